This is an optimization exercise on Yosys and OpenROAD, whose aim is small area and a short achievable clock period, not a production implementation.
At most, simulation tests tie the RTL to the original design; equivalence was not proved.
Order is by start time. A run may have started before the one above it ended, and the first run may already hold edits.
Not every run is shown, and edits may drop behaviour that the tests do not exercise.
Only the layout flow was run in runs 2 to 8, 13, 17, 18, 22 to 24, 26, 28, 30, 33, 36 and 41; the RTL was not checked for function there. No driver is modelled on the clock port, so clocking that relies on it looks cheaper here than on a real chip.

--- design/flow/design.v ---
module fifo(
  input clk,rst,wr_en,rd_en,
  input [7:0] buf_in, 
  output reg [7:0]buf_out,
  output reg buf_empty,buf_full,
  output reg [6:0] fifo_counter
);
  reg [5:0] wr_ptr,rd_ptr;
  reg [7:0] buf_mem[63:0];
  always@(fifo_counter)begin
    buf_empty=(fifo_counter==0);
    buf_full=(fifo_counter==64);
  end
  always@(posedge clk or posedge rst)begin
    if(rst) 
      fifo_counter<=0; 
    else if(!buf_full && wr_en && !buf_empty && rd_en)
      fifo_counter<=fifo_counter;
      else if(!buf_full && wr_en)
        fifo_counter<= fifo_counter +1;
      else if(!buf_empty && rd_en)
        fifo_counter<= fifo_counter -1;
      else 
        fifo_counter<=fifo_counter;
    end
  always@(posedge clk or posedge rst)begin
    if(rst)begin
      buf_out<=0;
    end
    else if(!buf_empty && rd_en)begin
      buf_out<=buf_mem[rd_ptr];
    end
    else begin
      buf_out<=buf_out;
    end
  end
  always@(posedge clk)begin
    if(!buf_full && wr_en)begin
      buf_mem[wr_ptr]<=buf_in;
    end
    else begin
      buf_mem[wr_ptr]<= buf_mem[wr_ptr];
    end
  end
  always@(posedge clk or posedge rst) begin
    if(rst)begin
      wr_ptr<=0;
      rd_ptr<=0;
    end
    else begin
      if(!buf_full && wr_en)begin
        wr_ptr<= wr_ptr +1;
      end
        else begin
          wr_ptr<= wr_ptr;
        end
      if(!buf_empty && rd_en) begin
        rd_ptr <= rd_ptr +1;
      end
      else begin
        rd_ptr<= rd_ptr;
      end
  end
  end
    endmodule
--- design/flow/run.sh ---
#!/bin/bash
# synth_recipe.tcl (not shown) runs the flow's synth.tcl, then flattens the netlist and writes it again
# the make line also repeats each setting of config.mk as NAME=value (left out here)
make -C /OpenROAD-flow-scripts/flow DESIGN_CONFIG=/design/flow/config.mk WORK_HOME=/design/flow/orfs CLKGATE_MAP_FILE= SYNTH_SCRIPT=/design/flow/synth_recipe.tcl finish
--- design/flow/config.mk ---
export PLATFORM = sky130hd
export DESIGN_NAME = fifo
export DESIGN_NICKNAME = fifo
export VERILOG_FILES = /design/flow/design.v
export SDC_FILE = /design/flow/constraint.sdc
export NUM_CORES = 4
export LEC_CHECK = 0
export CAP_MARGIN = 20
export CORE_MARGIN = 2
export CORE_UTILIZATION = 40
export SLEW_MARGIN = 20
--- design/flow/constraint.sdc ---
create_clock -name core_clock -period 3.3 [get_ports {clk}]
set_input_delay 0.6600 -clock core_clock [delete_from_list [all_inputs] [get_ports {clk}]]
set_output_delay 0.6600 -clock core_clock [all_outputs]
set_load 0.01 [all_outputs]
==> impl_metrics.ini, run 1 <==
[hold_path]
hp-class = input pin to flip-flop
hold_path_depth = 1
min_to = buf_mem[58][6]
min_from = buf_in[6]

[yosys]
ys_seq_elements = 539
synthArstFlopShare = 0.05009
synth-main-ff-cell = edfxtp_1
syn-cell-area_um2 = 21300
synthesis.nets = 1150
synth_edf_count = 512
ys_seq_area_frac = 0.7535
ys_warn_count = 1
syn_avg_cell_area_um2 = 18.87
ys_types = 52
syn_inst = 1129

[sta]
tightest_slew_ps = 750.8
rsz0062_at_grt = no
fin_skew_ps = 13.31
slew_violations = 0
hold_violations = 0
setup_viol = 0
max_slew_margin = 0.4995
tns_ps = 0
fin_crit_ps = 3004
period_share = 0.9102
clock.fmax_mhz = 332.9

[global_route]
antenna_found_initial = 0
grt_max_degree = 65
grt_pass1_vias = 11270
grtUsageTotal = 0.1788
grt_pass1_wl_um = 73540
grt.overflow.total = 0

[setup_path]
crit_type = flip-flop to output pin
cp-start-kind = flip-flop
cp_max_fo = 6
crit_buf_inv = 1
end_kind = output pin
critPathLaunch = fifo_counter[3]
rrSetupSlack_ps = 410
crit_family = simple AND/OR/NAND/NOR gates
crit_arrival_ps = 2340
path_cells = or4_4 > nor4_1 > clkdlybuf4s50_1
cp_slowest_stage_delay_ps = 580
cp_slowest_cell = or4_4
crit_required_ps = 2640
ff2ff_path_depth = 7
rr_endpoint = buf_out[3]
timing.rr.start = rd_ptr[2]

[floorplanning]
ios = 29
core_area_um2 = 52660
die_height_um = 234.8
die_area_um2 = 55110
initial_core_util = 0.4045
row_count = 84
die_w_um = 234.8

[finish]
antennaDiodeCount = 0
layout.nets = 1300
layout-drive-gt1-share = 0.2309
syn2layout_area_growth_pct = 16.63

[flow_run]
cap_violations = 0

[status]
outcome = finished clean

[drt]
vias_per_cell = 5.567
drt_pass1_iterations = 5
vias = 11180
wl_um = 49240
detail-route-antenna-nets = 0
drc = 0
drt_iter0_drc = 1094
wl_per_cell_um = 24.51

[cts]
cts_sinks = 539
clk_pin_slew_ps = 60
tritoncts = yes
cts_root_buf = clkbuf_16
cts_buffer_depth = 3
clock_latency_ps = 590
hold_buffers = 0
cts_buffers = 53
cts_resized = 0
cts_setup_buffers = 0
h-tree-depth = 2

[place]
gp_congestion = 0.8927
dp_hpwl_um = 32210
io_buffers = 28
## state kept, by name (all words and copies together) (netlist names)
name and cells:
buf_mem 512, buf_out 8, fifo_counter 7, rd_ptr 6, wr_ptr 6
## cells in the final DEF, fill, tap and decap left out, types with 20 or more instances in the layout
cell type / count
edfxtp_1: 512
buf_4: 125
mux2i_1: 104
nor2_1: 84
mux4_2: 77
clkbuf_16: 53
a21oi_1: 37
nand2_1: 24
dfrtp_1: 24
a22oi_1: 22
clkdlybuf4s50_1: 20
## worst max-delay path by stage
stage | endpoint | slack (ps) | cells after the start
4_1_cts | buf_empty | 250 | 3
6_report | buf_empty | 300 | 3
3_5_place_dp | fifo_counter[6] | 330 | 10
5_1_grt | buf_empty | 200 | 3
2_1_floorplan | fifo_counter[6] | 500 | 10
3_3_place_gp | fifo_counter[6] | 310 | 10
## cell type report
cell class                 instances  area (µm²)
timing repair buffer             160        1319
inverter                           6       22.52
fill                            4359       27810
clock buffer                      74        1425
clock inverter                    23       252.7
multi-input combinational        519        4901
sequential                       539       16060
tap                              688       860.8
## cells by family after synthesis
group | count (synthesis) | share of synthesized area
DFF | 539 | 0.7535
muxes | 191 | 0.1357
and+or+nand+nor | 162 | 0.03466
AOI/OAI and AO/OA | 142 | 0.04717
buffers and inverters | 71 | 0.01674
xor gates and xnor gates | 15 | 0.006521
adders and majority gates | 9 | 0.005639
## worst reg2reg max path, cell delays in order (launching register included)
cell and delay [ps]:
dfrtp_4 850, buf_4 450, buf_4 220, mux2i_1 80, a22oi_1 190, nand3_1 200, a211oi_1 640, a221o_1 200
## stage by stage
| stage | instances | utilization | hold WS [ps] | worst slack, ps | cell area [µm²] |
|---|---|---|---|---|---|
| 2_1_floorplan | 1129 | - | 457.9 | 501.1 | 21300 |
| 3_3_place_gp | 1912 | 0.4399 | 476.8 | 314.1 | 23160 |
| 3_5_place_dp | 1912 | 0.4399 | 480.8 | 331.3 | 23160 |
| 4_1_cts | 2009 | 0.4718 | 430.6 | 252.7 | 24840 |
| 5_1_grt | 2009 | 0.4718 | 446.5 | 200.2 | 24840 |
| 6_report | 2009 | 0.4718 | 451.2 | 296.3 | 24840 |
## synth_stat cells (all sizes together), types with 3 or more instances
library cell | number | area share
o21ai | 10 | 0.0023
nor2b | 8 | 0.0023
a211oi | 7 | 0.0025
a221o | 7 | 0.0033
clkbuf | 15 | 0.0026
a21oi | 37 | 0.0087
nor3 | 7 | 0.0016
nor2 | 84 | 0.015
a21o | 3 | 0.0011
ha | 8 | 0.0047
o221ai | 16 | 0.0066
o2111ai | 6 | 0.0025
mux4 | 77 | 0.081
nand3 | 14 | 0.0033
dfrtp | 27 | 0.032
nand2 | 24 | 0.0042
nor4 | 3 | 0.00088
inv | 6 | 0.0011
a22oi | 22 | 0.0078
mux2 | 10 | 0.0055
nand3b | 5 | 0.0018
o22ai | 10 | 0.0029
nand4 | 3 | 0.00088
xnor2 | 13 | 0.0057
or3b | 3 | 0.0012
buf | 50 | 0.013
a221oi | 8 | 0.0033
a2bb2oi | 6 | 0.0025
edfxtp | 512 | 0.72
mux2i | 104 | 0.049
## routing by layer
metal	GRT usage	share of wire	up-vias
met5	0	0	-
met4	0.06463	0.032	0
met3	0.02502	0.062	86
met2	0.2804	0.47	377
met1	0.2565	0.44	5845
li1	-	-	4876
Power of run 1 is not shown: the default activity estimate is doubtful for this run.
==> run 2, diff against run 1 <==
==> design/flow/design.v (replaced) <==
module fifo(
  input clk,rst,wr_en,rd_en,
  input [7:0] buf_in,
  output reg [7:0]buf_out,
  output reg buf_empty,buf_full,
  output reg [6:0] fifo_counter
);
  reg [7:0] buf_mem[63:0];
  wire wr_acc = wr_en & ~buf_full;
  wire rd_acc = rd_en & ~buf_empty;
  integer i;
  always @(posedge clk) begin
    if (wr_acc) begin
      buf_mem[0] <= buf_in;
      for (i = 1; i < 64; i = i + 1)
        buf_mem[i] <= buf_mem[i-1];
    end
  end
  wire [7:0] sel_lo, sel_hi;
  wire [63:0] sel;
  reg  [7:0] rd_data;
  genvar k;
  generate
    for (k = 0; k < 8; k = k + 1) begin : g_pre
      assign sel_lo[k] = (fifo_counter[2:0] == k);
      assign sel_hi[k] = (fifo_counter[5:3] == k);
    end
    for (k = 0; k < 64; k = k + 1) begin : g_sel
      assign sel[(k + 63) % 64] = sel_hi[k / 8] & sel_lo[k % 8];
    end
  endgenerate
  integer j;
  always @* begin
    rd_data = 8'd0;
    for (j = 0; j < 64; j = j + 1)
      rd_data = rd_data | (buf_mem[j] & {8{sel[j]}});
  end
  always @(posedge clk or posedge rst) begin
    if (rst)
      buf_out <= 8'd0;
    else if (rd_acc)
      buf_out <= rd_data;
  end
  always @(posedge clk or posedge rst) begin
    if (rst) begin
      fifo_counter <= 7'd0;
      buf_empty <= 1'b1;
      buf_full <= 1'b0;
    end else begin
      if (wr_acc & ~rd_acc)
        fifo_counter <= fifo_counter + 7'd1;
      else if (rd_acc & ~wr_acc)
        fifo_counter <= fifo_counter - 7'd1;
      buf_full  <= buf_full ? ~rd_en : (fifo_counter == 7'd63) & wr_en & ~rd_en;
      buf_empty <= buf_empty ? ~wr_en : (fifo_counter == 7'd1) & rd_en & ~wr_en;
    end
  end
endmodule
==> run 2 against run 1 <==
  * Worst hold slack got worse by 15 ps
  * Worst setup slack worse by 33 ps
  * Sequential share of layout area rose by 1.9 points
  * Cell area is 4.4% lower
  * Still clean on timing, DRC and antenna
  * Via count up 18%
  * Clock skew rose by 18 ps
  * Non-clock buffer count is 21 lower
  * First-iteration DRC count is 110% higher
  * Highest routed layer is now met5
==> impl_metrics.ini, run 2 <==
[floorplanning]
initial_core_util = 0.4030
core_area_um2 = 49970
ios = 29
die_area_um2 = 52150
die_height_um = 228.4
die_w_um = 228.4
row_count = 82

[yosys]
yosys-top-cells-count = 512 x edfxtp_1, 125 x a22oi_1, 66 x nor2_1
syn_inst = 1167
syn-cell-area_um2 = 20140
syn_avg_cell_area_um2 = 17.25
ys_seq_area_frac = 0.7848
synth_largest_area_cell = edfxtp_1
synth-main-ff-cell = edfxtp_1
synthesis.nets = 1187
ys_seq_elements = 529
synthArstFlopShare = 0.03214
yosysMostFrequentCell = edfxtp_1
ys_types = 64
synth.area.top_cells = edfxtp_1 76%, a22oi_1 4.7%, dfrtp_1 2.0%, a32oi_1 1.6%, nor2_1 1.2%
synth_edf_count = 512
ys_warn_count = 2
yosysTopAreaCellShare = 0.7636

[place]
gp_congestion = 1.003
io_buffers = 28
dp_hpwl_um = 47680

[sta]
fin_skew_ps = 31.15
tightest_slew_ps = 1206
max_slew_margin = 0.1934
hold_violations = 0
fin_crit_ps = 3036
holdWs_ps = 436.0
setup_viol = 0
clock.fmax_mhz = 329.3
slew_violations = 0
rsz0062_at_grt = no
period_share = 0.9201

[global_route]
grt_max_degree = 90
grt_pass1_vias = 12560
grtUsageTotal = 0.2596
antenna_found_initial = 2
grt.overflow.total = 0
grt_pass1_wl_um = 95650

[drt]
vias_per_cell = 6.510
detail-route-antenna-nets = 0
wl_per_cell_um = 34.01
wl_um = 68770
vias = 13160
drt_pass1_iterations = 8
drc = 0
drt_iter0_drc = 2328

[setup_path]
path_common_cell = buf_4
cp-start-kind = flip-flop
crit_required_ps = 3830
cp_slowest_cell = nor2_1
cp_slowest_stage_delay_ps = 700
cp_max_fo = 11
end_kind = flip-flop
path_cells = inv_1 > ha_1 > buf_4 > nand3b_1 > buf_4 > nor2_1 > buf_4 > a22oi_1 > nand4_1 > nor4_1 > a31oi_1
crit_arrival_ps = 3560
crit_type = flip-flop to flip-flop
crit_buf_inv = 4
crit_family = simple AND/OR/NAND/NOR gates

[cts]
cts_root_buf = clkbuf_16
cts_buffer_depth = 3
cts_buffers = 54
clk_pin_slew_ps = 60
cts_sinks = 529
clock_latency_ps = 620
cts_resized = 0
hold_buffers = 0
cts_setup_buffers = 0
tritoncts = yes
h-tree-depth = 2

[flow_run]
cap_violations = 0

[hold_path]
hp-class = flip-flop to flip-flop

[finish]
mostFrequentLayoutCells = 512 x edfxtp_1, 125 x a22oi_1, 100 x buf_4
reg_top3 = buf_mem x512, buf_out x8, fifo_counter x7
post-route-util = 0.4754
top_register = buf_mem
mostFrequentLayoutCell = edfxtp_1
largest_reg_flops = 512
syn2layout_area_growth_pct = 17.97
layout-drive-gt1-share = 0.1646
layout.nets = 1324

[status]
outcome = finished clean
-- run 2: cell types whose count changed after synthesis, moves of 16 or more --
cell / previous run / this run
o221ai_1: 16 / 0
a22oi_1: 22 / 125
a32oi_1: 0 / 36
clkbuf_1: 15 / 33
mux2i_1: 104 / 18
nand4_1: 3 / 27
mux4_2: 77 / 2
a22o_1: 1 / 25
nor2_1: 84 / 66
a21oi_1: 37 / 12
-- run 2: layout make-up --
| type | count | area [µm²] |
|---|---|---|
| Inverter | 6 | 22.52 |
| Antenna cell | 1 | 2.502 |
| Multi-Input combinational cell | 574 | 4079 |
| Clock buffer | 79 | 1556 |
| Tap cell | 672 | 840.8 |
| Clock inverter | 22 | 214.0 |
| Timing Repair Buffer | 139 | 1234 |
| Fill cell | 4232 | 26210 |
| Sequential cell | 529 | 15810 |
-- run 2: path summary, 6_finish.rpt --
kind,from,to,slack (ps),cells past startpoint
setup / recovery,fifo_counter[0],buf_out[4],260,11
hold / removal,buf_mem[11][3],buf_mem[12][3],440,0
setup reg to reg,fifo_counter[0],buf_out[4],260,11
hold reg to reg,buf_mem[11][3],buf_mem[12][3],440,0
max in group asynchronous,rst,buf_out[7],2070,3
min in group asynchronous,rst,buf_out[5],540,2
-- run 2: routing by layer --
layer	wire length (µm)	track usage	vias up
met5	10	0	-
met4	4390	0.1413	2
met3	10260	0.09007	284
met2	28680	0.3655	1236
met1	25430	0.3531	6500
li1	-	-	5142
-- run 2: worst register-to-register path: stages (launching register included) --
cell,delay (ps)
dfrtp_1,480
inv_1,150
ha_1,460
buf_4,240
nand3b_1,100
buf_4,180
nor2_1,700
buf_4,270
a22oi_1,90
nand4_1,110
nor4_1,50
a31oi_1,130
-- run 2: stage by stage --
step / std cells / TNS (ps) / instance area (µm²) / setup WS (ps)
after floorplan: 1167 / -2836750 / 20170 / -6488
after global placement: 1918 / 0 / 21960 / 413.4
after detailed placement: 1919 / 0 / 21970 / 351.6
after CTS: 2020 / 0 / 23740 / 323.6
after global routing: 2021 / 0 / 23750 / 178.1
final: 2022 / 0 / 23750 / 263.5
-- run 2: cell families after synthesis --
logic type                 after synthesis  share of synthesized area
muxes                                   32                    0.01790
DFF                                    529                     0.7848
adders and majority gates                8                   0.004971
AOI/OAI and AO/OA                      290                     0.1121
xor gates and xnor gates                 6                   0.002610
buffers and inverters                   64                    0.01411
and+or+nand+nor                        238                    0.06357
Power of run 2 is not shown: the default activity estimate is doubtful for this run.
==> run 3, diff against run 2 <==
==> design/flow/design.v (replaced) <==
module fifo(
  input clk,rst,wr_en,rd_en,
  input [7:0] buf_in,
  output reg [7:0]buf_out,
  output reg buf_empty,buf_full,
  output reg [6:0] fifo_counter
);
  reg [7:0] buf_mem[63:0];
  reg [7:0] rsel_lo, rsel_hi;    
  wire wr_acc = wr_en & ~buf_full;
  wire rd_acc = rd_en & ~buf_empty;
  wire inc = wr_acc & ~rd_acc;
  wire dec = rd_acc & ~wr_acc;
  integer i;
  always @(posedge clk) begin
    if (wr_acc) begin
      buf_mem[0] <= buf_in;
      for (i = 1; i < 64; i = i + 1)
        buf_mem[i] <= buf_mem[i-1];
    end
  end
  reg [7:0] rd_data;
  integer j;
  always @* begin
    rd_data = 8'd0;
    for (j = 0; j < 64; j = j + 1)
      rd_data = rd_data | (buf_mem[j] & {8{rsel_hi[j/8] & rsel_lo[j%8]}});
  end
  always @(posedge clk or posedge rst) begin
    if (rst)
      buf_out <= 8'd0;
    else if (rd_acc)
      buf_out <= rd_data;
  end
  always @(posedge clk or posedge rst) begin
    if (rst) begin
      fifo_counter <= 7'd0;
      rsel_lo <= 8'h80;
      rsel_hi <= 8'h80;
      buf_empty <= 1'b1;
      buf_full <= 1'b0;
    end else begin
      if (inc) begin
        fifo_counter <= fifo_counter + 7'd1;
        rsel_lo <= {rsel_lo[6:0], rsel_lo[7]};
        if (rsel_lo[7]) rsel_hi <= {rsel_hi[6:0], rsel_hi[7]};
      end else if (dec) begin
        fifo_counter <= fifo_counter - 7'd1;
        rsel_lo <= {rsel_lo[0], rsel_lo[7:1]};
        if (rsel_lo[0]) rsel_hi <= {rsel_hi[0], rsel_hi[7:1]};
      end
      buf_full  <= buf_full ? ~rd_en : (fifo_counter == 7'd63) & wr_en & ~rd_en;
      buf_empty <= buf_empty ? ~wr_en : (fifo_counter == 7'd1) & rd_en & ~wr_en;
    end
  end
endmodule
--- a/design/flow/config.mk
+++ b/design/flow/config.mk
@@ -9,3 +9,4 @@
 export CORE_MARGIN = 2
 export CORE_UTILIZATION = 40
+export SETUP_SLACK_MARGIN = 1.4
 export SLEW_MARGIN = 20
==> run 3 against run 2 <==
  * Die area rose by 1.1%
  * Non-clock buffer count up 34
  * Utilization increased by 1.5 points
  * Register-to-register slack gained 980 ps
  * Worst hold slack worse by 130 ps
  * Worst setup slack improved by 980 ps
  * Wire length decreased by 17%
  * Sequential share of layout area is 0.54 points lower
  * Critical path depth fell by 4
  * Clock skew down 7.4 ps
  * Flip-flop and latch count up 16
  * Global-route usage decreased by 5.0 points
  * Critical path type unchanged
  * Largest cell class unchanged
==> impl_metrics.ini, run 3 <==
[status]
outcome = finished clean

[drt]
wl_um = 57150
drt_iter0_drc = 2066
vias = 12540
detail-route-antenna-nets = 0
drc = 0
vias_per_cell = 6.125
wl_per_cell_um = 27.90
drt_pass1_iterations = 9

[setup_path]
crit_arrival_ps = 2530
cp-start-kind = flip-flop
crit_buf_inv = 2
crit_type = flip-flop to flip-flop
cp_slowest_cell = dfrtp_4
cp_max_fo = 6
crit_required_ps = 3770
crit_family = compound AO/OA/AOI/OAI gates
cp_slowest_stage_delay_ps = 520
path_cells = buf_6 > buf_12 > a222oi_1 > nor2_1 > nor3_2 > o2111ai_2 > o32a_1
end_kind = flip-flop

[hold_path]
hp-class = input pin to flip-flop

[yosys]
synthArstFlopShare = 0.06055
syn-cell-area_um2 = 20350
syn_avg_cell_area_um2 = 17.09
synth-main-ff-cell = edfxtp_1
synth_edf_count = 512
yosys-top-cells-count = 512 x edfxtp_1, 149 x a22oi_1, 69 x nand3_1
synth_largest_area_cell = edfxtp_1
ys_warn_count = 2
ys_seq_elements = 545
ys_seq_area_frac = 0.7962
ys_types = 51
synthesis.nets = 1207
yosysMostFrequentCell = edfxtp_1
syn_inst = 1191
yosysTopAreaCellShare = 0.7554
synth.area.top_cells = edfxtp_1 76%, a22oi_1 5.5%, dfrtp_1 3.7%, a222oi_1 1.7%, nand3_1 1.7%

[finish]
antennaDiodeCount = 0
syn2layout_area_growth_pct = 20.96
largest_reg_flops = 512
layout-drive-gt1-share = 0.2188
mostFrequentLayoutCell = edfxtp_1
top_register = buf_mem
layout.nets = 1349
mostFrequentLayoutCells = 512 x edfxtp_1, 137 x a22oi_1, 94 x buf_4

[sta]
fin_skew_ps = 23.73
clock.fmax_mhz = 485.8
tightest_slew_ps = 950.5
tns_ps = 0
slew_violations = 0
hold_violations = 0
max_slew_margin = 0.3654
period_share = 0.6237
setup_viol = 0
rsz0062_at_grt = yes
fin_crit_ps = 2058

[place]
dp_hpwl_um = 31340
io_buffers = 28
gp_congestion = 0.8214

[global_route]
grt_pass1_vias = 12080
grt_pass1_wl_um = 81060
grt_max_degree = 146
antenna_found_initial = 2
grt.overflow.total = 0
grtUsageTotal = 0.2092

[floorplanning]
die_w_um = 229.6
core_area_um2 = 50170
initial_core_util = 0.4057
die_area_um2 = 52700
row_count = 82
ios = 29
die_height_um = 229.6

[cts]
clock_latency_ps = 590
h-tree-depth = 2
cts_buffers = 52
clk_pin_slew_ps = 70
hold_buffers = 0
cts_buffer_depth = 3
cts_root_buf = clkbuf_16
cts_sinks = 545
tritoncts = yes

[flow_run]
cap_violations = 0
-- run 3: changes by cell type after synthesis, moves of 15 or more --
| cell | previous run | this run |
|---|---|---|
| nand3_1 | 22 | 69 |
| a21oi_1 | 12 | 54 |
| a32oi_1 | 36 | 0 |
| a222oi_1 | 4 | 35 |
| nand4_1 | 27 | 12 |
| o22ai_1 | 5 | 24 |
| nor2_1 | 66 | 34 |
| a22oi_1 | 125 | 149 |
-- run 3: cell families (layout without fill, tap and decap cells) --
logic type	after synthesis	in the layout	share of synthesized area
AO/OA/AOI/OAI	344	344	0.1245
AND/OR/NAND/NOR	170	170	0.04150
adder cells (fa/ha/maj)	4	4	0.002459
multiplexers	17	17	0.008361
XOR/XNOR	7	7	0.003012
flip-flops	545	545	0.7962
buffers and inverters	104	289	0.02398
-- run 3: repair_timing --
| action | in CTS | in global routing |
|---|---|---|
| gates resized for setup | 113 | 59 |
| pin swaps | 23 | 31 |
| setup buffers | 57 | 25 |
| endpoints found under the setup margin | 511 | 528 |
| cloned | 1 | 8 |
-- run 3: final timing paths --
path | endpoint | slack, ps | depth (start not counted) | start
worst max-delay path | buf_out[2] | 1240 | 7 | rsel_hi[1]
worst min-delay path | buf_full | 310 | 2 | rd_en
worst max register to register | buf_out[2] | 1240 | 7 | rsel_hi[1]
worst min register to register | buf_mem[54][2] | 450 | 0 | buf_mem[53][2]
max in group asynchronous | rsel_lo[1] | 1980 | 2 | rst
min in group asynchronous | rsel_lo[0] | 620 | 2 | rst
-- run 3: layout make-up --
type	instances	area, µm²
Tap cell	672	840.8
Timing Repair Buffer	173	1906
Clock buffer	68	1404
Sequential cell	545	16250
Multi-Input combinational cell	542	3904
Clock inverter	29	220.2
Fill cell	4034	25550
Inverter	19	97.59
-- run 3: stage by stage --
step | hold WS (ps) | worst slack, ps | cell area [µm²] | std cells | util
after floorplan | 418.8 | -6580 | 20400 | 1191 | -
after global placement | 428.9 | 572.2 | 21590 | 1860 | 0.4302
after detailed placement | 433.6 | 506.3 | 21590 | 1860 | 0.4302
after CTS | 447.5 | 1244 | 24040 | 2015 | 0.4792
after global routing | 332.8 | 1184 | 24620 | 2048 | 0.4907
final | 308.9 | 1242 | 24620 | 2048 | 0.4907
-- run 3: layer usage --
metal	wire length, µm	global-route usage	part of all wire	vias up
met5	28	0	0.00049	-
met3	6212	0.05354	0.11	140
li1	-	-	-	5203
met4	2144	0.08279	0.038	4
met2	25690	0.3113	0.45	824
met1	23070	0.2944	0.40	6372
-- run 3: worst reg2reg max path, stage by stage (launching register included) --
cell and delay (ps):
dfrtp_4 520, buf_6 150, buf_12 130, a222oi_1 420, nor2_1 110, nor3_2 190
o2111ai_2 130, o32a_1 310
Power of run 3 is not shown: the default activity estimate is doubtful for this run.
==> run 4, diff against run 3 <==
--- a/design/flow/config.mk
+++ b/design/flow/config.mk
@@ -9,4 +9,3 @@
 export CORE_MARGIN = 2
 export CORE_UTILIZATION = 40
-export SETUP_SLACK_MARGIN = 1.4
 export SLEW_MARGIN = 20
==> run 4 against run 3 <==
  * First-iteration DRC count fell by 8.7%
  * Flip-flop and latch count did not move
  * Worst setup slack got worse by 390 ps
  * Die area did not move
  * Area after synthesis did not move
  * Via count fell by 5.5%
  * Highest routed layer unchanged
  * Register-to-register slack got worse by 390 ps
  * Non-clock buffer count fell by 91
  * Count of clock-buffer cells in the layout did not move
  * Cell count fell by 4.4%
  * Synthesized cell count did not move
==> impl_metrics.ini, run 4 <==
[hold_path]
hp-class = flip-flop to flip-flop
hold_path_depth = 0
min_from = buf_mem[21][4]
min_to = buf_mem[22][4]

[flow_run]
cap_violations = 0

[cts]
cts_sinks = 545
cts_resized = 0
h-tree-depth = 2
cts_setup_buffers = 0
tritoncts = yes
cts_buffer_depth = 3
clock_latency_ps = 590
clk_pin_slew_ps = 60
cts_root_buf = clkbuf_16
cts_buffers = 52
hold_buffers = 0

[global_route]
grt_max_degree = 146
grt_pass1_vias = 11610
grtUsageTotal = 0.1979
antenna_found_initial = 1
grt.overflow.total = 0
grt_pass1_wl_um = 77340

[floorplanning]
ios = 29
row_count = 82
initial_core_util = 0.4057
die_height_um = 229.6
core_area_um2 = 50170
die_w_um = 229.6
die_area_um2 = 52700

[setup_path]
crit_type = flip-flop to flip-flop
crit_arrival_ps = 2890
cp_max_fo = 15
path_cells = buf_4 > a222oi_1 > nor2_1 > nor4_1 > a31oi_1
cp_slowest_cell = dfrtp_1
end_kind = flip-flop
rrSetupSlack_ps = 850
crit_required_ps = 3740
timing.rr.start = rsel_hi[3]
cp_slowest_stage_delay_ps = 720
rr_endpoint = buf_out[1]
ff2ff_path_depth = 5
cp-start-kind = flip-flop

[yosys]
syn-cell-area_um2 = 20350
ys_seq_elements = 545
ys_seq_area_frac = 0.7962
ys_types = 51
synthesis.nets = 1207
yosys-top-cells-count = 512 x edfxtp_1, 149 x a22oi_1, 69 x nand3_1
yosysMostFrequentCell = edfxtp_1
ys_warn_count = 2
synth.area.top_cells = edfxtp_1 76%, a22oi_1 5.5%, dfrtp_1 3.7%, a222oi_1 1.7%, nand3_1 1.7%
synth_edf_count = 512
yosysTopAreaCellShare = 0.7554
synth_largest_area_cell = edfxtp_1
syn_inst = 1191
syn_avg_cell_area_um2 = 17.09
synth-main-ff-cell = edfxtp_1
synthArstFlopShare = 0.06055

[finish]
layout.nets = 1258
layout-drive-gt1-share = 0.1121
final_area_um2 = 23210
syn2layout_area_growth_pct = 14.05
multi_input_area_um2 = 3687
fin_cells = 1958
largest_reg_flops = 512
seq_area_um2 = 16210
n_fill_cell = 4209
top_register = buf_mem
mostFrequentLayoutCells = 512 x edfxtp_1, 149 x a22oi_1, 69 x nand3_1
mostFrequentLayoutCell = edfxtp_1

[drt]
vias_per_cell = 6.051
detail-route-antenna-nets = 0
wl_um = 52870
drt_iter0_drc = 1887
drt_pass1_iterations = 7
drc = 0
wl_per_cell_um = 27.00
vias = 11850

[place]
dpl_cell_area_um2 = 21590
gp_congestion = 0.8214
io_buffers = 28
place_inst = 1860
dp_hpwl_um = 31340

[sta]
hold_violations = 0
max_slew_margin = 0.3510
slew_violations = 0
tightest_slew_ps = 973.5
setup_viol = 0
holdWs_ps = 446.1
rsz0062_at_grt = no
fin_skew_ps = 26.30
period_share = 0.7425
fin_crit_ps = 2450
clock.fmax_mhz = 408.1
tns_ps = 0

[status]
outcome = finished clean
[run 4: cell types whose count changed in the layout (fill, tap and decap cells not counted), moves of 6 or more]
cell	delta
buf_4	-47
clkdlybuf4s50_1	+18
buf_6	-14
a22oi_1	+12
a22oi_2	-12
buf_12	-11
buf_2	-9
dfrtp_1	+9
buf_16	-7
clkbuf_16	-6
dfrtp_4	-6
[run 4: layout make-up]
class                      count  area share
tap                          672     0.03622
clock buffer                  68     0.06048
timing repair buffer          82     0.03331
sequential                   545      0.6985
multi-input combinational    542      0.1589
inverter                      19    0.003072
clock inverter                29    0.009487
antenna                        1   0.0001078
[run 4: critical path, delay by kind of cell, from the launching register on]
kind	cells	cell delay, ps
and+or+nand+nor	2	610
buffers and inverters	1	340
DFF	1	720
AOI/OAI and AO/OA	2	630
[run 4: worst max-delay path by stage]
stage,slack (ps),endpoint,depth (start not counted),from
after floorplan,-6580,rsel_hi[5],8,wr_en
after global placement,570,fifo_counter[5],9,rd_en
after detailed placement,510,fifo_counter[5],9,rd_en
after CTS,890,buf_out[2],6,rsel_hi[3]
after global routing,760,buf_out[5],6,rsel_hi[5]
final,850,buf_out[1],5,rsel_hi[3]
[run 4: stage by stage]
stage / worst slack, ps / util
6_report: 849.9 / 0.4627
5_1_grt: 758.2 / 0.4626
4_1_cts: 885.8 / 0.4626
3_5_place_dp: 506.3 / 0.4302
3_3_place_gp: 572.2 / 0.4302
2_1_floorplan: -6580 / -
[run 4: routing by layer]
layer	wire length [µm]	part of all wire	track usage
met1	21840	0.41	0.2852
met5	9	0.00017	0
met2	24000	0.45	0.2966
met4	1484	0.028	0.06331
met3	5538	0.10	0.04694
[run 4: kinds of logic after synthesis]
group,share of synthesized area
multiplexers,0.008361
buffers and inverters,0.02398
adder cells (fa/ha/maj),0.002459
AND/OR/NAND/NOR,0.04150
XOR/XNOR,0.003012
AO/OA/AOI/OAI,0.1245
flip-flops,0.7962
Power of run 4 is not shown: the default activity estimate is doubtful for this run.
==> run 5, diff against run 4 <==
==> design/flow/flow/run.sh (new file) <==
#!/bin/bash
# Standard ORFS layout, with plain buffers on the ports and resizing not
# limited to each cell's footprint.
set -euo pipefail
bash standard.sh MATCH_CELL_FOOTPRINT=0 \
  "BUFFER_PORTS_ARGS=-buffer_cell sky130_fd_sc_hd__buf_4" \
  finish > flow.log 2>&1
==> design/flow/standard.sh (new file) <==
#!/bin/bash
# synth_recipe.tcl (not shown) runs the flow's synth.tcl, then flattens the netlist and writes it again
# the make line also repeats each setting of config.mk as NAME=value (left out here)
make -C /OpenROAD-flow-scripts/flow DESIGN_CONFIG=/design/flow/config.mk WORK_HOME=/design/flow/orfs CLKGATE_MAP_FILE= SYNTH_SCRIPT=/design/flow/synth_recipe.tcl "${@:-finish}"
--- a/design/flow/config.mk
+++ b/design/flow/config.mk
@@ -9,3 +9,4 @@
 export CORE_MARGIN = 2
 export CORE_UTILIZATION = 40
+export SETUP_SLACK_MARGIN = 1.4
 export SLEW_MARGIN = 20
removed: design/flow/run.sh
==> run 5 against run 4 <==
  * Still clean on timing, DRC and antenna
  * Area after synthesis unchanged
  * Register-to-register slack improved by 350 ps
  * Maximum frequency increased by 17%
  * Sequential share of layout area decreased by 4.0 points
  * Die area unchanged
  * Non-clock buffer count increased by 88
  * Cell area increased by 6.3%
  * Count of clock-buffer cells in the layout increased by 1
==> impl_metrics.ini, run 5 <==
[status]
outcome = finished clean

[global_route]
grt_pass1_wl_um = 81970
antenna_found_initial = 1
grt_max_degree = 171
grt_pass1_vias = 12190
grtUsageTotal = 0.2122
grt.overflow.total = 0

[finish]
mostFrequentLayoutCells = 512 x edfxtp_1, 138 x a22oi_1, 116 x buf_4
largest_reg_flops = 512
post-route-util = 0.4920
top_register = buf_mem
mostFrequentLayoutCell = edfxtp_1
layout.nets = 1349
multi_input_area_um2 = 3923
syn2layout_area_growth_pct = 21.28
final_area_um2 = 24680
n_fill_cell = 4094
layout-drive-gt1-share = 0.2406
seq_area_um2 = 16260

[floorplanning]
die_w_um = 229.6
row_count = 82
die_height_um = 229.6
die_area_um2 = 52700
core_area_um2 = 50170
ios = 29
initial_core_util = 0.4057

[yosys]
ys_warn_count = 2
yosysTopAreaCellShare = 0.7554
ys_types = 51
ys_seq_elements = 545
synthArstFlopShare = 0.06055
syn_inst = 1191
ys_seq_area_frac = 0.7962
yosysMostFrequentCell = edfxtp_1
synth-main-ff-cell = edfxtp_1
synthesis.nets = 1207
synth_largest_area_cell = edfxtp_1
yosys-top-cells-count = 512 x edfxtp_1, 149 x a22oi_1, 69 x nand3_1
synth.area.top_cells = edfxtp_1 76%, a22oi_1 5.5%, dfrtp_1 3.7%, a222oi_1 1.7%, nand3_1 1.7%
syn_avg_cell_area_um2 = 17.09
synth_edf_count = 512
syn-cell-area_um2 = 20350

[sta]
slew_violations = 0
setup_viol = 0
rsz0062_at_grt = yes
clock.fmax_mhz = 476.1
fin_crit_ps = 2101
period_share = 0.6365
max_slew_margin = 0.3517
tightest_slew_ps = 971.1
hold_violations = 0
fin_skew_ps = 10.95

[place]
gp_congestion = 0.8221
dpl_cell_area_um2 = 21450
io_buffers = 28
dp_hpwl_um = 31030

[drt]
wl_um = 57140
drt_pass1_iterations = 8
drt_iter0_drc = 1882
wl_per_cell_um = 27.89
detail-route-antenna-nets = 0
vias = 12510
vias_per_cell = 6.105
drc = 0

[hold_path]
hp-class = input pin to flip-flop

[cts]
cts_buffer_depth = 3
h-tree-depth = 2
clk_pin_slew_ps = 60
cts_buffers = 55
cts_root_buf = clkbuf_16
clock_latency_ps = 600
tritoncts = yes
cts_sinks = 545

[setup_path]
crit_arrival_ps = 2580
cp_max_fo = 4
cp_slowest_cell = dfrtp_4
crit_type = flip-flop to flip-flop
end_kind = flip-flop
crit_required_ps = 3780
cp_slowest_stage_delay_ps = 510
path_cells = buf_4 > a222oi_1 > o22ai_1 > nor3_2 > o2111ai_1 > o32a_1
cp-start-kind = flip-flop

[flow_run]
cap_violations = 0
run 5: per-layer routing:
layer	global-route usage	up-vias	routed length (µm)
met5	0	-	11
met4	0.08523	2	2119
met3	0.05503	137	6137
met2	0.3169	755	25730
met1	0.2967	6404	23140
li1	-	5212	-
run 5: kinds of logic after synthesis:
logic type / count (synthesis) / synth area share
flip-flops: 545 / 0.7962
AO/OA/AOI/OAI: 344 / 0.1245
adder cells (fa/ha/maj): 4 / 0.002459
multiplexers: 17 / 0.008361
AND/OR/NAND/NOR: 170 / 0.04150
buffers and inverters: 104 / 0.02398
XOR/XNOR: 7 / 0.003012
run 5: path summary, 6_finish.rpt:
kind	endpoint	from	slack (ps)	cells past startpoint
worst max-delay path	buf_out[2]	rsel_hi[4]	1200	6
worst min-delay path	buf_empty	wr_en	190	2
worst max register to register	buf_out[2]	rsel_hi[4]	1200	6
worst min register to register	buf_mem[23][5]	buf_mem[22][5]	440	0
max in group asynchronous	rsel_hi[1]	rst	2280	2
min in group asynchronous	buf_out[6]	rst	290	2
run 5: worst max-delay path, delay by kind of cell (launching register included):
family | cells | cell delay, ps
and+or+nand+nor | 1 | 140
AOI/OAI and AO/OA | 4 | 1130
DFF | 1 | 510
buffers and inverters | 1 | 190
run 5: area by class of cell:
type,instances,share of cell area
inverter,19,0.004157
antenna,1,0.0001014
multi-input combinational,542,0.1589
sequential,545,0.6586
tap,672,0.03407
timing repair buffer,170,0.07082
clock buffer,69,0.06083
clock inverter,31,0.01247
run 5: repair_timing:
item,CTS,global route
gates cloned,2,2
setup endpoints to repair,204,280
setup buffers,59,32
pin swaps,31,34
endpoints found under the hold margin,0,0
hold buffers,0,0
resized for setup,87,49
run 5: through the flow:
step / instances / setup TNS [ps] / worst slack (ps) / hold WS, ps
after global routing: 2048 / 0 / 1179 / 188.1
after CTS: 2014 / 0 / 1226 / 173.3
after floorplan: 1191 / -2940510 / -6542 / 418.8
after global placement: 1853 / 0 / 728.6 / 428.0
final: 2049 / 0 / 1199 / 189.5
after detailed placement: 1853 / 0 / 700.0 / 433.8
Power of run 5 is not shown: the default activity estimate is doubtful for this run.
==> run 6, diff against run 5 <==
--- a/design/flow/design.v
+++ b/design/flow/design.v
@@ -20,16 +20,16 @@
     end
   end
-  reg [7:0] rd_data;
+  reg [7:0] rd_next;
   integer j;
   always @* begin
-    rd_data = 8'd0;
+    rd_next = buf_out & {8{~rd_acc}};
     for (j = 0; j < 64; j = j + 1)
-      rd_data = rd_data | (buf_mem[j] & {8{rsel_hi[j/8] & rsel_lo[j%8]}});
+      rd_next = rd_next | (buf_mem[j] & {8{rsel_hi[j/8] & rsel_lo[j%8] & rd_acc}});
   end
   always @(posedge clk or posedge rst) begin
     if (rst)
       buf_out <= 8'd0;
-    else if (rd_acc)
-      buf_out <= rd_data;
+    else
+      buf_out <= rd_next;
   end
   always @(posedge clk or posedge rst) begin
==> run 6 against run 5 <==
  * Global-route usage rose by 4.7 points
  * Cell area fell by 0.31%
  * Area after synthesis rose by 0.68%
  * Synthesized cell count fell by 3.9%
  * Wire length rose by 22%
  * Cell count fell by 3.3%
  * Utilization fell by 0.35 points
  * Flip-flop and latch count did not move
  * Critical endpoint is now buf_out[6]
  * Highest routed layer is now met4
==> impl_metrics.ini, run 6 <==
[status]
outcome = finished clean

[place]
gp_congestion = 0.9827
dp_hpwl_um = 46010
io_buffers = 28
preCtsSetupSlack_ps = 334.6

[sta]
fin_crit_ps = 2504
period_share = 0.7589
rsz0062_at_grt = yes
clock.fmax_mhz = 399.3
hold_violations = 0
tightest_slew_ps = 1184
setup_viol = 0
slew_violations = 0
fin_skew_ps = 22.26
max_slew_margin = 0.2092
timing.final.ws_setup_ps = 795.8

[yosys]
yosysMostFrequentCell = edfxtp_1
syn_avg_cell_area_um2 = 17.91
synthesis.nets = 1160
synthArstFlopShare = 0.06055
synth.area.top_cells = edfxtp_1 75%, dfrtp_1 3.7%, a22oi_1 3.4%, a22o_1 2.9%, a221oi_1 2.4%
yosysTopAreaCellShare = 0.7504
yosys-top-cells-count = 512 x edfxtp_1, 92 x a22oi_1, 67 x a22o_1
syn-cell-area_um2 = 20490
synth_largest_area_cell = edfxtp_1
syn_inst = 1144
ys_seq_area_frac = 0.7909
synth-main-ff-cell = edfxtp_1
ys_seq_elements = 545
ys_types = 55
ys_warn_count = 2
synth_edf_count = 512

[floorplanning]
core_area_um2 = 50380
row_count = 82
die_w_um = 230.3
ios = 29
die_area_um2 = 53050
die_height_um = 230.3
initial_core_util = 0.4067

[drt]
wl_um = 69980
detail-route-antenna-nets = 0
vias_per_cell = 6.591
vias = 13060
drt_iter0_drc = 2493
drc = 0
wl_per_cell_um = 35.32
drt_pass1_iterations = 5

[finish]
n_fill_cell = 4152
largest_reg_flops = 512
multi_input_area_um2 = 4285
seq_area_um2 = 16210
mostFrequentLayoutCell = edfxtp_1
mostFrequentLayoutCells = 512 x edfxtp_1, 114 x buf_4, 92 x a22oi_1
layout.nets = 1278
top_register = buf_mem
syn2layout_area_growth_pct = 20.08
layout-drive-gt1-share = 0.2594

[cts]
hold_buffers = 0
tritoncts = yes
clk_pin_slew_ps = 60
clock_latency_ps = 610
cts_sinks = 545
cts_buffer_depth = 3
h-tree-depth = 2
cts_buffers = 55
cts_root_buf = clkbuf_16

[setup_path]
ff2ff_path_depth = 5
cp_max_fo = 13
crit_arrival_ps = 3040
crit_type = flip-flop to flip-flop
cp_slowest_stage_delay_ps = 1010
cp-start-kind = flip-flop
crit_required_ps = 3840
end_kind = flip-flop
path_cells = nor3b_1 > buf_4 > a221oi_1 > nand4_1 > or4_1
cp_slowest_cell = nor3b_1

[global_route]
grt_pass1_wl_um = 95970
grt_max_degree = 91
antenna_found_initial = 1
grt_pass1_vias = 12250
grtUsageTotal = 0.2593
grt.overflow.total = 0

[hold_path]
hp-class = input pin to flip-flop
hold_path_depth = 2

[flow_run]
cap_violations = 0
[run 6: cell count changes after synthesis, sizes merged, moves of 23 or more]
| cell | previous run | this run |
|---|---|---|
| a221oi | 3 | 61 |
| and4b | 0 | 26 |
| buf | 53 | 30 |
| a22oi | 150 | 92 |
| o22ai | 24 | 1 |
| nand3 | 69 | 15 |
| a22o | 24 | 67 |
| a21oi | 54 | 15 |
[run 6: final timing paths]
path                                    to  slack [ps]           start
setup / recovery                buf_out[6]         800      rsel_lo[4]
hold / removal                   buf_empty         220           wr_en
setup reg to reg                buf_out[6]         800      rsel_lo[4]
hold reg to reg             buf_mem[16][5]         450  buf_mem[15][5]
max in group asynchronous       rsel_hi[0]        2310             rst
min in group asynchronous  fifo_counter[5]         290             rst
[run 6: timing repair]
action | 4_1_cts | 5_1_grt
setup endpoints to repair | 101 | 284
setup buffers | 24 | 10
pin swaps | 12 | 9
gates resized for setup | 86 | 42
hold endpoints to repair | 0 | 0
gates cloned | 3 | 4
[run 6: through the flow]
stage | hold WS, ps | instance area [µm²] | TNS (ps) | std cells | utilization
6_report | 218.5 | 24600 | 0 | 1981 | 0.4884
5_1_grt | 221.1 | 24600 | 0 | 1979 | 0.4883
2_1_floorplan | 418.8 | 20830 | -2940460 | 1144 | -
4_1_cts | 190.7 | 24310 | 0 | 1965 | 0.4826
3_3_place_gp | 429.5 | 21960 | 0 | 1836 | 0.4360
3_5_place_dp | 433.8 | 21960 | 0 | 1836 | 0.4360
[run 6: final cells by class]
cell class	count	area share
well taps	672	0.03417
multi-input cells	509	0.1742
clock inverters	27	0.01058
clock buffers	75	0.06194
repair buffers	144	0.05873
inverters	7	0.001220
diodes	2	0.0002034
flip-flops and latches	545	0.6590
[run 6: worst max-delay path: cells and delay by family (launching register included)]
family	cells	cell delay (ps)
simple gates	3	1270
compound gates	1	110
buf+inv	1	360
flops	1	690
[run 6: routing by layer]
layer | wire length [µm] | vias up | part of all wire | track usage
met5 | 0 | - | 0 | 0
met4 | 3516 | 0 | 0.050 | 0.1185
met3 | 9273 | 243 | 0.13 | 0.08048
met2 | 29530 | 1160 | 0.42 | 0.3636
met1 | 27650 | 6566 | 0.40 | 0.3689
li1 | - | 5088 | - | -
[run 6: logic make-up after synthesis]
| group | synth area share |
|---|---|
| and+or+nand+nor | 0.05581 |
| adders and majority gates | 0.002443 |
| muxes | 0.008305 |
| xor gates and xnor gates | 0.002992 |
| AOI/OAI and AO/OA | 0.1182 |
| buffers and inverters | 0.02137 |
| DFF | 0.7909 |
Power of run 6 is not shown: the default activity estimate is doubtful for this run.
==> run 7, diff against run 6 <==
--- a/design/flow/design.v
+++ b/design/flow/design.v
@@ -20,16 +20,16 @@
     end
   end
-  reg [7:0] rd_next;
+  reg [7:0] rd_data;
   integer j;
   always @* begin
-    rd_next = buf_out & {8{~rd_acc}};
+    rd_data = 8'd0;
     for (j = 0; j < 64; j = j + 1)
-      rd_next = rd_next | (buf_mem[j] & {8{rsel_hi[j/8] & rsel_lo[j%8] & rd_acc}});
+      rd_data = rd_data | (buf_mem[j] & {8{rsel_hi[j/8] & rsel_lo[j%8]}});
   end
   always @(posedge clk or posedge rst) begin
     if (rst)
       buf_out <= 8'd0;
-    else
-      buf_out <= rd_next;
+    else if (rd_acc)
+      buf_out <= rd_data;
   end
   always @(posedge clk or posedge rst) begin
--- a/design/flow/config.mk
+++ b/design/flow/config.mk
@@ -9,4 +9,5 @@
 export CORE_MARGIN = 2
 export CORE_UTILIZATION = 40
+export CTS_BUF_LIST = sky130_fd_sc_hd__clkbuf_4 sky130_fd_sc_hd__clkbuf_8
 export SETUP_SLACK_MARGIN = 1.4
 export SLEW_MARGIN = 20
==> run 7 against run 6 <==
  * Still clean
  * Critical path depth increased by 1
  * Flip-flop and latch count unchanged
  * First-iteration DRC count is 18% lower
  * Worst setup slack improved by 420 ps
  * Register-to-register slack better by 420 ps
  * Via count shrank 3.6%
  * Utilization grew 0.17 points
  * Clock skew decreased by 1.2 ps
  * Maximum frequency rose by 20%
  * Global-route usage is 4.7 points lower
  * Critical endpoint is now buf_out[2]
==> impl_metrics.ini, run 7 <==
[status]
outcome = finished clean

[cts]
tritoncts = yes
clock_latency_ps = 670
cts_sinks = 545
hold_buffers = 0
h-tree-depth = 3
cts_buffer_depth = 3
cts_buffers = 85
cts_root_buf = clkbuf_8
clk_pin_slew_ps = 60

[finish]
multi_input_area_um2 = 3909
layout.nets = 1379
syn2layout_area_growth_pct = 20.82
largest_reg_flops = 512
post-route-util = 0.4901
layout-drive-gt1-share = 0.2701
mostFrequentLayoutCell = edfxtp_1
mostFrequentLayoutCells = 512 x edfxtp_1, 137 x a22oi_1, 99 x buf_4
antennaDiodeCount = 0
seq_area_um2 = 16260
n_fill_cell = 4130
top_register = buf_mem

[setup_path]
cp_slowest_stage_delay_ps = 500
crit_required_ps = 3850
crit_family = compound AO/OA/AOI/OAI gates
crit_arrival_ps = 2630
crit_type = flip-flop to flip-flop
end_kind = flip-flop
cp-start-kind = flip-flop
cp_slowest_cell = dfrtp_4
cp_max_fo = 4
path_cells = buf_4 > a222oi_1 > o22ai_1 > nor3_2 > o2111ai_1 > o32a_1
crit_buf_inv = 1

[drt]
detail-route-antenna-nets = 0
drt_iter0_drc = 2044
wl_per_cell_um = 27.45
drt_pass1_iterations = 6
wl_um = 57680
vias = 12580
vias_per_cell = 5.989
drc = 0

[sta]
rsz0062_at_grt = yes
max_slew_margin = 0.3492
slew_violations = 0
hold_violations = 0
fin_skew_ps = 21.11
clock.fmax_mhz = 480.7
period_share = 0.6304
fin_crit_ps = 2080
tightest_slew_ps = 974.8
setup_viol = 0

[yosys]
synth_largest_area_cell = edfxtp_1
syn_inst = 1191
yosys-top-cells-count = 512 x edfxtp_1, 149 x a22oi_1, 69 x nand3_1
synth_edf_count = 512
synth.area.top_cells = edfxtp_1 76%, a22oi_1 5.5%, dfrtp_1 3.7%, a222oi_1 1.7%, nand3_1 1.7%
yosysTopAreaCellShare = 0.7554
ys_warn_count = 2
ys_seq_elements = 545
synthesis.nets = 1207
ys_types = 51
synth-main-ff-cell = edfxtp_1
ys_seq_area_frac = 0.7962
synthArstFlopShare = 0.06055
syn-cell-area_um2 = 20350
syn_avg_cell_area_um2 = 17.09
yosysMostFrequentCell = edfxtp_1

[floorplanning]
row_count = 82
die_w_um = 229.6
die_height_um = 229.6
initial_core_util = 0.4057
ios = 29
die_area_um2 = 52700
core_area_um2 = 50170

[hold_path]
hp-class = input pin to flip-flop

[place]
dp_hpwl_um = 31030
gp_congestion = 0.8221
io_buffers = 28

[global_route]
grtUsageTotal = 0.2126
grt_max_degree = 171
grt_pass1_vias = 12370
grt_pass1_wl_um = 82140
grt.overflow.total = 0
antenna_found_initial = 0

[flow_run]
cap_violations = 0
run 7: changes by cell type after synthesis, moves of 14 or more:
cell,delta
a222oi_1,+22
buf_2,+14
and3_1,-16
a221oi_1,-54
nand4_1,-21
clkbuf_1,-20
and4b_1,-26
o22ai_1,+23
nor2_1,+14
a22oi_1,+57
a22o_1,-43
nand3_1,+54
a21oi_1,+39
run 7: final cells by class:
class | instances | share of cell area
clock inverter | 25 | 0.004885
sequential | 545 | 0.6612
multi-input combinational | 542 | 0.1590
clock buffer | 128 | 0.06198
timing repair buffer | 170 | 0.07480
inverter | 19 | 0.004020
tap | 672 | 0.03419
run 7: repair_timing:
item                       in CTS  in global routing
gates resized for setup       103                 43
gates cloned                    0                  6
hold endpoints to repair        0                  0
pin swaps                      21                 34
setup endpoints to repair     215                360
buffers inserted               63                 26
run 7: per-stage QoR:
step / instance area (µm²) / hold WS, ps / worst slack [ps] / setup TNS (ps) / cells
2_1_floorplan: 20410 / 418.8 / -6542 / -2940510 / 1191
3_3_place_gp: 21450 / 428.0 / 728.6 / 0 / 1853
3_5_place_dp: 21450 / 433.8 / 700.0 / 0 / 1853
4_1_cts: 24050 / 99.52 / 1219 / 0 / 2069
5_1_grt: 24590 / 113.2 / 1171 / 0 / 2101
6_report: 24590 / 125.1 / 1220 / 0 / 2101
run 7: cells by family (layout without fill, tap and decap cells):
| family | after synthesis | after routing | share of synthesized area |
|---|---|---|---|
| simple gates | 170 | 170 | 0.04150 |
| xor+xnor | 7 | 7 | 0.003012 |
| fa+ha+maj | 4 | 4 | 0.002459 |
| buf+inv | 104 | 342 | 0.02398 |
| mux | 17 | 17 | 0.008361 |
| flops | 545 | 545 | 0.7962 |
| compound gates | 344 | 344 | 0.1245 |
run 7: final timing paths:
path,start,end,slack (ps),cells past startpoint
worst max-delay path,rsel_hi[4],buf_out[2],1220,6
worst min-delay path,wr_en,buf_empty,130,2
worst max register to register,rsel_hi[4],buf_out[2],1220,6
worst min register to register,buf_mem[34][2],buf_mem[35][2],440,0
max in group asynchronous,rst,rsel_hi[2],2340,2
min in group asynchronous,rst,buf_out[4],230,2
run 7: per-layer routing:
metal	wire (µm)	vias up	global-route usage
li1	-	5287	-
met1	23210	6331	0.2974
met2	25960	817	0.3154
met3	6227	148	0.05715
met4	2281	0	0.08665
met5	0	-	0
Power of run 7 is not shown: the default activity estimate is doubtful for this run.
==> run 8, diff against run 7 <==
==> design/flow/flow/run.sh (replaced) <==
#!/bin/bash
# Standard ORFS layout, with plain buffers on the ports, resizing not limited
# to each cell's footprint, and larger clock-tree sink clusters.
set -euo pipefail
bash standard.sh MATCH_CELL_FOOTPRINT=0 \
  "BUFFER_PORTS_ARGS=-buffer_cell sky130_fd_sc_hd__buf_4" \
  "CTS_ARGS=-sink_clustering_enable -repair_clock_nets -dont_use_dummy_load -sink_clustering_size 30 -sink_clustering_max_diameter 100" \
  finish > flow.log 2>&1
--- a/design/flow/config.mk
+++ b/design/flow/config.mk
@@ -9,5 +9,4 @@
 export CORE_MARGIN = 2
 export CORE_UTILIZATION = 40
-export CTS_BUF_LIST = sky130_fd_sc_hd__clkbuf_4 sky130_fd_sc_hd__clkbuf_8
 export SETUP_SLACK_MARGIN = 1.4
 export SLEW_MARGIN = 20
==> run 8 against run 7 <==
  * Critical path depth increased by 2
  * Largest cell class unchanged
  * Die area unchanged
  * Non-clock buffer count down 18
  * Worst setup slack got worse by 43 ps
  * Still clean
  * Worst hold slack better by 86 ps
  * Sequential share of layout area increased by 4.0 points
  * Critical path type unchanged
  * Cell area down 5.7%
  * Synthesized cell count stayed put
==> impl_metrics.ini, run 8 <==
[global_route]
grt.overflow.total = 0
antenna_found_initial = 1
grtUsageTotal = 0.2019
grt_pass1_wl_um = 78720
grt_pass1_vias = 11730
grt_max_degree = 171

[sta]
tightest_slew_ps = 976.7
setup_viol = 0
rsz0062_at_grt = yes
fin_crit_ps = 2123
hold_violations = 0
period_share = 0.6434
fin_skew_ps = 60.62
slew_violations = 0
max_slew_margin = 0.3479
clock.fmax_mhz = 471.0

[yosys]
yosysTopAreaCellShare = 0.7554
syn-cell-area_um2 = 20350
synth.area.top_cells = edfxtp_1 76%, a22oi_1 5.5%, dfrtp_1 3.7%, a222oi_1 1.7%, nand3_1 1.7%
ys_seq_elements = 545
synthesis.nets = 1207
ys_warn_count = 2
syn_inst = 1191
synthArstFlopShare = 0.06055
synth-main-ff-cell = edfxtp_1
yosysMostFrequentCell = edfxtp_1
ys_seq_area_frac = 0.7962
synth_largest_area_cell = edfxtp_1
syn_avg_cell_area_um2 = 17.09
yosys-top-cells-count = 512 x edfxtp_1, 149 x a22oi_1, 69 x nand3_1
synth_edf_count = 512
ys_types = 51

[finish]
largest_reg_flops = 512
post-route-util = 0.4622
final_area_um2 = 23190
layout-drive-gt1-share = 0.1914
antennaDiodeCount = 0
top_register = buf_mem
syn2layout_area_growth_pct = 13.94
mostFrequentLayoutCells = 512 x edfxtp_1, 143 x a22oi_1, 106 x buf_4
layout.nets = 1298
mostFrequentLayoutCell = edfxtp_1

[drt]
wl_per_cell_um = 28.14
wl_um = 54920
detail-route-antenna-nets = 0
vias = 12080
drt_pass1_iterations = 8
drt_iter0_drc = 1951
drc = 0
vias_per_cell = 6.186

[setup_path]
worst-path-stages = 8
crit_family = flip-flops
path_cells = buf_12 > buf_8 > buf_4 > a22oi_1 > a21oi_2 > nor3_2 > nor4bb_4 > a31oi_1
crit_type = flip-flop to flip-flop
crit_arrival_ps = 2580
crit_required_ps = 3750
crit_buf_inv = 3
cp_max_fo = 6
end_kind = flip-flop
ff2ff_path_depth = 8
cp_slowest_cell = dfrtp_4
cp_slowest_stage_delay_ps = 590
cp-start-kind = flip-flop

[place]
io_buffers = 28
dpl_cell_area_um2 = 21450
dp_hpwl_um = 31030
gp_congestion = 0.8221

[hold_path]
hold_path_depth = 2
hp-class = input pin to flip-flop

[cts]
clock_latency_ps = 570
h-tree-depth = 1
tritoncts = yes
cts_root_buf = clkbuf_16
hold_buffers = 0
clk_pin_slew_ps = 110
cts_sinks = 545
cts_buffer_depth = 3
cts_buffers = 22

[floorplanning]
core_area_um2 = 50170
die_area_um2 = 52700
ios = 29
die_height_um = 229.6
initial_core_util = 0.4057
die_w_um = 229.6
row_count = 82

[flow_run]
cap_violations = 0

[status]
outcome = finished clean
[run 8: changes by cell type in the layout (fill, tap and decap cells not counted), sizes merged]
cell,previous run,this run
inv,9,10
clkinvlp,11,5
clkinv,24,4
clkbuf,135,26
buf,163,148
[run 8: area by class of cell]
| class | instances | area (µm²) |
|---|---|---|
| fill | 4222 | 26980 |
| sequential | 545 | 16260 |
| multi-input combinational | 542 | 3885 |
| timing repair buffer | 152 | 1562 |
| tap | 672 | 840.8 |
| clock buffer | 22 | 550.5 |
| inverter | 19 | 95.09 |
[run 8: per-stage QoR]
step / TNS, ps / hold WS, ps / std cells / setup slack, ps
after floorplan: -2940510 / 418.8 / 1191 / -6542
after global placement: 0 / 428.0 / 1853 / 728.6
after detailed placement: 0 / 433.8 / 1853 / 700.0
after CTS: 0 / 203.3 / 1926 / 1221
after global routing: 0 / 209.7 / 1952 / 1160
final: 0 / 210.8 / 1952 / 1177
[run 8: path summary, 6_finish.rpt]
kind                                start              to  slack (ps)
setup / recovery               rsel_lo[3]      buf_out[7]        1180
hold / removal                      wr_en       buf_empty         210
setup reg to reg               rsel_lo[3]      buf_out[7]        1180
hold reg to reg            buf_mem[32][1]  buf_mem[33][1]         390
max in group asynchronous             rst      rsel_hi[1]        2270
min in group asynchronous             rst      buf_out[6]         310
[run 8: timing repair]
item                                    in CTS  in global routing
gates cloned                                 0                  4
pin swaps                                   22                 21
endpoints found under the setup margin     203                234
gates resized for setup                     74                 34
buffers inserted                            51                 22
[run 8: cells by family after synthesis]
logic type	Yosys count	synth area share
AO/OA/AOI/OAI	344	0.1245
XOR/XNOR	7	0.003012
adder cells (fa/ha/maj)	4	0.002459
buffers and inverters	104	0.02398
flip-flops	545	0.7962
multiplexers	17	0.008361
AND/OR/NAND/NOR	170	0.04150
[run 8: layer usage]
layer  routed length [µm]  GRT usage  share of wire  up-vias
li1                     -          -              -     5061
met1                22280     0.2913           0.41     6155
met2                25040     0.3073           0.46      742
met3                 5536    0.04171           0.10      116
met4                 2060    0.06453          0.038        2
met5                   11          0        0.00020        -
[run 8: worst reg2reg max path: cells and delay by family, from the launching register on]
| kind | cells | cell delay (ps) |
|---|---|---|
| DFF | 1 | 590 |
| AOI/OAI and AO/OA | 3 | 420 |
| buffers and inverters | 3 | 450 |
| and+or+nand+nor | 2 | 570 |
Power of run 8 is not shown: the default activity estimate is doubtful for this run.
==> run 9, diff against run 8 <==
--- a/design/flow/design.v
+++ b/design/flow/design.v
@@ -20,10 +20,16 @@
     end
   end
+  reg [7:0] grp [7:0];
   reg [7:0] rd_data;
-  integer j;
+  integer g, j;
   always @* begin
+    for (g = 0; g < 8; g = g + 1) begin
+      grp[g] = 8'd0;
+      for (j = 0; j < 8; j = j + 1)
+        grp[g] = grp[g] | (buf_mem[8*g+j] & {8{rsel_lo[j]}});
+    end
     rd_data = 8'd0;
-    for (j = 0; j < 64; j = j + 1)
-      rd_data = rd_data | (buf_mem[j] & {8{rsel_hi[j/8] & rsel_lo[j%8]}});
+    for (g = 0; g < 8; g = g + 1)
+      rd_data = rd_data | (grp[g] & {8{rsel_hi[g]}});
   end
   always @(posedge clk or posedge rst) begin
==> design/flow/flow/run.sh (replaced) <==
#!/bin/bash
# Standard ORFS layout, with plain buffers on the ports and resizing not
# limited to each cell's footprint.
set -euo pipefail
bash standard.sh MATCH_CELL_FOOTPRINT=0 \
  "BUFFER_PORTS_ARGS=-buffer_cell sky130_fd_sc_hd__buf_4" \
  finish > flow.log 2>&1
==> run 9 against run 8 <==
  * Flip-flop and latch count stayed put
  * Worst setup slack better by 110 ps
  * Clock skew is 38 ps lower
  * Global-route usage down 1.2 points
  * Area after synthesis fell by 1.9%
  * Maximum frequency is 5.6% higher
  * Critical path depth is 2 lower
  * Worst hold slack got worse by 15 ps
  * Utilization is 2.9 points higher
  * Critical endpoint is now buf_out[0]
  * Largest cell class unchanged
==> impl_metrics.ini, run 9 <==
[yosys]
synth_compound_area_frac = 0.1300
synth_edf_count = 512
synth_fa_ha_area_frac = 0.002508
synth.area.top_cells = edfxtp_1 77%, a22oi_1 9.8%, dfrtp_1 3.8%, a41oi_1 1.5%, nand4_1 1.3%
ys_seq_area_frac = 0.8120
synthesis.nets = 1086
yosysTopAreaCellShare = 0.7704
ys_types = 32
synth_largest_area_cell = edfxtp_1
yosys.area_share.simple = 0.02232
synth-main-ff-cell = edfxtp_1
synthArstFlopShare = 0.06055
syn_inst = 1070
yosys-top-cells-count = 512 x edfxtp_1, 261 x a22oi_1, 45 x buf_2
ys_warn_count = 3
syn-cell-area_um2 = 19960
syn_avg_cell_area_um2 = 18.65
ys_seq_elements = 545
yosysMostFrequentCell = edfxtp_1
yosys.area_share.xor_xnor = 0.003072
synth_top_family_by_area = compound AO/OA/AOI/OAI gates
synthMuxAreaShare = 0.009028

[sta]
max_slew_margin = 0.1281
fin_skew_ps = 22.17
clock.fmax_mhz = 497.2
hold_violations = 0
tightest_slew_ps = 1308
rsz0062_at_grt = yes
tns_ps = 0
fin_crit_ps = 2011
period_share = 0.6094
slew_violations = 0
setup_viol = 0
holdWs_ps = 196.1

[setup_path]
cp_slowest_cell = dfrtp_4
ff2ff_path_depth = 6
path_common_cell = a41oi_2
crit_buf_inv = 2
end_kind = flip-flop
crit_type = flip-flop to flip-flop
crit_family = compound AO/OA/AOI/OAI gates
critPathLaunch = rsel_lo[2]
crit_required_ps = 3760
timing.rr.start = rsel_lo[2]
cp_max_fo = 7
crit_arrival_ps = 2470
cp-start-kind = flip-flop
cp_slowest_stage_delay_ps = 590
worst-path-stages = 6
path_cells = buf_12 > buf_4 > a22oi_2 > a41oi_2 > a2111oi_4 > a41oi_2
rrSetupSlack_ps = 1290

[floorplanning]
row_count = 81
die_area_um2 = 51690
initial_core_util = 0.4068
die_w_um = 227.4
die_height_um = 227.4
ios = 29
core_area_um2 = 49050

[drt]
drc = 0
detail-route-antenna-nets = 0
drt_pass1_iterations = 6
vias = 11180
vias_per_cell = 5.907
wl_per_cell_um = 26.06
drt_iter0_drc = 1306
wl_um = 49310

[finish]
layout-drive-gt1-share = 0.2476
layout.nets = 1198
fin_cells = 1892
top_register = buf_mem
mostFrequentLayoutCells = 512 x edfxtp_1, 223 x a22oi_1, 74 x buf_4
final_area_um2 = 24090
antennaDiodeCount = 0
syn2layout_area_growth_pct = 20.71
mostFrequentLayoutCell = edfxtp_1
largest_reg_flops = 512

[place]
gp_congestion = 0.7592
dpl_cell_area_um2 = 20930
io_buffers = 28
place_inst = 1720
dp_hpwl_um = 22910

[status]
outcome = finished clean

[global_route]
grt_pass1_vias = 11020
grt.overflow.total = 0
grt_max_degree = 168
antenna_found_initial = 0
grtUsageTotal = 0.1901
grt_pass1_wl_um = 72080

[hold_path]
hp-class = input pin to asynchronous set/reset pin

[cts]
cts_sinks = 545
clk_pin_slew_ps = 60
tritoncts = yes
hold_buffers = 0
cts_buffer_depth = 3
clock_latency_ps = 610
cts_buffers = 54
cts_root_buf = clkbuf_16
h-tree-depth = 2

[flow_run]
cap_violations = 0
run 9: cell types whose count changed after synthesis, moves of 29 or more:
cell and delta:
a22oi_1 +112, a222oi_1 -35, nand3_1 -67, a41oi_1 +33, a21oi_1 -43, nand4_1 +29
run 9: per-layer routing:
layer  up-vias  track usage  wire length, µm
met4         0      0.07042             1738
li1       4757            -                -
met2       484       0.2815            22380
met5         -            0                0
met1      5834       0.2731            21410
met3       101      0.04646             3782
run 9: worst reg2reg max path: cells and delay by family, from the launching register on:
kind / cells / cell delay (ps)
flip-flops: 1 / 590
AO/OA/AOI/OAI: 4 / 960
buffers and inverters: 2 / 310
run 9: cell type report:
cell class	instances	area [µm²]
well taps	664	830.8
clock buffers	75	1491
inverters	8	33.78
clock inverters	27	171.4
repair buffers	127	1476
fillers	4032	24960
flip-flops and latches	545	16240
multi-input cells	446	3841
run 9: final timing paths:
check	end
min in group core_clock	buf_empty
max in group asynchronous	buf_out[2]
worst min-delay path	rsel_lo[2]
worst max-delay path	buf_out[0]
worst max register to register	buf_out[0]
worst min register to register	buf_mem[42][3]
run 9: cells by family (layout without fill, tap and decap cells):
family          Yosys count  in the layout
buf+inv                  79            237
mux                      18             18
simple gates             82             82
xor+xnor                  7              7
fa+ha+maj                 4              4
flops                   545            545
compound gates          335            335
run 9: metrics by stage:
step                      setup WS, ps  utilization
after floorplan                  -6557            -
after global placement           802.3       0.4266
after detailed placement         855.4       0.4266
after CTS                         1340       0.4822
after global routing              1279       0.4911
final                             1289       0.4911
run 9: repair_timing:
item / in CTS / in global routing
resized for setup: 65 / 57
setup endpoints to repair: 37 / 352
pin swaps: 22 / 36
buffers inserted: 55 / 9
gates cloned: 5 / 1
Power of run 9 is not shown: the default activity estimate is doubtful for this run.
==> run 10, diff against run 9 <==
==> design/flow/design.v (replaced) <==
module fifo(
  input clk,rst,wr_en,rd_en,
  input [7:0] buf_in,
  output reg [7:0]buf_out,
  output buf_empty,
  output reg buf_full,
  output reg [6:0] fifo_counter
);
  reg [7:0] buf_mem[63:0];
  reg [7:0] rsel_lo0, rsel_lo1, rsel_lo2, rsel_lo3;   
  reg [7:0] rsel_hi;                                  
  reg not_empty;
  assign buf_empty = ~not_empty;
  wire wr_acc = wr_en & ~buf_full;
  wire rd_acc = rd_en & not_empty;
  wire inc = wr_acc & ~rd_acc;
  wire dec = rd_acc & ~wr_acc;
  integer i;
  always @(posedge clk) begin
    if (wr_acc) begin
      buf_mem[0] <= buf_in;
      for (i = 1; i < 64; i = i + 1)
        buf_mem[i] <= buf_mem[i-1];
    end
  end
  reg [7:0] grp [7:0];
  reg [7:0] lo;
  reg [7:0] rd_data;
  integer g, j;
  always @* begin
    for (g = 0; g < 8; g = g + 1) begin
      case (g / 2)
        0: lo = rsel_lo0;
        1: lo = rsel_lo1;
        2: lo = rsel_lo2;
        default: lo = rsel_lo3;
      endcase
      grp[g] = 8'd0;
      for (j = 0; j < 8; j = j + 1)
        grp[g] = grp[g] | (buf_mem[8*g+j] & {8{lo[j]}});
    end
    rd_data = 8'd0;
    for (g = 0; g < 8; g = g + 1)
      rd_data = rd_data | (grp[g] & {8{rsel_hi[g]}});
  end
  always @(posedge clk or posedge rst) begin
    if (rst)
      buf_out <= 8'd0;
    else if (rd_acc)
      buf_out <= rd_data;
  end
  wire [6:0] cnt_up = fifo_counter + 7'd1;
  wire [6:0] cnt_dn = fifo_counter - 7'd1;
  always @(posedge clk or posedge rst) begin
    if (rst) begin
      fifo_counter <= 7'd0;
      rsel_lo0 <= 8'h80;
      rsel_lo1 <= 8'h80;
      rsel_lo2 <= 8'h80;
      rsel_lo3 <= 8'h80;
      rsel_hi <= 8'h80;
      not_empty <= 1'b0;
      buf_full <= 1'b0;
    end else begin
      if (inc) begin
        fifo_counter <= cnt_up;
        rsel_lo0 <= {rsel_lo0[6:0], rsel_lo0[7]};
        rsel_lo1 <= {rsel_lo1[6:0], rsel_lo1[7]};
        rsel_lo2 <= {rsel_lo2[6:0], rsel_lo2[7]};
        rsel_lo3 <= {rsel_lo3[6:0], rsel_lo3[7]};
        if (rsel_lo0[7]) rsel_hi <= {rsel_hi[6:0], rsel_hi[7]};
      end else if (dec) begin
        fifo_counter <= cnt_dn;
        rsel_lo0 <= {rsel_lo0[0], rsel_lo0[7:1]};
        rsel_lo1 <= {rsel_lo1[0], rsel_lo1[7:1]};
        rsel_lo2 <= {rsel_lo2[0], rsel_lo2[7:1]};
        rsel_lo3 <= {rsel_lo3[0], rsel_lo3[7:1]};
        if (rsel_lo0[0]) rsel_hi <= {rsel_hi[0], rsel_hi[7:1]};
      end
      buf_full  <= buf_full ? ~rd_en : (fifo_counter == 7'd63) & wr_en & ~rd_en;
      not_empty <= not_empty ? ~((fifo_counter == 7'd1) & rd_en & ~wr_en) : wr_en;
    end
  end
endmodule
==> design/flow/flow/run.sh (replaced) <==
#!/bin/bash
# Standard ORFS layout, with plain buffers on the ports, resizing not limited
# to each cell's footprint, and larger clock-tree sink clusters.
set -euo pipefail
bash standard.sh MATCH_CELL_FOOTPRINT=0 \
  "BUFFER_PORTS_ARGS=-buffer_cell sky130_fd_sc_hd__buf_4" \
  "CTS_ARGS=-sink_clustering_enable -repair_clock_nets -dont_use_dummy_load -sink_clustering_size 30 -sink_clustering_max_diameter 100" \
  finish > flow.log 2>&1
==> run 10 against run 9 <==
  * Flip-flop and latch count grew 24
  * Maximum frequency increased by 3.5%
  * Wire length decreased by 7.3%
  * Register-to-register slack improved by 70 ps
  * Worst hold slack improved by 8.0 ps
  * Utilization down 4.9 points
  * Cell count grew 0.11%
  * Clock skew grew 16 ps
  * Cell area fell by 3.9%
  * Count of clock-buffer cells in the layout is 52 lower
==> impl_metrics.ini, run 10 <==
[status]
outcome = finished clean

[place]
gp_congestion = 0.7885
dp_hpwl_um = 27020
io_buffers = 28
dpl_cell_area_um2 = 21930

[cts]
cts_buffers = 23
tritoncts = yes
h-tree-depth = 1
hold_buffers = 0
clock_latency_ps = 580
cts_buffer_depth = 3
cts_sinks = 569
clk_pin_slew_ps = 120
cts_root_buf = clkbuf_16

[yosys]
ys_seq_elements = 569
yosysTopAreaCellShare = 0.7291
ys_warn_count = 3
synth_largest_area_cell = edfxtp_1
ys_types = 36
yosys-top-cells-count = 512 x edfxtp_1, 263 x a22oi_1, 52 x dfrtp_1
ys_seq_area_frac = 0.7970
syn_avg_cell_area_um2 = 17.83
yosysMostFrequentCell = edfxtp_1
syn-cell-area_um2 = 21090
synthArstFlopShare = 0.1002
syn_inst = 1183
synth.area.top_cells = edfxtp_1 73%, a22oi_1 9.4%, dfrtp_1 6.2%, mux2i_1 2.0%, a41oi_1 1.7%
synthesis.nets = 1199
synth-main-ff-cell = edfxtp_1
synth_edf_count = 512

[finish]
largest_reg_flops = 512
final_area_um2 = 23140
antennaDiodeCount = 0
layout.nets = 1224
mostFrequentLayoutCell = edfxtp_1
top_register = buf_mem
layout-drive-gt1-share = 0.1451
mostFrequentLayoutCells = 512 x edfxtp_1, 260 x a22oi_1, 66 x buf_4
syn2layout_area_growth_pct = 9.731
n_fill_cell = 4526

[global_route]
grtUsageTotal = 0.1632
grt_max_degree = 95
antenna_found_initial = 0
grt_pass1_wl_um = 68250
grt.overflow.total = 0
grt_pass1_vias = 10650

[hold_path]
hp-class = input pin to asynchronous set/reset pin

[drt]
drt_pass1_iterations = 5
drc = 0
wl_um = 45730
detail-route-antenna-nets = 0
wl_per_cell_um = 24.14
vias = 11090
drt_iter0_drc = 1350
vias_per_cell = 5.854

[floorplanning]
die_height_um = 233.6
core_area_um2 = 52340
row_count = 84
initial_core_util = 0.4029
die_w_um = 233.6
ios = 29
die_area_um2 = 54570

[sta]
hold_violations = 0
tightest_slew_ps = 858.2
max_slew_margin = 0.4279
clock.fmax_mhz = 514.5
holdWs_ps = 204.1
fin_crit_ps = 1944
slew_violations = 0
fin_skew_ps = 38.57
period_share = 0.5889
setup_viol = 0
rsz0062_at_grt = yes

[setup_path]
crit_required_ps = 3750
path_cells = buf_2 > buf_4 > a22oi_2 > nand4_1 > a2111oi_2 > a41oi_1
end_kind = flip-flop
ff2ff_path_depth = 6
cp_max_fo = 6
crit_type = flip-flop to flip-flop
cp-start-kind = flip-flop
crit_arrival_ps = 2390
cp_slowest_cell = dfrtp_2
cp_slowest_stage_delay_ps = 500

[flow_run]
cap_violations = 0
[run 10: cell types whose count changed after synthesis, moves of 3 or more]
| cell | before | now |
|---|---|---|
| buf_4 | 0 | 3 |
| a21oi_1 | 11 | 19 |
| buf_2 | 45 | 49 |
| nand2_1 | 9 | 33 |
| buf_6 | 9 | 14 |
| nand4_1 | 41 | 35 |
| a22oi_2 | 11 | 1 |
| o21ai_0 | 9 | 33 |
| a41oi_1 | 34 | 41 |
| dfrtp_1 | 30 | 52 |
| mux2i_1 | 18 | 42 |
[run 10: timing repair]
item | 4_1_cts | 5_1_grt
setup buffers | 1 | 27
gates resized for setup | 46 | 35
cloned | 2 | 2
pin swaps | 2 | 8
endpoints found under the setup margin | 310 | 294
[run 10: per-stage QoR]
step / utilization / setup TNS (ps) / cells / setup WS, ps
after floorplan: - / -3097810 / 1183 / -6564
after detailed placement: 0.4190 / 0 / 1839 / 824.6
final: 0.4421 / 0 / 1894 / 1356
after CTS: 0.4336 / 0 / 1865 / 1318
after global placement: 0.4190 / 0 / 1839 / 866.0
after global routing: 0.4421 / 0 / 1894 / 1293
[run 10: cell families after synthesis]
family          share of synthesized area
flops                              0.7970
xor+xnor                         0.002907
fa+ha+maj                        0.002373
buf+inv                           0.02628
mux                               0.01994
simple gates                      0.02302
compound gates                     0.1285
[run 10: final timing paths]
| path | end | from | slack (ps) |
|---|---|---|---|
| max | buf_out[1] | rsel_lo2[5] | 1360 |
| min | buf_full | rst | 200 |
| max reg2reg | buf_out[1] | rsel_lo2[5] | 1360 |
| min reg2reg | buf_mem[7][2] | buf_mem[6][2] | 420 |
| max in group asynchronous | rsel_lo3[7] | rst | 2400 |
| min in group core_clock | buf_full | rd_en | 250 |
[run 10: routing by layer]
layer	vias to the layer above	global-route usage	wire (µm)
met1	5780	0.2513	21380
met2	348	0.2482	20980
met4	0	0.03619	959
li1	4909	-	-
met5	-	0	0
met3	51	0.01978	2407
[run 10: critical path: cells and delay by family, from the launching register on]
kind                   cells  cell delay [ps]
and+or+nand+nor            1              180
DFF                        1              500
AOI/OAI and AO/OA          3              780
buffers and inverters      2              350
[run 10: area by class of cell]
| class | count | area [µm²] | area share |
|---|---|---|---|
| well taps | 688 | 860.8 | 0.03720 |
| clock buffers | 23 | 575.6 | 0.02487 |
| flip-flops and latches | 569 | 16880 | 0.7296 |
| multi-input cells | 520 | 3941 | 0.1703 |
| repair buffers | 85 | 840.8 | 0.03634 |
| inverters | 9 | 37.54 | 0.001622 |
Power of run 10 is not shown: the default activity estimate is doubtful for this run.
==> run 11, diff against run 10 <==
==> design/flow/design.v (replaced) <==
module fifo(
  input clk,rst,wr_en,rd_en,
  input [7:0] buf_in,
  output reg [7:0]buf_out,
  output reg buf_empty,buf_full,
  output reg [6:0] fifo_counter
);
  reg [7:0] buf_mem[63:0];
  reg [7:0] rsel_lo, rsel_hi;    
  wire wr_acc = wr_en & ~buf_full;
  wire rd_acc = rd_en & ~buf_empty;
  wire inc = wr_acc & ~rd_acc;
  wire dec = rd_acc & ~wr_acc;
  integer i;
  always @(posedge clk) begin
    if (wr_acc) begin
      buf_mem[0] <= buf_in;
      for (i = 1; i < 64; i = i + 1)
        buf_mem[i] <= buf_mem[i-1];
    end
  end
  reg [7:0] grp [7:0];
  reg [7:0] rd_data;
  integer g, j;
  always @* begin
    for (g = 0; g < 8; g = g + 1) begin
      grp[g] = 8'd0;
      for (j = 0; j < 8; j = j + 1)
        grp[g] = grp[g] | (buf_mem[8*g+j] & {8{rsel_lo[j]}});
    end
    rd_data = 8'd0;
    for (g = 0; g < 8; g = g + 1)
      rd_data = rd_data | (grp[g] & {8{rsel_hi[g]}});
  end
  always @(posedge clk or posedge rst) begin
    if (rst)
      buf_out <= 8'd0;
    else if (rd_acc)
      buf_out <= rd_data;
  end
  always @(posedge clk or posedge rst) begin
    if (rst) begin
      fifo_counter <= 7'd0;
      rsel_lo <= 8'h80;
      rsel_hi <= 8'h80;
      buf_empty <= 1'b1;
      buf_full <= 1'b0;
    end else begin
      if (inc) begin
        fifo_counter <= fifo_counter + 7'd1;
        rsel_lo <= {rsel_lo[6:0], rsel_lo[7]};
        if (rsel_lo[7]) rsel_hi <= {rsel_hi[6:0], rsel_hi[7]};
      end else if (dec) begin
        fifo_counter <= fifo_counter - 7'd1;
        rsel_lo <= {rsel_lo[0], rsel_lo[7:1]};
        if (rsel_lo[0]) rsel_hi <= {rsel_hi[0], rsel_hi[7:1]};
      end
      buf_full  <= buf_full ? ~rd_en : (fifo_counter == 7'd63) & wr_en & ~rd_en;
      buf_empty <= buf_empty ? ~wr_en : (fifo_counter == 7'd1) & rd_en & ~wr_en;
    end
  end
endmodule
==> run 11 against run 10 <==
  * Global-route usage grew 1.6 points
  * Synthesized cell count shrank 9.6%
  * Worst hold slack lost 24 ps
  * Highest routed layer unchanged
  * Area after synthesis shrank 5.4%
  * Cell area shrank 1.6%
  * Register-to-register slack lost 40 ps
  * Critical path type unchanged
  * Worst setup slack lost 35 ps
==> impl_metrics.ini, run 11 <==
[yosys]
syn_inst = 1070
synthMuxAreaShare = 0.009028
yosysMostFrequentCell = edfxtp_1
ys_seq_area_frac = 0.8120
yosysTopAreaCellShare = 0.7704
synth.area.top_cells = edfxtp_1 77%, a22oi_1 9.8%, dfrtp_1 3.8%, a41oi_1 1.5%, nand4_1 1.3%
synthArstFlopShare = 0.06055
synth-main-ff-cell = edfxtp_1
syn-cell-area_um2 = 19960
synth_fa_ha_area_frac = 0.002508
ys_warn_count = 3
yosys-top-cells-count = 512 x edfxtp_1, 261 x a22oi_1, 45 x buf_2
synth_edf_count = 512
ys_types = 32
syn_avg_cell_area_um2 = 18.65
synth_top_family_by_area = compound AO/OA/AOI/OAI gates
synth_compound_area_frac = 0.1300
synthesis.nets = 1086
yosys.area_share.simple = 0.02232
synth_largest_area_cell = edfxtp_1
yosys.area_share.xor_xnor = 0.003072
ys_seq_elements = 545

[cts]
cts_sinks = 545
cts_buffers = 22
h-tree-depth = 1
tritoncts = yes
clock_latency_ps = 580
clk_pin_slew_ps = 120
cts_root_buf = clkbuf_16
cts_buffer_depth = 3
hold_buffers = 0

[flow_run]
cap_violations = 0

[global_route]
grtUsageTotal = 0.1797
grt.overflow.total = 0
grt_pass1_wl_um = 68930
grt_max_degree = 168
grt_pass1_vias = 10510
antenna_found_initial = 0

[place]
gp_congestion = 0.7592
dpl_cell_area_um2 = 20930
preCtsSetupSlack_ps = 855.4
dp_hpwl_um = 22910
io_buffers = 28

[sta]
timing.final.ws_setup_ps = 1321
fin_skew_ps = 102.2
fin_crit_ps = 1979
setup_viol = 0
period_share = 0.5996
hold_violations = 0
rsz0062_at_grt = yes
clock.fmax_mhz = 505.4
tns_ps = 0
max_slew_margin = 0.3781
tightest_slew_ps = 932.8
slew_violations = 0
holdWs_ps = 180.3

[setup_path]
crit_family = compound AO/OA/AOI/OAI gates
crit_arrival_ps = 2420
crit_buf_inv = 1
cp_slowest_cell = dfrtp_4
path_cells = buf_12 > a22oi_1 > nand4_1 > a2111oi_4 > a41oi_1
rrSetupSlack_ps = 1320
crit_required_ps = 3740
critPathLaunch = rsel_lo[3]
timing.rr.start = rsel_lo[3]
end_kind = flip-flop
cp_max_fo = 11
crit_type = flip-flop to flip-flop
cp_slowest_stage_delay_ps = 610
cp-start-kind = flip-flop

[floorplanning]
die_area_um2 = 51690
die_height_um = 227.4
core_area_um2 = 49050
initial_core_util = 0.4068
row_count = 81
die_w_um = 227.4
ios = 29

[drt]
drt_pass1_iterations = 5
vias = 10690
vias_per_cell = 5.968
drt_iter0_drc = 1406
wl_per_cell_um = 25.92
detail-route-antenna-nets = 0
drc = 0
wl_um = 46440

[finish]
n_fill_cell = 4180
seq_area_um2 = 16240
antennaDiodeCount = 0
top_register = buf_mem
mostFrequentLayoutCells = 512 x edfxtp_1, 227 x a22oi_1, 55 x buf_4
layout-drive-gt1-share = 0.2021
mostFrequentLayoutCell = edfxtp_1
largest_reg_flops = 512
final_area_um2 = 22760
multi_input_area_um2 = 3809
layout.nets = 1146
syn2layout_area_growth_pct = 14.04

[hold_path]
hp-class = input pin to asynchronous set/reset pin

[status]
outcome = finished clean
[run 11: what timing repair did]
action	CTS	global route
pin swaps	26	18
endpoints found under the setup margin	37	373
gates cloned	2	0
buffers inserted	43	5
resized for setup	86	37
[run 11: metal layers]
layer  part of all wire  track usage  vias up
met4              0.022      0.04428        0
met1               0.44       0.2656     5634
met2               0.47       0.2812      405
met5                  0            0        -
met3              0.066      0.02646       67
li1                   -            -     4588
[run 11: worst register-to-register path, stage by stage, from the launching register on]
cell	delay (ps)
dfrtp_4	610
buf_12	210
a22oi_1	190
nand4_1	180
a2111oi_4	490
a41oi_1	160
[run 11: kinds of logic (layout without fill, tap and decap cells)]
group | after synthesis | in the layout
AO/OA/AOI/OAI | 335 | 335
XOR/XNOR | 7 | 7
adder cells (fa/ha/maj) | 4 | 4
buffers and inverters | 79 | 137
flip-flops | 545 | 545
multiplexers | 18 | 18
AND/OR/NAND/NOR | 82 | 82
[run 11: layout make-up]
cell class	instances	area share
sequential	545	0.7138
multi-input combinational	446	0.1674
timing repair buffer	107	0.05652
tap	664	0.03651
clock buffer	22	0.02419
inverter	8	0.001649
[run 11: through the flow]
step / util / instances
2_1_floorplan: - / 1070
3_3_place_gp: 0.4266 / 1720
3_5_place_dp: 0.4266 / 1720
4_1_cts: 0.4592 / 1787
5_1_grt: 0.4640 / 1792
6_report: 0.4640 / 1792
[run 11: path summary, 6_finish.rpt]
| path | end | cells past startpoint |
|---|---|---|
| worst max-delay path | buf_out[7] | 5 |
| worst min-delay path | buf_full | 2 |
| worst max register to register | buf_out[7] | 5 |
| worst min register to register | buf_mem[8][6] | 0 |
| max in group asynchronous | rsel_hi[7] | 3 |
| min in group core_clock | buf_empty | 2 |
Power of run 11 is not shown: the default activity estimate is doubtful for this run.
==> run 12, diff against run 11 <==
==> design/flow/design.v: back to that of run 10 <==
--- a/design/flow/config.mk
+++ b/design/flow/config.mk
@@ -9,4 +9,4 @@
 export CORE_MARGIN = 2
 export CORE_UTILIZATION = 40
-export SETUP_SLACK_MARGIN = 1.4
+export SETUP_SLACK_MARGIN = 1.7
 export SLEW_MARGIN = 20
==> run 12 against run 11 <==
  * Worst hold slack improved by 18 ps
  * Register-to-register slack improved by 60 ps
  * Wire length increased by 18%
  * First-iteration DRC count increased by 13%
  * Cell count increased by 17%
  * Non-clock buffer count increased by 175
  * Critical endpoint is now buf_out[3]
  * Flip-flop and latch count increased by 24
==> impl_metrics.ini, run 12 <==
[status]
outcome = finished clean

[finish]
n_fill_cell = 4139
mostFrequentLayoutCell = edfxtp_1
antennaDiodeCount = 0
syn2layout_area_growth_pct = 26.97
top_register = buf_mem
final_area_um2 = 26780
post-route-util = 0.5116
layout.nets = 1421
mostFrequentLayoutCells = 512 x edfxtp_1, 221 x a22oi_1, 110 x buf_4
layout-drive-gt1-share = 0.3286
largest_reg_flops = 512

[setup_path]
critPathLaunch = rsel_lo3[6]
end_kind = flip-flop
timing.rr.start = rsel_lo3[6]
crit_required_ps = 3750
cp_max_fo = 6
cp_slowest_stage_delay_ps = 550
crit_type = flip-flop to flip-flop
crit_family = compound AO/OA/AOI/OAI gates
cp_slowest_cell = dfrtp_4
cp-start-kind = flip-flop
path_common_cell = a41oi_2
crit_buf_inv = 1
path_cells = buf_4 > a22oi_1 > a41oi_2 > a2111oi_4 > a41oi_2
crit_arrival_ps = 2360

[sta]
slew_violations = 0
clock.fmax_mhz = 522.3
hold_violations = 0
setup_viol = 0
tightest_slew_ps = 988.9
fin_crit_ps = 1915
timing.final.ws_setup_ps = 1385
rsz0062_at_grt = yes
period_share = 0.5802
max_slew_margin = 0.3408
fin_skew_ps = 38.12

[drt]
drt_iter0_drc = 1594
vias_per_cell = 5.912
wl_um = 54720
vias = 12360
detail-route-antenna-nets = 0
drt_pass1_iterations = 5
drc = 0
wl_per_cell_um = 26.17

[floorplanning]
initial_core_util = 0.4029
die_height_um = 233.6
die_w_um = 233.6
die_area_um2 = 54570
row_count = 84
ios = 29
core_area_um2 = 52340

[yosys]
ys_seq_area_frac = 0.7970
ys_types = 36
synth_largest_area_cell = edfxtp_1
yosysTopAreaCellShare = 0.7291
syn_inst = 1183
synth.area.top_cells = edfxtp_1 73%, a22oi_1 9.4%, dfrtp_1 6.2%, mux2i_1 2.0%, a41oi_1 1.7%
syn-cell-area_um2 = 21090
synth_edf_count = 512
synth-main-ff-cell = edfxtp_1
synthArstFlopShare = 0.1002
ys_seq_elements = 569
yosysMostFrequentCell = edfxtp_1
ys_warn_count = 3
yosys-top-cells-count = 512 x edfxtp_1, 263 x a22oi_1, 52 x dfrtp_1
synthesis.nets = 1199
syn_avg_cell_area_um2 = 17.83

[cts]
cts_sinks = 569
cts_root_buf = clkbuf_16
hold_buffers = 0
clock_latency_ps = 580
clk_pin_slew_ps = 120
tritoncts = yes
cts_buffers = 23
h-tree-depth = 1
cts_buffer_depth = 3

[global_route]
grtUsageTotal = 0.1798
antenna_found_initial = 1
grt_pass1_vias = 11540
grt.overflow.total = 0
grt_pass1_wl_um = 74000
grt_max_degree = 61

[place]
gp_congestion = 0.7885
dp_hpwl_um = 27020
io_buffers = 28
preCtsSetupSlack_ps = 824.6
dpl_cell_area_um2 = 21930

[hold_path]
hp-class = input pin to asynchronous set/reset pin

[flow_run]
cap_violations = 0
==> run 12: layout make-up <==
cell class,count,area (µm²),area share
multi-input combinational,520,4508,0.1684
sequential,569,16910,0.6316
tap,688,860.8,0.03215
clock buffer,23,575.6,0.02150
timing repair buffer,282,3877,0.1448
inverter,9,41.29,0.001542
==> run 12: kinds of logic (layout without fill, tap and decap cells) <==
| group | count (synthesis) | after routing | synth area share |
|---|---|---|---|
| AO/OA/AOI/OAI | 368 | 368 | 0.1285 |
| flip-flops | 569 | 569 | 0.7970 |
| multiplexers | 42 | 42 | 0.01994 |
| adder cells (fa/ha/maj) | 4 | 4 | 0.002373 |
| AND/OR/NAND/NOR | 99 | 99 | 0.02302 |
| buffers and inverters | 94 | 314 | 0.02628 |
| XOR/XNOR | 7 | 7 | 0.002907 |
==> run 12: repair_timing <==
action / in CTS / in global routing
gates resized for setup: 166 / 163
gates cloned: 9 / 61
buffers inserted: 106 / 53
pin swaps: 31 / 39
endpoints found under the setup margin: 532 / 503
==> run 12: path summary, 6_finish.rpt <==
kind                             endpoint  slack [ps]  cells after the start
min reg2reg                buf_mem[12][0]         420                      0
min in group core_clock          buf_full         240                      2
max in group asynchronous      rsel_hi[7]        2400                      3
max                            buf_out[3]        1390                      5
min                              buf_full         200                      2
max reg2reg                    buf_out[3]        1390                      5
==> run 12: stage by stage <==
step	TNS, ps	hold WS (ps)	std cells
after floorplan	-3097810	427.2	1183
after global placement	0	429.7	1839
after detailed placement	0	433.7	1839
after CTS	0	211.6	1977
after global routing	0	229.9	2091
final	0	198.7	2091
==> run 12: per-layer routing <==
| layer | vias to the layer above | wire (µm) | track usage |
|---|---|---|---|
| met5 | - | 0 | 0 |
| met4 | 0 | 1100 | 0.05459 |
| met3 | 61 | 3333 | 0.03210 |
| met2 | 466 | 25990 | 0.2730 |
| met1 | 6520 | 24300 | 0.2642 |
| li1 | 5316 | - | - |
==> run 12: worst reg2reg max path: stages (launching register included) <==
cell and delay [ps]:
dfrtp_4 550, buf_4 190, a22oi_1 220, a41oi_2 240, a2111oi_4 430, a41oi_2 160
Power of run 12 is not shown: the default activity estimate is doubtful for this run.
==> run 13, diff against run 12 <==
--- a/design/flow/design.v
+++ b/design/flow/design.v
@@ -24,24 +24,23 @@
     end
   end
-  reg [7:0] grp [7:0];
-  reg [7:0] lo;
-  reg [7:0] rd_data;
-  integer g, j;
-  always @* begin
-    for (g = 0; g < 8; g = g + 1) begin
-      case (g / 2)
-        0: lo = rsel_lo0;
-        1: lo = rsel_lo1;
-        2: lo = rsel_lo2;
-        default: lo = rsel_lo3;
-      endcase
-      grp[g] = 8'd0;
-      for (j = 0; j < 8; j = j + 1)
-        grp[g] = grp[g] | (buf_mem[8*g+j] & {8{lo[j]}});
+  wire [7:0] grp [7:0];
+  wire [7:0] rd_data;
+  genvar gg, bb;
+  generate
+    for (gg = 0; gg < 8; gg = gg + 1) begin : g_grp
+      wire [7:0] lo = (gg < 2) ? rsel_lo0 : (gg < 4) ? rsel_lo1 : (gg < 6) ? rsel_lo2 : rsel_lo3;
+      for (bb = 0; bb < 8; bb = bb + 1) begin : g_bit
+        fifo_sel8 u_lo (
+          .d({buf_mem[8*gg+7][bb], buf_mem[8*gg+6][bb], buf_mem[8*gg+5][bb], buf_mem[8*gg+4][bb],
+              buf_mem[8*gg+3][bb], buf_mem[8*gg+2][bb], buf_mem[8*gg+1][bb], buf_mem[8*gg][bb]}),
+          .s(lo), .y(grp[gg][bb]));
+      end
     end
-    rd_data = 8'd0;
-    for (g = 0; g < 8; g = g + 1)
-      rd_data = rd_data | (grp[g] & {8{rsel_hi[g]}});
-  end
+    for (bb = 0; bb < 8; bb = bb + 1) begin : g_out
+      fifo_sel8 u_hi (
+        .d({grp[7][bb], grp[6][bb], grp[5][bb], grp[4][bb], grp[3][bb], grp[2][bb], grp[1][bb], grp[0][bb]}),
+        .s(rsel_hi), .y(rd_data[bb]));
+    end
+  endgenerate
   always @(posedge clk or posedge rst) begin
     if (rst)
@@ -83,2 +82,9 @@
   end
 endmodule
+module fifo_sel8(
+  input [7:0] d,
+  input [7:0] s,
+  output y
+);
+  assign y = |(d & s);
+endmodule
--- a/design/flow/config.mk
+++ b/design/flow/config.mk
@@ -9,4 +9,6 @@
 export CORE_MARGIN = 2
 export CORE_UTILIZATION = 40
-export SETUP_SLACK_MARGIN = 1.7
+export SETUP_SLACK_MARGIN = 1.4
 export SLEW_MARGIN = 20
+export SYNTH_HIERARCHICAL = 1
+export SYNTH_MINIMUM_KEEP_SIZE = 0
==> run 13 against run 12 <==
  * Still clean
  * Global-route usage decreased by 1.4 points
  * Worst hold slack got worse by 15 ps
  * Synthesized cell count decreased by 6.5%
  * Cell area down 13%
  * Sequential share of layout area up 9.7 points
  * Flip-flop and latch count unchanged
  * Register-to-register slack got worse by 97 ps
  * Critical path type unchanged
  * Largest cell class unchanged
==> impl_metrics.ini, run 13 <==
[yosys]
yosys-top-cells-count = 512 x edfxtp_1, 288 x a22oi_1, 74 x nand4_1
synth_largest_area_cell = edfxtp_1
synthesis.nets = 1122
syn-cell-area_um2 = 20680
synthMuxAreaShare = 0.02952
synth_top_family_by_area = compound AO/OA/AOI/OAI gates
yosys.area_share.simple = 0.03327
synthArstFlopShare = 0.1002
synth-main-ff-cell = edfxtp_1
syn_avg_cell_area_um2 = 18.70
ys_types = 31
syn_inst = 1106
synth_fa_ha_area_frac = 0.002420
synth_compound_area_frac = 0.1150
ys_seq_area_frac = 0.8126
yosysMostFrequentCell = edfxtp_1
synth_edf_count = 512
ys_warn_count = 9
ys_seq_elements = 569
yosysTopAreaCellShare = 0.7434
yosys.area_share.xor_xnor = 0.002964
synth.area.top_cells = edfxtp_1 74%, a22oi_1 10%, dfrtp_1 6.3%, nand4_1 2.2%, mux2i_1 1.6%

[setup_path]
cp_max_fo = 4
rrSetupSlack_ps = 1290
cp_slowest_cell = dfrtp_4
endpoint = buf_out[5]
ff2ff_path_depth = 6
path_cells = buf_4 > a22oi_1 > nand4_1 > a22oi_2 > nand4_1 > mux2_4
worst-path-stages = 6
rr_endpoint = buf_out[5]
timing.rr.start = rsel_lo0[4]
cp_slowest_stage_delay_ps = 520
crit_family = compound AO/OA/AOI/OAI gates
critPathLaunch = rsel_lo0[4]
cp-start-kind = flip-flop
crit_buf_inv = 1
end_kind = flip-flop
crit_type = flip-flop to flip-flop
crit_required_ps = 3760
crit_arrival_ps = 2470
path_common_cell = nand4_1

[drt]
vias_per_cell = 5.881
drc = 0
wl_met2_um = 20980
detail-route-antenna-nets = 0
dr_wl_met3_um = 3313
drt_iter0_drc = 1629
top_layer_used = met4
vias = 11060
met1_length_um = 20490
wl_per_cell_um = 24.17
wl_um = 45440
drt_pass1_iterations = 5

[sta]
period_share = 0.6094
tightest_slew_ps = 1076
slew_violations = 0
tns_ps = 0
hold_violations = 0
clock.fmax_mhz = 497.2
setup_viol = 0
rsz0062_at_grt = yes
fin_skew_ps = 33.57
max_slew_margin = 0.2826
fin_crit_ps = 2011

[finish]
syn2layout_area_growth_pct = 12.15
top_register = buf_mem
n_fill_cell = 4306
largest_reg_flops = 512
mostFrequentLayoutCell = edfxtp_1
final_area_um2 = 23190
mostFrequentLayoutCells = 512 x edfxtp_1, 253 x a22oi_1, 74 x nand4_1
layout.nets = 1217
layout-drive-gt1-share = 0.1827

[floorplanning]
die_area_um2 = 53540
die_w_um = 231.4
initial_core_util = 0.4040
core_area_um2 = 51200
ios = 29
row_count = 83
die_height_um = 231.4

[place]
io_buffers = 28
dp_hpwl_um = 25730
dpl_cell_area_um2 = 21820
gp_congestion = 0.8421

[global_route]
grt_max_degree = 189
grtUsageTotal = 0.1658
grt_pass1_wl_um = 67940
antenna_found_initial = 3
grt.overflow.total = 0
grt_pass1_vias = 10620

[cts]
cts_buffer_depth = 3
hold_buffers = 0
cts_buffers = 22
tritoncts = yes
clock_latency_ps = 580
cts_root_buf = clkbuf_16
h-tree-depth = 1
clk_pin_slew_ps = 120
cts_sinks = 569

[status]
outcome = finished clean

[flow_run]
cap_violations = 0

[hold_path]
hp-class = input pin to asynchronous set/reset pin
==> run 13: changes by cell type after synthesis, sizes merged, moves of 2 or more <==
cell / change
and3: -2
inv: -5
nand4: +39
mux2i: -8
nor3: -2
a22oi: +24
nor2: -17
a2111oi: -8
buf: -61
a41oi: -41
nand4b: +3
a21oi: -17
clkbuf: -9
mux2: +24
==> run 13: layout make-up <==
class,count,area (µm²),share of cell area
inverter,4,18.77,0.0008092
timing repair buffer,86,850.8,0.03668
clock buffer,22,550.5,0.02374
sequential,569,16890,0.7283
tap,680,850.8,0.03668
antenna,1,2.502,0.0001079
multi-input combinational,518,4029,0.1737
==> run 13: repair_timing <==
action,CTS,global route
buffers inserted,31,13
cloned,0,1
gates resized for setup,84,34
setup endpoints to repair,193,382
pin swaps,31,26
==> run 13: layer usage <==
layer | track usage | vias to the layer above
met3 | 0.03137 | 37
met1 | 0.2550 | 5779
met5 | 0 | -
li1 | - | 4877
met4 | 0.02742 | 0
met2 | 0.2490 | 363
==> run 13: through the flow <==
step / util / std cells / setup WS (ps) / hold WS [ps]
after detailed placement: 0.4263 / 1812 / 752.3 / 432.4
after CTS: 0.4473 / 1865 / 1362 / 201.4
after floorplan: - / 1106 / -6702 / 427.3
after global placement: 0.4263 / 1812 / 775.6 / 427.8
final: 0.4530 / 1880 / 1289 / 184.1
after global routing: 0.4530 / 1879 / 1258 / 216.0
==> run 13: cells by family after synthesis <==
logic type	after synthesis
flops	569
compound gates	327
simple gates	122
mux	58
buf+inv	19
xor+xnor	7
fa+ha+maj	4
==> run 13: worst min path at each step <==
stage	endpoint	slack [ps]
5_1_grt	buf_full	220
3_3_place_gp	buf_mem[35][2]	430
2_1_floorplan	buf_mem[10][0]	430
6_report	buf_full	180
4_1_cts	buf_full	200
3_5_place_dp	buf_mem[58][7]	430
==> run 13: per-module statistics from Yosys, one instance, submodules excluded <==
module	cell area (µm²)	cells
fifo	18070	746
fifo_sel8	36.28	5
==> run 13: worst reg2reg max path: stages (launching register included) <==
cell and delay (ps):
dfrtp_4 520, buf_4 160, a22oi_1 170, nand4_1 220
a22oi_2 380, nand4_1 150, mux2_4 280
Power of run 13 is not shown: the default activity estimate is doubtful for this run.
==> run 14, diff against run 13 <==
--- a/design/flow/design.v
+++ b/design/flow/design.v
@@ -24,23 +24,24 @@
     end
   end
-  wire [7:0] grp [7:0];
-  wire [7:0] rd_data;
-  genvar gg, bb;
-  generate
-    for (gg = 0; gg < 8; gg = gg + 1) begin : g_grp
-      wire [7:0] lo = (gg < 2) ? rsel_lo0 : (gg < 4) ? rsel_lo1 : (gg < 6) ? rsel_lo2 : rsel_lo3;
-      for (bb = 0; bb < 8; bb = bb + 1) begin : g_bit
-        fifo_sel8 u_lo (
-          .d({buf_mem[8*gg+7][bb], buf_mem[8*gg+6][bb], buf_mem[8*gg+5][bb], buf_mem[8*gg+4][bb],
-              buf_mem[8*gg+3][bb], buf_mem[8*gg+2][bb], buf_mem[8*gg+1][bb], buf_mem[8*gg][bb]}),
-          .s(lo), .y(grp[gg][bb]));
-      end
+  reg [7:0] grp [7:0];
+  reg [7:0] lo;
+  reg [7:0] rd_data;
+  integer g, j;
+  always @* begin
+    for (g = 0; g < 8; g = g + 1) begin
+      case (g / 2)
+        0: lo = rsel_lo0;
+        1: lo = rsel_lo1;
+        2: lo = rsel_lo2;
+        default: lo = rsel_lo3;
+      endcase
+      grp[g] = 8'd0;
+      for (j = 0; j < 8; j = j + 1)
+        grp[g] = grp[g] | (buf_mem[8*g+j] & {8{lo[j]}});
     end
-    for (bb = 0; bb < 8; bb = bb + 1) begin : g_out
-      fifo_sel8 u_hi (
-        .d({grp[7][bb], grp[6][bb], grp[5][bb], grp[4][bb], grp[3][bb], grp[2][bb], grp[1][bb], grp[0][bb]}),
-        .s(rsel_hi), .y(rd_data[bb]));
-    end
-  endgenerate
+    rd_data = 8'd0;
+    for (g = 0; g < 8; g = g + 1)
+      rd_data = rd_data | (grp[g] & {8{rsel_hi[g]}});
+  end
   always @(posedge clk or posedge rst) begin
     if (rst)
@@ -82,9 +83,2 @@
   end
 endmodule
-module fifo_sel8(
-  input [7:0] d,
-  input [7:0] s,
-  output y
-);
-  assign y = |(d & s);
-endmodule
--- a/design/flow/config.mk
+++ b/design/flow/config.mk
@@ -9,6 +9,4 @@
 export CORE_MARGIN = 2
 export CORE_UTILIZATION = 40
-export SETUP_SLACK_MARGIN = 1.4
+export SETUP_SLACK_MARGIN = 1.1
 export SLEW_MARGIN = 20
-export SYNTH_HIERARCHICAL = 1
-export SYNTH_MINIMUM_KEEP_SIZE = 0
==> run 14 against run 13 <==
  * Still clean
  * Sequential share of layout area rose by 1.8 points
  * Die area rose by 1.9%
  * Utilization fell by 2.2 points
  * Count of clock-buffer cells in the layout rose by 1
  * Flip-flop and latch count did not move
  * Non-clock buffer count fell by 33
  * Global-route usage fell by 0.22 points
  * Cell area fell by 2.8%
  * Cell count fell by 0.96%
  * Via count fell by 1.1%
  * Largest cell class unchanged
==> impl_metrics.ini, run 14 <==
[status]
outcome = finished clean

[global_route]
grt_pass1_vias = 10630
grtUsageTotal = 0.1636
antenna_found_initial = 1
grt_pass1_wl_um = 68060
grt.overflow.total = 0
grt_max_degree = 179

[floorplanning]
die_height_um = 233.6
initial_core_util = 0.4029
die_area_um2 = 54570
core_area_um2 = 52340
die_w_um = 233.6
ios = 29
row_count = 84

[sta]
fin_skew_ps = 52.87
holdWs_ps = 194.7
rsz0062_at_grt = yes
tightest_slew_ps = 965.9
period_share = 0.6441
max_slew_margin = 0.3560
slew_violations = 0
fin_crit_ps = 2126
hold_violations = 0
setup_viol = 0
clock.fmax_mhz = 470.5

[drt]
drc = 0
drt_iter0_drc = 1440
vias = 10940
vias_per_cell = 5.873
wl_per_cell_um = 24.03
drt_pass1_iterations = 8
detail-route-antenna-nets = 0
wl_um = 44740

[setup_path]
cp_slowest_stage_delay_ps = 970
crit_arrival_ps = 2600
timing.rr.start = rsel_lo1[3]
crit_type = flip-flop to flip-flop
path_cells = a22oi_1 > a41oi_1 > a2111oi_4 > a41oi_1
end_kind = flip-flop
crit_buf_inv = 0
cp-start-kind = flip-flop
rrSetupSlack_ps = 1170
path_common_cell = a41oi_1
cp_slowest_cell = dfrtp_1
ff2ff_path_depth = 4
crit_family = compound AO/OA/AOI/OAI gates
rr_endpoint = buf_out[4]
cp_max_fo = 19
crit_required_ps = 3780

[yosys]
syn_avg_cell_area_um2 = 17.83
syn-cell-area_um2 = 21090
ys_types = 36
ys_warn_count = 3
synth_edf_count = 512
synth.area.top_cells = edfxtp_1 73%, a22oi_1 9.4%, dfrtp_1 6.2%, mux2i_1 2.0%, a41oi_1 1.7%
ys_seq_area_frac = 0.7970
synth_fa_ha_area_frac = 0.002373
yosys.area_share.simple = 0.02302
synthArstFlopShare = 0.1002
syn_inst = 1183
synth_compound_area_frac = 0.1285
yosys.area_share.xor_xnor = 0.002907
synth-main-ff-cell = edfxtp_1
yosys-top-cells-count = 512 x edfxtp_1, 263 x a22oi_1, 52 x dfrtp_1
synthMuxAreaShare = 0.01994
synth_largest_area_cell = edfxtp_1
synth_top_family_by_area = compound AO/OA/AOI/OAI gates
yosysMostFrequentCell = edfxtp_1
synthesis.nets = 1199
ys_seq_elements = 569
yosysTopAreaCellShare = 0.7291

[finish]
seq_area_um2 = 16810
syn2layout_area_growth_pct = 6.894
mostFrequentLayoutCells = 512 x edfxtp_1, 263 x a22oi_1, 49 x buf_4
largest_reg_flops = 512
top_register = buf_mem
n_fill_cell = 4541
layout.nets = 1192
antennaDiodeCount = 0
layout-drive-gt1-share = 0.08518
multi_input_area_um2 = 3804
mostFrequentLayoutCell = edfxtp_1
fin_cells = 1862

[cts]
cts_sinks = 569
cts_root_buf = clkbuf_16
cts_buffers = 23
h-tree-depth = 1
tritoncts = yes
clk_pin_slew_ps = 120
cts_setup_buffers = 0
cts_buffer_depth = 3
clock_latency_ps = 580

[place]
dp_hpwl_um = 27090
place_inst = 1839
io_buffers = 28
gp_congestion = 0.7913

[hold_path]
hp-class = input pin to asynchronous set/reset pin

[flow_run]
cap_violations = 0
[run 14: cell types whose count changed in the layout (fill, tap and decap cells not counted), sizes merged, moves of 3 or more]
| cell | before | now |
|---|---|---|
| a22oi | 288 | 264 |
| inv | 3 | 9 |
| nand4 | 74 | 35 |
| mux2 | 24 | 0 |
| nor2 | 3 | 20 |
| a41oi | 0 | 41 |
| a2111oi | 0 | 8 |
| buf | 84 | 53 |
| mux2i | 34 | 42 |
| a21oi | 2 | 19 |
| nand4b | 3 | 0 |
[run 14: how the worst max path moves through the flow]
stage                startpoint               to  slack [ps]  depth (start not counted)
global placement          rd_en       rsel_hi[5]         900                          8
floorplan                 wr_en  fifo_counter[4]       -6560                          6
CTS                 rsel_lo3[6]       buf_out[2]        1110                          5
finish              rsel_lo1[3]       buf_out[4]        1170                          4
global route           buf_full    buf_mem[7][0]        1060                          3
detailed placement        rd_en       rsel_hi[7]         870                          8
[run 14: cell families after synthesis]
group                    after synthesis
XOR/XNOR                               7
AO/OA/AOI/OAI                        368
adder cells (fa/ha/maj)                4
AND/OR/NAND/NOR                       99
multiplexers                          42
flip-flops                           569
buffers and inverters                 94
[run 14: cell type report]
class	instances	share of cell area
well taps	688	0.03819
flip-flops and latches	569	0.7459
repair buffers	53	0.02015
multi-input cells	520	0.1687
inverters	9	0.001499
clock buffers	23	0.02553
[run 14: metrics by stage]
stage	instance area (µm²)	utilization	setup slack, ps	TNS [ps]
2_1_floorplan	21170	-	-6564	-3097810
3_3_place_gp	21890	0.4182	900.1	0
3_5_place_dp	21890	0.4182	874.5	0
4_1_cts	22480	0.4296	1112	0
5_1_grt	22540	0.4307	1058	0
6_report	22540	0.4307	1174	0
[run 14: what timing repair did]
action | in CTS | in global routing
resized for setup | 5 | 12
hold buffers | 0 | 0
endpoints found under the setup margin | 5 | 236
pin swaps | 0 | 0
gates cloned | 0 | 0
[run 14: per-layer routing]
layer	share of wire	track usage	vias to the layer above	wire [µm]
li1	-	-	4834	-
met1	0.45	0.2511	5618	20320
met2	0.45	0.2416	437	20290
met3	0.067	0.02710	47	3011
met4	0.025	0.04193	0	1119
met5	0	0	-	0
Power of run 14 is not shown: the default activity estimate is doubtful for this run.
==> run 15, diff against run 14 <==
--- a/design/flow/config.mk
+++ b/design/flow/config.mk
@@ -8,5 +8,6 @@
 export CAP_MARGIN = 20
 export CORE_MARGIN = 2
-export CORE_UTILIZATION = 40
-export SETUP_SLACK_MARGIN = 1.1
+export CORE_UTILIZATION = 70
+export PLACE_DENSITY = 0.8
+export SETUP_SLACK_MARGIN = 1.4
 export SLEW_MARGIN = 20
==> run 15 against run 14 <==
  * Maximum frequency rose by 7.8%
  * Critical path depth grew 1
  * Register-to-register slack improved by 150 ps
  * Flip-flop and latch count unchanged
  * Area after synthesis unchanged
  * Cell count fell by 11%
  * Count of clock-buffer cells in the layout is 1 lower
  * Cell area is 3.8% higher
  * Worst hold slack worse by 140 ps
  * Sequential share of layout area fell by 2.4 points
  * Synthesized cell count is the same
  * Global-route usage grew 13 points
  * Critical path type unchanged
  * Highest routed layer unchanged
==> impl_metrics.ini, run 15 <==
[sta]
fin_skew_ps = 52.95
max_slew_margin = 0.2622
tightest_slew_ps = 1107
slew_violations = 0
setup_viol = 0
fin_crit_ps = 1971
clock.fmax_mhz = 507.4
period_share = 0.5972
rsz0062_at_grt = yes
hold_violations = 0

[setup_path]
path_cells = buf_4 > a22oi_1 > nand4_1 > a22oi_2 > a41oi_1
rr_endpoint = buf_out[5]
crit_buf_inv = 1
ff2ff_path_depth = 5
cp_max_fo = 8
crit_arrival_ps = 2370
crit_required_ps = 3700
crit_type = flip-flop to flip-flop
timing.rr.start = rsel_lo2[5]
end_kind = flip-flop
cp_slowest_stage_delay_ps = 590
cp-start-kind = flip-flop
crit_family = compound AO/OA/AOI/OAI gates
cp_slowest_cell = dfrtp_4
rrSetupSlack_ps = 1330

[drt]
drt_iter0_drc = 1971
drc = 0
vias_per_cell = 7.300
wl_per_cell_um = 29.59
detail-route-antenna-nets = 0
vias = 12090
drt_pass1_iterations = 6
wl_um = 48990

[yosys]
ys_seq_elements = 569
synthesis.nets = 1199
synth-main-ff-cell = edfxtp_1
syn_avg_cell_area_um2 = 17.83
yosysMostFrequentCell = edfxtp_1
synth_edf_count = 512
synth_largest_area_cell = edfxtp_1
yosysTopAreaCellShare = 0.7291
ys_types = 36
synth.area.top_cells = edfxtp_1 73%, a22oi_1 9.4%, dfrtp_1 6.2%, mux2i_1 2.0%, a41oi_1 1.7%
syn-cell-area_um2 = 21090
ys_warn_count = 3
yosys-top-cells-count = 512 x edfxtp_1, 263 x a22oi_1, 52 x dfrtp_1
synthArstFlopShare = 0.1002
syn_inst = 1183
ys_seq_area_frac = 0.7970

[status]
outcome = finished clean

[cts]
cts_root_buf = clkbuf_16
cts_sinks = 569
tritoncts = yes
clock_latency_ps = 580
h-tree-depth = 1
clk_pin_slew_ps = 120
cts_buffer_depth = 3
cts_buffers = 22
hold_buffers = 0

[floorplanning]
initial_core_util = 0.7115
core_area_um2 = 29640
ios = 29
die_height_um = 177.6
die_w_um = 177.6
die_area_um2 = 31530
row_count = 63

[global_route]
grt_pass1_vias = 11300
grt.overflow.total = 0
grtUsageTotal = 0.2896
grt_pass1_wl_um = 67870
antenna_found_initial = 0
grt_max_degree = 142

[flow_run]
cap_violations = 0

[finish]
n_fill_cell = 1493
largest_reg_flops = 512
top_register = buf_mem
mostFrequentLayoutCells = 512 x edfxtp_1, 233 x a22oi_1, 119 x buf_4
layout-drive-gt1-share = 0.2133
post-route-util = 0.7898
antennaDiodeCount = 0
layout.nets = 1284
mostFrequentLayoutCell = edfxtp_1
syn2layout_area_growth_pct = 11.00

[place]
io_buffers = 28
gp_congestion = 0.7838
dp_hpwl_um = 26540

[hold_path]
hp-class = input pin to asynchronous set/reset pin
## run 15: layout make-up
type | count | area (µm²) | area share
Timing Repair Buffer | 145 | 1266 | 0.05409
Inverter | 9 | 41.29 | 0.001764
Sequential cell | 569 | 16900 | 0.7219
Tap cell | 390 | 488.0 | 0.02085
Clock buffer | 22 | 550.5 | 0.02352
Multi-Input combinational cell | 521 | 4164 | 0.1779
## run 15: worst reg2reg max path, cell delays in order (launching register included)
cell and delay, ps:
dfrtp_4 590, buf_4 210, a22oi_1 250, nand4_1 250, a22oi_2 330, a41oi_1 170
## run 15: logic make-up (layout without fill, tap and decap cells)
kind of cell / count (synthesis) / in the layout / share of synthesized area
DFF: 569 / 569 / 0.7970
AOI/OAI and AO/OA: 368 / 368 / 0.1285
and+or+nand+nor: 99 / 100 / 0.02302
buffers and inverters: 94 / 176 / 0.02628
muxes: 42 / 42 / 0.01994
xor gates and xnor gates: 7 / 7 / 0.002907
adders and majority gates: 4 / 4 / 0.002373
## run 15: worst max-delay path by stage
| stage | startpoint | to | cells past startpoint |
|---|---|---|---|
| 2_1_floorplan | wr_en | fifo_counter[4] | 6 |
| 3_3_place_gp | wr_en | rsel_hi[5] | 7 |
| 3_5_place_dp | wr_en | rsel_hi[1] | 7 |
| 4_1_cts | rsel_lo2[7] | buf_out[5] | 5 |
| 5_1_grt | rsel_lo2[5] | buf_out[2] | 5 |
| 6_report | rsel_lo2[5] | buf_out[5] | 5 |
## run 15: metal layers
layer  routed length, µm  share of wire  global-route usage  vias to the layer above
li1                    -              -                   -                     5013
met1               18420           0.38              0.4207                     6130
met2               24330           0.50              0.4612                      830
met3                4397          0.090             0.04477                      115
met4                1842          0.038             0.09665                        0
met5                   0              0                   0                        -
## run 15: through the flow
| stage | TNS, ps | area (µm²) | std cells | hold slack, ps | setup slack (ps) |
|---|---|---|---|---|---|
| floorplan | -3097810 | 21180 | 1183 | 427.2 | -6564 |
| global placement | 0 | 21570 | 1544 | 429.1 | 699.7 |
| detailed placement | 0 | 21570 | 1544 | 433.5 | 660.8 |
| CTS | 0 | 22560 | 1597 | 251.0 | 1300 |
| global route | 0 | 23410 | 1656 | 70.39 | 1294 |
| finish | 0 | 23410 | 1656 | 58.86 | 1329 |
## run 15: what timing repair did
item | in CTS | in global routing
pin swaps | 3 | 34
setup endpoints to repair | 54 | 23
gates cloned | 0 | 1
setup buffers | 31 | 57
gates resized for setup | 54 | 73
Power of run 15 is not shown: the default activity estimate is doubtful for this run.
==> run 16, diff against run 15 <==
--- a/design/flow/config.mk
+++ b/design/flow/config.mk
@@ -8,6 +8,6 @@
 export CAP_MARGIN = 20
 export CORE_MARGIN = 2
-export CORE_UTILIZATION = 70
-export PLACE_DENSITY = 0.8
+export CORE_UTILIZATION = 55
+export PLACE_DENSITY = 0.65
 export SETUP_SLACK_MARGIN = 1.4
 export SLEW_MARGIN = 20
==> run 16 against run 15 <==
  * Via count fell by 7.3%
  * Area after synthesis did not move
  * Worst hold slack improved by 160 ps
  * Register-to-register slack improved by 20 ps
  * Worst setup slack improved by 17 ps
  * Critical path depth fell by 2
==> impl_metrics.ini, run 16 <==
[setup_path]
rr_endpoint = buf_mem[60][1]
crit_required_ps = 3470
crit_arrival_ps = 2120
end_kind = flip-flop
crit_type = flip-flop to flip-flop
cp_max_fo = 196
timing.rr.start = buf_full
ff2ff_path_depth = 3
critPathLaunch = buf_full
endpoint = buf_mem[60][1]
cp-start-kind = flip-flop
rrSetupSlack_ps = 1350

[finish]
largest_reg_flops = 512
layout.nets = 1247
fin_cells = 1740
layout-drive-gt1-share = 0.1644
n_fill_cell = 2687
syn2layout_area_growth_pct = 9.837
top_register = buf_mem
mostFrequentLayoutCells = 512 x edfxtp_1, 255 x a22oi_1, 92 x buf_4
antennaDiodeCount = 0
mostFrequentLayoutCell = edfxtp_1

[floorplanning]
initial_core_util = 0.5585
die_area_um2 = 39920
row_count = 71
die_w_um = 199.8
die_height_um = 199.8
ios = 29
core_area_um2 = 37760

[yosys]
synthesis.nets = 1199
synth.area.top_cells = edfxtp_1 73%, a22oi_1 9.4%, dfrtp_1 6.2%, mux2i_1 2.0%, a41oi_1 1.7%
ys_types = 36
ys_seq_area_frac = 0.7970
synth_edf_count = 512
yosys-top-cells-count = 512 x edfxtp_1, 263 x a22oi_1, 52 x dfrtp_1
synth-main-ff-cell = edfxtp_1
syn-cell-area_um2 = 21090
yosysMostFrequentCell = edfxtp_1
synth_largest_area_cell = edfxtp_1
ys_seq_elements = 569
ys_warn_count = 3
yosysTopAreaCellShare = 0.7291
syn_inst = 1183
synthArstFlopShare = 0.1002
syn_avg_cell_area_um2 = 17.83

[global_route]
grt_max_degree = 197
grtUsageTotal = 0.2221
grt_pass1_wl_um = 66900
antenna_found_initial = 0
grt_pass1_vias = 11130
grt.overflow.total = 0

[drt]
vias_per_cell = 6.441
wl_per_cell_um = 25.78
drt_iter0_drc = 1234
vias = 11210
wl_um = 44870
drc = 0
drt_pass1_iterations = 5
detail-route-antenna-nets = 0

[sta]
fin_skew_ps = 37.99
rsz0062_at_grt = yes
hold_violations = 0
clock.fmax_mhz = 511.7
period_share = 0.5922
setup_viol = 0
tightest_slew_ps = 1095
fin_crit_ps = 1954
max_slew_margin = 0.2703
slew_violations = 0

[place]
dp_hpwl_um = 25930
place_inst = 1663
gp_congestion = 0.8032
io_buffers = 28

[cts]
cts_buffers = 22
cts_sinks = 569
clock_latency_ps = 570
cts_buffer_depth = 3
clk_pin_slew_ps = 110
h-tree-depth = 1
cts_root_buf = clkbuf_16
tritoncts = yes
hold_buffers = 0

[hold_path]
hp-class = input pin to asynchronous set/reset pin

[flow_run]
cap_violations = 0

[status]
outcome = finished clean
[run 16: cell counts after synthesis]
Identical to the previous run, type by type.
[run 16: cell type report]
class	count	area [µm²]	share of cell area
clock buffer	22	550.5	0.02377
inverter	9	37.54	0.001621
multi-input combinational	520	4041	0.1745
sequential	569	16890	0.7292
tap	511	639.4	0.02760
timing repair buffer	109	1003	0.04332
[run 16: repair_timing]
action                     4_1_cts  5_1_grt
pin swaps                        4       17
resized for setup               50       47
setup buffers                   16       38
setup endpoints to repair      282      372
gates cloned                     0        1
[run 16: stage by stage]
stage                     setup TNS, ps  setup WS, ps  hold slack (ps)  cell area, µm²  utilization
after floorplan                -3097810         -6564            427.2           21180            -
after global placement                0         704.9            430.2           21680       0.5742
after detailed placement              0         660.6            434.7           21680       0.5742
after CTS                             0          1350            221.5           22550       0.5973
after global routing                  0          1290            226.0           23160       0.6135
final                                 0          1346            218.5           23160       0.6135
[run 16: worst min-delay path by stage]
| stage | end | slack (ps) | cells past startpoint |
|---|---|---|---|
| final | buf_out[7] | 220 | 2 |
| after global routing | buf_full | 230 | 2 |
| after CTS | rsel_lo0[6] | 220 | 2 |
| after detailed placement | buf_mem[30][2] | 430 | 0 |
| after global placement | buf_mem[50][2] | 430 | 0 |
| after floorplan | buf_mem[11][3] | 430 | 0 |
[run 16: worst max-delay path: stages (launching register included)]
cell and delay [ps]:
dfrtp_1 450, nor2b_4 170, buf_12 130, buf_16 480
[run 16: routing by layer]
metal | share of wire | GRT usage | up-vias
li1 | - | - | 4948
met1 | 0.43 | 0.3242 | 5740
met2 | 0.49 | 0.3583 | 441
met3 | 0.061 | 0.02806 | 78
met4 | 0.026 | 0.06173 | 0
met5 | 0 | 0 | -
[run 16: cells by family (layout without fill, tap and decap cells)]
| kind of cell | after synthesis | after routing | synth area share |
|---|---|---|---|
| AO/OA/AOI/OAI | 368 | 368 | 0.1285 |
| XOR/XNOR | 7 | 7 | 0.002907 |
| adder cells (fa/ha/maj) | 4 | 4 | 0.002373 |
| multiplexers | 42 | 42 | 0.01994 |
| flip-flops | 569 | 569 | 0.7970 |
| buffers and inverters | 94 | 140 | 0.02628 |
| AND/OR/NAND/NOR | 99 | 99 | 0.02302 |
Power of run 16 is not shown: the default activity estimate is doubtful for this run.
==> run 17, diff against run 16 <==
--- a/design/flow/design.v
+++ b/design/flow/design.v
@@ -11,4 +11,5 @@
   reg [7:0] rsel_hi;                                  
   reg not_empty;
+  reg [7:0] full_g;    
   assign buf_empty = ~not_empty;
   wire wr_acc = wr_en & ~buf_full;
@@ -16,11 +17,10 @@
   wire inc = wr_acc & ~rd_acc;
   wire dec = rd_acc & ~wr_acc;
+  wire [7:0] shift_g = {8{wr_en}} & ~full_g;
   integer i;
   always @(posedge clk) begin
-    if (wr_acc) begin
-      buf_mem[0] <= buf_in;
-      for (i = 1; i < 64; i = i + 1)
-        buf_mem[i] <= buf_mem[i-1];
-    end
+    for (i = 0; i < 64; i = i + 1)
+      if (shift_g[i/8])
+        buf_mem[i] <= (i == 0) ? buf_in : buf_mem[(i+63)%64];
   end
   reg [7:0] grp [7:0];
@@ -62,4 +62,5 @@
       not_empty <= 1'b0;
       buf_full <= 1'b0;
+      full_g <= 8'd0;
     end else begin
       if (inc) begin
@@ -79,4 +80,6 @@
       end
       buf_full  <= buf_full ? ~rd_en : (fifo_counter == 7'd63) & wr_en & ~rd_en;
+      for (i = 0; i < 8; i = i + 1)
+        full_g[i] <= full_g[i] ? ~rd_en : (fifo_counter == 7'd63) & wr_en & ~rd_en;
       not_empty <= not_empty ? ~((fifo_counter == 7'd1) & rd_en & ~wr_en) : wr_en;
     end
--- a/design/flow/config.mk
+++ b/design/flow/config.mk
@@ -8,6 +8,5 @@
 export CAP_MARGIN = 20
 export CORE_MARGIN = 2
-export CORE_UTILIZATION = 55
-export PLACE_DENSITY = 0.65
+export CORE_UTILIZATION = 40
 export SETUP_SLACK_MARGIN = 1.4
 export SLEW_MARGIN = 20
==> run 17 against run 16 <==
  * Count of clock-buffer cells in the layout increased by 1
  * Sequential share of layout area is 2.3 points lower
  * Clock skew grew 15 ps
  * First-iteration DRC count is 8.6% higher
  * Wire length is 8.4% higher
  * Cell count grew 14%
  * Critical path type unchanged
==> impl_metrics.ini, run 17 <==
[global_route]
grt_max_degree = 65
use_met2 = 0.2644
grt-busiest-layer = met2
antenna_found_initial = 0
use_met1 = 0.2594
grt_pass1_vias = 11370
grtUsageMet3 = 0.02369
grt_pass1_wl_um = 73420
grt.overflow.total = 0
grtUsageTotal = 0.1718

[cts]
hold_buffers = 0
clock_latency_ps = 580
cts_buffers = 23
cts_buffer_depth = 3
h-tree-depth = 1
tritoncts = yes
cts_root_buf = clkbuf_16
cts_sinks = 577
clk_pin_slew_ps = 120

[finish]
syn2layout_area_growth_pct = 12.91
mostFrequentLayoutCell = edfxtp_1
top_register = buf_mem
layout-drive-gt1-share = 0.2196
mostFrequentLayoutCells = 512 x edfxtp_1, 235 x a22oi_1, 122 x buf_4
layout.nets = 1311
multi_input_area_um2 = 4375
n_fill_cell = 4516
seq_area_um2 = 17090
antennaDiodeCount = 0
largest_reg_flops = 512

[place]
io_buffers = 28
dp_hpwl_um = 28820
gp_congestion = 0.8028

[setup_path]
crit_type = flip-flop to flip-flop
end_kind = flip-flop
cp_max_fo = 7
crit_required_ps = 3740
cp-start-kind = flip-flop
crit_arrival_ps = 2360

[yosys]
ys_types = 36
yosysTopAreaCellShare = 0.7170
yosys-top-cells-count = 512 x edfxtp_1, 260 x a22oi_1, 60 x dfrtp_1
synth_largest_area_cell = edfxtp_1
syn_inst = 1215
synth-main-ff-cell = edfxtp_1
synth_edf_count = 512
synthesis.nets = 1231
ys_warn_count = 3
synthArstFlopShare = 0.1127
ys_seq_area_frac = 0.7932
syn_avg_cell_area_um2 = 17.65
ys_seq_elements = 577
syn-cell-area_um2 = 21440
yosysMostFrequentCell = edfxtp_1
synth.area.top_cells = edfxtp_1 72%, a22oi_1 9.1%, dfrtp_1 7.0%, mux2i_1 2.0%, a41oi_1 1.6%

[sta]
clock.fmax_mhz = 521.2
hold_violations = 0
rsz0062_at_grt = yes
fin_crit_ps = 1918
max_slew_margin = 0.4153
tightest_slew_ps = 877.0
period_share = 0.5814
tns_ps = 0
fin_skew_ps = 53.10
slew_violations = 0
setup_viol = 0

[drt]
drt_iter0_drc = 1340
detail-route-antenna-nets = 0
wl_per_cell_um = 24.56
vias_per_cell = 5.860
drc = 0
vias = 11610
drt_pass1_iterations = 5
wl_um = 48650

[hold_path]
hp-class = input pin to asynchronous set/reset pin

[floorplanning]
ios = 29
die_area_um2 = 55470
initial_core_util = 0.4064
row_count = 84
core_area_um2 = 52760
die_height_um = 235.5
die_w_um = 235.5

[status]
outcome = finished clean

[flow_run]
cap_violations = 0
==> run 17: cell count changes after synthesis, sizes merged, moves of 2 or more <==
cell / change
dfrtp: +8
nand4b: +2
inv: +9
nor2b: +7
a21oi: +8
nor4: +2
nor2: -2
==> run 17: cells by family after synthesis <==
group,count (synthesis),synth area share
AO/OA/AOI/OAI,374,0.1293
buffers and inverters,105,0.02725
AND/OR/NAND/NOR,106,0.02550
XOR/XNOR,7,0.002859
adder cells (fa/ha/maj),4,0.002334
flip-flops,577,0.7932
multiplexers,42,0.01961
==> run 17: final cells by class <==
type	instances	area share
Sequential cell	577	0.7059
Multi-Input combinational cell	533	0.1807
Timing Repair Buffer	142	0.05085
Tap cell	688	0.03556
Clock buffer	23	0.02377
Inverter	18	0.003204
==> run 17: routing by layer <==
layer | vias up | routed length, µm
met1 | 6044 | 21860
met2 | 410 | 22750
met4 | 0 | 983
met3 | 47 | 3054
li1 | 5108 | -
met5 | - | 0
==> run 17: critical path, cell delays in order (launching register included) <==
cell and delay [ps]:
dfrtp_4 550, buf_4 180, a22oi_1 190, a41oi_2 240, a2111oi_4 460, a41oi_1 160
==> run 17: path summary, 6_finish.rpt <==
path,endpoint,depth (start not counted),start,slack [ps]
max,buf_out[6],5,rsel_lo3[6],1380
min,rsel_lo1[2],2,rst,50
max reg2reg,buf_out[6],5,rsel_lo3[6],1380
min reg2reg,buf_mem[29][0],0,buf_mem[28][0],410
max in group asynchronous,rsel_lo3[7],3,rst,2500
min in group core_clock,buf_mem[0][7],1,buf_in[7],250
==> run 17: repair_timing <==
item	CTS	global route
pin swaps	14	22
resized for setup	73	45
cloned	0	1
setup endpoints to repair	36	36
buffers inserted	57	26
==> run 17: through the flow <==
step / utilization / instances / setup WS, ps / hold WS, ps / cell area [µm²]
after floorplan: - / 1215 / 1101 / 427.2 / 21650
after global placement: 0.4241 / 1874 / 763.9 / 429.5 / 22380
after detailed placement: 0.4241 / 1874 / 710.7 / 434.4 / 22380
after CTS: 0.4499 / 1954 / 1322 / 36.29 / 23740
after global routing: 0.4589 / 1981 / 1312 / 52.69 / 24210
final: 0.4589 / 1981 / 1382 / 51.75 / 24210
Power of run 17 is not shown: the default activity estimate is doubtful for this run.
==> run 18, diff against run 17 <==
--- a/design/flow/design.v
+++ b/design/flow/design.v
@@ -11,5 +11,4 @@
   reg [7:0] rsel_hi;                                  
   reg not_empty;
-  reg [7:0] full_g;    
   assign buf_empty = ~not_empty;
   wire wr_acc = wr_en & ~buf_full;
@@ -17,31 +16,33 @@
   wire inc = wr_acc & ~rd_acc;
   wire dec = rd_acc & ~wr_acc;
-  wire [7:0] shift_g = {8{wr_en}} & ~full_g;
   integer i;
   always @(posedge clk) begin
-    for (i = 0; i < 64; i = i + 1)
-      if (shift_g[i/8])
-        buf_mem[i] <= (i == 0) ? buf_in : buf_mem[(i+63)%64];
+    if (wr_acc) begin
+      buf_mem[0] <= buf_in;
+      for (i = 1; i < 64; i = i + 1)
+        buf_mem[i] <= buf_mem[i-1];
+    end
   end
-  reg [7:0] grp [7:0];
-  reg [7:0] lo;
-  reg [7:0] rd_data;
-  integer g, j;
-  always @* begin
-    for (g = 0; g < 8; g = g + 1) begin
-      case (g / 2)
-        0: lo = rsel_lo0;
-        1: lo = rsel_lo1;
-        2: lo = rsel_lo2;
-        default: lo = rsel_lo3;
-      endcase
-      grp[g] = 8'd0;
-      for (j = 0; j < 8; j = j + 1)
-        grp[g] = grp[g] | (buf_mem[8*g+j] & {8{lo[j]}});
+  wire [7:0] rd_data;
+  genvar gg, kk, bb;
+  generate
+    for (bb = 0; bb < 8; bb = bb + 1) begin : g_bit
+      wire [31:0] a;    
+      wire [7:0]  grp;  
+      wire [3:0]  c;    
+      for (gg = 0; gg < 8; gg = gg + 1) begin : g_grp
+        wire [7:0] lo = (gg < 2) ? rsel_lo0 : (gg < 4) ? rsel_lo1 : (gg < 6) ? rsel_lo2 : rsel_lo3;
+        for (kk = 0; kk < 4; kk = kk + 1) begin : g_pair
+          fifo_aoi22 u_a (.a1(buf_mem[8*gg+2*kk][bb]), .a2(lo[2*kk]),
+                          .b1(buf_mem[8*gg+2*kk+1][bb]), .b2(lo[2*kk+1]), .y(a[4*gg+kk]));
+        end
+        fifo_nand4 u_g (.a(a[4*gg]), .b(a[4*gg+1]), .c(a[4*gg+2]), .d(a[4*gg+3]), .y(grp[gg]));
+      end
+      for (kk = 0; kk < 4; kk = kk + 1) begin : g_hi
+        fifo_aoi22 u_c (.a1(grp[2*kk]), .a2(rsel_hi[2*kk]), .b1(grp[2*kk+1]), .b2(rsel_hi[2*kk+1]), .y(c[kk]));
+      end
+      fifo_nand4 u_o (.a(c[0]), .b(c[1]), .c(c[2]), .d(c[3]), .y(rd_data[bb]));
     end
-    rd_data = 8'd0;
-    for (g = 0; g < 8; g = g + 1)
-      rd_data = rd_data | (grp[g] & {8{rsel_hi[g]}});
-  end
+  endgenerate
   always @(posedge clk or posedge rst) begin
     if (rst)
@@ -62,5 +63,4 @@
       not_empty <= 1'b0;
       buf_full <= 1'b0;
-      full_g <= 8'd0;
     end else begin
       if (inc) begin
@@ -80,8 +80,12 @@
       end
       buf_full  <= buf_full ? ~rd_en : (fifo_counter == 7'd63) & wr_en & ~rd_en;
-      for (i = 0; i < 8; i = i + 1)
-        full_g[i] <= full_g[i] ? ~rd_en : (fifo_counter == 7'd63) & wr_en & ~rd_en;
       not_empty <= not_empty ? ~((fifo_counter == 7'd1) & rd_en & ~wr_en) : wr_en;
     end
   end
 endmodule
+module fifo_aoi22(input a1, a2, b1, b2, output y);
+  assign y = ~((a1 & a2) | (b1 & b2));
+endmodule
+module fifo_nand4(input a, b, c, d, output y);
+  assign y = ~(a & b & c & d);
+endmodule
--- a/design/flow/config.mk
+++ b/design/flow/config.mk
@@ -11,2 +11,4 @@
 export SETUP_SLACK_MARGIN = 1.4
 export SLEW_MARGIN = 20
+export SYNTH_HIERARCHICAL = 1
+export SYNTH_MINIMUM_KEEP_SIZE = 0
==> run 18 against run 17 <==
  * Non-clock buffer count is 4 lower
  * Wire length down 7.0%
  * Clock skew fell by 8.5 ps
  * Utilization is 0.61 points lower
  * Worst hold slack gained 160 ps
  * Sequential share of layout area is 2.5 points lower
  * Maximum frequency shrank 4.2%
==> impl_metrics.ini, run 18 <==
[drt]
vias = 11020
vias_per_cell = 5.633
drt_pass1_iterations = 4
wl_um = 45220
wl_per_cell_um = 23.12
drt_iter0_drc = 1098
drc = 0
detail-route-antenna-nets = 0

[finish]
seq_area_um2 = 16910
top_register = buf_mem
multi_input_area_um2 = 5269
mostFrequentLayoutCell = edfxtp_1
antennaDiodeCount = 0
layout.nets = 1270
largest_reg_flops = 512
mostFrequentLayoutCells = 512 x edfxtp_1, 288 x a22oi_2, 117 x buf_4
syn2layout_area_growth_pct = 12.31
n_fill_cell = 4690
layout-drive-gt1-share = 0.4161

[global_route]
grt_max_degree = 203
antenna_found_initial = 0
grt.overflow.total = 0
grt_pass1_wl_um = 70300
grtUsageTotal = 0.1594
grt_pass1_vias = 11390

[cts]
hold_buffers = 0
cts_sinks = 569
tritoncts = yes
clk_pin_slew_ps = 110
cts_buffer_depth = 3
h-tree-depth = 1
cts_buffers = 23
clock_latency_ps = 580
cts_root_buf = clkbuf_16

[hold_path]
hp-class = input pin to asynchronous set/reset pin

[setup_path]
crit_arrival_ps = 2190
end_kind = flip-flop
crit_type = flip-flop to flip-flop
crit_required_ps = 3490
cp_max_fo = 202
cp-start-kind = flip-flop

[yosys]
ys_warn_count = 9
syn_inst = 1106
synth.area.top_cells = edfxtp_1 69%, a22oi_2 16%, dfrtp_1 5.9%, nand4_1 2.1%, mux2i_1 1.5%
synth-main-ff-cell = edfxtp_1
yosysTopAreaCellShare = 0.6949
ys_seq_elements = 569
syn_avg_cell_area_um2 = 20.00
yosysMostFrequentCell = edfxtp_1
ys_seq_area_frac = 0.7597
synth_largest_area_cell = edfxtp_1
syn-cell-area_um2 = 22120
synthesis.nets = 1122
yosys.area_share.xor_xnor = 0.002771
synth_top_family_by_area = compound AO/OA/AOI/OAI gates
synth_compound_area_frac = 0.1727
yosys.area_share.simple = 0.03111
synth_edf_count = 512
synthArstFlopShare = 0.1002
synthMuxAreaShare = 0.02760
synth_fa_ha_area_frac = 0.002262
yosys-top-cells-count = 512 x edfxtp_1, 288 x a22oi_2, 74 x nand4_1
ys_types = 31

[floorplanning]
die_area_um2 = 57210
core_area_um2 = 54880
die_w_um = 239.2
die_height_um = 239.2
ios = 29
initial_core_util = 0.4031
row_count = 86

[place]
gp_congestion = 0.7284
dp_hpwl_um = 26260
io_buffers = 28

[status]
outcome = finished clean

[sta]
rsz0062_at_grt = yes
clock.fmax_mhz = 499.2
holdWs_ps = 215.0
fin_skew_ps = 44.61
slew_violations = 0
max_slew_margin = 0.1350
setup_viol = 0
hold_violations = 0
tightest_slew_ps = 1297
fin_crit_ps = 2003
period_share = 0.6071

[flow_run]
cap_violations = 0
==> run 18: cell types whose count changed after synthesis, sizes merged, moves of 7 or more <==
cell     change
nor2        -15
mux2        +24
nor2b        -8
a41oi       -40
mux2i        -8
a22oi       +23
dfrtp        -8
nand4       +40
buf         -62
a2111oi      -7
inv         -14
a21oi       -25
clkbuf      -10
==> run 18: cell type report <==
| type | count | share of cell area |
|---|---|---|
| flip-flops and latches | 569 | 0.6804 |
| multi-input cells | 518 | 0.2120 |
| clock buffers | 23 | 0.02316 |
| inverters | 4 | 0.0007553 |
| repair buffers | 138 | 0.04819 |
| well taps | 704 | 0.03545 |
==> run 18: cell families after synthesis <==
group / count (synthesis)
and+or+nand+nor: 122
muxes: 58
DFF: 569
AOI/OAI and AO/OA: 327
buffers and inverters: 19
xor gates and xnor gates: 7
adders and majority gates: 4
==> run 18: worst paths after layout <==
kind | start | end | slack, ps | cells past startpoint
worst max-delay path | buf_full | buf_mem[59][3] | 1300 | 2
worst min-delay path | rst | buf_out[1] | 210 | 2
worst max register to register | buf_full | buf_mem[59][3] | 1300 | 2
worst min register to register | buf_mem[5][6] | buf_mem[6][6] | 450 | 0
max in group asynchronous | rst | rsel_lo3[7] | 2310 | 3
min in group core_clock | buf_in[1] | buf_mem[0][1] | 260 | 1
==> run 18: critical path: stages (launching register included) <==
cell and delay (ps):
dfrtp_1 420, nor2b_4 280, buf_16 480
==> run 18: per-module statistics from Yosys, one instance, submodules excluded <==
module | area (µm²) | times used | cells | flip-flops and latches
fifo | 18070 | 1 | 746 | 569
fifo_aoi22 | 12.51 | 288 | 1 | 0
fifo_nand4 | 6.256 | 72 | 1 | 0
==> run 18: per-stage QoR <==
step	setup WS (ps)	std cells	utilization	instance area, µm²	TNS, ps
after floorplan	-6702	1106	-	22210	-3100260
after global placement	807.4	1857	0.4276	23470	0
after detailed placement	764.0	1857	0.4276	23470	0
after CTS	1371	1938	0.4494	24660	0
after global routing	1284	1956	0.4528	24850	0
final	1297	1956	0.4528	24850	0
==> run 18: metal layers <==
| metal | track usage | wire length (µm) |
|---|---|---|
| met3 | 0.01936 | 1462 |
| met2 | 0.2652 | 22190 |
| met4 | 0.03144 | 866 |
| met5 | 0 | 0 |
| met1 | 0.2270 | 20700 |
==> run 18: timing repair <==
action / CTS / global route
setup buffers: 58 / 18
setup endpoints to repair: 186 / 408
resized for setup: 61 / 11
cloned: 0 / 0
pin swaps: 18 / 9
Power of run 18 is not shown: the default activity estimate is doubtful for this run.
==> run 19, diff against run 18 <==
--- a/design/flow/design.v
+++ b/design/flow/design.v
@@ -24,25 +24,24 @@
     end
   end
-  wire [7:0] rd_data;
-  genvar gg, kk, bb;
-  generate
-    for (bb = 0; bb < 8; bb = bb + 1) begin : g_bit
-      wire [31:0] a;    
-      wire [7:0]  grp;  
-      wire [3:0]  c;    
-      for (gg = 0; gg < 8; gg = gg + 1) begin : g_grp
-        wire [7:0] lo = (gg < 2) ? rsel_lo0 : (gg < 4) ? rsel_lo1 : (gg < 6) ? rsel_lo2 : rsel_lo3;
-        for (kk = 0; kk < 4; kk = kk + 1) begin : g_pair
-          fifo_aoi22 u_a (.a1(buf_mem[8*gg+2*kk][bb]), .a2(lo[2*kk]),
-                          .b1(buf_mem[8*gg+2*kk+1][bb]), .b2(lo[2*kk+1]), .y(a[4*gg+kk]));
-        end
-        fifo_nand4 u_g (.a(a[4*gg]), .b(a[4*gg+1]), .c(a[4*gg+2]), .d(a[4*gg+3]), .y(grp[gg]));
-      end
-      for (kk = 0; kk < 4; kk = kk + 1) begin : g_hi
-        fifo_aoi22 u_c (.a1(grp[2*kk]), .a2(rsel_hi[2*kk]), .b1(grp[2*kk+1]), .b2(rsel_hi[2*kk+1]), .y(c[kk]));
-      end
-      fifo_nand4 u_o (.a(c[0]), .b(c[1]), .c(c[2]), .d(c[3]), .y(rd_data[bb]));
+  reg [7:0] grp [7:0];
+  reg [7:0] lo;
+  reg [7:0] rd_data;
+  integer g, j;
+  always @* begin
+    for (g = 0; g < 8; g = g + 1) begin
+      case (g / 2)
+        0: lo = rsel_lo0;
+        1: lo = rsel_lo1;
+        2: lo = rsel_lo2;
+        default: lo = rsel_lo3;
+      endcase
+      grp[g] = 8'd0;
+      for (j = 0; j < 8; j = j + 1)
+        grp[g] = grp[g] | (buf_mem[8*g+j] & {8{lo[j]}});
     end
-  endgenerate
+    rd_data = 8'd0;
+    for (g = 0; g < 8; g = g + 1)
+      rd_data = rd_data | (grp[g] & {8{rsel_hi[g]}});
+  end
   always @(posedge clk or posedge rst) begin
     if (rst)
@@ -84,8 +83,2 @@
   end
 endmodule
-module fifo_aoi22(input a1, a2, b1, b2, output y);
-  assign y = ~((a1 & a2) | (b1 & b2));
-endmodule
-module fifo_nand4(input a, b, c, d, output y);
-  assign y = ~(a & b & c & d);
-endmodule
==> design/flow/flow/run.sh (replaced) <==
#!/bin/bash
# Standard ORFS layout, with plain buffers on the ports, resizing not limited
# to each cell's footprint, larger clock-tree sink clusters, and downsizing
# of gates off the critical paths after global routing.
set -euo pipefail
bash standard.sh MATCH_CELL_FOOTPRINT=0 \
  "BUFFER_PORTS_ARGS=-buffer_cell sky130_fd_sc_hd__buf_4" \
  "CTS_ARGS=-sink_clustering_enable -repair_clock_nets -dont_use_dummy_load -sink_clustering_size 30 -sink_clustering_max_diameter 100" \
  RECOVER_POWER=100 \
  finish > flow.log 2>&1
--- a/design/flow/config.mk
+++ b/design/flow/config.mk
@@ -6,4 +6,5 @@
 export NUM_CORES = 4
 export LEC_CHECK = 0
+export ABC_AREA = 1
 export CAP_MARGIN = 20
 export CORE_MARGIN = 2
@@ -11,4 +12,2 @@
 export SETUP_SLACK_MARGIN = 1.4
 export SLEW_MARGIN = 20
-export SYNTH_HIERARCHICAL = 1
-export SYNTH_MINIMUM_KEEP_SIZE = 0
==> run 19 against run 18 <==
  * Cell count grew 40%
  * Worst setup slack got worse by 340 ps
  * Worst hold slack got worse by 41 ps
  * Global-route usage down 0.77 points
  * Clock skew increased by 7.6 ps
  * Register-to-register slack got worse by 340 ps
  * Critical path depth rose by 1
  * Wire length is 0.53% higher
  * Sequential share of layout area rose by 1.7 points
  * Synthesized cell count up 79%
  * Area after synthesis rose by 3.4%
  * Flip-flop and latch count is the same
  * Critical path type unchanged
  * Critical endpoint is now buf_mem[45][2]
==> impl_metrics.ini, run 19 <==
[yosys]
synth-main-ff-cell = edfxtp_1
yosys-top-cells-count = 996 x nand2_1, 512 x edfxtp_1, 179 x nor2_1
syn-cell-area_um2 = 22870
synth.area.top_cells = edfxtp_1 67%, nand2_1 16%, dfrtp_1 5.7%, nor2_1 2.9%, buf_6 2.8%
yosysMostFrequentCell = nand2_1
synthesis.nets = 1999
ys_seq_area_frac = 0.7350
syn_inst = 1983
synth_edf_count = 512
ys_warn_count = 3
ys_seq_elements = 569
synthArstFlopShare = 0.1002
syn_avg_cell_area_um2 = 11.53
ys_types = 28
yosysTopAreaCellShare = 0.6724
synth_largest_area_cell = edfxtp_1

[cts]
hold_buffers = 0
h-tree-depth = 1
cts_buffers = 23
tritoncts = yes
clk_pin_slew_ps = 120
clock_latency_ps = 590
cts_sinks = 569
cts_root_buf = clkbuf_16
cts_buffer_depth = 3

[global_route]
grt_pass1_wl_um = 72110
grt.overflow.total = 0
use_met1 = 0.2101
grt-busiest-layer = met2
grtUsageTotal = 0.1517
antenna_found_initial = 0
grt_max_degree = 94
grt_pass1_vias = 12990
use_met2 = 0.2563
grtUsageMet3 = 0.02012

[drt]
detail-route-antenna-nets = 0
drc = 0
drt_iter0_drc = 1142
wl_per_cell_um = 16.61
drt_pass1_iterations = 5
vias_per_cell = 4.823
wl_um = 45460
vias = 13200

[floorplanning]
die_w_um = 243.1
ios = 29
die_height_um = 243.1
core_area_um2 = 56500
die_area_um2 = 59090
initial_core_util = 0.4047
row_count = 87

[sta]
setup_viol = 0
rsz0062_at_grt = yes
timing.final.ws_setup_ps = 952.5
hold_violations = 0
max_slew_margin = 0.1897
slew_violations = 0
fin_crit_ps = 2348
fin_skew_ps = 52.21
clock.fmax_mhz = 426.0
period_share = 0.7114
tightest_slew_ps = 1216

[finish]
fin_cells = 2737
syn2layout_area_growth_pct = 5.833
layout-drive-gt1-share = 0.06865
antennaDiodeCount = 0
n_fill_cell = 5210
mostFrequentLayoutCell = nand2_1
layout.nets = 1999
largest_reg_flops = 512
final_area_um2 = 24200
mostFrequentLayoutCells = 995 x nand2_1, 512 x edfxtp_1, 177 x nor2_1
top_register = buf_mem

[setup_path]
crit_buf_inv = 2
crit_family = buffers and inverters
cp_max_fo = 85
end_kind = flip-flop
cp_slowest_stage_delay_ps = 980
cp_slowest_cell = clkbuf_4
crit_arrival_ps = 2530
critPathLaunch = buf_full
rrSetupSlack_ps = 950
cp-start-kind = flip-flop
crit_required_ps = 3480
path_cells = nor2_1 > buf_12 > clkbuf_4
timing.rr.start = buf_full
crit_type = flip-flop to flip-flop

[flow_run]
cap_violations = 0

[place]
gp_congestion = 0.7539
io_buffers = 28
dpl_cell_area_um2 = 23480
dp_hpwl_um = 26520
place_inst = 2694
preCtsSetupSlack_ps = 780.4

[status]
outcome = finished clean

[hold_path]
hp-class = input pin to asynchronous set/reset pin
-- run 19: area by class of cell --
type | instances | area [µm²] | share of cell area
Multi-Input combinational cell | 1299 | 5165 | 0.2134
Inverter | 25 | 112.6 | 0.004653
Sequential cell | 569 | 16890 | 0.6978
Clock buffer | 23 | 575.6 | 0.02378
Tap cell | 756 | 945.9 | 0.03909
Timing Repair Buffer | 65 | 513.0 | 0.02120
-- run 19: through the flow --
| stage | TNS [ps] | hold WS [ps] | util |
|---|---|---|---|
| after floorplan | -3052570 | 426.8 | - |
| after global routing | 0 | 191.6 | 0.4283 |
| after CTS | 0 | 217.9 | 0.4287 |
| after global placement | 0 | 429.6 | 0.4157 |
| after detailed placement | 0 | 432.4 | 0.4157 |
| final | 0 | 174.0 | 0.4283 |
-- run 19: metal layers --
layer	wire length (µm)	share of wire	vias up
li1	-	-	6485
met1	20740	0.46	6422
met2	22190	0.49	243
met3	1711	0.038	51
met4	820	0.018	0
met5	0	0	-
-- run 19: cell families (layout without fill, tap and decap cells) --
kind of cell | count (synthesis) | count (layout) | synth area share
flip-flops | 569 | 569 | 0.7350
AO/OA/AOI/OAI | 89 | 89 | 0.02129
buffers and inverters | 115 | 113 | 0.03984
XOR/XNOR | 6 | 6 | 0.002298
AND/OR/NAND/NOR | 1200 | 1200 | 0.1993
adder cells (fa/ha/maj) | 4 | 4 | 0.002189
-- run 19: timing repair --
item                                    CTS  global route
pin swaps                                 1             0
endpoints found under the setup margin  490           154
setup buffers                             5            11
cloned                                    2             1
gates resized for setup                  34            33
-- run 19: path summary, 6_finish.rpt --
kind	endpoint	cells after the start
hold / removal	buf_out[7]	2
max in group asynchronous	rsel_lo0[1]	4
hold reg to reg	buf_mem[12][3]	0
setup reg to reg	buf_mem[45][2]	3
setup / recovery	buf_mem[45][2]	3
min in group core_clock	buf_mem[0][4]	1
Power of run 19 is not shown: the default activity estimate is doubtful for this run.
==> run 20, diff against run 19 <==
==> design/flow/flow/run.sh (replaced) <==
#!/bin/bash
# Standard ORFS layout, with plain buffers on the ports, resizing not limited
# to each cell's footprint, and larger clock-tree sink clusters.
set -euo pipefail
bash standard.sh MATCH_CELL_FOOTPRINT=0 \
  "BUFFER_PORTS_ARGS=-buffer_cell sky130_fd_sc_hd__buf_4" \
  "CTS_ARGS=-sink_clustering_enable -repair_clock_nets -dont_use_dummy_load -sink_clustering_size 30 -sink_clustering_max_diameter 100" \
  finish > flow.log 2>&1
==> run 20 against run 19 <==
  * Critical endpoint is now buf_empty
  * Highest routed layer unchanged
  * Synthesized cell count unchanged
  * First-iteration DRC count shrank 1.4%
  * Non-clock buffer count unchanged
  * Cell area rose by 1.0%
  * Maximum frequency up 26%
  * Sequential share of layout area down 0.70 points
==> impl_metrics.ini, run 20 <==
[global_route]
grtUsageTotal = 0.1517
grt_pass1_wl_um = 72110
grt.overflow.total = 0
grt_max_degree = 94
grt_pass1_vias = 12990
antenna_found_initial = 0

[status]
outcome = finished clean

[sta]
max_slew_margin = 0.6179
fin_crit_ps = 1861
holdWs_ps = 66.56
clock.fmax_mhz = 537.4
tns_ps = 0
setup_viol = 0
fin_skew_ps = 52.57
hold_violations = 0
rsz0062_at_grt = yes
period_share = 0.5639
slew_violations = 0
tightest_slew_ps = 573.2

[drt]
drt_pass1_iterations = 8
vias_per_cell = 4.830
drt_iter0_drc = 1126
wl_um = 45640
vias = 13220
detail-route-antenna-nets = 0
wl_per_cell_um = 16.67
drc = 0

[cts]
cts_buffer_depth = 3
h-tree-depth = 1
cts_root_buf = clkbuf_16
tritoncts = yes
cts_sinks = 569
cts_buffers = 23
clock_latency_ps = 590
clk_pin_slew_ps = 120

[floorplanning]
ios = 29
die_area_um2 = 59090
die_w_um = 243.1
initial_core_util = 0.4047
core_area_um2 = 56500
row_count = 87
die_height_um = 243.1

[yosys]
syn_inst = 1983
ys_seq_area_frac = 0.7350
yosysMostFrequentCell = nand2_1
ys_warn_count = 3
synth_edf_count = 512
syn_avg_cell_area_um2 = 11.53
yosys-top-cells-count = 996 x nand2_1, 512 x edfxtp_1, 179 x nor2_1
synth.area.top_cells = edfxtp_1 67%, nand2_1 16%, dfrtp_1 5.7%, nor2_1 2.9%, buf_6 2.8%
yosysTopAreaCellShare = 0.6724
synth_largest_area_cell = edfxtp_1
synthArstFlopShare = 0.1002
synthesis.nets = 1999
ys_seq_elements = 569
synth-main-ff-cell = edfxtp_1
ys_types = 28
syn-cell-area_um2 = 22870

[setup_path]
crit_required_ps = 2640
cp_slowest_stage_delay_ps = 450
cp-start-kind = flip-flop
crit_arrival_ps = 1200
crit_type = flip-flop to output pin
end_kind = output pin
path_cells = inv_2 > buf_6
cp_slowest_cell = dfrtp_1
cp_max_fo = 3

[flow_run]
cap_violations = 0

[finish]
fin_cells = 2737
layout.nets = 1999
syn2layout_area_growth_pct = 6.911
mostFrequentLayoutCell = nand2_1
post-route-util = 0.4327
layout-drive-gt1-share = 0.08783
antennaDiodeCount = 0
largest_reg_flops = 512
mostFrequentLayoutCells = 994 x nand2_1, 512 x edfxtp_1, 176 x nor2_1
top_register = buf_mem

[place]
place_inst = 2694
gp_congestion = 0.7539
dp_hpwl_um = 26520
io_buffers = 28

[hold_path]
hp-class = input pin to asynchronous set/reset pin
run 20: cell counts after synthesis:
No cell type changed its count.
run 20: per-stage QoR:
step / worst slack, ps / instance area (µm²)
6_report: 1439 / 24450
5_1_grt: 1371 / 24450
4_1_cts: 1341 / 24220
3_5_place_dp: 780.4 / 23480
3_3_place_gp: 828.6 / 23480
2_1_floorplan: -6529 / 23040
run 20: cell type report:
cell class                 count  area [µm²]
timing repair buffer          65       654.4
clock buffer                  23       575.6
tap                          756       945.9
sequential                   569       16890
fill                        5163       32050
inverter                      25       115.1
multi-input combinational   1299        5266
run 20: final timing paths:
kind / start / slack, ps / to / cells after the start
hold reg to reg: buf_mem[11][3] / 400 / buf_mem[12][3] / 0
hold / removal: rst / 70 / buf_out[7] / 2
min in group core_clock: buf_in[1] / 240 / buf_mem[0][1] / 1
max in group asynchronous: rst / 2500 / rsel_lo0[7] / 4
setup reg to reg: rsel_lo1[2] / 1490 / buf_out[5] / 11
setup / recovery: not_empty / 1440 / buf_empty / 2
run 20: routing by layer:
layer  GRT usage  routed length (µm)
met5           0                   0
met4     0.03266                 836
met3     0.02012                1712
met2      0.2563               22130
met1      0.2101               20950
run 20: worst max-delay path: cells and delay by family (launching register included):
family | cells | cell delay (ps)
flip-flops | 1 | 450
buffers and inverters | 2 | 160
run 20: what timing repair did:
action	in CTS	in global routing
endpoints found under the setup margin	490	154
gates resized for setup	34	33
pin swaps	1	0
hold buffers	0	0
cloned	2	1
buffers inserted	5	11
run 20: kinds of logic after synthesis:
| family | after synthesis | share of synthesized area |
|---|---|---|
| xor gates and xnor gates | 6 | 0.002298 |
| buffers and inverters | 115 | 0.03984 |
| adders and majority gates | 4 | 0.002189 |
| and+or+nand+nor | 1200 | 0.1993 |
| AOI/OAI and AO/OA | 89 | 0.02129 |
| DFF | 569 | 0.7350 |
Power of run 20 is not shown: the default activity estimate is doubtful for this run.
==> run 21, diff against run 20 <==
==> design/flow/design.v (replaced) <==
module fifo(
  input clk,rst,wr_en,rd_en,
  input [7:0] buf_in,
  output reg [7:0]buf_out,
  output reg buf_empty,buf_full,
  output reg [6:0] fifo_counter
);
  reg [7:0] buf_mem[63:0];
  reg [7:0] rsel_lo, rsel_hi;    
  wire wr_acc = wr_en & ~buf_full;
  wire rd_acc = rd_en & ~buf_empty;
  wire inc = wr_acc & ~rd_acc;
  wire dec = rd_acc & ~wr_acc;
  integer i;
  always @(posedge clk) begin
    if (wr_acc) begin
      buf_mem[0] <= buf_in;
      for (i = 1; i < 64; i = i + 1)
        buf_mem[i] <= buf_mem[i-1];
    end
  end
  reg [7:0] grp [7:0];
  reg [7:0] rd_data;
  integer g, j;
  always @* begin
    for (g = 0; g < 8; g = g + 1) begin
      grp[g] = 8'd0;
      for (j = 0; j < 8; j = j + 1)
        grp[g] = grp[g] | (buf_mem[8*g+j] & {8{rsel_lo[j]}});
    end
    rd_data = 8'd0;
    for (g = 0; g < 8; g = g + 1)
      rd_data = rd_data | (grp[g] & {8{rsel_hi[g]}});
  end
  always @(posedge clk or posedge rst) begin
    if (rst)
      buf_out <= 8'd0;
    else if (rd_acc)
      buf_out <= rd_data;
  end
  always @(posedge clk or posedge rst) begin
    if (rst) begin
      fifo_counter <= 7'd0;
      rsel_lo <= 8'h80;
      rsel_hi <= 8'h80;
      buf_empty <= 1'b1;
      buf_full <= 1'b0;
    end else begin
      if (inc) begin
        fifo_counter <= fifo_counter + 7'd1;
        rsel_lo <= {rsel_lo[6:0], rsel_lo[7]};
        if (rsel_lo[7]) rsel_hi <= {rsel_hi[6:0], rsel_hi[7]};
      end else if (dec) begin
        fifo_counter <= fifo_counter - 7'd1;
        rsel_lo <= {rsel_lo[0], rsel_lo[7:1]};
        if (rsel_lo[0]) rsel_hi <= {rsel_hi[0], rsel_hi[7:1]};
      end
      buf_full  <= buf_full ? ~rd_en : (fifo_counter == 7'd63) & wr_en & ~rd_en;
      buf_empty <= buf_empty ? ~wr_en : (fifo_counter == 7'd1) & rd_en & ~wr_en;
    end
  end
endmodule
==> run 21 against run 20 <==
  * Still clean on timing, DRC and antenna
  * Clock skew is 7.4 ps lower
  * First-iteration DRC count up 2.1%
  * Worst setup slack worse by 140 ps
  * Synthesized cell count fell by 7.0%
  * Flip-flop and latch count shrank 24
  * Worst hold slack better by 180 ps
  * Sequential share of layout area grew 0.45 points
  * Cell area decreased by 4.4%
  * Critical path type is now flip-flop to flip-flop
  * Largest cell class unchanged
==> impl_metrics.ini, run 21 <==
[finish]
mostFrequentLayoutCells = 986 x nand2_1, 512 x edfxtp_1, 160 x nor2_1
layout-drive-gt1-share = 0.07234
syn2layout_area_growth_pct = 8.609
layout.nets = 1898
top_register = buf_mem
mostFrequentLayoutCell = nand2_1
antennaDiodeCount = 0
fin_cells = 2568
largest_reg_flops = 512
final_area_um2 = 23360

[yosys]
yosys.area_share.xor_xnor = 0.002850
yosysMostFrequentCell = nand2_1
synthMuxAreaShare = 0
yosys-top-cells-count = 987 x nand2_1, 512 x edfxtp_1, 161 x nor2_1
synth_fa_ha_area_frac = 0.002327
synthArstFlopShare = 0.06055
synth_compound_area_frac = 0.01006
synth-main-ff-cell = edfxtp_1
ys_seq_elements = 545
syn_avg_cell_area_um2 = 11.66
yosysTopAreaCellShare = 0.7148
ys_types = 23
yosys.area_share.simple = 0.2027
synth_top_family_by_area = simple AND/OR/NAND/NOR gates
syn_inst = 1844
synthesis.nets = 1860
synth_edf_count = 512
ys_seq_area_frac = 0.7534
synth.area.top_cells = edfxtp_1 71%, nand2_1 17%, dfrtp_1 3.5%, nor2_1 2.8%, buf_6 1.4%
ys_warn_count = 3
synth_largest_area_cell = edfxtp_1
syn-cell-area_um2 = 21510

[setup_path]
crit_type = flip-flop to flip-flop
cp_max_fo = 164
cp-start-kind = flip-flop
end_kind = flip-flop
crit_required_ps = 3470
rrSetupSlack_ps = 1300
crit_arrival_ps = 2180

[cts]
cts_sinks = 545
cts_root_buf = clkbuf_16
cts_buffer_depth = 3
hold_buffers = 0
tritoncts = yes
clk_pin_slew_ps = 110
cts_buffers = 22
clock_latency_ps = 590
h-tree-depth = 1

[global_route]
grt_pass1_wl_um = 69910
grt.overflow.total = 0
grtUsageTotal = 0.1588
grt_pass1_vias = 12100
grt_max_degree = 165
antenna_found_initial = 0

[place]
place_inst = 2512
dpl_cell_area_um2 = 22370
gp_congestion = 0.7519
dp_hpwl_um = 24730
io_buffers = 28

[sta]
period_share = 0.6071
clock.fmax_mhz = 499.2
fin_skew_ps = 45.14
rsz0062_at_grt = yes
tightest_slew_ps = 935.3
max_slew_margin = 0.3758
fin_crit_ps = 2003
setup_viol = 0
hold_violations = 0
slew_violations = 0

[drt]
drt_iter0_drc = 1150
drt_pass1_iterations = 5
vias = 12490
drc = 0
detail-route-antenna-nets = 0
wl_per_cell_um = 17.74
wl_um = 45550
vias_per_cell = 4.864

[floorplanning]
ios = 29
die_w_um = 235.9
die_height_um = 235.9
die_area_um2 = 55640
initial_core_util = 0.4069
core_area_um2 = 52870
row_count = 84

[flow_run]
cap_violations = 0

[status]
outcome = finished clean

[hold_path]
hp-class = input pin to flip-flop
[run 21: worst paths after layout]
check,start,to,cells past startpoint
max,buf_full,buf_mem[42][1],3
min,buf_in[6],buf_mem[0][6],1
max reg2reg,buf_full,buf_mem[42][1],3
min reg2reg,buf_mem[42][1],buf_mem[43][1],0
max in group asynchronous,rst,rsel_hi[7],3
min in group asynchronous,rst,fifo_counter[3],2
[run 21: cell families (layout without fill, tap and decap cells)]
group                      count (synthesis)  count (layout)
AOI/OAI and AO/OA                         38              38
xor gates and xnor gates                   7               7
and+or+nand+nor                         1157            1157
DFF                                      545             545
buffers and inverters                     93             129
adders and majority gates                  4               4
[run 21: area by class of cell]
cell class | count | area [µm²]
fillers | 4754 | 29500
repair buffers | 84 | 882.1
multi-input cells | 1206 | 4722
well taps | 688 | 860.8
clock buffers | 22 | 550.5
repair inverters | 1 | 5.005
flip-flops and latches | 545 | 16240
inverters | 22 | 96.34
[run 21: critical path: stages, from the launching register on]
cell and delay, ps:
dfrtp_1 430, nor2_4 130, buf_4 290, buf_16 530
[run 21: metrics by stage]
stage,utilization,setup WS [ps],TNS [ps],hold WS (ps)
after CTS,0.4376,1304,0,227.4
after global placement,0.4231,793.8,0,428.6
after floorplan,-,-6514,-2894410,426.8
after detailed placement,0.4231,734.3,0,431.7
final,0.4419,1297,0,243.3
after global routing,0.4419,1213,0,227.1
[run 21: layer usage]
metal	GRT usage	vias to the layer above	wire, µm	share of wire
met5	0	-	0	0
met2	0.2593	262	21410	0.47
met3	0.01311	36	1869	0.041
met4	0.02953	0	587	0.013
met1	0.2350	6085	21680	0.48
li1	-	6107	-	-
[run 21: repair_timing]
item | in CTS | in global routing
gates resized for setup | 22 | 15
hold endpoints to repair | 0 | 0
setup buffers | 10 | 22
cloned | 2 | 0
pin swaps | 2 | 0
endpoints found under the setup margin | 288 | 416
Power of run 21 is not shown: the default activity estimate is doubtful for this run.
==> run 22, diff against run 21 <==
==> design/flow/design.v (replaced) <==
module fifo(
  input clk,rst,wr_en,rd_en,
  input [7:0] buf_in,
  output reg [7:0]buf_out,
  output buf_empty,
  output buf_full,
  output [6:0] fifo_counter
);
  reg [6:0] count;
  reg full;
  reg [6:0] count_o;
  reg full_o;
  reg not_empty_o;
  assign fifo_counter = count_o;
  assign buf_full = full_o;
  assign buf_empty = ~not_empty_o;
  reg [7:0] buf_mem[63:0];
  reg [7:0] rsel_lo0, rsel_lo1, rsel_lo2, rsel_lo3;   
  reg [7:0] rsel_hi;                                  
  reg not_empty;
  wire wr_acc = wr_en & ~full;
  wire rd_acc = rd_en & not_empty;
  wire inc = wr_acc & ~rd_acc;
  wire dec = rd_acc & ~wr_acc;
  integer i;
  always @(posedge clk) begin
    if (wr_acc) begin
      buf_mem[0] <= buf_in;
      for (i = 1; i < 64; i = i + 1)
        buf_mem[i] <= buf_mem[i-1];
    end
  end
  reg [7:0] grp [7:0];
  reg [7:0] lo;
  reg [7:0] rd_data;
  integer g, j;
  always @* begin
    for (g = 0; g < 8; g = g + 1) begin
      case (g / 2)
        0: lo = rsel_lo0;
        1: lo = rsel_lo1;
        2: lo = rsel_lo2;
        default: lo = rsel_lo3;
      endcase
      grp[g] = 8'd0;
      for (j = 0; j < 8; j = j + 1)
        grp[g] = grp[g] | (buf_mem[8*g+j] & {8{lo[j]}});
    end
    rd_data = 8'd0;
    for (g = 0; g < 8; g = g + 1)
      rd_data = rd_data | (grp[g] & {8{rsel_hi[g]}});
  end
  always @(posedge clk or posedge rst) begin
    if (rst)
      buf_out <= 8'd0;
    else if (rd_acc)
      buf_out <= rd_data;
  end
  wire [6:0] cnt_up = count + 7'd1;
  wire [6:0] cnt_dn = count - 7'd1;
  wire [6:0] cnt_up_o = count_o + 7'd1;
  wire [6:0] cnt_dn_o = count_o - 7'd1;
  always @(posedge clk or posedge rst) begin
    if (rst) begin
      count <= 7'd0;
      count_o <= 7'd0;
      full_o <= 1'b0;
      not_empty_o <= 1'b0;
      rsel_lo0 <= 8'h80;
      rsel_lo1 <= 8'h80;
      rsel_lo2 <= 8'h80;
      rsel_lo3 <= 8'h80;
      rsel_hi <= 8'h80;
      not_empty <= 1'b0;
      full <= 1'b0;
    end else begin
      if (inc) begin
        count <= cnt_up;
        count_o <= cnt_up_o;
        rsel_lo0 <= {rsel_lo0[6:0], rsel_lo0[7]};
        rsel_lo1 <= {rsel_lo1[6:0], rsel_lo1[7]};
        rsel_lo2 <= {rsel_lo2[6:0], rsel_lo2[7]};
        rsel_lo3 <= {rsel_lo3[6:0], rsel_lo3[7]};
        if (rsel_lo0[7]) rsel_hi <= {rsel_hi[6:0], rsel_hi[7]};
      end else if (dec) begin
        count <= cnt_dn;
        count_o <= cnt_dn_o;
        rsel_lo0 <= {rsel_lo0[0], rsel_lo0[7:1]};
        rsel_lo1 <= {rsel_lo1[0], rsel_lo1[7:1]};
        rsel_lo2 <= {rsel_lo2[0], rsel_lo2[7:1]};
        rsel_lo3 <= {rsel_lo3[0], rsel_lo3[7:1]};
        if (rsel_lo0[0]) rsel_hi <= {rsel_hi[0], rsel_hi[7:1]};
      end
      full <= full ? ~rd_en : (count == 7'd63) & wr_en & ~rd_en;
      not_empty <= not_empty ? ~((count == 7'd1) & rd_en & ~wr_en) : wr_en;
      full_o <= full_o ? ~rd_en : (count == 7'd63) & wr_en & ~rd_en;
      not_empty_o <= not_empty_o ? ~((count == 7'd1) & rd_en & ~wr_en) : wr_en;
    end
  end
endmodule
==> run 22 against run 21 <==
  * Sequential share of layout area shrank 1.7 points
  * Worst setup slack gained 150 ps
  * Via count grew 9.5%
  * Register-to-register slack gained 150 ps
  * Count of clock-buffer cells in the layout grew 1
  * Critical path depth shrank 2
  * Maximum frequency grew 8.0%
  * Cell count grew 9.1%
  * Still clean on timing, DRC and antenna
  * Synthesized cell count grew 9.2%
  * Highest routed layer unchanged
==> impl_metrics.ini, run 22 <==
[sta]
tns_ps = 0
slew_violations = 0
setup_viol = 0
max_slew_margin = 0.4319
fin_skew_ps = 47.32
rsz0062_at_grt = yes
holdWs_ps = 83.01
period_share = 0.5621
fin_crit_ps = 1855
tightest_slew_ps = 852.2
hold_violations = 0
clock.fmax_mhz = 539.1

[finish]
mostFrequentLayoutCell = nand2_1
syn2layout_area_growth_pct = 7.686
largest_reg_flops = 512
layout.nets = 2060
antennaDiodeCount = 0
layout-drive-gt1-share = 0.1095
top_register = buf_mem
mostFrequentLayoutCells = 933 x nand2_1, 512 x edfxtp_1, 166 x nor2_1
n_fill_cell = 5336

[yosys]
yosys-top-cells-count = 935 x nand2_1, 512 x edfxtp_1, 173 x nor2_1
syn-cell-area_um2 = 23420
synthesis.nets = 2035
yosysMostFrequentCell = nand2_1
synth.area.top_cells = edfxtp_1 66%, nand2_1 15%, dfrtp_1 6.5%, buf_6 3.0%, nor2_1 2.8%
syn_inst = 2013
ys_types = 34
ys_warn_count = 3
syn_avg_cell_area_um2 = 11.64
synth_largest_area_cell = edfxtp_1
ys_seq_elements = 578
ys_seq_area_frac = 0.7271
synth-main-ff-cell = edfxtp_1
yosysTopAreaCellShare = 0.6563
synth_edf_count = 512
synthArstFlopShare = 0.1142

[flow_run]
cap_violations = 0

[cts]
h-tree-depth = 1
cts_buffer_depth = 3
clk_pin_slew_ps = 110
cts_buffers = 23
tritoncts = yes
cts_root_buf = clkbuf_16
clock_latency_ps = 580
cts_sinks = 578

[global_route]
antenna_found_initial = 0
grt.overflow.total = 0
grt_pass1_wl_um = 75970
grt_pass1_vias = 13530
grtUsageTotal = 0.1578
grt_max_degree = 108

[hold_path]
hp-class = input pin to asynchronous set/reset pin

[place]
gp_congestion = 0.7562
io_buffers = 28
dp_hpwl_um = 28100

[status]
outcome = finished clean

[setup_path]
path_cells = buf_6
rr_endpoint = buf_mem[45][5]
endpoint = buf_out[1]
crit_type = flip-flop to output pin
crit_required_ps = 2640
timing.rr.start = full
worst-path-stages = 1
cp_max_fo = 2
rrSetupSlack_ps = 1450
end_kind = output pin
crit_buf_inv = 1
crit_arrival_ps = 1190
crit_family = flip-flops
ff2ff_path_depth = 4
cp-start-kind = flip-flop
cp_slowest_stage_delay_ps = 480
cp_slowest_cell = dfrtp_2
critPathLaunch = buf_out[1]

[drt]
vias = 13680
drc = 0
detail-route-antenna-nets = 0
wl_per_cell_um = 17.23
wl_um = 48270
drt_iter0_drc = 1121
vias_per_cell = 4.883
drt_pass1_iterations = 5

[floorplanning]
die_area_um2 = 60510
initial_core_util = 0.4052
die_height_um = 246.0
row_count = 88
core_area_um2 = 57810
ios = 29
die_w_um = 246.0
## run 22: worst min path at each step
stage,startpoint,endpoint,slack [ps],cells after the start
after floorplan,buf_mem[9][0],buf_mem[10][0],430,0
after global placement,buf_mem[5][5],buf_mem[6][5],430,0
after detailed placement,buf_mem[45][6],buf_mem[46][6],430,0
after CTS,rst,full_o,70,2
after global routing,rst,full_o,80,2
final,rst,not_empty,80,2
## run 22: cells by family after synthesis
family / after synthesis / synth area share
xor+xnor: 13 / 0.004861
compound gates: 116 / 0.02729
fa+ha+maj: 10 / 0.005662
simple gates: 1161 / 0.1905
flops: 578 / 0.7271
buf+inv: 135 / 0.04460
## run 22: layer usage
layer,share of wire,vias to the layer above,track usage
met5,0,-,0
met1,0.46,6694,0.2158
li1,-,6681,-
met4,0.022,0,0.03743
met2,0.49,240,0.2684
met3,0.035,62,0.01917
## run 22: what timing repair did
item,CTS,global route
setup buffers,10,34
pin swaps,4,7
hold buffers,0,0
setup endpoints to repair,236,265
resized for setup,42,33
gates cloned,2,1
## run 22: area by class of cell
cell class              count  area (µm²)  share of cell area
repair buffers             91       818.3             0.03244
multi-input cells        1300        5579              0.2212
well taps                 765       957.2             0.03794
flip-flops and latches    578       17110              0.6781
clock buffers              23       575.6             0.02282
inverters                  44       188.9            0.007490
## run 22: per-stage QoR
step / setup WS (ps) / utilization / instances / instance area (µm²)
floorplan: -6985 / - / 2013 / 23710
global placement: 682.7 / 0.4163 / 2731 / 24060
detailed placement: 627.2 / 0.4163 / 2731 / 24060
CTS: 1328 / 0.4301 / 2766 / 24860
global route: 1365 / 0.4364 / 2801 / 25230
finish: 1445 / 0.4364 / 2801 / 25230
Power of run 22 is not shown: the default activity estimate is doubtful for this run.
==> run 23, diff against run 22 <==
==> design/flow/design.v (replaced) <==
module fifo(
  input clk,rst,wr_en,rd_en,
  input [7:0] buf_in,
  output reg [7:0]buf_out,
  output buf_empty,
  output reg buf_full,
  output reg [6:0] fifo_counter
);
  reg [7:0] buf_mem[63:0];
  reg [7:0] rsel_lo0, rsel_lo1, rsel_lo2, rsel_lo3;   
  reg [7:0] rsel_hi;                                  
  reg not_empty;
  assign buf_empty = ~not_empty;
  wire wr_acc = wr_en & ~buf_full;
  wire rd_acc = rd_en & not_empty;
  wire inc = wr_acc & ~rd_acc;
  wire dec = rd_acc & ~wr_acc;
  integer i;
  always @(posedge clk) begin
    if (wr_acc) begin
      buf_mem[0] <= buf_in;
      for (i = 1; i < 64; i = i + 1)
        buf_mem[i] <= buf_mem[i-1];
    end
  end
  wire [7:0] rd_data;
  genvar gg, kk, bb;
  generate
    for (bb = 0; bb < 8; bb = bb + 1) begin : g_bit
      wire [7:0] grp;   
      wire [7:0] n;     
      wire [3:0] m;
      wire [1:0] k;
      for (gg = 0; gg < 8; gg = gg + 1) begin : g_grp
        wire [7:0] lo = (gg < 2) ? rsel_lo0 : (gg < 4) ? rsel_lo1 : (gg < 6) ? rsel_lo2 : rsel_lo3;
        fifo_sel8 u_s (
          .d({buf_mem[8*gg+7][bb], buf_mem[8*gg+6][bb], buf_mem[8*gg+5][bb], buf_mem[8*gg+4][bb],
              buf_mem[8*gg+3][bb], buf_mem[8*gg+2][bb], buf_mem[8*gg+1][bb], buf_mem[8*gg][bb]}),
          .s(lo), .y(grp[gg]));
        fifo_nand2 u_n (.a(grp[gg]), .b(rsel_hi[gg]), .y(n[gg]));
      end
      for (kk = 0; kk < 4; kk = kk + 1) begin : g_m
        fifo_nand2 u_m (.a(n[2*kk]), .b(n[2*kk+1]), .y(m[kk]));
      end
      for (kk = 0; kk < 2; kk = kk + 1) begin : g_k
        fifo_nor2 u_k (.a(m[2*kk]), .b(m[2*kk+1]), .y(k[kk]));
      end
      fifo_nand2 u_o (.a(k[0]), .b(k[1]), .y(rd_data[bb]));
    end
  endgenerate
  always @(posedge clk or posedge rst) begin
    if (rst)
      buf_out <= 8'd0;
    else if (rd_acc)
      buf_out <= rd_data;
  end
  wire [6:0] cnt_up = fifo_counter + 7'd1;
  wire [6:0] cnt_dn = fifo_counter - 7'd1;
  always @(posedge clk or posedge rst) begin
    if (rst) begin
      fifo_counter <= 7'd0;
      rsel_lo0 <= 8'h80;
      rsel_lo1 <= 8'h80;
      rsel_lo2 <= 8'h80;
      rsel_lo3 <= 8'h80;
      rsel_hi <= 8'h80;
      not_empty <= 1'b0;
      buf_full <= 1'b0;
    end else begin
      if (inc) begin
        fifo_counter <= cnt_up;
        rsel_lo0 <= {rsel_lo0[6:0], rsel_lo0[7]};
        rsel_lo1 <= {rsel_lo1[6:0], rsel_lo1[7]};
        rsel_lo2 <= {rsel_lo2[6:0], rsel_lo2[7]};
        rsel_lo3 <= {rsel_lo3[6:0], rsel_lo3[7]};
        if (rsel_lo0[7]) rsel_hi <= {rsel_hi[6:0], rsel_hi[7]};
      end else if (dec) begin
        fifo_counter <= cnt_dn;
        rsel_lo0 <= {rsel_lo0[0], rsel_lo0[7:1]};
        rsel_lo1 <= {rsel_lo1[0], rsel_lo1[7:1]};
        rsel_lo2 <= {rsel_lo2[0], rsel_lo2[7:1]};
        rsel_lo3 <= {rsel_lo3[0], rsel_lo3[7:1]};
        if (rsel_lo0[0]) rsel_hi <= {rsel_hi[0], rsel_hi[7:1]};
      end
      buf_full  <= buf_full ? ~rd_en : (fifo_counter == 7'd63) & wr_en & ~rd_en;
      not_empty <= not_empty ? ~((fifo_counter == 7'd1) & rd_en & ~wr_en) : wr_en;
    end
  end
endmodule
module fifo_sel8(
  input [7:0] d,
  input [7:0] s,
  output y
);
  assign y = |(d & s);
endmodule
module fifo_nand2(input a, b, output y);
  assign y = ~(a & b);
endmodule
module fifo_nor2(input a, b, output y);
  assign y = ~(a | b);
endmodule
--- a/design/flow/config.mk
+++ b/design/flow/config.mk
@@ -6,5 +6,4 @@
 export NUM_CORES = 4
 export LEC_CHECK = 0
-export ABC_AREA = 1
 export CAP_MARGIN = 20
 export CORE_MARGIN = 2
@@ -12,2 +11,4 @@
 export SETUP_SLACK_MARGIN = 1.4
 export SLEW_MARGIN = 20
+export SYNTH_HIERARCHICAL = 1
+export SYNTH_MINIMUM_KEEP_SIZE = 0
==> run 23 against run 22 <==
  * Flip-flop and latch count shrank 9
  * Critical path depth grew 8
  * First-iteration DRC count grew 1.9%
  * Non-clock buffer count grew 2
  * Sequential share of layout area grew 4.2 points
  * Maximum frequency shrank 1.9%
  * Clock skew shrank 34 ps
  * Cell count shrank 30%
==> impl_metrics.ini, run 23 <==
[status]
outcome = finished clean

[setup_path]
crit_required_ps = 3770
cp_max_fo = 6
rrSetupSlack_ps = 1410
end_kind = flip-flop
crit_arrival_ps = 2370
crit_type = flip-flop to flip-flop
cp-start-kind = flip-flop

[place]
preCtsSetupSlack_ps = 784.7
dp_hpwl_um = 23840
io_buffers = 28
gp_congestion = 0.7708
place_inst = 1889

[yosys]
synth.area.top_cells = edfxtp_1 74%, a22oi_1 9.2%, dfrtp_1 6.2%, nand2_1 2.5%, nand4_1 2.0%
ys_warn_count = 8
synth_largest_area_cell = edfxtp_1
ys_seq_area_frac = 0.8046
yosys-top-cells-count = 512 x edfxtp_1, 257 x a22oi_1, 139 x nand2_1
yosysMostFrequentCell = edfxtp_1
yosysTopAreaCellShare = 0.7360
synth_edf_count = 512
synthArstFlopShare = 0.1002
synthesis.nets = 1201
syn-cell-area_um2 = 20890
syn_inst = 1185
ys_seq_elements = 569
ys_types = 31
synth-main-ff-cell = edfxtp_1
syn_avg_cell_area_um2 = 17.63

[global_route]
antenna_found_initial = 0
grt_max_degree = 193
grt_pass1_wl_um = 65490
grtUsageTotal = 0.1555
grt_pass1_vias = 10990
grt.overflow.total = 0

[sta]
slew_violations = 0
timing.final.ws_setup_ps = 1408
fin_skew_ps = 13.30
period_share = 0.5732
hold_violations = 0
rsz0062_at_grt = yes
clock.fmax_mhz = 528.6
max_slew_margin = 0.4883
setup_viol = 0
tightest_slew_ps = 765.9
fin_crit_ps = 1892
holdWs_ps = 201.9

[finish]
mostFrequentLayoutCells = 512 x edfxtp_1, 236 x a22oi_1, 127 x nand2_1
layout.nets = 1304
fin_cells = 1966
post-route-util = 0.4558
layout-drive-gt1-share = 0.1820
largest_reg_flops = 512
antennaDiodeCount = 0
mostFrequentLayoutCell = edfxtp_1
top_register = buf_mem
syn2layout_area_growth_pct = 12.39

[floorplanning]
die_area_um2 = 54070
die_height_um = 232.5
initial_core_util = 0.4055
ios = 29
die_w_um = 232.5
row_count = 83
core_area_um2 = 51510

[hold_path]
hp-class = input pin to asynchronous set/reset pin

[drt]
vias = 11180
wl_um = 44540
vias_per_cell = 5.684
wl_per_cell_um = 22.65
drc = 0
drt_iter0_drc = 1142
detail-route-antenna-nets = 0
drt_pass1_iterations = 5

[cts]
tritoncts = yes
clk_pin_slew_ps = 120
h-tree-depth = 1
cts_root_buf = clkbuf_16
cts_buffer_depth = 3
cts_buffers = 22
cts_sinks = 569
hold_buffers = 0
clock_latency_ps = 570

[flow_run]
cap_violations = 0
run 23: layout make-up:
class                   count  area (µm²)
inverters                   5       22.52
well taps                 680       850.8
clock buffers              22       550.5
fillers                  4507       28030
multi-input cells         597        4192
repair buffers             93       955.9
flip-flops and latches    569       16910
run 23: what timing repair did:
action                     4_1_cts  5_1_grt
setup buffers                   18       35
setup endpoints to repair      335      441
gates cloned                     0        2
pin swaps                        2       21
resized for setup               53       67
run 23: worst max-delay path, cell delays in order (launching register included):
cell and delay [ps]:
dfrtp_4 540, buf_4 160, buf_4 140, a22oi_1 170, nand4_1 130, nand2_1 100
nand2_2 110, nor2_4 130, nand2_1 80, mux2_2 260
run 23: path summary, 6_finish.rpt:
kind / startpoint / cells past startpoint / endpoint
setup reg to reg: rsel_lo1[3] / 9 / buf_out[7]
hold reg to reg: buf_mem[7][2] / 0 / buf_mem[8][2]
setup / recovery: rsel_lo1[3] / 9 / buf_out[7]
hold / removal: rst / 2 / fifo_counter[5]
max in group asynchronous: rst / 3 / rsel_lo1[7]
min in group core_clock: rd_en / 2 / buf_full
run 23: stage by stage:
stage	instance area (µm²)	setup TNS [ps]
floorplan	20940	-3106490
CTS	22810	0
finish	23480	0
global placement	21990	0
detailed placement	21990	0
global route	23480	0
run 23: modules after synthesis, one instance, submodules excluded:
module      cells  copies in the design  flip-flops and latches
fifo          745                     1                     569
fifo_nor2       1                    16                       0
fifo_nand2      1                   104                       0
fifo_sel8       5                    64                       0
run 23: cell families (layout without fill, tap and decap cells):
| group | after synthesis | count (layout) | synth area share |
|---|---|---|---|
| simple gates | 233 | 233 | 0.05247 |
| mux | 58 | 58 | 0.02923 |
| flops | 569 | 569 | 0.8046 |
| xor+xnor | 7 | 7 | 0.002935 |
| buf+inv | 19 | 120 | 0.005690 |
| fa+ha+maj | 4 | 4 | 0.002396 |
| compound gates | 295 | 295 | 0.1027 |
run 23: metal layers:
layer / vias to the layer above / wire (µm) / GRT usage
met5: - / 0 / 0
met1: 5775 / 19780 / 0.2272
li1: 5047 / - / -
met4: 0 / 958 / 0.03185
met3: 58 / 2197 / 0.02108
met2: 295 / 21600 / 0.2503
Power of run 23 is not shown: the default activity estimate is doubtful for this run.
==> run 24, diff against run 23 <==
==> design/flow/design.v (replaced) <==
module fifo(
  input clk,rst,wr_en,rd_en,
  input [7:0] buf_in,
  output reg [7:0]buf_out,
  output buf_empty,
  output reg buf_full,
  output reg [6:0] fifo_counter
);
  reg [7:0] buf_mem[63:0];
  reg not_empty;
  assign buf_empty = ~not_empty;
  wire wr_acc = wr_en & ~buf_full;
  wire rd_acc = rd_en & not_empty;
  wire inc = wr_acc & ~rd_acc;
  wire dec = rd_acc & ~wr_acc;
  integer i;
  always @(posedge clk) begin
    if (wr_acc) begin
      buf_mem[1] <= buf_in;
      for (i = 2; i < 64; i = i + 1)
        buf_mem[i] <= buf_mem[i-1];
      buf_mem[0] <= buf_mem[63];
    end
  end
  wire [7:0] lo0, lo1, lo2, lo3, hi;
  fifo_dec3 u_lo0 (.a(fifo_counter[2:0]), .y(lo0));
  fifo_dec3 u_lo1 (.a(fifo_counter[2:0]), .y(lo1));
  fifo_dec3 u_lo2 (.a(fifo_counter[2:0]), .y(lo2));
  fifo_dec3 u_lo3 (.a(fifo_counter[2:0]), .y(lo3));
  fifo_dec3 u_hi  (.a(fifo_counter[5:3]), .y(hi));
  wire [7:0] out_next;
  wire rd_hold_n = ~rd_acc;
  genvar gg, kk, bb;
  generate
    for (bb = 0; bb < 8; bb = bb + 1) begin : g_bit
      wire [7:0] grp;   
      wire [7:0] n;     
      wire [3:0] m;
      wire [1:0] k;
      wire h;           
      for (gg = 0; gg < 8; gg = gg + 1) begin : g_grp
        wire [7:0] lo = (gg < 2) ? lo0 : (gg < 4) ? lo1 : (gg < 6) ? lo2 : lo3;
        fifo_sel8 u_s (
          .d({buf_mem[8*gg+7][bb], buf_mem[8*gg+6][bb], buf_mem[8*gg+5][bb], buf_mem[8*gg+4][bb],
              buf_mem[8*gg+3][bb], buf_mem[8*gg+2][bb], buf_mem[8*gg+1][bb], buf_mem[8*gg][bb]}),
          .s(lo), .y(grp[gg]));
        fifo_nand3 u_n (.a(grp[gg]), .b(hi[gg]), .c(rd_acc), .y(n[gg]));
      end
      for (kk = 0; kk < 4; kk = kk + 1) begin : g_m
        fifo_nand2 u_m (.a(n[2*kk]), .b(n[2*kk+1]), .y(m[kk]));
      end
      for (kk = 0; kk < 2; kk = kk + 1) begin : g_k
        fifo_nor2 u_k (.a(m[2*kk]), .b(m[2*kk+1]), .y(k[kk]));
      end
      fifo_nand2 u_h (.a(buf_out[bb]), .b(rd_hold_n), .y(h));
      fifo_nand3 u_o (.a(k[0]), .b(k[1]), .c(h), .y(out_next[bb]));
    end
  endgenerate
  always @(posedge clk or posedge rst) begin
    if (rst)
      buf_out <= 8'd0;
    else
      buf_out <= out_next;
  end
  wire [6:0] cnt_up = fifo_counter + 7'd1;
  wire [6:0] cnt_dn = fifo_counter - 7'd1;
  always @(posedge clk or posedge rst) begin
    if (rst) begin
      fifo_counter <= 7'd0;
      not_empty <= 1'b0;
      buf_full <= 1'b0;
    end else begin
      if (inc)
        fifo_counter <= cnt_up;
      else if (dec)
        fifo_counter <= cnt_dn;
      buf_full  <= buf_full ? ~rd_en : (fifo_counter == 7'd63) & wr_en & ~rd_en;
      not_empty <= not_empty ? ~((fifo_counter == 7'd1) & rd_en & ~wr_en) : wr_en;
    end
  end
endmodule
module fifo_dec3(
  input [2:0] a,
  output [7:0] y
);
  assign y = 8'd1 << a;
endmodule
module fifo_sel8(
  input [7:0] d,
  input [7:0] s,
  output y
);
  assign y = |(d & s);
endmodule
module fifo_nand2(input a, b, output y);
  assign y = ~(a & b);
endmodule
module fifo_nand3(input a, b, c, output y);
  assign y = ~(a & b & c);
endmodule
module fifo_nor2(input a, b, output y);
  assign y = ~(a | b);
endmodule
==> run 24 against run 23 <==
  * Wire length rose by 1.9%
  * Area after synthesis fell by 7.5%
  * Cell area fell by 5.0%
  * Synthesized cell count fell by 11%
  * Cell count fell by 8.3%
  * Die area fell by 7.3%
  * Flip-flop and latch count fell by 40
  * Count of clock-buffer cells in the layout fell by 1
  * Register-to-register slack got worse by 210 ps
  * Critical path depth did not move
==> impl_metrics.ini, run 24 <==
[global_route]
grt_pass1_vias = 10480
grt_max_degree = 148
grt.overflow.total = 0
antenna_found_initial = 0
grt_pass1_wl_um = 66250
grtUsageTotal = 0.1744

[sta]
setup_viol = 0
hold_violations = 0
fin_skew_ps = 66.57
tns_ps = 0
clock.fmax_mhz = 476.7
fin_crit_ps = 2098
rsz0062_at_grt = yes
tightest_slew_ps = 861.2
max_slew_margin = 0.4259
slew_violations = 0
period_share = 0.6357

[setup_path]
worst-path-stages = 9
path_common_cell = nand3_1
path_cells = buf_6 > nor3b_4 > buf_8 > a22oi_1 > nand4_1 > nand3_1 > nand2_2 > nor2_4 > nand3_1
end_kind = flip-flop
timing.rr.start = fifo_counter[0]
crit_type = flip-flop to flip-flop
crit_family = simple AND/OR/NAND/NOR gates
endpoint = buf_out[6]
crit_required_ps = 3770
ff2ff_path_depth = 9
cp-start-kind = flip-flop
rrSetupSlack_ps = 1200
cp_max_fo = 16
rr_endpoint = buf_out[6]
cp_slowest_stage_delay_ps = 550
crit_buf_inv = 2
cp_slowest_cell = dfrtp_4
critPathLaunch = fifo_counter[0]
crit_arrival_ps = 2560

[finish]
multi_input_area_um2 = 4064
layout-drive-gt1-share = 0.2003
syn2layout_area_growth_pct = 15.37
n_fill_cell = 3978
layout.nets = 1206
top_register = buf_mem
antennaDiodeCount = 0
seq_area_um2 = 15820
largest_reg_flops = 512
mostFrequentLayoutCells = 512 x edfxtp_1, 228 x a22oi_1, 67 x nand4_1
reg_top3 = buf_mem x512, buf_out x8, fifo_counter x7
mostFrequentLayoutCell = edfxtp_1

[cts]
cts_root_buf = clkbuf_16
hold_buffers = 0
tritoncts = yes
cts_buffers = 21
cts_buffer_depth = 3
clk_pin_slew_ps = 120
cts_sinks = 529
clock_latency_ps = 580
h-tree-depth = 1

[floorplanning]
core_area_um2 = 47750
ios = 29
die_w_um = 223.8
die_height_um = 223.8
initial_core_util = 0.4048
die_area_um2 = 50100
row_count = 80

[place]
dp_hpwl_um = 26130
gp_congestion = 0.8253
io_buffers = 28

[drt]
drc = 0
wl_per_cell_um = 25.16
vias = 10850
detail-route-antenna-nets = 0
drt_pass1_iterations = 5
wl_um = 45370
vias_per_cell = 6.019
drt_iter0_drc = 1597

[yosys]
synth-main-ff-cell = edfxtp_1
ys_seq_area_frac = 0.8174
synth_largest_area_cell = edfxtp_1
syn_avg_cell_area_um2 = 18.24
syn-cell-area_um2 = 19330
ys_types = 30
yosys-top-cells-count = 512 x edfxtp_1, 257 x a22oi_1, 73 x nand3_1
ys_warn_count = 8
yosysTopAreaCellShare = 0.7954
syn_inst = 1060
synth_edf_count = 512
yosysMostFrequentCell = edfxtp_1
synth.area.top_cells = edfxtp_1 80%, a22oi_1 10%, dfrtp_1 2.2%, nand4_1 2.2%, nand3_1 1.9%
synthArstFlopShare = 0.03214
synthesis.nets = 1076
ys_seq_elements = 529

[flow_run]
cap_violations = 0

[hold_path]
hp-class = input pin to asynchronous set/reset pin

[status]
outcome = finished clean
-- run 24: cell count changes after synthesis, sizes merged, moves of 5 or more --
cell / before / now
and3: 0 / 5
and3b: 1 / 16
buf: 8 / 1
clkbuf: 6 / 1
dfrtp: 52 / 17
dfstp: 5 / 0
mux2: 24 / 0
mux2i: 34 / 1
nand2: 139 / 42
nand3: 0 / 73
nor3: 0 / 5
nor3b: 1 / 16
o21ai: 33 / 1
-- run 24: kinds of logic after synthesis --
kind of cell | after synthesis | share of synthesized area
simple gates | 248 | 0.07250
mux | 1 | 0.0005179
xor+xnor | 7 | 0.003172
fa+ha+maj | 4 | 0.002589
buf+inv | 8 | 0.001618
flops | 529 | 0.8174
compound gates | 263 | 0.1022
-- run 24: per-module statistics from Yosys (local to each module, per instance) --
module,flip-flops and latches,cells inside,cell area (µm²)
fifo,529,572,16110
fifo_dec3,0,8,65.06
fifo_sel8,0,5,36.28
fifo_nand3,0,1,5.005
fifo_nand2,0,1,3.754
fifo_nor2,0,1,3.754
-- run 24: area by class of cell --
class,instances,area share
clock buffers,21,0.02356
well taps,615,0.03450
repair buffers,103,0.04920
multi-input cells,529,0.1822
inverters,6,0.001178
flip-flops and latches,529,0.7093
-- run 24: how the worst min path moves through the flow --
| stage | from | end |
|---|---|---|
| after floorplan | buf_mem[63][0] | buf_mem[0][0] |
| after global placement | buf_mem[34][6] | buf_mem[35][6] |
| after detailed placement | buf_mem[25][2] | buf_mem[26][2] |
| after CTS | rst | fifo_counter[6] |
| after global routing | rst | not_empty |
| final | rst | fifo_counter[6] |
-- run 24: repair_timing --
| action | in CTS | in global routing |
|---|---|---|
| pin swaps | 31 | 47 |
| buffers inserted | 34 | 10 |
| resized for setup | 74 | 48 |
| cloned | 3 | 5 |
| setup endpoints to repair | 199 | 216 |
-- run 24: per-layer routing --
layer | vias up | track usage | routed length [µm]
met5 | - | 0 | 0
met4 | 0 | 0.03978 | 1048
met3 | 58 | 0.03423 | 3479
met2 | 452 | 0.2675 | 20880
met1 | 5579 | 0.2585 | 19950
li1 | 4764 | - | -
-- run 24: metrics by stage --
step	util	hold slack (ps)	cell area [µm²]	std cells	setup WS, ps
2_1_floorplan	-	427.3	19590	1060	-6564
3_3_place_gp	0.4357	428.3	20800	1730	871.5
3_5_place_dp	0.4357	433.5	20800	1730	897.0
4_1_cts	0.4603	232.2	21980	1788	1227
5_1_grt	0.4671	262.2	22300	1803	1190
6_report	0.4671	211.7	22300	1803	1202
Power of run 24 is not shown: the default activity estimate is doubtful for this run.
==> run 25, diff against run 24 <==
--- a/design/flow/design.v
+++ b/design/flow/design.v
@@ -8,4 +8,6 @@
 );
   reg [7:0] buf_mem[63:0];
+  reg [7:0] rsel_lo0, rsel_lo1, rsel_lo2, rsel_lo3;   
+  reg [7:0] rsel_hi;                                  
   reg not_empty;
   assign buf_empty = ~not_empty;
@@ -17,16 +19,9 @@
   always @(posedge clk) begin
     if (wr_acc) begin
-      buf_mem[1] <= buf_in;
-      for (i = 2; i < 64; i = i + 1)
+      buf_mem[0] <= buf_in;
+      for (i = 1; i < 64; i = i + 1)
         buf_mem[i] <= buf_mem[i-1];
-      buf_mem[0] <= buf_mem[63];
     end
   end
-  wire [7:0] lo0, lo1, lo2, lo3, hi;
-  fifo_dec3 u_lo0 (.a(fifo_counter[2:0]), .y(lo0));
-  fifo_dec3 u_lo1 (.a(fifo_counter[2:0]), .y(lo1));
-  fifo_dec3 u_lo2 (.a(fifo_counter[2:0]), .y(lo2));
-  fifo_dec3 u_lo3 (.a(fifo_counter[2:0]), .y(lo3));
-  fifo_dec3 u_hi  (.a(fifo_counter[5:3]), .y(hi));
   wire [7:0] out_next;
   wire rd_hold_n = ~rd_acc;
@@ -40,10 +35,10 @@
       wire h;           
       for (gg = 0; gg < 8; gg = gg + 1) begin : g_grp
-        wire [7:0] lo = (gg < 2) ? lo0 : (gg < 4) ? lo1 : (gg < 6) ? lo2 : lo3;
+        wire [7:0] lo = (gg < 2) ? rsel_lo0 : (gg < 4) ? rsel_lo1 : (gg < 6) ? rsel_lo2 : rsel_lo3;
         fifo_sel8 u_s (
           .d({buf_mem[8*gg+7][bb], buf_mem[8*gg+6][bb], buf_mem[8*gg+5][bb], buf_mem[8*gg+4][bb],
               buf_mem[8*gg+3][bb], buf_mem[8*gg+2][bb], buf_mem[8*gg+1][bb], buf_mem[8*gg][bb]}),
           .s(lo), .y(grp[gg]));
-        fifo_nand3 u_n (.a(grp[gg]), .b(hi[gg]), .c(rd_acc), .y(n[gg]));
+        fifo_nand3 u_n (.a(grp[gg]), .b(rsel_hi[gg]), .c(rd_acc), .y(n[gg]));
       end
       for (kk = 0; kk < 4; kk = kk + 1) begin : g_m
@@ -68,21 +63,31 @@
     if (rst) begin
       fifo_counter <= 7'd0;
+      rsel_lo0 <= 8'h80;
+      rsel_lo1 <= 8'h80;
+      rsel_lo2 <= 8'h80;
+      rsel_lo3 <= 8'h80;
+      rsel_hi <= 8'h80;
       not_empty <= 1'b0;
       buf_full <= 1'b0;
     end else begin
-      if (inc)
+      if (inc) begin
         fifo_counter <= cnt_up;
-      else if (dec)
+        rsel_lo0 <= {rsel_lo0[6:0], rsel_lo0[7]};
+        rsel_lo1 <= {rsel_lo1[6:0], rsel_lo1[7]};
+        rsel_lo2 <= {rsel_lo2[6:0], rsel_lo2[7]};
+        rsel_lo3 <= {rsel_lo3[6:0], rsel_lo3[7]};
+        if (rsel_lo0[7]) rsel_hi <= {rsel_hi[6:0], rsel_hi[7]};
+      end else if (dec) begin
         fifo_counter <= cnt_dn;
+        rsel_lo0 <= {rsel_lo0[0], rsel_lo0[7:1]};
+        rsel_lo1 <= {rsel_lo1[0], rsel_lo1[7:1]};
+        rsel_lo2 <= {rsel_lo2[0], rsel_lo2[7:1]};
+        rsel_lo3 <= {rsel_lo3[0], rsel_lo3[7:1]};
+        if (rsel_lo0[0]) rsel_hi <= {rsel_hi[0], rsel_hi[7:1]};
+      end
       buf_full  <= buf_full ? ~rd_en : (fifo_counter == 7'd63) & wr_en & ~rd_en;
       not_empty <= not_empty ? ~((fifo_counter == 7'd1) & rd_en & ~wr_en) : wr_en;
     end
   end
-endmodule
-module fifo_dec3(
-  input [2:0] a,
-  output [7:0] y
-);
-  assign y = 8'd1 << a;
 endmodule
 module fifo_sel8(
--- a/design/flow/config.mk
+++ b/design/flow/config.mk
@@ -9,5 +9,5 @@
 export CORE_MARGIN = 2
 export CORE_UTILIZATION = 40
-export SETUP_SLACK_MARGIN = 1.4
+export SETUP_SLACK_MARGIN = 1.55
 export SLEW_MARGIN = 20
 export SYNTH_HIERARCHICAL = 1
==> run 25 against run 24 <==
  * Flip-flop and latch count up 40
  * Count of clock-buffer cells in the layout is 1 higher
  * Clock skew down 46 ps
  * Register-to-register slack better by 170 ps
  * First-iteration DRC count decreased by 21%
==> impl_metrics.ini, run 25 <==
[global_route]
antenna_found_initial = 0
grt_pass1_vias = 11090
grtUsageTotal = 0.1596
grt_pass1_wl_um = 67390
grt_max_degree = 199
grt.overflow.total = 0

[floorplanning]
initial_core_util = 0.4053
die_w_um = 232.2
row_count = 83
ios = 29
die_area_um2 = 53930
die_height_um = 232.2
core_area_um2 = 51410

[cts]
tritoncts = yes
cts_root_buf = clkbuf_16
hold_buffers = 0
cts_sinks = 569
clk_pin_slew_ps = 120
cts_buffers = 22
clock_latency_ps = 570
cts_buffer_depth = 3
h-tree-depth = 1

[drt]
vias = 11430
drt_pass1_iterations = 5
drc = 0
drt_iter0_drc = 1269
detail-route-antenna-nets = 0
wl_per_cell_um = 22.96
vias_per_cell = 5.738
wl_um = 45740

[flow_run]
cap_violations = 0

[yosys]
ys_warn_count = 8
yosysTopAreaCellShare = 0.7380
synth_edf_count = 512
ys_seq_area_frac = 0.8067
yosys-top-cells-count = 512 x edfxtp_1, 256 x a22oi_1, 80 x nand2_1
synth_largest_area_cell = edfxtp_1
synthArstFlopShare = 0.1002
syn-cell-area_um2 = 20830
synth.area.top_cells = edfxtp_1 74%, a22oi_1 9.2%, dfrtp_1 6.2%, mux2i_1 2.0%, nand4_1 2.0%
synth-main-ff-cell = edfxtp_1
syn_inst = 1198
ys_types = 30
syn_avg_cell_area_um2 = 17.39
yosysMostFrequentCell = edfxtp_1
synthesis.nets = 1214
ys_seq_elements = 569

[setup_path]
cp_slowest_cell = dfrtp_2
crit_family = flip-flops
crit_type = flip-flop to flip-flop
crit_arrival_ps = 2120
cp_slowest_stage_delay_ps = 450
end_kind = flip-flop
crit_required_ps = 3490
crit_buf_inv = 1
cp-start-kind = flip-flop
cp_max_fo = 198
path_cells = nor2b_4 > buf_16

[finish]
syn2layout_area_growth_pct = 12.95
mostFrequentLayoutCells = 512 x edfxtp_1, 249 x a22oi_1, 79 x nand2_1
seq_area_um2 = 16910
n_fill_cell = 4477
layout.nets = 1330
top_register = buf_mem
largest_reg_flops = 512
fin_cells = 1992
antennaDiodeCount = 0
multi_input_area_um2 = 4100
layout-drive-gt1-share = 0.1578
mostFrequentLayoutCell = edfxtp_1

[sta]
fin_skew_ps = 20.86
fin_crit_ps = 1928
rsz0062_at_grt = yes
timing.final.ws_setup_ps = 1372
slew_violations = 0
period_share = 0.5843
tightest_slew_ps = 1252
setup_viol = 0
hold_violations = 0
max_slew_margin = 0.1654
clock.fmax_mhz = 518.6

[place]
io_buffers = 28
dp_hpwl_um = 25170
preCtsSetupSlack_ps = 856.1
gp_congestion = 0.7541
place_inst = 1904

[hold_path]
hp-class = input pin to asynchronous set/reset pin

[status]
outcome = finished clean
run 25: area by class of cell:
type | count | share of cell area
repair buffers | 106 | 0.04663
flip-flops and latches | 569 | 0.7185
inverters | 5 | 0.001117
clock buffers | 22 | 0.02339
well taps | 680 | 0.03615
multi-input cells | 610 | 0.1742
run 25: worst register-to-register path, stage by stage (launching register included):
cell and delay (ps):
dfrtp_2 450, nor2b_4 210, buf_16 430
run 25: final timing paths:
| check | end | slack [ps] | from | cells past startpoint |
|---|---|---|---|---|
| setup reg to reg | buf_mem[0][7] | 1370 | buf_full | 2 |
| setup / recovery | buf_mem[0][7] | 1370 | buf_full | 2 |
| min in group core_clock | buf_mem[0][5] | 270 | buf_in[5] | 1 |
| max in group asynchronous | rsel_lo0[6] | 2270 | rst | 3 |
| hold reg to reg | buf_mem[21][0] | 450 | buf_mem[20][0] | 0 |
| hold / removal | buf_out[4] | 20 | rst | 2 |
run 25: cell families (layout without fill, tap and decap cells):
logic type | Yosys count | after routing | synth area share
xor gates and xnor gates | 7 | 7 | 0.002943
buffers and inverters | 19 | 133 | 0.004144
adders and majority gates | 4 | 4 | 0.002402
muxes | 42 | 42 | 0.02018
DFF | 569 | 569 | 0.8067
and+or+nand+nor | 256 | 256 | 0.05994
AOI/OAI and AO/OA | 301 | 301 | 0.1037
run 25: repair_timing:
item                                    CTS  global route
endpoints found under the setup margin  422           365
resized for setup                        61            53
setup buffers                            11            51
gates cloned                              2             2
pin swaps                                 6            16
run 25: through the flow:
step	TNS, ps	utilization	cell area (µm²)	hold slack (ps)
2_1_floorplan	-3101100	-	20960	427.3
3_5_place_dp	0	0.4286	22030	432.6
5_1_grt	0	0.4578	23530	14.87
4_1_cts	0	0.4449	22870	1.584
6_report	0	0.4578	23530	18.90
3_3_place_gp	0	0.4286	22030	428.5
run 25: per-module statistics from Yosys (local to each module, per instance):
module      cells inside  copies in the design  area [µm²]  flip-flops and latches
fifo                 750                     1       17940                     569
fifo_sel8              5                    64       36.28                       0
fifo_nand3             1                    72       5.005                       0
fifo_nand2             1                    40       3.754                       0
fifo_nor2              1                    16       3.754                       0
run 25: layer usage:
layer  GRT usage  vias up  wire (µm)
li1            -     5160          -
met1      0.2307     5901      20380
met2      0.2642      319      22340
met3     0.01928       51       2203
met4     0.02604        0        825
met5           0        -          0
Power of run 25 is not shown: the default activity estimate is doubtful for this run.
==> run 26, diff against run 25 <==
--- a/design/flow/design.v
+++ b/design/flow/design.v
@@ -9,5 +9,4 @@
   reg [7:0] buf_mem[63:0];
   reg [7:0] rsel_lo0, rsel_lo1, rsel_lo2, rsel_lo3;   
-  reg [7:0] rsel_hi;                                  
   reg not_empty;
   assign buf_empty = ~not_empty;
@@ -19,9 +18,12 @@
   always @(posedge clk) begin
     if (wr_acc) begin
-      buf_mem[0] <= buf_in;
-      for (i = 1; i < 64; i = i + 1)
+      buf_mem[1] <= buf_in;
+      for (i = 2; i < 64; i = i + 1)
         buf_mem[i] <= buf_mem[i-1];
+      buf_mem[0] <= buf_mem[63];
     end
   end
+  wire [7:0] rsel_hi;
+  fifo_dec3 u_hi (.a(fifo_counter[5:3]), .y(rsel_hi));
   wire [7:0] out_next;
   wire rd_hold_n = ~rd_acc;
@@ -63,9 +65,8 @@
     if (rst) begin
       fifo_counter <= 7'd0;
-      rsel_lo0 <= 8'h80;
-      rsel_lo1 <= 8'h80;
-      rsel_lo2 <= 8'h80;
-      rsel_lo3 <= 8'h80;
-      rsel_hi <= 8'h80;
+      rsel_lo0 <= 8'h01;
+      rsel_lo1 <= 8'h01;
+      rsel_lo2 <= 8'h01;
+      rsel_lo3 <= 8'h01;
       not_empty <= 1'b0;
       buf_full <= 1'b0;
@@ -77,5 +78,4 @@
         rsel_lo2 <= {rsel_lo2[6:0], rsel_lo2[7]};
         rsel_lo3 <= {rsel_lo3[6:0], rsel_lo3[7]};
-        if (rsel_lo0[7]) rsel_hi <= {rsel_hi[6:0], rsel_hi[7]};
       end else if (dec) begin
         fifo_counter <= cnt_dn;
@@ -84,5 +84,4 @@
         rsel_lo2 <= {rsel_lo2[0], rsel_lo2[7:1]};
         rsel_lo3 <= {rsel_lo3[0], rsel_lo3[7:1]};
-        if (rsel_lo0[0]) rsel_hi <= {rsel_hi[0], rsel_hi[7:1]};
       end
       buf_full  <= buf_full ? ~rd_en : (fifo_counter == 7'd63) & wr_en & ~rd_en;
@@ -90,4 +89,10 @@
     end
   end
+endmodule
+module fifo_dec3(
+  input [2:0] a,
+  output [7:0] y
+);
+  assign y = 8'd1 << a;
 endmodule
 module fifo_sel8(
--- a/design/flow/config.mk
+++ b/design/flow/config.mk
@@ -9,5 +9,5 @@
 export CORE_MARGIN = 2
 export CORE_UTILIZATION = 40
-export SETUP_SLACK_MARGIN = 1.55
+export SETUP_SLACK_MARGIN = 1.4
 export SLEW_MARGIN = 20
 export SYNTH_HIERARCHICAL = 1
==> run 26 against run 25 <==
  * Still clean on timing, DRC and antenna
  * Worst hold slack worse by 10 ps
  * Die area shrank 1.3%
  * First-iteration DRC count is 19% higher
  * Maximum frequency rose by 0.36%
  * Area after synthesis fell by 1.4%
  * Global-route usage is 1.2 points higher
==> impl_metrics.ini, run 26 <==
[cts]
h-tree-depth = 1
clk_pin_slew_ps = 120
tritoncts = yes
cts_sinks = 561
clock_latency_ps = 580
cts_buffer_depth = 3
cts_buffers = 22
cts_root_buf = clkbuf_16

[setup_path]
cp_slowest_stage_delay_ps = 540
crit_buf_inv = 1
end_kind = output pin
crit_required_ps = 2640
cp-start-kind = flip-flop
rr_endpoint = buf_mem[24][4]
cp_slowest_cell = dfrtp_4
crit_arrival_ps = 1260
crit_family = flip-flops
path_cells = buf_6
crit_type = flip-flop to output pin
rrSetupSlack_ps = 1480
ff2ff_path_depth = 3
timing.rr.start = buf_full
cp_max_fo = 2

[yosys]
ys_warn_count = 8
synth_largest_area_cell = edfxtp_1
yosysMostFrequentCell = edfxtp_1
synth.area.top_cells = edfxtp_1 75%, a22oi_1 9.4%, dfrtp_1 5.5%, nand4_1 2.0%, nand3_1 1.8%
ys_types = 35
synth_edf_count = 512
syn-cell-area_um2 = 20550
syn_avg_cell_area_um2 = 17.58
yosys-top-cells-count = 512 x edfxtp_1, 256 x a22oi_1, 76 x nand2_1
synth-main-ff-cell = edfxtp_1
synthArstFlopShare = 0.08734
yosysTopAreaCellShare = 0.7481
ys_seq_elements = 561
ys_seq_area_frac = 0.8080
synthesis.nets = 1185
syn_inst = 1169

[floorplanning]
row_count = 83
initial_core_util = 0.4022
core_area_um2 = 51090
die_area_um2 = 53210
ios = 29
die_height_um = 230.7
die_w_um = 230.7

[sta]
clock.fmax_mhz = 520.5
rsz0062_at_grt = yes
max_slew_margin = 0.4199
tightest_slew_ps = 870.2
fin_skew_ps = 26.65
hold_violations = 0
period_share = 0.5822
fin_crit_ps = 1921
slew_violations = 0
setup_viol = 0

[finish]
top_register = buf_mem
layout.nets = 1249
mostFrequentLayoutCells = 512 x edfxtp_1, 256 x a22oi_1, 75 x nand2_1
antennaDiodeCount = 0
mostFrequentLayoutCell = edfxtp_1
n_fill_cell = 4465
final_area_um2 = 22520
post-route-util = 0.4408
fin_cells = 1911
layout-drive-gt1-share = 0.1137
syn2layout_area_growth_pct = 9.601
largest_reg_flops = 512

[drt]
drt_pass1_iterations = 6
drc = 0
vias_per_cell = 5.854
wl_per_cell_um = 24.05
wl_um = 45960
detail-route-antenna-nets = 0
vias = 11190
drt_iter0_drc = 1516

[global_route]
antenna_found_initial = 0
grt_max_degree = 157
grt_pass1_wl_um = 69730
grt.overflow.total = 0
grt_pass1_vias = 10880
grtUsageTotal = 0.1714

[place]
dpl_cell_area_um2 = 21780
gp_congestion = 0.7838
io_buffers = 28
dp_hpwl_um = 26990
place_inst = 1878

[flow_run]
cap_violations = 0

[status]
outcome = finished clean

[hold_path]
hp-class = input pin to asynchronous set/reset pin
run 26: how the worst max path moves through the flow:
stage | startpoint | to | slack (ps) | depth (start not counted)
global placement | wr_en | fifo_counter[3] | 970 | 6
detailed placement | wr_en | fifo_counter[3] | 940 | 6
floorplan | wr_en | fifo_counter[5] | -6620 | 6
CTS | fifo_counter[3] | fifo_counter[3] | 1330 | 1
finish | fifo_counter[3] | fifo_counter[3] | 1380 | 1
global route | fifo_counter[3] | fifo_counter[3] | 1350 | 1
run 26: repair_timing:
item	in CTS	in global routing
pin swaps	0	0
setup endpoints to repair	51	48
gates resized for setup	19	30
hold buffers	0	0
setup buffers	11	0
run 26: metal layers:
layer,part of all wire,wire length [µm],vias up,track usage
met2,0.46,20970,375,0.2542
met1,0.44,20340,5772,0.2569
met4,0.033,1537,0,0.05202
li1,-,-,4977,-
met5,0,0,-,0
met3,0.068,3113,63,0.03249
run 26: through the flow:
step	TNS [ps]	setup slack [ps]	hold WS, ps
after floorplan	-3044380	-6623	427.3
after global placement	0	971.2	428.5
after detailed placement	0	942.8	432.4
after CTS	0	1330	5.532
after global routing	0	1346	13.37
final	0	1379	8.528
run 26: cell families (layout without fill, tap and decap cells):
kind of cell	count (synthesis)	after routing	share of synthesized area
compound gates	296	296	0.1044
mux	32	32	0.01559
fa+ha+maj	4	4	0.002435
simple gates	251	251	0.06192
flops	561	561	0.8080
xor+xnor	7	7	0.002983
buf+inv	18	80	0.004688
run 26: area by class of cell:
cell class	instances	area, µm²	share of cell area
Clock buffer	22	550.5	0.02444
Sequential cell	561	16660	0.7396
Timing Repair Buffer	53	515.5	0.02289
Tap cell	680	850.8	0.03777
Inverter	5	22.52	0.0009999
Multi-Input combinational cell	590	3926	0.1743
run 26: per-module statistics from Yosys, one instance, submodules excluded:
module | area, µm² | copies in the design | flip-flops and latches | cells
fifo_nor2 | 3.754 | 16 | 0 | 1
fifo_dec3 | 65.06 | 1 | 0 | 8
fifo_sel8 | 36.28 | 64 | 0 | 5
fifo_nand2 | 3.754 | 40 | 0 | 1
fifo | 17590 | 1 | 561 | 713
fifo_nand3 | 5.005 | 72 | 0 | 1
Power of run 26 is not shown: the default activity estimate is doubtful for this run.
==> run 27, diff against run 26 <==
--- a/design/flow/design.v
+++ b/design/flow/design.v
@@ -9,4 +9,5 @@
   reg [7:0] buf_mem[63:0];
   reg [7:0] rsel_lo0, rsel_lo1, rsel_lo2, rsel_lo3;   
+  reg [7:0] rsel_hi;                                  
   reg not_empty;
   assign buf_empty = ~not_empty;
@@ -18,12 +19,9 @@
   always @(posedge clk) begin
     if (wr_acc) begin
-      buf_mem[1] <= buf_in;
-      for (i = 2; i < 64; i = i + 1)
+      buf_mem[0] <= buf_in;
+      for (i = 1; i < 64; i = i + 1)
         buf_mem[i] <= buf_mem[i-1];
-      buf_mem[0] <= buf_mem[63];
     end
   end
-  wire [7:0] rsel_hi;
-  fifo_dec3 u_hi (.a(fifo_counter[5:3]), .y(rsel_hi));
   wire [7:0] out_next;
   wire rd_hold_n = ~rd_acc;
@@ -65,8 +63,9 @@
     if (rst) begin
       fifo_counter <= 7'd0;
-      rsel_lo0 <= 8'h01;
-      rsel_lo1 <= 8'h01;
-      rsel_lo2 <= 8'h01;
-      rsel_lo3 <= 8'h01;
+      rsel_lo0 <= 8'h80;
+      rsel_lo1 <= 8'h80;
+      rsel_lo2 <= 8'h80;
+      rsel_lo3 <= 8'h80;
+      rsel_hi <= 8'h80;
       not_empty <= 1'b0;
       buf_full <= 1'b0;
@@ -78,4 +77,5 @@
         rsel_lo2 <= {rsel_lo2[6:0], rsel_lo2[7]};
         rsel_lo3 <= {rsel_lo3[6:0], rsel_lo3[7]};
+        if (rsel_lo0[7]) rsel_hi <= {rsel_hi[6:0], rsel_hi[7]};
       end else if (dec) begin
         fifo_counter <= cnt_dn;
@@ -84,4 +84,5 @@
         rsel_lo2 <= {rsel_lo2[0], rsel_lo2[7:1]};
         rsel_lo3 <= {rsel_lo3[0], rsel_lo3[7:1]};
+        if (rsel_lo0[0]) rsel_hi <= {rsel_hi[0], rsel_hi[7:1]};
       end
       buf_full  <= buf_full ? ~rd_en : (fifo_counter == 7'd63) & wr_en & ~rd_en;
@@ -89,10 +90,4 @@
     end
   end
-endmodule
-module fifo_dec3(
-  input [2:0] a,
-  output [7:0] y
-);
-  assign y = 8'd1 << a;
 endmodule
 module fifo_sel8(
==> run 27 against run 26 <==
  * Synthesized cell count up 2.5%
  * Utilization grew 0.30 points
  * Still clean on timing, DRC and antenna
  * Worst setup slack better by 28 ps
  * Critical path type is now flip-flop to flip-flop
  * Non-clock buffer count down 2
  * Worst hold slack improved by 9.6 ps
  * Flip-flop and latch count increased by 8
  * Area after synthesis grew 1.4%
  * Highest routed layer unchanged
  * Clock skew down 5.0 ps
  * Sequential share of layout area is 0.13 points lower
  * Wire length is 5.2% lower
  * Die area grew 1.4%
  * Critical endpoint is now fifo_counter[5]
  * Via count shrank 0.51%
==> impl_metrics.ini, run 27 <==
[status]
outcome = finished clean

[yosys]
synth.area.top_cells = edfxtp_1 74%, a22oi_1 9.2%, dfrtp_1 6.2%, mux2i_1 2.0%, nand4_1 2.0%
syn_avg_cell_area_um2 = 17.39
yosysTopAreaCellShare = 0.7380
syn_inst = 1198
ys_warn_count = 8
synthesis.nets = 1214
syn-cell-area_um2 = 20830
ys_seq_elements = 569
ys_seq_area_frac = 0.8067
synth-main-ff-cell = edfxtp_1
synthArstFlopShare = 0.1002
synth_largest_area_cell = edfxtp_1
yosys-top-cells-count = 512 x edfxtp_1, 256 x a22oi_1, 80 x nand2_1
yosysMostFrequentCell = edfxtp_1
synth_edf_count = 512
ys_types = 30

[sta]
fin_crit_ps = 1894
fin_skew_ps = 21.64
slew_violations = 0
max_slew_margin = 0.3913
hold_violations = 0
tightest_slew_ps = 913.1
tns_ps = 0
setup_viol = 0
rsz0062_at_grt = yes
clock.fmax_mhz = 528.1
period_share = 0.5739

[global_route]
grt_max_degree = 199
grt.overflow.total = 0
antenna_found_initial = 0
grt_pass1_wl_um = 66510
grt_pass1_vias = 10950
grtUsageTotal = 0.1570

[drt]
wl_per_cell_um = 22.50
drc = 0
vias_per_cell = 5.746
drt_iter0_drc = 1212
vias = 11130
detail-route-antenna-nets = 0
wl_um = 43590
drt_pass1_iterations = 6

[cts]
tritoncts = yes
cts_buffers = 22
clock_latency_ps = 570
cts_root_buf = clkbuf_16
cts_sinks = 569
clk_pin_slew_ps = 120
h-tree-depth = 1
cts_buffer_depth = 3

[floorplanning]
core_area_um2 = 51410
row_count = 83
ios = 29
initial_core_util = 0.4053
die_w_um = 232.2
die_area_um2 = 53930
die_height_um = 232.2

[setup_path]
cp_slowest_cell = or4_4
crit_arrival_ps = 2390
crit_type = flip-flop to flip-flop
critPathLaunch = buf_full
end_kind = flip-flop
timing.rr.start = buf_full
ff2ff_path_depth = 5
cp-start-kind = flip-flop
rr_endpoint = fifo_counter[5]
crit_buf_inv = 0
worst-path-stages = 5
rrSetupSlack_ps = 1410
cp_slowest_stage_delay_ps = 540
crit_required_ps = 3790
crit_family = simple AND/OR/NAND/NOR gates
cp_max_fo = 3
endpoint = fifo_counter[5]
path_cells = nor2b_4 > ha_4 > or4_4 > o22ai_2 > xor2_1

[finish]
layout-drive-gt1-share = 0.1018
layout.nets = 1275
antennaDiodeCount = 0
largest_reg_flops = 512
mostFrequentLayoutCell = edfxtp_1
top_register = buf_mem
syn2layout_area_growth_pct = 9.513
mostFrequentLayoutCells = 512 x edfxtp_1, 256 x a22oi_1, 79 x nand2_1

[flow_run]
cap_violations = 0

[place]
io_buffers = 28
dp_hpwl_um = 25170
gp_congestion = 0.7541

[hold_path]
hp-class = input pin to asynchronous set/reset pin
[run 27: area by class of cell]
| class | count | area [µm²] |
|---|---|---|
| Fill cell | 4537 | 28590 |
| Sequential cell | 569 | 16840 |
| Multi-Input combinational cell | 610 | 4023 |
| Tap cell | 680 | 850.8 |
| Clock buffer | 22 | 550.5 |
| Timing Repair Buffer | 51 | 520.5 |
| Inverter | 5 | 26.28 |
[run 27: how the worst min path moves through the flow]
stage / to / from / cells after the start / slack [ps]
2_1_floorplan: buf_mem[10][0] / buf_mem[9][0] / 0 / 430
3_3_place_gp: buf_mem[62][7] / buf_mem[61][7] / 0 / 430
3_5_place_dp: buf_mem[42][0] / buf_mem[41][0] / 0 / 430
4_1_cts: fifo_counter[6] / rst / 2 / 2
5_1_grt: buf_out[4] / rst / 2 / 20
6_report: buf_out[4] / rst / 2 / 20
[run 27: layer usage]
metal | global-route usage | wire length [µm] | part of all wire
met5 | 0 | 0 | 0
met3 | 0.01854 | 1947 | 0.045
met1 | 0.2306 | 19860 | 0.46
met2 | 0.2561 | 21220 | 0.49
met4 | 0.02524 | 563 | 0.013
[run 27: kinds of logic after synthesis]
| group | after synthesis | share of synthesized area |
|---|---|---|
| XOR/XNOR | 7 | 0.002943 |
| adder cells (fa/ha/maj) | 4 | 0.002402 |
| multiplexers | 42 | 0.02018 |
| buffers and inverters | 19 | 0.004144 |
| AND/OR/NAND/NOR | 256 | 0.05994 |
| flip-flops | 569 | 0.8067 |
| AO/OA/AOI/OAI | 301 | 0.1037 |
[run 27: through the flow]
| step | instance area [µm²] | hold WS, ps | utilization | setup slack, ps | instances |
|---|---|---|---|---|---|
| after floorplan | 20960 | 427.3 | - | -6924 | 1198 |
| after global placement | 22030 | 428.5 | 0.4286 | 899.0 | 1904 |
| after detailed placement | 22030 | 432.6 | 0.4286 | 856.1 | 1904 |
| after CTS | 22630 | 1.583 | 0.4401 | 1402 | 1928 |
| after global routing | 22820 | 18.88 | 0.4438 | 1278 | 1937 |
| final | 22820 | 18.09 | 0.4438 | 1406 | 1937 |
[run 27: Yosys stat by module (local to each module, per instance)]
module      copies in the design  area (µm²)  cells
fifo_nor2                     16       3.754      1
fifo_nand3                    72       5.005      1
fifo_nand2                    40       3.754      1
fifo_sel8                     64       36.28      5
fifo                           1       17940    750
[run 27: repair_timing]
action,4_1_cts,5_1_grt
hold buffers,0,0
resized for setup,15,23
buffers inserted,2,5
gates cloned,0,3
endpoints found under the setup margin,164,266
Power of run 27 is not shown: the default activity estimate is doubtful for this run.
==> run 28, diff against run 27 <==
--- a/design/flow/design.v
+++ b/design/flow/design.v
@@ -9,5 +9,4 @@
   reg [7:0] buf_mem[63:0];
   reg [7:0] rsel_lo0, rsel_lo1, rsel_lo2, rsel_lo3;   
-  reg [7:0] rsel_hi;                                  
   reg not_empty;
   assign buf_empty = ~not_empty;
@@ -19,9 +18,12 @@
   always @(posedge clk) begin
     if (wr_acc) begin
-      buf_mem[0] <= buf_in;
-      for (i = 1; i < 64; i = i + 1)
+      buf_mem[1] <= buf_in;
+      for (i = 2; i < 64; i = i + 1)
         buf_mem[i] <= buf_mem[i-1];
+      buf_mem[0] <= buf_mem[63];
     end
   end
+  wire [7:0] rsel_hi;
+  fifo_dec3 u_hi (.a(fifo_counter[5:3]), .y(rsel_hi));
   wire [7:0] out_next;
   wire rd_hold_n = ~rd_acc;
@@ -63,9 +65,8 @@
     if (rst) begin
       fifo_counter <= 7'd0;
-      rsel_lo0 <= 8'h80;
-      rsel_lo1 <= 8'h80;
-      rsel_lo2 <= 8'h80;
-      rsel_lo3 <= 8'h80;
-      rsel_hi <= 8'h80;
+      rsel_lo0 <= 8'h01;
+      rsel_lo1 <= 8'h01;
+      rsel_lo2 <= 8'h01;
+      rsel_lo3 <= 8'h01;
       not_empty <= 1'b0;
       buf_full <= 1'b0;
@@ -77,5 +78,4 @@
         rsel_lo2 <= {rsel_lo2[6:0], rsel_lo2[7]};
         rsel_lo3 <= {rsel_lo3[6:0], rsel_lo3[7]};
-        if (rsel_lo0[7]) rsel_hi <= {rsel_hi[6:0], rsel_hi[7]};
       end else if (dec) begin
         fifo_counter <= cnt_dn;
@@ -84,5 +84,4 @@
         rsel_lo2 <= {rsel_lo2[0], rsel_lo2[7:1]};
         rsel_lo3 <= {rsel_lo3[0], rsel_lo3[7:1]};
-        if (rsel_lo0[0]) rsel_hi <= {rsel_hi[0], rsel_hi[7:1]};
       end
       buf_full  <= buf_full ? ~rd_en : (fifo_counter == 7'd63) & wr_en & ~rd_en;
@@ -90,4 +89,10 @@
     end
   end
+endmodule
+module fifo_dec3(
+  input [2:0] a,
+  output [7:0] y
+);
+  assign y = 8'd1 << a;
 endmodule
 module fifo_sel8(
--- a/design/flow/config.mk
+++ b/design/flow/config.mk
@@ -9,4 +9,5 @@
 export CORE_MARGIN = 2
 export CORE_UTILIZATION = 40
+export HOLD_SLACK_MARGIN = 0.1
 export SETUP_SLACK_MARGIN = 1.4
 export SLEW_MARGIN = 20
==> run 28 against run 27 <==
  * Die area decreased by 1.3%
  * Via count is 0.56% higher
  * Critical path depth shrank 4
  * Synthesized cell count fell by 2.4%
  * Worst setup slack got worse by 28 ps
  * Count of clock-buffer cells in the layout unchanged
  * Cell count fell by 1.3%
  * Cell area down 1.2%
  * Area after synthesis fell by 1.4%
  * Critical endpoint is now fifo_counter[3]
==> impl_metrics.ini, run 28 <==
[setup_path]
cp-start-kind = flip-flop
crit_required_ps = 2640
cp_slowest_stage_delay_ps = 540
rr_endpoint = buf_mem[24][4]
worst-path-stages = 1
crit_type = flip-flop to output pin
crit_arrival_ps = 1260
rrSetupSlack_ps = 1460
path_cells = buf_6
end_kind = output pin
timing.rr.start = buf_full
crit_buf_inv = 1
cp_slowest_cell = dfrtp_4
crit_family = flip-flops
ff2ff_path_depth = 3
endpoint = fifo_counter[3]
critPathLaunch = fifo_counter[3]
cp_max_fo = 2

[sta]
setup_viol = 0
fin_crit_ps = 1922
tns_ps = 0
hold_violations = 0
period_share = 0.5824
holdWs_ps = 255.9
tightest_slew_ps = 884.7
rsz0062_at_grt = yes
slew_violations = 0
max_slew_margin = 0.4102
timing.final.ws_setup_ps = 1378
fin_skew_ps = 26.93
clock.fmax_mhz = 520.3

[floorplanning]
die_height_um = 230.7
die_area_um2 = 53210
ios = 29
row_count = 83
die_w_um = 230.7
initial_core_util = 0.4022
core_area_um2 = 51090

[yosys]
synthesis.nets = 1185
synth_edf_count = 512
synth-main-ff-cell = edfxtp_1
synth_largest_area_cell = edfxtp_1
yosysTopAreaCellShare = 0.7481
yosys-top-cells-count = 512 x edfxtp_1, 256 x a22oi_1, 76 x nand2_1
syn_inst = 1169
ys_seq_area_frac = 0.8080
syn-cell-area_um2 = 20550
ys_warn_count = 8
ys_types = 35
synth.area.top_cells = edfxtp_1 75%, a22oi_1 9.4%, dfrtp_1 5.5%, nand4_1 2.0%, nand3_1 1.8%
syn_avg_cell_area_um2 = 17.58
ys_seq_elements = 561
yosysMostFrequentCell = edfxtp_1
synthArstFlopShare = 0.08734

[finish]
fin_cells = 1912
layout-drive-gt1-share = 0.1136
largest_reg_flops = 512
mostFrequentLayoutCell = edfxtp_1
antennaDiodeCount = 0
layout.nets = 1250
syn2layout_area_growth_pct = 9.650
top_register = buf_mem
mostFrequentLayoutCells = 512 x edfxtp_1, 256 x a22oi_1, 75 x nand2_1

[global_route]
grt.overflow.total = 0
grtUsageTotal = 0.1715
use_met2 = 0.2544
grt-busiest-layer = met1
grt_pass1_vias = 10880
grt_pass1_wl_um = 69750
antenna_found_initial = 0
use_met1 = 0.2569
grtUsageMet3 = 0.03249
grt_max_degree = 157

[status]
outcome = finished clean

[place]
place_inst = 1878
gp_congestion = 0.7838
dp_hpwl_um = 26990
preCtsSetupSlack_ps = 942.8
io_buffers = 28

[drt]
vias_per_cell = 5.854
drt_iter0_drc = 1441
detail-route-antenna-nets = 0
drc = 0
wl_um = 45980
wl_per_cell_um = 24.05
vias = 11190
drt_pass1_iterations = 5

[flow_run]
cap_violations = 0

[cts]
cts_root_buf = clkbuf_16
clk_pin_slew_ps = 120
cts_buffers = 22
tritoncts = yes
clock_latency_ps = 580
cts_buffer_depth = 3
h-tree-depth = 1
cts_sinks = 561

[hold_path]
hp-class = input pin to flip-flop
[run 28: cell count changes after synthesis, moves of 2 or more]
cell     change
mux2i_1     -10
a21oi_1      -6
and3b_2      +3
o21ai_0     -27
o21ai_1     +27
nor2_1      -12
nor3b_1      +2
dfrtp_1      -7
nand3_1      +2
buf_2        -3
nand2_1      -4
[run 28: timing repair]
| item | CTS | global route |
|---|---|---|
| hold endpoints to repair | 6 | 0 |
| hold buffers | 1 | 0 |
| buffers inserted | 11 | 0 |
| setup endpoints to repair | 51 | 48 |
| gates resized for setup | 19 | 30 |
[run 28: kinds of logic (layout without fill, tap and decap cells)]
| kind of cell | after synthesis | count (layout) | synth area share |
|---|---|---|---|
| AO/OA/AOI/OAI | 296 | 296 | 0.1044 |
| multiplexers | 32 | 32 | 0.01559 |
| AND/OR/NAND/NOR | 251 | 251 | 0.06192 |
| XOR/XNOR | 7 | 7 | 0.002983 |
| buffers and inverters | 18 | 81 | 0.004688 |
| flip-flops | 561 | 561 | 0.8080 |
| adder cells (fa/ha/maj) | 4 | 4 | 0.002435 |
[run 28: area by class of cell]
class / instances / area, µm²
fillers: 4464 / 28560
flip-flops and latches: 561 / 16660
multi-input cells: 590 / 3926
well taps: 680 / 850.8
clock buffers: 22 / 550.5
repair buffers: 54 / 525.5
inverters: 5 / 22.52
[run 28: metrics by stage]
| stage | cell area (µm²) | util |
|---|---|---|
| 3_3_place_gp | 21780 | 0.4263 |
| 5_1_grt | 22530 | 0.4410 |
| 3_5_place_dp | 21780 | 0.4263 |
| 4_1_cts | 22480 | 0.4401 |
| 2_1_floorplan | 20680 | - |
| 6_report | 22530 | 0.4410 |
[run 28: worst min path at each step]
| stage | cells after the start | slack (ps) | startpoint | to |
|---|---|---|---|---|
| 4_1_cts | 1 | 240 | buf_in[6] | buf_mem[1][6] |
| 3_3_place_gp | 0 | 430 | buf_mem[45][3] | buf_mem[46][3] |
| 6_report | 1 | 260 | buf_in[1] | buf_mem[1][1] |
| 3_5_place_dp | 0 | 430 | buf_mem[25][0] | buf_mem[26][0] |
| 5_1_grt | 1 | 240 | buf_in[3] | buf_mem[1][3] |
| 2_1_floorplan | 0 | 430 | buf_mem[63][0] | buf_mem[0][0] |
[run 28: routing by layer]
layer	routed length (µm)	vias up
met1	20450	5785
met3	3089	63
li1	-	4977
met5	0	-
met2	20900	367
met4	1539	0
[run 28: modules after synthesis, one instance, submodules excluded]
module / area [µm²] / flops+latches / copies in the design / cells inside
fifo_dec3: 65.06 / 0 / 1 / 8
fifo_nand2: 3.754 / 0 / 40 / 1
fifo_sel8: 36.28 / 0 / 64 / 5
fifo_nand3: 5.005 / 0 / 72 / 1
fifo_nor2: 3.754 / 0 / 16 / 1
fifo: 17590 / 561 / 1 / 713
Power of run 28 is not shown: the default activity estimate is doubtful for this run.
==> run 29, diff against run 28 <==
--- a/design/flow/design.v
+++ b/design/flow/design.v
@@ -8,5 +8,5 @@
 );
   reg [7:0] buf_mem[63:0];
-  reg [7:0] rsel_lo0, rsel_lo1, rsel_lo2, rsel_lo3;   
+  reg [7:0] rsel_lo0, rsel_lo1;   
   reg not_empty;
   assign buf_empty = ~not_empty;
@@ -37,5 +37,5 @@
       wire h;           
       for (gg = 0; gg < 8; gg = gg + 1) begin : g_grp
-        wire [7:0] lo = (gg < 2) ? rsel_lo0 : (gg < 4) ? rsel_lo1 : (gg < 6) ? rsel_lo2 : rsel_lo3;
+        wire [7:0] lo = (gg < 4) ? rsel_lo0 : rsel_lo1;
         fifo_sel8 u_s (
           .d({buf_mem[8*gg+7][bb], buf_mem[8*gg+6][bb], buf_mem[8*gg+5][bb], buf_mem[8*gg+4][bb],
@@ -67,6 +67,4 @@
       rsel_lo0 <= 8'h01;
       rsel_lo1 <= 8'h01;
-      rsel_lo2 <= 8'h01;
-      rsel_lo3 <= 8'h01;
       not_empty <= 1'b0;
       buf_full <= 1'b0;
@@ -76,12 +74,8 @@
         rsel_lo0 <= {rsel_lo0[6:0], rsel_lo0[7]};
         rsel_lo1 <= {rsel_lo1[6:0], rsel_lo1[7]};
-        rsel_lo2 <= {rsel_lo2[6:0], rsel_lo2[7]};
-        rsel_lo3 <= {rsel_lo3[6:0], rsel_lo3[7]};
       end else if (dec) begin
         fifo_counter <= cnt_dn;
         rsel_lo0 <= {rsel_lo0[0], rsel_lo0[7:1]};
         rsel_lo1 <= {rsel_lo1[0], rsel_lo1[7:1]};
-        rsel_lo2 <= {rsel_lo2[0], rsel_lo2[7:1]};
-        rsel_lo3 <= {rsel_lo3[0], rsel_lo3[7:1]};
       end
       buf_full  <= buf_full ? ~rd_en : (fifo_counter == 7'd63) & wr_en & ~rd_en;
--- a/design/flow/config.mk
+++ b/design/flow/config.mk
@@ -9,5 +9,4 @@
 export CORE_MARGIN = 2
 export CORE_UTILIZATION = 40
-export HOLD_SLACK_MARGIN = 0.1
 export SETUP_SLACK_MARGIN = 1.4
 export SLEW_MARGIN = 20
==> run 29 against run 28 <==
  * Die area decreased by 3.6%
  * Register-to-register slack about the same
  * Sequential share of layout area increased by 0.32 points
  * Worst setup slack improved by 71 ps
  * Worst hold slack got worse by 70 ps
  * Global-route usage decreased by 0.73 points
  * Cell area decreased by 2.9%
  * Synthesized cell count decreased by 6.2%
  * Cell count decreased by 3.5%
==> impl_metrics.ini, run 29 <==
[yosys]
yosysMostFrequentCell = edfxtp_1
synth.area.top_cells = edfxtp_1 78%, a22oi_1 9.7%, dfrtp_1 3.9%, nand4_1 2.1%, nand3_1 1.8%
syn_inst = 1097
ys_seq_elements = 545
ys_seq_area_frac = 0.8187
synthesis.nets = 1113
synthArstFlopShare = 0.06055
yosys-top-cells-count = 512 x edfxtp_1, 257 x a22oi_1, 73 x nand3_1
syn-cell-area_um2 = 19790
synth-main-ff-cell = edfxtp_1
ys_types = 31
syn_avg_cell_area_um2 = 18.04
synth_edf_count = 512
yosysTopAreaCellShare = 0.7768
ys_warn_count = 8
synth_largest_area_cell = edfxtp_1

[sta]
setup_viol = 0
max_slew_margin = 0.4279
hold_violations = 0
slew_violations = 0
rsz0062_at_grt = no
fin_crit_ps = 1851
tns_ps = 0
clock.fmax_mhz = 540.3
period_share = 0.5608
fin_skew_ps = 61.39
tightest_slew_ps = 858.2
timing.final.ws_setup_ps = 1449

[finish]
mostFrequentLayoutCell = edfxtp_1
mostFrequentLayoutCells = 512 x edfxtp_1, 257 x a22oi_1, 67 x nand4_1
seq_area_um2 = 16240
syn2layout_area_growth_pct = 10.53
top_register = buf_mem
multi_input_area_um2 = 3618
largest_reg_flops = 512
antennaDiodeCount = 0
layout.nets = 1199
n_fill_cell = 4299
layout-drive-gt1-share = 0.1092

[drt]
wl_met2_um = 19770
detail-route-antenna-nets = 0
vias = 10590
drt_iter0_drc = 1224
wl_per_cell_um = 22.75
top_layer_used = met4
wl_um = 41970
drc = 0
vias_per_cell = 5.740
met1_length_um = 19390
dr_wl_met3_um = 2260
drt_pass1_iterations = 5

[global_route]
grt_pass1_wl_um = 64720
grtUsageTotal = 0.1642
antenna_found_initial = 1
grt_pass1_vias = 10480
grt.overflow.total = 0
grt_max_degree = 172

[floorplanning]
die_w_um = 226.4
ios = 29
core_area_um2 = 48850
die_height_um = 226.4
row_count = 81
initial_core_util = 0.4052
die_area_um2 = 51280

[cts]
tritoncts = yes
cts_buffers = 22
hold_buffers = 0
cts_buffer_depth = 3
h-tree-depth = 1
cts_root_buf = clkbuf_16
cts_sinks = 545
clock_latency_ps = 560
clk_pin_slew_ps = 120

[setup_path]
crit_arrival_ps = 1190
cp_slowest_stage_delay_ps = 470
end_kind = output pin
crit_family = flip-flops
crit_type = flip-flop to output pin
cp_slowest_cell = dfrtp_2
rr_endpoint = buf_mem[56][6]
ff2ff_path_depth = 2
path_cells = buf_4
crit_required_ps = 2640
cp-start-kind = flip-flop
rrSetupSlack_ps = 1460
timing.rr.start = buf_full
crit_buf_inv = 1
cp_max_fo = 2

[status]
outcome = finished clean

[flow_run]
cap_violations = 0

[place]
dp_hpwl_um = 23310
io_buffers = 28
gp_congestion = 0.7332
preCtsSetupSlack_ps = 934.5

[hold_path]
hp-class = input pin to asynchronous set/reset pin
==> run 29: cell types whose count changed in the layout (fill, tap and decap cells not counted), sizes merged, moves of 14 or more <==
cell	before	now
nand2	76	58
buf	53	69
o21ai	33	17
mux2i	32	17
dfrtp	45	31
==> run 29: how the worst max path moves through the flow <==
stage,startpoint,endpoint,slack [ps],cells after the start
3_5_place_dp,wr_en,rsel_lo0[1],930,6
5_1_grt,not_empty,buf_empty,1400,2
6_report,buf_out[4],buf_out[4],1450,1
4_1_cts,rsel_lo1[5],buf_out[0],1400,7
3_3_place_gp,wr_en,rsel_lo1[2],980,6
2_1_floorplan,wr_en,fifo_counter[6],-6510,5
==> run 29: final cells by class <==
cell class | instances | area share
flip-flops and latches | 545 | 0.7424
multi-input cells | 539 | 0.1654
well taps | 664 | 0.03798
repair buffers | 69 | 0.02780
clock buffers | 22 | 0.02517
inverters | 6 | 0.001201
==> run 29: logic make-up (layout without fill, tap and decap cells) <==
group                      Yosys count  count (layout)  share of synthesized area
DFF                                545             545                     0.8187
AOI/OAI and AO/OA                  279             279                     0.1039
and+or+nand+nor                    232             232                    0.06063
muxes                               17              17                   0.008598
buffers and inverters               13              97                   0.002592
xor gates and xnor gates             7               7                   0.003098
adders and majority gates            4               4                   0.002529
==> run 29: per-module statistics from Yosys, one instance, submodules excluded <==
| module | times used | cell area, µm² | flops+latches |
|---|---|---|---|
| fifo | 1 | 16830 | 545 |
| fifo_dec3 | 1 | 65.06 | 0 |
| fifo_nand2 | 40 | 3.754 | 0 |
| fifo_nand3 | 72 | 5.005 | 0 |
| fifo_nor2 | 16 | 3.754 | 0 |
| fifo_sel8 | 64 | 36.28 | 0 |
==> run 29: stage by stage <==
| step | cells | util | cell area, µm² | hold slack, ps |
|---|---|---|---|---|
| detailed placement | 1810 | 0.4333 | 21160 | 432.4 |
| CTS | 1836 | 0.4460 | 21790 | 187.3 |
| finish | 1845 | 0.4478 | 21870 | 185.4 |
| global placement | 1810 | 0.4333 | 21160 | 428.8 |
| floorplan | 1097 | - | 19910 | 427.3 |
| global route | 1845 | 0.4478 | 21870 | 195.2 |
==> run 29: what timing repair did <==
item | in CTS | in global routing
buffers inserted | 4 | 9
resized for setup | 17 | 9
setup endpoints to repair | 51 | 165
==> run 29: worst register-to-register path: stages, from the launching register on <==
cell and delay, ps:
dfrtp_1 440, nor2b_4 280, buf_16 610
==> run 29: layer usage <==
metal,vias up,global-route usage
li1,4772,-
met1,5464,0.2485
met2,313,0.2599
met3,41,0.01879
met4,0,0.02907
met5,-,0
Power of run 29 is not shown: the default activity estimate is doubtful for this run.
==> run 30, diff against run 29 <==
--- a/design/flow/design.v
+++ b/design/flow/design.v
@@ -8,5 +8,5 @@
 );
   reg [7:0] buf_mem[63:0];
-  reg [7:0] rsel_lo0, rsel_lo1;   
+  reg [7:0] rsel_lo;   
   reg not_empty;
   assign buf_empty = ~not_empty;
@@ -37,5 +37,5 @@
       wire h;           
       for (gg = 0; gg < 8; gg = gg + 1) begin : g_grp
-        wire [7:0] lo = (gg < 4) ? rsel_lo0 : rsel_lo1;
+        wire [7:0] lo = rsel_lo;
         fifo_sel8 u_s (
           .d({buf_mem[8*gg+7][bb], buf_mem[8*gg+6][bb], buf_mem[8*gg+5][bb], buf_mem[8*gg+4][bb],
@@ -65,6 +65,5 @@
     if (rst) begin
       fifo_counter <= 7'd0;
-      rsel_lo0 <= 8'h01;
-      rsel_lo1 <= 8'h01;
+      rsel_lo <= 8'h01;
       not_empty <= 1'b0;
       buf_full <= 1'b0;
@@ -72,10 +71,8 @@
       if (inc) begin
         fifo_counter <= cnt_up;
-        rsel_lo0 <= {rsel_lo0[6:0], rsel_lo0[7]};
-        rsel_lo1 <= {rsel_lo1[6:0], rsel_lo1[7]};
+        rsel_lo <= {rsel_lo[6:0], rsel_lo[7]};
       end else if (dec) begin
         fifo_counter <= cnt_dn;
-        rsel_lo0 <= {rsel_lo0[0], rsel_lo0[7:1]};
-        rsel_lo1 <= {rsel_lo1[0], rsel_lo1[7:1]};
+        rsel_lo <= {rsel_lo[0], rsel_lo[7:1]};
       end
       buf_full  <= buf_full ? ~rd_en : (fifo_counter == 7'd63) & wr_en & ~rd_en;
==> run 30 against run 29 <==
  * Highest routed layer unchanged
  * Cell count fell by 3.6%
  * Synthesized cell count fell by 3.1%
  * Register-to-register slack barely moved
  * Largest cell class unchanged
  * Sequential share of layout area fell by 0.44 points
  * Critical path depth did not move
==> impl_metrics.ini, run 30 <==
[floorplanning]
core_area_um2 = 47850
ios = 29
die_area_um2 = 50360
row_count = 80
die_w_um = 224.4
initial_core_util = 0.4061
die_height_um = 224.4

[sta]
slew_violations = 0
clock.fmax_mhz = 534.0
period_share = 0.5675
rsz0062_at_grt = yes
max_slew_margin = 0.6408
setup_viol = 0
timing.final.ws_setup_ps = 1427
tightest_slew_ps = 538.8
hold_violations = 0
fin_skew_ps = 38.53
fin_crit_ps = 1873

[place]
io_buffers = 28
gp_congestion = 0.7557
preCtsSetupSlack_ps = 886.7
dpl_cell_area_um2 = 20760
dp_hpwl_um = 22750
place_inst = 1726

[drt]
wl_um = 44810
top_layer_used = met4
wl_per_cell_um = 25.20
drt_iter0_drc = 1291
vias = 10720
drt_pass1_iterations = 5
vias_per_cell = 6.028
dr_wl_met3_um = 2690
drc = 0
detail-route-antenna-nets = 0
met1_length_um = 20020
wl_met2_um = 21420

[finish]
mostFrequentLayoutCells = 512 x edfxtp_1, 257 x a22oi_1, 67 x nand4_1
reg_top3 = buf_mem x512, buf_out x8, rsel_lo x8
n_fill_cell = 4147
mostFrequentLayoutCell = edfxtp_1
syn2layout_area_growth_pct = 11.81
largest_reg_flops = 512
antennaDiodeCount = 0
layout.nets = 1181
top_register = buf_mem
layout-drive-gt1-share = 0.1212
fin_cells = 1778
final_area_um2 = 21730

[global_route]
grt_pass1_vias = 10600
grtUsageTotal = 0.1723
grt.overflow.total = 0
grt_pass1_wl_um = 66630
grt_max_degree = 102
antenna_found_initial = 0

[yosys]
yosysMostFrequentCell = edfxtp_1
ys_types = 31
synth_largest_area_cell = edfxtp_1
ys_warn_count = 8
synthArstFlopShare = 0.04655
synth.area.top_cells = edfxtp_1 79%, a22oi_1 9.9%, dfrtp_1 3.1%, nand4_1 2.2%, nand3_1 1.9%
syn_inst = 1063
yosysTopAreaCellShare = 0.7912
synth-main-ff-cell = edfxtp_1
synthesis.nets = 1079
synth_edf_count = 512
ys_seq_elements = 537
yosys-top-cells-count = 512 x edfxtp_1, 257 x a22oi_1, 73 x nand3_1
syn-cell-area_um2 = 19430
syn_avg_cell_area_um2 = 18.28
ys_seq_area_frac = 0.8234

[setup_path]
cp-start-kind = flip-flop
crit_arrival_ps = 1210
ff2ff_path_depth = 3
cp_max_fo = 2
cp_slowest_cell = dfrtp_1
crit_required_ps = 2640
path_cells = buf_4
rrSetupSlack_ps = 1450
timing.rr.start = buf_full
end_kind = output pin
crit_family = flip-flops
cp_slowest_stage_delay_ps = 460
crit_type = flip-flop to output pin
rr_endpoint = buf_mem[32][3]
crit_buf_inv = 1

[flow_run]
cap_violations = 0

[cts]
cts_sinks = 537
hold_buffers = 0
cts_buffers = 21
cts_root_buf = clkbuf_16
tritoncts = yes
h-tree-depth = 1
clk_pin_slew_ps = 120
cts_buffer_depth = 3
clock_latency_ps = 580

[status]
outcome = finished clean

[hold_path]
hp-class = input pin to asynchronous set/reset pin
## run 30: changes by cell type after synthesis, sizes merged
cell	previous run	this run
dfrtp	31	24
nand2	58	50
dfstp	2	1
clkbuf	5	3
o21ai	17	9
mux2i	17	9
## run 30: cell type report
cell class / count / area (µm²) / share of cell area
multi-input cells: 515 / 3461 / 0.1593
inverters: 6 / 26.28 / 0.001209
flip-flops and latches: 537 / 16040 / 0.7381
repair buffers: 84 / 909.6 / 0.04186
clock buffers: 21 / 525.5 / 0.02419
well taps: 615 / 769.5 / 0.03541
## run 30: worst max path at each step
stage	start	cells after the start	end
2_1_floorplan	wr_en	6	fifo_counter[6]
3_3_place_gp	wr_en	4	buf_mem[21][1]
4_1_cts	fifo_counter[3]	1	fifo_counter[3]
5_1_grt	buf_full	3	buf_mem[44][3]
3_5_place_dp	wr_en	4	buf_mem[11][3]
6_report	buf_out[5]	1	buf_out[5]
## run 30: tightest hold or removal path, cell delays in order
cell,delay (ps)
buf_4,110
inv_1,40
buf_4,360
## run 30: layer usage
layer  vias to the layer above  global-route usage
met2                       365              0.2764
met3                        50             0.01946
li1                       4687                   -
met5                         -                   0
met1                      5615              0.2558
met4                         0             0.03674
## run 30: cell families (layout without fill, tap and decap cells)
kind of cell	Yosys count	count (layout)	share of synthesized area
mux	9	9	0.004636
compound gates	271	271	0.1037
xor+xnor	7	7	0.003155
buf+inv	11	111	0.002253
simple gates	224	224	0.06020
flops	537	537	0.8235
fa+ha+maj	4	4	0.002576
## run 30: stage by stage
stage               hold WS, ps  utilization   TNS, ps
detailed placement        433.6       0.4339         0
global route              195.6       0.4541         0
finish                    174.9       0.4541         0
CTS                       181.5       0.4491         0
floorplan                 427.3            -  -2889080
global placement          429.0       0.4339         0
## run 30: per-module statistics from Yosys (local to each module, per instance)
| module | cells | area, µm² |
|---|---|---|
| fifo_dec3 | 8 | 65.06 |
| fifo_nand2 | 1 | 3.754 |
| fifo_sel8 | 5 | 36.28 |
| fifo | 607 | 16470 |
| fifo_nand3 | 1 | 5.005 |
| fifo_nor2 | 1 | 3.754 |
## run 30: timing repair
action                                  in CTS  in global routing
buffers inserted                             9                 19
cloned                                       2                  1
gates resized for setup                     15                 15
endpoints found under the setup margin     249                190
Power of run 30 is not shown: the default activity estimate is doubtful for this run.
==> run 31, diff against run 30 <==
--- a/design/flow/design.v
+++ b/design/flow/design.v
@@ -8,5 +8,5 @@
 );
   reg [7:0] buf_mem[63:0];
-  reg [7:0] rsel_lo;   
+  reg [7:0] rsel_lo0, rsel_lo1;   
   reg not_empty;
   assign buf_empty = ~not_empty;
@@ -37,5 +37,5 @@
       wire h;           
       for (gg = 0; gg < 8; gg = gg + 1) begin : g_grp
-        wire [7:0] lo = rsel_lo;
+        wire [7:0] lo = (gg < 4) ? rsel_lo0 : rsel_lo1;
         fifo_sel8 u_s (
           .d({buf_mem[8*gg+7][bb], buf_mem[8*gg+6][bb], buf_mem[8*gg+5][bb], buf_mem[8*gg+4][bb],
@@ -65,5 +65,6 @@
     if (rst) begin
       fifo_counter <= 7'd0;
-      rsel_lo <= 8'h01;
+      rsel_lo0 <= 8'h01;
+      rsel_lo1 <= 8'h01;
       not_empty <= 1'b0;
       buf_full <= 1'b0;
@@ -71,8 +72,10 @@
       if (inc) begin
         fifo_counter <= cnt_up;
-        rsel_lo <= {rsel_lo[6:0], rsel_lo[7]};
+        rsel_lo0 <= {rsel_lo0[6:0], rsel_lo0[7]};
+        rsel_lo1 <= {rsel_lo1[6:0], rsel_lo1[7]};
       end else if (dec) begin
         fifo_counter <= cnt_dn;
-        rsel_lo <= {rsel_lo[0], rsel_lo[7:1]};
+        rsel_lo0 <= {rsel_lo0[0], rsel_lo0[7:1]};
+        rsel_lo1 <= {rsel_lo1[0], rsel_lo1[7:1]};
       end
       buf_full  <= buf_full ? ~rd_en : (fifo_counter == 7'd63) & wr_en & ~rd_en;
--- a/design/flow/config.mk
+++ b/design/flow/config.mk
@@ -9,4 +9,5 @@
 export CORE_MARGIN = 2
 export CORE_UTILIZATION = 40
+export HOLD_SLACK_MARGIN = 0.1
 export SETUP_SLACK_MARGIN = 1.4
 export SLEW_MARGIN = 20
==> run 31 against run 30 <==
  * Still clean on timing, DRC and antenna
  * Cell area up 0.67%
  * Die area is 1.8% higher
  * Sequential share of layout area increased by 0.44 points
  * First-iteration DRC count down 5.2%
  * Clock skew is 23 ps higher
  * Critical endpoint is now buf_out[4]
  * Highest routed layer unchanged
==> impl_metrics.ini, run 31 <==
[sta]
max_slew_margin = 0.4279
clock.fmax_mhz = 540.3
slew_violations = 0
hold_violations = 0
period_share = 0.5608
timing.final.ws_setup_ps = 1449
rsz0062_at_grt = no
fin_skew_ps = 61.39
setup_viol = 0
holdWs_ps = 185.4
tightest_slew_ps = 858.2
fin_crit_ps = 1851

[drt]
wl_per_cell_um = 22.75
vias_per_cell = 5.740
vias = 10590
wl_um = 41970
drt_iter0_drc = 1224
drt_pass1_iterations = 5
drc = 0
detail-route-antenna-nets = 0

[global_route]
grt.overflow.total = 0
antenna_found_initial = 1
grtUsageTotal = 0.1642
grt_pass1_wl_um = 64720
grt_max_degree = 172
grt_pass1_vias = 10480

[setup_path]
ff2ff_path_depth = 2
cp_max_fo = 2
cp-start-kind = flip-flop
cp_slowest_stage_delay_ps = 470
worst-path-stages = 1
path_cells = buf_4
end_kind = output pin
crit_buf_inv = 1
cp_slowest_cell = dfrtp_2
crit_arrival_ps = 1190
crit_type = flip-flop to output pin
crit_family = flip-flops
crit_required_ps = 2640

[finish]
mostFrequentLayoutCells = 512 x edfxtp_1, 257 x a22oi_1, 67 x nand4_1
layout.nets = 1199
antennaDiodeCount = 0
syn2layout_area_growth_pct = 10.53
post-route-util = 0.4478
mostFrequentLayoutCell = edfxtp_1
top_register = buf_mem
layout-drive-gt1-share = 0.1092
n_fill_cell = 4299
largest_reg_flops = 512

[flow_run]
cap_violations = 0

[place]
io_buffers = 28
preCtsSetupSlack_ps = 934.5
dp_hpwl_um = 23310
gp_congestion = 0.7332

[cts]
h-tree-depth = 1
cts_buffer_depth = 3
cts_buffers = 22
cts_sinks = 545
cts_root_buf = clkbuf_16
tritoncts = yes
clk_pin_slew_ps = 120
hold_buffers = 0
clock_latency_ps = 560

[yosys]
synthArstFlopShare = 0.06055
yosys-top-cells-count = 512 x edfxtp_1, 257 x a22oi_1, 73 x nand3_1
synth-main-ff-cell = edfxtp_1
syn_avg_cell_area_um2 = 18.04
ys_warn_count = 8
yosysMostFrequentCell = edfxtp_1
synth_edf_count = 512
syn-cell-area_um2 = 19790
ys_types = 31
syn_inst = 1097
synth_largest_area_cell = edfxtp_1
synth.area.top_cells = edfxtp_1 78%, a22oi_1 9.7%, dfrtp_1 3.9%, nand4_1 2.1%, nand3_1 1.8%
synthesis.nets = 1113
yosysTopAreaCellShare = 0.7768
ys_seq_area_frac = 0.8187
ys_seq_elements = 545

[floorplanning]
ios = 29
row_count = 81
initial_core_util = 0.4052
core_area_um2 = 48850
die_w_um = 226.4
die_area_um2 = 51280
die_height_um = 226.4

[status]
outcome = finished clean

[hold_path]
hp-class = input pin to asynchronous set/reset pin
[run 31: through the flow]
step	instance area, µm²	instances	TNS, ps
floorplan	19910	1097	-2941100
global placement	21160	1810	0
detailed placement	21160	1810	0
CTS	21790	1836	0
global route	21870	1845	0
finish	21870	1845	0
[run 31: path summary, 6_finish.rpt]
| kind | start | endpoint | slack [ps] |
|---|---|---|---|
| max in group asynchronous | rst | rsel_lo0[4] | 2730 |
| max | buf_out[4] | buf_out[4] | 1450 |
| max reg2reg | buf_full | buf_mem[56][6] | 1460 |
| min | rst | buf_out[6] | 190 |
| min reg2reg | buf_mem[6][5] | buf_mem[7][5] | 390 |
| min in group core_clock | buf_in[5] | buf_mem[1][5] | 270 |
[run 31: cells by family (layout without fill, tap and decap cells)]
logic type | after synthesis | after routing | share of synthesized area
compound gates | 279 | 279 | 0.1039
xor+xnor | 7 | 7 | 0.003098
fa+ha+maj | 4 | 4 | 0.002529
buf+inv | 13 | 97 | 0.002592
flops | 545 | 545 | 0.8187
mux | 17 | 17 | 0.008598
simple gates | 232 | 232 | 0.06063
[run 31: layout make-up]
class	count	area, µm²	area share
flip-flops and latches	545	16240	0.7424
multi-input cells	539	3618	0.1654
well taps	664	830.8	0.03798
repair buffers	69	608.1	0.02780
clock buffers	22	550.5	0.02517
inverters	6	26.28	0.001201
[run 31: worst reg2reg max path: stages, from the launching register on]
cell and delay [ps]:
dfrtp_1 440, nor2b_4 280, buf_16 610
[run 31: per-module statistics from Yosys, one instance, submodules excluded]
| module | cells | copies in the design | flip-flops and latches |
|---|---|---|---|
| fifo_nand2 | 1 | 40 | 0 |
| fifo_dec3 | 8 | 1 | 0 |
| fifo_nand3 | 1 | 72 | 0 |
| fifo | 641 | 1 | 545 |
| fifo_nor2 | 1 | 16 | 0 |
| fifo_sel8 | 5 | 64 | 0 |
[run 31: per-layer routing]
layer,track usage,routed length (µm),vias to the layer above
li1,-,-,4772
met1,0.2485,19390,5464
met2,0.2599,19770,313
met3,0.01879,2260,41
met4,0.02907,547,0
met5,0,0,-
[run 31: repair_timing]
action / in CTS / in global routing
setup endpoints to repair: 51 / 165
buffers inserted: 4 / 9
resized for setup: 17 / 9
pin swaps: 0 / 0
Power of run 31 is not shown: the default activity estimate is doubtful for this run.
==> run 32, diff against run 31 <==
--- a/design/flow/config.mk
+++ b/design/flow/config.mk
@@ -8,5 +8,5 @@
 export CAP_MARGIN = 20
 export CORE_MARGIN = 2
-export CORE_UTILIZATION = 40
+export CORE_UTILIZATION = 50
 export HOLD_SLACK_MARGIN = 0.1
 export SETUP_SLACK_MARGIN = 1.4
==> run 32 against run 31 <==
  * Worst setup slack worse by 22 ps
  * Area after synthesis stayed put
  * Register-to-register slack worse by 30 ps
  * Synthesized cell count stayed put
==> impl_metrics.ini, run 32 <==
[status]
outcome = finished clean

[floorplanning]
core_area_um2 = 38830
ios = 29
die_w_um = 203.0
die_height_um = 203.0
initial_core_util = 0.5097
die_area_um2 = 41190
row_count = 72

[finish]
layout-drive-gt1-share = 0.1131
mostFrequentLayoutCell = edfxtp_1
layout.nets = 1203
antennaDiodeCount = 0
top_register = buf_mem
syn2layout_area_growth_pct = 10.01
largest_reg_flops = 512
final_area_um2 = 21770
mostFrequentLayoutCells = 512 x edfxtp_1, 257 x a22oi_1, 67 x nand4_1

[yosys]
syn_avg_cell_area_um2 = 18.04
synthesis.nets = 1113
synthArstFlopShare = 0.06055
yosys-top-cells-count = 512 x edfxtp_1, 257 x a22oi_1, 73 x nand3_1
ys_seq_area_frac = 0.8187
yosysMostFrequentCell = edfxtp_1
yosysTopAreaCellShare = 0.7768
ys_seq_elements = 545
syn_inst = 1097
synth_largest_area_cell = edfxtp_1
synth_edf_count = 512
ys_warn_count = 8
synth-main-ff-cell = edfxtp_1
synth.area.top_cells = edfxtp_1 78%, a22oi_1 9.7%, dfrtp_1 3.9%, nand4_1 2.1%, nand3_1 1.8%
syn-cell-area_um2 = 19790
ys_types = 31

[cts]
clk_pin_slew_ps = 110
clock_latency_ps = 560
cts_sinks = 545
cts_buffers = 22
tritoncts = yes
cts_root_buf = clkbuf_16
cts_buffer_depth = 3
hold_buffers = 0
h-tree-depth = 1

[place]
dp_hpwl_um = 23030
dpl_cell_area_um2 = 20940
io_buffers = 28
gp_congestion = 0.7509

[global_route]
antenna_found_initial = 0
grtUsageTotal = 0.2018
grt_pass1_vias = 10520
grt_pass1_wl_um = 64140
grt.overflow.total = 0
grt_max_degree = 80

[drt]
wl_um = 41700
wl_per_cell_um = 24.49
drt_pass1_iterations = 5
drt_iter0_drc = 1061
vias = 10580
vias_per_cell = 6.210
drc = 0
detail-route-antenna-nets = 0

[sta]
fin_skew_ps = 64.32
period_share = 0.5675
max_slew_margin = 0.6303
rsz0062_at_grt = yes
fin_crit_ps = 1873
setup_viol = 0
clock.fmax_mhz = 534.0
hold_violations = 0
tightest_slew_ps = 554.6
slew_violations = 0

[hold_path]
hp-class = input pin to asynchronous set/reset pin

[flow_run]
cap_violations = 0

[setup_path]
crit_arrival_ps = 2090
ff2ff_path_depth = 3
cp_max_fo = 79
cp-start-kind = flip-flop
crit_type = flip-flop to flip-flop
crit_required_ps = 3510
end_kind = flip-flop
[run 32: area by class of cell]
cell class | count | area, µm²
Clock buffer | 22 | 550.5
Fill cell | 3041 | 17060
Inverter | 6 | 26.28
Multi-Input combinational cell | 539 | 3622
Sequential cell | 545 | 16250
Tap cell | 518 | 648.1
Timing Repair Buffer | 73 | 674.4
[run 32: routing by layer]
layer | vias to the layer above | GRT usage | wire length, µm
met5 | - | 0 | 0
met4 | 0 | 0.03285 | 578
met3 | 37 | 0.02520 | 2205
met2 | 279 | 0.3176 | 19850
met1 | 5486 | 0.3106 | 19060
li1 | 4774 | - | -
[run 32: through the flow]
stage | setup TNS (ps) | util | instances | setup slack, ps | hold WS, ps
final | 0 | 0.5607 | 1703 | 1427 | 188.6
after global routing | 0 | 0.5607 | 1703 | 1358 | 210.5
after CTS | 0 | 0.5570 | 1691 | 1387 | 192.8
after detailed placement | 0 | 0.5394 | 1664 | 826.2 | 434.1
after global placement | 0 | 0.5394 | 1664 | 848.1 | 428.6
after floorplan | -2941100 | - | 1097 | -6510 | 427.3
[run 32: final timing paths]
path                                start             end  slack [ps]
min                                   rst      buf_out[1]         190
max                              buf_full   buf_mem[0][6]        1430
max in group asynchronous             rst     rsel_lo1[2]        2730
min reg2reg                buf_mem[21][1]  buf_mem[22][1]         380
min in group core_clock         buf_in[3]   buf_mem[1][3]         270
max reg2reg                      buf_full   buf_mem[0][6]        1430
[run 32: repair_timing]
item | CTS | global route
pin swaps | 0 | 0
setup endpoints to repair | 392 | 75
buffers inserted | 3 | 12
gates resized for setup | 23 | 17
cloned | 2 | 0
[run 32: modules after synthesis (local to each module, per instance)]
| module | cells inside | copies in the design | cell area [µm²] |
|---|---|---|---|
| fifo_nor2 | 1 | 16 | 3.754 |
| fifo_dec3 | 8 | 1 | 65.06 |
| fifo_sel8 | 5 | 64 | 36.28 |
| fifo | 641 | 1 | 16830 |
| fifo_nand2 | 1 | 40 | 3.754 |
| fifo_nand3 | 1 | 72 | 5.005 |
[run 32: cell families after synthesis]
group	after synthesis	synth area share
compound gates	279	0.1039
flops	545	0.8187
fa+ha+maj	4	0.002529
xor+xnor	7	0.003098
mux	17	0.008598
buf+inv	13	0.002592
simple gates	232	0.06063
[run 32: critical path, stage by stage (launching register included)]
cell and delay, ps:
dfrtp_1 440, nor2b_4 160, buf_6 420, buf_12 410
Power of run 32 is not shown: the default activity estimate is doubtful for this run.
==> run 33, diff against run 32 <==
--- a/design/flow/design.v
+++ b/design/flow/design.v
@@ -8,5 +8,5 @@
 );
   reg [7:0] buf_mem[63:0];
-  reg [7:0] rsel_lo0, rsel_lo1;   
+  reg [7:0] rsel_lo;   
   reg not_empty;
   assign buf_empty = ~not_empty;
@@ -37,5 +37,5 @@
       wire h;           
       for (gg = 0; gg < 8; gg = gg + 1) begin : g_grp
-        wire [7:0] lo = (gg < 4) ? rsel_lo0 : rsel_lo1;
+        wire [7:0] lo = rsel_lo;
         fifo_sel8 u_s (
           .d({buf_mem[8*gg+7][bb], buf_mem[8*gg+6][bb], buf_mem[8*gg+5][bb], buf_mem[8*gg+4][bb],
@@ -65,6 +65,5 @@
     if (rst) begin
       fifo_counter <= 7'd0;
-      rsel_lo0 <= 8'h01;
-      rsel_lo1 <= 8'h01;
+      rsel_lo <= 8'h01;
       not_empty <= 1'b0;
       buf_full <= 1'b0;
@@ -72,10 +71,8 @@
       if (inc) begin
         fifo_counter <= cnt_up;
-        rsel_lo0 <= {rsel_lo0[6:0], rsel_lo0[7]};
-        rsel_lo1 <= {rsel_lo1[6:0], rsel_lo1[7]};
+        rsel_lo <= {rsel_lo[6:0], rsel_lo[7]};
       end else if (dec) begin
         fifo_counter <= cnt_dn;
-        rsel_lo0 <= {rsel_lo0[0], rsel_lo0[7:1]};
-        rsel_lo1 <= {rsel_lo1[0], rsel_lo1[7:1]};
+        rsel_lo <= {rsel_lo[0], rsel_lo[7:1]};
       end
       buf_full  <= buf_full ? ~rd_en : (fifo_counter == 7'd63) & wr_en & ~rd_en;
--- a/design/flow/config.mk
+++ b/design/flow/config.mk
@@ -8,7 +8,6 @@
 export CAP_MARGIN = 20
 export CORE_MARGIN = 2
-export CORE_UTILIZATION = 50
-export HOLD_SLACK_MARGIN = 0.1
-export SETUP_SLACK_MARGIN = 1.4
+export CORE_UTILIZATION = 40
+export SETUP_SLACK_MARGIN = 1.3
 export SLEW_MARGIN = 20
 export SYNTH_HIERARCHICAL = 1
==> run 33 against run 32 <==
  * Still clean on timing, DRC and antenna
  * Sequential share of layout area is 0.48 points lower
  * Clock skew is 44 ps lower
  * First-iteration DRC count is 29% higher
  * Critical path depth is 2 lower
  * Critical endpoint is now fifo_counter[3]
==> impl_metrics.ini, run 33 <==
[status]
outcome = finished clean

[global_route]
grt_pass1_wl_um = 65600
grt_pass1_vias = 10420
grt.overflow.total = 0
antenna_found_initial = 0
grtUsageTotal = 0.1701
grt_max_degree = 124

[place]
io_buffers = 28
dp_hpwl_um = 23170
dpl_cell_area_um2 = 20880
gp_congestion = 0.7353

[setup_path]
crit_required_ps = 2640
end_kind = output pin
cp_slowest_stage_delay_ps = 560
cp_slowest_cell = dfrtp_4
cp-start-kind = flip-flop
crit_arrival_ps = 1310
path_cells = buf_4
crit_buf_inv = 1
crit_family = flip-flops
cp_max_fo = 8
crit_type = flip-flop to output pin

[yosys]
yosysMostFrequentCell = edfxtp_1
ys_warn_count = 8
syn-cell-area_um2 = 19430
ys_seq_area_frac = 0.8234
synthesis.nets = 1079
synth_edf_count = 512
syn_avg_cell_area_um2 = 18.28
synth_largest_area_cell = edfxtp_1
synth.area.top_cells = edfxtp_1 79%, a22oi_1 9.9%, dfrtp_1 3.1%, nand4_1 2.2%, nand3_1 1.9%
ys_seq_elements = 537
yosys-top-cells-count = 512 x edfxtp_1, 257 x a22oi_1, 73 x nand3_1
synth-main-ff-cell = edfxtp_1
syn_inst = 1063
yosysTopAreaCellShare = 0.7912
synthArstFlopShare = 0.04655
ys_types = 31

[sta]
tightest_slew_ps = 920.3
fin_crit_ps = 1973
rsz0062_at_grt = yes
hold_violations = 0
clock.fmax_mhz = 506.8
tns_ps = 0
max_slew_margin = 0.3858
fin_skew_ps = 20.07
slew_violations = 0
setup_viol = 0
period_share = 0.5980

[drt]
vias_per_cell = 6.010
drc = 0
vias = 10610
drt_iter0_drc = 1369
detail-route-antenna-nets = 0
wl_per_cell_um = 24.65
wl_um = 43500
drt_pass1_iterations = 5

[finish]
syn2layout_area_growth_pct = 11.25
layout-drive-gt1-share = 0.1165
final_area_um2 = 21620
mostFrequentLayoutCell = edfxtp_1
seq_area_um2 = 16030
mostFrequentLayoutCells = 512 x edfxtp_1, 257 x a22oi_1, 67 x nand4_1
layout.nets = 1168
post-route-util = 0.4519
top_register = buf_mem
antennaDiodeCount = 0
n_fill_cell = 4074
largest_reg_flops = 512
reg_top3 = buf_mem x512, buf_out x8, rsel_lo x8
multi_input_area_um2 = 3526

[cts]
hold_buffers = 0
tritoncts = yes
cts_root_buf = clkbuf_16
h-tree-depth = 1
cts_buffers = 21
cts_buffer_depth = 3
clk_pin_slew_ps = 110
clock_latency_ps = 570
cts_sinks = 537

[hold_path]
hp-class = input pin to flip-flop

[floorplanning]
die_area_um2 = 50360
core_area_um2 = 47850
initial_core_util = 0.4061
ios = 29
row_count = 80
die_w_um = 224.4
die_height_um = 224.4

[flow_run]
cap_violations = 0
-- run 33: changes by cell type after synthesis, sizes merged --
cell	previous run	this run
nand2	58	50
dfrtp	31	24
mux2i	17	9
clkbuf	5	3
o21ai	17	9
dfstp	2	1
-- run 33: area by class of cell --
class / count / share of cell area
timing repair buffer: 71 / 0.03420
sequential: 537 / 0.7416
multi-input combinational: 515 / 0.1631
inverter: 6 / 0.001215
clock buffer: 21 / 0.02431
tap: 615 / 0.03559
-- run 33: repair_timing --
action,in CTS,in global routing
buffers inserted,3,10
cloned,1,1
resized for setup,7,7
endpoints found under the setup margin,209,132
-- run 33: path summary, 6_finish.rpt --
| kind | from | endpoint | slack, ps | depth (start not counted) |
|---|---|---|---|---|
| setup / recovery | fifo_counter[3] | fifo_counter[3] | 1330 | 1 |
| hold / removal | buf_in[7] | buf_mem[1][7] | 260 | 1 |
| setup reg to reg | buf_full | buf_mem[1][4] | 1330 | 3 |
| hold reg to reg | buf_mem[33][6] | buf_mem[34][6] | 450 | 0 |
| max in group asynchronous | rst | fifo_counter[3] | 2300 | 3 |
| min in group asynchronous | rst | buf_out[2] | 300 | 2 |
-- run 33: modules after synthesis, one instance, submodules excluded --
module / cells / flip-flops and latches / times used
fifo: 607 / 537 / 1
fifo_dec3: 8 / 0 / 1
fifo_sel8: 5 / 0 / 64
fifo_nand3: 1 / 0 / 72
fifo_nand2: 1 / 0 / 40
fifo_nor2: 1 / 0 / 16
-- run 33: metrics by stage --
| stage | hold WS, ps | std cells | setup WS [ps] |
|---|---|---|---|
| after floorplan | 427.3 | 1063 | -6554 |
| after global placement | 428.4 | 1729 | 951.7 |
| after detailed placement | 432.6 | 1729 | 904.4 |
| after CTS | 242.0 | 1754 | 1250 |
| after global routing | 239.3 | 1765 | 1246 |
| final | 261.1 | 1765 | 1327 |
-- run 33: routing by layer --
layer | GRT usage | wire, µm | vias to the layer above
li1 | - | - | 4657
met1 | 0.2614 | 19820 | 5462
met2 | 0.2561 | 19390 | 436
met3 | 0.02587 | 3422 | 53
met4 | 0.03974 | 875 | 0
met5 | 0 | 0 | -
-- run 33: worst register-to-register path, delay by kind of cell, from the launching register on --
family,cells,cell delay [ps]
buffers and inverters,2,910
flip-flops,1,450
AND/OR/NAND/NOR,1,190
-- run 33: logic make-up (layout without fill, tap and decap cells) --
| family | count (synthesis) | after routing | share of synthesized area |
|---|---|---|---|
| XOR/XNOR | 7 | 7 | 0.003155 |
| buffers and inverters | 11 | 98 | 0.002253 |
| multiplexers | 9 | 9 | 0.004636 |
| AND/OR/NAND/NOR | 224 | 224 | 0.06020 |
| adder cells (fa/ha/maj) | 4 | 4 | 0.002576 |
| flip-flops | 537 | 537 | 0.8235 |
| AO/OA/AOI/OAI | 271 | 271 | 0.1037 |
Power of run 33 is not shown: the default activity estimate is doubtful for this run.
==> run 34, diff against run 33 <==
--- a/design/flow/design.v
+++ b/design/flow/design.v
@@ -8,5 +8,5 @@
 );
   reg [7:0] buf_mem[63:0];
-  reg [7:0] rsel_lo;   
+  reg [7:0] rsel_lo0, rsel_lo1;   
   reg not_empty;
   assign buf_empty = ~not_empty;
@@ -37,5 +37,5 @@
       wire h;           
       for (gg = 0; gg < 8; gg = gg + 1) begin : g_grp
-        wire [7:0] lo = rsel_lo;
+        wire [7:0] lo = (gg < 4) ? rsel_lo0 : rsel_lo1;
         fifo_sel8 u_s (
           .d({buf_mem[8*gg+7][bb], buf_mem[8*gg+6][bb], buf_mem[8*gg+5][bb], buf_mem[8*gg+4][bb],
@@ -65,5 +65,6 @@
     if (rst) begin
       fifo_counter <= 7'd0;
-      rsel_lo <= 8'h01;
+      rsel_lo0 <= 8'h01;
+      rsel_lo1 <= 8'h01;
       not_empty <= 1'b0;
       buf_full <= 1'b0;
@@ -71,8 +72,10 @@
       if (inc) begin
         fifo_counter <= cnt_up;
-        rsel_lo <= {rsel_lo[6:0], rsel_lo[7]};
+        rsel_lo0 <= {rsel_lo0[6:0], rsel_lo0[7]};
+        rsel_lo1 <= {rsel_lo1[6:0], rsel_lo1[7]};
       end else if (dec) begin
         fifo_counter <= cnt_dn;
-        rsel_lo <= {rsel_lo[0], rsel_lo[7:1]};
+        rsel_lo0 <= {rsel_lo0[0], rsel_lo0[7:1]};
+        rsel_lo1 <= {rsel_lo1[0], rsel_lo1[7:1]};
       end
       buf_full  <= buf_full ? ~rd_en : (fifo_counter == 7'd63) & wr_en & ~rd_en;
==> run 34 against run 33 <==
  * Register-to-register slack got worse by 60 ps
  * Sequential share of layout area is 0.17 points higher
  * Worst setup slack worse by 55 ps
  * Synthesized cell count up 3.2%
  * Area after synthesis up 1.8%
  * Utilization shrank 0.48 points
==> impl_metrics.ini, run 34 <==
[yosys]
syn-cell-area_um2 = 19790
synthArstFlopShare = 0.06055
ys_types = 31
ys_seq_elements = 545
syn_inst = 1097
synth.area.top_cells = edfxtp_1 78%, a22oi_1 9.7%, dfrtp_1 3.9%, nand4_1 2.1%, nand3_1 1.8%
ys_seq_area_frac = 0.8187
synth-main-ff-cell = edfxtp_1
yosysMostFrequentCell = edfxtp_1
synth_edf_count = 512
yosys-top-cells-count = 512 x edfxtp_1, 257 x a22oi_1, 73 x nand3_1
ys_warn_count = 8
syn_avg_cell_area_um2 = 18.04
yosysTopAreaCellShare = 0.7768
synth_largest_area_cell = edfxtp_1
synthesis.nets = 1113

[floorplanning]
core_area_um2 = 48850
row_count = 81
die_area_um2 = 51280
die_height_um = 226.4
initial_core_util = 0.4052
die_w_um = 226.4
ios = 29

[setup_path]
cp_max_fo = 112
crit_required_ps = 3440
crit_arrival_ps = 2170
end_kind = flip-flop
crit_type = flip-flop to flip-flop
cp-start-kind = flip-flop

[global_route]
antenna_found_initial = 0
grt_pass1_vias = 10580
use_met2 = 0.2620
grt_max_degree = 202
grtUsageMet3 = 0.01840
grt-busiest-layer = met2
grt.overflow.total = 0
grtUsageTotal = 0.1646
use_met1 = 0.2500
grt_pass1_wl_um = 65310

[finish]
layout-drive-gt1-share = 0.1110
mostFrequentLayoutCells = 512 x edfxtp_1, 257 x a22oi_1, 67 x nand4_1
layout.nets = 1198
largest_reg_flops = 512
top_register = buf_mem
syn2layout_area_growth_pct = 10.34
antennaDiodeCount = 0
mostFrequentLayoutCell = edfxtp_1

[drt]
vias_per_cell = 5.767
wl_um = 42130
vias = 10630
drt_iter0_drc = 1259
drt_pass1_iterations = 5
drc = 0
wl_per_cell_um = 22.85
detail-route-antenna-nets = 0

[cts]
cts_buffer_depth = 3
h-tree-depth = 1
cts_root_buf = clkbuf_16
hold_buffers = 0
clock_latency_ps = 570
cts_sinks = 545
clk_pin_slew_ps = 110
cts_buffers = 22
tritoncts = yes

[sta]
hold_violations = 0
clock.fmax_mhz = 493.0
setup_viol = 0
period_share = 0.6147
fin_crit_ps = 2028
tns_ps = 0
max_slew_margin = 0.2327
rsz0062_at_grt = yes
tightest_slew_ps = 1151
fin_skew_ps = 63.09
slew_violations = 0

[hold_path]
hp-class = input pin to asynchronous set/reset pin

[place]
gp_congestion = 0.7506
dp_hpwl_um = 23480
io_buffers = 28

[flow_run]
cap_violations = 0

[status]
outcome = finished clean
[run 34: per-module statistics from Yosys (local to each module, per instance)]
module,times used,area (µm²),cells inside,flops+latches
fifo_sel8,64,36.28,5,0
fifo_dec3,1,65.06,8,0
fifo,1,16830,641,545
fifo_nand3,72,5.005,1,0
fifo_nor2,16,3.754,1,0
fifo_nand2,40,3.754,1,0
[run 34: layout make-up]
cell class | instances | area (µm²)
clock buffers | 22 | 550.5
fillers | 4288 | 27010
inverters | 6 | 26.28
multi-input cells | 539 | 3646
flip-flops and latches | 545 | 16230
well taps | 664 | 830.8
repair buffers | 68 | 553.0
[run 34: per-layer routing]
layer / share of wire / up-vias / wire, µm
met2: 0.47 / 311 / 19930
met5: 0 / - / 0
met1: 0.46 / 5519 / 19440
met4: 0.013 / 0 / 563
li1: - / 4766 / -
met3: 0.052 / 38 / 2204
[run 34: final timing paths]
| path | startpoint | end | slack (ps) | cells after the start |
|---|---|---|---|---|
| worst max register to register | buf_full | buf_mem[8][2] | 1270 | 3 |
| worst min-delay path | rst | buf_out[5] | 190 | 3 |
| min in group core_clock | buf_in[1] | buf_mem[1][1] | 260 | 1 |
| worst max-delay path | buf_full | buf_mem[8][2] | 1270 | 3 |
| worst min register to register | buf_mem[9][2] | buf_mem[10][2] | 380 | 0 |
| max in group asynchronous | rst | rsel_lo1[3] | 2710 | 3 |
[run 34: timing repair]
action / in CTS / in global routing
pin swaps: 0 / 0
endpoints found under the setup margin: 73 / 328
gates resized for setup: 16 / 3
setup buffers: 0 / 7
[run 34: stage by stage]
step	util	hold WS (ps)	cells	worst slack, ps	instance area, µm²
after detailed placement	0.4338	432.5	1815	870.5	21190
after global placement	0.4338	427.5	1815	932.1	21190
after CTS	0.4458	196.9	1837	1293	21780
after floorplan	-	427.3	1097	-6510	19950
final	0.4471	185.9	1844	1272	21840
after global routing	0.4471	219.1	1844	1187	21840
[run 34: logic make-up after synthesis]
logic type / share of synthesized area
compound gates: 0.1039
xor+xnor: 0.003098
fa+ha+maj: 0.002529
buf+inv: 0.002592
flops: 0.8187
mux: 0.008598
simple gates: 0.06063
[run 34: critical path: stages, from the launching register on]
cell and delay (ps):
dfrtp_1 430, nor2b_4 220, buf_4 380, buf_16 440
Power of run 34 is not shown: the default activity estimate is doubtful for this run.
==> run 35, diff against run 34 <==
--- a/design/flow/flow/run.sh
+++ b/design/flow/flow/run.sh
@@ -4,5 +4,5 @@
 set -euo pipefail
 bash standard.sh MATCH_CELL_FOOTPRINT=0 \
-  "BUFFER_PORTS_ARGS=-buffer_cell sky130_fd_sc_hd__buf_4" \
+  "BUFFER_PORTS_ARGS=-buffer_cell sky130_fd_sc_hd__buf_2" \
   "CTS_ARGS=-sink_clustering_enable -repair_clock_nets -dont_use_dummy_load -sink_clustering_size 30 -sink_clustering_max_diameter 100" \
   finish > flow.log 2>&1
--- a/design/flow/config.mk
+++ b/design/flow/config.mk
@@ -9,5 +9,5 @@
 export CORE_MARGIN = 2
 export CORE_UTILIZATION = 40
-export SETUP_SLACK_MARGIN = 1.3
+export SETUP_SLACK_MARGIN = 1.4
 export SLEW_MARGIN = 20
 export SYNTH_HIERARCHICAL = 1
==> run 35 against run 34 <==
  * Still clean
  * Count of clock-buffer cells in the layout is the same
  * Utilization shrank 0.067 points
  * Non-clock buffer count grew 1
  * Cell count is essentially flat
  * Register-to-register slack gained 130 ps
  * Worst setup slack gained 130 ps
  * Die area is the same
  * Critical path depth is the same
  * Global-route usage shrank 0.26 points
  * Flip-flop and latch count is the same
  * Critical path type unchanged
  * Largest cell class unchanged
==> impl_metrics.ini, run 35 <==
[yosys]
synth-main-ff-cell = edfxtp_1
syn_avg_cell_area_um2 = 18.04
ys_seq_area_frac = 0.8187
yosys-top-cells-count = 512 x edfxtp_1, 257 x a22oi_1, 73 x nand3_1
synth_largest_area_cell = edfxtp_1
yosysMostFrequentCell = edfxtp_1
ys_warn_count = 8
synthesis.nets = 1113
yosysTopAreaCellShare = 0.7768
syn-cell-area_um2 = 19790
synth_edf_count = 512
ys_types = 31
synthArstFlopShare = 0.06055
synth.area.top_cells = edfxtp_1 78%, a22oi_1 9.7%, dfrtp_1 3.9%, nand4_1 2.1%, nand3_1 1.8%
syn_inst = 1097
ys_seq_elements = 545

[drt]
wl_per_cell_um = 22.89
detail-route-antenna-nets = 0
drt_iter0_drc = 1232
drt_pass1_iterations = 5
drc = 0
vias = 10760
wl_um = 42230
vias_per_cell = 5.831

[floorplanning]
die_area_um2 = 51280
row_count = 81
core_area_um2 = 48850
initial_core_util = 0.4052
die_height_um = 226.4
die_w_um = 226.4
ios = 29

[finish]
syn2layout_area_growth_pct = 10.18
largest_reg_flops = 512
layout-drive-gt1-share = 0.1075
antennaDiodeCount = 0
mostFrequentLayoutCell = edfxtp_1
top_register = buf_mem
post-route-util = 0.4464
mostFrequentLayoutCells = 512 x edfxtp_1, 257 x a22oi_1, 67 x nand4_1
layout.nets = 1199

[setup_path]
crit_type = flip-flop to flip-flop
critPathLaunch = buf_full
timing.rr.start = buf_full
end_kind = flip-flop
crit_required_ps = 3500
cp_max_fo = 185
crit_arrival_ps = 2100
cp-start-kind = flip-flop

[hold_path]
hp-class = input pin to asynchronous set/reset pin

[place]
io_buffers = 28
dp_hpwl_um = 22990
gp_congestion = 0.7309
preCtsSetupSlack_ps = 795.1

[cts]
tritoncts = yes
cts_root_buf = clkbuf_16
cts_sinks = 545
clock_latency_ps = 570
cts_buffer_depth = 3
cts_buffers = 22
hold_buffers = 0
clk_pin_slew_ps = 110
h-tree-depth = 1

[global_route]
grtUsageTotal = 0.1621
grt_max_degree = 186
antenna_found_initial = 0
grt_pass1_wl_um = 63990
grt.overflow.total = 0
grt_pass1_vias = 10450

[sta]
hold_violations = 0
rsz0062_at_grt = yes
setup_viol = 0
max_slew_margin = 0.3664
fin_skew_ps = 63.60
tightest_slew_ps = 950.3
clock.fmax_mhz = 525.9
slew_violations = 0
period_share = 0.5762
fin_crit_ps = 1902
timing.final.ws_setup_ps = 1398
holdWs_ps = 170.4

[status]
outcome = finished clean

[flow_run]
cap_violations = 0
run 35: cell counts after synthesis:
Identical to the previous run, type by type.
run 35: area by class of cell:
cell class,count,area (µm²)
Tap cell,664,830.8
Timing Repair Buffer,69,546.8
Multi-Input combinational cell,539,3606
Clock buffer,22,550.5
Sequential cell,545,16250
Fill cell,4303,27040
Inverter,6,26.28
run 35: worst paths after layout:
check / cells after the start / to / slack, ps
worst max-delay path: 3 / buf_mem[47][6] / 1400
worst min-delay path: 3 / buf_out[6] / 170
worst max register to register: 3 / buf_mem[47][6] / 1400
worst min register to register: 0 / buf_mem[2][1] / 390
max in group asynchronous: 3 / rsel_lo1[5] / 2720
min in group core_clock: 1 / buf_mem[1][2] / 270
run 35: stage by stage:
step / cells / area (µm²) / setup TNS (ps)
final: 1845 / 21810 / 0
after global routing: 1845 / 21810 / 0
after CTS: 1838 / 21690 / 0
after detailed placement: 1809 / 21040 / 0
after global placement: 1809 / 21040 / 0
after floorplan: 1097 / 19910 / -2941100
run 35: critical path, stage by stage (launching register included):
cell     delay (ps)
dfrtp_1         440
nor2b_4         160
buf_12          150
buf_16          590
run 35: Yosys stat by module (local to each module, per instance):
module | copies in the design | cells inside
fifo | 1 | 641
fifo_dec3 | 1 | 8
fifo_nand2 | 40 | 1
fifo_nand3 | 72 | 1
fifo_nor2 | 16 | 1
fifo_sel8 | 64 | 5
run 35: cell families (layout without fill, tap and decap cells):
group,Yosys count,after routing,synth area share
simple gates,232,232,0.06063
mux,17,17,0.008598
flops,545,545,0.8187
xor+xnor,7,7,0.003098
compound gates,279,279,0.1039
buf+inv,13,97,0.002592
fa+ha+maj,4,4,0.002529
run 35: metal layers:
layer | vias up | track usage | routed length (µm)
met1 | 5610 | 0.2433 | 19000
met2 | 345 | 0.2549 | 19950
met5 | - | 0 | 0
met4 | 0 | 0.03417 | 641
li1 | 4763 | - | -
met3 | 40 | 0.02022 | 2640
run 35: repair_timing:
| action | 4_1_cts | 5_1_grt |
|---|---|---|
| gates cloned | 0 | 1 |
| gates resized for setup | 17 | 12 |
| endpoints found under the setup margin | 359 | 190 |
| buffers inserted | 7 | 6 |
Power of run 35 is not shown: the default activity estimate is doubtful for this run.
==> run 36, diff against run 35 <==
--- a/design/flow/design.v
+++ b/design/flow/design.v
@@ -26,4 +26,5 @@
   wire [7:0] rsel_hi;
   fifo_dec3 u_hi (.a(fifo_counter[5:3]), .y(rsel_hi));
+  wire [7:0] hi_rd = rsel_hi & {8{rd_acc}};
   wire [7:0] out_next;
   wire rd_hold_n = ~rd_acc;
@@ -42,5 +43,5 @@
               buf_mem[8*gg+3][bb], buf_mem[8*gg+2][bb], buf_mem[8*gg+1][bb], buf_mem[8*gg][bb]}),
           .s(lo), .y(grp[gg]));
-        fifo_nand3 u_n (.a(grp[gg]), .b(rsel_hi[gg]), .c(rd_acc), .y(n[gg]));
+        fifo_nand2 u_n (.a(grp[gg]), .b(hi_rd[gg]), .y(n[gg]));
       end
       for (kk = 0; kk < 4; kk = kk + 1) begin : g_m
--- a/design/flow/flow/run.sh
+++ b/design/flow/flow/run.sh
@@ -4,5 +4,5 @@
 set -euo pipefail
 bash standard.sh MATCH_CELL_FOOTPRINT=0 \
-  "BUFFER_PORTS_ARGS=-buffer_cell sky130_fd_sc_hd__buf_2" \
+  "BUFFER_PORTS_ARGS=-buffer_cell sky130_fd_sc_hd__buf_4" \
   "CTS_ARGS=-sink_clustering_enable -repair_clock_nets -dont_use_dummy_load -sink_clustering_size 30 -sink_clustering_max_diameter 100" \
   finish > flow.log 2>&1
==> run 36 against run 35 <==
  * Area after synthesis shrank 0.13%
  * Via count decreased by 1.4%
  * Global-route usage about the same
  * Critical endpoint is now buf_out[3]
  * Highest routed layer unchanged
==> impl_metrics.ini, run 36 <==
[global_route]
grt_pass1_wl_um = 64220
grt_pass1_vias = 10360
antenna_found_initial = 0
grtUsageTotal = 0.1623
grt_max_degree = 97
grt.overflow.total = 0

[setup_path]
end_kind = output pin
ff2ff_path_depth = 7
cp-start-kind = flip-flop
cp_max_fo = 2
cp_slowest_stage_delay_ps = 470
crit_buf_inv = 1
cp_slowest_cell = dfrtp_1
crit_family = flip-flops
path_cells = buf_4
worst-path-stages = 1
crit_required_ps = 2640
crit_type = flip-flop to output pin
crit_arrival_ps = 1220

[yosys]
yosys-top-cells-count = 512 x edfxtp_1, 257 x a22oi_1, 122 x nand2_1
yosysTopAreaCellShare = 0.7779
synthesis.nets = 1122
ys_seq_area_frac = 0.8198
ys_types = 32
syn_inst = 1106
syn-cell-area_um2 = 19770
synth.area.top_cells = edfxtp_1 78%, a22oi_1 9.8%, dfrtp_1 3.9%, nand2_1 2.3%, nand4_1 2.1%
synth_edf_count = 512
syn_avg_cell_area_um2 = 17.87
synth_largest_area_cell = edfxtp_1
ys_seq_elements = 545
synthArstFlopShare = 0.06055
ys_warn_count = 8
synth-main-ff-cell = edfxtp_1
yosysMostFrequentCell = edfxtp_1

[sta]
fin_crit_ps = 1877
fin_skew_ps = 57.25
holdWs_ps = 185.1
slew_violations = 0
tightest_slew_ps = 597.8
clock.fmax_mhz = 532.7
hold_violations = 0
period_share = 0.5689
rsz0062_at_grt = yes
setup_viol = 0
max_slew_margin = 0.6015
timing.final.ws_setup_ps = 1423

[floorplanning]
die_height_um = 226.3
core_area_um2 = 48850
ios = 29
initial_core_util = 0.4046
die_area_um2 = 51210
die_w_um = 226.3
row_count = 81

[cts]
cts_sinks = 545
cts_buffer_depth = 3
cts_buffers = 22
tritoncts = yes
clock_latency_ps = 570
h-tree-depth = 1
clk_pin_slew_ps = 110
cts_root_buf = clkbuf_16

[finish]
mostFrequentLayoutCell = edfxtp_1
mostFrequentLayoutCells = 512 x edfxtp_1, 257 x a22oi_1, 121 x nand2_1
antennaDiodeCount = 0
largest_reg_flops = 512
layout.nets = 1213
post-route-util = 0.4485
syn2layout_area_growth_pct = 10.85
final_area_um2 = 21910
layout-drive-gt1-share = 0.1088
top_register = buf_mem

[drt]
vias = 10610
drc = 0
drt_pass1_iterations = 5
detail-route-antenna-nets = 0
wl_per_cell_um = 22.51
drt_iter0_drc = 1222
vias_per_cell = 5.705
wl_um = 41850

[status]
outcome = finished clean

[place]
preCtsSetupSlack_ps = 600.1
dpl_cell_area_um2 = 21020
dp_hpwl_um = 22520
io_buffers = 28
gp_congestion = 0.7277

[flow_run]
cap_violations = 0

[hold_path]
hp-class = input pin to asynchronous set/reset pin
## run 36: cell count changes after synthesis
cell,previous run,this run
nand2_1,58,122
inv_1,6,5
nand3_1,73,9
and3_1,0,8
clkbuf_1,5,7
## run 36: worst paths after layout
kind | end | from | slack [ps]
min in group core_clock | buf_mem[1][4] | buf_in[4] | 260
setup reg to reg | buf_out[2] | rsel_lo0[6] | 1460
hold reg to reg | buf_mem[11][1] | buf_mem[10][1] | 390
max in group asynchronous | rsel_lo1[7] | rst | 2720
hold / removal | buf_out[6] | rst | 190
setup / recovery | buf_out[3] | buf_out[3] | 1420
## run 36: final cells by class
type                    instances  area, µm²
fillers                      4318      26940
flip-flops and latches        545      16250
multi-input cells             547       3537
well taps                     664      830.8
repair buffers                 76      719.4
clock buffers                  22      550.5
inverters                       5      18.77
## run 36: layer usage
| layer | routed length (µm) | up-vias | GRT usage |
|---|---|---|---|
| met4 | 702 | 0 | 0.03183 |
| met3 | 2230 | 42 | 0.01814 |
| li1 | - | 4749 | - |
| met2 | 19570 | 331 | 0.2544 |
| met1 | 19350 | 5484 | 0.2471 |
| met5 | 0 | - | 0 |
## run 36: kinds of logic after synthesis
kind of cell	count (synthesis)	synth area share
AO/OA/AOI/OAI	279	0.1040
XOR/XNOR	7	0.003102
adder cells (fa/ha/maj)	4	0.002532
buffers and inverters	14	0.002786
flip-flops	545	0.8198
multiplexers	17	0.008609
AND/OR/NAND/NOR	240	0.05919
## run 36: stage by stage
| step | instances | TNS, ps |
|---|---|---|
| after floorplan | 1106 | -2941100 |
| after detailed placement | 1811 | 0 |
| after CTS | 1845 | 0 |
| after global placement | 1811 | 0 |
| after global routing | 1859 | 0 |
| final | 1859 | 0 |
## run 36: per-module statistics from Yosys, one instance, submodules excluded
module / cells / flops+latches / copies in the design / area [µm²]
fifo: 650 / 545 / 1 / 16890
fifo_dec3: 8 / 0 / 1 / 65.06
fifo_nand2: 1 / 0 / 104 / 3.754
fifo_nand3: 1 / 0 / 8 / 5.005
fifo_nor2: 1 / 0 / 16 / 3.754
fifo_sel8: 5 / 0 / 64 / 36.28
## run 36: what timing repair did
item	4_1_cts	5_1_grt
pin swaps	0	1
hold buffers	0	0
buffers inserted	10	13
endpoints found under the setup margin	352	107
endpoints found under the hold margin	0	0
gates resized for setup	26	12
cloned	2	1
Power of run 36 is not shown: the default activity estimate is doubtful for this run.
==> run 37, diff against run 36 <==
--- a/design/flow/design.v
+++ b/design/flow/design.v
@@ -26,5 +26,4 @@
   wire [7:0] rsel_hi;
   fifo_dec3 u_hi (.a(fifo_counter[5:3]), .y(rsel_hi));
-  wire [7:0] hi_rd = rsel_hi & {8{rd_acc}};
   wire [7:0] out_next;
   wire rd_hold_n = ~rd_acc;
@@ -43,5 +42,5 @@
               buf_mem[8*gg+3][bb], buf_mem[8*gg+2][bb], buf_mem[8*gg+1][bb], buf_mem[8*gg][bb]}),
           .s(lo), .y(grp[gg]));
-        fifo_nand2 u_n (.a(grp[gg]), .b(hi_rd[gg]), .y(n[gg]));
+        fifo_nand3 u_n (.a(grp[gg]), .b(rsel_hi[gg]), .c(rd_acc), .y(n[gg]));
       end
       for (kk = 0; kk < 4; kk = kk + 1) begin : g_m
--- a/design/flow/config.mk
+++ b/design/flow/config.mk
@@ -9,4 +9,5 @@
 export CORE_MARGIN = 2
 export CORE_UTILIZATION = 40
+export GPL_ROUTABILITY_DRIVEN = 0
 export SETUP_SLACK_MARGIN = 1.4
 export SLEW_MARGIN = 20
==> run 37 against run 36 <==
  * Critical path depth unchanged
  * Worst hold slack about the same
  * Wire length increased by 0.28%
  * Non-clock buffer count decreased by 7
  * First-iteration DRC count increased by 0.16%
  * Maximum frequency increased by 1.4%
  * Critical endpoint is now buf_out[4]
  * Worst setup slack improved by 27 ps
  * Critical path type unchanged
  * Global-route usage increased by 0.19 points
  * Highest routed layer unchanged
  * Die area increased by 0.13%
==> impl_metrics.ini, run 37 <==
[drt]
detail-route-antenna-nets = 0
wl_per_cell_um = 22.75
vias_per_cell = 5.740
drt_iter0_drc = 1224
drt_pass1_iterations = 5
drc = 0
wl_um = 41970
vias = 10590

[setup_path]
crit_family = flip-flops
crit_arrival_ps = 1190
cp_max_fo = 2
rr_endpoint = buf_mem[56][6]
ff2ff_path_depth = 2
path_cells = buf_4
worst-path-stages = 1
crit_buf_inv = 1
crit_required_ps = 2640
cp-start-kind = flip-flop
cp_slowest_stage_delay_ps = 470
cp_slowest_cell = dfrtp_2
rrSetupSlack_ps = 1460
crit_type = flip-flop to output pin
timing.rr.start = buf_full
end_kind = output pin

[sta]
period_share = 0.5608
tightest_slew_ps = 858.2
setup_viol = 0
slew_violations = 0
max_slew_margin = 0.4279
timing.final.ws_setup_ps = 1449
rsz0062_at_grt = no
clock.fmax_mhz = 540.3
fin_skew_ps = 61.39
fin_crit_ps = 1851
hold_violations = 0

[cts]
tritoncts = yes
clock_latency_ps = 560
cts_buffers = 22
cts_buffer_depth = 3
clk_pin_slew_ps = 120
cts_sinks = 545
h-tree-depth = 1
cts_root_buf = clkbuf_16

[finish]
layout.nets = 1199
post-route-util = 0.4478
n_fill_cell = 4299
mostFrequentLayoutCells = 512 x edfxtp_1, 257 x a22oi_1, 67 x nand4_1
antennaDiodeCount = 0
syn2layout_area_growth_pct = 10.53
final_area_um2 = 21870
largest_reg_flops = 512
top_register = buf_mem
layout-drive-gt1-share = 0.1092
seq_area_um2 = 16240
multi_input_area_um2 = 3618
mostFrequentLayoutCell = edfxtp_1

[yosys]
ys_seq_elements = 545
syn_inst = 1097
yosysTopAreaCellShare = 0.7768
synth_edf_count = 512
synth_largest_area_cell = edfxtp_1
ys_types = 31
syn_avg_cell_area_um2 = 18.04
yosys-top-cells-count = 512 x edfxtp_1, 257 x a22oi_1, 73 x nand3_1
synthArstFlopShare = 0.06055
synthesis.nets = 1113
yosysMostFrequentCell = edfxtp_1
ys_seq_area_frac = 0.8187
synth.area.top_cells = edfxtp_1 78%, a22oi_1 9.7%, dfrtp_1 3.9%, nand4_1 2.1%, nand3_1 1.8%
synth-main-ff-cell = edfxtp_1
syn-cell-area_um2 = 19790
ys_warn_count = 8

[hold_path]
hp-class = input pin to asynchronous set/reset pin

[global_route]
antenna_found_initial = 1
grt.overflow.total = 0
grt_pass1_wl_um = 64720
grtUsageMet3 = 0.01879
grt_pass1_vias = 10480
grt-busiest-layer = met2
use_met1 = 0.2485
use_met2 = 0.2599
grtUsageTotal = 0.1642
grt_max_degree = 172

[floorplanning]
initial_core_util = 0.4052
ios = 29
die_height_um = 226.4
core_area_um2 = 48850
die_w_um = 226.4
row_count = 81
die_area_um2 = 51280

[place]
dp_hpwl_um = 23310
preCtsSetupSlack_ps = 934.5
dpl_cell_area_um2 = 21160
io_buffers = 28

[flow_run]
cap_violations = 0

[status]
outcome = finished clean
-- run 37: cell type report --
class                   count  share of cell area
flip-flops and latches    545              0.7424
multi-input cells         539              0.1654
well taps                 664             0.03798
repair buffers             69             0.02780
clock buffers              22             0.02517
inverters                   6            0.001201
-- run 37: how the worst max path moves through the flow --
stage | to | start | slack (ps)
2_1_floorplan | fifo_counter[6] | wr_en | -6510
3_5_place_dp | rsel_lo0[1] | wr_en | 930
5_1_grt | buf_empty | not_empty | 1400
3_3_place_gp | rsel_lo1[2] | wr_en | 980
6_report | buf_out[4] | buf_out[4] | 1450
4_1_cts | buf_out[0] | rsel_lo1[5] | 1400
-- run 37: metal layers --
| metal | wire length, µm | vias to the layer above |
|---|---|---|
| li1 | - | 4772 |
| met4 | 547 | 0 |
| met2 | 19770 | 313 |
| met3 | 2260 | 41 |
| met1 | 19390 | 5464 |
| met5 | 0 | - |
-- run 37: stage by stage --
stage / std cells / hold WS (ps) / setup TNS (ps)
after global placement: 1810 / 428.8 / 0
after detailed placement: 1810 / 432.4 / 0
after global routing: 1845 / 195.2 / 0
after CTS: 1836 / 187.3 / 0
after floorplan: 1097 / 427.3 / -2941100
final: 1845 / 185.4 / 0
-- run 37: what timing repair did --
item	in CTS	in global routing
resized for setup	17	9
setup endpoints to repair	51	165
buffers inserted	4	9
hold buffers	0	0
-- run 37: logic make-up (layout without fill, tap and decap cells) --
group,after synthesis,count (layout),share of synthesized area
adders and majority gates,4,4,0.002529
DFF,545,545,0.8187
xor gates and xnor gates,7,7,0.003098
AOI/OAI and AO/OA,279,279,0.1039
buffers and inverters,13,97,0.002592
muxes,17,17,0.008598
and+or+nand+nor,232,232,0.06063
-- run 37: Yosys stat by module, one instance, submodules excluded --
module	copies in the design	cells inside	flip-flops and latches	area [µm²]
fifo_nand2	40	1	0	3.754
fifo_nand3	72	1	0	5.005
fifo_sel8	64	5	0	36.28
fifo_nor2	16	1	0	3.754
fifo_dec3	1	8	0	65.06
fifo	1	641	545	16830
Power of run 37 is not shown: the default activity estimate is doubtful for this run.
==> run 38, diff against run 37 <==
--- a/design/flow/config.mk
+++ b/design/flow/config.mk
@@ -9,6 +9,5 @@
 export CORE_MARGIN = 2
 export CORE_UTILIZATION = 40
-export GPL_ROUTABILITY_DRIVEN = 0
-export SETUP_SLACK_MARGIN = 1.4
+export SETUP_SLACK_MARGIN = 1.5
 export SLEW_MARGIN = 20
 export SYNTH_HIERARCHICAL = 1
==> run 38 against run 37 <==
  * Die area did not move
  * Largest cell class unchanged
  * Worst setup slack improved by 16 ps
  * Count of clock-buffer cells in the layout did not move
  * Wire length rose by 2.2%
  * Sequential share of layout area fell by 1.1 points
  * Flip-flop and latch count did not move
  * Via count rose by 1.6%
==> impl_metrics.ini, run 38 <==
[finish]
syn2layout_area_growth_pct = 12.18
top_register = buf_mem
mostFrequentLayoutCells = 512 x edfxtp_1, 257 x a22oi_1, 67 x nand4_1
layout-drive-gt1-share = 0.1256
largest_reg_flops = 512
antennaDiodeCount = 0
layout.nets = 1220
fin_cells = 1866
multi_input_area_um2 = 3630
post-route-util = 0.4545
seq_area_um2 = 16250
n_fill_cell = 4263
mostFrequentLayoutCell = edfxtp_1

[floorplanning]
ios = 29
core_area_um2 = 48850
die_w_um = 226.4
die_height_um = 226.4
die_area_um2 = 51280
row_count = 81
initial_core_util = 0.4052

[cts]
clk_pin_slew_ps = 120
cts_buffers = 22
cts_sinks = 545
cts_buffer_depth = 3
tritoncts = yes
cts_root_buf = clkbuf_16
h-tree-depth = 1
clock_latency_ps = 560

[place]
io_buffers = 28
place_inst = 1810
preCtsSetupSlack_ps = 934.5
gp_congestion = 0.7332
dp_hpwl_um = 23310

[yosys]
synthesis.nets = 1113
synth_edf_count = 512
synth-main-ff-cell = edfxtp_1
synth.area.top_cells = edfxtp_1 78%, a22oi_1 9.7%, dfrtp_1 3.9%, nand4_1 2.1%, nand3_1 1.8%
ys_seq_area_frac = 0.8187
syn-cell-area_um2 = 19790
synthArstFlopShare = 0.06055
syn_avg_cell_area_um2 = 18.04
ys_types = 31
synth_largest_area_cell = edfxtp_1
yosysMostFrequentCell = edfxtp_1
yosys-top-cells-count = 512 x edfxtp_1, 257 x a22oi_1, 73 x nand3_1
ys_warn_count = 8
ys_seq_elements = 545
syn_inst = 1097
yosysTopAreaCellShare = 0.7768

[flow_run]
cap_violations = 0

[drt]
top_layer_used = met4
wl_met2_um = 20140
drt_pass1_iterations = 5
detail-route-antenna-nets = 0
vias = 10760
drt_iter0_drc = 1263
wl_um = 42910
vias_per_cell = 5.768
drc = 0
wl_per_cell_um = 22.99
dr_wl_met3_um = 2595
met1_length_um = 19470

[global_route]
grt_pass1_wl_um = 64880
grtUsageTotal = 0.1646
grt_max_degree = 172
grt_pass1_vias = 10530
grt.overflow.total = 0
antenna_found_initial = 1

[hold_path]
hp-class = input pin to asynchronous set/reset pin

[setup_path]
crit_buf_inv = 1
crit_arrival_ps = 1170
cp_slowest_stage_delay_ps = 470
end_kind = output pin
cp_slowest_cell = dfrtp_2
rrSetupSlack_ps = 1490
cp-start-kind = flip-flop
cp_max_fo = 2
crit_family = flip-flops
crit_type = flip-flop to output pin
path_cells = buf_6
crit_required_ps = 2640

[sta]
tightest_slew_ps = 891.3
hold_violations = 0
fin_crit_ps = 1835
timing.final.ws_setup_ps = 1465
period_share = 0.5560
clock.fmax_mhz = 545.1
max_slew_margin = 0.4058
setup_viol = 0
slew_violations = 0
fin_skew_ps = 59.78
holdWs_ps = 184.6
rsz0062_at_grt = yes

[status]
outcome = finished clean
run 38: path summary, 6_finish.rpt:
check | depth (start not counted) | endpoint | startpoint
worst min register to register | 0 | buf_mem[7][5] | buf_mem[6][5]
worst max register to register | 2 | buf_mem[55][6] | buf_full
min in group core_clock | 1 | buf_mem[1][5] | buf_in[5]
max in group asynchronous | 3 | rsel_lo0[1] | rst
worst max-delay path | 1 | buf_out[4] | buf_out[4]
worst min-delay path | 3 | buf_out[6] | rst
run 38: per-layer routing:
layer | vias up | GRT usage
met1 | 5528 | 0.2482
met5 | - | 0
met3 | 47 | 0.01853
li1 | 4819 | -
met2 | 370 | 0.2607
met4 | 0 | 0.03183
run 38: layout make-up:
type / count / share of cell area
inverters: 6 / 0.001183
multi-input cells: 540 / 0.1635
clock buffers: 22 / 0.02480
well taps: 664 / 0.03742
flip-flops and latches: 545 / 0.7319
repair buffers: 89 / 0.04120
run 38: tightest hold or removal path, cell delays in order:
cell,delay (ps)
buf_4,110
inv_1,40
buf_4,380
run 38: logic make-up (layout without fill, tap and decap cells):
group,after synthesis,after routing,synth area share
compound gates,279,279,0.1039
mux,17,17,0.008598
simple gates,232,233,0.06063
xor+xnor,7,7,0.003098
flops,545,545,0.8187
buf+inv,13,117,0.002592
fa+ha+maj,4,4,0.002529
run 38: through the flow:
stage / setup TNS [ps] / cell area, µm²
finish: 0 / 22200
global route: 0 / 22200
CTS: 0 / 21930
detailed placement: 0 / 21160
global placement: 0 / 21160
floorplan: -2941100 / 19910
run 38: repair_timing:
action,4_1_cts,5_1_grt
pin swaps,0,3
gates cloned,0,2
hold buffers,0,0
endpoints found under the setup margin,214,342
buffers inserted,12,20
resized for setup,40,10
run 38: modules after synthesis, one instance, submodules excluded:
module	cells	times used	flip-flops and latches	cell area [µm²]
fifo	641	1	545	16830
fifo_dec3	8	1	0	65.06
fifo_nand2	1	40	0	3.754
fifo_nand3	1	72	0	5.005
fifo_nor2	1	16	0	3.754
fifo_sel8	5	64	0	36.28
Power of run 38 is not shown: the default activity estimate is doubtful for this run.
==> run 39, diff against run 38 <==
--- a/design/flow/config.mk
+++ b/design/flow/config.mk
@@ -9,5 +9,5 @@
 export CORE_MARGIN = 2
 export CORE_UTILIZATION = 40
-export SETUP_SLACK_MARGIN = 1.5
+export SETUP_SLACK_MARGIN = 1.55
 export SLEW_MARGIN = 20
 export SYNTH_HIERARCHICAL = 1
==> run 39 against run 38 <==
  * Still clean on timing, DRC and antenna
  * Sequential share of layout area fell by 0.34 points
  * Cell count rose by 0.11%
  * Worst hold slack improved by 3.7 ps
  * Critical path depth did not move
  * Flip-flop and latch count did not move
  * Cell area rose by 0.46%
  * Critical endpoint unchanged
==> impl_metrics.ini, run 39 <==
[place]
io_buffers = 28
dpl_cell_area_um2 = 21160
dp_hpwl_um = 23310
gp_congestion = 0.7332

[finish]
largest_reg_flops = 512
antennaDiodeCount = 0
n_fill_cell = 4238
syn2layout_area_growth_pct = 12.69
top_register = buf_mem
mostFrequentLayoutCell = edfxtp_1
layout.nets = 1222
layout-drive-gt1-share = 0.1304
mostFrequentLayoutCells = 512 x edfxtp_1, 257 x a22oi_1, 67 x nand4_1
final_area_um2 = 22300

[yosys]
syn_inst = 1097
ys_warn_count = 8
synth.area.top_cells = edfxtp_1 78%, a22oi_1 9.7%, dfrtp_1 3.9%, nand4_1 2.1%, nand3_1 1.8%
yosysMostFrequentCell = edfxtp_1
yosys.area_share.simple = 0.06063
syn_avg_cell_area_um2 = 18.04
synth-main-ff-cell = edfxtp_1
synthArstFlopShare = 0.06055
yosys-top-cells-count = 512 x edfxtp_1, 257 x a22oi_1, 73 x nand3_1
synthesis.nets = 1113
synth_top_family_by_area = compound AO/OA/AOI/OAI gates
yosys.area_share.xor_xnor = 0.003098
synth_compound_area_frac = 0.1039
ys_seq_elements = 545
yosysTopAreaCellShare = 0.7768
syn-cell-area_um2 = 19790
ys_seq_area_frac = 0.8187
synth_largest_area_cell = edfxtp_1
ys_types = 31
synth_edf_count = 512
synth_fa_ha_area_frac = 0.002529
synthMuxAreaShare = 0.008598

[setup_path]
critPathLaunch = buf_out[4]
crit_family = flip-flops
cp_slowest_cell = dfrtp_2
worst-path-stages = 1
timing.rr.start = not_empty
crit_type = flip-flop to output pin
rr_endpoint = fifo_counter[5]
rrSetupSlack_ps = 1520
cp-start-kind = flip-flop
crit_buf_inv = 1
endpoint = buf_out[4]
end_kind = output pin
path_cells = buf_6
cp_slowest_stage_delay_ps = 470
crit_arrival_ps = 1170
crit_required_ps = 2640
ff2ff_path_depth = 6
cp_max_fo = 2

[drt]
vias_per_cell = 5.728
vias = 10700
detail-route-antenna-nets = 0
drt_iter0_drc = 1209
drc = 0
wl_per_cell_um = 22.98
wl_um = 42920
drt_pass1_iterations = 5

[cts]
cts_sinks = 545
h-tree-depth = 1
clock_latency_ps = 560
tritoncts = yes
clk_pin_slew_ps = 120
cts_root_buf = clkbuf_16
cts_buffer_depth = 3
cts_buffers = 22

[sta]
setup_viol = 0
fin_crit_ps = 1828
clock.fmax_mhz = 546.9
max_slew_margin = 0.5709
hold_violations = 0
tightest_slew_ps = 643.7
period_share = 0.5541
fin_skew_ps = 64.56
rsz0062_at_grt = yes
holdWs_ps = 188.3
slew_violations = 0

[floorplanning]
row_count = 81
initial_core_util = 0.4052
die_area_um2 = 51280
core_area_um2 = 48850
die_height_um = 226.4
die_w_um = 226.4
ios = 29

[global_route]
grtUsageTotal = 0.1656
grt_pass1_vias = 10560
grt_max_degree = 114
grt.overflow.total = 0
grt_pass1_wl_um = 65210
antenna_found_initial = 1

[status]
outcome = finished clean

[hold_path]
hp-class = input pin to asynchronous set/reset pin

[flow_run]
cap_violations = 0
[run 39: cell count changes in the layout (fill, tap and decap cells not counted), sizes merged]
| cell | change |
|---|---|
| clkbuf | +1 |
| buf | +2 |
| nand2 | -1 |
[run 39: per-stage QoR]
| stage | util | setup slack (ps) | TNS, ps | instances |
|---|---|---|---|---|
| 2_1_floorplan | - | -6510 | -2941100 | 1097 |
| 3_3_place_gp | 0.4333 | 982.7 | 0 | 1810 |
| 3_5_place_dp | 0.4333 | 934.5 | 0 | 1810 |
| 4_1_cts | 0.4503 | 1449 | 0 | 1848 |
| 5_1_grt | 0.4566 | 1408 | 0 | 1868 |
| 6_report | 0.4566 | 1472 | 0 | 1868 |
[run 39: worst register-to-register path, cell delays in order, from the launching register on]
cell,delay [ps]
dfrtp_2,390
buf_4,140
nand2_8,90
ha_4,200
or4_4,420
a221oi_2,290
xor2_1,170
[run 39: how the worst min path moves through the flow]
| stage | start | endpoint | slack (ps) |
|---|---|---|---|
| after floorplan | buf_mem[63][0] | buf_mem[0][0] | 430 |
| after global placement | buf_mem[33][4] | buf_mem[34][4] | 430 |
| after detailed placement | buf_mem[9][6] | buf_mem[10][6] | 430 |
| after CTS | rst | buf_out[6] | 190 |
| after global routing | rst | buf_out[1] | 190 |
| final | rst | buf_out[6] | 190 |
[run 39: cell type report]
type	count	area (µm²)	area share
clock buffers	22	550.5	0.02468
inverters	6	26.28	0.001178
multi-input cells	539	3631	0.1628
flip-flops and latches	545	16250	0.7285
well taps	664	830.8	0.03725
repair buffers	92	1016	0.04555
[run 39: repair_timing]
item	CTS	global route
setup endpoints to repair	217	27
buffers inserted	15	20
resized for setup	45	12
cloned	1	0
pin swaps	1	0
hold buffers	0	0
[run 39: metal layers]
layer | vias to the layer above | wire length, µm | track usage
li1 | 4832 | - | -
met2 | 341 | 20150 | 0.2635
met5 | - | 0 | 0
met3 | 49 | 2378 | 0.01853
met4 | 0 | 706 | 0.03183
met1 | 5477 | 19680 | 0.2486
[run 39: logic make-up (layout without fill, tap and decap cells)]
kind of cell    after synthesis  count (layout)
xor+xnor                      7               7
compound gates              279             279
fa+ha+maj                     4               4
buf+inv                      13             120
simple gates                232             232
mux                          17              17
flops                       545             545
[run 39: modules after synthesis, one instance, submodules excluded]
module	flops+latches	cells inside	area, µm²
fifo_sel8	0	5	36.28
fifo	545	641	16830
fifo_nand2	0	1	3.754
fifo_nand3	0	1	5.005
fifo_dec3	0	8	65.06
fifo_nor2	0	1	3.754
Power of run 39 is not shown: the default activity estimate is doubtful for this run.
==> run 40, diff against run 39 <==
--- a/design/flow/config.mk
+++ b/design/flow/config.mk
@@ -9,5 +9,5 @@
 export CORE_MARGIN = 2
 export CORE_UTILIZATION = 40
-export SETUP_SLACK_MARGIN = 1.55
+export SETUP_SLACK_MARGIN = 1.45
 export SLEW_MARGIN = 20
 export SYNTH_HIERARCHICAL = 1
==> run 40 against run 39 <==
  * Non-clock buffer count down 19
  * Register-to-register slack hardly changed
  * Utilization shrank 0.66 points
  * Worst setup slack improved by 9.9 ps
  * Count of clock-buffer cells in the layout unchanged
  * Area after synthesis did not move
  * Sequential share of layout area rose by 1.1 points
  * Wire length fell by 1.2%
  * Critical endpoint unchanged
  * Largest cell class unchanged
==> impl_metrics.ini, run 40 <==
[floorplanning]
ios = 29
die_w_um = 226.4
die_area_um2 = 51280
row_count = 81
initial_core_util = 0.4052
core_area_um2 = 48850
die_height_um = 226.4

[sta]
rsz0062_at_grt = yes
tightest_slew_ps = 644.0
fin_crit_ps = 1819
period_share = 0.5511
max_slew_margin = 0.5706
fin_skew_ps = 61.55
setup_viol = 0
clock.fmax_mhz = 549.9
slew_violations = 0
tns_ps = 0
hold_violations = 0
timing.final.ws_setup_ps = 1481

[yosys]
synth-main-ff-cell = edfxtp_1
synthArstFlopShare = 0.06055
synth_largest_area_cell = edfxtp_1
synth_top_family_by_area = compound AO/OA/AOI/OAI gates
synth_fa_ha_area_frac = 0.002529
syn_avg_cell_area_um2 = 18.04
ys_seq_area_frac = 0.8187
syn_inst = 1097
syn-cell-area_um2 = 19790
synth_edf_count = 512
ys_types = 31
yosys.area_share.xor_xnor = 0.003098
synth.area.top_cells = edfxtp_1 78%, a22oi_1 9.7%, dfrtp_1 3.9%, nand4_1 2.1%, nand3_1 1.8%
ys_warn_count = 8
yosysMostFrequentCell = edfxtp_1
ys_seq_elements = 545
synthMuxAreaShare = 0.008598
yosys-top-cells-count = 512 x edfxtp_1, 257 x a22oi_1, 73 x nand3_1
synthesis.nets = 1113
synth_compound_area_frac = 0.1039
yosys.area_share.simple = 0.06063
yosysTopAreaCellShare = 0.7768

[setup_path]
rr_endpoint = fifo_counter[5]
path_cells = buf_6
cp-start-kind = flip-flop
cp_max_fo = 2
cp_slowest_cell = dfrtp_2
end_kind = output pin
cp_slowest_stage_delay_ps = 470
crit_type = flip-flop to output pin
crit_required_ps = 2640
crit_buf_inv = 1
crit_family = flip-flops
crit_arrival_ps = 1160
ff2ff_path_depth = 6
timing.rr.start = not_empty
rrSetupSlack_ps = 1520

[cts]
cts_buffers = 22
clk_pin_slew_ps = 110
h-tree-depth = 1
cts_sinks = 545
cts_buffer_depth = 3
cts_root_buf = clkbuf_16
tritoncts = yes
clock_latency_ps = 560

[status]
outcome = finished clean

[drt]
detail-route-antenna-nets = 0
wl_met2_um = 20090
vias_per_cell = 5.778
wl_um = 42410
met1_length_um = 19470
drc = 0
drt_iter0_drc = 1193
drt_pass1_iterations = 5
top_layer_used = met4
vias = 10680
wl_per_cell_um = 22.93
dr_wl_met3_um = 2310

[global_route]
antenna_found_initial = 1
grt.overflow.total = 0
grtUsageTotal = 0.1653
grt_pass1_wl_um = 65050
grt_pass1_vias = 10520
grt_max_degree = 114

[finish]
mostFrequentLayoutCells = 512 x edfxtp_1, 257 x a22oi_1, 67 x nand4_1
top_register = buf_mem
post-route-util = 0.4500
mostFrequentLayoutCell = edfxtp_1
layout.nets = 1203
antennaDiodeCount = 0
syn2layout_area_growth_pct = 11.08
n_fill_cell = 4292
layout-drive-gt1-share = 0.1131
largest_reg_flops = 512

[hold_path]
hp-class = input pin to asynchronous set/reset pin

[place]
preCtsSetupSlack_ps = 934.5
io_buffers = 28
gp_congestion = 0.7332
dp_hpwl_um = 23310

[flow_run]
cap_violations = 0
==> run 40: cell counts after synthesis <==
No cell type changed its count.
==> run 40: timing repair <==
item                                    in CTS  in global routing
gates resized for setup                     25                 11
setup buffers                                7                  9
endpoints found under the setup margin     209                101
hold buffers                                 0                  0
pin swaps                                    0                  1
cloned                                       1                  0
==> run 40: final cells by class <==
class                           count  area [µm²]  area share
Clock buffer                       22       550.5     0.02504
Inverter                            6       26.28    0.001195
Multi-Input combinational cell    539        3618      0.1646
Sequential cell                   545       16250      0.7390
Tap cell                          664       830.8     0.03779
Timing Repair Buffer               73       710.7     0.03233
==> run 40: worst max-delay path by stage <==
stage / start / to / slack [ps] / depth (start not counted)
global route: buf_out[4] / buf_out[4] / 1430 / 1
finish: buf_out[4] / buf_out[4] / 1480 / 1
global placement: wr_en / rsel_lo1[2] / 980 / 6
CTS: buf_full / rsel_lo0[2] / 1420 / 5
floorplan: wr_en / fifo_counter[6] / -6510 / 5
detailed placement: wr_en / rsel_lo0[1] / 930 / 6
==> run 40: Yosys stat by module, one instance, submodules excluded <==
module	flip-flops and latches	area [µm²]	copies in the design	cells inside
fifo_nand3	0	5.005	72	1
fifo_nor2	0	3.754	16	1
fifo	545	16830	1	641
fifo_dec3	0	65.06	1	8
fifo_sel8	0	36.28	64	5
fifo_nand2	0	3.754	40	1
==> run 40: metal layers <==
layer  track usage  vias up
li1              -     4784
met1        0.2495     5528
met2        0.2626      332
met3       0.01879       40
met4       0.02907        0
met5             0        -
==> run 40: kinds of logic (layout without fill, tap and decap cells) <==
group                    count (synthesis)  in the layout
AO/OA/AOI/OAI                          279            279
XOR/XNOR                                 7              7
adder cells (fa/ha/maj)                  4              4
buffers and inverters                   13            101
flip-flops                             545            545
multiplexers                            17             17
AND/OR/NAND/NOR                        232            232
==> run 40: per-stage QoR <==
stage                     instances  hold WS, ps  instance area, µm²
after global placement         1810        428.8               21160
after global routing           1849        196.3               21980
after detailed placement       1810        432.4               21160
final                          1849        190.2               21980
after CTS                      1840        187.3               21860
after floorplan                1097        427.3               19910
Power of run 40 is not shown: the default activity estimate is doubtful for this run.
==> run 41, diff against run 40 <==
--- a/design/flow/design.v
+++ b/design/flow/design.v
@@ -8,5 +8,5 @@
 );
   reg [7:0] buf_mem[63:0];
-  reg [7:0] rsel_lo0, rsel_lo1;   
+  reg [7:0] rsel_lo;   
   reg not_empty;
   assign buf_empty = ~not_empty;
@@ -37,5 +37,5 @@
       wire h;           
       for (gg = 0; gg < 8; gg = gg + 1) begin : g_grp
-        wire [7:0] lo = (gg < 4) ? rsel_lo0 : rsel_lo1;
+        wire [7:0] lo = rsel_lo;
         fifo_sel8 u_s (
           .d({buf_mem[8*gg+7][bb], buf_mem[8*gg+6][bb], buf_mem[8*gg+5][bb], buf_mem[8*gg+4][bb],
@@ -65,6 +65,5 @@
     if (rst) begin
       fifo_counter <= 7'd0;
-      rsel_lo0 <= 8'h01;
-      rsel_lo1 <= 8'h01;
+      rsel_lo <= 8'h01;
       not_empty <= 1'b0;
       buf_full <= 1'b0;
@@ -72,10 +71,8 @@
       if (inc) begin
         fifo_counter <= cnt_up;
-        rsel_lo0 <= {rsel_lo0[6:0], rsel_lo0[7]};
-        rsel_lo1 <= {rsel_lo1[6:0], rsel_lo1[7]};
+        rsel_lo <= {rsel_lo[6:0], rsel_lo[7]};
       end else if (dec) begin
         fifo_counter <= cnt_dn;
-        rsel_lo0 <= {rsel_lo0[0], rsel_lo0[7:1]};
-        rsel_lo1 <= {rsel_lo1[0], rsel_lo1[7:1]};
+        rsel_lo <= {rsel_lo[0], rsel_lo[7:1]};
       end
       buf_full  <= buf_full ? ~rd_en : (fifo_counter == 7'd63) & wr_en & ~rd_en;
==> run 41 against run 40 <==
  * Wire length is 6.2% higher
  * Worst hold slack worse by 16 ps
  * First-iteration DRC count up 4.8%
  * Worst setup slack worse by 69 ps
==> impl_metrics.ini, run 41 <==
[status]
outcome = finished clean

[setup_path]
ff2ff_path_depth = 3
cp_slowest_stage_delay_ps = 460
crit_required_ps = 3490
cp_slowest_cell = dfrtp_2
path_cells = nor2b_4 > buf_4 > buf_16
crit_type = flip-flop to flip-flop
cp-start-kind = flip-flop
crit_arrival_ps = 2080
cp_max_fo = 101
end_kind = flip-flop

[sta]
max_slew_margin = 0.5871
tns_ps = 0
hold_violations = 0
fin_skew_ps = 35.92
rsz0062_at_grt = yes
slew_violations = 0
period_share = 0.5719
holdWs_ps = 174.2
setup_viol = 0
tightest_slew_ps = 619.4
fin_crit_ps = 1887
clock.fmax_mhz = 529.9

[floorplanning]
ios = 29
initial_core_util = 0.4061
die_w_um = 224.4
die_area_um2 = 50360
row_count = 80
die_height_um = 224.4
core_area_um2 = 47850

[drt]
vias = 10820
detail-route-antenna-nets = 0
drt_pass1_iterations = 5
vias_per_cell = 6.050
drc = 0
wl_per_cell_um = 25.19
wl_um = 45040
drt_iter0_drc = 1250

[finish]
layout-drive-gt1-share = 0.1364
mostFrequentLayoutCells = 512 x edfxtp_1, 256 x a22oi_1, 67 x nand4_1
largest_reg_flops = 512
post-route-util = 0.4577
reg_top3 = buf_mem x512, buf_out x8, rsel_lo x8
mostFrequentLayoutCell = edfxtp_1
syn2layout_area_growth_pct = 12.70
top_register = buf_mem
antennaDiodeCount = 0
layout.nets = 1191
final_area_um2 = 21900

[yosys]
yosys-top-cells-count = 512 x edfxtp_1, 257 x a22oi_1, 73 x nand3_1
synthArstFlopShare = 0.04655
synthesis.nets = 1079
syn-cell-area_um2 = 19430
ys_warn_count = 8
ys_seq_area_frac = 0.8234
ys_seq_elements = 537
synth-main-ff-cell = edfxtp_1
syn_inst = 1063
synth_edf_count = 512
synth.area.top_cells = edfxtp_1 79%, a22oi_1 9.9%, dfrtp_1 3.1%, nand4_1 2.2%, nand3_1 1.9%
ys_types = 31
yosysTopAreaCellShare = 0.7912
yosysMostFrequentCell = edfxtp_1
synth_largest_area_cell = edfxtp_1
syn_avg_cell_area_um2 = 18.28

[place]
io_buffers = 28
dpl_cell_area_um2 = 20760
gp_congestion = 0.7557
dp_hpwl_um = 22750

[flow_run]
cap_violations = 0

[cts]
h-tree-depth = 1
cts_sinks = 537
tritoncts = yes
cts_root_buf = clkbuf_16
clk_pin_slew_ps = 120
clock_latency_ps = 580
cts_buffers = 21
cts_buffer_depth = 3
hold_buffers = 0

[global_route]
grt_max_degree = 102
grt_pass1_vias = 10640
antenna_found_initial = 0
grt.overflow.total = 0
grtUsageTotal = 0.1735
grt_pass1_wl_um = 66960

[hold_path]
hp-class = input pin to asynchronous set/reset pin
## run 41: layout make-up
class | instances | area [µm²]
Clock buffer | 21 | 525.5
Fill cell | 4139 | 25940
Inverter | 6 | 26.28
Multi-Input combinational cell | 515 | 3483
Sequential cell | 537 | 16040
Tap cell | 615 | 769.5
Timing Repair Buffer | 94 | 1056
## run 41: routing by layer
layer	GRT usage	wire, µm
met1	0.2578	20160
met2	0.2787	21570
met3	0.01855	2602
met4	0.03717	701
met5	0	0
## run 41: path summary, 6_finish.rpt
path                                       end            from  slack (ps)
min in group core_clock          buf_mem[1][2]       buf_in[2]         250
worst min register to register  buf_mem[39][0]  buf_mem[38][0]         440
max in group asynchronous           rsel_lo[0]             rst        2770
worst max register to register  buf_mem[32][1]        buf_full        1410
worst min-delay path                rsel_lo[5]             rst         170
worst max-delay path            buf_mem[32][1]        buf_full        1410
## run 41: cells by family (layout without fill, tap and decap cells)
| group | count (synthesis) | in the layout | share of synthesized area |
|---|---|---|---|
| mux | 9 | 9 | 0.004636 |
| flops | 537 | 537 | 0.8235 |
| fa+ha+maj | 4 | 4 | 0.002576 |
| buf+inv | 11 | 121 | 0.002253 |
| compound gates | 271 | 271 | 0.1037 |
| xor+xnor | 7 | 7 | 0.003155 |
| simple gates | 224 | 224 | 0.06020 |
## run 41: timing repair
action                     4_1_cts  5_1_grt
pin swaps                        0        1
cloned                           2        2
buffers inserted                15       22
setup endpoints to repair      385      377
gates resized for setup         28       25
## run 41: through the flow
stage | setup slack, ps | std cells
finish | 1413 | 1788
global route | 1390 | 1788
CTS | 1277 | 1764
detailed placement | 886.7 | 1726
global placement | 911.6 | 1726
floorplan | -6554 | 1063
## run 41: critical path: cells and delay by family (launching register included)
kind / cells / cell delay, ps
simple gates: 1 / 130
buf+inv: 2 / 710
flops: 1 / 460
## run 41: modules after synthesis (local to each module, per instance)
| module | cells inside | area [µm²] | times used | flip-flops and latches |
|---|---|---|---|---|
| fifo_nand3 | 1 | 5.005 | 72 | 0 |
| fifo_nor2 | 1 | 3.754 | 16 | 0 |
| fifo_dec3 | 8 | 65.06 | 1 | 0 |
| fifo_sel8 | 5 | 36.28 | 64 | 0 |
| fifo_nand2 | 1 | 3.754 | 40 | 0 |
| fifo | 607 | 16470 | 1 | 537 |
Power of run 41 is not shown: the default activity estimate is doubtful for this run.
==> run 42, diff against run 41 <==
--- a/design/flow/design.v
+++ b/design/flow/design.v
@@ -8,5 +8,5 @@
 );
   reg [7:0] buf_mem[63:0];
-  reg [7:0] rsel_lo;   
+  reg [7:0] rsel_lo0, rsel_lo1;   
   reg not_empty;
   assign buf_empty = ~not_empty;
@@ -37,5 +37,5 @@
       wire h;           
       for (gg = 0; gg < 8; gg = gg + 1) begin : g_grp
-        wire [7:0] lo = rsel_lo;
+        wire [7:0] lo = (gg < 4) ? rsel_lo0 : rsel_lo1;
         fifo_sel8 u_s (
           .d({buf_mem[8*gg+7][bb], buf_mem[8*gg+6][bb], buf_mem[8*gg+5][bb], buf_mem[8*gg+4][bb],
@@ -65,5 +65,6 @@
     if (rst) begin
       fifo_counter <= 7'd0;
-      rsel_lo <= 8'h01;
+      rsel_lo0 <= 8'h01;
+      rsel_lo1 <= 8'h01;
       not_empty <= 1'b0;
       buf_full <= 1'b0;
@@ -71,8 +72,10 @@
       if (inc) begin
         fifo_counter <= cnt_up;
-        rsel_lo <= {rsel_lo[6:0], rsel_lo[7]};
+        rsel_lo0 <= {rsel_lo0[6:0], rsel_lo0[7]};
+        rsel_lo1 <= {rsel_lo1[6:0], rsel_lo1[7]};
       end else if (dec) begin
         fifo_counter <= cnt_dn;
-        rsel_lo <= {rsel_lo[0], rsel_lo[7:1]};
+        rsel_lo0 <= {rsel_lo0[0], rsel_lo0[7:1]};
+        rsel_lo1 <= {rsel_lo1[0], rsel_lo1[7:1]};
       end
       buf_full  <= buf_full ? ~rd_en : (fifo_counter == 7'd63) & wr_en & ~rd_en;
==> design/flow/flow/run.sh (replaced) <==
#!/bin/bash
# Standard ORFS layout, with plain buffers on the ports, resizing not limited
# to each cell's footprint, and larger clock-tree sink clusters.
set -euo pipefail
bash standard.sh MATCH_CELL_FOOTPRINT=0 \
  "BUFFER_PORTS_ARGS=-buffer_cell sky130_fd_sc_hd__buf_4" \
  "CTS_ARGS=-sink_clustering_enable -repair_clock_nets -dont_use_dummy_load -sink_clustering_size 24 -sink_clustering_max_diameter 80" \
  finish > flow.log 2>&1
==> run 42 against run 41 <==
  * Still clean on timing, DRC and antenna
  * Sequential share of layout area increased by 0.20 points
  * Flip-flop and latch count rose by 8
  * Wire length decreased by 5.7%
  * Utilization is 0.48 points lower
  * Worst hold slack got worse by 17 ps
==> impl_metrics.ini, run 42 <==
[drt]
detail-route-antenna-nets = 0
wl_um = 42490
drc = 0
wl_per_cell_um = 22.89
drt_iter0_drc = 1189
vias = 10740
drt_pass1_iterations = 5
vias_per_cell = 5.786

[sta]
clock.fmax_mhz = 537.5
fin_crit_ps = 1860
hold_violations = 0
tightest_slew_ps = 869.8
slew_violations = 0
period_share = 0.5638
setup_viol = 0
rsz0062_at_grt = yes
holdWs_ps = 156.7
max_slew_margin = 0.4202
fin_skew_ps = 43.83

[setup_path]
timing.rr.start = buf_full
critPathLaunch = buf_out[4]
crit_family = flip-flops
crit_buf_inv = 1
end_kind = output pin
crit_type = flip-flop to output pin
crit_required_ps = 2640
crit_arrival_ps = 1200
cp_slowest_stage_delay_ps = 470
cp_slowest_cell = dfrtp_2
cp_max_fo = 2
cp-start-kind = flip-flop
path_cells = buf_6

[yosys]
synth_largest_area_cell = edfxtp_1
ys_seq_elements = 545
synthesis.nets = 1113
synthArstFlopShare = 0.06055
yosys-top-cells-count = 512 x edfxtp_1, 257 x a22oi_1, 73 x nand3_1
syn_avg_cell_area_um2 = 18.04
ys_seq_area_frac = 0.8187
ys_warn_count = 8
syn_inst = 1097
synth_edf_count = 512
syn-cell-area_um2 = 19790
synth-main-ff-cell = edfxtp_1
synth.area.top_cells = edfxtp_1 78%, a22oi_1 9.7%, dfrtp_1 3.9%, nand4_1 2.1%, nand3_1 1.8%
ys_types = 31
yosysTopAreaCellShare = 0.7768
yosysMostFrequentCell = edfxtp_1

[cts]
clock_latency_ps = 590
tritoncts = yes
cts_buffers = 29
cts_root_buf = clkbuf_16
hold_buffers = 0
clk_pin_slew_ps = 100
cts_buffer_depth = 3
h-tree-depth = 1
cts_sinks = 545

[finish]
layout-drive-gt1-share = 0.1183
mostFrequentLayoutCells = 512 x edfxtp_1, 257 x a22oi_1, 67 x nand4_1
layout.nets = 1210
mostFrequentLayoutCell = edfxtp_1
top_register = buf_mem
antennaDiodeCount = 0
n_fill_cell = 4273
largest_reg_flops = 512
syn2layout_area_growth_pct = 11.78

[place]
io_buffers = 28
gp_congestion = 0.7332
dp_hpwl_um = 23310

[status]
outcome = finished clean

[floorplanning]
die_w_um = 226.4
core_area_um2 = 48850
die_area_um2 = 51280
initial_core_util = 0.4052
die_height_um = 226.4
ios = 29
row_count = 81

[global_route]
grt_pass1_wl_um = 65230
grt.overflow.total = 0
grtUsageTotal = 0.1658
grt_pass1_vias = 10600
antenna_found_initial = 1
grt_max_degree = 172

[hold_path]
hp-class = input pin to asynchronous set/reset pin

[flow_run]
cap_violations = 0
## run 42: per-layer routing
metal / part of all wire / vias to the layer above / global-route usage
met3: 0.057 / 42 / 0.02151
li1: - / 4799 / -
met2: 0.47 / 334 / 0.2604
met5: 0 / - / 0
met1: 0.46 / 5563 / 0.2501
met4: 0.012 / 0 / 0.03183
## run 42: kinds of logic (layout without fill, tap and decap cells)
logic type,after synthesis,in the layout,share of synthesized area
flip-flops,545,545,0.8187
AO/OA/AOI/OAI,279,279,0.1039
AND/OR/NAND/NOR,232,232,0.06063
multiplexers,17,17,0.008598
buffers and inverters,13,108,0.002592
XOR/XNOR,7,7,0.003098
adder cells (fa/ha/maj),4,4,0.002529
## run 42: through the flow
stage	setup slack [ps]	setup TNS, ps	util	instance area [µm²]	cells
final	1440	0	0.4529	22120	1856
after global routing	1402	0	0.4529	22120	1856
after CTS	1409	0	0.4507	22020	1846
after detailed placement	934.5	0	0.4333	21160	1810
after global placement	982.7	0	0.4333	21160	1810
after floorplan	-6510	-2941100	-	19910	1097
## run 42: worst paths after layout
| check | end | slack, ps | cells after the start |
|---|---|---|---|
| max in group asynchronous | rsel_lo1[1] | 2710 | 3 |
| setup reg to reg | buf_mem[49][6] | 1490 | 2 |
| hold / removal | buf_out[6] | 160 | 3 |
| hold reg to reg | buf_mem[18][6] | 430 | 0 |
| setup / recovery | buf_out[4] | 1440 | 1 |
| min in group core_clock | buf_mem[1][5] | 240 | 1 |
## run 42: repair_timing
item                                    CTS  global route
setup buffers                             7            10
resized for setup                        27            11
pin swaps                                 0             1
endpoints found under the setup margin  182           201
## run 42: area by class of cell
type                            count  area, µm²  share of cell area
Timing Repair Buffer               73      675.6             0.03054
Tap cell                          664      830.8             0.03755
Sequential cell                   545      16250              0.7344
Multi-Input combinational cell    539       3618              0.1636
Inverter                            6      26.28            0.001188
Clock buffer                       29      725.7             0.03280
## run 42: per-module statistics from Yosys, one instance, submodules excluded
module / times used / flip-flops and latches / cells inside
fifo_sel8: 64 / 0 / 5
fifo_nor2: 16 / 0 / 1
fifo_dec3: 1 / 0 / 8
fifo: 1 / 545 / 641
fifo_nand3: 72 / 0 / 1
fifo_nand2: 40 / 0 / 1
Power of run 42 is not shown: the default activity estimate is doubtful for this run.

[separate check: timing with driven ports]
No port has a modelled driver above. Below, the same layouts with a new extraction and two added sets of constraints. Step 1 assumes that a clkbuf_16 drives the clock port and a buf_2 every other input. Step 2 also shifts input and output timing later by t, the mid clock arrival at the registers, as if the neighbouring blocks saw the same clock. Three values: ideal, step 1, step 2; two values: the first two.
run | t, ns | setup WS [ns] | hold WS [ns] | latest minus earliest clock arrival (ns) | pins driven straight from the clock port
run 1 | 0.637 | 0.296 / 0.239 / 0.339 | 0.451 / 0.413 / 0.502 | 0.013 / 0.013 | 1
run 2 | 0.663 | 0.264 / 0.264 / 0.264 | 0.436 / 0.436 / 0.436 | 0.035 / 0.035 | 1
run 3 | 0.629 | 1.242 / 1.242 / 0.739 | 0.309 / 0.276 / 0.447 | 0.026 / 0.025 | 1
run 4 | 0.634 | 0.850 / 0.850 / 0.492 | 0.446 / 0.446 / 0.446 | 0.028 / 0.028 | 1
run 5 | 0.655 | 1.199 / 1.199 / 0.909 | 0.189 / 0.160 / 0.444 | 0.012 / 0.012 | 1
run 6 | 0.649 | 0.796 / 0.796 / 0.423 | 0.219 / 0.191 / 0.446 | 0.026 / 0.026 | 1
run 7 | 0.718 | 1.220 / 1.170 / 0.984 | 0.125 / 0.097 / 0.438 | 0.029 / 0.029 | 1
run 8 | 0.601 | 1.177 / 1.177 / 0.991 | 0.211 / 0.180 / 0.390 | 0.069 / 0.069 | 1
run 9 | 0.656 | 1.289 / 1.289 / 0.988 | 0.196 / 0.162 / 0.436 | 0.024 / 0.024 | 1
run 10 | 0.613 | 1.356 / 1.356 / 1.121 | 0.204 / 0.173 / 0.422 | 0.040 / 0.040 | 1
run 11 | 0.586 | 1.321 / 1.308 / 1.056 | 0.180 / 0.147 / 0.396 | 0.103 / 0.103 | 1
run 12 | 0.617 | 1.385 / 1.385 / 1.194 | 0.199 / 0.167 / 0.418 | 0.043 / 0.042 | 1
run 13 | 0.625 | 1.289 / 1.289 / 1.034 | 0.184 / 0.149 / 0.457 | 0.035 / 0.035 | 1
run 14 | 0.617 | 1.174 / 1.174 / 0.876 | 0.195 / 0.159 / 0.415 | 0.059 / 0.059 | 1
run 15 | 0.607 | 1.329 / 1.329 / 1.128 | 0.059 / 0.028 / 0.416 | 0.054 / 0.053 | 1
run 16 | 0.611 | 1.346 / 1.346 / 1.023 | 0.218 / 0.184 / 0.452 | 0.039 / 0.040 | 1
run 17 | 0.612 | 1.382 / 1.367 / 1.124 | 0.052 / 0.017 / 0.412 | 0.057 / 0.056 | 1
run 18 | 0.611 | 1.297 / 1.297 / 0.909 | 0.215 / 0.180 / 0.450 | 0.045 / 0.045 | 1
run 19 | 0.624 | 0.952 / 0.952 / 0.566 | 0.174 / 0.141 / 0.400 | 0.062 / 0.062 | 1
run 20 | 0.622 | 1.439 / 1.385 / 1.190 | 0.067 / 0.034 / 0.401 | 0.056 / 0.056 | 1
run 21 | 0.617 | 1.297 / 1.297 / 0.901 | 0.243 / 0.216 / 0.430 | 0.051 / 0.051 | 1
run 22 | 0.609 | 1.445 / 1.390 / 1.046 | 0.083 / 0.049 / 0.419 | 0.049 / 0.049 | 1
run 23 | 0.619 | 1.408 / 1.391 / 1.117 | 0.202 / 0.179 / 0.447 | 0.019 / 0.019 | 1
run 24 | 0.598 | 1.202 / 1.174 / 1.138 | 0.212 / 0.181 / 0.422 | 0.072 / 0.072 | 1
run 25 | 0.613 | 1.372 / 1.372 / 1.026 | 0.019 / -0.010 / 0.455 | 0.023 / 0.023 | 1
run 26 | 0.617 | 1.379 / 1.325 / 1.107 | 0.009 / -0.021 / 0.442 | 0.027 / 0.027 | 1
run 27 | 0.613 | 1.406 / 1.367 / 1.058 | 0.018 / -0.011 / 0.456 | 0.023 / 0.023 | 1
run 28 | 0.617 | 1.378 / 1.324 / 1.107 | 0.256 / 0.226 / 0.441 | 0.029 / 0.029 | 1
run 29 | 0.583 | 1.449 / 1.395 / 1.131 | 0.185 / 0.152 / 0.386 | 0.066 / 0.067 | 1
run 30 | 0.611 | 1.427 / 1.377 / 1.129 | 0.175 / 0.145 / 0.440 | 0.045 / 0.045 | 1
run 31 | 0.583 | 1.449 / 1.395 / 1.131 | 0.185 / 0.152 / 0.386 | 0.066 / 0.067 | 1
run 32 | 0.582 | 1.427 / 1.396 / 1.109 | 0.189 / 0.154 / 0.378 | 0.064 / 0.065 | 1
run 33 | 0.609 | 1.327 / 1.279 / 0.995 | 0.261 / 0.239 / 0.450 | 0.021 / 0.020 | 1
run 34 | 0.590 | 1.272 / 1.272 / 0.952 | 0.186 / 0.154 / 0.381 | 0.065 / 0.065 | 1
run 35 | 0.594 | 1.398 / 1.381 / 1.040 | 0.170 / 0.132 / 0.387 | 0.067 / 0.068 | 1
run 36 | 0.595 | 1.423 / 1.366 / 1.073 | 0.185 / 0.149 / 0.385 | 0.062 / 0.062 | 1
run 37 | 0.583 | 1.449 / 1.395 / 1.131 | 0.185 / 0.152 / 0.386 | 0.066 / 0.067 | 1
run 38 | 0.586 | 1.465 / 1.413 / 1.171 | 0.185 / 0.152 / 0.385 | 0.066 / 0.066 | 1
run 39 | 0.586 | 1.472 / 1.419 / 1.120 | 0.188 / 0.156 / 0.388 | 0.066 / 0.066 | 1
run 40 | 0.582 | 1.481 / 1.429 / 1.247 | 0.190 / 0.158 / 0.387 | 0.067 / 0.067 | 1
run 41 | 0.613 | 1.413 / 1.388 / 1.087 | 0.174 / 0.145 / 0.443 | 0.045 / 0.045 | 1
run 42 | 0.623 | 1.440 / 1.388 / 1.108 | 0.157 / 0.125 / 0.426 | 0.050 / 0.050 | 1
After both steps every run listed still meets setup and hold. For run 3, which loses most, drivers alone change the setup slack by 0.000 ns; drivers and shift together by -0.503 ns.
